Source: an optimization exercise on an open RTL-to-GDS flow (aim: small area, a short achievable clock period and few clock cycles). Production flows keep margins and buffers that such runs may drop. RTL that was checked went through simulation tests only; none was proved equivalent to the original. Runs are listed by start time; runs that overlapped did not see each other's results, and the first one shown may already differ from the original design. Some runs may be left out. An edit can pass the tests and still lose a function that they never use. The RTL of runs 2, 3, 5, 6, 9, 10, 24, 30 to 32 and 38 was laid out without a check of its function. No activity file was given, so power comes from the tool's default toggle rates.

===== design/flow/run.sh =====
#!/bin/bash
# synth_recipe.tcl (not shown) runs the flow's synth.tcl, then flattens the netlist and writes it again
# the make line also repeats each setting of config.mk as NAME=value (left out here)
make -C /OpenROAD-flow-scripts/flow DESIGN_CONFIG=/design/flow/config.mk WORK_HOME=/design/flow/orfs CLKGATE_MAP_FILE= SYNTH_SCRIPT=/design/flow/synth_recipe.tcl finish

===== design/flow/config.mk =====
export PLATFORM = sky130hd
export DESIGN_NAME = SNN
export DESIGN_NICKNAME = SNN
export VERILOG_FILES = /design/flow/design.v
export SDC_FILE = /design/flow/constraint.sdc
export NUM_CORES = 4
export LEC_CHECK = 0
export CAP_MARGIN = 20
export CORE_MARGIN = 2
export CORE_UTILIZATION = 40
export SLEW_MARGIN = 20

===== design/flow/constraint.sdc =====
create_clock -name core_clock -period 15.0 [get_ports {clk}]
set_input_delay 3.0000 -clock core_clock [delete_from_list [all_inputs] [get_ports {clk}]]
set_output_delay 3.0000 -clock core_clock [all_outputs]
set_load 0.01 [all_outputs]

===== design/flow/design.v =====
module SNN(
	clk,
	rst_n,
	in_valid,
	img,
	ker,
	weight,
	out_valid,
	out_data
);
input clk;
input rst_n;
input in_valid;
input [7:0] img;
input [7:0] ker;
input [7:0] weight;
output reg out_valid;
output reg [9:0] out_data;
parameter IDLE = 4'b0000;
parameter IN_DATA = 4'b0001;
parameter CONV = 4'b0010;
parameter QUAN = 4'b0011;
parameter MAX_P = 4'b0100;
parameter F_C = 4'b0101;
parameter L1_D = 4'b0110;
parameter ACTIVE = 4'b0111;
parameter OUT = 4'b1000;
integer i;
reg [3:0] current_state,next_state;
wire conv_done,quan_done,mp_done,fc_done,l1_done,ac_done;
reg conv_start,quan_start,mp_start,fc_start,l1_start,ac_start;
reg [7:0] in_cnt;
reg [1:0] matrix_cnt;
reg [7:0] m_in[0:71]; 
reg [7:0] kernel [0:8];
reg [7:0] w[0:3];
reg [7:0] nn1,nn2,nn3,nn4,nn5,nn6,nn7,nn8; 
reg [7:0] c1,c2,c3,c4,c5,c6,c7,c8,c9,c10,c11,c12,c13,c14,c15,c16,c17,c18,c19,c20,c21,c22,c23,c24,c25,c26,c27,c28,c29,c30,c31,c32,c33,c34,c35,c36;
wire [19:0] q1,q2,q3,q4,q5,q6,q7,q8,q9,q10,q11,q12,q13,q14,q15,q16;
wire [7:0] mp1,mp2,mp3,mp4,mp5,mp6,mp7,mp8,mp9,mp10,mp11,mp12,mp13,mp14,mp15,mp16;
wire [7:0] fc1,fc2,fc3,fc4;
wire [7:0] snn1,snn2,snn3,snn4;
wire [9:0] fo,l1o;
reg sleep_in,sleep_conv,sleep_quan,sleep_mp,sleep_fc,sleep_l1,sleep_ac,sleep_out;
always @(posedge clk or negedge rst_n) begin
	if(!rst_n) conv_start<=0;
	else if(next_state==CONV) conv_start<=1;
	else  conv_start<=0;
end
always @(posedge clk or negedge rst_n) begin
	if(!rst_n) quan_start<=0;
	else if(next_state==QUAN) quan_start<=1;
	else quan_start<=0;
end
always @(posedge clk or negedge rst_n) begin
	if(!rst_n) mp_start<=0;
	else if(next_state==MAX_P) mp_start<=1;
	else mp_start<=0;
end
always @(posedge clk or negedge rst_n) begin
	if(!rst_n) fc_start<=0;
	else if(next_state==F_C) fc_start<=1;
	else fc_start<=0;
end
always @(posedge clk or negedge rst_n) begin
	if(!rst_n) l1_start<=0;
	else if(next_state==L1_D) l1_start<=1;
	else l1_start<=0;
end
always @(posedge clk or negedge rst_n) begin
	if(!rst_n) ac_start<=0;
	else if(next_state==ACTIVE) ac_start<=1;
	else ac_start<=0;
end
always @(posedge clk or negedge rst_n) begin
	if(!rst_n) matrix_cnt<=0;
	else if(current_state==MAX_P&&(next_state==MAX_P)) matrix_cnt<=matrix_cnt+1;
	else if(current_state==L1_D) matrix_cnt<=0;
end
always @(posedge clk or negedge rst_n) begin
	if(!rst_n) in_cnt<=0;
	else if(in_cnt==71) in_cnt<=0;
	else if(in_valid) in_cnt<=in_cnt+1;
end
always @(posedge clk or negedge rst_n) begin
	if(!rst_n) begin
		for(i=0;i<72;i=i+1) begin
			m_in[i]<=0;
		end
	end
	else if(in_valid) m_in[in_cnt]<=img;
end
always @(posedge clk or negedge rst_n) begin
	if(!rst_n)begin
		for(i=0;i<9;i=i+1) kernel[i]<=0;
	end
	else if(in_valid&&(in_cnt<9)) kernel[in_cnt]<=ker;
end
always @(posedge clk or negedge rst_n) begin
	if(!rst_n) begin
		for(i=0;i<4;i=i+1) w[i]<=0;
	end
	else if(in_valid&&(in_cnt<4)) w[in_cnt]<=weight;
end
always @(posedge clk or negedge rst_n) begin
	if(!rst_n) current_state<=0;
	else current_state<=next_state;
end
always @(*) begin
	case(current_state)
	IDLE:begin 
		if(in_valid) next_state = IN_DATA;
		else next_state = IDLE;
	end
	IN_DATA:begin 
		if(in_cnt==71) next_state = CONV;
		else next_state = IN_DATA;
	end
	CONV:begin 
		if(conv_done) next_state = QUAN;
		else next_state = CONV;
	end
	QUAN:begin 
		if(quan_done) next_state = MAX_P;
		else next_state = QUAN;
	end
	MAX_P:begin 
		if(mp_done) next_state = F_C;
		else next_state = MAX_P;
	end
	F_C:begin 
		if(fc_done)begin
			if(matrix_cnt==2) next_state = L1_D;
			else next_state = CONV;
		end
		else next_state = F_C;
	end
	L1_D:begin 
		if(l1_done) next_state = ACTIVE;
		else next_state = L1_D;
	end
	ACTIVE:begin 
		next_state = OUT;
	end
	OUT:begin 
		next_state = IDLE;
	end
	default:next_state = IDLE;
	endcase
end
always @(posedge clk or negedge rst_n) begin
	if(!rst_n)begin
		c1<=0;
		c2<=0;
		c3<=0;
		c4<=0;
		c5<=0;
		c6<=0;
		c7<=0;
		c8<=0;
		c9<=0;
		c10<=0;
		c11<=0;
		c12<=0;
		c13<=0;
		c14<=0;
		c15<=0;
		c16<=0;
		c17<=0;
		c18<=0;
		c19<=0;
		c20<=0;
		c21<=0;
		c22<=0;
		c23<=0;
		c24<=0;
		c25<=0;
		c26<=0;
		c27<=0;
		c28<=0;
		c29<=0;
		c30<=0;
		c31<=0;
		c32<=0;
		c33<=0;
		c34<=0;
		c35<=0;
		c36<=0;
	end
	else  if(matrix_cnt==0&&next_state==CONV)begin
		c1 <= m_in[0];
		c2 <= m_in[1];
		c3 <= m_in[2];
		c4 <= m_in[3];
		c5 <= m_in[4];
		c6 <= m_in[5];
		c7 <= m_in[6];
		c8 <= m_in[7];
		c9 <= m_in[8];
		c10 <= m_in[9];
		c11 <= m_in[10];
		c12 <= m_in[11];
		c13 <= m_in[12];
		c14 <= m_in[13];
		c15 <= m_in[14];
		c16 <= m_in[15];
		c17 <= m_in[16];
		c18 <= m_in[17];
		c19 <= m_in[18];
		c20 <= m_in[19];
		c21 <= m_in[20];
		c22 <= m_in[21];
		c23 <= m_in[22];
		c24 <= m_in[23];
		c25 <= m_in[24];
		c26 <= m_in[25];
		c27 <= m_in[26];
		c28 <= m_in[27];
		c29 <= m_in[28];
		c30 <= m_in[29];
		c31 <= m_in[30];
		c32 <= m_in[31];
		c33 <= m_in[32];
		c34 <= m_in[33];
		c35 <= m_in[34];
		c36 <= m_in[35];
	end
	else if(matrix_cnt==1&&next_state==CONV) begin
		c1 <= m_in[36];
		c2 <= m_in[37];
		c3 <= m_in[38];
		c4 <= m_in[39];
		c5 <= m_in[40];
		c6 <= m_in[41];
		c7 <= m_in[42];
		c8 <= m_in[43];
		c9 <= m_in[44];
		c10 <= m_in[45];
		c11 <= m_in[46];
		c12 <= m_in[47];
		c13 <= m_in[48];
		c14 <= m_in[49];
		c15 <= m_in[50];
		c16 <= m_in[51];
		c17 <= m_in[52];
		c18 <= m_in[53];
		c19 <= m_in[54];
		c20 <= m_in[55];
		c21 <= m_in[56];
		c22 <= m_in[57];
		c23 <= m_in[58];
		c24 <= m_in[59];
		c25 <= m_in[60];
		c26 <= m_in[61];
		c27 <= m_in[62];
		c28 <= m_in[63];
		c29 <= m_in[64];
		c30 <= m_in[65];
		c31 <= m_in[66];
		c32 <= m_in[67];
		c33 <= m_in[68];
		c34 <= m_in[69];
		c35 <= m_in[70];
		c36 <= m_in[71];
	end
end
always @(posedge clk or negedge rst_n) begin
	if(!rst_n) nn1<=0;
	else if(fc_done&&(matrix_cnt==1)) nn1<=snn1;
end
always @(posedge clk or negedge rst_n) begin
	if(!rst_n) nn2<=0;
	else if(fc_done&&(matrix_cnt==1)) nn2<=snn2;
end
always @(posedge clk or negedge rst_n) begin
	if(!rst_n) nn3<=0;
	else if(fc_done&&(matrix_cnt==1)) nn3<=snn3;
end
always @(posedge clk or negedge rst_n) begin
	if(!rst_n) nn4<=0;
	else if(fc_done&&(matrix_cnt==1)) nn4<=snn4;
end
always @(posedge clk or negedge rst_n) begin
	if(!rst_n) nn5<=0;
	else if(fc_done&&(matrix_cnt==2))nn5<=snn1;
end
always @(posedge clk or negedge rst_n) begin
	if(!rst_n) nn6<=0;
	else if(fc_done&&(matrix_cnt==2)) nn6<=snn2;
end
always @(posedge clk or negedge rst_n) begin
	if(!rst_n) nn7<=0;
	else if(fc_done&&(matrix_cnt==2))nn7<=snn3;
end
always @(posedge clk or negedge rst_n) begin
	if(!rst_n) nn8<=0;
	else if(fc_done&&(matrix_cnt==2)) nn8<=snn4;
end
CONVOLUTION C1(.clk(clk),.rst_n(rst_n),.start(conv_start),.in1(c1),.in2(c2),.in3(c3),.in4(c4),.in5(c5),.in6(c6),.in7(c7),.in8(c8),.in9(c9),.in10(c10),.in11(c11),
.in12(c12),.in13(c13),.in14(c14),.in15(c15),.in16(c16),.in17(c17),.in18(c18),.in19(c19),.in20(c20),.in21(c21),.in22(c22),.in23(c23),.in24(c24),.in25(c25),.in26(c26),.in27(c27),
.in28(c28),.in29(c29),.in30(c30),.in31(c31),.in32(c32),.in33(c33),.in34(c34),.in35(c35),.in36(c36),
.k1(kernel[0]),.k2(kernel[1]),.k3(kernel[2]),.k4(kernel[3]),.k5(kernel[4]),.k6(kernel[5]),.k7(kernel[6]),.k8(kernel[7]),.k9(kernel[8]),
.out1(q1),.out2(q2),.out3(q3),.out4(q4),.out5(q5),.out6(q6),.out7(q7),.out8(q8),.out9(q9),.out10(q10),.out11(q11),.out12(q12),.out13(q13),.out14(q14),.out15(q15),.out16(q16),
.done(conv_done));
QUANTIZATION Q1(.clk(clk),.rst_n(rst_n),.start(quan_start),.in1(q1),.in2(q2),.in3(q3),.in4(q4),.in5(q5),.in6(q6),.in7(q7),.in8(q8),.in9(q9),.in10(q10),.in11(q11),.in12(q12),.in13(q13),.in14(q14),.in15(q15),.in16(q16),
.out1(mp1),.out2(mp2),.out3(mp3),.out4(mp4),.out5(mp5),.out6(mp6),.out7(mp7),.out8(mp8),.out9(mp9),.out10(mp10),.out11(mp11),.out12(mp12),.out13(mp13),.out14(mp14),.out15(mp15),.out16(mp16),.done(quan_done));
MAX_POOLING MP1(.clk(clk),.rst_n(rst_n),.start(mp_start),.in1(mp1),.in2(mp2),.in3(mp3),.in4(mp4),.in5(mp5),.in6(mp6),.in7(mp7),.in8(mp8),.in9(mp9),.in10(mp10),.in11(mp11),.in12(mp12),.in13(mp13),.in14(mp14),.in15(mp15),.in16(mp16),
.out1(fc1),.out2(fc2),.out3(fc3),.out4(fc4),.done(mp_done));
FULLLY_CONNECT FC1(.clk(clk),.rst_n(rst_n),.start(fc_start),.in1(fc1),.in2(fc2),.in3(fc3),.in4(fc4),.w1(w[0]),.w2(w[1]),.w3(w[2]),.w4(w[3]),.out1(snn1),.out2(snn2),.out3(snn3),.out4(snn4),.done(fc_done));
L1_DISTANCE LD1(.clk(clk),.rst_n(rst_n),.start(l1_start),.in11(nn1),.in12(nn2),.in13(nn3),.in14(nn4),.in21(nn5),.in22(nn6),.in23(nn7),.in24(nn8),.out(l1o),.done(l1_done));
ACTIVATION AC1(.clk(clk),.rst_n(rst_n),.start(ac_start),.in(l1o),.out(fo),.done(ac_done));
always @(posedge clk or negedge rst_n) begin
	if(!rst_n) out_data<=0;
	else if(current_state==OUT) out_data<=fo;
	else out_data<=0;
end
always @(posedge clk or negedge rst_n) begin
	if(!rst_n) out_valid<=0;
	else if(current_state==OUT) out_valid<=1;
	else out_valid<=0;
end
endmodule
module CONVOLUTION (clk,rst_n,start,
in1,in2,in3,in4,in5,in6,in7,in8,in9,in10,in11,in12,in13,in14,in15,in16,in17,in18,in19,in20,in21,in22,in23,in24,in25,in26,in27,in28,in29,in30,in31,in32,in33,in34,in35,in36,
k1,k2,k3,k4,k5,k6,k7,k8,k9,
out1,out2,out3,out4,out5,out6,out7,out8,out9,out10,out11,out12,out13,out14,out15,out16,
done
);	
input clk,rst_n,start;
input [7:0] in1,in2,in3,in4,in5,in6,in7,in8,in9,in10,in11,in12,in13,in14,in15,in16,in17,in18,in19,in20,in21,in22,in23,in24,in25,in26,in27,in28,in29,in30,in31,in32,in33,in34,in35,in36;
input [7:0] k1,k2,k3,k4,k5,k6,k7,k8,k9;
output reg done;
output reg [19:0] out1,out2,out3,out4,out5,out6,out7,out8,out9,out10,out11,out12,out13,out14,out15,out16;
reg [7:0] now_cal1,now_cal2,now_cal3,now_cal4,now_cal5,now_cal6,now_cal7,now_cal8,now_cal9;
wire [19:0] out;
reg [5:0] conv_cnt;
always @(posedge clk or negedge rst_n) begin
	if(!rst_n) conv_cnt<=0;
	else if(conv_cnt==17) conv_cnt<=0;
	else if(start) conv_cnt<=conv_cnt+1;
end
always @(posedge clk or negedge rst_n) begin
	if(!rst_n) done<=0;
	else if(conv_cnt>15) done<=1;
	else done<=0;
end
always @(*) begin
	case(conv_cnt)
	0:begin
		now_cal1 = in1;
		now_cal2 = in2;
		now_cal3 = in3;
		now_cal4 = in7;
		now_cal5 = in8;
		now_cal6 = in9;
		now_cal7 =in13;
		now_cal8 =in14;
		now_cal9 =in15;
	end
	1:begin
		now_cal1 = in2;
		now_cal2 = in3;
		now_cal3 = in4;
		now_cal4 = in8;
		now_cal5 = in9;
		now_cal6 = in10;
		now_cal7 = in14;
		now_cal8 = in15;
		now_cal9 = in16;
	end
	2:begin
		now_cal1 = in3;
		now_cal2 = in4;
		now_cal3 = in5;
		now_cal4 = in9;
		now_cal5 =in10;
		now_cal6 =in11;
		now_cal7 =in15;
		now_cal8 =in16;
		now_cal9 =in17;
	end
	3:begin
		now_cal1 = in4;
		now_cal2 =in5;
		now_cal3 =in6;
		now_cal4 =in10;
		now_cal5 =in11;
		now_cal6 =in12;
		now_cal7 =in16;
		now_cal8 =in17;
		now_cal9 =in18;
	end
	4:begin
		now_cal1 = in7;
		now_cal2 =in8;
		now_cal3 =in9;
		now_cal4 =in13;
		now_cal5 =in14;
		now_cal6 =in15;
		now_cal7 =in19;
		now_cal8 =in20;
		now_cal9 =in21;
	end
	5:begin
		now_cal1 = in8;
		now_cal2 =in9;
		now_cal3 =in10;
		now_cal4 =in14;
		now_cal5 =in15;
		now_cal6 =in16;
		now_cal7 =in20;
		now_cal8 =in21;
		now_cal9 =in22;
	end
	6:begin
		now_cal1 = in9;
		now_cal2 =in10;
		now_cal3 =in11;
		now_cal4 =in15;
		now_cal5 =in16;
		now_cal6 =in17;
		now_cal7 =in21;
		now_cal8 =in22;
		now_cal9 =in23;
	end
	7:begin
		now_cal1 = in10;
		now_cal2 =in11;
		now_cal3 =in12;
		now_cal4 =in16;
		now_cal5 =in17;
		now_cal6 =in18;
		now_cal7 =in22;
		now_cal8 =in23;
		now_cal9 =in24;
	end
	8:begin
		now_cal1 = in13;
		now_cal2 =in14;
		now_cal3 =in15;
		now_cal4 =in19;
		now_cal5 =in20;
		now_cal6 =in21;
		now_cal7 =in25;
		now_cal8 =in26;
		now_cal9 =in27;
	end
	9:begin
		now_cal1 = in14;
		now_cal2 =in15;
		now_cal3 =in16;
		now_cal4 =in20;
		now_cal5 =in21;
		now_cal6 =in22;
		now_cal7 =in26;
		now_cal8 =in27;
		now_cal9 =in28;
	end
	10:begin
		now_cal1 = in15;
		now_cal2 =in16;
		now_cal3 =in17;
		now_cal4 =in21;
		now_cal5 =in22;
		now_cal6 =in23;
		now_cal7 =in27;
		now_cal8 =in28;
		now_cal9 =in29;
	end
	11:begin
		now_cal1 = in16;
		now_cal2 =in17;
		now_cal3 =in18;
		now_cal4 =in22;
		now_cal5 =in23;
		now_cal6 =in24;
		now_cal7 =in28;
		now_cal8 =in29;
		now_cal9 =in30;
	end
	12:begin
		now_cal1 = in19;
		now_cal2 =in20;
		now_cal3 =in21;
		now_cal4 =in25;
		now_cal5 =in26;
		now_cal6 =in27;
		now_cal7 =in31;
		now_cal8 =in32;
		now_cal9 =in33;
	end
	13:begin
		now_cal1 = in20;
		now_cal2 =in21;
		now_cal3 =in22;
		now_cal4 =in26;
		now_cal5 =in27;
		now_cal6 =in28;
		now_cal7 =in32;
		now_cal8 =in33;
		now_cal9 =in34;
	end
	14:begin
		now_cal1 = in21;
		now_cal2 =in22;
		now_cal3 =in23;
		now_cal4 =in27;
		now_cal5 =in28;
		now_cal6 =in29;
		now_cal7 =in33;
		now_cal8 =in34;
		now_cal9 =in35;
	end
	15:begin
		now_cal1 = in22;
		now_cal2 =in23;
		now_cal3 =in24;
		now_cal4 =in28;
		now_cal5 =in29;
		now_cal6 =in30;
		now_cal7 =in34;
		now_cal8 =in35;
		now_cal9 =in36;
	end
	default:begin
		now_cal1 = 0;
		now_cal2 =0;
		now_cal3 =0;
		now_cal4 =0;
		now_cal5 =0;
		now_cal6 =0;
		now_cal7 =0;
		now_cal8 =0;
		now_cal9 =0;
	end
	endcase
end
CONV_CELL CC1(.in1(now_cal1),.in2(now_cal2),.in3(now_cal3),.in4(now_cal4),.in5(now_cal5),.in6(now_cal6),.in7(now_cal7),.in8(now_cal8),.in9(now_cal9),
.k1(k1),.k2(k2),.k3(k3),.k4(k4),.k5(k5),.k6(k6),.k7(k7),.k8(k8),.k9(k9),.out(out));
always @(posedge clk or negedge rst_n) begin
	if(!rst_n)begin
		out1<=0;
		out2<=0;
		out3<=0;
		out4<=0;
		out5<=0;
		out6<=0;
		out7<=0;
		out8<=0;
		out9<=0;
		out10<=0;
		out11<=0;
		out12<=0;
		out13<=0;
		out14<=0;
		out15<=0;
		out16<=0;
	end
	else begin
		case(conv_cnt)
		0:out1<=out;
		1:out2<=out;
		2:out3<=out;
		3:out4<=out;
		4:out5<=out;
		5:out6<=out;
		6:out7<=out;
		7:out8<=out;
		8:out9<=out;
		9:out10<=out;
		10:out11<=out;
		11:out12<=out;
		12:out13<=out;
		13:out14<=out;
		14:out15<=out;
		15:out16<=out;
		endcase
	end
end
endmodule
module CONV_CELL (
	in1,in2,in3,in4,in5,in6,in7,in8,in9,
	k1,k2,k3,k4,k5,k6,k7,k8,k9,
	out
);
input [7:0] in1,in2,in3,in4,in5,in6,in7,in8,in9;
input [7:0] k1,k2,k3,k4,k5,k6,k7,k8,k9;
output reg [19:0] out;
always @(*) begin
	out =in1*k1+in2*k2+in3*k3+in4*k4+in5*k5+in6*k6+in7*k7+in8*k8+in9*k9;	
end
endmodule
module QUANTIZATION (
	clk,rst_n,start,
	in1,in2,in3,in4,in5,in6,in7,in8,in9,in10,in11,in12,in13,in14,in15,in16,
    out1,out2,out3,out4,out5,out6,out7,out8,out9,out10,out11,out12,out13,out14,out15,out16,
	done
);
	input clk,rst_n,start;
	input [19:0] in1,in2,in3,in4,in5,in6,in7,in8,in9,in10,in11,in12,in13,in14,in15,in16;
	output reg [7:0]  out1,out2,out3,out4,out5,out6,out7,out8,out9,out10,out11,out12,out13,out14,out15,out16;
	output reg done;
reg [4:0] qua_cnt;
parameter down = 2295;
always @(posedge clk or negedge rst_n) begin
	if(!rst_n) qua_cnt<=0;
	else if(qua_cnt==17) qua_cnt<=0;
	else if(start) qua_cnt<=qua_cnt+1;
end
always @(posedge clk or negedge rst_n) begin
	if(!rst_n)done<=0;
	else if(qua_cnt>15) done<=1;
	else done<=0;
end
always @(posedge clk or negedge rst_n) begin
	if(!rst_n)begin
		out1<=0;
		out2<=0;
		out3<=0;
		out4<=0;
		out5<=0;
		out6<=0;
		out7<=0;
		out8<=0;
		out9<=0;
		out10<=0;
		out11<=0;
		out12<=0;
		out13<=0;
		out14<=0;
		out15<=0;
		out16<=0;
	end
	else begin
		case(qua_cnt)
		0:out1<=in1/down;
		1:out2<=in2/down;
		2:out3<=in3/down;
		3:out4<=in4/down;
		4:out5<=in5/down;
		5:out6<=in6/down;
		6:out7<=in7/down;
		7:out8<=in8/down;
		8:out9<=in9/down;
		9:out10<=in10/down;
		10:out11<=in11/down;
		11:out12<=in12/down;
		12:out13<=in13/down;
		13:out14<=in14/down;
		14:out15<=in15/down;
		15:out16<=in16/down;
		endcase
	end
end
endmodule
module MAX_POOLING (
	clk,rst_n,start,
	in1,in2,in3,in4,in5,in6,in7,in8,in9,in10,in11,in12,in13,in14,in15,in16,
	out1,out2,out3,out4,
	done
);
	input clk,rst_n,start;
	input [7:0]in1,in2,in3,in4,in5,in6,in7,in8,in9,in10,in11,in12,in13,in14,in15,in16;
	output reg [7:0] out1,out2,out3,out4;
	output reg done;
	wire [7:0] b1,b2,b3,b4;
	FBB f1(.in1(in1),.in2(in2),.in3(in5),.in4(in6),.out(b1));
	FBB f2(.in1(in3),.in2(in4),.in3(in7),.in4(in8),.out(b2));
	FBB f3(.in1(in9),.in2(in10),.in3(in13),.in4(in14),.out(b3));
	FBB f4(.in1(in11),.in2(in12),.in3(in15),.in4(in16),.out(b4));
	always @(*) begin
		out1 = b1;
		out2 = b2;
		out3 = b3;
		out4 = b4;
	end
	always @(posedge clk or negedge rst_n) begin
		if(!rst_n) done<=0;
		else if(start) done<=1;
		else done<=0;
	end
endmodule
module FBB (
	in1,in2,in3,in4,
	out
);
input [7:0] in1,in2,in3,in4;
output reg [7:0] out;
	always @(*) begin
		if((in1>=in2)&&(in1>=in3)&&(in1>=in4)) out = in1;
		else if((in2>in1)&&(in2>=in3)&&(in2>=in4)) out = in2;
		else if((in3>in1)&&(in3>in2)&&(in3>=in4)) out = in3;
		else out = in4;
	end
endmodule
module FULLLY_CONNECT (
	clk,rst_n,start,
	in1,in2,in3,in4,
	w1,w2,w3,w4,
	out1,out2,out3,out4,
	done
);
	input clk,rst_n,start;
	input [7:0] in1,in2,in3,in4;
	input [7:0] w1,w2,w3,w4;
	output reg [7:0] out1,out2,out3,out4;
	output reg done;
	reg [2:0] fc_cnt;
	reg [19:0] o1,o2,o3,o4;
	parameter down = 510;
	always @(posedge clk or negedge rst_n) begin
		if(!rst_n) fc_cnt<=0;
		else if(fc_cnt==4)fc_cnt<=0;
		else if(start&&(!done)) fc_cnt<=fc_cnt+1;
	end
	always @(posedge clk or negedge rst_n) begin
		if(!rst_n) done<=0;
		else if(fc_cnt==4) done<=1;
		else done<=0;
	end
	always @(posedge clk or negedge rst_n) begin
		if(!rst_n)begin
			o1<=0;
			o2<=0;
			o3<=0;
			o4<=0;
		end
		else begin
			case(fc_cnt)
			0: o1<=in1*w1+in2*w3;
			1: o2<=in1*w2+in2*w4;
			2: o3<=in3*w1+in4*w3;
			3: o4<=in3*w2+in4*w4;
			endcase
		end
	end
	always @(posedge clk or negedge rst_n) begin
		if(!rst_n)begin
			out1<=0;
			out2<=0;
			out3<=0;
			out4<=0;
		end
		else begin
			case(fc_cnt)
			1:out1<=o1/down;
			2:out2<=o2/down;
			3:out3<=o3/down;
			4:out4<=o4/down;
			endcase
		end
	end
endmodule
module L1_DISTANCE (
	clk,rst_n,start,
	in11,in12,in13,in14,
	in21,in22,in23,in24,
	out,
	done
);	
	input clk,rst_n,start;
	input [7:0] in11,in12,in13,in14;
	input [7:0] in21,in22,in23,in24;
	output reg [9:0] out;
	output reg done;
	wire [7:0] big1,big2,big3,big4;
	wire [7:0] small1,small2,small3,small4;
	reg [2:0] l1_cnt;
	reg [7:0] o1,o2,o3,o4;
	always @(posedge clk or negedge rst_n) begin
		if(!rst_n) l1_cnt<=0;
		else if(start) l1_cnt<=l1_cnt+1;
		else l1_cnt<=0;
	end
	always @(posedge clk or negedge rst_n) begin
		if(!rst_n) done<=0;
		else if(l1_cnt==4) done<=1;
		else done<=0;
	end
		assign big1 = (in11>in21)?in11:in21;
		assign big2 = (in12>in22)?in12:in22;
		assign big3 = (in13>in23)?in13:in23;
		assign big4 = (in14>in24)?in14:in24;
		assign small1 = (in11<in21)?in11:in21;
		assign small2 = (in12<in22)?in12:in22;
		assign small3 = (in13<in23)?in13:in23;
		assign small4 = (in14<in24)?in14:in24;
	always @(posedge clk or negedge rst_n) begin
		if(!rst_n)begin
			o1<=0;
			o2<=0;
			o3<=0;
			o4<=0;
		end
		else begin
			case(l1_cnt)
			0:o1<=big1-small1;
			1:o2<=big2-small2;
			2:o3<=big3-small3;
			3:o4<=big4-small4;
			endcase
		end
	end
	always @(posedge clk or negedge rst_n) begin
		if(!rst_n) out<=0;
		else begin
			case(l1_cnt)
			4:out<=o1+o2+o3+o4;
			endcase
		end
	end
endmodule
module ACTIVATION (
	clk,rst_n,start,
	in,
	out,
	done
);
	input clk,rst_n,start;
	input [9:0] in;
	output reg [9:0] out;
	output reg done;
	always @(posedge clk or negedge rst_n) begin
		if(!rst_n) done<=0;
		else if(start) done<=1;
		else done<=0;
	end
	always @(posedge clk or negedge rst_n) begin
		if(!rst_n) out<=0;
		else if(start) out<=(in>=16)?in:0;
	end
endmodule

==> results of run 1 <==
==> worst max-delay path: cells and delay by family, from the launching register on <==
family	cells	cell delay, ns
simple gates	6	2.34
compound gates	18	3.74
buf+inv	9	1.59
xor+xnor	1	0.13
flops	1	0.40
fa+ha+maj	11	5.21
==> synthesized netlist by cell type, drive strengths merged (94+ instances only) <==
cell | count | area (µm²)
a22o | 241 | 2111
o211ai | 194 | 1516
nor2b | 275 | 1720
nand4 | 160 | 1020
o21ai | 1470 | 7428
dfrtp | 1681 | 42070
a221oi | 250 | 2215
nand3 | 509 | 2572
nand2b | 251 | 1573
maj3 | 94 | 944.7
mux2 | 887 | 9988
and2 | 666 | 4169
o21bai | 150 | 1134
buf | 266 | 1196
a31oi | 271 | 1792
or3 | 138 | 878.3
or2 | 136 | 850.8
mux2i | 499 | 5010
xnor2 | 633 | 5574
and3 | 270 | 1689
nor4 | 103 | 724.4
o21a | 117 | 878.3
nand2 | 2354 | 8848
a21o | 208 | 1562
nor3 | 387 | 2073
a21oi | 882 | 4493
ha | 928 | 11610
o31ai | 144 | 1187
a22oi | 194 | 1471
xor2 | 248 | 2172
inv | 1563 | 5867
a211oi | 204 | 1684
clkbuf | 778 | 2925
fa | 836 | 16740
nor2 | 1005 | 3792
==> layer usage <==
metal / global-route usage / vias up
met5: 0 / -
met3: 0.03334 / 1131
met4: 0.1040 / 14
met2: 0.4111 / 4889
li1: - / 72110
met1: 0.3445 / 75780
==> area by class of cell <==
| cell class | instances | area share |
|---|---|---|
| Antenna cell | 32 | 0.0004288 |
| Clock inverter | 90 | 0.006084 |
| Clock buffer | 267 | 0.02952 |
| Inverter | 1564 | 0.03144 |
| Timing Repair Buffer | 219 | 0.009682 |
| Sequential cell | 1681 | 0.2253 |
| Tap cell | 5734 | 0.03842 |
| Multi-Input combinational cell | 16160 | 0.6592 |
==> logic make-up after synthesis <==
group,after synthesis
multiplexers,1386
adder cells (fa/ha/maj),1858
XOR/XNOR,881
AND/OR/NAND/NOR,6603
AO/OA/AOI/OAI,5434
buffers and inverters,2608
flip-flops,1681
==> power by group <==
| group | leakage (nW) | switching [mW] | internal (mW) | total (mW) |
|---|---|---|---|---|
| registers | 23.0 | 0.747 | 5.06 | 5.81 |
| logic | 54.1 | 0.531 | 0.599 | 1.13 |
| clock network | 3.24 | 2.16 | 2.87 | 5.03 |
==> worst paths after layout <==
check / start / to / slack (ns) / cells after the start
max: C1.conv_cnt[5]$_DFFE_PN0P_ / C1.out5[19]$_DFFE_PN0N_ / 1.33 / 45
min: mp_start$_DFF_PN0_ / MP1.done$_DFF_PN0_ / 0.36 / 0
max reg2reg: C1.conv_cnt[5]$_DFFE_PN0P_ / C1.out5[19]$_DFFE_PN0N_ / 1.33 / 45
min reg2reg: mp_start$_DFF_PN0_ / MP1.done$_DFF_PN0_ / 0.36 / 0
max in group asynchronous: rst_n / c32[5]$_DFFE_PN0P_ / 9.65 / 4
min in group asynchronous: rst_n / FC1.out2[6]$_DFFE_PN0N_ / 2.05 / 1
==> per-stage QoR <==
stage	total power [mW]	area [µm²]	std cells	hold WS (ns)
4_1_cts	12.08	186600	25720	0.3568
3_3_place_gp	6.972	180000	25360	0.3315
3_5_place_dp	7.030	180000	25360	0.3418
5_1_grt	12.43	186700	25720	0.3587
2_1_floorplan	6.378	174700	20450	0.3312
6_report	11.97	186700	25750	0.3553
==> run notes, run 1 <==
CTS
The H-tree depth is 4. The count of hold buffers inserted by post-cts repair is 0. The count of cells resized by post-cts repair is 0. The clock tree from TritonCTS is built. The buffer levels on the longest clock path is 4. TritonCTS created between 150 and 200 clock buffers.

Clock-pin slew was measured on the worst setup and hold paths at 0.06 ns. The tree built by TritonCTS fans out to roughly 1,700 sinks. After clock tree synthesis, the setup repair step added 0 buffers.

Clock tree synthesis selected as its root buffer the cell sky130_fd_sc_hd__clkbuf_16. The later-pin clock latency in the skew report is about 1.0 ns.

Pwr
The worst-case vdd ir drop is ~0.00013 V. The static power due to leakage is 80.41 nW. In this run the power density over the cells is around 64 nW/µm².

Yosys
Yosys mapped a number of flops with a built-in enable equal to 0. The post-synthesis xor/xnor area fraction is 0.04433. After synthesis, the share of flip-flops with an asynchronous set or reset is 1.000.

Of the post-synthesis cell area, the part taken by muxes is 0.08583. Of the total synthesized cell area, the portion taken by AND, OR, NAND and NOR gates is 0.1884. The register bit total from synthesis is between 1,500 and 2,000.

The synthesized-area fraction occupied by ao, oa, aoi and oai cells is 0.2159. Of the total synthesized cell area, the portion taken by full adders, half adders and majority gates is 0.1676. The total of warnings raised by yosys is 15. The prevailing post-synth register cell is sky130_fd_sc_hd__dfrtp_1.

The area of the mapped netlist is 174,700 µm². The net count of the mapped netlist is ~22,000. The average footprint of a synthesized cell is ~8.5 µm². The count of mapped cells out of synthesis is between 20,000 and 25,000.

The largest family of logic cells by synthesized area is compound AO/OA/AOI/OAI gates. The number of distinct library cells after synthesis is roughly 160. The sequential element share of the synthesized area is 0.2407.

Setup path
In this design, the stage delay of the slowest critical-path cell is 0.79 ns. The data required time at the worst endpoint is roughly 16 ns. The worst setup path is captured at a flip-flop.

The standard cell with the maximum stage delay on the critical path is sky130_fd_sc_hd__and2_2. The type of origin of the critical path is a flip-flop. The largest driver fanout on the critical path is 33. The arrival time of the worst setup path is ~14 ns.

The critical path class is reg2reg. The most numerous cell type found on the critical path is sky130_fd_sc_hd__fa_1.

Timing
Dividing the final minimum period by the clock period gives 0.9115. The final worst-path setup slack is approximately 1.3 ns. The clock period minus final worst setup slack is approximately 14 ns. The worst clock skew is 0.1502 ns. The worst pin sits at a relative slew slack of 0.2230. The actual slew at the worst max-slew pin is between 1 and 1.5 ns.

After routing, the total negative slack on setup checks comes to 0 ns. The fmax is about 73 MHz. Setup repair after global routing left no endpoint under its margin.

The final max-slew violation count came to 0. The number of hold-slack violations in the final timing report is 0. The number of setup violations in the final report is 0.

Die
The die is around 660 µm wide. The initial utilization of the core area, before any placement, comes to 0.4019. For this design the top-level I/O count stands at 38.

The initialized floorplan defines approximately 240 standard-cell rows. The die covers around 440,000 µm². The die is 665.0 µm tall.

The core region area is about 430,000 µm².

Finish
The flip-flop count of the largest register, all copies and words added is between 500 and 600. After the last flow step, the layout net total stands at ~22,000. The fraction of final layout cells with drive strength greater than 1 is 0.09768. The area used by sequential logic in the layout is about 42,000 µm². Counting the fill cells in the layout gives around 43,000. Once layout is complete, the utilization of the core stands at 0.4295. In the final layout, the multi-input gates occupy ~120,000 µm². The top cell types in the final layout, fill and taps aside, are 2,339 x sky130_fd_sc_hd__nand2_1, 1,681 x sky130_fd_sc_hd__dfrtp_1, 1,563 x sky130_fd_sc_hd__inv_1. Counting flops per register, the top entry is m_in.

The leading cell type in the layout, fill and taps excluded is sky130_fd_sc_hd__nand2_1. The layout-stage area growth over the synthesis result is 6.863%.

Global route
The number of global-route vias before repair came to ~150k. The maximum number of pins on one net before global-route repair is ~240. The global-route wire length before repair is 895,100 µm. The total routing usage reported by global routing is 0.2548. After global routing the overflow that remains totals 0. The number of antenna violations at the first check in global routing is 47.

Routing
Using the TritonRoute via totals, the vias-per-cell ratio works out to 5.978. The met3 routed wirelength is roughly 35,000 µm. The DRC violation count after routing is 0. The number of DRC markers in iteration 0 is approximately 14,000. The routed layout has 153,900 vias. The mean routed wirelength per cell is roughly 23 µm.

The final layout contains routed wiring with a total length of approximately 580,000 µm. The routed design uses between 200,000 and 300,000 µm of met2 wire. In this run the remaining antenna-violating nets after routing total 0. The detailed-routing iteration count for the pre-antenna-repair pass is 6.

For this block, wires on met1 add up to 254,300 µm. The detailed router used layers up to and including met5.

Placement
At the placement stage, the worst setup path has a slack of 1.628 ns. The number of input and output port buffers inserted is 37. The routability congestion estimate from global placement is 0.9681. The detailed-placement wirelength estimate is ~440,000 µm.

Job
The number of maximum-capacitance constraint violations is 0.

Worst hold path
The type of the tightest min-delay check is reg2reg.

Outcome
The run finished with no timing, DRC or antenna violations.
Testbench counts, summed over its fixed seeds: cycles 53,768.
==> inputs of run 2 (changes only) <==
==> design/flow/design.v (replaced) <==
module SNN(
	clk,
	rst_n,
	in_valid,
	img,
	ker,
	weight,
	out_valid,
	out_data
);
input clk;
input rst_n;
input in_valid;
input [7:0] img;
input [7:0] ker;
input [7:0] weight;
output reg out_valid;
output reg [9:0] out_data;
integer i;
reg [2:0] col, row;
reg       im;
always @(posedge clk or negedge rst_n) begin
	if(!rst_n) begin
		col <= 0; row <= 0; im <= 0;
	end
	else if(in_valid) begin
		if(col == 5) begin
			col <= 0;
			if(row == 5) begin
				row <= 0;
				im  <= ~im;
			end
			else row <= row + 1;
		end
		else col <= col + 1;
	end
end
wire [3:0] kpos = row[0] ? col + 6 : {1'b0, col};
wire kload = in_valid && !im && row[2:1] == 0;
reg [7:0] k [0:8];
reg [7:0] w [0:3];
always @(posedge clk) begin
	for(i = 0; i < 9; i = i + 1)
		if(kload && kpos == i) k[i] <= ker;
end
always @(posedge clk) begin
	for(i = 0; i < 4; i = i + 1)
		if(kload && kpos == i) w[i] <= weight;
end
reg [7:0] px;
reg       v1;
reg [2:0] col1, row1;
reg       im1;
always @(posedge clk) begin
	px <= img;
	col1 <= col;
	row1 <= row;
	im1 <= im;
end
always @(posedge clk or negedge rst_n) begin
	if(!rst_n) v1 <= 0;
	else v1 <= in_valid;
end
reg [7:0] lb [0:11];
always @(posedge clk) begin
	lb[0] <= px;
	for(i = 1; i < 12; i = i + 1) lb[i] <= lb[i-1];
end
wire [7:0] pt = lb[11];
wire [7:0] pm = lb[5];
wire [7:0] pb = px;
reg [17:0] s1;
reg [18:0] s2;
reg [19:0] cv;
reg        v2;
reg [1:0]  c2;
reg [1:0]  r2;
reg        im2;
always @(posedge clk) begin
	s1 <= pt*k[0] + pm*k[3] + pb*k[6];
	s2 <= s1 + pt*k[1] + pm*k[4] + pb*k[7];
	cv <= s2 + pt*k[2] + pm*k[5] + pb*k[8];
	c2 <= col1 - 2;
	r2 <= row1 - 2;
	im2 <= im1;
end
always @(posedge clk or negedge rst_n) begin
	if(!rst_n) v2 <= 0;
	else v2 <= v1 && row1 >= 2 && col1 >= 2;
end
reg [19:0] mx [0:1];
reg        v3;
reg [1:0]  q3;     
reg        im3;
always @(posedge clk) begin
	if(v2) begin
		if(!r2[0] && !c2[0]) mx[c2[1]] <= cv;
		else if(cv > mx[c2[1]]) mx[c2[1]] <= cv;
	end
	q3 <= {r2[1], c2[1]};
	im3 <= im2;
end
always @(posedge clk or negedge rst_n) begin
	if(!rst_n) v3 <= 0;
	else v3 <= v2 && r2[0] && c2[0];
end
wire [19:0] pooled = mx[q3[0]];
reg [7:0] qv;
reg       v4;
reg [1:0] q4;
reg       im4;
always @(posedge clk) begin
	qv <= (pooled * 38'd233931) >> 29;
	q4 <= q3;
	im4 <= im3;
end
always @(posedge clk or negedge rst_n) begin
	if(!rst_n) v4 <= 0;
	else v4 <= v3;
end
reg [7:0] qa, qb, qc;
always @(posedge clk) begin
	if(v4 && q4 == 0) qa <= qv;
	if(v4 && q4 == 2) qc <= qv;
end
wire [7:0] fu = q4[1] ? qc : qa;
reg [16:0] fa, fb;
reg        v5, h5, im5;
always @(posedge clk) begin
	fa <= fu*w[0] + qv*w[2];
	fb <= fu*w[1] + qv*w[3];
	h5 <= q4[1];
	im5 <= im4;
end
always @(posedge clk or negedge rst_n) begin
	if(!rst_n) v5 <= 0;
	else v5 <= v4 && q4[0];
end
reg [7:0] na, nb;
reg       v6, h6, im6;
always @(posedge clk) begin
	na <= (fa * 35'd131587) >> 26;
	nb <= (fb * 35'd131587) >> 26;
	h6 <= h5;
	im6 <= im5;
end
always @(posedge clk or negedge rst_n) begin
	if(!rst_n) v6 <= 0;
	else v6 <= v5;
end
reg [7:0] n1 [0:3];
reg [8:0] dh;
always @(posedge clk) begin
	if(v6 && !im6) begin
		n1[{h6,1'b0}] <= na;
		n1[{h6,1'b1}] <= nb;
	end
end
wire [7:0] da = (na > n1[{h6,1'b0}]) ? na - n1[{h6,1'b0}] : n1[{h6,1'b0}] - na;
wire [7:0] db = (nb > n1[{h6,1'b1}]) ? nb - n1[{h6,1'b1}] : n1[{h6,1'b1}] - nb;
wire [9:0] l1d = dh + da + db;
always @(posedge clk) begin
	if(v6 && im6 && !h6) dh <= da + db;
end
wire fin = v6 && im6 && h6;
always @(posedge clk or negedge rst_n) begin
	if(!rst_n) begin
		out_valid <= 0;
		out_data <= 0;
	end
	else begin
		out_valid <= fin;
		out_data <= (fin && l1d >= 16) ? l1d : 10'd0;
	end
end
endmodule
==> run notes, run 2 <==
Outcome
The flow ran to the end and the layout has no timing, DRC or antenna violations.

Die
In this run the horizontal extent of the chip is about 370 µm. The region available for standard cell placement spans 133,300 µm². Measured along the y axis, the die boundary spans approximately 370 µm. The die covers roughly 140,000 µm². For this configuration, the core starts out at a cell density of 0.4029.

During I/O placement, the number of pins put on the boundary was 38. The number of standard-cell rows in the floorplan is 134.

Setup path
The type of origin of the critical path is a flip-flop. The stage delay of the slowest cell on the critical path is between 1 and 1.5 ns. The source of the critical timing path is lb[11][4]$_DFF_P_. The number of cells on the worst reg-to-reg path is 22. The endpoint identified for the worst register-to-register timing path is s1[17]$_DFF_P_. The critical path goes through and2_1 -> fa_1 -> inv_1 -> fa_1 -> fa_1 -> inv_1 -> fa_1 -> fa_1 -> inv_1 -> fa_1 -> inv_1 -> fa_1 -> ha_1 -> nor2b_1 -> o21ai_1 -> a21boi_1 -> nor4_1 -> o31ai_1 -> or4_1 -> a31o_1 -> a21oi_1 -> xnor2_1.

The category of the worst setup path capture point is a flip-flop. Data arrives at the worst endpoint at between 7 and 8 ns. The critical path endpoint is s1[17]$_DFF_P_.

Along the worst path, the maximum fanout reaches 24. The critical path's most frequent cell is sky130_fd_sc_hd__fa_1. The data required time at the worst endpoint is around 16 ns. By startpoint and endpoint, the worst setup path is classified as reg2reg.

The startpoint identified for the worst register-to-register timing path is lb[11][4]$_DFF_P_. The worst register-to-register path has a setup slack of 7.78 ns. For this design, the slowest cell found on the critical path is sky130_fd_sc_hd__dfxtp_1.

CTS
For this design, the CTS-stage hold fixing added 0 buffers. The longest clock path from root to sink contains 3 buffers. Clock tree synthesis inserted a total of 58 buffers. The later-pin clock latency in the skew report is between 0.6 and 0.7 ns.

TritonCTS built the clock tree. CTS built an H-tree with a depth of 2. The count of clock tree sinks is 466. The root buffer cell is sky130_fd_sc_hd__clkbuf_16. The count of cells resized by post-cts repair is 0.

Clock-pin slew was measured on the worst setup and hold paths at approximately 0.06 ns. The post-CTS setup buffer count is 0.

Finish
Ranked by flip-flop count, first place goes to lb. The library cells used most frequently in the layout, excluding fill and tap cells, are 1,329 x sky130_fd_sc_hd__inv_1, 840 x sky130_fd_sc_hd__fa_1, 835 x sky130_fd_sc_hd__ha_1. The library cell used most frequently in the layout, excluding fill and tap cells, is sky130_fd_sc_hd__inv_1. The flip-flop count of the largest register, all copies and words added is 96. The share of the core filled with cells in the final layout is 0.4372. In the final design database the tool counted roughly 7,000 nets. The layout-stage area growth over the synthesis result is 8.520%. The count of placed standard cells in the final layout, fillers left out is approximately 7,000. The fraction of final layout cells with drive strength greater than 1 is 0.03235.

The number of antenna diodes in the final layout is 0.

Routing
Detailed routing inserted a total of 33,560 vias. The detailed-routing iteration count for the pre-antenna-repair pass is 5. The total wirelength of the detailed-routed design is about 120,000 µm. The number of DRC markers in iteration 0 is between 1,000 and 1,500.

After detailed routing, the average wire length per cell comes to between 15 and 20 µm. The DRC violation count after routing is 0. The count of nets left with antenna violations once routing finished came out at 0. Dividing the detail-routed via count by the number of cells gives approximately 4.8.

Timing
Of the available clock period, the critical path in the final layout requires 0.4815. The final max-slew violation count is 0. After routing, the total negative slack on setup checks comes to 0 ns. The actual slew at the worst max-slew pin is approximately 1.1 ns. On the final layout, the worst clock skew is about 0.057 ns.

Across all hold checks on the routed design, the worst slack comes to a little under 0.3 ns. Static timing analysis puts the maximum clock frequency at approximately 140 MHz. The worst pin sits at a relative slew slack of 0.2412. The clock period minus final worst setup slack is slightly above 7 ns. Setup repair after global routing left no endpoint under its margin.

The number of hold-slack violations in the final timing report came to 0. The number of setup violations in the final report is 0.

Yosys
The leading area contributor after synthesis is sky130_fd_sc_hd__fa_1. The most used flip-flop cell after synthesis is sky130_fd_sc_hd__dfxtp_1. Sorting the synthesized cells by how often they occur yields 1,329 x sky130_fd_sc_hd__inv_1, 840 x sky130_fd_sc_hd__fa_1, 835 x sky130_fd_sc_hd__ha_1. The sequential element share of the synthesized area is 0.2134. The average footprint of a synthesized cell is between 10 and 15 µm².

In this run, synthesis inferred ~200 flip-flops with an integrated enable. Counting flops with an async set or reset pin after synthesis yields a share of 0.05150. The count of mapped cells out of synthesis is between 5,000 and 6,000. Synthesis instantiated between 60 and 70 different standard cells from the library. The number of nets handed over by synthesis was slightly below 7,000.

The most common cell in the synthesized netlist is sky130_fd_sc_hd__inv_1. Synthesis inferred around 470 register bits. The share of synthesized area in the top cell type comes to 0.3131. In this run the cell area of the synthesized design comes to 53,700 µm². Sorting the synthesized cells by area gives the leading types as sky130_fd_sc_hd__fa_1 31%, sky130_fd_sc_hd__ha_1 19%, sky130_fd_sc_hd__edfxtp_1 11%.

The total of warnings raised by yosys is 4.

Placement
Input and output buffers added on the ports amount to 37. The routability congestion estimate from global placement is 0.8543. The detailed-placement wirelength estimate is between 90,000 and 100,000 µm. The placed instance count is 6,914.

Job
The tool flagged a number of max-cap violations equal to 0.

Global route
Entering global routing, the biggest net connects 26 pins. The first global-routing pass estimated slightly below 200,000 µm of wire. The total congestion overflow is 0. The number of antenna violations at the first check in global routing is 9. For this run, the total global-route usage over all layers was measured as 0.1845. The number of global-route vias before repair is ~37,000.

Worst hold path
In this run the worst hold path is classified as reg2reg. The worst hold path passes through 0 cells.
## run 2: metal layers
layer,part of all wire,vias to the layer above,track usage
li1,-,15930,-
met1,0.43,16890,0.2347
met2,0.50,566,0.3298
met3,0.039,171,0.02039
met4,0.029,4,0.05230
met5,0.00020,-,0
## run 2: critical path, delay by kind of cell (launching register included)
kind                     cells  cell delay (ns)
flip-flops                   1             1.06
XOR/XNOR                     1             0.13
buffers and inverters        4             0.24
AO/OA/AOI/OAI                5             0.88
adder cells (fa/ha/maj)      8             3.67
AND/OR/NAND/NOR              4             1.20
## run 2: final cells by class
cell class	count	area, µm²
fillers	12690	75010
multi-input cells	3281	36970
flip-flops and latches	466	11460
inverters	1329	4989
well taps	1768	2212
clock buffers	69	1523
repair buffers	71	633.1
clock inverters	39	484.2
## run 2: how the worst min path moves through the flow
stage                  endpoint  slack, ns        startpoint
2_1_floorplan     c2[0]$_DFF_P_       0.31   col1[0]$_DFF_P_
3_3_place_gp   lb[4][5]$_DFF_P_       0.31  lb[3][5]$_DFF_P_
3_5_place_dp        im4$_DFF_P_       0.31       im3$_DFF_P_
4_1_cts             im4$_DFF_P_       0.28       im3$_DFF_P_
5_1_grt             im4$_DFF_P_       0.30       im3$_DFF_P_
6_report            im4$_DFF_P_       0.30       im3$_DFF_P_
## run 2: kinds of logic (layout without fill, tap and decap cells)
kind of cell | count (synthesis) | in the layout | share of synthesized area
xor gates and xnor gates | 122 | 122 | 0.01990
adders and majority gates | 1675 | 1675 | 0.5077
and+or+nand+nor | 1105 | 1105 | 0.1081
DFF | 466 | 466 | 0.2134
AOI/OAI and AO/OA | 301 | 301 | 0.03728
buffers and inverters | 1409 | 1508 | 0.09869
muxes | 78 | 78 | 0.01493
## run 2: stage by stage
| stage | area [µm²] | worst slack (ns) |
|---|---|---|
| 6_report | 58280 | 7.777 |
| 5_1_grt | 58280 | 7.499 |
| 4_1_cts | 58250 | 7.783 |
| 3_5_place_dp | 56240 | 7.844 |
| 3_3_place_gp | 56240 | 7.923 |
| 2_1_floorplan | 53700 | 8.611 |
Power of run 2 is not shown: default switching activity piles up to over one toggle a cycle in this logic, so the estimate is an artifact.
--- run 3: outline of the changes from run 2 ---
design/flow/design.v: 176 -> 1772 lines; modules unchanged: 0
  SNN: edited, 176 -> 1772 lines, shown in part
==> module SNN, changes in run 3, first 34 of 1776 lines <==
@@ -42,8 +42,6 @@
 always @(posedge clk) begin
 	for(i = 0; i < 9; i = i + 1)
 		if(kload && kpos == i) k[i] <= ker;
-end
-always @(posedge clk) begin
 	for(i = 0; i < 4; i = i + 1)
 		if(kload && kpos == i) w[i] <= weight;
 end
@@ -69,100 +67,1698 @@
 wire [7:0] pt = lb[11];
 wire [7:0] pm = lb[5];
 wire [7:0] pb = px;
+wire [7:0] k0 = k[0], k1 = k[1], k2 = k[2], k3 = k[3], k4 = k[4],
+           k5 = k[5], k6 = k[6], k7 = k[7], k8 = k[8];
 reg [17:0] s1;
 reg [18:0] s2;
 reg [19:0] cv;
+wire [17:0] s1_n;
+wire [18:0] s2_n;
+wire [19:0] cv_n;
+wire cva_1 = (pt[0] & k0[6]) ^ (pt[1] & k0[5]) ^ (pt[2] & k0[4]);
+wire cva_2 = ((pt[0] & k0[6]) & (pt[1] & k0[5])) | ((pt[0] & k0[6]) & (pt[2] & k0[4])) | ((pt[1] & k0[5]) & (pt[2] & k0[4]));
+wire cva_3 = (pt[0] & k0[7]) ^ (pt[1] & k0[6]) ^ (pt[2] & k0[5]);
+wire cva_4 = ((pt[0] & k0[7]) & (pt[1] & k0[6])) | ((pt[0] & k0[7]) & (pt[2] & k0[5])) | ((pt[1] & k0[6]) & (pt[2] & k0[5]));
+wire cva_5 = (pt[3] & k0[4]) ^ (pt[4] & k0[3]) ^ (pt[5] & k0[2]);
+wire cva_6 = ((pt[3] & k0[4]) & (pt[4] & k0[3])) | ((pt[3] & k0[4]) & (pt[5] & k0[2])) | ((pt[4] & k0[3]) & (pt[5] & k0[2]));
+wire cva_7 = (pt[6] & k0[1]) ^ (pt[7] & k0[0]) ^ (pm[0] & k3[7]);
+wire cva_8 = ((pt[6] & k0[1]) & (pt[7] & k0[0])) | ((pt[6] & k0[1]) & (pm[0] & k3[7])) | ((pt[7] & k0[0]) & (pm[0] & k3[7]));
+wire cva_9 = (pt[1] & k0[7]) ^ (pt[2] & k0[6]) ^ (pt[3] & k0[5]);
+wire cva_10 = ((pt[1] & k0[7]) & (pt[2] & k0[6])) | ((pt[1] & k0[7]) & (pt[3] & k0[5])) | ((pt[2] & k0[6]) & (pt[3] & k0[5]));
+wire cva_11 = (pt[4] & k0[4]) ^ (pt[5] & k0[3]) ^ (pt[6] & k0[2]);
+wire cva_12 = ((pt[4] & k0[4]) & (pt[5] & k0[3])) | ((pt[4] & k0[4]) & (pt[6] & k0[2])) | ((pt[5] & k0[3]) & (pt[6] & k0[2]));
+wire cva_13 = (pt[7] & k0[1]) ^ (pm[1] & k3[7]);
==> run notes, run 3 <==
Outcome
The flow ran to the end and the layout has no timing, DRC or antenna violations.

Routing
The number of DRC markers in iteration 0 is around 1,700. In this run the remaining antenna-violating nets after routing total 0. The mean number of vias per cell is around 5.1. The detailed router placed roughly 27,000 vias in this run. In the final routed layout, each cell accounts on average for 19.50 µm. The detailed-routing iteration count for the pre-antenna-repair pass is 8.

The total wirelength of the detailed-routed design is about 100,000 µm. After detailed routing, the number of remaining DRC violations is 0.

Timing
The clock period minus final worst setup slack is 8.536 ns. Setup violations remaining at the end of the flow were counted as 0. For the final database, setup skew stands at between 0.02 and 0.025 ns. The final max-slew violation count is 0. At the pin with the least slew margin, the transition time is 1.014 ns. The fmax is around 120 MHz.

In the finished design, the share of the clock period the worst path needs comes to 0.5691. The worst pin sits at a relative slew slack of 0.3225. Setup total negative slack on the finished layout was measured at 0 ns. Setup repair after global routing left no endpoint under its margin. The number of hold-slack violations in the final timing report is 0.

Setup path
The data required time at the worst endpoint is 15.48 ns. STA puts the critical path data arrival time at between 9 and 10 ns. In this run the worst setup path begins at c3[1]$_DFF_P_. The reg-to-reg endpoint is f5[16]$_DFF_P_. The largest driver fanout on the critical path is 65. The startpoint of the lowest-slack register-to-register path is c3[1]$_DFF_P_. The depth of the most critical reg-to-reg path is 24. The slack of the worst reg-to-reg path is roughly 6.5 ns.

The critical path class is reg2reg. STA classifies the critical path startpoint as a flip-flop. The worst setup path is captured at a flip-flop.

Die
Measured along the y axis, the die boundary spans 319.4 µm. 38 I/O pins were placed. The region available for standard cell placement spans 98,560 µm².

The floorplan step defined a die boundary enclosing around 100,000 µm². The initial standard-cell utilization of the core is 0.4038. The floorplan has between 100 and 150 rows. The die boundary width is ~320 µm.

Yosys
The net count of the mapped netlist is approximately 4,900. The share of the Yosys chip area taken by registers is 0.2387. In the post-synthesis netlist, the biggest area contributors are sky130_fd_sc_hd__fa_1 35%, sky130_fd_sc_hd__edfxtp_1 12%, sky130_fd_sc_hd__dfxtp_1 10%. By count the netlist is led by 810 x sky130_fd_sc_hd__inv_1, 701 x sky130_fd_sc_hd__fa_1, 436 x sky130_fd_sc_hd__and2_1. The prevailing post-synth register cell is sky130_fd_sc_hd__dfxtp_1.

After synthesis the netlist holds a flip-flop and latch count of 387. The biggest area contributor in the post-synthesis netlist is sky130_fd_sc_hd__fa_1. The cell with the most instances after synthesis is sky130_fd_sc_hd__inv_1. Summing every instance area after synthesis gives 39,800 µm².

The top-area cell type share of the netlist area is 0.3526. The total of warnings raised by yosys is 5. The average footprint of a synthesized cell is ~10 µm². The count of mapped cells out of synthesis is ~3,900. Of all flip-flops after synthesis, the portion carrying an async set or reset was 0.06718. In this run, distinct cell masters in the synthesized netlist total 77. The count of flip-flops with a built-in enable after synthesis is 162.

Finish
The number of nets in the layout is approximately 4,900. In the final layout, flip-flops and latches occupy between 9000 and 10,000 µm². The area growth from synthesis to layout is 8.727%.

After filler insertion, the fill cell instance count of the layout stands at 9,382. The flip-flop count of the largest register, all copies and words added is 96. The count of placed standard cells in the final layout, fillers left out is 5,235. The fraction of final layout cells with drive strength greater than 1 is 0.04206.

The multi-input combinational cells in the finished layout cover a total of 26,810 µm². Counting flops per register, the top entry is lb. Leaving out fill and tap cells, the most frequent cell in the layout is sky130_fd_sc_hd__inv_1. The library cells used most frequently in the layout, excluding fill and tap cells, are 810 x sky130_fd_sc_hd__inv_1, 701 x sky130_fd_sc_hd__fa_1, 436 x sky130_fd_sc_hd__and2_1.

Placement
The routability congestion estimate from global placement is roughly 0.9. Counting tap cells, the placed design contains a total of between 5,000 and 6,000 instances. The number of input and output port buffers inserted is 37. The detailed-placement wirelength estimate is 79,590 µm.

CTS
The H-tree generated during clock tree synthesis spans 2 levels. The number of clock buffers added by TritonCTS is 44. Post-CTS repair changed the size of 0 cells. The clock drives slightly below 400 sinks. The clock tree from TritonCTS is built. The buffer levels on the longest clock path is 3. For this design, the CTS-stage hold fixing added 0 buffers.

Clock-pin slew was measured on the worst setup and hold paths at 0.06 ns. The number of setup buffers added after CTS is 0. The later-pin clock latency in the skew report is between 0.6 and 0.7 ns. The root buffer cell is sky130_fd_sc_hd__clkbuf_16.

Worst hold path
The tightest min-delay check is of the reg2reg type. The depth of the worst hold-timing path is 0. In this run the most critical hold path is launched from c2[0]$_DFF_P_. The terminating pin of the worst hold path is c3[0]$_DFF_P_.

Job
Max-cap violations in this run came to 0.

Global route
The first global-routing pass estimated between 150,000 and 200,000 µm of wire. The total routing usage reported by global routing is 0.2061. The maximum number of pins on one net before global-route repair is 77. The number of antenna violations at the first check in global routing is 4.

The number of global-route vias before repair is roughly 29,000. The total congestion overflow is 0.
[run 3: cell count changes after synthesis, sizes merged, moves of 39 or more]
cell,change
inv,-519
and2,-115
nor3,+59
nand2,-79
nand3,+62
fa,-139
dfxtp,-42
a211oi,+69
mux2i,-40
edfxtp,-39
ha,-607
[run 3: cell families after synthesis]
group,count (synthesis),synth area share
AO/OA/AOI/OAI,430,0.07586
AND/OR/NAND/NOR,1099,0.1451
adder cells (fa/ha/maj),929,0.4243
XOR/XNOR,84,0.01849
buffers and inverters,933,0.08834
flip-flops,387,0.2387
multiplexers,35,0.009243
[run 3: worst max-delay path by stage]
stage                          end  cells after the start
finish              f5[16]$_DFF_P_                     24
floorplan           f5[16]$_DFF_P_                     26
CTS                 f5[16]$_DFF_P_                     24
global route        f5[16]$_DFF_P_                     24
global placement    f5[16]$_DFF_P_                     24
detailed placement  f5[16]$_DFF_P_                     24
[run 3: metrics by stage]
step	cell area, µm²	setup slack [ns]	util	hold WS, ns
floorplan	39800	7.636	-	0.3096
global placement	41730	6.736	0.4234	0.3095
detailed placement	41730	6.609	0.4234	0.3121
CTS	43270	6.556	0.4390	0.3213
global route	43270	6.028	0.4390	0.3237
finish	43270	6.464	0.4390	0.3134
[run 3: area by class of cell]
type / instances / area share
Clock inverter: 24 / 0.005696
Timing Repair Buffer: 89 / 0.01758
Clock buffer: 58 / 0.02981
Sequential cell: 387 / 0.2197
Inverter: 812 / 0.07044
Multi-Input combinational cell: 2577 / 0.6195
Antenna cell: 1 / 0.00005783
Tap cell: 1287 / 0.03721
[run 3: critical path, cell delays in order (launching register included)]
cell and delay (ns):
sky130_fd_sc_hd__dfxtp_1 0.75, sky130_fd_sc_hd__mux2i_1 0.77, sky130_fd_sc_hd__ha_1 0.38, sky130_fd_sc_hd__nor2b_1 0.14, sky130_fd_sc_hd__o21a_1 0.16, sky130_fd_sc_hd__o21a_1 0.16
sky130_fd_sc_hd__o21ai_0 0.28, sky130_fd_sc_hd__a211oi_2 0.21, sky130_fd_sc_hd__nor2_4 0.13, sky130_fd_sc_hd__buf_4 0.57, sky130_fd_sc_hd__a211oi_1 0.21, sky130_fd_sc_hd__fa_1 0.58
sky130_fd_sc_hd__inv_1 0.05, sky130_fd_sc_hd__fa_1 0.53, sky130_fd_sc_hd__inv_1 0.05, sky130_fd_sc_hd__fa_1 0.46, sky130_fd_sc_hd__fa_1 0.52, sky130_fd_sc_hd__fa_1 0.52
sky130_fd_sc_hd__inv_1 0.04, sky130_fd_sc_hd__ha_1 0.22, sky130_fd_sc_hd__or3_1 0.38, sky130_fd_sc_hd__o221a_2 0.27, sky130_fd_sc_hd__o41ai_1 0.50, sky130_fd_sc_hd__o21ai_0 0.24
sky130_fd_sc_hd__a31o_2 0.29
[run 3: routing by layer]
metal / track usage / wire (µm) / share of wire
met4: 0.06677 / 3194 / 0.031
met3: 0.02501 / 4817 / 0.047
met1: 0.2779 / 45360 / 0.44
met5: 0 / 0 / 0
met2: 0.3458 / 48730 / 0.48
Power of run 3 is left out for the same reason.
==> run 4: too many edits to list; what changed since run 3 <==
design/flow/design.v: 1772 -> 1670 lines; modules unchanged: 0
  SNN: edited, 1772 -> 1670 lines, shown in part
==> module SNN, changes in run 4, first 29 of 2716 lines <==
@@ -69,1113 +69,1073 @@
 wire [7:0] pb = px;
 wire [7:0] k0 = k[0], k1 = k[1], k2 = k[2], k3 = k[3], k4 = k[4],
            k5 = k[5], k6 = k[6], k7 = k[7], k8 = k[8];
+wire [7:0] nt = lb[10];
+wire [7:0] nm = lb[4];
+reg  [16:0] tm0, tm1, tm2;
+wire [16:0] tm0_n, tm1_n, tm2_n;
 reg [17:0] s1;
 reg [18:0] s2;
 reg [19:0] cv;
 wire [17:0] s1_n;
 wire [18:0] s2_n;
 wire [19:0] cv_n;
-wire cva_1 = (pt[0] & k0[6]) ^ (pt[1] & k0[5]) ^ (pt[2] & k0[4]);
-wire cva_2 = ((pt[0] & k0[6]) & (pt[1] & k0[5])) | ((pt[0] & k0[6]) & (pt[2] & k0[4])) | ((pt[1] & k0[5]) & (pt[2] & k0[4]));
-wire cva_3 = (pt[0] & k0[7]) ^ (pt[1] & k0[6]) ^ (pt[2] & k0[5]);
-wire cva_4 = ((pt[0] & k0[7]) & (pt[1] & k0[6])) | ((pt[0] & k0[7]) & (pt[2] & k0[5])) | ((pt[1] & k0[6]) & (pt[2] & k0[5]));
-wire cva_5 = (pt[3] & k0[4]) ^ (pt[4] & k0[3]) ^ (pt[5] & k0[2]);
-wire cva_6 = ((pt[3] & k0[4]) & (pt[4] & k0[3])) | ((pt[3] & k0[4]) & (pt[5] & k0[2])) | ((pt[4] & k0[3]) & (pt[5] & k0[2]));
-wire cva_7 = (pt[6] & k0[1]) ^ (pt[7] & k0[0]) ^ (pm[0] & k3[7]);
-wire cva_8 = ((pt[6] & k0[1]) & (pt[7] & k0[0])) | ((pt[6] & k0[1]) & (pm[0] & k3[7])) | ((pt[7] & k0[0]) & (pm[0] & k3[7]));
-wire cva_9 = (pt[1] & k0[7]) ^ (pt[2] & k0[6]) ^ (pt[3] & k0[5]);
-wire cva_10 = ((pt[1] & k0[7]) & (pt[2] & k0[6])) | ((pt[1] & k0[7]) & (pt[3] & k0[5])) | ((pt[2] & k0[6]) & (pt[3] & k0[5]));
-wire cva_11 = (pt[4] & k0[4]) ^ (pt[5] & k0[3]) ^ (pt[6] & k0[2]);
-wire cva_12 = ((pt[4] & k0[4]) & (pt[5] & k0[3])) | ((pt[4] & k0[4]) & (pt[6] & k0[2])) | ((pt[5] & k0[3]) & (pt[6] & k0[2]));
-wire cva_13 = (pt[7] & k0[1]) ^ (pm[1] & k3[7]);
-wire cva_14 = (pt[7] & k0[1]) & (pm[1] & k3[7]);
-wire cva_15 = (pt[2] & k0[7]) ^ (pt[3] & k0[6]) ^ (pt[4] & k0[5]);
==> run notes, run 4 <==
Die
The total I/O pin count is 38. Measured along the x axis, the die boundary spans ~320 µm. The vertical extent of the die is 324.2 µm. For this configuration, the core starts out at a cell density of 0.4031.

The number of standard-cell rows in the floorplan is 117. The core region is 101,700 µm². The die covers around 110,000 µm².

Placement
The detailed-placement wirelength estimate is approximately 72,000 µm. Buffers placed on the I/O ports in this run total 37. The routability congestion estimate from global placement is 0.8796. The pre-CTS worst setup slack is roughly 8.6 ns.

Setup path
Along the worst path, the maximum fanout reaches 10. At the worst endpoint, the arrival time is slightly below 7 ns. The data required time at the worst endpoint is 15.49 ns. The setup path with the least slack is of type reg2reg. The worst register-to-register path begins at c3[1]$_DFF_P_. The category of the worst setup path capture point is a flip-flop. Tracing the worst setup path back leads to its startpoint at c3[1]$_DFF_P_. The type of origin of the critical path is a flip-flop.

The depth of the most critical reg-to-reg path is 20.

Worst hold path
The depth of the worst hold-timing path is 0. The path class of the tightest hold or removal check is reg2reg. The source of the worst hold timing path is lb[0][2]$_DFF_P_.

Routing
The DRC violation count after routing is 0. For this block, the initial DRC count from the detailed router was about 1,200. Before antenna repair, the detailed router went through 8 iterations. In the final routed layout, each cell accounts on average for around 17 µm. The final antenna-violating net count is 0.

Summed over all layers, the routed wires come to between 90,000 and 100,000 µm. In the routed layout, each cell is associated on average with a via count of roughly 4.8. Summing over every cut layer, the via total after detailed routing is 25,620.

Outcome
The run finished with no timing, DRC or antenna violations.

Yosys
The number of distinct library cells after synthesis is 67. The area of the mapped netlist is approximately 40,000 µm². After synthesis the netlist holds a flip-flop and latch count of 471.

The count of flip-flops with a built-in enable after synthesis is about 200. The share of synthesized flip-flops with an asynchronous set or reset is 0.05520. The leading area contributor after synthesis is sky130_fd_sc_hd__fa_1. The prevailing post-synth register cell is sky130_fd_sc_hd__dfxtp_1. Counting every net in the synthesized netlist gives between 4,000 and 5,000. Sorting the synthesized cells by how often they occur yields 811 x sky130_fd_sc_hd__inv_1, 634 x sky130_fd_sc_hd__fa_1, 493 x sky130_fd_sc_hd__and2_1. Yosys attributes the largest share of cell area to sky130_fd_sc_hd__fa_1 31%, sky130_fd_sc_hd__edfxtp_1 15%, sky130_fd_sc_hd__dfxtp_1 12%. The Yosys step of the flow raised 5 warnings. In the post-synthesis netlist, the cell with the most instances is sky130_fd_sc_hd__inv_1. Synthesis produced 3,870 cells.

Of the synthesized area, sequential elements account for 0.2824. The top-area cell type share of the netlist area is 0.3094. The average instance in the mapped netlist occupies 10.60 µm².

CTS
The clock transition time at the flip-flop clock pins of the worst setup and hold paths is approximately 0.070 ns. The count of hold buffers inserted by post-cts repair is 0. In this run the number of H-tree levels came out at 2. The clock net in this run drives a total of approximately 470 sinks. TritonCTS built the clock tree. The later-pin clock latency in the skew report is between 0.6 and 0.7 ns.

Gates resized during post-CTS repair numbered 0. The tree is rooted in a sky130_fd_sc_hd__clkbuf_16. The clock passes through at most 3 buffers. The number of buffers created by CTS is slightly above 50.

Buffers added to address setup during post-CTS repair amount to 0.

Global route
In the global route stage, overall resource usage came out at 0.1853. The number of antenna violations at the first check in global routing is 1. The number of global-route vias before repair came to 27,510.

The maximum number of pins on one net before global-route repair is 48. For this run the aggregate overflow at the end of global routing stands at 0. The first global-routing pass estimated 151,400 µm of wire.

Timing
Dividing the final minimum period by the clock period gives 0.4262. On the final layout, the worst clock skew is 0.03517 ns. The headroom to the max-slew limit is 0.2574.

The fmax is about 160 MHz. Hold timing on the final database bottoms out at a slack of 0.3081 ns. The final worst-path setup slack is ~8.6 ns. The clock period minus final worst setup slack is 6.393 ns. The final max-slew violation count was 0. The actual slew at the worst max-slew pin is around 1.1 ns. The number of hold-slack violations in the final timing report came to 0. Setup repair after global routing left no endpoint under its margin. The number of setup violations in the final report is 0. The post-route setup TNS is 0 ns.

Job
The tool flagged a number of max-cap violations equal to 0.

Finish
The fraction of final layout cells with drive strength greater than 1 is 0.04371. From synthesis to final layout, the design area changed by 9.386%. The final layout contains between 4,000 and 5,000 nets. The share of the core filled with cells in the final layout is 0.4410.

The flip-flop count of the largest register, all copies and words added is 88. Counting flops per register, the top entry is lb. The library cell used most frequently in the layout, excluding fill and tap cells, is sky130_fd_sc_hd__inv_1. In the layout the commonest cells are 811 x sky130_fd_sc_hd__inv_1, 634 x sky130_fd_sc_hd__fa_1, 493 x sky130_fd_sc_hd__and2_1.
## run 4: cell types whose count changed in the layout (fill, tap and decap cells not counted), sizes merged, moves of 44 or more
| cell | delta |
|---|---|
| and2 | +57 |
| fa | -67 |
| ha | +62 |
| a211oi | -59 |
| nor3 | -65 |
| nand3 | -62 |
| dfxtp | +44 |
## run 4: worst paths after layout
kind,end,slack (ns)
worst max-delay path,f5[16]$_DFF_P_,8.61
worst min-delay path,lb[1][2]$_DFF_P_,0.31
worst max register to register,f5[16]$_DFF_P_,8.61
worst min register to register,lb[1][2]$_DFF_P_,0.31
max in group asynchronous,v5$_DFF_PN0_,11.94
min in group asynchronous,nim$_DFFE_PN0P_,2.77
## run 4: cell type report
cell class	count	area, µm²
inverters	811	3044
clock inverters	28	262.8
clock buffers	67	1545
flip-flops and latches	471	11580
multi-input cells	2513	26120
well taps	1368	1712
repair buffers	68	603.1
diodes	1	2.502
fillers	9663	56870
## run 4: per-layer routing
metal	track usage	routed length (µm)	part of all wire	vias to the layer above
li1	-	-	-	12130
met1	0.2422	40610	0.44	12890
met2	0.3137	45020	0.48	453
met3	0.02497	3607	0.039	147
met4	0.06934	3624	0.039	0
met5	0	0	0	-
## run 4: cells by family after synthesis
group	Yosys count	share of synthesized area
xor+xnor	131	0.02797
buf+inv	886	0.08157
simple gates	994	0.1304
flops	471	0.2824
compound gates	393	0.06162
fa+ha+maj	924	0.3979
mux	71	0.01821
## run 4: worst max-delay path, cell delays in order (launching register included)
cell                      delay [ns]
sky130_fd_sc_hd__dfxtp_1        0.64
sky130_fd_sc_hd__mux2i_1        0.24
sky130_fd_sc_hd__nor2_1         0.05
sky130_fd_sc_hd__a21oi_1        0.17
sky130_fd_sc_hd__nor2_1         0.06
sky130_fd_sc_hd__a21oi_1        0.58
sky130_fd_sc_hd__nor2_1         0.16
sky130_fd_sc_hd__fa_1           0.54
sky130_fd_sc_hd__inv_1          0.06
sky130_fd_sc_hd__fa_1           0.48
sky130_fd_sc_hd__fa_1           0.55
sky130_fd_sc_hd__fa_1           0.43
sky130_fd_sc_hd__fa_1           0.51
sky130_fd_sc_hd__inv_1          0.04
sky130_fd_sc_hd__ha_1           0.34
sky130_fd_sc_hd__a21o_1         0.20
sky130_fd_sc_hd__or4_1          0.50
sky130_fd_sc_hd__a31oi_1        0.23
sky130_fd_sc_hd__nor3_1         0.11
sky130_fd_sc_hd__a31oi_1        0.24
sky130_fd_sc_hd__o21ai_0        0.13
## run 4: through the flow
step	cells	cell area [µm²]
4_1_cts	5326	44860
3_5_place_dp	5231	43060
5_1_grt	5326	44860
6_report	5327	44870
2_1_floorplan	3870	41020
3_3_place_gp	5231	43060
Testbench counts for the RTL of run 4, summed over its fixed seeds: cycles 24,648.
Power of run 4 is left out for the same reason.
==> run 5: too many edits to list; what changed since run 4 <==
design/flow/design.v: 1670 -> 1600 lines; modules unchanged: 0
  SNN: edited, 1670 -> 1600 lines, shown in part
==> module SNN, changes in run 5, first 39 of 2982 lines <==
@@ -69,1077 +69,1194 @@
 wire [7:0] pb = px;
 wire [7:0] k0 = k[0], k1 = k[1], k2 = k[2], k3 = k[3], k4 = k[4],
            k5 = k[5], k6 = k[6], k7 = k[7], k8 = k[8];
+reg        fa_a, fa_b, fa_cd, fb_cd;
+reg  [7:0] q3;
+reg  [7:0] mx [0:1];
 wire [7:0] nt = lb[10];
 wire [7:0] nm = lb[4];
-reg  [16:0] tm0, tm1, tm2;
-wire [16:0] tm0_n, tm1_n, tm2_n;
+wire [7:0] ua = fa_a ? mx[0] : nt;
+wire [7:0] um = fa_a ? 8'd0 : nm;
+wire [7:0] kw0 = fa_a ? w[0] : k0;
+wire [7:0] kw1 = fa_a ? w[1] : k1;
+reg  [7:0] pbm, kw6, kw7;
+reg  [16:0] tm0a, tm0b, tm1a, tm1b, tm2a, tm2b;
+wire [16:0] tm0a_n, tm0b_n, tm1a_n, tm1b_n, tm2a_n, tm2b_n;
 reg [17:0] s1;
 reg [18:0] s2;
 reg [19:0] cv;
 wire [17:0] s1_n;
 wire [18:0] s2_n;
 wire [19:0] cv_n;
-wire tm0_1 = (nt[0] & k0[6]) ^ (nt[1] & k0[5]);
-wire tm0_2 = (nt[0] & k0[6]) & (nt[1] & k0[5]);
-wire tm0_3 = (nt[0] & k0[7]) ^ (nt[1] & k0[6]) ^ (nt[2] & k0[5]);
-wire tm0_4 = ((nt[0] & k0[7]) & (nt[1] & k0[6])) | ((nt[0] & k0[7]) & (nt[2] & k0[5])) | ((nt[1] & k0[6]) & (nt[2] & k0[5]));
-wire tm0_5 = (nt[3] & k0[4]) ^ (nt[4] & k0[3]) ^ (nt[5] & k0[2]);
-wire tm0_6 = ((nt[3] & k0[4]) & (nt[4] & k0[3])) | ((nt[3] & k0[4]) & (nt[5] & k0[2])) | ((nt[4] & k0[3]) & (nt[5] & k0[2]));
-wire tm0_7 = (nt[1] & k0[7]) ^ (nt[2] & k0[6]) ^ (nt[3] & k0[5]);
-wire tm0_8 = ((nt[1] & k0[7]) & (nt[2] & k0[6])) | ((nt[1] & k0[7]) & (nt[3] & k0[5])) | ((nt[2] & k0[6]) & (nt[3] & k0[5]));
-wire tm0_9 = (nt[4] & k0[4]) ^ (nt[5] & k0[3]);
-wire tm0_10 = (nt[4] & k0[4]) & (nt[5] & k0[3]);
-wire tm0_11 = (nt[2] & k0[7]) ^ (nt[3] & k0[6]);
-wire tm0_12 = (nt[2] & k0[7]) & (nt[3] & k0[6]);
-wire tm0_13 = (nt[0] & k0[4]) ^ (nt[1] & k0[3]);
-wire tm0_14 = (nt[0] & k0[4]) & (nt[1] & k0[3]);
-wire tm0_15 = (nt[0] & k0[5]) ^ (nt[1] & k0[4]) ^ (nt[2] & k0[3]);
==> run notes, run 5 <==
Outcome
The run finished with no timing, DRC or antenna violations.

Routing
Detailed routing placed a total of approximately 4700 µm of wire on met3. For this block, wires on met1 add up to just over 40,000 µm. Dividing the detail-routed via count by the number of cells gives roughly 4.8. In the detailed route, the total length drawn on met2 is around 39,000 µm. The first detailed-routing pass ran for 5 iterations. The first routing iteration left approximately 1,300 violations. The count of vias placed by the detailed router is 23,070. The total wirelength of the detailed-routed design is about 86,000 µm.

After detailed routing, the number of remaining DRC violations is 0. The highest layer used for signal routing is met4. The final antenna-violating net count is 0.

After detailed routing, the average wire length per cell comes to 17.79 µm.

Worst hold path
In this run the worst hold path is classified as reg2reg.

Yosys
In the synthesized netlist, the cells that appear most often are 730 x sky130_fd_sc_hd__inv_1, 592 x sky130_fd_sc_hd__fa_1, 406 x sky130_fd_sc_hd__and2_1. The sequential element share of the synthesized area is 0.3359. The cell with the most instances after synthesis is sky130_fd_sc_hd__inv_1. In this run, synthesis produced a sequential element count of approximately 540. After synthesis, the netlist uses 80 different library cells. The share of synthesized flip-flops with an asynchronous set or reset is 0.05176. In the synthesized netlist, the number of instances is 3,451. Of the post-synthesis cell area, the dominant cell type holds 0.3064.

Yosys printed 5 warnings. Ranked by total cell area, the synthesized netlist is headed by sky130_fd_sc_hd__fa_1 31%, sky130_fd_sc_hd__dfxtp_1 16%, sky130_fd_sc_hd__edfxtp_1 16%. The largest total area in the synthesized netlist belongs to sky130_fd_sc_hd__fa_1. Each instance of the synthesized netlist takes up on average ~11 µm². Yosys mapped a number of flops with a built-in enable equal to 202.

The net count of the mapped netlist is between 4,000 and 5,000. The synthesized netlist occupies a cell area of 38,680 µm². Among all flip-flop cells after synthesis, the most frequent one is sky130_fd_sc_hd__dfxtp_1.

Placement
The number of input and output port buffers inserted is 37. Routability-driven placement finished with a final weighted congestion of ~0.86. Including well taps, the total number of placed cells is about 4,700. The detailed-placement wirelength estimate is roughly 69,000 µm.

Timing
The number of hold-slack violations in the final timing report came to 0. Setup violations remaining at the end of the flow were counted as 0. The actual slew at the worst max-slew pin is about 1.1 ns. The worst clock skew is between 0.04 and 0.05 ns. The final max-slew violation count is 0. Measured against its own limit, the worst slew margin works out to 0.2786. For the final routed database, the setup TNS stands at 0 ns. After layout, the minimum clock period comes to approximately 5.6 ns. The fmax is ~180 MHz. The part of the cycle the worst path needs is 0.3765. Setup repair after global routing left no endpoint under its margin.

Setup path
The worst setup path is of the reg2reg kind. The worst setup path is launched from a flip-flop. In this run the worst path has a maximum fanout of 10. The data required time at the worst endpoint is roughly 15 ns. STA classifies the critical path endpoint as a flip-flop. Data arrives at the worst endpoint at about 6.1 ns.

Finish
For this run, the number of standard cells in the final layout without fillers is 4,856. The layout-stage area growth over the synthesis result is 10.28%. More flip-flops sit in one register than any other, and that register is lb. In the layout the commonest cells are 730 x sky130_fd_sc_hd__inv_1, 592 x sky130_fd_sc_hd__fa_1, 406 x sky130_fd_sc_hd__and2_1. The antenna diode instance count is 0. In the final layout, the share of cells above drive strength 1 is 0.05196. The number of nets in the layout is approximately 4,400. The flip-flop count of the largest register, all copies and words added is a little under 90. The share of the core filled with cells in the final layout is 0.4430.

The leading cell type in the layout, fill and taps excluded is sky130_fd_sc_hd__inv_1. The filler cell count in the final layout is 9,029.

CTS
The clock passes through at most 3 buffers. The H-tree depth is 2. After clock tree synthesis, the repair step resized 0 gates. The later-pin clock latency in the skew report is ~0.65 ns. The count of clock tree sinks is 541. TritonCTS built the clock tree. The root buffer cell is sky130_fd_sc_hd__clkbuf_16. Clock-pin slew was measured on the worst setup and hold paths at approximately 0.060 ns. Post-CTS timing repair inserted 0 buffers for setup. The number of buffers created by CTS is between 50 and 60.

Hold repair after CTS inserted 0 buffers.

Die
After floorplanning, the core was sized to cover 96,280 µm². After floorplanning, the core was divided into 114 placement rows. The die boundary width is between 300 and 400 µm. The initial standard-cell utilization of the core is 0.4017. Pin placement for this block handled 38 I/O pins. The vertical extent of the die is 315.0 µm.

The die covers around 99,000 µm².

Global route
The global-route wire length before repair is around 140,000 µm. The number of global-route vias before repair came to around 25,000. Across every metal layer, demand over resource in global routing totals 0.1817. The total congestion overflow is 0. Entering global routing, the biggest net connects 50 pins. The number of antenna violations at the first check in global routing is 1.

Job
Across the run, the number of max-cap violations was 0.
==> run 5: cell count changes after synthesis, sizes merged, moves of 33 or more <==
cell,delta
a21oi,-47
nor2,+110
ha,-53
nand2,-106
xnor2,-36
clkbuf,-33
inv,-81
fa,-42
dfxtp,+68
and2,-86
==> run 5: final timing paths <==
| check | slack, ns | cells after the start | start | endpoint |
|---|---|---|---|---|
| worst max-delay path | 9.35 | 23 | na[0]$_DFF_P_ | out_data[0]$_DFF_PN0_ |
| worst min-delay path | 0.32 | 0 | fb_cd$_DFF_PN0_ | cd5$_DFF_P_ |
| worst max register to register | 9.35 | 23 | na[0]$_DFF_P_ | out_data[0]$_DFF_PN0_ |
| worst min register to register | 0.32 | 0 | fb_cd$_DFF_PN0_ | cd5$_DFF_P_ |
| max in group asynchronous | 11.92 | 2 | rst_n | fa_a$_DFF_PN0_ |
| min in group asynchronous | 2.75 | 2 | rst_n | v1$_DFF_PN0_ |
==> run 5: cell families (layout without fill, tap and decap cells) <==
family | after synthesis | count (layout) | share of synthesized area
buf+inv | 775 | 904 | 0.07644
xor+xnor | 95 | 95 | 0.02151
compound gates | 259 | 259 | 0.04471
mux | 63 | 63 | 0.01692
simple gates | 889 | 889 | 0.1215
fa+ha+maj | 829 | 829 | 0.3831
flops | 541 | 541 | 0.3359
==> run 5: cell type report <==
| type | instances | area (µm²) | share of cell area |
|---|---|---|---|
| multi-input combinational | 2135 | 22770 | 0.5339 |
| sequential | 541 | 13000 | 0.3047 |
| clock buffer | 81 | 1682 | 0.03942 |
| inverter | 731 | 2745 | 0.06436 |
| timing repair buffer | 62 | 558.0 | 0.01308 |
| clock inverter | 30 | 301.5 | 0.007069 |
| tap | 1276 | 1597 | 0.03743 |
==> run 5: per-stage QoR <==
| step | cell area [µm²] | hold slack (ns) | setup WS (ns) |
|---|---|---|---|
| floorplan | 38680 | 0.3096 | 9.994 |
| global placement | 40660 | 0.3098 | 9.220 |
| detailed placement | 40660 | 0.3121 | 9.326 |
| CTS | 42640 | 0.3188 | 9.304 |
| global route | 42650 | 0.3282 | 8.871 |
| finish | 42650 | 0.3181 | 9.353 |
==> run 5: critical path, stage by stage, from the launching register on <==
cell,delay (ns)
sky130_fd_sc_hd__dfxtp_1,0.30
sky130_fd_sc_hd__inv_1,0.05
sky130_fd_sc_hd__ha_1,0.16
sky130_fd_sc_hd__inv_1,0.05
sky130_fd_sc_hd__fa_1,0.40
sky130_fd_sc_hd__nand2_1,0.08
sky130_fd_sc_hd__nand2_1,0.05
sky130_fd_sc_hd__a21oi_1,0.21
sky130_fd_sc_hd__o21ai_0,0.10
sky130_fd_sc_hd__a21oi_1,0.30
sky130_fd_sc_hd__o21ai_0,0.13
sky130_fd_sc_hd__a21oi_1,0.79
sky130_fd_sc_hd__xnor2_1,0.22
sky130_fd_sc_hd__fa_1,0.57
sky130_fd_sc_hd__inv_1,0.04
sky130_fd_sc_hd__ha_1,0.32
sky130_fd_sc_hd__nor2b_1,0.14
sky130_fd_sc_hd__o21ai_0,0.14
sky130_fd_sc_hd__nand2b_1,0.10
sky130_fd_sc_hd__a311oi_1,0.38
sky130_fd_sc_hd__xor2_1,0.28
sky130_fd_sc_hd__nand3_1,0.13
sky130_fd_sc_hd__nor4_2,0.46
sky130_fd_sc_hd__nor3b_1,0.11
==> run 5: metal layers <==
metal,vias up,global-route usage
met2,478,0.2863
met4,0,0.05368
li1,10810,-
met1,11650,0.2554
met5,-,0
met3,127,0.03401
Power of run 5 is left out for the same reason.
==> inputs of run 6 (changes only) <==
--- a/design/flow/design.v
+++ b/design/flow/design.v
@@ -35,16 +35,6 @@
 		else col <= col + 1;
 	end
 end
-wire [3:0] kpos = row[0] ? col + 6 : {1'b0, col};
-wire kload = in_valid && !im && row[2:1] == 0;
-reg [7:0] k [0:8];
-reg [7:0] w [0:3];
-always @(posedge clk) begin
-	for(i = 0; i < 9; i = i + 1)
-		if(kload && kpos == i) k[i] <= ker;
-	for(i = 0; i < 4; i = i + 1)
-		if(kload && kpos == i) w[i] <= weight;
-end
 reg [7:0] px;
 reg       v1;
 reg [2:0] col1, row1;
@@ -59,6 +49,21 @@
 	if(!rst_n) v1 <= 0;
 	else v1 <= in_valid;
 end
+reg [7:0] ker1, wt1;
+always @(posedge clk) begin
+	ker1 <= ker;
+	wt1 <= weight;
+end
+wire [3:0] kpos = row1[0] ? col1 + 6 : {1'b0, col1};
+wire kload = v1 && !im1 && row1[2:1] == 0;
+reg [7:0] k [0:8];
+reg [7:0] w [0:3];
+always @(posedge clk) begin
+	for(i = 0; i < 9; i = i + 1)
+		if(kload && kpos == i) k[i] <= ker1;
+	for(i = 0; i < 4; i = i + 1)
+		if(kload && kpos == i) w[i] <= wt1;
+end
 reg [7:0] lb [0:11];
 always @(posedge clk) begin
 	lb[0] <= px;
@@ -74,10 +79,7 @@
 reg  [7:0] mx [0:1];
 wire [7:0] nt = lb[10];
 wire [7:0] nm = lb[4];
-wire [7:0] ua = fa_a ? mx[0] : nt;
-wire [7:0] um = fa_a ? 8'd0 : nm;
-wire [7:0] kw0 = fa_a ? w[0] : k0;
-wire [7:0] kw1 = fa_a ? w[1] : k1;
+reg  [7:0] ua, um, kw0, kw1;
 reg  [7:0] pbm, kw6, kw7;
 reg  [16:0] tm0a, tm0b, tm1a, tm1b, tm2a, tm2b;
 wire [16:0] tm0a_n, tm0b_n, tm1a_n, tm1b_n, tm2a_n, tm2b_n;
@@ -1458,36 +1460,43 @@
 wire [22:0] qa_189 = {qa_187, qa_185, qa_183, qa_181, qa_179, qa_177, qa_175, qa_173, qa_171, qa_169, qa_167, qa_165, qa_163, qa_161, qa_159, qa_157, qa_155, qa_153, qa_151, qa_149, qa_147, qa_145, 1'b1};
 wire [22:0] qa_190 = {qa_186, qa_184, qa_182, qa_180, qa_178, qa_176, qa_174, qa_172, qa_170, qa_168, qa_166, qa_164, qa_162, qa_160, qa_158, qa_156, qa_154, qa_152, qa_150, qa_148, qa_146, qa_144, qa_143};
 assign qp = qa_189 + qa_190;
-reg [19:0] mr [0:1];
+reg [19:0] mr;
 wire first2 = !r2[0] && !c2[0];
-wire gt2 = first2 || cv > mr[c2[1]];
+wire gt2 = cv > mr;
 always @(posedge clk) begin
-	if(v2 && gt2) mr[c2[1]] <= cv;
+	if(v2 && c2[1] && (first2 || gt2)) mr <= cv;
 end
-reg       v3, gt3;
-reg [1:0] c3;
+reg       v3;
+reg [1:0] c3, r3;
 always @(posedge clk) begin
 	q3 <= qp[22:15];
-	gt3 <= gt2;
 	c3 <= c2;
+	r3 <= r2;
 end
 always @(posedge clk or negedge rst_n) begin
 	if(!rst_n) v3 <= 0;
 	else v3 <= v2;
 end
-wire [7:0] pool = gt3 ? q3 : mx[c3[1]];
+wire first3 = !r3[0] && !c3[0];
+wire [7:0] mxs = mx[c3[1]];
+wire [7:0] pool = (first3 || q3 > mxs) ? q3 : mxs;
 always @(posedge clk) begin
 	if(v3) mx[c3[1]] <= pool;
 end
-wire [7:0] m3 = gt3 ? q3 : mx[1];
-wire [7:0] vb = !fa_cd ? mx[1] : gt2 ? qp[22:15] : m3;
+wire a_cd = v1 && row1 == 5 && col1 == 5;
+wire a_ab = v1 && row1 == 4 && col1 == 3;
+wire       bq = fa_a && fa_cd && gt2;
+wire [7:0] vr = !fa_a ? img : !fa_cd ? mx[1] : pool;
+wire a_next = a_cd || a_ab;
 always @(posedge clk) begin
-	pbm <= fa_a ? vb : img;
+	pbm <= ({8{bq}} & qp[22:15]) | ({8{!bq}} & vr);
+	ua <= a_next ? (a_cd ? pool : mx[0]) : lb[9];
+	um <= a_next ? 8'd0 : lb[3];
+	kw0 <= a_next ? w[0] : k0;
+	kw1 <= a_next ? w[1] : k1;
 	kw6 <= fa_a ? w[2] : k6;
 	kw7 <= fa_a ? w[3] : k7;
 end
-wire a_cd = v1 && row1 == 5 && col1 == 5;
-wire a_ab = v1 && row1 == 4 && col1 == 3;
 reg  v5;
 always @(posedge clk or negedge rst_n) begin
 	if(!rst_n) begin
@@ -1501,60 +1510,98 @@
 		v5 <= fa_b;
 	end
 end
-wire [17:0] npa, npb;
-wire dva_1 = s1[0] ^ s1[8];
-wire dva_2 = s1[0] & s1[8];
-wire dva_3 = s1[16] ^ dva_1;
-wire dva_4 = s1[16] & dva_1;
-wire dva_5, dva_6;
-assign {dva_6, dva_5} = {1'b0, s1[1]} + {1'b0, s1[9]} + {1'b0, dva_2};
-wire dva_7 = s1[2] ^ s1[10];
-wire dva_8 = s1[2] & s1[10];
-wire dva_9 = s1[3] ^ s1[11];
-wire dva_10 = s1[3] & s1[11];
-wire dva_11 = s1[4] ^ s1[12];
-wire dva_12 = s1[4] & s1[12];
-wire dva_13 = s1[5] ^ s1[13];
-wire dva_14 = s1[5] & s1[13];
-wire dva_15 = s1[6] ^ s1[14];
-wire dva_16 = s1[6] & s1[14];
-wire dva_17 = s1[7] ^ s1[15];
-wire dva_18 = s1[7] & s1[15];
-wire dva_19 = s1[8] ^ s1[16];
-wire dva_20 = s1[8] & s1[16];
-wire [17:0] dva_21 = {1'b0, s1[16], s1[15], s1[14], s1[13], s1[12], s1[11], s1[10], s1[9], dva_19, dva_17, dva_15, dva_13, dva_11, dva_9, dva_7, dva_5, 1'b1};
-wire [17:0] dva_22 = {1'b0, 1'b0, 1'b0, 1'b0, 1'b0, 1'b0, 1'b0, 1'b0, dva_20, dva_18, dva_16, dva_14, dva_12, dva_10, dva_8, dva_6, dva_4, dva_3};
-assign npa = dva_21 + dva_22;
-wire dvb_1 = s2[0] ^ s2[8];
-wire dvb_2 = s2[0] & s2[8];
-wire dvb_3 = s2[16] ^ dvb_1;
-wire dvb_4 = s2[16] & dvb_1;
-wire dvb_5, dvb_6;
-assign {dvb_6, dvb_5} = {1'b0, s2[1]} + {1'b0, s2[9]} + {1'b0, dvb_2};
-wire dvb_7 = s2[2] ^ s2[10];
-wire dvb_8 = s2[2] & s2[10];
-wire dvb_9 = s2[3] ^ s2[11];
-wire dvb_10 = s2[3] & s2[11];
-wire dvb_11 = s2[4] ^ s2[12];
-wire dvb_12 = s2[4] & s2[12];
-wire dvb_13 = s2[5] ^ s2[13];
-wire dvb_14 = s2[5] & s2[13];
-wire dvb_15 = s2[6] ^ s2[14];
-wire dvb_16 = s2[6] & s2[14];
-wire dvb_17 = s2[7] ^ s2[15];
-wire dvb_18 = s2[7] & s2[15];
-wire dvb_19 = s2[8] ^ s2[16];
-wire dvb_20 = s2[8] & s2[16];
-wire [17:0] dvb_21 = {1'b0, s2[16], s2[15], s2[14], s2[13], s2[12], s2[11], s2[10], s2[9], dvb_19, dvb_17, dvb_15, dvb_13, dvb_11, dvb_9, dvb_7, dvb_5, 1'b1};
-wire [17:0] dvb_22 = {1'b0, 1'b0, 1'b0, 1'b0, 1'b0, 1'b0, 1'b0, 1'b0, dvb_20, dvb_18, dvb_16, dvb_14, dvb_12, dvb_10, dvb_8, dvb_6, dvb_4, dvb_3};
-assign npb = dvb_21 + dvb_22;
-reg  [7:0] na, nb;
-reg        v6, cd6;
+reg [7:0] n1 [0:3];
 reg        pim;      
+wire [7:0] n0m = pim ? n1[0] : 8'd0;
+wire [7:0] n1m = pim ? n1[1] : 8'd0;
+wire [18:0] nqa, nqb;
+wire dqa_1 = s1[0] ^ s1[8];
+wire dqa_2 = s1[0] & s1[8];
+wire dqa_3 = s1[16] ^ dqa_1;
+wire dqa_4 = s1[16] & dqa_1;
+wire dqa_5, dqa_6;
+assign {dqa_6, dqa_5} = {1'b0, s1[1]} + {1'b0, s1[9]} + {1'b0, dqa_2};
+wire dqa_7 = s1[2] ^ s1[10];
+wire dqa_8 = s1[2] & s1[10];
+wire dqa_9 = s1[3] ^ s1[11];
+wire dqa_10 = s1[3] & s1[11];
+wire dqa_11 = s1[4] ^ s1[12];
+wire dqa_12 = s1[4] & s1[12];
+wire dqa_13 = s1[5] ^ s1[13];
+wire dqa_14 = s1[5] & s1[13];
+wire dqa_15 = s1[6] ^ s1[14];
+wire dqa_16 = s1[6] & s1[14];
+wire dqa_17 = s1[7] ^ s1[15];
+wire dqa_18 = s1[7] & s1[15];
+wire dqa_19 = s1[8] ^ s1[16];
+wire dqa_20 = s1[8] & s1[16];
+wire dqa_21, dqa_22;
+assign {dqa_22, dqa_21} = {1'b0, s1[9]} + {1'b0, ~n0m[0]} + {1'b0, 1'b1};
+wire dqa_23 = s1[10] ^ ~n0m[1];
+wire dqa_24 = s1[10] & ~n0m[1];
+wire dqa_25 = s1[11] ^ ~n0m[2];
+wire dqa_26 = s1[11] & ~n0m[2];
+wire dqa_27 = s1[12] ^ ~n0m[3];
+wire dqa_28 = s1[12] & ~n0m[3];
+wire dqa_29 = s1[13] ^ ~n0m[4];
+wire dqa_30 = s1[13] & ~n0m[4];
+wire dqa_31 = s1[14] ^ ~n0m[5];
+wire dqa_32 = s1[14] & ~n0m[5];
+wire dqa_33 = s1[15] ^ ~n0m[6];
+wire dqa_34 = s1[15] & ~n0m[6];
+wire dqa_35 = s1[16] ^ ~n0m[7];
+wire dqa_36 = s1[16] & ~n0m[7];
+wire [18:0] dqa_37 = {1'b1, 1'b1, dqa_35, dqa_33, dqa_31, dqa_29, dqa_27, dqa_25, dqa_23, dqa_21, dqa_19, dqa_17, dqa_15, dqa_13, dqa_11, dqa_9, dqa_7, dqa_5, 1'b1};
+wire [18:0] dqa_38 = {1'b0, dqa_36, dqa_34, dqa_32, dqa_30, dqa_28, dqa_26, dqa_24, dqa_22, dqa_20, dqa_18, dqa_16, dqa_14, dqa_12, dqa_10, dqa_8, dqa_6, dqa_4, dqa_3};
+assign nqa = dqa_37 + dqa_38;
+wire dqb_1 = s2[0] ^ s2[8];
+wire dqb_2 = s2[0] & s2[8];
+wire dqb_3 = s2[16] ^ dqb_1;
+wire dqb_4 = s2[16] & dqb_1;
+wire dqb_5, dqb_6;
+assign {dqb_6, dqb_5} = {1'b0, s2[1]} + {1'b0, s2[9]} + {1'b0, dqb_2};
+wire dqb_7 = s2[2] ^ s2[10];
+wire dqb_8 = s2[2] & s2[10];
+wire dqb_9 = s2[3] ^ s2[11];
+wire dqb_10 = s2[3] & s2[11];
+wire dqb_11 = s2[4] ^ s2[12];
+wire dqb_12 = s2[4] & s2[12];
+wire dqb_13 = s2[5] ^ s2[13];
+wire dqb_14 = s2[5] & s2[13];
+wire dqb_15 = s2[6] ^ s2[14];
+wire dqb_16 = s2[6] & s2[14];
+wire dqb_17 = s2[7] ^ s2[15];
+wire dqb_18 = s2[7] & s2[15];
+wire dqb_19 = s2[8] ^ s2[16];
+wire dqb_20 = s2[8] & s2[16];
+wire dqb_21, dqb_22;
+assign {dqb_22, dqb_21} = {1'b0, s2[9]} + {1'b0, ~n1m[0]} + {1'b0, 1'b1};
+wire dqb_23 = s2[10] ^ ~n1m[1];
+wire dqb_24 = s2[10] & ~n1m[1];
+wire dqb_25 = s2[11] ^ ~n1m[2];
+wire dqb_26 = s2[11] & ~n1m[2];
+wire dqb_27 = s2[12] ^ ~n1m[3];
+wire dqb_28 = s2[12] & ~n1m[3];
+wire dqb_29 = s2[13] ^ ~n1m[4];
+wire dqb_30 = s2[13] & ~n1m[4];
+wire dqb_31 = s2[14] ^ ~n1m[5];
+wire dqb_32 = s2[14] & ~n1m[5];
+wire dqb_33 = s2[15] ^ ~n1m[6];
+wire dqb_34 = s2[15] & ~n1m[6];
+wire dqb_35 = s2[16] ^ ~n1m[7];
+wire dqb_36 = s2[16] & ~n1m[7];
+wire [18:0] dqb_37 = {1'b1, 1'b1, dqb_35, dqb_33, dqb_31, dqb_29, dqb_27, dqb_25, dqb_23, dqb_21, dqb_19, dqb_17, dqb_15, dqb_13, dqb_11, dqb_9, dqb_7, dqb_5, 1'b1};
+wire [18:0] dqb_38 = {1'b0, dqb_36, dqb_34, dqb_32, dqb_30, dqb_28, dqb_26, dqb_24, dqb_22, dqb_20, dqb_18, dqb_16, dqb_14, dqb_12, dqb_10, dqb_8, dqb_6, dqb_4, dqb_3};
+assign nqb = dqb_37 + dqb_38;
+reg  [7:0] xa, xb;
+reg        sa, sb;
+reg        v6, cd6;
 reg        cd5;
 always @(posedge clk) begin
-	na <= npa[16:9];
-	nb <= npb[16:9];
+	xa <= nqa[16:9] ^ {8{nqa[18]}};
+	xb <= nqb[16:9] ^ {8{nqb[18]}};
+	sa <= nqa[18];
+	sb <= nqb[18];
 	cd5 <= fb_cd;
 	cd6 <= cd5;
 end
@@ -1569,20 +1616,15 @@
 		else if(v1 && !im1 && row1 == 0 && col1 == 0) pim <= 0;
 	end
 end
-reg [7:0] n1 [0:3];
-wire [8:0] da = {1'b0, na} - {1'b0, n1[0]};
-wire [8:0] db = {1'b0, nb} - {1'b0, n1[1]};
-wire [7:0] xa = da[7:0] ^ {8{da[8]}};
-wire [7:0] xb = db[7:0] ^ {8{db[8]}};
 reg  [9:0] dacc;
 wire [9:0] dbase = cd6 ? dacc : 10'd0;
-wire [9:0] l1d = dbase + xa + xb + da[8] + db[8];
+wire [9:0] l1d = dbase + xa + xb + sa + sb;
 always @(posedge clk) begin
 	if(v6) begin
 		n1[0] <= n1[2];
 		n1[1] <= n1[3];
-		n1[2] <= na;
-		n1[3] <= nb;
+		n1[2] <= xa;
+		n1[3] <= xb;
 		dacc <= l1d;
 	end
 end
==> run notes, run 6 <==
Job
Across the run, the number of max-cap violations was 0.

Timing
The number of setup violations in the final report is 0. The post-route setup TNS is 0 ns. Setup repair after global routing left no endpoint under its margin. The final max-slew violation count is 0.

The clock period minus final worst setup slack is 5.465 ns. The number of hold-slack violations in the final timing report is 0. Timing would allow up to 183.0 MHz. In the finished design, the share of the clock period the worst path needs comes to 0.3643.

At the pin with the least slew margin, the transition time is 1.068 ns. For the final database, setup skew stands at 0.05423 ns. Headroom to the max-slew limit came out at 0.2872.

CTS
Clock latency on the worst-skew pair, taken at its later pin, is 0.68 ns. The clock tree from TritonCTS is built. The H-tree depth is 2. The tree is rooted in a sky130_fd_sc_hd__clkbuf_16. The clock passes through at most 3 buffers. Once the clock tree was built, the resizer swapped 0 gates to a different size.

The clock transition time at the flip-flop clock pins of the worst setup and hold paths is around 0.070 ns. The number of buffers created by CTS is 61. The clock drives around 570 sinks. After clock tree synthesis, the setup repair step added 0 buffers.

After clock tree synthesis, the flow added hold-fix buffers numbering 0.

Die
Measured along the x axis, the die boundary spans ~320 µm. For this configuration, the core starts out at a cell density of 0.4015. The die outline area is between 100,000 and 150,000 µm². The core region is just under 100,000 µm². Pin placement for this block handled 38 I/O pins. Measured along the y axis, the die boundary spans between 300 and 400 µm. The number of standard-cell rows in the floorplan is approximately 120.

Setup path
The worst register-to-register path begins at pbm[0]$_DFF_P_. The arrival time of the worst setup path is ~6 ns. The number of cells on the worst reg-to-reg path is 16. The category of the worst setup path capture point is a flip-flop. The source of the critical timing path is pbm[0]$_DFF_P_. The data required time at the worst endpoint is ~16 ns.

The largest driver fanout on the critical path is 16. The critical path class is reg2reg. The worst setup path is launched from a flip-flop.

Routing
The final antenna-violating net count is 0. The routed design has roughly 90,000 µm of wire. After detailed routing, the number of vias per cell comes to roughly 4.8. The first routing iteration left 1,366 violations. The mean routed wirelength per cell is around 19 µm. After detailed routing, the number of remaining DRC violations is 0.

The detailed-routing iteration count for the pre-antenna-repair pass is 5. The final route contains 23,270 vias.

Finish
Of the cells placed in the final design, the portion with a size suffix greater than 1 is 0.05298. The register bank with the most flops is lb. The leading cell type in the layout, fill and taps excluded is sky130_fd_sc_hd__inv_1.

Compared with the post-synthesis result, the final layout area differs by 10.73%. After filler insertion, the fill cell instance count of the layout stands at between 9,000 and 10,000. The library cells used most frequently in the layout, excluding fill and tap cells, are 732 x sky130_fd_sc_hd__inv_1, 593 x sky130_fd_sc_hd__fa_1, 485 x sky130_fd_sc_hd__and2_1. The register with the most flip-flops in the layout has 88 of them. The net count of the finished layout is about 4,400.

Yosys
For this run, the number of Yosys warnings is 5. The register bit total from synthesis is about 570. The leading area contributor after synthesis is sky130_fd_sc_hd__fa_1.

The share of the Yosys chip area taken by registers is 0.3409. The average footprint of a synthesized cell is approximately 11 µm². The cell with the most instances after synthesis is sky130_fd_sc_hd__inv_1. In this run, distinct cell masters in the synthesized netlist total 73. Yosys mapped a number of flops with a built-in enable equal to 182. The prevailing post-synth register cell is sky130_fd_sc_hd__dfxtp_1.

The cell count after synthesis came out at around 3,500. Counting instances in the post-synthesis netlist gives the leading cell types as 732 x sky130_fd_sc_hd__inv_1, 593 x sky130_fd_sc_hd__fa_1, 485 x sky130_fd_sc_hd__and2_1. The area of the mapped netlist is between 30,000 and 40,000 µm². Sorting the synthesized cells by area gives the leading types as sky130_fd_sc_hd__fa_1 30%, sky130_fd_sc_hd__dfxtp_1 18%, sky130_fd_sc_hd__edfxtp_1 14%.

The net count of the mapped netlist is 4,340. The share of synthesized flip-flops with an asynchronous set or reset is 0.04895. The top-area cell type share of the netlist area is 0.3017.

Placement
The number of input and output port buffers inserted is 37. The HPWL after detailed placement is about 72,000 µm. The routability congestion estimate from global placement is 0.8237.

Global route
The total routing usage reported by global routing is 0.1893. The number of global-route vias before repair is between 20,000 and 25,000. Entering global routing, the biggest net connects 51 pins. The total congestion overflow is 0. The global-route wire length before repair is 145,700 µm.

The number of antenna violations at the first check in global routing is 5.

Worst hold path
The worst hold path begins at lb[6][6]$_DFF_P_. The depth of the worst hold-timing path is 0. The type of the tightest min-delay check is reg2reg.

Outcome
The flow ran to the end and the layout has no timing, DRC or antenna violations.
[run 6: worst paths after layout]
| check | end | slack, ns |
|---|---|---|
| max | s2[17]$_DFF_P_ | 9.53 |
| max in group asynchronous | fa_a$_DFF_PN0_ | 11.97 |
| max reg2reg | s2[17]$_DFF_P_ | 9.53 |
| min | lb[7][6]$_DFF_P_ | 0.32 |
| min reg2reg | lb[7][6]$_DFF_P_ | 0.32 |
| min in group asynchronous | out_data[4]$_DFF_PN0_ | 2.71 |
[run 6: through the flow]
stage	area (µm²)	worst slack [ns]	hold slack, ns	instances	util
floorplan	39340	9.969	0.3096	3463	-
global placement	41280	9.631	0.3098	4757	0.4213
detailed placement	41280	9.547	0.3121	4757	0.4213
CTS	43560	9.535	0.3159	4873	0.4445
global route	43560	9.226	0.3140	4873	0.4445
finish	43560	9.535	0.3181	4875	0.4446
[run 6: cell type report]
class                      instances  area, µm²  area share
multi-input combinational       2113      23020      0.5284
sequential                       572      13420      0.3079
inverter                         732       2748     0.06307
clock buffer                      70       1687     0.03872
tap                             1287       1610     0.03696
clock inverter                    46      589.3     0.01353
timing repair buffer              53      490.5     0.01126
antenna                            2      5.005   0.0001149
[run 6: critical path, stage by stage (launching register included)]
cell and delay (ns):
sky130_fd_sc_hd__dfxtp_1 0.67, sky130_fd_sc_hd__and2_1 0.22, sky130_fd_sc_hd__fa_1 0.41, sky130_fd_sc_hd__inv_1 0.09
sky130_fd_sc_hd__fa_1 0.44, sky130_fd_sc_hd__fa_1 0.55, sky130_fd_sc_hd__fa_1 0.43, sky130_fd_sc_hd__fa_1 0.49
sky130_fd_sc_hd__inv_1 0.04, sky130_fd_sc_hd__ha_1 0.19, sky130_fd_sc_hd__or4_1 0.54, sky130_fd_sc_hd__o21bai_1 0.21
sky130_fd_sc_hd__and4b_1 0.24, sky130_fd_sc_hd__o21a_1 0.20, sky130_fd_sc_hd__o31ai_1 0.32, sky130_fd_sc_hd__mux2i_1 0.23
sky130_fd_sc_hd__nand2_1 0.06
[run 6: logic make-up (layout without fill, tap and decap cells)]
kind of cell / Yosys count / in the layout / share of synthesized area
AO/OA/AOI/OAI: 235 / 235 / 0.04106
buffers and inverters: 778 / 901 / 0.07477
AND/OR/NAND/NOR: 878 / 878 / 0.1232
other: 0 / 2 / 0
adder cells (fa/ha/maj): 850 / 850 / 0.3835
XOR/XNOR: 90 / 90 / 0.02004
flip-flops: 572 / 572 / 0.3409
multiplexers: 60 / 60 / 0.01654
[run 6: metal layers]
| layer | global-route usage | up-vias | share of wire |
|---|---|---|---|
| met3 | 0.03707 | 119 | 0.058 |
| met1 | 0.2703 | 11850 | 0.47 |
| li1 | - | 10800 | - |
| met2 | 0.2977 | 500 | 0.45 |
| met4 | 0.04487 | 4 | 0.022 |
| met5 | 0 | - | 0.00027 |
Power of run 6 is left out for the same reason.
==> inputs of run 7 (changes only) <==
--- a/design/flow/design.v
+++ b/design/flow/design.v
@@ -17,38 +17,33 @@
 output reg out_valid;
 output reg [9:0] out_data;
 integer i;
-reg [2:0] col, row;
-reg       im;
-always @(posedge clk or negedge rst_n) begin
-	if(!rst_n) begin
-		col <= 0; row <= 0; im <= 0;
-	end
-	else if(in_valid) begin
-		if(col == 5) begin
-			col <= 0;
-			if(row == 5) begin
-				row <= 0;
-				im  <= ~im;
-			end
-			else row <= row + 1;
-		end
-		else col <= col + 1;
-	end
-end
 reg [7:0] px;
 reg       v1;
 reg [2:0] col1, row1;
 reg       im1;
 always @(posedge clk) begin
 	px <= img;
-	col1 <= col;
-	row1 <= row;
-	im1 <= im;
 end
 always @(posedge clk or negedge rst_n) begin
 	if(!rst_n) v1 <= 0;
 	else v1 <= in_valid;
 end
+always @(posedge clk or negedge rst_n) begin
+	if(!rst_n) begin
+		col1 <= 0; row1 <= 0; im1 <= 0;
+	end
+	else if(v1) begin
+		if(col1 == 5) begin
+			col1 <= 0;
+			if(row1 == 5) begin
+				row1 <= 0;
+				im1  <= ~im1;
+			end
+			else row1 <= row1 + 1;
+		end
+		else col1 <= col1 + 1;
+	end
+end
 reg [7:0] ker1, wt1;
 always @(posedge clk) begin
 	ker1 <= ker;
==> run notes, run 7 <==
Outcome
The run finished with no timing, DRC or antenna violations.

Yosys
For this run, the number of Yosys warnings is 5. In the synthesized netlist, the number of instances is 3,481. The share of synthesized flip-flops with an asynchronous set or reset is 0.04956. The net count of the mapped netlist is roughly 4,400.

After synthesis the netlist holds a flip-flop and latch count of ~570. After synthesis the cells add up to slightly below 40,000 µm². Among all flip-flop cells after synthesis, the most frequent one is sky130_fd_sc_hd__dfxtp_1. Sorting the synthesized cells by area gives the leading types as sky130_fd_sc_hd__fa_1 30%, sky130_fd_sc_hd__dfxtp_1 18%, sky130_fd_sc_hd__edfxtp_1 14%. The count of flip-flops with a built-in enable after synthesis is between 150 and 200. The cell with the most instances after synthesis is sky130_fd_sc_hd__inv_1. The top-area cell type share of the netlist area is 0.3023. The share of the Yosys chip area taken by registers is 0.3374. The average footprint of a synthesized cell is about 11 µm². The number of distinct library cells after synthesis is 73. In the synthesized netlist, the cells that appear most often are 735 x sky130_fd_sc_hd__inv_1, 594 x sky130_fd_sc_hd__fa_1, 519 x sky130_fd_sc_hd__and2_1.

The leading area contributor after synthesis is sky130_fd_sc_hd__fa_1.

Global route
The number of antenna violations at the first check in global routing is 3. The number of global-route vias before repair is 24,740. For this run the aggregate overflow at the end of global routing stands at 0.

The global-route wire length before repair is roughly 140,000 µm. The maximum number of pins on one net before global-route repair is between 50 and 60. Across every metal layer, demand over resource in global routing totals 0.1847.

Routing
In this run the remaining antenna-violating nets after routing total 0. The number of DRC markers in iteration 0 is 1,472. The total wirelength of the detailed-routed design is around 90,000 µm. The routed wire length on met2 is 39,770 µm.

The mean routed wirelength per cell is 18.37 µm. The detailed-routing iteration count for the pre-antenna-repair pass is 6. After detailed routing, the wire length on met1 is between 40,000 and 50,000 µm. Detailed routing placed a total of between 3000 and 4000 µm of wire on met3. The DRC violation count after routing is 0.

For this block, the via count after detailed routing is around 23,000. The mean number of vias per cell is ~4.7. The highest layer used for signal routing is met4.

CTS
The clock transition time at the flip-flop clock pins of the worst setup and hold paths is roughly 0.060 ns. Hold repair after CTS inserted 0 buffers. Clock latency on the worst-skew pair, taken at its later pin, is between 0.6 and 0.7 ns. After clock tree synthesis, the setup repair step added 0 buffers. The clock drives between 500 and 600 sinks.

The clock tree from TritonCTS is built. The buffer levels on the longest clock path is 3. The root buffer cell is sky130_fd_sc_hd__clkbuf_16. The count of cells resized by post-cts repair is 0. The number of buffers created by CTS is 66.

The H-tree generated during clock tree synthesis spans 3 levels.

Timing
The post-route setup TNS is 0 ns. The number of hold-slack violations in the final timing report was 0. Setup violations remaining at the end of the flow were counted as 0.

The worst clock skew is slightly above 0.05 ns. The part of the cycle the worst path needs is 0.3554. Setup repair after global routing left no endpoint under its margin. For the pin with the worst max-slew slack, the measured transition is between 0.9 and 1 ns. The final max-slew violation count was 0. Measured against its own limit, the worst slew margin works out to 0.3631. Subtracting the final worst setup slack from the clock period gives between 5 and 6 ns. Timing would allow up to ~190 MHz.

Die
In this run the horizontal extent of the chip is around 320 µm. In this run the count of I/O pins placed on the die edge is 38. The initial utilization of the core area, before any placement, comes to 0.4015. The die is around 320 µm tall. The die outline area is ~100,000 µm². The region available for standard cell placement spans approximately 98,000 µm². The number of standard-cell rows in the floorplan is about 120.

Finish
The register with the most flip-flops in the final layout is lb. Leaving out fill and tap cells, the most frequent cell in the layout is sky130_fd_sc_hd__inv_1. The number of nets in the layout is roughly 4,400. The layout-stage area growth over the synthesis result is 10.90%. The flip-flop count of the largest register, all copies and words added is a little under 90. The footprint of the multi-input gates is 23,140 µm².

The top cell types in the final layout, fill and taps aside, are 735 x sky130_fd_sc_hd__inv_1, 594 x sky130_fd_sc_hd__fa_1, 519 x sky130_fd_sc_hd__and2_1. After filler insertion, the fill cell instance count of the layout stands at just over 9,000. The fraction of final layout cells with drive strength greater than 1 is 0.04824.

The area used by sequential logic in the layout is 13,280 µm².

Worst hold path
The type of the tightest min-delay check is reg2reg.

Setup path
The worst setup path is launched from a flip-flop. For the worst setup path, the data required time is between 15 and 20 ns. The category of the worst setup path capture point is a flip-flop. The worst register-to-register path has a setup slack of between 9 and 10 ns. STA puts the critical path data arrival time at 5.87 ns. In this run the worst path has a maximum fanout of 16. The critical path class is reg2reg.

Placement
During placement, the flow inserted port buffers numbering 37. The routability congestion estimate from global placement is slightly below 0.9. Once detailed placement completed, the half-perimeter wirelength came to 71,540 µm.

Job
Across the run, the number of max-cap violations was 0.
run 7: cell types whose count changed in the layout (fill, tap and decap cells not counted), sizes merged, moves of 6 or more:
cell	previous run	this run
o211ai	2	8
clkbuf	70	82
nand2b	13	6
and2	485	519
a221oi	8	1
xnor2	59	66
mux2i	23	14
xor2	31	18
nand2	167	158
or3	5	12
dfxtp	362	355
a21oi	62	75
o21ai	39	53
nor2b	37	21
run 7: cell families after synthesis:
group           synth area share
compound gates           0.04624
xor+xnor                 0.01870
fa+ha+maj                 0.3843
flops                     0.3374
simple gates              0.1233
buf+inv                  0.07506
mux                      0.01501
run 7: layout make-up:
class / count / share of cell area
clock buffer: 82 / 0.04207
clock inverter: 39 / 0.01213
sequential: 565 / 0.3043
timing repair buffer: 50 / 0.01061
antenna: 1 / 0.00005736
multi-input combinational: 2132 / 0.5304
inverter: 739 / 0.06358
tap: 1287 / 0.03691
run 7: per-stage QoR:
stage                     hold WS, ns  cell area (µm²)  std cells  setup WS, ns  utilization
after CTS                      0.3216            43620       4894         9.597       0.4452
after floorplan                0.3096            39340       3481         10.08            -
after global placement         0.3097            41260       4773         9.787       0.4210
final                          0.3198            43630       4895         9.669       0.4453
after global routing           0.3253            43630       4894         9.339       0.4452
after detailed placement       0.3121            41260       4773         9.702       0.4210
run 7: worst paths after layout:
check	startpoint	end	depth (start not counted)
worst max-delay path	pbm[0]$_DFF_P_	s2[17]$_DFF_P_	17
min in group asynchronous	rst_n	out_data[8]$_DFF_PN0_	1
worst min-delay path	lb[5][1]$_DFF_P_	lb[6][1]$_DFF_P_	0
worst min register to register	lb[5][1]$_DFF_P_	lb[6][1]$_DFF_P_	0
worst max register to register	pbm[0]$_DFF_P_	s2[17]$_DFF_P_	17
max in group asynchronous	rst_n	fa_a$_DFF_PN0_	1
run 7: layer usage:
layer,global-route usage,up-vias
li1,-,10900
met1,0.2729,11780
met2,0.2866,403
met3,0.02974,103
met4,0.03968,0
met5,0,-
run 7: worst max-delay path, stage by stage (launching register included):
cell,delay (ns)
sky130_fd_sc_hd__dfxtp_1,0.63
sky130_fd_sc_hd__and2_1,0.22
sky130_fd_sc_hd__fa_1,0.41
sky130_fd_sc_hd__inv_1,0.09
sky130_fd_sc_hd__fa_1,0.44
sky130_fd_sc_hd__fa_1,0.56
sky130_fd_sc_hd__fa_1,0.45
sky130_fd_sc_hd__fa_1,0.49
sky130_fd_sc_hd__inv_1,0.04
sky130_fd_sc_hd__ha_1,0.34
sky130_fd_sc_hd__a21o_1,0.19
sky130_fd_sc_hd__a21oi_1,0.24
sky130_fd_sc_hd__nand2_1,0.09
sky130_fd_sc_hd__o21a_1,0.23
sky130_fd_sc_hd__a211o_1,0.29
sky130_fd_sc_hd__a31o_1,0.20
sky130_fd_sc_hd__a21oi_1,0.17
sky130_fd_sc_hd__xnor2_1,0.13
Testbench counts for the RTL of run 7, summed over its fixed seeds: cycles 24,648.
Power of run 7 is left out for the same reason.
==> inputs of run 8 (changes only) <==
--- a/design/flow/config.mk
+++ b/design/flow/config.mk
@@ -7,5 +7,6 @@
 export LEC_CHECK = 0
 export CAP_MARGIN = 20
 export CORE_MARGIN = 2
-export CORE_UTILIZATION = 40
+export CORE_UTILIZATION = 65
+export CTS_BUF_LIST = sky130_fd_sc_hd__clkbuf_4 sky130_fd_sc_hd__clkbuf_8
 export SLEW_MARGIN = 20
==> run notes, run 8 <==
Die
The vertical extent of the die is between 200 and 300 µm. The floorplan step defined a core boundary enclosing ~60,000 µm². The floorplan has 90 rows. The initial standard-cell utilization of the core is 0.6542. Pin placement for this block handled 38 I/O pins. The die covers between 60,000 and 70,000 µm². From left edge to right edge, the die measures roughly 250 µm.

CTS
Gates resized during post-CTS repair numbered 0. The clock transition time at the flip-flop clock pins of the worst setup and hold paths is about 0.060 ns. The count of clock tree sinks is 565. The number of setup buffers added after CTS is 0. The later-pin clock latency in the skew report is just over 0.7 ns.

CTS placed an instance of sky130_fd_sc_hd__clkbuf_8 at the clock tree root. The count of hold buffers inserted by post-cts repair is 0. The number of buffers created by CTS is 94.

The clock tree from TritonCTS is built. The H-tree depth is 3. The longest clock path from root to sink contains 3 buffers.

Setup path
At the worst endpoint, the required time is approximately 16 ns. The worst setup path is captured at a flip-flop. The startpoint identified for the worst register-to-register timing path is pbm[0]$_DFF_P_.

The reg-to-reg endpoint is s2[17]$_DFF_P_. For the worst flop-to-flop path, the logic depth is 17. The worst setup path is of the reg2reg kind.

The worst setup path is launched from a flip-flop. The slack of the worst reg-to-reg path is 9.57 ns. STA puts the critical path data arrival time at approximately 6 ns.

The largest driver fanout on the critical path is 16.

Yosys
After synthesis, the cell types taking the most area are sky130_fd_sc_hd__fa_1 30%, sky130_fd_sc_hd__dfxtp_1 18%, sky130_fd_sc_hd__edfxtp_1 14%. The count of mapped cells out of synthesis is between 3,000 and 4,000. The synthesized-area fraction occupied by ao, oa, aoi and oai cells is 0.04624. The area of the mapped netlist is approximately 40,000 µm². The count of flip-flops with a built-in enable after synthesis is around 180.

After synthesis, the largest family of logic cells by area is adder cells. The synthesized design contains 565 register bits. The sequential element share of the synthesized area is 0.3374. Of the total synthesized cell area, the portion taken by XOR and XNOR cells is 0.01870. The top-area cell type share of the netlist area is 0.3023. The cell with the most instances after synthesis is sky130_fd_sc_hd__inv_1.

For this run, asynchronously set or reset flops after synthesis account for 0.04956. The number of different library cells used by synthesis comes to 73. The leading area contributor after synthesis is sky130_fd_sc_hd__fa_1.

The post-synthesis share of cell area spent on full adders, half adders and majority gates is 0.3843. For this run, the number of Yosys warnings is 5. After synthesis, the share of cell area in mux cells is 0.01501.

Of the total synthesized cell area, the portion taken by AND, OR, NAND and NOR gates is 0.1233. Among all flip-flop cells after synthesis, the most frequent one is sky130_fd_sc_hd__dfxtp_1. In the synthesized netlist, the cells that appear most often are 735 x sky130_fd_sc_hd__inv_1, 594 x sky130_fd_sc_hd__fa_1, 519 x sky130_fd_sc_hd__and2_1. Counting every net in the synthesized netlist gives 4,360. The average footprint of a synthesized cell is ~11 µm².

Routing
The first routing iteration left about 1,600 violations. Dividing the detail-routed wire length by the instance count gives around 21 µm. The final antenna-violating net count is 0. The first detailed-routing pass ran for 5 iterations. The total wirelength of the detailed-routed design is 91,640 µm. The count of vias placed by the detailed router is 23,980. The DRC violation count after routing is 0.

Using the TritonRoute via totals, the vias-per-cell ratio works out to between 5 and 6.

Timing
Dividing the final minimum period by the clock period gives 0.3619. Setup repair after global routing left no endpoint under its margin. The number of hold-slack violations in the final timing report was 0. Setup violations remaining at the end of the flow were counted as 0.

The actual slew at the worst max-slew pin is between 1 and 1.5 ns. The final max-slew violation count is 0. The post-route setup TNS is 0 ns. On the final layout, the worst clock skew is 0.03678 ns. The fmax is around 180 MHz. The headroom to the max-slew limit is 0.2174. The clock period minus final worst setup slack is around 5.4 ns.

Global route
The global-route wire length before repair is around 150,000 µm. The total routing usage reported by global routing is 0.3070. The number of antenna violations at the first check in global routing is 3. The maximum number of pins on one net before global-route repair is 51.

Summed over all layers, the global routing overflow is 0. The number of global-route vias before repair is around 26,000.

Placement
Routability-driven placement finished with a final weighted congestion of about 0.93. Port buffering added 37 buffers. The detailed-placement wirelength estimate is about 70,000 µm.

Finish
The library cell used most frequently in the layout, excluding fill and tap cells, is sky130_fd_sc_hd__inv_1. Fill cells in the final layout number approximately 4,300. Leaving out fill and tap cells, the most frequent cells in the layout are 735 x sky130_fd_sc_hd__inv_1, 594 x sky130_fd_sc_hd__fa_1, 519 x sky130_fd_sc_hd__and2_1. For this run, the post-layout net count is approximately 4,500.

The register bank with the most flops is lb. The footprint of the multi-input gates is 23,140 µm². The register with the most flip-flops in the layout has between 80 and 90 of them. The fraction of final layout cells with drive strength greater than 1 is 0.06289. Summing all flip-flop and latch instances after layout gives 13,280 µm². The layout-stage area growth over the synthesis result is 8.730%.

Worst hold path
In this run the most critical hold path is launched from lb[6][7]$_DFF_P_. The terminating pin of the worst hold path is lb[7][7]$_DFF_P_. The worst hold path was traced through 0 stages. The worst hold path belongs to the class reg2reg.

Job
The number of maximum-capacitance constraint violations is 0.

Outcome
The run finished with no timing, DRC or antenna violations.
==> run 8: cell count changes in the layout (fill, tap and decap cells not counted), moves of 2 or more <==
cell,previous run,this run
sky130_fd_sc_hd__clkbuf_8,6,115
sky130_fd_sc_hd__inv_6,4,1
sky130_fd_sc_hd__clkbuf_16,69,0
sky130_fd_sc_hd__clkbuf_1,7,0
sky130_fd_sc_hd__clkinvlp_4,4,6
sky130_fd_sc_hd__inv_12,0,2
sky130_fd_sc_hd__clkinv_16,5,0
sky130_fd_sc_hd__clkbuf_4,0,23
sky130_fd_sc_hd__clkinv_8,1,4
sky130_fd_sc_hd__clkinv_2,10,14
sky130_fd_sc_hd__buf_4,13,8
sky130_fd_sc_hd__nor3_2,3,1
sky130_fd_sc_hd__dfrtp_2,2,0
==> run 8: routing by layer <==
layer  share of wire  track usage  vias up
li1                -            -    10950
met1            0.46       0.4481    12140
met2            0.45       0.4754      757
met3           0.070      0.06008      141
met4           0.022      0.08469        0
met5               0            0        -
==> run 8: critical path, stage by stage (launching register included) <==
cell,delay (ns)
sky130_fd_sc_hd__dfxtp_1,0.70
sky130_fd_sc_hd__and2_1,0.24
sky130_fd_sc_hd__fa_1,0.42
sky130_fd_sc_hd__inv_1,0.10
sky130_fd_sc_hd__fa_1,0.45
sky130_fd_sc_hd__fa_1,0.54
sky130_fd_sc_hd__fa_1,0.43
sky130_fd_sc_hd__fa_1,0.49
sky130_fd_sc_hd__inv_1,0.05
sky130_fd_sc_hd__ha_1,0.34
sky130_fd_sc_hd__a21o_1,0.19
sky130_fd_sc_hd__a21oi_1,0.24
sky130_fd_sc_hd__nand2_1,0.08
sky130_fd_sc_hd__o21a_1,0.22
sky130_fd_sc_hd__a211o_1,0.29
sky130_fd_sc_hd__a31o_1,0.22
sky130_fd_sc_hd__a21oi_1,0.18
sky130_fd_sc_hd__xnor2_1,0.14
==> run 8: final cells by class <==
cell class	count	area share
Timing Repair Buffer	45	0.009945
Sequential cell	565	0.3104
Tap cell	782	0.02287
Multi-Input combinational cell	2132	0.5409
Clock buffer	138	0.04104
Antenna cell	1	0.00005850
Clock inverter	38	0.009945
Inverter	739	0.06485
==> run 8: logic make-up (layout without fill, tap and decap cells) <==
group	after synthesis	count (layout)
compound gates	266	266
simple gates	876	876
other cells	0	1
buf+inv	784	960
flops	565	565
mux	54	54
xor+xnor	84	84
fa+ha+maj	852	852
==> run 8: worst max-delay path by stage <==
| stage | from | to | slack, ns |
|---|---|---|---|
| 3_5_place_dp | pbm[0]$_DFF_P_ | s2[17]$_DFF_P_ | 9.65 |
| 3_3_place_gp | cv[14]$_DFF_P_ | pbm[3]$_DFF_P_ | 9.76 |
| 2_1_floorplan | pbm[0]$_DFF_P_ | s2[17]$_DFF_P_ | 10.08 |
| 4_1_cts | pbm[0]$_DFF_P_ | s2[17]$_DFF_P_ | 9.60 |
| 5_1_grt | pbm[0]$_DFF_P_ | s2[17]$_DFF_P_ | 9.33 |
| 6_report | pbm[0]$_DFF_P_ | s2[17]$_DFF_P_ | 9.57 |
==> run 8: through the flow <==
step,hold WS (ns),std cells,instance area [µm²],utilization,setup slack (ns)
after floorplan,0.3096,3481,39340,-,10.08
after global placement,0.3099,4263,40590,0.6750,9.760
after detailed placement,0.3121,4263,40590,0.6750,9.652
after CTS,0.3240,4439,42770,0.7112,9.603
after global routing,0.3282,4440,42770,0.7113,9.330
final,0.3186,4440,42770,0.7113,9.572
Power of run 8 is left out for the same reason.
--- run 9: outline of the changes from run 8 ---
design/flow/design.v: 1637 -> 1636 lines; modules unchanged: 0
  SNN: edited, 1637 -> 1636 lines, shown in part
==> module SNN, changes in run 9, first 35 of 846 lines <==
@@ -72,8 +72,8 @@
 reg        fa_a, fa_b, fa_cd, fb_cd;
 reg  [7:0] q3;
 reg  [7:0] mx [0:1];
-wire [7:0] nt = lb[10];
-wire [7:0] nm = lb[4];
+wire [7:0] nt2 = lb[9];
+wire [7:0] nm2 = lb[3];
 reg  [7:0] ua, um, kw0, kw1;
 reg  [7:0] pbm, kw6, kw7;
 reg  [16:0] tm0a, tm0b, tm1a, tm1b, tm2a, tm2b;
@@ -512,76 +512,76 @@
 wire [16:0] tm1_212 = {1'b0, tm1_210, tm1_208, tm1_206, tm1_204, tm1_202, tm1_200, tm1_198, tm1_196, tm1_194, tm1_192, tm1_190, tm1_188, tm1_186, tm1_184, tm1_183, (um[0] & k4[0])};
 assign tm1a_n = tm1_211;
 assign tm1b_n = tm1_212;
-wire tm2_1 = (nt[0] & k2[6]) ^ (nt[1] & k2[5]);
-wire tm2_2 = (nt[0] & k2[6]) & (nt[1] & k2[5]);
+wire tm2_1 = (nt2[0] & k2[6]) ^ (nt2[1] & k2[5]);
+wire tm2_2 = (nt2[0] & k2[6]) & (nt2[1] & k2[5]);
 wire tm2_3, tm2_4;
-assign {tm2_4, tm2_3} = {1'b0, (nt[0] & k2[7])} + {1'b0, (nt[1] & k2[6])} + {1'b0, (nt[2] & k2[5])};
+assign {tm2_4, tm2_3} = {1'b0, (nt2[0] & k2[7])} + {1'b0, (nt2[1] & k2[6])} + {1'b0, (nt2[2] & k2[5])};
 wire tm2_5, tm2_6;
-assign {tm2_6, tm2_5} = {1'b0, (nt[3] & k2[4])} + {1'b0, (nt[4] & k2[3])} + {1'b0, (nt[5] & k2[2])};
+assign {tm2_6, tm2_5} = {1'b0, (nt2[3] & k2[4])} + {1'b0, (nt2[4] & k2[3])} + {1'b0, (nt2[5] & k2[2])};
 wire tm2_7, tm2_8;
-assign {tm2_8, tm2_7} = {1'b0, (nt[1] & k2[7])} + {1'b0, (nt[2] & k2[6])} + {1'b0, (nt[3] & k2[5])};
-wire tm2_9 = (nt[4] & k2[4]) ^ (nt[5] & k2[3]);
-wire tm2_10 = (nt[4] & k2[4]) & (nt[5] & k2[3]);
-wire tm2_11 = (nt[2] & k2[7]) ^ (nt[3] & k2[6]);
-wire tm2_12 = (nt[2] & k2[7]) & (nt[3] & k2[6]);
-wire tm2_13 = (nt[0] & k2[4]) ^ (nt[1] & k2[3]);
-wire tm2_14 = (nt[0] & k2[4]) & (nt[1] & k2[3]);
+assign {tm2_8, tm2_7} = {1'b0, (nt2[1] & k2[7])} + {1'b0, (nt2[2] & k2[6])} + {1'b0, (nt2[3] & k2[5])};
+wire tm2_9 = (nt2[4] & k2[4]) ^ (nt2[5] & k2[3]);
--- a/design/flow/config.mk
+++ b/design/flow/config.mk
@@ -8,5 +8,6 @@
 export CAP_MARGIN = 20
 export CORE_MARGIN = 2
 export CORE_UTILIZATION = 65
-export CTS_BUF_LIST = sky130_fd_sc_hd__clkbuf_4 sky130_fd_sc_hd__clkbuf_8
+export CTS_BUF_LIST = sky130_fd_sc_hd__clkbuf_4 sky130_fd_sc_hd__clkbuf_8 sky130_fd_sc_hd__clkbuf_16
+export CTS_CLUSTER_SIZE = 20
 export SLEW_MARGIN = 20
==> run notes, run 9 <==
Outcome
The flow ran to the end and the layout has no timing, DRC or antenna violations.

Routing
The DRC violation count after routing is 0. The routed layout has 24,780 vias. For this block, the initial DRC count from the detailed router was ~1,700. In the final routed layout, each cell accounts on average for 21.24 µm. Once detail routing completed, the nets flagged for antenna violations numbered 0. Wires add up to ~95,000 µm. The detailed-routing iteration count for the pre-antenna-repair pass is 5. The mean number of vias per cell is roughly 5.6.

Global route
The number of global-route vias before repair is roughly 27,000. The global-route wire length before repair is between 150,000 and 200,000 µm. The total routing usage reported by global routing is 0.3186. Entering global routing, the biggest net connects 50 pins. The total congestion overflow is 0. The number of antenna violations at the first check in global routing was 2.

Die
38 I/O pins were placed. The die is roughly 250 µm wide. The die covers roughly 63,000 µm². Row generation in the floorplan step produced 90 rows. The vertical extent of the die is 250.5 µm. The initial standard-cell utilization of the core is 0.6555. The core region is 60,250 µm².

Yosys
Of the total synthesized cell area, the portion taken by full adders, half adders and majority gates is 0.3824. The area of the mapped netlist is between 30,000 and 40,000 µm². The most used flip-flop cell after synthesis is sky130_fd_sc_hd__dfxtp_1.

The largest family of logic cells by synthesized area is adder cells. Of the total synthesized cell area, the portion taken by AND, OR, NAND and NOR gates is 0.1366. In this run the mean area of a mapped cell was between 10 and 15 µm². The cell with the most instances after synthesis is sky130_fd_sc_hd__inv_1. The post-synthesis xor/xnor area fraction is 0.01841. By area the synthesized netlist is led by sky130_fd_sc_hd__fa_1 30%, sky130_fd_sc_hd__dfxtp_1 18%, sky130_fd_sc_hd__edfxtp_1 14%. The synthesized-area fraction occupied by ao, oa, aoi and oai cells came to 0.04598.

The share of synthesized flip-flops with an asynchronous set or reset is 0.05027. The top-area cell type share of the netlist area is 0.3016. Counting flops and latches in the post-synthesis netlist gives roughly 560.

The leading area contributor after synthesis is sky130_fd_sc_hd__fa_1. The synthesized design contains ~180 enable-type register cells. Ranked by instance count, the synthesized netlist is headed by 729 x sky130_fd_sc_hd__inv_1, 595 x sky130_fd_sc_hd__fa_1, 503 x sky130_fd_sc_hd__and2_1. The net count of the mapped netlist is roughly 4,500.

The share of synthesized area spent on multiplexers is 0.009854. Synthesis produced around 3,600 cells. After synthesis, the netlist uses 70 different library cells. The share of the Yosys chip area taken by registers is 0.3321. The total of warnings raised by yosys is 5.

Finish
The number of nets in the layout is roughly 4,500. The fraction of final layout cells with drive strength greater than 1 is 0.04484. The library cell used most frequently in the layout, excluding fill and tap cells, is sky130_fd_sc_hd__inv_1. The flip-flop count of the largest register, all copies and words added is 80. The register bank with the most flops is lb. The area growth from synthesis to layout is 8.381%. In the layout the commonest cells are 729 x sky130_fd_sc_hd__inv_1, 595 x sky130_fd_sc_hd__fa_1, 503 x sky130_fd_sc_hd__and2_1.

Setup path
The category of the worst setup path capture point is a flip-flop. The worst register-to-register path begins at cv[12]$_DFF_P_. The reg-to-reg endpoint is pbm[7]$_DFF_P_. The type of origin of the critical path is a flip-flop. The data required time at the worst endpoint is ~15 ns.

Measured in cells, the most critical reg-to-reg path has a length of 14. Counting stages on the worst path, the most repeated cell is sky130_fd_sc_hd__fa_1. Walking the worst path, the cells encountered are inv_1 -> fa_1 -> fa_1 -> fa_1 -> inv_1 -> fa_1 -> ha_1 -> o21ai_0 -> o21ai_1 -> a211oi_1 -> o31ai_1 -> a211o_1 -> a311o_1 -> mux2_2. The worst setup path is of the reg2reg kind. The stage delay of the slowest cell on the critical path is 0.66 ns. The largest driver fanout on the critical path is 7. The standard cell with the maximum stage delay on the critical path is sky130_fd_sc_hd__a211oi_1.

STA puts the critical path data arrival time at 6.11 ns. For flop-to-flop paths, the worst setup slack is roughly 9.4 ns.

Timing
The part of the cycle the worst path needs is 0.3743. The final max-slew violation count is 0. The number of hold-slack violations in the final timing report is 0. Setup repair after global routing left no endpoint under its margin. The number of setup violations in the final report is 0. The clock period minus final worst setup slack is around 5.6 ns. Measured against its own limit, the worst slew margin works out to 0.2979. Based on the critical path, the design can be clocked at up to roughly 180 MHz.

Adding up every negative setup slack in the final design gives 0 ns. At the pin with the least slew margin, the transition time is 1.047 ns. Across the routed clock network, the largest skew measured is slightly below 0.07 ns.

CTS
After clock tree synthesis, the repair step resized 0 gates. After clock tree synthesis, the flow added hold-fix buffers numbering 0. The post-CTS setup buffer count is 0. The number of buffers created by CTS is a little under 60.

The later-pin clock latency in the skew report is approximately 0.67 ns. The buffer levels on the longest clock path is 3. The count of clock tree sinks is approximately 560.

The clock transition time at the flip-flop clock pins of the worst setup and hold paths is 0.06 ns. The root buffer cell chosen for the clock tree is sky130_fd_sc_hd__clkbuf_16. The clock tree from TritonCTS is built.

In this run the number of H-tree levels came out at 2.

Worst hold path
The worst hold path was traced through 0 stages. The type of the tightest min-delay check is reg2reg. The worst hold path begins at lb[1][1]$_DFF_P_. The terminating pin of the worst hold path is lb[2][1]$_DFF_P_.

Placement
Once detailed placement completed, the half-perimeter wirelength came to ~74,000 µm. The number of input and output port buffers inserted is 37. The routability congestion estimate from global placement is 0.9074.

Job
The number of maximum-capacitance constraint violations is 0.
-- run 9: worst max-delay path, delay by kind of cell, from the launching register on --
kind	cells	cell delay [ns]
DFF	1	0.57
buffers and inverters	2	0.27
muxes	1	0.26
AOI/OAI and AO/OA	6	2.01
adders and majority gates	5	2.39
-- run 9: kinds of logic after synthesis --
kind of cell / Yosys count
multiplexers: 36
buffers and inverters: 785
flip-flops: 557
AO/OA/AOI/OAI: 275
adder cells (fa/ha/maj): 850
XOR/XNOR: 83
AND/OR/NAND/NOR: 989
-- run 9: per-layer routing --
metal,track usage,up-vias,wire [µm]
met2,0.5321,815,45060
met5,0,-,0
li1,-,11190,-
met1,0.4340,12590,40040
met4,0.09872,0,3248
met3,0.04884,193,6440
-- run 9: how the worst max path moves through the flow --
stage          depth (start not counted)  slack, ns           start        endpoint
2_1_floorplan                         18      10.18  pbm[2]$_DFF_P_  s2[16]$_DFF_P_
3_3_place_gp                          16       9.56  cv[14]$_DFF_P_  pbm[7]$_DFF_P_
3_5_place_dp                          14       9.45  cv[12]$_DFF_P_  pbm[7]$_DFF_P_
4_1_cts                               14       9.42  cv[12]$_DFF_P_  pbm[7]$_DFF_P_
5_1_grt                               16       9.13  cv[14]$_DFF_P_  pbm[7]$_DFF_P_
6_report                              14       9.39  cv[12]$_DFF_P_  pbm[7]$_DFF_P_
-- run 9: final cells by class --
class / instances / area [µm²]
clock buffers: 83 / 1748
well taps: 782 / 978.4
flip-flops and latches: 557 / 13110
fillers: 4366 / 17450
inverters: 733 / 2751
multi-input cells: 2233 / 23450
repair buffers: 45 / 425.4
diodes: 1 / 2.502
clock inverters: 29 / 326.6
-- run 9: per-stage QoR --
stage               instances  utilization  hold slack (ns)  worst slack [ns]  instance area [µm²]
floorplan                3575            -           0.3096             10.18                39490
global placement         4350       0.6759           0.3096             9.560                40720
detailed placement       4350       0.6759           0.3138             9.448                40720
CTS                      4462       0.7103           0.2697             9.416                42790
global route             4462       0.7103           0.2774             9.128                42790
finish                   4463       0.7104           0.2697             9.385                42800
Power of run 9 is left out for the same reason.
==> inputs of run 10 (changes only) <==
==> design/flow/config.mk (replaced) <==
export PLATFORM = sky130hd
export DESIGN_NAME = SNN
export DESIGN_NICKNAME = SNN
export VERILOG_FILES = /design/flow/design.v
export SDC_FILE = /design/flow/constraint.sdc
export NUM_CORES = 4
export LEC_CHECK = 0
export CAP_MARGIN = 20
export CORE_MARGIN = 2
export CORE_UTILIZATION = 40
export SLEW_MARGIN = 20
==> run notes, run 10 <==
Outcome
The flow ran to the end and the layout has no timing, DRC or antenna violations.

Yosys
The share of synthesized flip-flops with an asynchronous set or reset is 0.05027. The prevailing post-synth register cell is sky130_fd_sc_hd__dfxtp_1. The register bit total from synthesis is ~560. The leading area contributor after synthesis is sky130_fd_sc_hd__fa_1. The number of different library cells used by synthesis comes to 70. The commonest cells after synthesis are 729 x sky130_fd_sc_hd__inv_1, 595 x sky130_fd_sc_hd__fa_1, 503 x sky130_fd_sc_hd__and2_1.

The net count of the mapped netlist is 4,452. The sequential element share of the synthesized area is 0.3321. The area of the mapped netlist is roughly 39,000 µm². In the post-synthesis netlist, the biggest area contributors are sky130_fd_sc_hd__fa_1 30%, sky130_fd_sc_hd__dfxtp_1 18%, sky130_fd_sc_hd__edfxtp_1 14%. Each instance of the synthesized netlist takes up on average 11.05 µm². The count of flip-flops with a built-in enable after synthesis is around 180. The cell with the most instances after synthesis is sky130_fd_sc_hd__inv_1. The total of warnings raised by yosys is 5. The top-area cell type share of the netlist area is 0.3016. The count of mapped cells out of synthesis is about 3,600.

Placement
The number of input and output port buffers inserted is 37. The HPWL after detailed placement is roughly 74,000 µm. The placed instance area is between 40,000 and 50,000 µm².

The routability congestion estimate from global placement is between 0.8 and 0.9. In this run, placement finished with an instance count of a little under 5,000.

Timing
Setup repair after global routing left no endpoint under its margin. The part of the cycle the worst path needs is 0.3644. The actual slew at the worst max-slew pin is about 0.93 ns. The number of hold-slack violations in the final timing report was 0. The number of setup violations in the final report is 0. The worst clock skew is 0.03451 ns. Subtracting the final worst setup slack from the clock period gives 5.466 ns.

The final max-slew violation count is 0. For the final routed database, the setup TNS stands at 0 ns. Headroom to the max-slew limit came out at 0.3749. Hold timing on the final database bottoms out at a slack of 0.3205 ns.

Derived from the worst setup path, the maximum achievable clock frequency is around 180 MHz.

Die
In this run the core area contains 115 standard-cell rows. The die is approximately 320 µm wide. The die covers slightly above 100,000 µm². The vertical extent of the die is approximately 320 µm. The region available for standard cell placement spans 98,130 µm². For this configuration, the core starts out at a cell density of 0.4024. In this run the count of I/O pins placed on the die edge is 38.

CTS
In this run, post-CTS repair resized a total of 0 instances. The H-tree was split into 2 levels. Clock tree synthesis found a total of about 560 sinks. In this run, post-CTS hold repair placed 0 buffers.

TritonCTS built the clock tree. The clock transition time at the flip-flop clock pins of the worst setup and hold paths is about 0.070 ns. The cell sitting at the root of the clock tree is a sky130_fd_sc_hd__clkbuf_16.

The post-CTS setup buffer count is 0. Counting the buffers created by CTS gives between 50 and 60. The longest clock path from root to sink contains 3 buffers. For the worst-skew pair, the clock arrives at the later sink with an insertion delay of roughly 0.66 ns.

Finish
The top cell types in the final layout, fill and taps aside, are 729 x sky130_fd_sc_hd__inv_1, 595 x sky130_fd_sc_hd__fa_1, 503 x sky130_fd_sc_hd__and2_1. The library cell used most frequently in the layout, excluding fill and tap cells, is sky130_fd_sc_hd__inv_1. The fraction of final layout cells with drive strength greater than 1 is 0.04315. The layout-stage area growth over the synthesis result is 10.07%.

The final non-filler cell area is 43,460 µm². The register bank with the most flops is lb. The flip-flop count of the largest register, all copies and words added is 80. Once layout is complete, the cells apart from fillers number between 4,000 and 5,000. The number of nets in the layout is 4,511.

Global route
Entering global routing, the biggest net connects 59 pins. The total routing usage reported by global routing is 0.1944. The most used routing layer is met2. The total congestion overflow is 0.

The first global-routing pass estimated roughly 150,000 µm of wire. The number of global-route vias before repair is about 26,000. For this run, global-route usage on met2 was measured as 0.3142. The number of antenna violations at the first check in global routing is 2.

The fraction of met3 tracks used by global routing is 0.03053. In the global route stage, met1 resource usage came out at 0.2720.

Setup path
The worst setup path is launched from a flip-flop. The data required time at the worst endpoint is 15.52 ns. Data arrives at the worst endpoint at 5.99 ns. The largest driver fanout on the critical path is 7.

The category of the worst setup path capture point is a flip-flop. The critical path class is reg2reg.

Routing
The DRC violation count after routing is 0. For this run, the detailed router's first-pass iteration total came to 4. The routed layout has roughly 24,000 vias. The total wirelength of the detailed-routed design is between 90,000 and 100,000 µm. The final antenna-violating net count is 0. The mean number of vias per cell is roughly 4.8. In this run, the number of DRC markers left after iteration 0 of detailed routing was 1,440.

In the final routed layout, each cell accounts on average for around 19 µm.

Job
Across the run, the number of max-cap violations was 0.

Worst hold path
The path class of the tightest hold or removal check is reg2reg.
==> run 10: cell counts after synthesis <==
No cell type changed its count.
==> run 10: worst max-delay path, stage by stage, from the launching register on <==
cell and delay [ns]:
sky130_fd_sc_hd__dfxtp_1 0.55, sky130_fd_sc_hd__inv_1 0.23, sky130_fd_sc_hd__fa_1 0.56, sky130_fd_sc_hd__inv_1 0.10, sky130_fd_sc_hd__fa_1 0.51, sky130_fd_sc_hd__inv_1 0.05
sky130_fd_sc_hd__fa_1 0.41, sky130_fd_sc_hd__fa_1 0.51, sky130_fd_sc_hd__inv_1 0.04, sky130_fd_sc_hd__ha_1 0.29, sky130_fd_sc_hd__nand4_1 0.14, sky130_fd_sc_hd__nor3_1 0.07
sky130_fd_sc_hd__a211oi_1 0.64, sky130_fd_sc_hd__o31ai_1 0.31, sky130_fd_sc_hd__a211o_1 0.34, sky130_fd_sc_hd__a311o_1 0.33, sky130_fd_sc_hd__mux2_2 0.26
==> run 10: worst paths after layout <==
| kind | from | endpoint | slack [ns] | depth (start not counted) |
|---|---|---|---|---|
| setup / recovery | cv[12]$_DFF_P_ | pbm[7]$_DFF_P_ | 9.53 | 16 |
| hold / removal | lb[2][7]$_DFF_P_ | lb[3][7]$_DFF_P_ | 0.32 | 0 |
| max in group asynchronous | rst_n | v6$_DFF_PN0_ | 11.90 | 1 |
| min in group asynchronous | rst_n | col1[0]$_DFFE_PN0P_ | 2.48 | 1 |
| hold reg to reg | lb[2][7]$_DFF_P_ | lb[3][7]$_DFF_P_ | 0.32 | 0 |
| setup reg to reg | cv[12]$_DFF_P_ | pbm[7]$_DFF_P_ | 9.53 | 16 |
==> run 10: layout make-up <==
| cell class | count | area, µm² |
|---|---|---|
| Timing Repair Buffer | 50 | 470.5 |
| Antenna cell | 2 | 5.005 |
| Tap cell | 1287 | 1610 |
| Fill cell | 9240 | 54670 |
| Multi-Input combinational cell | 2233 | 23450 |
| Clock inverter | 34 | 346.6 |
| Sequential cell | 557 | 13120 |
| Clock buffer | 78 | 1715 |
| Inverter | 733 | 2751 |
==> run 10: cells by family after synthesis <==
logic type,after synthesis,synth area share
xor+xnor,83,0.01841
compound gates,275,0.04598
simple gates,989,0.1366
flops,557,0.3321
fa+ha+maj,850,0.3824
mux,36,0.009854
buf+inv,785,0.07465
==> run 10: per-layer routing <==
metal  wire length (µm)  vias to the layer above
li1                   -                    11190
met1              44380                    12200
met2              43670                      532
met3               4927                      133
met4               2356                        0
met5                  0                        -
==> run 10: through the flow <==
stage               utilization  setup slack, ns
floorplan                     -            10.18
global placement         0.4217            9.528
detailed placement       0.4217            9.462
CTS                      0.4427            9.448
global route             0.4429            9.164
finish                   0.4429            9.534
Power of run 10 is left out for the same reason.
==> inputs of run 11 (changes only) <==
--- a/design/flow/design.v
+++ b/design/flow/design.v
@@ -74,7 +74,9 @@
 reg  [7:0] mx [0:1];
 wire [7:0] nt2 = lb[9];
 wire [7:0] nm2 = lb[3];
-reg  [7:0] ua, um, kw0, kw1;
+reg  [7:0] ua, um;
+wire [7:0] kw0 = fa_a ? w[0] : k0;
+wire [7:0] kw1 = fa_a ? w[1] : k1;
 reg  [7:0] pbm, kw6, kw7;
 reg  [16:0] tm0a, tm0b, tm1a, tm1b, tm2a, tm2b;
 wire [16:0] tm0a_n, tm0b_n, tm1a_n, tm1b_n, tm2a_n, tm2b_n;
@@ -1486,8 +1488,6 @@
 	pbm <= ({8{bq}} & qp[22:15]) | ({8{!bq}} & vr);
 	ua <= a_next ? (a_cd ? pool : mx[0]) : lb[9];
 	um <= a_next ? 8'd0 : lb[3];
-	kw0 <= a_next ? w[0] : k0;
-	kw1 <= a_next ? w[1] : k1;
 	kw6 <= fa_a ? w[2] : k6;
 	kw7 <= fa_a ? w[3] : k7;
 end
==> run notes, run 11 <==
Outcome
The run finished with no timing, DRC or antenna violations.

Yosys
The cell with the most instances after synthesis is sky130_fd_sc_hd__inv_1. The count of mapped cells out of synthesis is around 3,400. The leading area contributor after synthesis is sky130_fd_sc_hd__fa_1. The register bit total from synthesis is around 540. The share of synthesized area spent on multiplexers is 0.01755. The total of warnings raised by yosys is 5. The post-synthesis xor/xnor area fraction is 0.02101. After synthesis, the share of flip-flops with an asynchronous set or reset is 0.05176.

The number of distinct library cells after synthesis is 65. When the netlist entered floorplanning its net count stood at approximately 4,300. The synthesized design contains between 150 and 200 enable-type register cells.

The post-synthesis share of cell area spent on full adders, half adders and majority gates is 0.3900. For this run, the register share of the synthesized area comes to 0.3304. By count the netlist is led by 732 x sky130_fd_sc_hd__inv_1, 595 x sky130_fd_sc_hd__fa_1, 382 x sky130_fd_sc_hd__and2_1. The area of the mapped netlist is ~39,000 µm². The synthesized-area fraction occupied by ao, oa, aoi and oai cells came to 0.03855.

The top-area cell type share of the netlist area is 0.3076. By area the synthesized netlist is led by sky130_fd_sc_hd__fa_1 31%, sky130_fd_sc_hd__dfxtp_1 17%, sky130_fd_sc_hd__edfxtp_1 14%. The prevailing post-synth register cell is sky130_fd_sc_hd__dfxtp_1. Of the total synthesized cell area, the portion taken by AND, OR, NAND and NOR gates is 0.1266.

The average footprint of a synthesized cell is approximately 11 µm². The largest family of logic cells by synthesized area is adder cells.

Finish
Leaving out fill and tap cells, the most frequent cells in the layout are 732 x sky130_fd_sc_hd__inv_1, 595 x sky130_fd_sc_hd__fa_1, 382 x sky130_fd_sc_hd__and2_1. The number of nets in the layout is around 4,400. The multi-input combinational cells in the finished layout cover a total of approximately 23,000 µm². More flip-flops sit in one register than any other, and that register is lb. The antenna diode instance count is 0. Of the cells placed in the final design, the portion with a size suffix greater than 1 is 0.04345.

The flip-flop count of the largest register, all copies and words added is 80. Counting the fill cells in the layout gives between 9,000 and 10,000. The leading cell type in the layout, fill and taps excluded is sky130_fd_sc_hd__inv_1. The layout-stage area growth over the synthesis result is 9.769%. The area used by sequential logic in the layout is approximately 13,000 µm².

CTS
The number of buffers created by CTS is 57. The count of cells resized by post-cts repair is 0. TritonCTS built the clock tree. The clock drives approximately 540 sinks.

The clock transition time at the flip-flop clock pins of the worst setup and hold paths is around 0.06 ns. The later-pin clock latency in the skew report is roughly 0.65 ns. In this run the deepest clock path goes through 3 buffers. For this design, the CTS-stage hold fixing added 0 buffers.

The H-tree generated during clock tree synthesis spans 2 levels. The post-CTS setup buffer count is 0. The root buffer cell is sky130_fd_sc_hd__clkbuf_16.

Die
From bottom edge to top edge, the die measures ~320 µm. The total I/O pin count is 38. The floorplan step defined a die boundary enclosing 99,300 µm². From left edge to right edge, the die measures about 320 µm.

The floorplan step defined a core boundary enclosing between 90,000 and 100,000 µm². The initial utilization of the core area, before any placement, comes to 0.4021. The floorplan has about 110 rows.

Setup path
The worst setup path is launched from a flip-flop. STA classifies the critical path endpoint as a flip-flop. The worst register-to-register path begins at pbm[1]$_DFF_P_. The critical path class is reg2reg. The critical path starts at pbm[1]$_DFF_P_. Data on the critical path arrives at its endpoint at about 6.1 ns. The slack of the worst reg-to-reg path is approximately 9.4 ns. Of all nets on the critical path, the largest fanout is 16.

STA puts the critical path data required time at roughly 16 ns. The reg-to-reg endpoint is s2[17]$_DFF_P_. The depth of the most critical reg-to-reg path is 17.

Global route
The global-route wire length before repair is around 140,000 µm. The maximum number of pins on one net before global-route repair is 54. Summed over all layers, the global routing overflow is 0.

The number of antenna violations at the first check in global routing came to 9. The total routing usage reported by global routing is 0.1907. The number of global-route vias before repair came to about 24,000.

Routing
The detailed-routing iteration count for the pre-antenna-repair pass is 4. The detailed router placed 22,880 vias in this run. The mean routed wirelength per cell is 18.90 µm. For this run, design rule violations remaining after detail routing come to 0. Summed over all layers, the routed wires come to between 90,000 and 100,000 µm.

In this run the remaining antenna-violating nets after routing total 0. For this block, the initial DRC count from the detailed router was ~1,300. After detailed routing, the number of vias per cell comes to ~4.7.

Timing
Setup violations remaining at the end of the flow were counted as 0. Headroom to the max-slew limit came out at 0.3227. Timing would allow up to around 180 MHz. The number of hold-slack violations in the final timing report was 0. The post-route setup TNS is 0 ns. The final max-slew violation count is 0.

The actual slew at the worst max-slew pin is just under 1 ns. Setup repair after global routing left no endpoint under its margin. Dividing the final minimum period by the clock period gives 0.3708.

The clock period minus final worst setup slack is 5.562 ns. The clock arrives with between 0.03 and 0.04 ns of skew.

Worst hold path
Along the worst hold path, the cell count comes to 0. The worst hold path begins at lb[6][2]$_DFF_P_. The type of the tightest min-delay check is reg2reg. The terminating pin of the worst hold path is lb[7][2]$_DFF_P_.

Placement
The detailed-placement wirelength estimate is ~71,000 µm. Port buffering added 37 buffers. At the end of routability-driven placement, the weighted congestion stood at 0.8856.

Job
Across the run, the number of max-cap violations was 0.
[run 11: stage by stage]
stage | util | cell area [µm²] | hold WS, ns | std cells | worst slack, ns
floorplan | - | 38720 | 0.3096 | 3433 | 9.817
global placement | 0.4217 | 40610 | 0.3100 | 4711 | 9.541
detailed placement | 0.4218 | 40610 | 0.3121 | 4711 | 9.471
CTS | 0.4414 | 42500 | 0.3221 | 4819 | 9.448
global route | 0.4414 | 42500 | 0.3299 | 4820 | 9.059
finish | 0.4414 | 42500 | 0.3229 | 4820 | 9.438
[run 11: worst max-delay path by stage]
stage | slack (ns) | depth (start not counted) | end
after floorplan | 9.82 | 18 | s2[17]$_DFF_P_
after global placement | 9.54 | 16 | pbm[2]$_DFF_P_
after detailed placement | 9.47 | 17 | s2[17]$_DFF_P_
after CTS | 9.45 | 17 | s2[17]$_DFF_P_
after global routing | 9.06 | 18 | pbm[7]$_DFF_P_
final | 9.44 | 17 | s2[17]$_DFF_P_
[run 11: cell type report]
cell class | instances | area share
Sequential cell | 541 | 0.3011
Timing Repair Buffer | 51 | 0.01101
Inverter | 732 | 0.06465
Multi-Input combinational cell | 2112 | 0.5413
Tap cell | 1276 | 0.03756
Clock inverter | 41 | 0.008214
Clock buffer | 67 | 0.03615
[run 11: logic make-up (layout without fill, tap and decap cells)]
group,Yosys count,after routing
AO/OA/AOI/OAI,230,230
flip-flops,541,541
multiplexers,65,65
XOR/XNOR,92,92
AND/OR/NAND/NOR,875,875
buffers and inverters,780,891
adder cells (fa/ha/maj),850,850
[run 11: worst max-delay path, cell delays in order, from the launching register on]
cell	delay, ns
sky130_fd_sc_hd__dfxtp_1	0.66
sky130_fd_sc_hd__and2_1	0.23
sky130_fd_sc_hd__fa_1	0.45
sky130_fd_sc_hd__fa_1	0.52
sky130_fd_sc_hd__inv_1	0.05
sky130_fd_sc_hd__fa_1	0.45
sky130_fd_sc_hd__fa_1	0.48
sky130_fd_sc_hd__fa_1	0.49
sky130_fd_sc_hd__inv_1	0.04
sky130_fd_sc_hd__ha_1	0.19
sky130_fd_sc_hd__nor3_1	0.18
sky130_fd_sc_hd__o21ai_0	0.15
sky130_fd_sc_hd__and3_1	0.23
sky130_fd_sc_hd__a41o_1	0.25
sky130_fd_sc_hd__or4_1	0.53
sky130_fd_sc_hd__a311o_1	0.29
sky130_fd_sc_hd__a21oi_1	0.17
sky130_fd_sc_hd__xnor2_1	0.12
[run 11: routing by layer]
metal  vias up  part of all wire  global-route usage  wire length (µm)
met5         -           0.00036                   0                33
li1      10660                 -                   -                 -
met1     11520              0.46              0.2718             42020
met4         4             0.026             0.04729              2380
met3       129             0.062             0.03697              5663
met2       557              0.45              0.2992             41020
Testbench counts for the RTL of run 11, summed over its fixed seeds: cycles 24,648.
Power of run 11 is left out for the same reason.
==> inputs of run 12 (changes only) <==
==> design/flow/config.mk (replaced) <==
export PLATFORM = sky130hd
export DESIGN_NAME = SNN
export DESIGN_NICKNAME = SNN
export VERILOG_FILES = /design/flow/design.v
export SDC_FILE = /design/flow/constraint.sdc
export NUM_CORES = 4
export LEC_CHECK = 0
export CAP_MARGIN = 50
export CORE_MARGIN = 2
export CORE_UTILIZATION = 60
export SLEW_MARGIN = 70
==> run notes, run 12 <==
Yosys
The cell with the most instances after synthesis is sky130_fd_sc_hd__inv_1. Yosys attributes the largest share of cell area to sky130_fd_sc_hd__fa_1 31%, sky130_fd_sc_hd__dfxtp_1 17%, sky130_fd_sc_hd__edfxtp_1 14%. The most used flip-flop cell after synthesis is sky130_fd_sc_hd__dfxtp_1.

The sequential element share of the synthesized area is 0.3304. The top-area cell type share of the netlist area is 0.3076. When the netlist entered floorplanning its net count stood at ~4,300. In this run, synthesis inferred ~180 flip-flops with an integrated enable.

In the synthesized netlist, the cells that appear most often are 732 x sky130_fd_sc_hd__inv_1, 595 x sky130_fd_sc_hd__fa_1, 382 x sky130_fd_sc_hd__and2_1. The area of the mapped netlist is 38,720 µm². During synthesis, Yosys emitted a total of 5 warnings. The average footprint of a synthesized cell is about 11 µm². The leading area contributor after synthesis is sky130_fd_sc_hd__fa_1. Counting distinct cell types in the post-synthesis netlist gives between 60 and 70.

Synthesis produced roughly 3,400 cells. The register bit total from synthesis is roughly 540. The share of synthesized flip-flops with an asynchronous set or reset is 0.05176.

Timing
The tightest hold path in the finished design has a slack of about 0.32 ns. The number of hold-slack violations in the final timing report came to 0. The clock period minus final worst setup slack is 5.485 ns. Of the available clock period, the critical path in the final layout requires 0.3657.

Setup violations remaining at the end of the flow were counted as 0. The final max-slew violation count came to 0. Timing would allow up to around 180 MHz. Across the routed clock network, the largest skew measured is about 0.035 ns. The actual slew at the worst max-slew pin is 0.4362 ns. Adding up every negative setup slack in the final design gives 0 ns. Setup repair after global routing left no endpoint under its margin. Headroom to the max-slew limit came out at 0.7030.

Routing
The final antenna-violating net count is 0. Before antenna repair, the detailed router went through 7 iterations. For this run, design rule violations remaining after detail routing come to 0.

The mean number of vias per cell is ~5.3. Dividing the detail-routed wire length by the instance count gives between 20 and 25 µm. Summed over all layers, the routed wires come to approximately 93,000 µm. The final route contains around 24,000 vias. After the first detailed-routing iteration, the DRC count stood at 1,567.

Finish
For this run, the post-layout net count is ~4,400. The library cell used most frequently in the layout, excluding fill and tap cells, is sky130_fd_sc_hd__inv_1. The filler cell count in the final layout is just under 5,000. In the final layout, the share of cells above drive strength 1 is 0.07244. The count of cells in the finished layout, fillers not included, comes to between 4,000 and 5,000. The share of the core filled with cells in the final layout is 0.6643.

lb holds more flip-flops than any other register. The register with the most flip-flops in the layout has 80 of them. The library cells used most frequently in the layout, excluding fill and tap cells, are 731 x sky130_fd_sc_hd__inv_1, 595 x sky130_fd_sc_hd__fa_1, 382 x sky130_fd_sc_hd__and2_1. From synthesis to final layout, the design area changed by 9.998%.

The antenna diode instance count is 0.

Placement
The placed instance count is roughly 4,300. Buffers placed on the I/O ports in this run total 37. The routability congestion estimate from global placement is approximately 0.91. Summed over all nets, the half-perimeter wirelength after detailed placement is between 70,000 and 80,000 µm.

Setup path
The standard cell with the maximum stage delay on the critical path is sky130_fd_sc_hd__or4_1. The critical path goes through and2_1 -> fa_1 -> fa_1 -> inv_1 -> fa_1 -> fa_1 -> fa_1 -> inv_1 -> ha_1 -> nor3_1 -> o21ai_0 -> and3_1 -> a41o_1 -> or4_1 -> a311o_1 -> a21oi_1 -> xnor2_1. Of all nets on the critical path, the largest fanout is 8. The category of the worst setup path capture point is a flip-flop. The type of origin of the critical path is a flip-flop. The arrival time of the worst setup path is between 6 and 7 ns. The family with the most delay on the worst path is adder cells. The data required time at the worst endpoint is 15.53 ns.

Counting both buffers and inverters, the worst setup path holds a total of 2. The critical path's most frequent cell is sky130_fd_sc_hd__fa_1. For this run, the slowest stage of the critical path takes between 0.5 and 0.6 ns.

The critical path class is reg2reg.

Worst hold path
In this run the worst hold path is classified as reg2reg.

Die
The core region area is ~64,000 µm². The total I/O pin count is 38. The die outline area is between 60,000 and 70,000 µm². The initial standard-cell utilization of the core is 0.6039. The die boundary width is 258.0 µm. The number of standard-cell rows in the floorplan is 93. The die is 258.0 µm tall.

CTS
The clock tree from TritonCTS is built. In this run the number of H-tree levels came out at 2. In this run the deepest clock path goes through 3 buffers. For this design, the sink count on the clock tree is approximately 540. The clock reaches the later pin of the worst-skew pair after approximately 0.62 ns. Buffers inserted during clock tree synthesis total between 50 and 60.

Once the clock tree was built, the setup fixing pass inserted 0 buffers. After clock tree synthesis, the repair step resized 0 gates. The count of hold buffers inserted by post-cts repair is 0. After clock tree synthesis, the clock-pin slew on the worst setup and hold paths is approximately 0.06 ns. The root buffer cell is sky130_fd_sc_hd__clkbuf_16.

Outcome
The run finished with no timing, DRC or antenna violations.

Global route
The number of global-route vias before repair came to ~26,000. The global-route wire length before repair is 148,600 µm. The total routing usage reported by global routing is 0.2949. Entering global routing, the biggest net connects 55 pins. The total congestion overflow is 0. The number of antenna violations at the first check in global routing is 5.

Job
Across the run, the number of max-cap violations was 0.
run 12: metrics by stage:
stage,cell area (µm²),setup WS (ns)
global route,42590,9.265
global placement,40050,9.569
CTS,42480,9.548
finish,42590,9.515
floorplan,38720,9.817
detailed placement,40560,9.590
run 12: layer usage:
metal  GRT usage  share of wire
met1      0.4071           0.44
met3     0.04348          0.054
met5           0              0
met2      0.4907           0.48
met4     0.08317          0.028
run 12: final timing paths:
kind	startpoint	endpoint	slack, ns	cells after the start
max	kw7[5]$_DFF_P_	s2[17]$_DFF_P_	9.52	17
min	lb[2][7]$_DFF_P_	lb[3][7]$_DFF_P_	0.32	0
max reg2reg	kw7[5]$_DFF_P_	s2[17]$_DFF_P_	9.52	17
min reg2reg	lb[2][7]$_DFF_P_	lb[3][7]$_DFF_P_	0.32	0
max in group asynchronous	rst_n	fa_a$_DFF_PN0_	12.40	1
min in group asynchronous	rst_n	out_data[7]$_DFF_PN0_	2.28	1
run 12: kinds of logic (layout without fill, tap and decap cells):
group           count (synthesis)  count (layout)  synth area share
mux                            65              65           0.01755
compound gates                230             230           0.03855
fa+ha+maj                     850             850            0.3900
flops                         541             541            0.3304
xor+xnor                       92              92           0.02101
buf+inv                       780             895           0.07581
simple gates                  875             875            0.1266
run 12: final cells by class:
class                   count  area, µm²  share of cell area
flip-flops and latches    541      12910              0.3030
multi-input cells        2112      23350              0.5482
clock buffers              81       1704             0.04001
repair buffers             58      596.8             0.01401
well taps                 855       1070             0.02512
inverters                 732       2748             0.06451
clock inverters            24      219.0            0.005141
Power of run 12 is left out for the same reason.
==> inputs of run 13 (changes only) <==
--- a/design/flow/config.mk
+++ b/design/flow/config.mk
@@ -7,5 +7,5 @@
 export LEC_CHECK = 0
 export CAP_MARGIN = 50
 export CORE_MARGIN = 2
-export CORE_UTILIZATION = 60
+export CORE_UTILIZATION = 40
 export SLEW_MARGIN = 70
==> run notes, run 13 <==
Outcome
The run finished with no timing, DRC or antenna violations.

CTS
In this run the clock root is driven by a sky130_fd_sc_hd__clkbuf_16. The buffer levels on the longest clock path is 3. The tree built by TritonCTS fans out to ~540 sinks. Clock tree synthesis inserted a total of 58 buffers. Post-CTS repair changed the size of 0 cells.

The number of setup buffers added after CTS is 0. The clock transition time at the flip-flop clock pins of the worst setup and hold paths is 0.06 ns. The later-pin clock latency in the skew report is between 0.6 and 0.7 ns. The H-tree depth is 2.

The clock tree from TritonCTS is built. In this run, post-CTS hold repair placed 0 buffers.

Finish
The count of placed standard cells in the final layout, fillers left out is roughly 4,800. The filler cells instantiated in the layout total roughly 9,000. The library cells used most frequently in the layout, excluding fill and tap cells, are 731 x sky130_fd_sc_hd__inv_1, 595 x sky130_fd_sc_hd__fa_1, 381 x sky130_fd_sc_hd__and2_1. The footprint of the multi-input gates is 23,340 µm². In the final layout, the share of cells above drive strength 1 is 0.07103.

The leading cell type in the layout, fill and taps excluded is sky130_fd_sc_hd__inv_1. The area growth from synthesis to layout is 11.37%. Across the whole layout, storage elements account for around 13,000 µm². The final non-filler cell area is approximately 43,000 µm². The register bank with the most flops is lb.

The number of nets in the layout is 4,389. The flip-flop count of the largest register, all copies and words added is 80.

Die
The region available for standard cell placement spans 96,280 µm². The floorplan has between 100 and 150 rows. The die is approximately 320 µm tall. The total I/O pin count is 38. The die boundary width is 315.1 µm. For this configuration, the core starts out at a cell density of 0.4021. The die outline area is 99,300 µm².

Global route
The number of antenna violations at the first check in global routing was 6. The total routing usage reported by global routing is 0.1919. The maximum number of pins on one net before global-route repair is 45.

The global-route wire length before repair is roughly 140,000 µm. The total overflow left after global routing is 0. The number of global-route vias before repair came to approximately 24,000.

Placement
The wire-length estimate of the detail-placed layout is between 70,000 and 80,000 µm. In this run, placement finished with an instance count of approximately 4,700. Once placement finished, the instance area stood at about 41,000 µm². The number of input and output port buffers inserted is 37. The congestion estimate from routability-driven global placement came to around 0.89.

Yosys
The top-area cell type share of the netlist area is 0.3076. The Yosys step of the flow raised 5 warnings. The count of flip-flops with a built-in enable after synthesis is 182. After synthesis the cells add up to between 30,000 and 40,000 µm². By area the synthesized netlist is led by sky130_fd_sc_hd__fa_1 31%, sky130_fd_sc_hd__dfxtp_1 17%, sky130_fd_sc_hd__edfxtp_1 14%. The most used flip-flop cell after synthesis is sky130_fd_sc_hd__dfxtp_1. The share of the Yosys chip area taken by registers is 0.3304. The average footprint of a synthesized cell is approximately 11 µm². Summed over all instances, the cell type with the most area after synthesis is sky130_fd_sc_hd__fa_1. For this run, asynchronously set or reset flops after synthesis account for 0.05176.

The register bit total from synthesis is between 500 and 600. When the netlist entered floorplanning its net count stood at between 4,000 and 5,000. The count of mapped cells out of synthesis is approximately 3,400. The commonest cells after synthesis are 732 x sky130_fd_sc_hd__inv_1, 595 x sky130_fd_sc_hd__fa_1, 382 x sky130_fd_sc_hd__and2_1. The cell with the most instances after synthesis is sky130_fd_sc_hd__inv_1.

In this run, distinct cell masters in the synthesized netlist total 65.

Setup path
Data on the critical path arrives at its endpoint at 5.95 ns. The signal on the critical path passes through and2_1 -> fa_1 -> fa_1 -> inv_1 -> fa_1 -> fa_1 -> fa_1 -> inv_1 -> ha_1 -> o21ai_0 -> nand2b_1 -> and3_1 -> a41o_1 -> or4_1 -> a311o_1 -> a21oi_1 -> xnor2_1. The worst register-to-register path begins at kw7[5]$_DFF_P_. In this design, the stage delay of the slowest critical-path cell is between 0.5 and 0.6 ns. The type of origin of the critical path is a flip-flop. The data required time at the worst endpoint is ~16 ns. In this run the worst setup path begins at kw7[5]$_DFF_P_. The largest individual stage delay along the critical path comes from the cell sky130_fd_sc_hd__or4_1. STA classifies the critical path endpoint as a flip-flop. The critical path class is reg2reg. Of all nets on the critical path, the largest fanout is 8. By instance count, the cell type seen most on the critical path is sky130_fd_sc_hd__fa_1.

Routing
The first routing iteration left approximately 1,300 violations. The count of vias placed by the detailed router is around 23,000. Using the TritonRoute via totals, the vias-per-cell ratio works out to between 4 and 5. The total wirelength of the detailed-routed design is a little over 90,000 µm.

After detailed routing, the number of remaining DRC violations is 0. The final antenna-violating net count is 0. The mean routed wirelength per cell is roughly 19 µm.

The detailed-routing iteration count for the pre-antenna-repair pass is 4.

Timing
The clock period minus final worst setup slack is between 5 and 6 ns. The post-route setup TNS is 0 ns. Setup violations remaining at the end of the flow were counted as 0. The number of hold-slack violations in the final timing report is 0. The final max-slew violation count is 0.

Timing would allow up to between 150 and 200 MHz. The part of the cycle the worst path needs is 0.3588. The actual slew at the worst max-slew pin is about 0.46 ns. The headroom to the max-slew limit is 0.6925. Setup repair after global routing left no endpoint under its margin. The worst clock skew is about 0.038 ns.

Job
Max-cap violations in this run came to 0.

Worst hold path
The type of the tightest min-delay check is reg2reg. In this run the most critical hold path is launched from lb[1][3]$_DFF_P_.
run 13: cell counts after synthesis:
No cell type changed its count.
run 13: kinds of logic after synthesis:
logic type,Yosys count,synth area share
compound gates,230,0.03855
xor+xnor,92,0.02101
fa+ha+maj,850,0.3900
buf+inv,780,0.07581
flops,541,0.3304
mux,65,0.01755
simple gates,875,0.1266
run 13: metal layers:
layer / global-route usage / up-vias / share of wire
met1: 0.2729 / 11500 / 0.47
li1: - / 10700 / -
met3: 0.03888 / 125 / 0.061
met5: 0 / - / 0.00014
met2: 0.2986 / 500 / 0.45
met4: 0.05173 / 2 / 0.026
run 13: final timing paths:
path,end,slack (ns),cells past startpoint
min in group asynchronous,fa_cd$_DFF_PN0_,2.20,1
max reg2reg,s2[17]$_DFF_P_,9.62,17
min reg2reg,lb[2][3]$_DFF_P_,0.31,0
max,s2[17]$_DFF_P_,9.62,17
min,lb[2][3]$_DFF_P_,0.31,0
max in group asynchronous,v6$_DFF_PN0_,12.41,2
run 13: cell type report:
type	instances	area share
Multi-Input combinational cell	2112	0.5413
Clock buffer	85	0.03726
Antenna cell	2	0.0001161
Inverter	732	0.06372
Sequential cell	541	0.2991
Tap cell	1276	0.03702
Timing Repair Buffer	67	0.01567
Clock inverter	25	0.005832
run 13: through the flow:
stage / utilization / hold WS, ns / worst slack [ns]
after floorplan: - / 0.3096 / 9.817
after global placement: 0.4217 / 0.3100 / 9.541
after detailed placement: 0.4278 / 0.3121 / 9.609
after CTS: 0.4471 / 0.2934 / 9.564
after global routing: 0.4478 / 0.3236 / 9.348
final: 0.4479 / 0.3145 / 9.618
run 13: critical path, delay by kind of cell (launching register included):
family	cells	cell delay (ns)
AOI/OAI and AO/OA	4	0.81
and+or+nand+nor	4	1.07
xor gates and xnor gates	1	0.13
adders and majority gates	6	2.71
buffers and inverters	2	0.09
DFF	1	0.50
Power of run 13 is left out for the same reason.
==> inputs of run 14 (changes only) <==
==> design/flow/config.mk (replaced) <==
export PLATFORM = sky130hd
export DESIGN_NAME = SNN
export DESIGN_NICKNAME = SNN
export VERILOG_FILES = /design/flow/design.v
export SDC_FILE = /design/flow/constraint.sdc
export NUM_CORES = 4
export LEC_CHECK = 0
export CAP_MARGIN = 70
export CORE_MARGIN = 2
export CORE_UTILIZATION = 40
export SLEW_MARGIN = 85
==> run notes, run 14 <==
Yosys
The leading area contributor after synthesis is sky130_fd_sc_hd__fa_1. The top-area cell type share of the netlist area is 0.3076. The area of the mapped netlist is between 30,000 and 40,000 µm². Synthesis handed over a netlist of 3,433 instances.

The netlist uses 65 different library cells. Dividing the synthesized area by the synthesized cell count gives approximately 11 µm². By area the synthesized netlist is led by sky130_fd_sc_hd__fa_1 31%, sky130_fd_sc_hd__dfxtp_1 17%, sky130_fd_sc_hd__edfxtp_1 14%.

The commonest cells after synthesis are 732 x sky130_fd_sc_hd__inv_1, 595 x sky130_fd_sc_hd__fa_1, 382 x sky130_fd_sc_hd__and2_1. The share of synthesized flip-flops with an asynchronous set or reset is 0.05176. In this run, synthesis inferred approximately 180 flip-flops with an integrated enable. The register bit total from synthesis is between 500 and 600. The net count of the mapped netlist is between 4,000 and 5,000. The prevailing post-synth register cell is sky130_fd_sc_hd__dfxtp_1. The cell with the most instances after synthesis is sky130_fd_sc_hd__inv_1. Of the synthesized area, sequential elements account for 0.3304.

The total of warnings raised by yosys is 5.

Die
The die outline area is between 90,000 and 100,000 µm². The die is about 320 µm tall. The die boundary width is 315.1 µm. The initial standard-cell utilization of the core is 0.4021.

After floorplanning, the core was divided into 114 placement rows. Pin placement for this block handled 38 I/O pins. The total area inside the core boundary comes to about 96,000 µm².

Outcome
The flow ran to the end and the layout has no timing, DRC or antenna violations.

Timing
The post-route setup TNS is 0 ns. The number of setup violations in the final report is 0. Setup repair after global routing left no endpoint under its margin.

The worst path in the final design needs a cycle of 14.21 ns, including I/O delays and setup. The final worst-path setup slack is 0.7926 ns. Final hold analysis gives a worst-case slack of roughly 0.32 ns. The number of hold-slack violations in the final timing report is 0. Between clock sinks in the finished design, the worst skew comes to about 0.033 ns.

The final max-slew violation count is 0. The headroom to the max-slew limit is 0.8541. The part of the cycle the worst path needs is 0.9472. The actual slew at the worst max-slew pin is around 0.21 ns. The fmax is just over 70 MHz.

Routing
The total wirelength of the detailed-routed design is roughly 94,000 µm. The DRC violation count after routing is 0. The count of vias placed by the detailed router is between 20,000 and 25,000. The mean routed wirelength per cell is approximately 18 µm. After detailed routing, the met2 layer carries 43,350 µm of wire. The final antenna-violating net count is 0. The detailed-routing iteration count for the pre-antenna-repair pass is 5.

The highest layer used for signal routing is met4. The post-route met1 wirelength is roughly 43,000 µm. The number of DRC markers in iteration 0 is 1,278. The mean number of vias per cell is roughly 4.7. The met3 routed wirelength is about 5500 µm.

Global route
The total routing usage reported by global routing is 0.1961. Summed over all layers, the global routing overflow is 0. The maximum number of pins on one net before global-route repair is 21.

The first global-routing pass estimated between 100,000 and 150,000 µm of wire. The number of antenna violations at the first check in global routing is 8. The number of global-route vias before repair is between 20,000 and 30,000.

CTS
Clock latency on the worst-skew pair, taken at its later pin, is 0.66 ns. The number of hold buffers added after CTS was 0. The count of clock tree sinks is approximately 540. The clock tree from TritonCTS is built. The buffer levels on the longest clock path is 3. The H-tree was split into 2 levels. The number of buffers created by CTS is 58.

The tree is rooted in a sky130_fd_sc_hd__clkbuf_16. The clock transition time at the flip-flop clock pins of the worst setup and hold paths is about 0.06 ns.

Setup path
The critical path class is reg2reg. The arrival time of the worst setup path is roughly 15 ns. The data required time at the worst endpoint is roughly 16 ns. The category of the worst setup path capture point is a flip-flop. The stage delay of the slowest cell on the critical path is around 0.55 ns. Among the stages of the critical path, the cell type that occurs most often is sky130_fd_sc_hd__clkdlybuf4s50_1. The type of origin of the critical path is a flip-flop. The depth of the most critical reg-to-reg path is 39. The largest driver fanout on the critical path is 5. The standard cell with the maximum stage delay on the critical path is sky130_fd_sc_hd__fa_1.

Placement
The number of input and output port buffers inserted is 37. The detailed-placement wirelength estimate is between 70,000 and 80,000 µm. The congestion estimate from routability-driven global placement came to 0.8856. The pre-CTS worst setup slack is between 6 and 7 ns.

Finish
The fraction of final layout cells with drive strength greater than 1 is 0.1682. The library cells used most frequently in the layout, excluding fill and tap cells, are 716 x sky130_fd_sc_hd__inv_1, 590 x sky130_fd_sc_hd__fa_1, 380 x sky130_fd_sc_hd__and2_1. The number of nets in the layout is ~4,700. The leading cell type in the layout, fill and taps excluded is sky130_fd_sc_hd__inv_1. The flip-flop count of the largest register, all copies and words added is 80. Compared with the post-synthesis result, the final layout area differs by 20.27%.

The antenna diode instance count is 0. The register bank with the most flops is lb.

Job
The number of maximum-capacitance constraint violations is 0.

Worst hold path
Along the worst hold path, the cell count comes to 0. The min-delay analysis places its worst path in the category reg2reg.
## run 14: logic make-up after synthesis
logic type / Yosys count / synth area share
multiplexers: 65 / 0.01755
adder cells (fa/ha/maj): 850 / 0.3900
flip-flops: 541 / 0.3304
AO/OA/AOI/OAI: 230 / 0.03855
XOR/XNOR: 92 / 0.02101
buffers and inverters: 780 / 0.07581
AND/OR/NAND/NOR: 875 / 0.1266
## run 14: worst max-delay path, delay by kind of cell, from the launching register on
family          cells  cell delay (ns)
buf+inv            27             9.93
fa+ha+maj           5             2.34
compound gates      5             1.06
flops               1             0.39
simple gates        1             0.21
xor+xnor            1             0.15
## run 14: routing by layer
layer	global-route usage	up-vias
met2	0.3095	494
met1	0.2730	12180
met5	0	-
li1	-	11230
met4	0.05260	0
met3	0.04322	130
## run 14: worst paths after layout
path | startpoint | end | slack, ns
setup / recovery | cv[6]$_DFF_P_ | pbm[2]$_DFF_P_ | 0.79
hold / removal | lb[8][5]$_DFF_P_ | lb[9][5]$_DFF_P_ | 0.32
setup reg to reg | cv[6]$_DFF_P_ | pbm[2]$_DFF_P_ | 0.79
hold reg to reg | lb[8][5]$_DFF_P_ | lb[9][5]$_DFF_P_ | 0.32
max in group asynchronous | rst_n | v6$_DFF_PN0_ | 12.51
min in group asynchronous | rst_n | pim$_DFFE_PN0P_ | 2.15
## run 14: area by class of cell
class | count | area (µm²)
multi-input cells | 2112 | 24570
fillers | 8640 | 49720
repair buffers | 340 | 2529
well taps | 1276 | 1597
clock inverters | 18 | 132.6
inverters | 732 | 2760
flip-flops and latches | 541 | 13140
clock buffers | 92 | 1836
## run 14: through the flow
step	cell area, µm²	instances	util
floorplan	38720	3433	-
global placement	40610	4711	0.4217
detailed placement	43560	4945	0.4524
CTS	45520	5055	0.4728
global route	46560	5111	0.4836
finish	46560	5111	0.4836
## run 14: timing repair
item,4_1_cts,5_1_grt
setup endpoints to repair,0,6
setup buffers,0,3
resized for setup,0,2
Power of run 14 is left out for the same reason.
==> inputs of run 15 (changes only) <==
==> design/flow/flow/run.sh (new file) <==
#!/bin/bash
# The standard layout with one netlist pass between synthesis and floorplan:
# flow/invopt.py folds away the inverters that Yosys's full-adder extraction
# leaves between full adder cells (a full adder is self-dual, so adders are
# flipped to need fewer inverters). Registers and all other cells are kept.
# Each tool writes its full output to its own log in this folder.
set -euo pipefail
R=orfs/results/${FLOW_PLATFORM}/SNN/base
bash standard.sh synth > synth.log 2>&1
cp "$R/1_2_yosys.v" 1_2_yosys.before_invopt.v
python3 flow/invopt.py "$R/1_2_yosys.v" > invopt.log 2>&1
rm -f "$R/1_synth.odb" "$R/1_synth.sdc"
bash standard.sh > layout.log 2>&1
==> design/flow/flow/invopt.py (new file) <==
#!/usr/bin/env python3
"""Removes the inverters that Yosys's full-adder extraction leaves between
full adder cells. A full adder is self-dual (FA(~a,~b,~c) = ~FA(a,b,c) on
both outputs), so each full adder may be flipped: its inputs and outputs
change polarity. Flips are chosen by local search to minimise the number of
signals whose complement is needed; then every inverter is rebuilt, one per
signal that needs its complement. Registers and all other cells are kept.
usage: invopt.py netlist.v  (rewrites the file in place)"""
import re, sys

path = sys.argv[1]
src = open(path).read()
m = re.search(r'^(.*?\bmodule\s+\S+\s*\(.*?\);)(.*)(\bendmodule\b.*)$', src, re.S)
head, body, tail = m.group(1), m.group(2), m.group(3)

OUTS = {'X', 'Y', 'Q', 'Q_N', 'SUM', 'COUT', 'HI', 'LO'}
stmts = [s for s in body.split(';')]
decls, insts, others = [], [], []
inst_re = re.compile(r'^\s*(sky130_fd_sc_hd__\w+)\s+(\S+)\s*\((.*)\)\s*$', re.S)
pin_re = re.compile(r'\.(\w+)\s*\(\s*(.*?)\s*\)\s*(?:,|$)', re.S)
for s in stmts:
    t = re.sub(r'\(\*.*?\*\)', '', s).strip()
    if not t:
        continue
    mi = inst_re.match(t)
    if mi:
        pins = [(p, n.strip()) for p, n in pin_re.findall(mi.group(3))]
        insts.append([mi.group(1), mi.group(2), pins])
    elif re.match(r'^(input|output|inout|wire|reg)\b', t):
        decls.append(t)
    else:
        others.append(t)

# nets referenced outside cell pins (ports, assigns) stay as they are
port_nets = set()
for d in decls:
    if d.startswith('output') or d.startswith('input'):
        pass
fixed_text = ' '.join(others)

driver = {}
for idx, (typ, name, pins) in enumerate(insts):
    for p, n in pins:
        if p in OUTS:
            driver[n] = (idx, p)

def is_inv(idx):
    return insts[idx][0].startswith('sky130_fd_sc_hd__inv_')

out_ports = set()
for d in decls:
    mo = re.match(r'^output\s+(?:\[(\d+):(\d+)\]\s*)?(\S+)', d)
    if mo:
        if mo.group(1):
            for b in range(int(mo.group(2)), int(mo.group(1)) + 1):
                out_ports.add(f'{mo.group(3)}[{b}]')
        else:
            out_ports.add(mo.group(3))

def keep_inv(idx):
    y = dict(insts[idx][2])['Y']
    return y in out_ports or y in fixed_text

def root(n):
    """(root net, parity) following removable inverters"""
    par = 0
    seen = 0
    while n in driver and is_inv(driver[n][0]) and not keep_inv(driver[n][0]) and seen < 100:
        n = dict(insts[driver[n][0]][2])['A']
        par ^= 1
        seen += 1
    return n, par

# consumers: (inst idx, pin, root, parity)
cons = []
for idx, (typ, name, pins) in enumerate(insts):
    if is_inv(idx) and not keep_inv(idx):
        continue
    for p, n in pins:
        if p in OUTS:
            continue
        r, par = root(n)
        cons.append([idx, p, r, par])

fa = [i for i, (t, _, _) in enumerate(insts) if t.startswith('sky130_fd_sc_hd__fa_')]
fa_set = set(fa)
flip = {i: 0 for i in fa}

def drv_flip(r):
    d = driver.get(r)
    if d and d[0] in fa_set:
        return flip[d[0]]
    return 0

by_root = {}
for c in cons:
    by_root.setdefault(c[2], []).append(c)
def need_comp(r):
    f = drv_flip(r)
    for idx, p, rr, par in by_root[r]:
        e = par ^ f ^ (flip[idx] if idx in fa_set else 0)
        if e:
            return 1
    return 0
def cost_around(i):
    roots = set()
    for p, n in insts[i][2]:
        if p in OUTS:
            roots.add(n)
        else:
            roots.add(root(n)[0])
    return sum(need_comp(r) for r in roots if r in by_root), roots

before = sum(need_comp(r) for r in by_root)
improved = True
rounds = 0
while improved and rounds < 50:
    improved = False
    rounds += 1
    for i in fa:
        c0, roots = cost_around(i)
        flip[i] ^= 1
        c1 = sum(need_comp(r) for r in roots if r in by_root)
        if c1 < c0:
            improved = True
        else:
            flip[i] ^= 1
after = sum(need_comp(r) for r in by_root)

# rebuild: remove removable inverters, one new inverter per root needing its complement
comp_net = {}
new_insts = []
k = 0
for r in sorted(by_root):
    if need_comp(r):
        k += 1
        nn = f'_invopt_n{k}_'
        comp_net[r] = nn
        new_insts.append(['sky130_fd_sc_hd__inv_1', f'_invopt_{k}_', [('A', r), ('Y', nn)]])
newpins = {}
for idx, p, r, par in cons:
    e = par ^ drv_flip(r) ^ (flip[idx] if idx in fa_set else 0)
    newpins[(idx, p)] = comp_net[r] if e else r
out = []
for idx, (typ, name, pins) in enumerate(insts):
    if is_inv(idx) and not keep_inv(idx):
        continue
    ps = [(p, newpins.get((idx, p), n)) for p, n in pins]
    out.append([typ, name, ps])
out += new_insts

def net(n):
    return n + ' ' if n.startswith('\\') else n
lines = [head]
for d in decls:
    lines.append('  ' + d + ' ;')
for d in new_insts:
    lines.append(f'  wire {d[2][1][1]};')
for typ, name, ps in out:
    conn = ',\n    '.join(f'.{p}({net(n)})' for p, n in ps)
    lines.append(f'  {typ} {net(name)}(\n    {conn}\n  );')
for o in others:
    lines.append('  ' + o + ' ;')
lines.append(tail)
open(path, 'w').write('\n'.join(lines) + ('\n' if not tail.endswith('\n') else ''))
ninv = sum(1 for i in range(len(insts)) if is_inv(i))
print(f'invopt: {ninv} inverters before, {len(new_insts)} after '
      f'({sum(1 for i in range(len(insts)) if is_inv(i) and keep_inv(i))} kept on ports); '
      f'{sum(flip.values())} of {len(fa)} full adders flipped; {rounds} rounds')
==> design/flow/standard.sh (new file) <==
#!/bin/bash
# synth_recipe.tcl (not shown) runs the flow's synth.tcl, then flattens the netlist and writes it again
# the make line also repeats each setting of config.mk as NAME=value (left out here)
make -C /OpenROAD-flow-scripts/flow DESIGN_CONFIG=/design/flow/config.mk WORK_HOME=/design/flow/orfs CLKGATE_MAP_FILE= SYNTH_SCRIPT=/design/flow/synth_recipe.tcl "${@:-finish}"
==> design/flow/config.mk (replaced) <==
export PLATFORM = sky130hd
export DESIGN_NAME = SNN
export DESIGN_NICKNAME = SNN
export VERILOG_FILES = /design/flow/design.v
export SDC_FILE = /design/flow/constraint.sdc
export NUM_CORES = 4
export LEC_CHECK = 0
export CAP_MARGIN = 20
export CORE_MARGIN = 2
export CORE_UTILIZATION = 40
export SLEW_MARGIN = 20
removed: design/flow/run.sh
==> run notes, run 15 <==
Outcome
The flow ran to the end and the layout has no timing, DRC or antenna violations.

Global route
The number of antenna violations at the first check in global routing is 6. Entering global routing, the biggest net connects 53 pins. The global-route wire length before repair is ~140,000 µm.

The total congestion overflow is 0. The total routing usage reported by global routing is 0.1947. The number of global-route vias before repair is between 20,000 and 25,000.

Die
The core region area is between 90,000 and 100,000 µm². Pin placement for this block handled 38 I/O pins. The number of standard-cell rows in the floorplan is roughly 110. The die covers ~95,000 µm². The vertical extent of the die is roughly 310 µm.

The initial standard-cell utilization of the core is 0.4033. The die is 307.8 µm wide.

Finish
The repair_antennas step left the layout with diodes totalling 0. The top cell types in the final layout, fill and taps aside, are 595 x sky130_fd_sc_hd__fa_1, 382 x sky130_fd_sc_hd__and2_1, 331 x sky130_fd_sc_hd__dfxtp_1. The flip-flop count of the largest register, all copies and words added is 80.

The leading cell type in the layout, fill and taps excluded is sky130_fd_sc_hd__fa_1. After filler insertion, the fill cell instance count of the layout stands at roughly 8,300. The layout-stage area growth over the synthesis result is 10.64%. The number of nets in the layout is just under 4,000. The fraction of final layout cells with drive strength greater than 1 is 0.05172.

Ranked by flip-flop count, first place goes to lb. Leaving out filler cells and counting taps, the final layout contains 4,260.

Yosys
The net count of the mapped netlist is 3,828. The total of warnings raised by yosys is 5. Synthesis handed over a netlist of 2,951 instances. The mapped netlist covers 36,910 µm².

After synthesis, the mean cell area works out to around 13 µm².

Routing
The mean routed wirelength per cell is between 20 and 25 µm. The routed wire length on met2 is 40,620 µm. For this block, the via count after detailed routing is 21,410. The total wirelength of the detailed-routed design is slightly below 90,000 µm.

For this run, the detailed router's first-pass iteration total came to 5. The post-route met1 wirelength is about 40,000 µm. In this run, the number of DRC markers left after iteration 0 of detailed routing was roughly 1,300. In this run the remaining antenna-violating nets after routing total 0. Dividing the detail-routed via count by the number of cells gives between 5 and 6. The DRC violation count after routing is 0. The highest layer used for signal routing is met4. Summed over all nets, wire length on met3 after detailed routing comes to between 5000 and 6000 µm.

Timing
Timing would allow up to 176.9 MHz. The worst-case hold slack is approximately 0.31 ns. For the final database, setup skew stands at 0.04296 ns. The clock period minus final worst setup slack is about 5.7 ns. The part of the cycle the worst path needs is 0.3768.

The final max-slew violation count was 0. The number of hold-slack violations in the final timing report came to 0. For the final routed database, the setup TNS stands at 0 ns. Setup repair after global routing left no endpoint under its margin. In this run the tightest slew margin relative to its limit is 0.2923.

At the pin with the least slew margin, the transition time is around 1.1 ns. Setup violations remaining at the end of the flow were counted as 0.

Setup path
The category of the worst setup path capture point is a flip-flop. The type of origin of the critical path is a flip-flop. The worst setup path is of the reg2reg kind. The arrival time of the worst setup path is around 6.2 ns.

The largest driver fanout on the critical path is 16. STA puts the critical path data required time at around 16 ns.

CTS
The clock tree from TritonCTS is built. The post-CTS setup buffer count is 0. The count of hold buffers inserted by post-cts repair is 0. TritonCTS created 61 clock buffers. The later-pin clock latency in the skew report is ~0.68 ns. The count of clock tree sinks is around 540.

The H-tree depth is 2. After clock tree synthesis, the clock-pin slew on the worst setup and hold paths is about 0.070 ns. The clock passes through at most 3 buffers. The count of cells resized by post-cts repair is 0. The root buffer cell is sky130_fd_sc_hd__clkbuf_16.

Worst hold path
The tightest min-delay check is of the reg2reg type.

Placement
The routability congestion estimate from global placement is between 0.8 and 0.9. Input and output buffers added on the ports amount to 37. Once placement completed, the tool counted placed cells totaling a little over 4,000. Detailed placement ended at an HPWL of about 69,000 µm.

Job
The number of maximum-capacitance constraint violations is 0.
==> run 15: through the flow <==
stage	cell area (µm²)	worst slack, ns	utilization
global route	40840	8.963	0.4462
CTS	40840	9.338	0.4462
detailed placement	38720	9.356	0.4231
global placement	38710	9.503	0.4230
floorplan	36910	9.907	-
finish	40840	9.349	0.4462
==> run 15: worst max-delay path, stage by stage (launching register included) <==
cell                      delay (ns)
sky130_fd_sc_hd__dfxtp_1        0.81
sky130_fd_sc_hd__and2_1         0.26
sky130_fd_sc_hd__fa_1           0.44
sky130_fd_sc_hd__fa_1           0.54
sky130_fd_sc_hd__fa_1           0.43
sky130_fd_sc_hd__fa_1           0.53
sky130_fd_sc_hd__fa_1           0.42
sky130_fd_sc_hd__ha_1           0.22
sky130_fd_sc_hd__nor3_1         0.17
sky130_fd_sc_hd__o21ai_0        0.15
sky130_fd_sc_hd__and3_1         0.23
sky130_fd_sc_hd__a41o_1         0.26
sky130_fd_sc_hd__or4_1          0.53
sky130_fd_sc_hd__a311o_1        0.29
sky130_fd_sc_hd__a21oi_1        0.18
sky130_fd_sc_hd__xnor2_1        0.13
==> run 15: area by class of cell <==
type                    count  area, µm²  area share
repair buffers             55      500.5     0.01226
clock inverters            30      352.8    0.008640
inverters                 250      938.4     0.02298
clock buffers              86       1765     0.04323
well taps                1186       1484     0.03634
flip-flops and latches    541      12800      0.3133
multi-input cells        2112      23000      0.5632
==> run 15: metal layers <==
layer,GRT usage,vias up
li1,-,9717
met1,0.2710,10950
met2,0.3071,605
met3,0.04164,138
met4,0.05536,0
met5,0,-
==> run 15: path summary, 6_finish.rpt <==
path / from / endpoint / slack [ns] / cells past startpoint
worst max-delay path: pbm[0]$_DFF_P_ / s2[17]$_DFF_P_ / 9.35 / 15
worst min-delay path: lb[0][3]$_DFF_P_ / lb[1][3]$_DFF_P_ / 0.31 / 0
worst max register to register: pbm[0]$_DFF_P_ / s2[17]$_DFF_P_ / 9.35 / 15
worst min register to register: lb[0][3]$_DFF_P_ / lb[1][3]$_DFF_P_ / 0.31 / 0
max in group asynchronous: rst_n / fa_a$_DFF_PN0_ / 11.84 / 1
min in group asynchronous: rst_n / out_data[9]$_DFF_PN0_ / 2.48 / 1
Power of run 15 is left out for the same reason.
==> inputs of run 16 (changes only) <==
==> design/flow/config.mk (replaced) <==
export PLATFORM = sky130hd
export DESIGN_NAME = SNN
export DESIGN_NICKNAME = SNN
export VERILOG_FILES = /design/flow/design.v
export SDC_FILE = /design/flow/constraint.sdc
export NUM_CORES = 4
export LEC_CHECK = 0
export CAP_MARGIN = 50
export CORE_MARGIN = 2
export CORE_UTILIZATION = 40
export SLEW_MARGIN = 70
==> run notes, run 16 <==
Die
The die is between 300 and 400 µm wide. Pin placement for this block handled 38 I/O pins. The core region area is 91,520 µm². The initial standard-cell utilization of the core is 0.4033. The die covers approximately 95,000 µm².

The number of standard-cell rows in the floorplan is between 100 and 150. From bottom edge to top edge, the die measures 307.8 µm.

Timing
The worst clock skew is between 0.05 and 0.06 ns. The post-route setup TNS is 0 ns. The number of hold-slack violations in the final timing report was 0. The actual slew at the worst max-slew pin is about 0.47 ns. The clock period minus final worst setup slack is about 5.3 ns. Dividing the final minimum period by the clock period gives 0.3555. Setup violations remaining at the end of the flow were counted as 0. The final max-slew violation count is 0. The headroom to the max-slew limit is 0.6828. Derived from the worst setup path, the maximum achievable clock frequency is around 190 MHz. Setup repair after global routing left no endpoint under its margin.

Global route
The total congestion overflow is 0. The first global-routing pass estimated ~140,000 µm of wire. The number of antenna violations at the first check in global routing is 4. Entering global routing, the biggest net connects between 40 and 50 pins.

The number of global-route vias before repair is ~23,000. In the global route stage, overall resource usage came out at 0.1956.

Finish
Summing all multi-input logic gate instances after layout gives about 23,000 µm². The register bank with the most flops is lb. The number of nets in the layout is roughly 4,000. The library cell used most frequently in the layout, excluding fill and tap cells, is sky130_fd_sc_hd__fa_1. From synthesis to final layout, the design area changed by 12.04%.

The flip-flop count of the largest register, all copies and words added is 80. In the final layout, the share of cells above drive strength 1 is 0.08498. The repair_antennas step left the layout with diodes totalling 0. Leaving out fill and tap cells, the most frequent cells in the layout are 595 x sky130_fd_sc_hd__fa_1, 381 x sky130_fd_sc_hd__and2_1, 275 x sky130_fd_sc_hd__dfxtp_1. After filler insertion, the fill cell instance count of the layout stands at around 8,200. Summing all flip-flop and latch instances after layout gives 12,890 µm².

Yosys
During synthesis, Yosys emitted a total of 5 warnings. The cell area that synthesis handed to floorplanning was between 30,000 and 40,000 µm². The number of nets handed over by synthesis was around 3,800. The count of mapped cells out of synthesis is around 3,000. The average footprint of a synthesized cell is ~13 µm².

Routing
The mean number of vias per cell is about 5.0. The DRC violation count after routing is 0. The detailed-routing iteration count for the pre-antenna-repair pass is 7. The mean routed wirelength per cell is about 21 µm. The count of nets left with antenna violations once routing finished came out at 0. The count of vias placed by the detailed router is 21,400. Summed over all layers, the routed wires come to between 80,000 and 90,000 µm. The first routing iteration left between 1,000 and 1,500 violations.

Placement
Routability-driven placement finished with a final weighted congestion of 0.8591. Detailed placement ended at an HPWL of roughly 70,000 µm. Port buffering added 37 buffers.

Setup path
Among all stages on the critical path, the largest delay is contributed by sky130_fd_sc_hd__dfxtp_2. Among the stages of the critical path, the cell type that occurs most often is sky130_fd_sc_hd__fa_1. The arrival time of the worst setup path is 5.89 ns. STA classifies the critical path endpoint as a flip-flop. The largest driver fanout on the critical path is 16. In this design, the stage delay of the slowest critical-path cell is ~0.56 ns. The data required time at the worst endpoint is 15.55 ns.

The worst setup path is launched from a flip-flop. The signal on the critical path passes through and2_1 -> fa_1 -> fa_1 -> fa_1 -> fa_1 -> fa_1 -> ha_1 -> nor3_1 -> o21ai_0 -> and3_1 -> a41o_1 -> or4_1 -> a311o_1 -> a21oi_1 -> xnor2_1. The critical path class is reg2reg.

CTS
The root buffer cell is sky130_fd_sc_hd__clkbuf_16. The H-tree depth is 2. The longest clock path from root to sink contains 3 buffers.

The count of hold buffers inserted by post-cts repair is 0. The post-CTS setup buffer count is 0. Clock tree synthesis found a total of about 540 sinks. TritonCTS built the clock tree.

The number of buffers created by CTS is 60. The count of cells resized by post-cts repair is 0. The later pin in the worst-skew pair is clocked with a latency of around 0.66 ns. After clock tree synthesis, the clock-pin slew on the worst setup and hold paths is 0.06 ns.

Outcome
The run finished with no timing, DRC or antenna violations.

Job
The number of maximum-capacitance constraint violations is 0.

Worst hold path
The type of the tightest min-delay check is reg2reg.
[run 16: final timing paths]
kind / start / cells after the start / slack [ns] / endpoint
max: pbm[0]$_DFF_P_ / 15 / 9.67 / s2[17]$_DFF_P_
min: lb[1][3]$_DFF_P_ / 0 / 0.30 / lb[2][3]$_DFF_P_
max reg2reg: pbm[0]$_DFF_P_ / 15 / 9.67 / s2[17]$_DFF_P_
min reg2reg: lb[1][3]$_DFF_P_ / 0 / 0.30 / lb[2][3]$_DFF_P_
max in group asynchronous: rst_n / 1 / 12.41 / pim$_DFFE_PN0P_
min in group asynchronous: rst_n / 1 / 2.25 / v3$_DFF_PN0_
[run 16: metal layers]
metal / share of wire / global-route usage / up-vias / wire length [µm]
li1: - / - / 9751 / -
met4: 0.025 / 0.05661 / 4 / 2261
met3: 0.065 / 0.03923 / 128 / 5754
met1: 0.45 / 0.2714 / 10980 / 39830
met2: 0.46 / 0.3110 / 536 / 40980
met5: 0.00030 / 0 / - / 27
[run 16: worst max-delay path: cells and delay by family (launching register included)]
family                   cells  cell delay [ns]
AO/OA/AOI/OAI                4             0.87
XOR/XNOR                     1             0.13
flip-flops                   1             0.56
AND/OR/NAND/NOR              4             1.13
adder cells (fa/ha/maj)      6             2.57
[run 16: layout make-up]
class / instances / share of cell area
clock inverters: 27 / 0.007867
multi-input cells: 2112 / 0.5627
inverters: 250 / 0.02269
repair buffers: 67 / 0.01640
clock buffers: 86 / 0.04266
flip-flops and latches: 541 / 0.3118
well taps: 1186 / 0.03588
[run 16: stage by stage]
| step | instances | hold slack [ns] | setup slack [ns] | instance area, µm² | utilization |
|---|---|---|---|---|---|
| 2_1_floorplan | 2951 | 0.3096 | 9.907 | 36910 | - |
| 3_3_place_gp | 4143 | 0.3099 | 9.503 | 38710 | 0.4230 |
| 3_5_place_dp | 4154 | 0.3121 | 9.651 | 39200 | 0.4282 |
| 4_1_cts | 4267 | 0.2997 | 9.623 | 41280 | 0.4511 |
| 5_1_grt | 4269 | 0.3055 | 9.366 | 41350 | 0.4518 |
| 6_report | 4269 | 0.2987 | 9.667 | 41350 | 0.4518 |
Power of run 16 is left out for the same reason.
==> inputs of run 17 (changes only) <==
--- a/design/flow/flow/run.sh
+++ b/design/flow/flow/run.sh
@@ -10,4 +10,5 @@
 cp "$R/1_2_yosys.v" 1_2_yosys.before_invopt.v
 python3 flow/invopt.py "$R/1_2_yosys.v" > invopt.log 2>&1
 rm -f "$R/1_synth.odb" "$R/1_synth.sdc"
-bash standard.sh > layout.log 2>&1
+# repair aims at a setup slack of 10.5 ns (the clock period is unchanged)
+bash standard.sh finish SETUP_SLACK_MARGIN=10.5 > layout.log 2>&1
--- a/design/flow/flow/invopt.py
+++ b/design/flow/flow/invopt.py
@@ -92,16 +92,34 @@
         return flip[d[0]]
     return 0
 
+# simple gates that have a complementary cell with the same inputs: a root
+# driven by one whose consumers all want the complement is swapped instead
+SWAP = {}
+for a, b in [('and2_1', 'nand2_1'), ('or2_1', 'nor2_1'), ('xor2_1', 'xnor2_1'),
+             ('and3_1', 'nand3_1'), ('or3_1', 'nor3_1'), ('a21o_1', 'a21oi_1'),
+             ('o21a_1', 'o21ai_1'), ('a22o_1', 'a22oi_1'), ('o22a_1', 'o22ai_1'),
+             ('a31o_1', 'a31oi_1'), ('a211o_1', 'a211oi_1'), ('o211a_1', 'o211ai_1')]:
+    SWAP['sky130_fd_sc_hd__' + a] = ('sky130_fd_sc_hd__' + b, 'X', 'Y')
+    SWAP['sky130_fd_sc_hd__' + b] = ('sky130_fd_sc_hd__' + a, 'Y', 'X')
+def swappable(r):
+    d = driver.get(r)
+    return d is not None and insts[d[0]][0] in SWAP and r not in out_ports and r not in fixed_text
+
 by_root = {}
 for c in cons:
     by_root.setdefault(c[2], []).append(c)
+def comp_state(r):
+    """0: no consumer wants the complement, 1: some do (an inverter), 2: all
+    do and the driver can be swapped for its complement instead"""
+    f = drv_flip(r)
+    es = [par ^ f ^ (flip[idx] if idx in fa_set else 0) for idx, p, rr, par in by_root[r]]
+    if not any(es):
+        return 0
+    if all(es) and swappable(r):
+        return 2
+    return 1
 def need_comp(r):
-    f = drv_flip(r)
-    for idx, p, rr, par in by_root[r]:
-        e = par ^ f ^ (flip[idx] if idx in fa_set else 0)
-        if e:
-            return 1
-    return 0
+    return 1 if comp_state(r) == 1 else 0
 def cost_around(i):
     roots = set()
     for p, n in insts[i][2]:
@@ -112,27 +130,49 @@
     return sum(need_comp(r) for r in roots if r in by_root), roots
 
 before = sum(need_comp(r) for r in by_root)
-improved = True
-rounds = 0
-while improved and rounds < 50:
-    improved = False
-    rounds += 1
+def descend():
+    rounds = 0
+    improved = True
+    while improved and rounds < 50:
+        improved = False
+        rounds += 1
+        for i in fa:
+            c0, roots = cost_around(i)
+            flip[i] ^= 1
+            c1 = sum(need_comp(r) for r in roots if r in by_root)
+            if c1 < c0:
+                improved = True
+            else:
+                flip[i] ^= 1
+    return rounds
+import random
+rng = random.Random(1)
+rounds = descend()
+best = (sum(need_comp(r) for r in by_root), dict(flip))
+for trial in range(300):
+    # perturb the best solution and descend again
     for i in fa:
-        c0, roots = cost_around(i)
+        flip[i] = best[1][i]
+    for i in rng.sample(fa, max(1, len(fa) // 10)):
         flip[i] ^= 1
-        c1 = sum(need_comp(r) for r in roots if r in by_root)
-        if c1 < c0:
-            improved = True
-        else:
-            flip[i] ^= 1
+    descend()
+    c = sum(need_comp(r) for r in by_root)
+    if c < best[0]:
+        best = (c, dict(flip))
+for i in fa:
+    flip[i] = best[1][i]
 after = sum(need_comp(r) for r in by_root)
 
 # rebuild: remove removable inverters, one new inverter per root needing its complement
 comp_net = {}
 new_insts = []
+swapped = set()
 k = 0
 for r in sorted(by_root):
-    if need_comp(r):
+    if comp_state(r) == 2:
+        swapped.add(r)
+        comp_net[r] = r
+    elif need_comp(r):
         k += 1
         nn = f'_invopt_n{k}_'
         comp_net[r] = nn
@@ -146,6 +186,11 @@
     if is_inv(idx) and not keep_inv(idx):
         continue
     ps = [(p, newpins.get((idx, p), n)) for p, n in pins]
+    outnets = [n for p, n in pins if p in OUTS]
+    if outnets and outnets[0] in swapped:
+        ntyp, po, pn = SWAP[typ]
+        typ = ntyp
+        ps = [(pn if p == po else p, n) for p, n in ps]
     out.append([typ, name, ps])
 out += new_insts
 
@@ -166,4 +211,4 @@
 ninv = sum(1 for i in range(len(insts)) if is_inv(i))
 print(f'invopt: {ninv} inverters before, {len(new_insts)} after '
       f'({sum(1 for i in range(len(insts)) if is_inv(i) and keep_inv(i))} kept on ports); '
-      f'{sum(flip.values())} of {len(fa)} full adders flipped; {rounds} rounds')
+      f'{sum(flip.values())} of {len(fa)} full adders flipped; {len(swapped)} gates swapped')
==> run notes, run 17 <==
Placement
The detailed-placement wirelength estimate is around 72,000 µm. During placement, the flow inserted port buffers numbering 37. The routability congestion estimate from global placement is around 0.89. The placed instance count is between 4,000 and 5,000.

Timing analysis after detailed placement gives a worst setup slack of slightly below 10 ns.

Finish
The filler cells instantiated in the layout total around 8,000. The layout-stage area growth over the synthesis result is 16.33%. The footprint of the multi-input gates is 24,290 µm².

The number of antenna diodes in the final layout is 0. Leaving out fill and tap cells, the most frequent cells in the layout are 580 x sky130_fd_sc_hd__fa_1, 447 x sky130_fd_sc_hd__and2_1, 251 x sky130_fd_sc_hd__dfxtp_1. The leading cell type in the layout, fill and taps excluded is sky130_fd_sc_hd__fa_1. The register bank with the most flops is lb. After the last flow step, the layout net total stands at roughly 3,900. The flip-flop count of the largest register, all copies and words added is 80. Excluding fillers, the count of instances in the completed layout stands at ~4,200. The area used by sequential logic in the layout is about 13,000 µm².

The fraction of final layout cells with drive strength greater than 1 is 0.1643.

Timing
The part of the cycle the worst path needs is 0.3268. The worst clock skew is between 0.02 and 0.03 ns. Setup repair after global routing could not meet its margin everywhere. The post-route setup TNS is 0 ns.

For the pin with the worst max-slew slack, the measured transition is 0.4593 ns. The clock period minus final worst setup slack is 4.901 ns. The worst pin sits at a relative slew slack of 0.6924. The final max-slew violation count is 0. The number of setup violations in the final report is 0.

The number of hold-slack violations in the final timing report is 0. Across all setup checks in the final design, the least slack found is about 10 ns. The fmax is 204.0 MHz.

Die
The die outline area is around 94,000 µm². For this design the top-level I/O count stands at 38. The vertical extent of the die is ~310 µm. The initial utilization of the core area, before any placement, comes to 0.4017. The floorplan has between 100 and 150 rows.

After floorplanning, the core was sized to cover between 90,000 and 100,000 µm². The die boundary width is 306.7 µm.

Yosys
The average instance in the mapped netlist occupies approximately 13 µm². The total of warnings raised by yosys is 5. The net count of the mapped netlist is between 3,000 and 4,000. The cell count after synthesis came out at 2,826. The area of the mapped netlist is 36,650 µm².

Global route
The maximum number of pins on one net before global-route repair is 45. For met3 alone, demand over resource in global routing was 0.04742. The number of global-route vias before repair came to ~24,000.

The first global-routing pass estimated approximately 140,000 µm of wire. The total congestion overflow is 0. The number of antenna violations at the first check in global routing was 1. For met1 alone, demand over resource in global routing was 0.2695. The total routing usage reported by global routing is 0.2038. The most used routing layer is met2.

For met2 alone, demand over resource in global routing was 0.3339.

Setup path
In this run the register-to-register setup slack is about 10 ns. The category of the worst setup path capture point is a flip-flop. Walking the worst path, the cells encountered are and2_4 -> fa_1 -> fa_1 -> fa_1 -> fa_1 -> fa_1 -> ha_4 -> nor3_4 -> o21ai_2 -> and3_4 -> a41o_1 -> or4_4 -> a311o_1 -> a21oi_2 -> xnor2_1. The critical path is of the reg2reg type.

The reg-to-reg endpoint is s2[17]$_DFF_P_. The stage delay of the slowest cell on the critical path is approximately 0.52 ns. The arrival time of the worst setup path is roughly 5.5 ns. In this run the worst path has a maximum fanout of 4.

The worst register-to-register path has a depth of 15. The type of origin of the critical path is a flip-flop. The cell that appears most often on the critical path is sky130_fd_sc_hd__fa_1. The largest individual stage delay along the critical path comes from the cell sky130_fd_sc_hd__fa_1. The startpoint of the lowest-slack register-to-register path is pbm[1]$_DFF_P_. The data required time at the worst endpoint is roughly 16 ns.

CTS
The root buffer cell is sky130_fd_sc_hd__clkbuf_16. The buffer levels on the longest clock path is 3. At the later pin of the worst-skew pair, clock insertion delay measures 0.65 ns. TritonCTS built the clock tree. After clock tree synthesis, the clock-pin slew on the worst setup and hold paths is about 0.060 ns. The count of hold buffers inserted by post-cts repair is 0. CTS built an H-tree with a depth of 2. The number of buffers created by CTS is 59. Clock tree synthesis found a total of 541 sinks.

Routing
In the final routed layout, each cell accounts on average for about 22 µm. After detailed routing, the number of vias per cell comes to 5.179. For this run, the detailed router's first-pass iteration total came to 5. For this block, the routed nets add up to about 94,000 µm of wire. In the routed design, unresolved DRC markers number 0.

The final antenna-violating net count is 0. For this block, the initial DRC count from the detailed router was 1,413. Summing over every cut layer, the via total after detailed routing is roughly 22,000.

Worst hold path
The worst hold path begins at lb[8][1]$_DFF_P_. The path class of the tightest hold or removal check is reg2reg. The worst hold path terminates at lb[9][1]$_DFF_P_. Counting instances, the worst hold path has a depth of 0.

Job
The tool flagged a number of max-cap violations equal to 0.

Outcome
The run finished with no timing, DRC or antenna violations.
run 17: cell types whose count changed in the layout (fill, tap and decap cells not counted), moves of 18 or more:
cell,change
sky130_fd_sc_hd__ha_1,-18
sky130_fd_sc_hd__nand2_1,-89
sky130_fd_sc_hd__and2_1,+66
sky130_fd_sc_hd__dfxtp_4,+28
sky130_fd_sc_hd__dfxtp_1,-24
sky130_fd_sc_hd__buf_4,+70
sky130_fd_sc_hd__inv_1,-130
sky130_fd_sc_hd__and2_4,+19
run 17: area by class of cell:
cell class / instances / area share
multi-input cells: 2112 / 0.5698
flip-flops and latches: 541 / 0.3047
clock buffers: 76 / 0.03909
well taps: 1186 / 0.03480
repair buffers: 153 / 0.03090
inverters: 125 / 0.01147
clock inverters: 36 / 0.009243
run 17: routing by layer:
metal	share of wire	wire, µm	vias to the layer above
met3	0.070	6638	153
li1	-	-	9649
met4	0.030	2841	0
met1	0.42	40080	11480
met2	0.47	44750	623
met5	0	0	-
run 17: worst max-delay path by stage:
stage / startpoint / to / slack (ns) / cells past startpoint
2_1_floorplan: pbm[0]$_DFF_P_ / s2[17]$_DFF_P_ / 10.15 / 16
3_3_place_gp: cv[13]$_DFF_P_ / pbm[2]$_DFF_P_ / 9.74 / 13
3_5_place_dp: cv[15]$_DFF_P_ / pbm[2]$_DFF_P_ / 9.77 / 14
4_1_cts: tm2a[5]$_SDFF_PP0_ / s2[17]$_DFF_P_ / 10.09 / 14
5_1_grt: pbm[1]$_DFF_P_ / s2[17]$_DFF_P_ / 9.91 / 16
6_report: pbm[1]$_DFF_P_ / s2[17]$_DFF_P_ / 10.10 / 15
run 17: what timing repair did:
action | CTS | global route
pin swaps | 57 | 86
setup buffers | 62 | 22
gates resized for setup | 121 | 78
endpoints found under the setup margin | 47 | 34
run 17: critical path, delay by kind of cell (launching register included):
kind / cells / cell delay [ns]
AOI/OAI and AO/OA: 4 / 0.77
xor gates and xnor gates: 1 / 0.12
and+or+nand+nor: 4 / 1.00
DFF: 1 / 0.36
adders and majority gates: 6 / 2.60
run 17: per-stage QoR:
step / utilization / cell area (µm²) / hold slack, ns
CTS: 0.4607 / 42040 / 0.3255
finish: 0.4673 / 42640 / 0.3215
detailed placement: 0.4279 / 39040 / 0.3120
floorplan: - / 36770 / 0.3096
global placement: 0.4222 / 38530 / 0.3099
global route: 0.4673 / 42640 / 0.3266
Power of run 17 is left out for the same reason.
==> inputs of run 18 (changes only) <==
--- a/design/flow/flow/run.sh
+++ b/design/flow/flow/run.sh
@@ -10,5 +10,5 @@
 cp "$R/1_2_yosys.v" 1_2_yosys.before_invopt.v
 python3 flow/invopt.py "$R/1_2_yosys.v" > invopt.log 2>&1
 rm -f "$R/1_synth.odb" "$R/1_synth.sdc"
-# repair aims at a setup slack of 10.5 ns (the clock period is unchanged)
-bash standard.sh finish SETUP_SLACK_MARGIN=10.5 > layout.log 2>&1
+# repair aims at a setup slack of 10 ns (the clock period is unchanged)
+bash standard.sh finish SETUP_SLACK_MARGIN=10 > layout.log 2>&1
==> run notes, run 18 <==
Timing
Setup repair after global routing could not meet its margin everywhere. The part of the cycle the worst path needs is 0.3332. The final worst-path setup slack is roughly 10 ns. For this run, the top clock speed supported by timing is roughly 200 MHz. The final max-slew violation count is 0. The worst path needs 4.998 ns of the cycle, external delays included. The actual slew at the worst max-slew pin is 0.4614 ns. On the final layout, the worst clock skew is ~0.051 ns.

The number of setup violations in the final report is 0. The headroom to the max-slew limit is 0.6920. Adding up every negative setup slack in the final design gives 0 ns. The number of hold-slack violations in the final timing report is 0.

Routing
The first routing iteration left 1,190 violations. The mean routed wirelength per cell is between 20 and 25 µm. After detailed routing, the number of remaining DRC violations is 0.

Dividing the detail-routed via count by the number of cells gives 5.146. The count of vias placed by the detailed router is roughly 22,000. The detailed-routing iteration count for the pre-antenna-repair pass is 5. Wires add up to around 92,000 µm. The final antenna-violating net count is 0.

Placement
The congestion estimate from routability-driven global placement came to 0.8587. The number of input and output port buffers inserted is 37. The wire-length estimate of the detail-placed layout is 71,550 µm. The pre-CTS worst setup slack is about 9.7 ns. The placed instance area is just under 40,000 µm².

Setup path
The critical path endpoint is s2[17]$_DFF_P_. For flop-to-flop paths, the worst setup slack is around 10 ns. STA puts the critical path data arrival time at 5.57 ns. The type of origin of the critical path is a flip-flop. The startpoint of the lowest-slack register-to-register path is tm1a[5]$_DFF_P_. The stage delay of the slowest cell on the critical path is 0.56 ns. In this run the worst path has a maximum fanout of 3. Tracing the worst setup path back leads to its startpoint at tm1a[5]$_DFF_P_.

The depth of the most critical reg-to-reg path is 14. The worst register-to-register path ends at s2[17]$_DFF_P_. For this design, the slowest cell found on the critical path is sky130_fd_sc_hd__fa_1. At the worst endpoint, the required time is about 16 ns. The critical path's most frequent cell is sky130_fd_sc_hd__fa_1. Traced cell by cell, the critical path runs through fa_1 -> fa_1 -> fa_1 -> fa_1 -> fa_1 -> ha_1 -> o21ai_0 -> nand2b_1 -> and3_4 -> a41o_1 -> or4_4 -> a311o_1 -> a21oi_2 -> xnor2_1. The critical path is of the reg2reg type. The category of the worst setup path capture point is a flip-flop.

Finish
The register bank with the most flops is lb. The layout has approximately 8,000 filler cells. Measured on the finished design, the core utilization comes to 0.4577. In the layout the commonest cells are 593 x sky130_fd_sc_hd__fa_1, 464 x sky130_fd_sc_hd__and2_1, 261 x sky130_fd_sc_hd__dfxtp_1. The number of nets in the layout is 3,821. Summing all multi-input logic gate instances after layout gives 23,720 µm². The sequential cells in the finished layout cover a total of about 13,000 µm². In the final layout, the share of cells above drive strength 1 is 0.1152. The flip-flop count of the largest register, all copies and words added is 80. The final non-filler cell area is approximately 42,000 µm².

Leaving out fill and tap cells, the most frequent cell in the layout is sky130_fd_sc_hd__fa_1. The layout-stage area growth over the synthesis result is 13.94%.

Die
The core region area is approximately 90,000 µm². The vertical extent of the die is 306.7 µm. In this run the core area contains ~110 standard-cell rows. The floorplan step defined a die boundary enclosing around 94,000 µm².

38 I/O pins were placed. The initial utilization of the core area, before any placement, comes to 0.4017. The die boundary width is roughly 310 µm.

Global route
Global routing finished with a remaining overflow of 0. The total routing usage reported by global routing is 0.2015. The number of global-route vias before repair is about 24,000. The global-route wire length before repair is between 100,000 and 150,000 µm. The number of antenna violations at the first check in global routing is 4. The maximum number of pins on one net before global-route repair is 45.

Yosys
Synthesis produced approximately 2,800 cells. Counting every net in the synthesized netlist gives between 3,000 and 4,000. Dividing the synthesized area by the synthesized cell count gives approximately 13 µm².

For this run, the number of Yosys warnings is 5. The area of the mapped netlist is between 30,000 and 40,000 µm².

CTS
The later-pin clock latency in the skew report is roughly 0.65 ns. The clock tree from TritonCTS is built. The root buffer cell is sky130_fd_sc_hd__clkbuf_16. Hold repair after CTS inserted 0 buffers. The number of buffers created by CTS is between 60 and 70. After clock tree synthesis, the clock-pin slew on the worst setup and hold paths is 0.06 ns. The H-tree was split into 2 levels. The clock drives between 500 and 600 sinks.

The buffer levels on the longest clock path is 3.

Job
The number of maximum-capacitance constraint violations is 0.

Outcome
The run finished with no timing, DRC or antenna violations.

Worst hold path
The type of the tightest min-delay check is reg2reg.
-- run 18: cell types whose count changed in the layout (fill, tap and decap cells not counted), moves of 12 or more --
| cell | delta |
|---|---|
| sky130_fd_sc_hd__a21oi_1 | +12 |
| sky130_fd_sc_hd__and2_1 | +17 |
| sky130_fd_sc_hd__and2_4 | -16 |
| sky130_fd_sc_hd__buf_4 | -42 |
| sky130_fd_sc_hd__fa_1 | +13 |
| sky130_fd_sc_hd__fa_2 | -13 |
| sky130_fd_sc_hd__ha_1 | +15 |
| sky130_fd_sc_hd__ha_4 | -15 |
-- run 18: per-stage QoR --
stage	instances	hold WS (ns)
after floorplan	2826	0.3096
after global placement	4012	0.3097
after detailed placement	4033	0.3120
after CTS	4152	0.3161
after global routing	4182	0.3160
final	4185	0.3163
-- run 18: worst max-delay path: cells and delay by family, from the launching register on --
family                   cells  cell delay (ns)
flip-flops                   1             0.31
AO/OA/AOI/OAI                4             0.85
XOR/XNOR                     1             0.14
adder cells (fa/ha/maj)      6             2.83
AND/OR/NAND/NOR              3             0.79
-- run 18: area by class of cell --
cell class,count,area share
multi-input combinational,2112,0.5679
sequential,541,0.3103
clock buffer,77,0.04075
tap,1186,0.03553
timing repair buffer,103,0.02265
inverter,125,0.01177
clock inverter,38,0.01097
antenna,3,0.0001798
-- run 18: timing repair --
item,CTS,global route
setup buffers,4,27
pin swaps,3,15
hold endpoints to repair,0,0
setup endpoints to repair,11,13
resized for setup,30,32
-- run 18: worst min-delay path by stage --
| stage | startpoint | endpoint | slack, ns | depth (start not counted) |
|---|---|---|---|---|
| detailed placement | lb[2][5]$_DFF_P_ | lb[3][5]$_DFF_P_ | 0.31 | 0 |
| floorplan | cd5$_DFF_P_ | cd6$_DFF_P_ | 0.31 | 0 |
| global placement | lb[8][6]$_DFF_P_ | lb[9][6]$_DFF_P_ | 0.31 | 0 |
| global route | lb[2][3]$_DFF_P_ | lb[3][3]$_DFF_P_ | 0.32 | 0 |
| finish | lb[0][5]$_DFF_P_ | lb[1][5]$_DFF_P_ | 0.32 | 0 |
| CTS | lb[0][5]$_DFF_P_ | lb[1][5]$_DFF_P_ | 0.32 | 0 |
-- run 18: per-layer routing --
metal / track usage / wire length [µm] / vias up / share of wire
li1: - / - / 9556 / -
met1: 0.2709 / 39970 / 11190 / 0.43
met2: 0.3251 / 42960 / 595 / 0.47
met3: 0.03763 / 5395 / 198 / 0.059
met4: 0.07592 / 3622 / 0 / 0.039
met5: 0 / 0 / - / 0
Power of run 18 is left out for the same reason.
==> inputs of run 19 (changes only) <==
==> design/flow/flow/invopt.py: back to that of run 15 <==
==> run notes, run 19 <==
Outcome
The flow ran to the end and the layout has no timing, DRC or antenna violations.

Global route
The number of antenna violations at the first check in global routing came to 5. Summed over all layers, the global routing overflow is 0. The maximum number of pins on one net before global-route repair is 45.

Across every metal layer, demand over resource in global routing totals 0.1984. The global-route wire length before repair is approximately 140,000 µm. The number of global-route vias before repair is roughly 24,000.

Routing
For this block, the routed nets add up to roughly 90,000 µm of wire. The DRC violation count after routing is 0. The count of nets left with antenna violations once routing finished came out at 0.

The detailed-routing iteration count for the pre-antenna-repair pass is 5. The mean routed wirelength per cell is around 21 µm. The count of vias placed by the detailed router is ~22,000.

After the first detailed-routing iteration, the DRC count stood at approximately 1,200. After detailed routing, the number of vias per cell comes to between 5 and 6.

Die
The initial standard-cell utilization of the core is 0.4033. Measured along the y axis, the die boundary spans between 300 and 400 µm. The floorplan step defined a core boundary enclosing ~92,000 µm².

Row generation in the floorplan step produced between 100 and 150 rows. From left edge to right edge, the die measures between 300 and 400 µm. The die outline area is ~95,000 µm². For this design the top-level I/O count stands at 38.

Timing
The clock period minus final worst setup slack is slightly below 5 ns. The final worst-path setup slack is a little over 10 ns. Setup violations remaining at the end of the flow were counted as 0. The post-route setup TNS is 0 ns. The worst clock skew is 0.03461 ns.

The final max-slew violation count was 0. In the finished design, the share of the clock period the worst path needs comes to 0.3274. The number of hold-slack violations in the final timing report came to 0. The headroom to the max-slew limit is 0.7131. The fmax is around 200 MHz. Setup repair after global routing could not meet its margin everywhere.

The actual slew at the worst max-slew pin is 0.4214 ns.

Finish
The number of nets in the layout is 3,945. Summing all multi-input logic gate instances after layout gives ~24,000 µm². With fillers left out, the area of the finished cells amounts to between 40,000 and 50,000 µm². The area used by sequential logic in the layout is about 13,000 µm².

Leaving out fill and tap cells, the most frequent cells in the layout are 594 x sky130_fd_sc_hd__fa_1, 381 x sky130_fd_sc_hd__and2_1, 264 x sky130_fd_sc_hd__dfxtp_1. The leading cell type in the layout, fill and taps excluded is sky130_fd_sc_hd__fa_1. Counting flops per register, the top entry is lb. After filler insertion, the fill cell instance count of the layout stands at 8,178. The flip-flop count of the largest register, all copies and words added is 80. The area growth from synthesis to layout is 13.89%. The fraction of final layout cells with drive strength greater than 1 is 0.1115. Measured on the finished design, the core utilization comes to 0.4593.

CTS
The later-pin clock latency in the skew report is around 0.63 ns. The clock tree from TritonCTS is built. After clock tree synthesis, the clock-pin slew on the worst setup and hold paths is roughly 0.060 ns. The H-tree was split into 3 levels. The root buffer cell is sky130_fd_sc_hd__clkbuf_16.

Clock tree synthesis found a total of between 500 and 600 sinks. Counting the buffers created by CTS gives 66. The clock passes through at most 3 buffers.

Yosys
Averaged over all synthesized cells, the footprint is roughly 13 µm². The count of mapped cells out of synthesis is roughly 3,000. The number of nets handed over by synthesis was around 3,800. The total of warnings raised by yosys is 5.

The area of the mapped netlist is roughly 37,000 µm².

Setup path
The critical path class is reg2reg. The type of origin of the critical path is a flip-flop. For the worst setup path, the data arrival time is ~5.4 ns. The category of the worst setup path capture point is a flip-flop.

The data required time at the worst endpoint is ~16 ns. In this run the worst path has a maximum fanout of 5.

Worst hold path
In this run the worst hold path is classified as reg2reg.

Placement
Routability-driven placement finished with a final weighted congestion of about 0.86. Prior to clock tree synthesis, the placed netlist has a worst setup slack of about 9.7 ns. Buffers placed on the I/O ports in this run total 37. After detailed placement, the total cell area comes to slightly below 40,000 µm². The detailed-placement wirelength estimate is a little under 70,000 µm.

Job
The number of maximum-capacitance constraint violations is 0.
run 19: critical path: stages (launching register included):
cell and delay [ns]:
sky130_fd_sc_hd__dfxtp_4 0.38, sky130_fd_sc_hd__buf_4 0.16, sky130_fd_sc_hd__and2_1 0.14, sky130_fd_sc_hd__fa_1 0.50
sky130_fd_sc_hd__inv_1 0.05, sky130_fd_sc_hd__fa_1 0.45, sky130_fd_sc_hd__fa_1 0.49, sky130_fd_sc_hd__inv_1 0.05
sky130_fd_sc_hd__fa_1 0.47, sky130_fd_sc_hd__fa_1 0.54, sky130_fd_sc_hd__ha_4 0.22, sky130_fd_sc_hd__and3_4 0.16
sky130_fd_sc_hd__a41o_1 0.22, sky130_fd_sc_hd__or4_4 0.43, sky130_fd_sc_hd__a311o_1 0.29, sky130_fd_sc_hd__a21oi_2 0.16
sky130_fd_sc_hd__xnor2_1 0.13
run 19: through the flow:
stage               cells  hold WS, ns
floorplan            2951       0.3096
global placement     4144       0.3098
detailed placement   4157       0.3121
CTS                  4297       0.3222
global route         4306       0.3253
finish               4308       0.3196
run 19: what timing repair did:
| item | 4_1_cts | 5_1_grt |
|---|---|---|
| gates resized for setup | 40 | 30 |
| pin swaps | 21 | 19 |
| hold buffers | 0 | 0 |
| setup endpoints to repair | 13 | 17 |
| setup buffers | 20 | 7 |
run 19: final cells by class:
| cell class | count | area share |
|---|---|---|
| Clock inverter | 32 | 0.007144 |
| Tap cell | 1186 | 0.03530 |
| Sequential cell | 541 | 0.3083 |
| Clock buffer | 88 | 0.04596 |
| Inverter | 250 | 0.02250 |
| Antenna cell | 2 | 0.0001191 |
| Timing Repair Buffer | 97 | 0.02158 |
| Multi-Input combinational cell | 2112 | 0.5591 |
run 19: final timing paths:
check | from | end | slack (ns) | cells after the start
setup / recovery | pbm[4]$_DFF_P_ | s2[17]$_DFF_P_ | 10.09 | 16
min in group asynchronous | rst_n | fa_a$_DFF_PN0_ | 2.31 | 1
hold reg to reg | lb[0][7]$_DFF_P_ | lb[1][7]$_DFF_P_ | 0.32 | 0
setup reg to reg | pbm[4]$_DFF_P_ | s2[17]$_DFF_P_ | 10.09 | 16
max in group asynchronous | rst_n | col1[0]$_DFFE_PN0P_ | 12.40 | 1
hold / removal | lb[0][7]$_DFF_P_ | lb[1][7]$_DFF_P_ | 0.32 | 0
run 19: per-layer routing:
layer | GRT usage | vias up | wire [µm]
li1 | - | 9830 | -
met1 | 0.2718 | 11070 | 40590
met3 | 0.03613 | 116 | 4949
met5 | 0 | - | 0
met2 | 0.3229 | 525 | 42710
met4 | 0.05604 | 0 | 2298
Power of run 19 is left out for the same reason.
==> inputs of run 20 (changes only) <==
==> design/flow/flow/invopt.py: back to that of run 17 <==
--- a/design/flow/config.mk
+++ b/design/flow/config.mk
@@ -7,5 +7,5 @@
 export LEC_CHECK = 0
 export CAP_MARGIN = 50
 export CORE_MARGIN = 2
-export CORE_UTILIZATION = 40
+export CORE_UTILIZATION = 60
 export SLEW_MARGIN = 70
==> run notes, run 20 <==
Routing
For this block, the routed nets add up to roughly 91,000 µm of wire. The detailed-routing iteration count for the pre-antenna-repair pass is 5. The count of vias placed by the detailed router is roughly 22,000. The mean number of vias per cell is approximately 5.7. For this block, the initial DRC count from the detailed router was approximately 1,400. For this run, design rule violations remaining after detail routing come to 0. Once detail routing completed, the nets flagged for antenna violations numbered 0. After detailed routing, the average wire length per cell comes to between 20 and 25 µm.

Global route
The global-route wire length before repair is about 140,000 µm. The number of global-route vias before repair came to 24,280. The routing usage on met2 is 0.5033. The total overflow left after global routing is 0. The number of antenna violations at the first check in global routing is 8. Entering global routing, the biggest net connects 44 pins. The total routing usage reported by global routing is 0.3049. The fraction of met3 tracks used by global routing is 0.04608. In the global route stage, met1 resource usage came out at 0.4223. met2 is the most crowded layer.

CTS
The count of hold buffers inserted by post-cts repair is 0. The clock transition time at the flip-flop clock pins of the worst setup and hold paths is 0.06 ns. The buffer levels on the longest clock path is 3. CTS saw 541 sinks.

TritonCTS created 58 clock buffers. In this run the clock root is driven by a sky130_fd_sc_hd__clkbuf_16. TritonCTS built the clock tree.

The later-pin clock latency in the skew report is 0.66 ns. In this run the number of H-tree levels came out at 2.

Setup path
The arrival time of the worst setup path is around 5.5 ns. Across all register-to-register paths, the minimum setup slack is ~10 ns. STA classifies the critical path startpoint as a flip-flop. STA classifies the critical path endpoint as a flip-flop. The largest driver fanout on the critical path is 5. The depth of the most critical reg-to-reg path is 16.

The startpoint identified for the worst register-to-register timing path is pbm[1]$_DFF_P_. The critical path class is reg2reg. The endpoint identified for the worst register-to-register timing path is s2[15]$_DFF_P_. For the worst setup path, the data required time is ~16 ns.

Timing
The number of hold-slack violations in the final timing report came to 0. Setup violations remaining at the end of the flow were counted as 0. Clock skew on the completed layout was measured at between 0.06 and 0.07 ns.

In the finished design, the share of the clock period the worst path needs comes to 0.3318. Setup repair after global routing could not meet its margin everywhere. The clock period minus final worst setup slack is 4.977 ns. Adding up every negative setup slack in the final design gives 0 ns.

Headroom to the max-slew limit came out at 0.6930. For this run, the top clock speed supported by timing is 200.9 MHz. The final max-slew violation count is 0. For the pin with the worst max-slew slack, the measured transition is ~0.46 ns.

Job
The number of maximum-capacitance constraint violations is 0.

Die
After floorplanning, the core was sized to cover approximately 60,000 µm². The total I/O pin count is 38. The die boundary width is between 200 and 300 µm. The initial utilization of the core area, before any placement, comes to 0.6073.

The die covers 63,080 µm². The number of standard-cell rows in the floorplan is 90. The vertical extent of the die is roughly 250 µm.

Worst hold path
The type of the tightest min-delay check is reg2reg. The depth of the worst hold-timing path is 0. The source of the worst hold timing path is lb[6][0]$_DFF_P_.

The terminating pin of the worst hold path is lb[7][0]$_DFF_P_.

Finish
The library cell used most frequently in the layout, excluding fill and tap cells, is sky130_fd_sc_hd__fa_1. Ranked by flip-flop count, first place goes to lb. The register with the most flip-flops in the layout has 80 of them. The fraction of final layout cells with drive strength greater than 1 is 0.1090.

At the end of the flow, the number of nets in the layout was roughly 3,800. The library cells used most frequently in the layout, excluding fill and tap cells, are 594 x sky130_fd_sc_hd__fa_1, 465 x sky130_fd_sc_hd__and2_1, 261 x sky130_fd_sc_hd__dfxtp_1. The antenna diode instance count is 0. The area growth from synthesis to layout is 11.63%.

Placement
The routability congestion estimate from global placement is around 0.90. The detailed-placement wirelength estimate is just over 70,000 µm. The number of input and output port buffers inserted is 37.

Yosys
When the netlist entered floorplanning its net count stood at about 3,700. Averaged over all synthesized cells, the footprint is approximately 13 µm². The count of mapped cells out of synthesis is between 2,000 and 3,000. For this run, the number of Yosys warnings is 5. The mapped netlist covers around 37,000 µm².

Outcome
The flow ran to the end and the layout has no timing, DRC or antenna violations.
[run 20: metal layers]
| metal | wire length [µm] | part of all wire |
|---|---|---|
| met5 | 45 | 0.00049 |
| met4 | 2877 | 0.032 |
| met3 | 5158 | 0.056 |
| met2 | 43930 | 0.48 |
| met1 | 39290 | 0.43 |
[run 20: through the flow]
stage / worst slack [ns] / utilization / instances / hold WS [ns] / area [µm²]
after detailed placement: 9.474 / 0.6359 / 3619 / 0.3121 / 38380
after global routing: 9.898 / 0.6779 / 3754 / 0.3293 / 40920
after floorplan: 10.01 / - / 2826 / 0.3096 / 36650
after global placement: 9.372 / 0.6284 / 3611 / 0.3098 / 37930
after CTS: 9.993 / 0.6734 / 3741 / 0.3220 / 40640
final: 10.02 / 0.6779 / 3754 / 0.3216 / 40920
[run 20: worst max-delay path by stage]
stage                               from        endpoint
final                     pbm[1]$_DFF_P_  s2[15]$_DFF_P_
after global routing      pbm[1]$_DFF_P_  s2[15]$_DFF_P_
after CTS                 pbm[0]$_DFF_P_  s2[17]$_DFF_P_
after detailed placement  pbm[1]$_DFF_P_  s2[17]$_DFF_P_
after global placement    cv[17]$_DFF_P_  pbm[6]$_DFF_P_
after floorplan           pbm[0]$_DFF_P_  s2[17]$_DFF_P_
[run 20: area by class of cell]
| cell class | instances | area, µm² |
|---|---|---|
| Clock buffer | 79 | 1663 |
| Sequential cell | 541 | 12940 |
| Clock inverter | 31 | 372.9 |
| Timing Repair Buffer | 84 | 769.5 |
| Inverter | 125 | 476.7 |
| Fill cell | 4395 | 19440 |
| Multi-Input combinational cell | 2112 | 23710 |
| Tap cell | 782 | 978.4 |
[run 20: what timing repair did]
action | 4_1_cts | 5_1_grt
pin swaps | 17 | 15
buffers inserted | 12 | 9
setup endpoints to repair | 10 | 11
resized for setup | 40 | 18
[run 20: critical path: stages, from the launching register on]
cell,delay (ns)
sky130_fd_sc_hd__dfxtp_4,0.36
sky130_fd_sc_hd__and2_4,0.16
sky130_fd_sc_hd__fa_1,0.47
sky130_fd_sc_hd__fa_1,0.53
sky130_fd_sc_hd__fa_1,0.43
sky130_fd_sc_hd__fa_1,0.51
sky130_fd_sc_hd__fa_1,0.46
sky130_fd_sc_hd__ha_4,0.20
sky130_fd_sc_hd__nor3_4,0.15
sky130_fd_sc_hd__o21ai_2,0.10
sky130_fd_sc_hd__and3_4,0.18
sky130_fd_sc_hd__a41o_1,0.22
sky130_fd_sc_hd__or4_4,0.42
sky130_fd_sc_hd__buf_4,0.15
sky130_fd_sc_hd__a31o_2,0.23
sky130_fd_sc_hd__a21oi_2,0.15
sky130_fd_sc_hd__xnor2_1,0.12
Power of run 20 is left out for the same reason.
==> inputs of run 21 (changes only) <==
--- a/design/flow/config.mk
+++ b/design/flow/config.mk
@@ -8,4 +8,5 @@
 export CAP_MARGIN = 50
 export CORE_MARGIN = 2
 export CORE_UTILIZATION = 60
+export CTS_BUF_LIST = sky130_fd_sc_hd__clkbuf_8
 export SLEW_MARGIN = 70
==> run notes, run 21 <==
CTS
The H-tree depth is 3. The count of clock tree sinks is ~540. The number of hold buffers added after CTS was 0.

The number of buffers created by CTS is between 90 and 100. The later-pin clock latency in the skew report is approximately 0.71 ns. TritonCTS built the clock tree. CTS placed an instance of sky130_fd_sc_hd__clkbuf_8 at the clock tree root. The clock transition time at the flip-flop clock pins of the worst setup and hold paths is around 0.07 ns. The buffer levels on the longest clock path is 3.

Global route
In the global route stage, met3 resource usage came out at 0.05498. In the global route stage, overall resource usage came out at 0.3066. The most used routing layer is met2. For this run, global-route usage on met1 was measured as 0.4229. The global-route wire length before repair is roughly 140,000 µm. The maximum number of pins on one net before global-route repair is 44. The number of antenna violations at the first check in global routing is 6. The number of global-route vias before repair is 24,510. Summed over all layers, the global routing overflow is 0. For this run, global-route usage on met2 was measured as 0.4951.

Timing
The worst clock skew is around 0.044 ns. The headroom to the max-slew limit is 0.6751. The final max-slew violation count is 0. The clock period minus final worst setup slack is 4.950 ns. Setup repair after global routing could not meet its margin everywhere. The number of hold-slack violations in the final timing report came to 0. The post-route setup TNS is 0 ns. Setup violations remaining at the end of the flow were counted as 0.

On the final layout, the worst hold slack is 0.3196 ns. The actual slew at the worst max-slew pin is slightly below 0.5 ns. The part of the cycle the worst path needs is 0.3300. For this run, the top clock speed supported by timing is roughly 200 MHz.

Routing
The total wirelength of the detailed-routed design is slightly above 90,000 µm. The mean number of vias per cell is approximately 5.7. The number of DRC markers in iteration 0 is 1,444. For this run, the detailed router's first-pass iteration total came to 5. In the routed design, unresolved DRC markers number 0.

The count of vias placed by the detailed router is roughly 22,000. Dividing the detail-routed wire length by the instance count gives around 24 µm. In this run the remaining antenna-violating nets after routing total 0.

Finish
The leading cell type in the layout, fill and taps excluded is sky130_fd_sc_hd__fa_1. In the layout the commonest cells are 594 x sky130_fd_sc_hd__fa_1, 466 x sky130_fd_sc_hd__and2_1, 261 x sky130_fd_sc_hd__dfxtp_1. The fraction of final layout cells with drive strength greater than 1 is 0.1218. The register bank with the most flops is lb. The flip-flop count of the largest register, all copies and words added is 80. The layout-stage area growth over the synthesis result is 11.73%. The share of the core filled with cells in the final layout is 0.6785. In the final design database the tool counted around 3,800 nets.

Setup path
The critical path class is reg2reg. The critical path's most frequent cell is sky130_fd_sc_hd__fa_1. Along the worst path, the maximum fanout reaches 8. The slack of the worst reg-to-reg path is about 10 ns.

The worst path buffer plus inverter count is 0. On the worst path, the slowest cell contributes a delay of 0.53 ns. For the worst setup path, the data arrival time is ~5.6 ns.

The standard cell with the maximum stage delay on the critical path is sky130_fd_sc_hd__fa_1. The data required time at the worst endpoint is 15.62 ns. The type of origin of the critical path is a flip-flop. The category of the worst setup path capture point is a flip-flop. The critical path goes through and2_4 -> fa_1 -> fa_1 -> fa_1 -> fa_1 -> fa_1 -> ha_4 -> nor3_4 -> o21ai_2 -> and3_4 -> a41o_1 -> or4_4 -> a311o_1 -> a21oi_2 -> xnor2_1. The cell family contributing the most delay on the critical path is adder cells.

Yosys
The area of the mapped netlist is around 37,000 µm². In this run the mean area of a mapped cell was 12.97 µm². The total of warnings raised by yosys is 5.

In the synthesized netlist, the number of instances is 2,826. The net count of the mapped netlist is roughly 3,700.

Die
The total I/O pin count is 38. The number of standard-cell rows in the floorplan is 90. The die boundary width is between 200 and 300 µm. The vertical extent of the die is ~250 µm. The core region is 60,360 µm². For this configuration, the core starts out at a cell density of 0.6073. The die outline area is about 63,000 µm².

Placement
The detailed-placement wirelength estimate is approximately 71,000 µm. The congestion estimate from routability-driven global placement came to roughly 0.9. The number of input and output port buffers inserted is 37.

Job
The number of maximum-capacitance constraint violations is 0.

Outcome
The flow ran to the end and the layout has no timing, DRC or antenna violations.

Worst hold path
The worst hold path belongs to the class reg2reg.
[run 21: final cells by class]
type / count / area (µm²)
Antenna cell: 2 / 5.005
Clock buffer: 106 / 1459
Clock inverter: 65 / 656.9
Fill cell: 4431 / 19410
Inverter: 125 / 476.7
Multi-Input combinational cell: 2112 / 23680
Sequential cell: 541 / 12950
Tap cell: 782 / 978.4
Timing Repair Buffer: 81 / 749.5
[run 21: path summary, 6_finish.rpt]
path                                       end              from  cells past startpoint
setup / recovery                s2[17]$_DFF_P_    kw7[6]$_DFF_P_                     15
hold / removal                lb[9][4]$_DFF_P_  lb[8][4]$_DFF_P_                      0
setup reg to reg                s2[17]$_DFF_P_    kw7[6]$_DFF_P_                     15
hold reg to reg               lb[9][4]$_DFF_P_  lb[8][4]$_DFF_P_                      0
max in group asynchronous         v6$_DFF_PN0_             rst_n                      1
min in group asynchronous  row1[0]$_DFFE_PN0P_             rst_n                      1
[run 21: layer usage]
| metal | wire [µm] | up-vias |
|---|---|---|
| li1 | - | 9600 |
| met1 | 39340 | 11310 |
| met2 | 43520 | 706 |
| met3 | 5635 | 195 |
| met4 | 3251 | 2 |
| met5 | 13 | - |
[run 21: per-stage QoR]
stage          instance area (µm²)  worst slack, ns  std cells
3_3_place_gp                 37930            9.372       3611
6_report                     40950            10.05       3814
3_5_place_dp                 38380            9.474       3619
2_1_floorplan                36650            10.01       2826
4_1_cts                      40670            9.998       3798
5_1_grt                      40950            9.922       3813
[run 21: repair_timing]
action,4_1_cts,5_1_grt
setup endpoints to repair,10,13
gates resized for setup,39,16
buffers inserted,8,11
pin swaps,14,11
[run 21: worst reg2reg max path, cell delays in order (launching register included)]
cell and delay, ns:
sky130_fd_sc_hd__dfxtp_4 0.38, sky130_fd_sc_hd__and2_4 0.16, sky130_fd_sc_hd__fa_1 0.53, sky130_fd_sc_hd__fa_1 0.44
sky130_fd_sc_hd__fa_1 0.53, sky130_fd_sc_hd__fa_1 0.43, sky130_fd_sc_hd__fa_1 0.50, sky130_fd_sc_hd__ha_4 0.20
sky130_fd_sc_hd__nor3_4 0.15, sky130_fd_sc_hd__o21ai_2 0.09, sky130_fd_sc_hd__and3_4 0.19, sky130_fd_sc_hd__a41o_1 0.22
sky130_fd_sc_hd__or4_4 0.43, sky130_fd_sc_hd__a311o_1 0.30, sky130_fd_sc_hd__a21oi_2 0.15, sky130_fd_sc_hd__xnor2_1 0.14
Power of run 21 is left out for the same reason.
==> inputs of run 22 (changes only) <==
--- a/design/flow/config.mk
+++ b/design/flow/config.mk
@@ -8,5 +8,7 @@
 export CAP_MARGIN = 50
 export CORE_MARGIN = 2
 export CORE_UTILIZATION = 60
-export CTS_BUF_LIST = sky130_fd_sc_hd__clkbuf_8
+export CTS_BUF_LIST = sky130_fd_sc_hd__clkbuf_16
+export CTS_CLUSTER_DIAMETER = 70
+export CTS_CLUSTER_SIZE = 32
 export SLEW_MARGIN = 70
==> run notes, run 22 <==
Timing
The worst clock skew is about 0.05 ns. The final worst-path setup slack is approximately 10 ns. Setup repair after global routing could not meet its margin everywhere. Counting I/O delays and the setup requirement, the final critical path takes roughly 4.9 ns. Setup violations remaining at the end of the flow were counted as 0. In this run the tightest slew margin relative to its limit is 0.7005. Based on the critical path, the design can be clocked at up to 202.3 MHz. The part of the cycle the worst path needs is 0.3295. The number of hold-slack violations in the final timing report is 0.

The final max-slew violation count is 0. Summed over all failing endpoints, the final setup total negative slack is 0 ns. At the pin with the least slew margin, the transition time is approximately 0.45 ns.

Setup path
The stage delay of the slowest cell on the critical path is roughly 0.57 ns. STA classifies the critical path endpoint as a flip-flop. The setup path with the least slack is of type reg2reg. Traced cell by cell, the critical path runs through buf_12 -> and2_4 -> fa_1 -> fa_1 -> fa_1 -> fa_1 -> fa_1 -> ha_4 -> a21o_1 -> or3_4 -> a31o_4 -> nand3_4 -> nand3_4 -> a31o_4 -> a21oi_2 -> xnor2_1. Of all nets on the critical path, the largest fanout is 5. The depth of the most critical reg-to-reg path is 16. Among all stages on the critical path, the largest delay is contributed by sky130_fd_sc_hd__fa_1.

The type of origin of the critical path is a flip-flop. The arrival time of the worst setup path is around 5.5 ns. For the worst setup path, the data required time is 15.52 ns. By instance count, the cell type seen most on the critical path is sky130_fd_sc_hd__fa_1.

Finish
In the layout the commonest cells are 592 x sky130_fd_sc_hd__fa_1, 463 x sky130_fd_sc_hd__and2_1, 261 x sky130_fd_sc_hd__dfxtp_1. The final non-filler cell area is slightly above 40,000 µm². Ranked by flip-flop count, first place goes to lb.

Relative to the synthesized area, the layout overhead comes to 10.68%. The number of nets in the layout is between 3,000 and 4,000. The fraction of final layout cells with drive strength greater than 1 is 0.1087.

The flip-flop count of the largest register, all copies and words added is 80. The leading cell type in the layout, fill and taps excluded is sky130_fd_sc_hd__fa_1.

Routing
In this run the remaining antenna-violating nets after routing total 0. The mean routed wirelength per cell is 24.31 µm. In this run, the number of DRC markers left after iteration 0 of detailed routing was approximately 1,400. For this run, the detailed router's first-pass iteration total came to 5. For this run, design rule violations remaining after detail routing come to 0. The count of vias placed by the detailed router is 21,620.

The mean number of vias per cell is 5.795. Wires add up to just over 90,000 µm.

Die
The die is around 250 µm tall. The core region area is approximately 60,000 µm². The number of standard-cell rows in the floorplan is 90. The die outline area is about 63,000 µm².

The initial utilization of the core area, before any placement, comes to 0.6073. The total I/O pin count is 38. The die is roughly 250 µm wide.

Global route
The number of antenna violations at the first check in global routing is 5. The met1 demand-to-capacity share in global routing is 0.4202. Summed over all layers, the global routing overflow is 0. The fraction of met3 tracks used by global routing is 0.04960.

The number of global-route vias before repair is between 20,000 and 25,000. The routing usage on met2 is 0.4987. The layer flagged by global routing as most heavily used is met2. The first global-routing pass estimated roughly 140,000 µm of wire. Entering global routing, the biggest net connects between 40 and 50 pins. In the global route stage, overall resource usage came out at 0.3027.

Placement
The routability congestion estimate from global placement is ~0.9. The placed instances occupy a cell area of ~38,000 µm². Input and output buffers added on the ports amount to 37. The pre-CTS worst setup slack is between 9 and 10 ns. The wire-length estimate of the detail-placed layout is 70,980 µm.

Outcome
The flow ran to the end and the layout has no timing, DRC or antenna violations.

CTS
CTS built an H-tree with a depth of 2. The clock passes through at most 3 buffers. TritonCTS built the clock tree. After clock tree synthesis, the clock-pin slew on the worst setup and hold paths is 0.11 ns. Clock tree synthesis selected as its root buffer the cell sky130_fd_sc_hd__clkbuf_16. Buffers inserted during clock tree synthesis total 38.

The count of clock tree sinks is about 540. The later-pin clock latency in the skew report is roughly 0.62 ns.

Worst hold path
The depth of the worst hold-timing path is 0. The type of the tightest min-delay check is reg2reg.

Job
Max-cap violations in this run came to 0.

Yosys
The total of warnings raised by yosys is 5. The mapped netlist covers approximately 37,000 µm². Synthesis handed over a netlist of between 2,000 and 3,000 instances. Counting every net in the synthesized netlist gives approximately 3,700.

The average footprint of a synthesized cell is approximately 13 µm².
[run 22: per-layer routing]
layer | wire length [µm] | share of wire
met1 | 39020 | 0.43
met2 | 43380 | 0.48
met4 | 2851 | 0.031
met3 | 5384 | 0.059
met5 | 39 | 0.00043
[run 22: layout make-up]
class / instances / area, µm²
clock buffers: 39 / 975.9
multi-input cells: 2112 / 23790
repair buffers: 97 / 885.9
diodes: 3 / 7.507
inverters: 125 / 484.2
clock inverters: 31 / 504.2
flip-flops and latches: 541 / 12940
well taps: 782 / 978.4
fillers: 4415 / 19790
[run 22: final timing paths]
check | start | endpoint | slack, ns
setup / recovery | kw7[6]$_DFF_P_ | s2[18]$_DFF_P_ | 10.06
hold / removal | lb[5][6]$_DFF_P_ | lb[6][6]$_DFF_P_ | 0.32
setup reg to reg | kw7[6]$_DFF_P_ | s2[18]$_DFF_P_ | 10.06
hold reg to reg | lb[5][6]$_DFF_P_ | lb[6][6]$_DFF_P_ | 0.32
max in group asynchronous | rst_n | v6$_DFF_PN0_ | 12.40
min in group asynchronous | rst_n | col1[2]$_DFFE_PN0P_ | 2.29
[run 22: critical path: cells and delay by family (launching register included)]
family | cells | cell delay, ns
adder cells (fa/ha/maj) | 6 | 2.74
AO/OA/AOI/OAI | 4 | 0.82
buffers and inverters | 1 | 0.13
flip-flops | 1 | 0.38
XOR/XNOR | 1 | 0.12
AND/OR/NAND/NOR | 4 | 0.65
[run 22: through the flow]
stage | util | instances | hold slack (ns)
after floorplan | - | 2826 | 0.3096
after global placement | 0.6284 | 3611 | 0.3098
after detailed placement | 0.6359 | 3619 | 0.3121
after CTS | 0.6654 | 3707 | 0.3242
after global routing | 0.6720 | 3727 | 0.3197
final | 0.6721 | 3730 | 0.3241
[run 22: what timing repair did]
item                                    in CTS  in global routing
gates resized for setup                     44                 28
endpoints found under the setup margin      11                 15
setup buffers                               18                 17
hold buffers                                 0                  0
pin swaps                                   23                 29
Power of run 22 is left out for the same reason.
==> inputs of run 23 (changes only) <==
--- a/design/flow/config.mk
+++ b/design/flow/config.mk
@@ -9,6 +9,6 @@
 export CORE_MARGIN = 2
 export CORE_UTILIZATION = 60
 export CTS_BUF_LIST = sky130_fd_sc_hd__clkbuf_16
-export CTS_CLUSTER_DIAMETER = 70
-export CTS_CLUSTER_SIZE = 32
+export CTS_CLUSTER_DIAMETER = 60
+export CTS_CLUSTER_SIZE = 24
 export SLEW_MARGIN = 70
==> run notes, run 23 <==
Outcome
The flow ran to the end and the layout has no timing, DRC or antenna violations.

Timing
The final max-slew violation count is 0. The number of setup violations in the final report is 0. The number of hold-slack violations in the final timing report is 0. For the final database, setup skew stands at 0.06021 ns. In the finished design, the share of the clock period the worst path needs comes to 0.3295.

Timing would allow up to ~200 MHz. The post-route setup TNS is 0 ns. Setup repair after global routing could not meet its margin everywhere. The headroom to the max-slew limit is 0.6912.

Setup slack closes at around 10 ns. The actual slew at the worst max-slew pin is 0.4633 ns. The clock period minus final worst setup slack is 4.942 ns.

Routing
Across all layers, the routed design uses about 22,000 vias. The number of DRC markers in iteration 0 is between 1,000 and 1,500. The total wirelength of the detailed-routed design is slightly above 90,000 µm.

The detailed-routing iteration count for the pre-antenna-repair pass is 7. The final antenna-violating net count is 0. The mean routed wirelength per cell is between 20 and 25 µm.

Dividing the detail-routed via count by the number of cells gives about 5.8. In the routed design, unresolved DRC markers number 0.

Job
The number of maximum-capacitance constraint violations is 0.

Setup path
The arrival time of the worst setup path is between 5 and 6 ns. The source of the critical timing path is pbm[1]$_DFF_P_. The critical path class is reg2reg. The slack of the worst reg-to-reg path is between 10 and 15 ns. At the worst endpoint, the required time is 15.53 ns. The startpoint of the lowest-slack register-to-register path is pbm[1]$_DFF_P_. The largest driver fanout on the critical path is 5. The category of the worst setup path capture point is a flip-flop. The type of origin of the critical path is a flip-flop.

CTS
The later-pin clock latency in the skew report is around 0.65 ns. The H-tree was split into 2 levels. The root buffer cell is sky130_fd_sc_hd__clkbuf_16. The clock tree from TritonCTS is built. The number of buffers created by CTS is 43. No sink is reached through more buffers than the 3 on the longest clock path. The tree built by TritonCTS fans out to about 540 sinks. The clock transition time at the flip-flop clock pins of the worst setup and hold paths is 0.09 ns.

Die
38 I/O pins were placed. The initial utilization of the core area, before any placement, comes to 0.6073. Measured along the y axis, the die boundary spans ~250 µm.

The die boundary width is roughly 250 µm. The number of standard-cell rows in the floorplan is 90. The floorplan step defined a core boundary enclosing roughly 60,000 µm².

The floorplan step defined a die boundary enclosing 63,080 µm².

Global route
Entering global routing, the biggest net connects 44 pins. The number of antenna violations at the first check in global routing is 6. The number of global-route vias before repair was between 20,000 and 25,000.

The total congestion overflow is 0. The global-route wire length before repair is 142,100 µm. Across every metal layer, demand over resource in global routing totals 0.3017.

Finish
The register bank with the most flops is lb. The layout-stage area growth over the synthesis result is 11.17%. Leaving out fill and tap cells, the most frequent cell in the layout is sky130_fd_sc_hd__fa_1.

The flip-flop count of the largest register, all copies and words added is 80. The net count of the finished layout is about 3,800. In the layout the commonest cells are 589 x sky130_fd_sc_hd__fa_1, 464 x sky130_fd_sc_hd__and2_1, 261 x sky130_fd_sc_hd__dfxtp_1. The filler cell count in the final layout is 4,430.

The fraction of final layout cells with drive strength greater than 1 is 0.1137.

Placement
The routability congestion estimate from global placement is about 0.90. The number of input and output port buffers inserted is 37. At the placement stage, the worst setup path has a slack of 9.474 ns. The HPWL after detailed placement is slightly above 70,000 µm.

Yosys
The cell area that synthesis handed to floorplanning was roughly 37,000 µm². The count of mapped cells out of synthesis is 2,826. The average footprint of a synthesized cell is 12.97 µm². Yosys printed 5 warnings. The net count of the mapped netlist is about 3,700.

Worst hold path
The type of the tightest min-delay check is reg2reg. The worst hold path begins at lb[6][5]$_DFF_P_.
run 23: metrics by stage:
stage | hold slack, ns | cells | utilization | instance area [µm²]
6_report | 0.3176 | 3751 | 0.6751 | 40750
3_3_place_gp | 0.3098 | 3611 | 0.6284 | 37930
5_1_grt | 0.3164 | 3745 | 0.6749 | 40730
4_1_cts | 0.3216 | 3714 | 0.6666 | 40230
3_5_place_dp | 0.3121 | 3619 | 0.6359 | 38380
2_1_floorplan | 0.3096 | 2826 | - | 36650
run 23: layout make-up:
type / instances / area [µm²] / area share
Timing Repair Buffer: 105 / 930.9 / 0.02285
Sequential cell: 541 / 12960 / 0.3181
Tap cell: 782 / 978.4 / 0.02401
Clock inverter: 37 / 530.5 / 0.01302
Inverter: 125 / 488.0 / 0.01198
Multi-Input combinational cell: 2112 / 23770 / 0.5833
Antenna cell: 6 / 15.01 / 0.0003685
Clock buffer: 43 / 1076 / 0.02641
run 23: timing repair:
item | 4_1_cts | 5_1_grt
pin swaps | 21 | 28
buffers inserted | 15 | 27
gates resized for setup | 41 | 39
hold endpoints to repair | 0 | 0
setup endpoints to repair | 11 | 18
hold buffers | 0 | 0
run 23: final timing paths:
path / endpoint / cells past startpoint
setup / recovery: s2[15]$_DFF_P_ / 15
hold / removal: lb[7][5]$_DFF_P_ / 0
setup reg to reg: s2[15]$_DFF_P_ / 15
hold reg to reg: lb[7][5]$_DFF_P_ / 0
max in group asynchronous: v6$_DFF_PN0_ / 1
min in group asynchronous: v2$_DFF_PN0_ / 1
run 23: critical path, cell delays in order, from the launching register on:
cell and delay (ns):
sky130_fd_sc_hd__dfxtp_4 0.37, sky130_fd_sc_hd__buf_6 0.12, sky130_fd_sc_hd__and2_4 0.15, sky130_fd_sc_hd__fa_2 0.54
sky130_fd_sc_hd__fa_1 0.46, sky130_fd_sc_hd__fa_2 0.60, sky130_fd_sc_hd__fa_1 0.41, sky130_fd_sc_hd__fa_1 0.54
sky130_fd_sc_hd__ha_4 0.21, sky130_fd_sc_hd__buf_4 0.14, sky130_fd_sc_hd__a41o_1 0.25, sky130_fd_sc_hd__or4_4 0.42
sky130_fd_sc_hd__buf_4 0.15, sky130_fd_sc_hd__a31o_2 0.23, sky130_fd_sc_hd__a21oi_2 0.13, sky130_fd_sc_hd__xnor2_1 0.12
run 23: per-layer routing:
layer,vias up,track usage,routed length [µm]
met5,-,0,27
met2,599,0.4967,43530
li1,9532,-,-
met1,11330,0.4214,39650
met3,168,0.04659,4942
met4,4,0.08282,2569
Power of run 23 is left out for the same reason.
==> inputs of run 24 (changes only) <==
--- a/design/flow/design.v
+++ b/design/flow/design.v
@@ -74,7 +74,8 @@
 reg  [7:0] mx [0:1];
 wire [7:0] nt2 = lb[9];
 wire [7:0] nm2 = lb[3];
-reg  [7:0] ua, um;
+wire [7:0] ua = fa_a ? mx[0] : lb[10];
+wire [7:0] um = fa_a ? 8'd0 : lb[4];
 wire [7:0] kw0 = fa_a ? w[0] : k0;
 wire [7:0] kw1 = fa_a ? w[1] : k1;
 reg  [7:0] pbm, kw6, kw7;
@@ -1486,8 +1487,6 @@
 wire a_next = a_cd || a_ab;
 always @(posedge clk) begin
 	pbm <= ({8{bq}} & qp[22:15]) | ({8{!bq}} & vr);
-	ua <= a_next ? (a_cd ? pool : mx[0]) : lb[9];
-	um <= a_next ? 8'd0 : lb[3];
 	kw6 <= fa_a ? w[2] : k6;
 	kw7 <= fa_a ? w[3] : k7;
 end
--- a/design/flow/flow/run.sh
+++ b/design/flow/flow/run.sh
@@ -2,7 +2,8 @@
 # The standard layout with one netlist pass between synthesis and floorplan:
 # flow/invopt.py folds away the inverters that Yosys's full-adder extraction
 # leaves between full adder cells (a full adder is self-dual, so adders are
-# flipped to need fewer inverters). Registers and all other cells are kept.
+# flipped to need fewer inverters, and simple gates swapped for their
+# complementary cells). Registers and all other cells are kept.
 # Each tool writes its full output to its own log in this folder.
 set -euo pipefail
 R=orfs/results/${FLOW_PLATFORM}/SNN/base
--- a/design/flow/flow/invopt.py
+++ b/design/flow/flow/invopt.py
@@ -3,8 +3,10 @@
 full adder cells. A full adder is self-dual (FA(~a,~b,~c) = ~FA(a,b,c) on
 both outputs), so each full adder may be flipped: its inputs and outputs
 change polarity. Flips are chosen by local search to minimise the number of
-signals whose complement is needed; then every inverter is rebuilt, one per
-signal that needs its complement. Registers and all other cells are kept.
+signals whose complement is needed; a simple gate whose loads all want its
+complement is swapped for its complementary cell (and2 <-> nand2, ...);
+then every remaining inverter is rebuilt, one per signal that needs its
+complement. Registers and all other cells are kept as they are.
 usage: invopt.py netlist.v  (rewrites the file in place)"""
 import re, sys
 
@@ -94,13 +96,32 @@
 
 # simple gates that have a complementary cell with the same inputs: a root
 # driven by one whose consumers all want the complement is swapped instead
+INV_AREA = 3.75
+PAIRS = [('and2_1','nand2_1',6.26,3.75,'X','Y'), ('or2_1','nor2_1',6.26,3.75,'X','Y'),
+    ('xor2_1','xnor2_1',8.76,8.76,'X','Y'), ('and3_1','nand3_1',6.26,5.00,'X','Y'),
+    ('or3_1','nor3_1',6.26,5.00,'X','Y'), ('nor2b_1','or2b_1',6.26,7.51,'Y','X'),
+    ('nand2b_1','and2b_1',6.26,7.51,'Y','X'), ('a21o_1','a21oi_1',7.51,5.00,'X','Y'),
+    ('o21a_1','o21ai_1',7.51,5.00,'X','Y'), ('o21a_1','o21ai_0',7.51,5.00,'X','Y'),
+    ('a22o_1','a22oi_1',8.76,7.51,'X','Y'), ('o22a_1','o22ai_1',8.76,6.26,'X','Y'),
+    ('a31o_1','a31oi_1',8.76,6.26,'X','Y'), ('a211o_1','a211oi_1',8.76,7.51,'X','Y'),
+    ('o211a_1','o211ai_1',10.01,7.51,'X','Y'), ('mux2_1','mux2i_1',11.26,10.01,'X','Y'),
+    ('and4_1','nand4_1',8.76,6.26,'X','Y'), ('or4_1','nor4_1',7.51,6.26,'X','Y'),
+    ('a21bo_1','a21boi_0',10.01,7.51,'X','Y'), ('o21ba_1','o21bai_1',10.01,7.51,'X','Y'),
+    ('a2bb2o_1','a2bb2oi_1',10.01,8.76,'X','Y'), ('o2bb2a_1','o2bb2ai_1',10.01,8.76,'X','Y'),
+    ('a32o_1','a32oi_1',10.01,8.76,'X','Y'), ('o31a_1','o31ai_1',8.76,7.51,'X','Y'),
+    ('o32a_1','o32ai_1',10.01,8.76,'X','Y'), ('a311o_1','a311oi_1',10.01,8.76,'X','Y'),
+    ('o311a_1','o311ai_0',10.01,8.76,'X','Y'), ('a41o_1','a41oi_1',10.01,8.76,'X','Y'),
+    ('o41a_1','o41ai_1',11.26,8.76,'X','Y'), ('a221o_1','a221oi_1',10.01,8.76,'X','Y'),
+    ('o221a_1','o221ai_1',11.26,8.76,'X','Y'), ('a2111o_1','a2111oi_0',11.26,8.76,'X','Y'),
+    ('o2111a_1','o2111ai_1',11.26,8.76,'X','Y'), ('and3b_1','nand3b_1',8.76,7.51,'X','Y'),
+    ('or3b_1','nor3b_1',8.76,7.51,'X','Y'), ('and4b_1','nand4b_1',10.01,8.76,'X','Y'),
+    ('or4b_1','nor4b_1',10.01,8.76,'X','Y')]
+# cell -> (complementary cell, its output pin here, output pin there, area change)
 SWAP = {}
-for a, b in [('and2_1', 'nand2_1'), ('or2_1', 'nor2_1'), ('xor2_1', 'xnor2_1'),
-             ('and3_1', 'nand3_1'), ('or3_1', 'nor3_1'), ('a21o_1', 'a21oi_1'),
-             ('o21a_1', 'o21ai_1'), ('a22o_1', 'a22oi_1'), ('o22a_1', 'o22ai_1'),
-             ('a31o_1', 'a31oi_1'), ('a211o_1', 'a211oi_1'), ('o211a_1', 'o211ai_1')]:
-    SWAP['sky130_fd_sc_hd__' + a] = ('sky130_fd_sc_hd__' + b, 'X', 'Y')
-    SWAP['sky130_fd_sc_hd__' + b] = ('sky130_fd_sc_hd__' + a, 'Y', 'X')
+for a, b, aa, ab, oa, ob in PAIRS:
+    pa, pb = 'sky130_fd_sc_hd__' + a, 'sky130_fd_sc_hd__' + b
+    SWAP.setdefault(pa, (pb, oa, ob, ab - aa))
+    SWAP.setdefault(pb, (pa, ob, oa, aa - ab))
 def swappable(r):
     d = driver.get(r)
     return d is not None and insts[d[0]][0] in SWAP and r not in out_ports and r not in fixed_text
@@ -109,17 +130,29 @@
 for c in cons:
     by_root.setdefault(c[2], []).append(c)
 def comp_state(r):
-    """0: no consumer wants the complement, 1: some do (an inverter), 2: all
-    do and the driver can be swapped for its complement instead"""
+    """(state, area): 0 no consumer wants the complement; 1 some do (an
+    inverter); 2 all do and swapping the driver for its complementary cell
+    costs less than an inverter"""
     f = drv_flip(r)
     es = [par ^ f ^ (flip[idx] if idx in fa_set else 0) for idx, p, rr, par in by_root[r]]
     if not any(es):
-        return 0
+        return 0, 0.0
     if all(es) and swappable(r):
-        return 2
-    return 1
+        d = SWAP[insts[driver[r][0]][0]][3]
+        if d < INV_AREA:
+            return 2, d
+    return 1, INV_AREA
+PHASE = [1]
 def need_comp(r):
-    return 1 if comp_state(r) == 1 else 0
+    st, a = comp_state(r)
+    if PHASE[0] == 1:
+        # first phase: count inverters only, any swap is free
+        if st == 0:
+            return 0.0
+        f = drv_flip(r)
+        es = [par ^ f ^ (flip[idx] if idx in fa_set else 0) for idx, p, rr, par in by_root[r]]
+        return 0.0 if (all(es) and swappable(r)) else 1.0
+    return a
 def cost_around(i):
     roots = set()
     for p, n in insts[i][2]:
@@ -140,27 +173,32 @@
             c0, roots = cost_around(i)
             flip[i] ^= 1
             c1 = sum(need_comp(r) for r in roots if r in by_root)
-            if c1 < c0:
+            if c1 < c0 - 1e-9:
                 improved = True
             else:
                 flip[i] ^= 1
     return rounds
 import random
 rng = random.Random(1)
-rounds = descend()
-best = (sum(need_comp(r) for r in by_root), dict(flip))
-for trial in range(300):
-    # perturb the best solution and descend again
+def search(trials):
+    descend()
+    best = (sum(need_comp(r) for r in by_root), dict(flip))
+    for trial in range(trials):
+        # perturb the best solution and descend again
+        for i in fa:
+            flip[i] = best[1][i]
+        for i in rng.sample(fa, max(1, len(fa) // 10)):
+            flip[i] ^= 1
+        descend()
+        c = sum(need_comp(r) for r in by_root)
+        if c < best[0] - 1e-9:
+            best = (c, dict(flip))
     for i in fa:
         flip[i] = best[1][i]
-    for i in rng.sample(fa, max(1, len(fa) // 10)):
-        flip[i] ^= 1
-    descend()
-    c = sum(need_comp(r) for r in by_root)
-    if c < best[0]:
-        best = (c, dict(flip))
-for i in fa:
-    flip[i] = best[1][i]
+search(300)
+PHASE[0] = 2
+before = len([i for i in range(len(insts)) if is_inv(i)]) * INV_AREA
+search(100)
 after = sum(need_comp(r) for r in by_root)
 
 # rebuild: remove removable inverters, one new inverter per root needing its complement
@@ -169,10 +207,10 @@
 swapped = set()
 k = 0
 for r in sorted(by_root):
-    if comp_state(r) == 2:
+    if comp_state(r)[0] == 2:
         swapped.add(r)
         comp_net[r] = r
-    elif need_comp(r):
+    elif comp_state(r)[0] == 1:
         k += 1
         nn = f'_invopt_n{k}_'
         comp_net[r] = nn
@@ -188,7 +226,7 @@
     ps = [(p, newpins.get((idx, p), n)) for p, n in pins]
     outnets = [n for p, n in pins if p in OUTS]
     if outnets and outnets[0] in swapped:
-        ntyp, po, pn = SWAP[typ]
+        ntyp, po, pn, _ = SWAP[typ]
         typ = ntyp
         ps = [(pn if p == po else p, n) for p, n in ps]
     out.append([typ, name, ps])
@@ -209,6 +247,6 @@
 lines.append(tail)
 open(path, 'w').write('\n'.join(lines) + ('\n' if not tail.endswith('\n') else ''))
 ninv = sum(1 for i in range(len(insts)) if is_inv(i))
-print(f'invopt: {ninv} inverters before, {len(new_insts)} after '
+print(f'invopt: area of inverters and swaps {before:.1f} -> {after:.1f} um2; {ninv} inverters before, {len(new_insts)} after '
       f'({sum(1 for i in range(len(insts)) if is_inv(i) and keep_inv(i))} kept on ports); '
       f'{sum(flip.values())} of {len(fa)} full adders flipped; {len(swapped)} gates swapped')
==> run notes, run 24 <==
Outcome
The flow ran to the end and the layout has no timing, DRC or antenna violations.

Finish
Counting the fill cells in the layout gives 4,433. In the layout the commonest cells are 595 x sky130_fd_sc_hd__fa_1, 347 x sky130_fd_sc_hd__nand2_1, 268 x sky130_fd_sc_hd__inv_1. The flip-flop count of the largest register, all copies and words added is 88. Once layout is complete, the utilization of the core stands at 0.6708.

The antenna diode instance count is 0. lb holds more flip-flops than any other register. The layout-stage area growth over the synthesis result is 11.19%.

The leading cell type in the layout, fill and taps excluded is sky130_fd_sc_hd__fa_1. In the final layout, the share of cells above drive strength 1 is 0.1070. The number of nets in the layout is 3,962.

Yosys
The total of warnings raised by yosys is 5. The net count of the mapped netlist is just under 4,000. The area of the mapped netlist is approximately 36,000 µm². The average footprint of a synthesized cell is between 10 and 15 µm². In the synthesized netlist, the number of instances is 2,976.

Routing
For this block, the initial DRC count from the detailed router was around 1,500. The first detailed-routing pass ran for 5 iterations. The total wirelength of the detailed-routed design is roughly 90,000 µm. The count of vias placed by the detailed router is between 20,000 and 25,000.

In the final routed layout, each cell accounts on average for 23.04 µm. The DRC violation count after routing is 0. The detail route stage leaves a number of antenna-violating nets equal to 0.

The mean number of vias per cell is 5.675.

Die
From left edge to right edge, the die measures 249.7 µm. The initial standard-cell utilization of the core is 0.6033. The floorplan has 90 rows. Measured along the y axis, the die boundary spans 249.7 µm.

The total I/O pin count is 38. The floorplan step defined a core boundary enclosing ~60,000 µm². The die outline area is roughly 62,000 µm².

Global route
The number of antenna violations at the first check in global routing is 2. After global routing the overflow that remains totals 0. The total routing usage reported by global routing is 0.3026. Entering global routing, the biggest net connects 42 pins. The first global-routing pass estimated about 140,000 µm of wire. The number of global-route vias before repair is between 20,000 and 25,000.

Worst hold path
The worst hold path was traced through 0 stages. The terminating pin of the worst hold path is lb[3][0]$_DFF_P_. The source of the worst hold timing path is lb[2][0]$_DFF_P_. In this run the worst hold path is classified as reg2reg.

Setup path
The source of the critical timing path is kw7[6]$_DFF_P_. STA classifies the critical path startpoint as a flip-flop. The startpoint of the lowest-slack register-to-register path is kw7[6]$_DFF_P_. The critical path's most frequent cell is sky130_fd_sc_hd__fa_1. The critical path goes through and2_4 -> fa_1 -> fa_1 -> fa_1 -> fa_1 -> fa_1 -> ha_4 -> a21oi_1 -> o21ai_0 -> a21boi_2 -> a41o_1 -> or4_4 -> a311oi_4 -> a21oi_2 -> xor2_1. In this run the critical register-to-register path is captured at s2[18]$_DFF_P_.

At the worst endpoint, the arrival time is between 5 and 6 ns. The critical path class is reg2reg. For the worst flop-to-flop path, the logic depth is 15. The standard cell with the maximum stage delay on the critical path is sky130_fd_sc_hd__fa_1. For flop-to-flop paths, the worst setup slack is just over 10 ns. The largest driver fanout on the critical path is 8. The data required time at the worst endpoint is 15.50 ns.

STA classifies the critical path endpoint as a flip-flop. In this design, the stage delay of the slowest critical-path cell is ~0.57 ns.

Timing
Setup violations remaining at the end of the flow were counted as 0. The fmax is between 200 and 250 MHz. The worst clock skew is around 0.053 ns.

Measured against its own limit, the worst slew margin works out to 0.6849. The actual slew at the worst max-slew pin is between 0.4 and 0.5 ns. Adding up every negative setup slack in the final design gives 0 ns. Counting I/O delays and the setup requirement, the final critical path takes a little under 5 ns. The final max-slew violation count is 0. Setup repair after global routing could not meet its margin everywhere.

The tightest hold path in the finished design has a slack of ~0.3 ns. The number of hold-slack violations in the final timing report is 0. Of the available clock period, the critical path in the final layout requires 0.3279. The final worst-path setup slack is 10.08 ns.

Placement
Buffers placed on the I/O ports in this run total 37. At the placement stage, the worst setup path has a slack of slightly below 10 ns. At the end of routability-driven placement, the weighted congestion stood at approximately 0.93. Summed over all nets, the half-perimeter wirelength after detailed placement is just over 70,000 µm.

CTS
The tree is rooted in a sky130_fd_sc_hd__clkbuf_16. Clock-pin slew was measured on the worst setup and hold paths at around 0.090 ns. Clock tree synthesis found a total of about 530 sinks.

The H-tree depth is 2. TritonCTS built the clock tree. The buffer levels on the longest clock path is 3. At the later pin of the worst-skew pair, clock insertion delay measures around 0.63 ns.

The number of buffers created by CTS is 44.

Job
The number of maximum-capacitance constraint violations is 0.
run 24: changes by cell type in the layout (fill, tap and decap cells not counted), sizes merged, moves of 8 or more:
cell	change
and3	-15
nand2b	-11
nor2b	-114
or2	+8
xnor2	-11
nand2	+285
nor2	+132
dfxtp	-8
and2	-277
o21ai	-14
inv	+146
run 24: worst max-delay path: cells and delay by family, from the launching register on:
family	cells	cell delay [ns]
adder cells (fa/ha/maj)	6	2.75
AND/OR/NAND/NOR	2	0.61
flip-flops	1	0.39
AO/OA/AOI/OAI	6	0.92
XOR/XNOR	1	0.15
run 24: worst max path at each step:
stage	cells past startpoint	slack, ns	end
floorplan	16	10.03	s2[18]$_DFF_P_
global placement	16	9.69	s2[18]$_DFF_P_
detailed placement	15	9.78	s2[18]$_DFF_P_
CTS	15	9.95	s2[18]$_DFF_P_
global route	15	9.95	s2[18]$_DFF_P_
finish	15	10.08	s2[18]$_DFF_P_
run 24: final cells by class:
class | instances | area [µm²] | share of cell area
clock buffer | 44 | 1101 | 0.02735
clock inverter | 38 | 534.3 | 0.01327
inverter | 270 | 1025 | 0.02545
multi-input combinational | 2125 | 22850 | 0.5675
sequential | 533 | 12760 | 0.3169
tap | 782 | 978.4 | 0.02430
timing repair buffer | 111 | 1015 | 0.02520
run 24: timing repair:
item | 4_1_cts | 5_1_grt
endpoints found under the setup margin | 23 | 26
cloned | 1 | 0
buffers inserted | 10 | 14
pin swaps | 5 | 6
hold buffers | 0 | 0
gates resized for setup | 22 | 25
endpoints found under the hold margin | 0 | 0
run 24: stage by stage:
step	instance area, µm²	std cells
finish	40260	3903
global route	40260	3903
CTS	39940	3882
detailed placement	38150	3789
global placement	37550	3766
floorplan	36240	2976
run 24: routing by layer:
layer	GRT usage	up-vias	wire length, µm
li1	-	9858	-
met1	0.4107	11340	37350
met2	0.4957	745	43200
met3	0.04172	203	5234
met4	0.1260	0	4147
met5	0	-	0
Power of run 24 is left out for the same reason.
==> inputs of run 25 (changes only) <==
--- a/design/flow/design.v
+++ b/design/flow/design.v
@@ -74,8 +74,7 @@
 reg  [7:0] mx [0:1];
 wire [7:0] nt2 = lb[9];
 wire [7:0] nm2 = lb[3];
-wire [7:0] ua = fa_a ? mx[0] : lb[10];
-wire [7:0] um = fa_a ? 8'd0 : lb[4];
+reg  [7:0] ua, um;
 wire [7:0] kw0 = fa_a ? w[0] : k0;
 wire [7:0] kw1 = fa_a ? w[1] : k1;
 reg  [7:0] pbm, kw6, kw7;
@@ -1487,6 +1486,8 @@
 wire a_next = a_cd || a_ab;
 always @(posedge clk) begin
 	pbm <= ({8{bq}} & qp[22:15]) | ({8{!bq}} & vr);
+	ua <= a_next ? (a_cd ? pool : mx[0]) : lb[9];
+	um <= a_next ? 8'd0 : lb[3];
 	kw6 <= fa_a ? w[2] : k6;
 	kw7 <= fa_a ? w[3] : k7;
 end
==> run notes, run 25 <==
Timing
Setup repair after global routing could not meet its margin everywhere. In the finished design, the share of the clock period the worst path needs comes to 0.3268. The number of hold-slack violations in the final timing report is 0. The number of setup violations in the final report is 0. The worst path meets setup with 10.10 ns of slack. Subtracting the final worst setup slack from the clock period gives ~5 ns. For the final database, setup skew stands at between 0.03 and 0.04 ns. For the final routed database, the setup TNS stands at 0 ns. The headroom to the max-slew limit is 0.6974. The actual slew at the worst max-slew pin is ~0.45 ns. Across all hold checks on the routed design, the worst slack comes to approximately 0.32 ns. The final max-slew violation count is 0. The fmax is between 200 and 250 MHz.

CTS
The later-pin clock latency in the skew report is 0.60 ns. The H-tree depth is 2. The root buffer cell chosen for the clock tree is sky130_fd_sc_hd__clkbuf_16.

The number of buffers created by CTS is 41. TritonCTS built the clock tree. The tree built by TritonCTS fans out to between 500 and 600 sinks. The count of hold buffers inserted by post-cts repair is 0.

The clock transition time at the flip-flop clock pins of the worst setup and hold paths is 0.09 ns. The clock passes through at most 3 buffers.

Global route
The number of antenna violations at the first check in global routing is 5. The number of global-route vias before repair is 23,920. The global-route wire length before repair is about 140,000 µm. The total congestion overflow is 0. For this run, the total global-route usage over all layers was measured as 0.2931. The maximum number of pins on one net before global-route repair is 45.

Finish
0 antenna diodes ended up in the layout. The leading cell type in the layout, fill and taps excluded is sky130_fd_sc_hd__fa_1. In the layout the commonest cells are 595 x sky130_fd_sc_hd__fa_1, 352 x sky130_fd_sc_hd__nand2_1, 276 x sky130_fd_sc_hd__inv_1. The filler cell count in the final layout is ~4,500.

Ranked by flip-flop count, first place goes to lb. The count of placed standard cells in the final layout, fillers left out is a little under 4,000. The register with the most flip-flops in the layout has 80 of them. The fraction of final layout cells with drive strength greater than 1 is 0.1005. The area growth from synthesis to layout is 10.55%. The number of nets in the layout is 3,949.

Routing
The detailed router finished its first iteration with about 1,400 violations. The routed layout has between 20,000 and 25,000 vias. Dividing the detail-routed via count by the number of cells gives ~5.7.

In the routed design, unresolved DRC markers number 0. The detail route stage leaves a number of antenna-violating nets equal to 0. The pre-antenna-repair detailed-routing pass consisted of 5 iterations. The mean routed wirelength per cell is 22.84 µm. For this block, the routed nets add up to slightly below 90,000 µm of wire.

Placement
Including well taps, the total number of placed cells is about 3,800. At the end of routability-driven placement, the weighted congestion stood at about 0.94. In this run the tool buffered the top-level ports with 37 buffer cells. The pre-CTS worst setup slack is 9.689 ns. The detailed-placement wirelength estimate is roughly 71,000 µm.

Setup path
The data required time at the worst endpoint is ~16 ns. The most critical setup path has its startpoint at kw7[6]$_DFF_P_. The type of origin of the critical path is a flip-flop. Following the worst setup path forward leads to its endpoint at s2[17]$_DFF_P_.

The arrival time of the worst setup path is approximately 5.4 ns. The critical path class is reg2reg. In this run the critical register-to-register path is captured at s2[17]$_DFF_P_. For the worst flop-to-flop path, the logic depth is 14.

The slack of the worst reg-to-reg path is between 10 and 15 ns. STA classifies the critical path endpoint as a flip-flop. The startpoint of the lowest-slack register-to-register path is kw7[6]$_DFF_P_. The largest driver fanout on the critical path is 4.

Yosys
The count of mapped cells out of synthesis is between 2,000 and 3,000. The average footprint of a synthesized cell is 12.27 µm². The area of the mapped netlist is around 36,000 µm². The net count of the mapped netlist is 3,852. The Yosys step of the flow raised 5 warnings.

Die
The vertical extent of the die is between 200 and 300 µm. The number of standard-cell rows in the floorplan is 90. The total I/O pin count is 38. The core region is roughly 60,000 µm². The initial standard-cell utilization of the core is 0.6058.

The die outline area is roughly 63,000 µm². In this run the horizontal extent of the chip is between 200 and 300 µm.

Outcome
The run finished with no timing, DRC or antenna violations.

Worst hold path
The path class of the tightest hold or removal check is reg2reg.

Job
The tool flagged a number of max-cap violations equal to 0.
-- run 25: cell count changes in the layout (fill, tap and decap cells not counted), moves of 8 or more --
cell / change
sky130_fd_sc_hd__xnor2_1: +11
sky130_fd_sc_hd__and2_1: -11
sky130_fd_sc_hd__nor2_1: -132
sky130_fd_sc_hd__dfxtp_4: +8
sky130_fd_sc_hd__nor2b_1: +120
sky130_fd_sc_hd__inv_1: +8
sky130_fd_sc_hd__and3_1: +14
sky130_fd_sc_hd__o21ai_0: +11
sky130_fd_sc_hd__or2_2: -8
-- run 25: what timing repair did --
| item | in CTS | in global routing |
|---|---|---|
| pin swaps | 14 | 11 |
| buffers inserted | 17 | 21 |
| gates cloned | 0 | 0 |
| resized for setup | 33 | 30 |
| setup endpoints to repair | 8 | 14 |
-- run 25: critical path, stage by stage (launching register included) --
cell and delay [ns]:
sky130_fd_sc_hd__dfxtp_4 0.36, sky130_fd_sc_hd__buf_4 0.14, sky130_fd_sc_hd__and2_1 0.14, sky130_fd_sc_hd__fa_1 0.51, sky130_fd_sc_hd__fa_1 0.44, sky130_fd_sc_hd__fa_1 0.57
sky130_fd_sc_hd__fa_1 0.44, sky130_fd_sc_hd__fa_1 0.56, sky130_fd_sc_hd__ha_4 0.22, sky130_fd_sc_hd__a21o_1 0.21, sky130_fd_sc_hd__buf_4 0.14, sky130_fd_sc_hd__or4_4 0.49
sky130_fd_sc_hd__a311o_1 0.31, sky130_fd_sc_hd__a21oi_2 0.14, sky130_fd_sc_hd__xnor2_1 0.14
-- run 25: final cells by class --
type / count / area [µm²] / area share
clock inverters: 33 / 414.1 / 0.01026
repair buffers: 102 / 949.7 / 0.02354
well taps: 782 / 978.4 / 0.02425
multi-input cells: 2112 / 22960 / 0.5691
clock buffers: 42 / 1051 / 0.02605
flip-flops and latches: 541 / 12960 / 0.3212
inverters: 274 / 1032 / 0.02558
-- run 25: worst min path at each step --
| stage | start | to | slack (ns) | cells after the start |
|---|---|---|---|---|
| 6_report | lb[8][6]$_DFF_P_ | lb[9][6]$_DFF_P_ | 0.32 | 0 |
| 4_1_cts | lb[8][6]$_DFF_P_ | lb[9][6]$_DFF_P_ | 0.32 | 0 |
| 3_5_place_dp | lb[4][1]$_DFF_P_ | lb[5][1]$_DFF_P_ | 0.31 | 0 |
| 2_1_floorplan | cd5$_DFF_P_ | cd6$_DFF_P_ | 0.31 | 0 |
| 3_3_place_gp | lb[7][1]$_DFF_P_ | lb[8][1]$_DFF_P_ | 0.31 | 0 |
| 5_1_grt | lb[5][6]$_DFF_P_ | lb[6][6]$_DFF_P_ | 0.32 | 0 |
-- run 25: stage by stage --
stage	cell area, µm²	util
after floorplan	36500	-
after global placement	37750	0.6266
after detailed placement	38270	0.6352
after CTS	39960	0.6633
after global routing	40350	0.6697
final	40350	0.6697
-- run 25: metal layers --
layer,routed length (µm),vias to the layer above,global-route usage
li1,-,9809,-
met4,2655,2,0.08435
met5,13,-,0
met3,5871,154,0.04957
met2,42450,679,0.4810
met1,37750,11360,0.4062
Testbench counts for the RTL of run 25, summed over its fixed seeds: cycles 24,648.
Power of run 25 is left out for the same reason.
==> inputs of run 26 (changes only) <==
--- a/design/flow/config.mk
+++ b/design/flow/config.mk
@@ -11,4 +11,5 @@
 export CTS_BUF_LIST = sky130_fd_sc_hd__clkbuf_16
 export CTS_CLUSTER_DIAMETER = 60
 export CTS_CLUSTER_SIZE = 24
+export PLACE_DENSITY = 0.75
 export SLEW_MARGIN = 70
==> run notes, run 26 <==
CTS
The buffer levels on the longest clock path is 3. The count of clock tree sinks is 541. TritonCTS created 42 clock buffers. The cell sitting at the root of the clock tree is a sky130_fd_sc_hd__clkbuf_16. After clock tree synthesis, the clock-pin slew on the worst setup and hold paths is approximately 0.08 ns. The H-tree depth is 2.

TritonCTS built the clock tree. For the worst-skew pair, the clock arrives at the later sink with an insertion delay of between 0.6 and 0.7 ns.

Finish
The register with the most flip-flops in the layout has 80 of them. Compared with the post-synthesis result, the final layout area differs by 10.34%. In the layout the commonest cells are 595 x sky130_fd_sc_hd__fa_1, 352 x sky130_fd_sc_hd__nand2_1, 274 x sky130_fd_sc_hd__inv_1.

The area used by sequential logic in the layout is 12,940 µm². The register bank with the most flops is lb. The footprint of the multi-input gates is about 23,000 µm². The number of nets in the layout is 3,952.

In the final layout, the share of cells above drive strength 1 is 0.09746. The leading cell type in the layout, fill and taps excluded is sky130_fd_sc_hd__fa_1. The share of the core filled with cells in the final layout is 0.6685. The filler cell count in the final layout is roughly 4,300.

Setup path
Of all nets on the critical path, the largest fanout is 8. The critical path class is reg2reg. STA puts the critical path data arrival time at approximately 5.5 ns.

The category of the worst setup path capture point is a flip-flop. The data required time at the worst endpoint is approximately 16 ns. STA classifies the critical path startpoint as a flip-flop.

Timing
The post-route setup TNS is 0 ns. Of the available clock period, the critical path in the final layout requires 0.3343. The final max-slew violation count is 0. The worst clock skew is just over 0.04 ns. The headroom to the max-slew limit is 0.6776.

Setup repair after global routing could not meet its margin everywhere. Setup violations remaining at the end of the flow were counted as 0. The final worst-path setup slack is 9.986 ns. For the pin with the worst max-slew slack, the measured transition is 0.4820 ns.

The fmax is roughly 200 MHz. The number of hold-slack violations in the final timing report is 0. The worst path needs 5.014 ns of the cycle, external delays included.

Global route
Entering global routing, the biggest net connects 44 pins. The total congestion overflow is 0. The global-route wire length before repair is ~140,000 µm. The number of global-route vias before repair is approximately 25,000. The number of antenna violations at the first check in global routing is 6. In the global route stage, overall resource usage came out at 0.2915.

Die
The floorplan step defined a die boundary enclosing around 63,000 µm². The die is between 200 and 300 µm tall. The total I/O pin count is 38. In this run the horizontal extent of the chip is between 200 and 300 µm. The number of standard-cell rows in the floorplan is 90. In this run the standard cell core region covers approximately 60,000 µm². For this configuration, the core starts out at a cell density of 0.6058.

Routing
The total wirelength of the detailed-routed design is around 87,000 µm. The mean number of vias per cell is approximately 5.8. The DRC violation count after routing is 0. Dividing the detail-routed wire length by the instance count gives around 22 µm. The detailed-routing iteration count for the pre-antenna-repair pass is 7. The routed layout has 22,440 vias. The final antenna-violating net count is 0. The detailed router finished its first iteration with between 1,500 and 2,000 violations.

Yosys
Synthesis produced a netlist with a net count of about 3,900. After synthesis the cells add up to 36,500 µm². The count of mapped cells out of synthesis is ~3,000. The average footprint of a synthesized cell is approximately 12 µm².

Yosys printed 5 warnings.

Job
The tool flagged a number of max-cap violations equal to 0.

Placement
The detailed-placement wirelength estimate is 69,110 µm. At the placement stage, the worst setup path has a slack of ~9.7 ns. Port buffering added 37 buffers.

At the end of routability-driven placement, the weighted congestion stood at approximately 0.94.

Outcome
The flow ran to the end and the layout has no timing, DRC or antenna violations.

Worst hold path
The worst hold path belongs to the class reg2reg.
## run 26: worst max-delay path, stage by stage, from the launching register on
cell	delay, ns
sky130_fd_sc_hd__dfxtp_4	0.38
sky130_fd_sc_hd__and2_4	0.16
sky130_fd_sc_hd__fa_1	0.52
sky130_fd_sc_hd__fa_1	0.44
sky130_fd_sc_hd__fa_1	0.56
sky130_fd_sc_hd__fa_1	0.42
sky130_fd_sc_hd__fa_1	0.44
sky130_fd_sc_hd__ha_1	0.21
sky130_fd_sc_hd__nor3_2	0.14
sky130_fd_sc_hd__o21ai_1	0.12
sky130_fd_sc_hd__and3_4	0.20
sky130_fd_sc_hd__a41o_1	0.26
sky130_fd_sc_hd__or4_4	0.51
sky130_fd_sc_hd__a311o_1	0.29
sky130_fd_sc_hd__a21oi_2	0.15
sky130_fd_sc_hd__xnor2_1	0.13
## run 26: final cells by class
class,count,area share
multi-input cells,2112,0.5688
flip-flops and latches,541,0.3213
inverters,274,0.02573
diodes,1,0.00006214
clock inverters,35,0.01028
repair buffers,104,0.02287
clock buffers,43,0.02672
well taps,782,0.02430
## run 26: through the flow
stage	cells	hold slack (ns)	cell area [µm²]
finish	3892	0.3208	40270
global route	3891	0.3295	40270
CTS	3864	0.3226	39950
detailed placement	3772	0.3121	38280
global placement	3755	0.3111	37750
floorplan	2975	0.3096	36500
## run 26: path summary, 6_finish.rpt
kind                                   from                to  slack, ns  cells past startpoint
setup reg to reg             kw7[6]$_DFF_P_    s2[17]$_DFF_P_       9.99                     15
hold reg to reg            lb[8][3]$_DFF_P_  lb[9][3]$_DFF_P_       0.32                      0
min in group asynchronous             rst_n   fa_cd$_DFF_PN0_       2.29                      1
hold / removal             lb[8][3]$_DFF_P_  lb[9][3]$_DFF_P_       0.32                      0
max in group asynchronous             rst_n      v6$_DFF_PN0_      12.38                      1
setup / recovery             kw7[6]$_DFF_P_    s2[17]$_DFF_P_       9.99                     15
## run 26: what timing repair did
| action | CTS | global route |
|---|---|---|
| pin swaps | 7 | 1 |
| endpoints found under the hold margin | 0 | 0 |
| resized for setup | 26 | 22 |
| buffers inserted | 14 | 24 |
| gates cloned | 0 | 0 |
| endpoints found under the setup margin | 6 | 16 |
| hold buffers | 0 | 0 |
## run 26: layer usage
metal | share of wire | track usage | vias up
met5 | 0.00015 | 0 | -
li1 | - | - | 9816
met4 | 0.038 | 0.1126 | 2
met3 | 0.077 | 0.05082 | 216
met1 | 0.41 | 0.3929 | 11520
met2 | 0.47 | 0.4765 | 888
Power of run 26 is left out for the same reason.
==> inputs of run 27 (changes only) <==
--- a/design/flow/config.mk
+++ b/design/flow/config.mk
@@ -7,9 +7,8 @@
 export LEC_CHECK = 0
 export CAP_MARGIN = 50
 export CORE_MARGIN = 2
-export CORE_UTILIZATION = 60
+export CORE_UTILIZATION = 70
 export CTS_BUF_LIST = sky130_fd_sc_hd__clkbuf_16
 export CTS_CLUSTER_DIAMETER = 60
 export CTS_CLUSTER_SIZE = 24
-export PLACE_DENSITY = 0.75
 export SLEW_MARGIN = 70
==> run notes, run 27 <==
Global route
The number of antenna violations at the first check in global routing is 3. The total overflow left after global routing is 0. The total routing usage reported by global routing is 0.3562.

Entering global routing, the biggest net connects 41 pins. The global-route wire length before repair is 142,500 µm. The number of global-route vias before repair is between 20,000 and 30,000.

Finish
In the layout the commonest cells are 594 x sky130_fd_sc_hd__fa_1, 349 x sky130_fd_sc_hd__nand2_1, 271 x sky130_fd_sc_hd__inv_1. The layout-stage area growth over the synthesis result is 11.34%. The leading cell type in the layout, fill and taps excluded is sky130_fd_sc_hd__fa_1. The register bank with the most flops is lb. The register with the most flip-flops in the layout has 80 of them. The area used by sequential logic in the layout is about 13,000 µm². At the end of the flow, the number of nets in the layout was roughly 4,000. The fraction of final layout cells with drive strength greater than 1 is 0.1146. In the final layout, the multi-input gates occupy 23,050 µm². Excluding fillers, the count of instances in the completed layout stands at ~3,800. The filler cell count in the final layout is about 3,100.

Worst hold path
The startpoint identified for the worst hold timing path is lb[7][1]$_DFF_P_. The terminating pin of the worst hold path is lb[8][1]$_DFF_P_. The min-delay analysis places its worst path in the category reg2reg. The depth of the worst hold-timing path is 0.

Yosys
The net count of the mapped netlist is roughly 3,900. During synthesis, Yosys emitted a total of 5 warnings. Dividing the synthesized area by the synthesized cell count gives between 10 and 15 µm². The count of mapped cells out of synthesis is 2,975. The area of the mapped netlist is approximately 36,000 µm².

Job
Across the run, the number of max-cap violations was 0.

Timing
Setup repair after global routing could not meet its margin everywhere. In this run the tightest slew margin relative to its limit is 0.6694. The clock period minus final worst setup slack is between 5 and 6 ns. Hold is met by ~0.31 ns. The fmax is 199.3 MHz.

The worst clock skew is a little over 0.04 ns. The post-route setup TNS is 0 ns. The final worst-path setup slack is roughly 10 ns. The number of hold-slack violations in the final timing report is 0. Of the available clock period, the critical path in the final layout requires 0.3346.

The final max-slew violation count is 0. Setup violations remaining at the end of the flow were counted as 0. The actual slew at the worst max-slew pin is just under 0.5 ns.

CTS
For the worst-skew pair, the clock arrives at the later sink with an insertion delay of between 0.6 and 0.7 ns. The count of hold buffers inserted by post-cts repair is 0. The clock transition time at the flip-flop clock pins of the worst setup and hold paths is 0.09 ns. The clock passes through at most 3 buffers. The number of buffers created by CTS is 43.

TritonCTS built the clock tree. The tree is rooted in a sky130_fd_sc_hd__clkbuf_16. The count of clock tree sinks is between 500 and 600.

In this run the number of H-tree levels came out at 2.

Die
The die outline area is approximately 54,000 µm². The vertical extent of the die is ~230 µm. In this run the standard cell core region covers between 50,000 and 60,000 µm². Pin placement for this block handled 38 I/O pins. The initial standard-cell utilization of the core is 0.7100. In this run the horizontal extent of the chip is between 200 and 250 µm. The number of standard-cell rows in the floorplan is 83.

Setup path
The slack of the worst reg-to-reg path is 9.98 ns. Data on the critical path arrives at its endpoint at 5.52 ns. The critical path goes through buf_4 -> and2_1 -> ha_1 -> fa_1 -> fa_1 -> fa_1 -> fa_1 -> ha_4 -> nor3_4 -> o21ai_2 -> buf_4 -> buf_6 -> buf_4 -> buf_6 -> buf_6 -> buf_6 -> buf_6 -> buf_6 -> buf_6 -> buf_6 -> buf_6 -> buf_6 -> a21oi_2 -> nor2_1.

The worst setup path is launched from a flip-flop. The largest driver fanout on the critical path is 5. In this design, the stage delay of the slowest critical-path cell is about 0.54 ns.

The critical path is of the reg2reg type. The depth of the most critical reg-to-reg path is 24. The standard cell with the maximum stage delay on the critical path is sky130_fd_sc_hd__fa_1. The category of the worst setup path capture point is a flip-flop. The endpoint identified for the worst register-to-register timing path is s2[7]$_DFF_P_. The data required time at the worst endpoint is approximately 16 ns. The startpoint of the lowest-slack register-to-register path is pbm[2]$_DFF_P_. The cell that appears most often on the critical path is sky130_fd_sc_hd__buf_6.

Routing
The first detailed-routing pass took 6 iterations. After detailed routing, the number of vias per cell comes to 6.057. Dividing the detail-routed wire length by the instance count gives about 24 µm. The final layout contains routed wiring with a total length of between 90,000 and 100,000 µm.

Detailed routing inserted a total of between 20,000 and 25,000 vias. The DRC violation count after routing is 0. Once detail routing completed, the nets flagged for antenna violations numbered 0. The number of DRC markers in iteration 0 is around 2,000.

Placement
At the placement stage, the worst setup path has a slack of around 9.7 ns. The placed instance count is between 3,000 and 4,000. Once detailed placement completed, the half-perimeter wirelength came to slightly below 70,000 µm.

Routability-driven placement finished with a final weighted congestion of ~1. Input and output buffers added on the ports amount to 37.

Outcome
The run finished with no timing, DRC or antenna violations.
[run 27: changes by cell type in the layout (fill, tap and decap cells not counted), moves of 5 or more]
cell / before / now
sky130_fd_sc_hd__buf_4: 52 / 66
sky130_fd_sc_hd__buf_6: 2 / 16
sky130_fd_sc_hd__dfxtp_1: 262 / 255
sky130_fd_sc_hd__dfxtp_2: 49 / 54
sky130_fd_sc_hd__buf_2: 10 / 3
sky130_fd_sc_hd__clkinv_8: 2 / 8
[run 27: cell type report]
class                           count  share of cell area
Antenna cell                        1          0.00006158
Timing Repair Buffer              126             0.02876
Multi-Input combinational cell   2112              0.5673
Inverter                          274             0.02559
Clock inverter                     37             0.01216
Tap cell                          680             0.02094
Sequential cell                   541              0.3187
Clock buffer                       43             0.02648
[run 27: worst max-delay path, delay by kind of cell (launching register included)]
kind | cells | cell delay [ns]
simple gates | 3 | 0.36
compound gates | 2 | 0.24
flops | 1 | 0.38
fa+ha+maj | 6 | 2.49
buf+inv | 13 | 1.47
[run 27: how the worst max path moves through the flow]
stage               slack [ns]              to            from
CTS                       9.94  s2[17]$_DFF_P_  pbm[0]$_DFF_P_
detailed placement        9.67  s2[17]$_DFF_P_  pbm[1]$_DFF_P_
finish                    9.98   s2[7]$_DFF_P_  pbm[2]$_DFF_P_
global placement          9.65  pbm[6]$_DFF_P_  cv[13]$_DFF_P_
global route              9.85   s2[7]$_DFF_P_  kw7[5]$_DFF_P_
floorplan                10.01  s2[17]$_DFF_P_  pbm[4]$_DFF_P_
[run 27: per-layer routing]
layer	wire length (µm)	global-route usage	up-vias
met5	0	0	-
met4	4523	0.1512	0
met3	7297	0.06643	310
met2	44320	0.5822	1116
met1	35960	0.4722	11790
li1	-	-	9882
[run 27: stage by stage]
step	util	instance area [µm²]
floorplan	-	36500
CTS	0.7791	40050
detailed placement	0.7412	38100
global route	0.7905	40630
finish	0.7905	40640
global placement	0.7320	37630
[run 27: what timing repair did]
item	4_1_cts	5_1_grt
pin swaps	21	49
setup endpoints to repair	6	16
gates cloned	0	0
buffers inserted	31	31
resized for setup	40	51
Power of run 27 is left out for the same reason.
==> run 28: too many edits to list; what changed since run 27 <==
design/flow/design.v: 1636 -> 1295 lines; modules unchanged: 0
  SNN: edited, 1636 -> 1295 lines, shown in part
==> module SNN as of run 28, first 80 of 1295 lines <==
module SNN(
	clk,
	rst_n,
	in_valid,
	img,
	ker,
	weight,
	out_valid,
	out_data
);
input clk;
input rst_n;
input in_valid;
input [7:0] img;
input [7:0] ker;
input [7:0] weight;
output reg out_valid;
output reg [9:0] out_data;
integer i;
reg [7:0] px;
reg       v1;
reg [2:0] col1, row1;
reg       im1;
always @(posedge clk) begin
	px <= img;
end
always @(posedge clk or negedge rst_n) begin
	if(!rst_n) v1 <= 0;
	else v1 <= in_valid;
end
always @(posedge clk or negedge rst_n) begin
	if(!rst_n) begin
		col1 <= 0; row1 <= 0; im1 <= 0;
	end
	else if(v1) begin
		if(col1 == 5) begin
			col1 <= 0;
			if(row1 == 5) begin
				row1 <= 0;
				im1  <= ~im1;
			end
			else row1 <= row1 + 1;
		end
		else col1 <= col1 + 1;
	end
end
reg [7:0] ker1, wt1;
always @(posedge clk) begin
	ker1 <= ker;
	wt1 <= weight;
end
wire [3:0] kpos = row1[0] ? col1 + 6 : {1'b0, col1};
wire kload = v1 && !im1 && row1[2:1] == 0;
reg [7:0] k [0:8];
reg [7:0] w [0:3];
always @(posedge clk) begin
	for(i = 0; i < 9; i = i + 1)
		if(kload && kpos == i) k[i] <= ker1;
	for(i = 0; i < 4; i = i + 1)
		if(kload && kpos == i) w[i] <= wt1;
end
reg [7:0] lb [0:11];
always @(posedge clk) begin
	lb[0] <= px;
	for(i = 1; i < 12; i = i + 1) lb[i] <= lb[i-1];
end
wire [7:0] pt = lb[11];
wire [7:0] pm = lb[5];
wire [7:0] pb = px;
wire [7:0] k0 = k[0], k1 = k[1], k2 = k[2], k3 = k[3], k4 = k[4],
           k5 = k[5], k6 = k[6], k7 = k[7], k8 = k[8];
reg  [7:0] q3;
reg  [7:0] mx [0:1];
reg  [7:0] ab_a, ab_b;
reg        e0, e1, e2, e3, e4;    
wire [7:0] l10 = lb[10], l11 = lb[11], l4 = lb[4], l5 = lb[5];
reg        pj1, qj1, pacc, qrqd, qzero;
wire [2:0] ncol = v1 ? (col1 == 5 ? 3'd0 : col1 + 1) : col1;    
wire [7:0] pta = e0 ? ab_a : e2 ? mx[0] : pj1 ? l11 : l10;
wire [7:0] ptb = e0 ? ab_b : e2 ? 8'd0  : pj1 ? l5 : l4;
--- a/design/flow/config.mk
+++ b/design/flow/config.mk
@@ -7,7 +7,7 @@
 export LEC_CHECK = 0
 export CAP_MARGIN = 50
 export CORE_MARGIN = 2
-export CORE_UTILIZATION = 70
+export CORE_UTILIZATION = 60
 export CTS_BUF_LIST = sky130_fd_sc_hd__clkbuf_16
 export CTS_CLUSTER_DIAMETER = 60
 export CTS_CLUSTER_SIZE = 24
==> run notes, run 28 <==
Outcome
The run finished with no timing, DRC or antenna violations.

Global route
Entering global routing, the biggest net connects 45 pins. The total congestion overflow is 0. The global-route wire length before repair is 128,400 µm. The total routing usage reported by global routing is 0.2961. The number of antenna violations at the first check in global routing came to 1. The number of global-route vias before repair came to between 20,000 and 25,000.

Die
The die boundary width is approximately 240 µm. The total I/O pin count is 38. The region available for standard cell placement spans 55,310 µm².

The vertical extent of the die is between 200 and 250 µm. The number of standard-cell rows in the floorplan is between 80 and 90. The die covers 58,020 µm². The initial utilization of the core area, before any placement, comes to 0.6087.

Finish
The filler cell count in the final layout is a little over 4,000. Relative to the synthesized area, the layout overhead comes to 13.33%. The leading cell type in the layout, fill and taps excluded is sky130_fd_sc_hd__fa_1. The flip-flop count of the largest register, all copies and words added is 96.

The fraction of final layout cells with drive strength greater than 1 is 0.1431. The number of nets in the layout is approximately 3,600. The final non-filler cell area is approximately 38,000 µm². In the layout the commonest cells are 431 x sky130_fd_sc_hd__fa_1, 346 x sky130_fd_sc_hd__nor2_1, 295 x sky130_fd_sc_hd__dfxtp_1. The repair_antennas step left the layout with diodes totalling 0.

The register bank with the most flops is lb.

Placement
The detailed-placement wirelength estimate is around 66,000 µm. The placed instance area is between 30,000 and 40,000 µm². The number of input and output port buffers inserted is 37. The routability congestion estimate from global placement is 0.9212. Prior to clock tree synthesis, the placed netlist has a worst setup slack of around 9.8 ns.

Setup path
The worst setup path is of the reg2reg kind. The worst setup path is captured at a flip-flop. At the worst endpoint, the required time is 15.47 ns. The stage delay of the slowest cell on the critical path is around 0.55 ns.

The number of buffers and inverters on the critical path is 4. STA classifies the critical path startpoint as a flip-flop. Broken down by cell family, the worst path's largest delay share belongs to adder cells.

The arrival time of the worst setup path is between 5 and 6 ns. Walking the worst path, the cells encountered are buf_8 -> or2_4 -> buf_8 -> buf_16 -> nor2_2 -> a21oi_2 -> or2_2 -> fa_1 -> inv_1 -> fa_1 -> fa_1 -> fa_2 -> fa_1 -> fa_1. The critical path's most frequent cell is sky130_fd_sc_hd__fa_1. In this run the worst path has a maximum fanout of 19. The standard cell with the maximum stage delay on the critical path is sky130_fd_sc_hd__fa_1.

CTS
Clock tree synthesis found a total of approximately 560 sinks. After clock tree synthesis, the clock-pin slew on the worst setup and hold paths is approximately 0.090 ns. Buffers inserted to repair hold after CTS numbered 0. The H-tree depth is 2. The root buffer cell is sky130_fd_sc_hd__clkbuf_16. The later pin in the worst-skew pair is clocked with a latency of around 0.62 ns. The clock passes through at most 3 buffers. TritonCTS built the clock tree.

The number of buffers created by CTS is 42.

Timing
For the pin with the worst max-slew slack, the measured transition is a little under 0.5 ns. Setup repair after global routing could not meet its margin everywhere. The number of hold-slack violations in the final timing report is 0. Setup violations remaining at the end of the flow were counted as 0. The worst clock skew is about 0.045 ns. The fmax is about 200 MHz. The post-route setup TNS is 0 ns. The worst-case hold slack is between 0.3 and 0.4 ns.

The clock period minus final worst setup slack is approximately 5 ns. The final worst-path setup slack is roughly 10 ns. The final max-slew violation count is 0. The part of the cycle the worst path needs is 0.3255. The worst pin sits at a relative slew slack of 0.6668.

Yosys
The net count of the mapped netlist is approximately 3,500. The count of mapped cells out of synthesis is 2,799. A synthesized cell averages 12.03 µm². The area of the mapped netlist is about 34,000 µm². The total of warnings raised by yosys is 5.

Routing
The final antenna-violating net count is 0. In the final routed layout, each cell accounts on average for roughly 22 µm. The final layout contains routed wiring with a total length of ~83,000 µm.

Detailed routing inserted a total of between 20,000 and 25,000 vias. The number of DRC markers in iteration 0 is 1,558. In the routed design, unresolved DRC markers number 0. In the routed layout, each cell is associated on average with a via count of about 5.7. The detailed-routing iteration count for the pre-antenna-repair pass is 7.

Job
The number of maximum-capacitance constraint violations is 0.

Worst hold path
The type of the tightest min-delay check is reg2reg.
run 28: worst paths after layout:
check | from | end | slack, ns | depth (start not counted)
min in group asynchronous | rst_n | e1$_DFF_PN0_ | 2.30 | 1
worst max register to register | e2$_DFF_PN0_ | tpa[8]$_DFF_P_ | 10.12 | 14
worst min register to register | lb[7][0]$_DFF_P_ | lb[8][0]$_DFF_P_ | 0.32 | 0
worst max-delay path | e2$_DFF_PN0_ | tpa[8]$_DFF_P_ | 10.12 | 14
worst min-delay path | lb[7][0]$_DFF_P_ | lb[8][0]$_DFF_P_ | 0.32 | 0
max in group asynchronous | rst_n | e4$_DFF_PN0_ | 12.37 | 1
run 28: per-stage QoR:
stage / utilization / cells
2_1_floorplan: - / 2799
3_3_place_gp: 0.6313 / 3549
3_5_place_dp: 0.6501 / 3565
4_1_cts: 0.6802 / 3651
5_1_grt: 0.6898 / 3689
6_report: 0.6898 / 3689
run 28: per-layer routing:
| metal | global-route usage | vias to the layer above | share of wire |
|---|---|---|---|
| li1 | - | 9566 | - |
| met1 | 0.4046 | 10810 | 0.42 |
| met2 | 0.4924 | 636 | 0.49 |
| met3 | 0.04987 | 126 | 0.067 |
| met4 | 0.08287 | 0 | 0.025 |
| met5 | 0 | - | 0 |
run 28: layout make-up:
cell class / count / area, µm² / area share
well taps: 748 / 935.9 / 0.02453
flip-flops and latches: 561 / 13450 / 0.3525
multi-input cells: 1993 / 20320 / 0.5326
inverters: 190 / 735.7 / 0.01928
clock buffers: 45 / 1126 / 0.02951
clock inverters: 33 / 434.2 / 0.01138
repair buffers: 119 / 1151 / 0.03017
run 28: what timing repair did:
action,in CTS,in global routing
gates cloned,0,1
pin swaps,1,12
gates resized for setup,10,40
buffers inserted,8,33
endpoints found under the setup margin,25,31
run 28: worst register-to-register path, delay by kind of cell (launching register included):
kind | cells | cell delay [ns]
buffers and inverters | 4 | 0.54
and+or+nand+nor | 3 | 0.71
DFF | 1 | 0.49
adders and majority gates | 6 | 2.89
AOI/OAI and AO/OA | 1 | 0.10
Testbench counts for the RTL of run 28, summed over its fixed seeds: cycles 24,968.
Power of run 28 is left out for the same reason.
==> inputs of run 29 (changes only) <==
--- a/design/flow/config.mk
+++ b/design/flow/config.mk
@@ -9,6 +9,6 @@
 export CORE_MARGIN = 2
 export CORE_UTILIZATION = 60
 export CTS_BUF_LIST = sky130_fd_sc_hd__clkbuf_16
-export CTS_CLUSTER_DIAMETER = 60
-export CTS_CLUSTER_SIZE = 24
+export CTS_CLUSTER_DIAMETER = 70
+export CTS_CLUSTER_SIZE = 32
 export SLEW_MARGIN = 70
==> run notes, run 29 <==
Setup path
The slowest stage of the critical path belongs to the cell sky130_fd_sc_hd__fa_1. For the worst setup path, the data arrival time is about 5.4 ns. The startpoint of the lowest-slack register-to-register path is e2$_DFF_PN0_. The type of origin of the critical path is a flip-flop. The data required time at the worst endpoint is around 15 ns. The critical path class is reg2reg. Along the worst path, the maximum fanout reaches 19. In this run the worst setup path begins at e2$_DFF_PN0_. The signal on the critical path passes through buf_8 -> or2_4 -> buf_8 -> buf_16 -> nor2_2 -> a21oi_2 -> or2_2 -> fa_1 -> inv_1 -> fa_1 -> fa_1 -> fa_2 -> fa_1 -> fa_1. The stage delay of the slowest cell on the critical path is around 0.56 ns.

Counting stages on the worst path, the most repeated cell is sky130_fd_sc_hd__fa_1. The category of the worst setup path capture point is a flip-flop.

Global route
The number of antenna violations at the first check in global routing is 2. The global-route wire length before repair is roughly 130,000 µm. Entering global routing, the biggest net connects 45 pins.

In the global route stage, overall resource usage came out at 0.2949. For this run the aggregate overflow at the end of global routing stands at 0. The number of global-route vias before repair is about 22,000.

Yosys
The area of the mapped netlist is approximately 34,000 µm². In the synthesized netlist, the number of instances is roughly 2,800. Yosys printed 5 warnings.

The average footprint of a synthesized cell is approximately 12 µm². When the netlist entered floorplanning its net count stood at between 3,000 and 4,000.

Timing
The worst clock skew is roughly 0.054 ns. The worst path in the final design needs a cycle of 4.903 ns, including I/O delays and setup. The number of hold-slack violations in the final timing report is 0. The headroom to the max-slew limit is 0.6504.

The number of setup violations in the final report is 0. The final max-slew violation count is 0. The fmax is a little over 200 MHz.

Setup repair after global routing could not meet its margin everywhere. The actual slew at the worst max-slew pin is a little over 0.5 ns. Of the available clock period, the critical path in the final layout requires 0.3269. The post-route setup TNS is 0 ns.

CTS
The count of clock tree sinks is 561. Counting the buffers created by CTS gives 34. In this run the deepest clock path goes through 3 buffers. The root buffer cell is sky130_fd_sc_hd__clkbuf_16. The clock transition time at the flip-flop clock pins of the worst setup and hold paths is roughly 0.11 ns. The clock tree from TritonCTS is built. For the worst-skew pair, the clock arrives at the later sink with an insertion delay of 0.59 ns. The H-tree depth is 2. The count of hold buffers inserted by post-cts repair is 0.

Die
The die covers a little under 60,000 µm². The initial utilization of the core area, before any placement, comes to 0.6087. Measured along the y axis, the die boundary spans around 240 µm. The number of standard-cell rows in the floorplan is 86. The die is between 200 and 250 µm wide. The total I/O pin count is 38.

The core region area is 55,310 µm².

Routing
Using the TritonRoute via totals, the vias-per-cell ratio works out to 5.727. The count of vias placed by the detailed router is between 20,000 and 25,000. After the first detailed-routing iteration, the DRC count stood at roughly 1,400. The detail route stage leaves a number of antenna-violating nets equal to 0. The final layout contains routed wiring with a total length of 82,590 µm. The DRC violation count after routing is 0. The mean routed wirelength per cell is 22.49 µm. The first detailed-routing pass ran for 5 iterations.

Placement
The count of buffers added on input and output ports is 37. The detailed-placement wirelength estimate is roughly 66,000 µm. At the end of routability-driven placement, the weighted congestion stood at just over 0.9.

Worst hold path
The type of the tightest min-delay check is reg2reg. The source of the worst hold timing path is lb[0][0]$_DFF_P_.

Finish
The layout-stage area growth over the synthesis result is 12.25%. Leaving out fill and tap cells, the most frequent cells in the layout are 431 x sky130_fd_sc_hd__fa_1, 346 x sky130_fd_sc_hd__nor2_1, 296 x sky130_fd_sc_hd__dfxtp_1. The number of nets in the layout is between 3,000 and 4,000. After filler insertion, the fill cell instance count of the layout stands at 4,175. The leading cell type in the layout, fill and taps excluded is sky130_fd_sc_hd__fa_1. Of the cells placed in the final design, the portion with a size suffix greater than 1 is 0.1378. Ranked by flip-flop count, first place goes to lb. The number of antenna diodes in the final layout is 0.

The register with the most flip-flops in the layout has 96 of them.

Outcome
The run finished with no timing, DRC or antenna violations.

Job
The number of maximum-capacitance constraint violations is 0.
[run 29: critical path, delay by kind of cell (launching register included)]
kind	cells	cell delay [ns]
adder cells (fa/ha/maj)	6	2.91
buffers and inverters	4	0.54
AND/OR/NAND/NOR	3	0.70
flip-flops	1	0.50
AO/OA/AOI/OAI	1	0.10
[run 29: cell type report]
type	instances	area (µm²)	area share
sequential	561	13450	0.3558
clock buffer	36	900.9	0.02384
clock inverter	25	276.5	0.007317
multi-input combinational	1993	20340	0.5383
timing repair buffer	119	1154	0.03053
tap	748	935.9	0.02477
inverter	190	735.7	0.01947
[run 29: path summary, 6_finish.rpt]
path | to | slack [ns] | cells past startpoint
max in group asynchronous | e4$_DFF_PN0_ | 12.35 | 1
hold / removal | lb[1][0]$_DFF_P_ | 0.33 | 0
min in group asynchronous | e1$_DFF_PN0_ | 2.32 | 1
setup reg to reg | tpa[8]$_DFF_P_ | 10.10 | 14
setup / recovery | tpa[8]$_DFF_P_ | 10.10 | 14
hold reg to reg | lb[1][0]$_DFF_P_ | 0.33 | 0
[run 29: per-stage QoR]
stage          utilization  hold slack (ns)  instances  cell area [µm²]  worst slack, ns
6_report            0.6833           0.3277       3672            37790            10.10
3_5_place_dp        0.6501           0.3121       3565            35960            9.789
4_1_cts             0.6733           0.3325       3634            37240            9.947
2_1_floorplan            -           0.3096       2799            33670            10.00
5_1_grt             0.6833           0.3403       3672            37790            9.926
3_3_place_gp        0.6313           0.3096       3549            34910            9.278
[run 29: what timing repair did]
| action | in CTS | in global routing |
|---|---|---|
| resized for setup | 10 | 38 |
| gates cloned | 0 | 1 |
| pin swaps | 1 | 14 |
| setup buffers | 8 | 34 |
| endpoints found under the setup margin | 23 | 30 |
[run 29: metal layers]
layer  vias to the layer above  share of wire  global-route usage
li1                       9537              -                   -
met1                     10710           0.42              0.4008
met2                       635           0.49              0.4912
met3                       146          0.063             0.05296
met4                         0          0.026             0.08006
met5                         -              0                   0
Power of run 29 is left out for the same reason.
==> inputs of run 30 (changes only) <==
--- a/design/flow/design.v
+++ b/design/flow/design.v
@@ -74,7 +74,7 @@
 reg  [7:0] ab_a, ab_b;
 reg        e0, e1, e2, e3, e4;    
 wire [7:0] l10 = lb[10], l11 = lb[11], l4 = lb[4], l5 = lb[5];
-reg        pj1, qj1, pacc, qrqd, qzero;
+reg        pj1, qj1, pacc, qrqd, qrp;
 wire [2:0] ncol = v1 ? (col1 == 5 ? 3'd0 : col1 + 1) : col1;    
 wire [7:0] pta = e0 ? ab_a : e2 ? mx[0] : pj1 ? l11 : l10;
 wire [7:0] ptb = e0 ? ab_b : e2 ? 8'd0  : pj1 ? l5 : l4;
@@ -92,7 +92,7 @@
 wire [18:0] RP_n;
 wire [19:0] RQ_n;
 wire [18:0] accp = pacc ? RPd : 19'd0;
-wire [18:0] accq = qzero ? 19'd0 : qrqd ? RQd : RP;
+wire [18:0] accq = ({19{qrqd}} & RQd) | ({19{qrp}} & RP);
 wire tmp_1 = (pta[0] & pka[6]) ^ (pta[1] & pka[5]);
 wire tmp_2 = (pta[0] & pka[6]) & (pta[1] & pka[5]);
 wire tmp_3, tmp_4;
@@ -907,8 +907,8 @@
 	pj1 <= ncol == 3 || ncol == 4;
 	qj1 <= ncol == 0 || ncol == 1;
 	pacc <= (ncol == 4 || ncol == 5) && !e0 && !e2;
-	qrqd <= ncol == 3 || ncol == 4;
-	qzero <= e1 || e2;
+	qrqd <= (ncol == 3 || ncol == 4) && !e1 && !e2;
+	qrp <= !(ncol == 3 || ncol == 4) && !e1 && !e2;
 end
 always @(posedge clk or negedge rst_n) begin
 	if(!rst_n) begin
--- a/design/flow/config.mk
+++ b/design/flow/config.mk
@@ -9,6 +9,6 @@
 export CORE_MARGIN = 2
 export CORE_UTILIZATION = 60
 export CTS_BUF_LIST = sky130_fd_sc_hd__clkbuf_16
-export CTS_CLUSTER_DIAMETER = 70
-export CTS_CLUSTER_SIZE = 32
+export CTS_CLUSTER_DIAMETER = 60
+export CTS_CLUSTER_SIZE = 24
 export SLEW_MARGIN = 70
==> run notes, run 30 <==
Outcome
The flow ran to the end and the layout has no timing, DRC or antenna violations.

Worst hold path
The type of the tightest min-delay check is reg2reg. Along the worst hold path, the cell count comes to 0.

Global route
The number of antenna violations at the first check in global routing was 2. The number of global-route vias before repair is around 23,000. The total congestion overflow is 0.

In the global route stage, overall resource usage came out at 0.2987. The maximum number of pins on one net before global-route repair is 59. The first global-routing pass estimated about 130,000 µm of wire.

Timing
The clock arrives with about 0.037 ns of skew. The fmax is 203.3 MHz. The post-route setup TNS is 0 ns. Counting I/O delays and the setup requirement, the final critical path takes between 4 and 5 ns. Setup repair after global routing could not meet its margin everywhere.

Setup violations remaining at the end of the flow were counted as 0. The actual slew at the worst max-slew pin is 0.4257 ns. The number of hold-slack violations in the final timing report is 0. The headroom to the max-slew limit is 0.7081.

The final max-slew violation count is 0. The part of the cycle the worst path needs is 0.3279.

CTS
In this run, CTS created clock tree buffers numbering 42. For this design, the CTS-stage hold fixing added 0 buffers. No sink is reached through more buffers than the 3 on the longest clock path. At the later pin of the worst-skew pair, clock insertion delay measures 0.61 ns. The clock tree from TritonCTS is built. Clock tree synthesis selected as its root buffer the cell sky130_fd_sc_hd__clkbuf_16. Clock-pin slew was measured on the worst setup and hold paths at ~0.09 ns.

Clock tree synthesis found a total of roughly 560 sinks. The H-tree depth is 2.

Die
The initial standard-cell utilization of the core is 0.6103. After floorplanning, the core was sized to cover ~55,000 µm². The floorplan has 86 rows.

The vertical extent of the die is 241.2 µm. The total I/O pin count is 38. The die outline area is 58,170 µm². The die boundary width is between 200 and 250 µm.

Setup path
The critical path class is reg2reg. The category of the worst setup path capture point is a flip-flop. The arrival time of the worst setup path is approximately 5.4 ns.

STA classifies the critical path startpoint as a flip-flop. Measured in cells, the most critical reg-to-reg path has a length of 16. STA puts the critical path data required time at around 16 ns. The largest driver fanout on the critical path is 7.

Finish
The fraction of final layout cells with drive strength greater than 1 is 0.1334. The number of nets in the layout is around 3,600. In the layout the commonest cells are 433 x sky130_fd_sc_hd__fa_1, 322 x sky130_fd_sc_hd__nor2_1, 299 x sky130_fd_sc_hd__dfxtp_1. The leading cell type in the layout, fill and taps excluded is sky130_fd_sc_hd__fa_1. The flip-flop count of the largest register, all copies and words added is 96.

The filler cell count in the final layout is 4,104. The register bank with the most flops is lb. From synthesis to final layout, the design area changed by 12.46%.

Yosys
The count of mapped cells out of synthesis is about 2,800. The average footprint of a synthesized cell is roughly 12 µm². The total of warnings raised by yosys is 5. In this run the cell area of the synthesized design comes to between 30,000 and 40,000 µm². The number of nets in the synthesized netlist is 3,475.

Routing
The total wirelength of the detailed-routed design is between 80,000 and 90,000 µm. The mean number of vias per cell is 5.807. The detailed router placed 21,210 vias in this run. For this run, design rule violations remaining after detail routing come to 0. The final antenna-violating net count is 0. The pre-antenna-repair detailed-routing pass consisted of 5 iterations.

The mean routed wirelength per cell is around 23 µm. The detailed router finished its first iteration with 1,460 violations.

Placement
The number of input and output port buffers inserted is 37. The routability congestion estimate from global placement is 0.8949. The detailed-placement wirelength estimate is about 66,000 µm.

Job
The number of maximum-capacitance constraint violations is 0.
## run 30: cell count changes in the layout (fill, tap and decap cells not counted), sizes merged, moves of 14 or more
cell   delta
nor2     -29
buf      -27
mux2i    -26
a22o     +16
a21o     +14
## run 30: path summary, 6_finish.rpt
kind / startpoint / end / slack (ns)
worst min-delay path: lb[7][1]$_DFF_P_ / lb[8][1]$_DFF_P_ / 0.32
worst max-delay path: pbot[0]$_SDFF_PP0_ / RP[16]$_DFF_P_ / 10.08
worst max register to register: pbot[0]$_SDFF_PP0_ / RP[16]$_DFF_P_ / 10.08
min in group asynchronous: rst_n / row1[2]$_DFFE_PN0P_ / 2.31
worst min register to register: lb[7][1]$_DFF_P_ / lb[8][1]$_DFF_P_ / 0.32
max in group asynchronous: rst_n / pim$_DFFE_PN0P_ / 12.37
## run 30: per-layer routing
metal / wire length, µm / track usage / up-vias
met2: 40720 / 0.4969 / 619
met5: 0 / 0 / -
met1: 35200 / 0.4074 / 10880
met3: 5018 / 0.04678 / 153
met4: 2565 / 0.09035 / 0
li1: - / - / 9557
## run 30: area by class of cell
type                       count  area, µm²  share of cell area
multi-input combinational   1982      20420              0.5381
sequential                   562      13460              0.3546
clock buffer                  43       1076             0.02835
timing repair buffer          91      955.9             0.02518
tap                          748      935.9             0.02466
inverter                     189      713.2             0.01879
clock inverter                35      386.6             0.01019
antenna                        3      7.507           0.0001978
## run 30: critical path, stage by stage, from the launching register on
cell	delay [ns]
sky130_fd_sc_hd__dfxtp_4	0.41
sky130_fd_sc_hd__and2_4	0.18
sky130_fd_sc_hd__fa_1	0.46
sky130_fd_sc_hd__fa_1	0.49
sky130_fd_sc_hd__inv_1	0.06
sky130_fd_sc_hd__fa_1	0.45
sky130_fd_sc_hd__fa_1	0.51
sky130_fd_sc_hd__inv_1	0.06
sky130_fd_sc_hd__fa_1	0.51
sky130_fd_sc_hd__ha_4	0.20
sky130_fd_sc_hd__nor3_2	0.10
sky130_fd_sc_hd__o211ai_1	0.19
sky130_fd_sc_hd__a31o_2	0.34
sky130_fd_sc_hd__o41ai_4	0.38
sky130_fd_sc_hd__o21bai_1	0.14
sky130_fd_sc_hd__a21oi_2	0.18
sky130_fd_sc_hd__xnor2_2	0.14
## run 30: through the flow
step / area (µm²) / std cells / hold slack, ns / utilization / worst slack (ns)
final: 37960 / 3653 / 0.3248 / 0.6863 / 10.08
after global routing: 37950 / 3650 / 0.3248 / 0.6862 / 9.934
after CTS: 37600 / 3636 / 0.3237 / 0.6798 / 9.966
after detailed placement: 36080 / 3557 / 0.3121 / 0.6523 / 9.765
after global placement: 35040 / 3544 / 0.3098 / 0.6336 / 9.406
after floorplan: 33750 / 2786 / 0.3096 / - / 10.27
## run 30: what timing repair did
action,4_1_cts,5_1_grt
gates resized for setup,16,31
cloned,0,1
endpoints found under the hold margin,0,0
pin swaps,3,17
buffers inserted,1,13
setup endpoints to repair,17,31
Power of run 30 is left out for the same reason.
==> inputs of run 31 (changes only) <==
--- a/design/flow/flow/run.sh
+++ b/design/flow/flow/run.sh
@@ -11,5 +11,5 @@
 cp "$R/1_2_yosys.v" 1_2_yosys.before_invopt.v
 python3 flow/invopt.py "$R/1_2_yosys.v" > invopt.log 2>&1
 rm -f "$R/1_synth.odb" "$R/1_synth.sdc"
-# repair aims at a setup slack of 10 ns (the clock period is unchanged)
-bash standard.sh finish SETUP_SLACK_MARGIN=10 > layout.log 2>&1
+# repair aims at a setup slack of 10.5 ns (the clock period is unchanged)
+bash standard.sh finish SETUP_SLACK_MARGIN=10.5 > layout.log 2>&1
==> run notes, run 31 <==
Outcome
The run finished with no timing, DRC or antenna violations.

CTS
After clock tree synthesis, the clock-pin slew on the worst setup and hold paths is about 0.09 ns. The number of buffers created by CTS is between 40 and 50. The longest clock path from root to sink contains 3 buffers. CTS placed an instance of sky130_fd_sc_hd__clkbuf_16 at the clock tree root. The H-tree was split into 2 levels. For the worst-skew pair, the clock arrives at the later sink with an insertion delay of a little over 0.6 ns. The clock tree from TritonCTS is built. The count of hold buffers inserted by post-cts repair is 0. The count of clock tree sinks is about 560.

Global route
For this run, the total global-route usage over all layers was measured as 0.3093. After global routing the overflow that remains totals 0. The number of antenna violations at the first check in global routing is 1. The number of global-route vias before repair is ~23,000. The maximum number of pins on one net before global-route repair is 45. The global-route wire length before repair is around 130,000 µm.

Yosys
The synthesized netlist occupies a cell area of between 30,000 and 40,000 µm². The average instance in the mapped netlist occupies approximately 12 µm². The net count of the mapped netlist is about 3,500. Yosys printed 5 warnings. After technology mapping, the gate count stands at 2,786.

Routing
The mean routed wirelength per cell is between 20 and 25 µm. The first TritonRoute pass finished after 6 iterations. The total wirelength of the detailed-routed design is roughly 87,000 µm.

The mean number of vias per cell is approximately 5.8. The final antenna-violating net count is 0. The detailed router finished its first iteration with 1,751 violations. In the routed design, unresolved DRC markers number 0.

The detailed router placed roughly 22,000 vias in this run.

Die
For this configuration, the core starts out at a cell density of 0.6103. The core region is 55,310 µm². The total I/O pin count is 38.

The die covers between 50,000 and 60,000 µm². The die boundary width is 241.2 µm. The vertical extent of the die is ~240 µm. Row generation in the floorplan step produced 86 rows.

Setup path
STA classifies the critical path startpoint as a flip-flop. STA puts the critical path data required time at between 15 and 20 ns. The largest driver fanout on the critical path is 8. The critical path class is reg2reg. The slack of the worst reg-to-reg path is 10.19 ns. STA classifies the critical path endpoint as a flip-flop. The worst register-to-register path begins at e2$_DFF_PN0_. For the worst flop-to-flop path, the logic depth is 14. Data arrives at the worst endpoint at roughly 5.3 ns. In this run the critical register-to-register path is captured at tpa[8]$_DFF_P_.

Finish
The filler cells instantiated in the layout total around 4,000. The leading cell type in the layout, fill and taps excluded is sky130_fd_sc_hd__fa_1. The share of the core filled with cells in the final layout is 0.7215. The register bank with the most flops is lb. The register with the most flip-flops in the layout has 96 of them. In the final design database the tool counted approximately 3,700 nets. The repair_antennas step left the layout with diodes totalling 0. Of the cells placed in the final design, the portion with a size suffix greater than 1 is 0.2209. Compared with the post-synthesis result, the final layout area differs by 18.23%. In the layout the commonest cells are 387 x sky130_fd_sc_hd__fa_1, 302 x sky130_fd_sc_hd__nor2_1, 289 x sky130_fd_sc_hd__dfxtp_1.

Placement
The HPWL after detailed placement is about 65,000 µm. The routability congestion estimate from global placement is roughly 0.96. Input and output buffers added on the ports amount to 37. The pre-CTS worst setup slack is between 9 and 10 ns.

Worst hold path
The worst hold path begins at lb[0][1]$_DFF_P_. The worst hold path belongs to the class reg2reg. The worst hold path passes through 0 cells.

The worst hold path terminates at lb[1][1]$_DFF_P_.

Timing
The final worst-path setup slack is approximately 10 ns. The actual slew at the worst max-slew pin is roughly 0.45 ns. Subtracting the final worst setup slack from the clock period gives roughly 4.8 ns. In this run the tightest slew margin relative to its limit is 0.6909. Of the available clock period, the critical path in the final layout requires 0.3207. The number of hold-slack violations in the final timing report came to 0. Hold timing on the final database bottoms out at a slack of 0.3290 ns. The post-route setup TNS is 0 ns. Setup violations remaining at the end of the flow were counted as 0. The final max-slew violation count is 0. The clock arrives with about 0.043 ns of skew. Setup repair after global routing could not meet its margin everywhere.

Static timing analysis puts the maximum clock frequency at around 210 MHz.

Job
The number of maximum-capacitance constraint violations is 0.
run 31: layout make-up:
type | count | area (µm²) | share of cell area
timing repair buffer | 182 | 1752 | 0.04390
clock inverter | 35 | 479.2 | 0.01201
multi-input combinational | 1983 | 21340 | 0.5347
sequential | 562 | 13510 | 0.3385
inverter | 189 | 743.2 | 0.01862
clock buffer | 46 | 1151 | 0.02885
tap | 748 | 935.9 | 0.02345
run 31: worst max path at each step:
stage,to,from,depth (start not counted)
after floorplan,RQ[19]$_DFF_P_,qbot[0]$_SDFF_PP0_,15
after global placement,qbot[7]$_SDFF_PP0_,RQ[16]$_DFF_P_,14
after detailed placement,tpa[8]$_DFF_P_,e2$_DFF_PN0_,14
after CTS,tpa[8]$_DFF_P_,e2$_DFF_PN0_,14
after global routing,tqa[8]$_DFF_P_,e2$_DFF_PN0_,13
final,tpa[8]$_DFF_P_,e2$_DFF_PN0_,14
run 31: routing by layer:
metal / wire length, µm / up-vias / GRT usage
met5: 0 / - / 0
met4: 3066 / 0 / 0.1074
met3: 5467 / 176 / 0.04861
met2: 42030 / 706 / 0.5047
met1: 36710 / 11190 / 0.4246
li1: - / 9718 / -
run 31: timing repair:
| action | in CTS | in global routing |
|---|---|---|
| setup endpoints to repair | 75 | 66 |
| gates resized for setup | 221 | 93 |
| cloned | 4 | 0 |
| buffers inserted | 92 | 24 |
| pin swaps | 151 | 103 |
run 31: worst max-delay path, stage by stage, from the launching register on:
cell                      delay [ns]
sky130_fd_sc_hd__dfrtp_4        0.51
sky130_fd_sc_hd__buf_16         0.15
sky130_fd_sc_hd__buf_16         0.13
sky130_fd_sc_hd__or2_4          0.29
sky130_fd_sc_hd__buf_12         0.16
sky130_fd_sc_hd__nor2_4         0.10
sky130_fd_sc_hd__a21oi_4        0.06
sky130_fd_sc_hd__or2_4          0.24
sky130_fd_sc_hd__fa_1           0.54
sky130_fd_sc_hd__inv_1          0.05
sky130_fd_sc_hd__fa_2           0.54
sky130_fd_sc_hd__fa_2           0.45
sky130_fd_sc_hd__fa_2           0.55
sky130_fd_sc_hd__fa_2           0.44
sky130_fd_sc_hd__fa_1           0.44
run 31: per-stage QoR:
stage,cell area (µm²),cells
global route,39900,3745
floorplan,33810,2786
finish,39900,3745
global placement,35020,3536
CTS,39280,3721
detailed placement,35970,3544
Power of run 31 is left out for the same reason.
==> inputs of run 32 (changes only) <==
--- a/design/flow/flow/run.sh
+++ b/design/flow/flow/run.sh
@@ -11,5 +11,5 @@
 cp "$R/1_2_yosys.v" 1_2_yosys.before_invopt.v
 python3 flow/invopt.py "$R/1_2_yosys.v" > invopt.log 2>&1
 rm -f "$R/1_synth.odb" "$R/1_synth.sdc"
-# repair aims at a setup slack of 10.5 ns (the clock period is unchanged)
-bash standard.sh finish SETUP_SLACK_MARGIN=10.5 > layout.log 2>&1
+# repair aims at a setup slack of 9.6 ns (the clock period is unchanged)
+bash standard.sh finish SETUP_SLACK_MARGIN=9.6 > layout.log 2>&1
==> run notes, run 32 <==
Setup path
The critical path endpoint is tpa[8]$_DFF_P_. The reg-to-reg endpoint is tpa[8]$_DFF_P_. On the worst path, the slowest cell contributes a delay of approximately 0.54 ns.

Among cell families on the critical path, the largest total delay comes from adder cells. The critical path goes through clkbuf_8 -> or2_4 -> buf_8 -> buf_16 -> nor2_1 -> a21oi_4 -> or2_2 -> fa_1 -> inv_1 -> fa_1 -> fa_1 -> fa_1 -> fa_1 -> fa_1. STA puts the critical path data required time at roughly 15 ns.

The worst path buffer plus inverter count is 4. The type of origin of the critical path is a flip-flop. The arrival time of the worst setup path is between 5 and 6 ns. The number of cells on the worst reg-to-reg path is 14. The critical path class is reg2reg. The startpoint of the lowest-slack register-to-register path is e2$_DFF_PN0_. The category of the worst setup path capture point is a flip-flop. The critical path's most frequent cell is sky130_fd_sc_hd__fa_1. The slack of the worst reg-to-reg path is around 10 ns. In this run the worst setup path begins at e2$_DFF_PN0_. Of all nets on the critical path, the largest fanout is a little under 60. The critical path runs through a total of 14 cells.

The largest individual stage delay along the critical path comes from the cell sky130_fd_sc_hd__fa_1.

Die
The total I/O pin count is 38. The initial standard-cell utilization of the core is 0.6103. The number of standard-cell rows in the floorplan is 86.

The core region area is between 50,000 and 60,000 µm². The die boundary width is roughly 240 µm. The die outline area is 58,170 µm². The die is roughly 240 µm tall.

Timing
In the finished design, the share of the clock period the worst path needs comes to 0.3433. The worst path needs ~5 ns of the cycle, external delays included. Across the routed clock network, the largest skew measured is between 0.03 and 0.04 ns. At the pin with the least slew margin, the transition time is around 0.45 ns.

Based on the critical path, the design can be clocked at up to approximately 200 MHz. The post-route setup TNS is 0 ns. The number of setup violations in the final report is 0. The final max-slew violation count was 0. The number of hold-slack violations in the final timing report is 0. The headroom to the max-slew limit is 0.6964. Setup repair after global routing left no endpoint under its margin.

CTS
The later-pin clock latency in the skew report is 0.61 ns. The root buffer cell is sky130_fd_sc_hd__clkbuf_16. The number of buffers created by CTS is 42.

TritonCTS built the clock tree. The H-tree depth is 2. The clock drives around 560 sinks.

Clock-pin slew was measured on the worst setup and hold paths at around 0.09 ns. Counting along the longest clock path gives a buffer depth of 3.

Placement
During placement, the flow inserted port buffers numbering 37. The routability congestion estimate from global placement is just under 0.9. The detailed-placement wirelength estimate is around 66,000 µm.

Routing
After detailed routing, the total wire length is slightly above 80,000 µm. After detailed routing, the number of remaining DRC violations is 0. The pre-antenna-repair detailed-routing pass consisted of 5 iterations.

The mean routed wirelength per cell is about 23 µm. Using the TritonRoute via totals, the vias-per-cell ratio works out to ~5.8. The detailed router finished its first iteration with approximately 1,400 violations. The final route contains about 21,000 vias. Once detail routing completed, the nets flagged for antenna violations numbered 0.

Global route
The total overflow left after global routing is 0. The first global-routing pass estimated roughly 130,000 µm of wire. The number of antenna violations at the first check in global routing is 3. The maximum number of pins on one net before global-route repair is between 50 and 60. The number of global-route vias before repair came to between 20,000 and 25,000. Across every metal layer, demand over resource in global routing totals 0.2987.

Yosys
The net count of the mapped netlist is 3,475. The total of warnings raised by yosys is 5. The average footprint of a synthesized cell is ~12 µm². The count of mapped cells out of synthesis is around 2,800. Summing every instance area after synthesis gives 33,750 µm².

Worst hold path
The type of the tightest min-delay check is reg2reg. The source of the worst hold timing path is lb[7][1]$_DFF_P_.

Job
The number of maximum-capacitance constraint violations is 0.

Finish
The register with the most flip-flops in the layout has 96 of them. The fraction of final layout cells with drive strength greater than 1 is 0.1215. The register with the most flip-flops in the final layout is lb. Leaving out fill and tap cells, the most frequent cell in the layout is sky130_fd_sc_hd__fa_1. For this run, the post-layout net count is 3,543.

Compared with the post-synthesis result, the final layout area differs by 11.67%. In the layout the commonest cells are 433 x sky130_fd_sc_hd__fa_1, 323 x sky130_fd_sc_hd__nor2_1, 307 x sky130_fd_sc_hd__dfxtp_1.

Outcome
The run finished with no timing, DRC or antenna violations.
[run 32: worst min path at each step]
| stage | slack [ns] | cells past startpoint | end |
|---|---|---|---|
| 3_5_place_dp | 0.31 | 0 | lb[2][7]$_DFF_P_ |
| 3_3_place_gp | 0.31 | 0 | lb[9][7]$_DFF_P_ |
| 2_1_floorplan | 0.31 | 0 | lb[10][0]$_DFF_P_ |
| 4_1_cts | 0.32 | 0 | lb[8][1]$_DFF_P_ |
| 6_report | 0.32 | 0 | lb[8][1]$_DFF_P_ |
| 5_1_grt | 0.32 | 0 | lb[8][1]$_DFF_P_ |
[run 32: per-layer routing]
layer / vias to the layer above / part of all wire / track usage
met5: - / 0 / 0
met4: 0 / 0.031 / 0.09035
met3: 154 / 0.065 / 0.04678
met2: 643 / 0.49 / 0.4967
met1: 10840 / 0.42 / 0.4073
li1: 9532 / - / -
[run 32: what timing repair did]
item,4_1_cts,5_1_grt
endpoints found under the setup margin,0,2
buffers inserted,0,1
hold buffers,0,0
gates resized for setup,0,1
endpoints found under the hold margin,0,0
[run 32: metrics by stage]
| step | instance area (µm²) | worst slack (ns) | utilization | hold WS (ns) | cells |
|---|---|---|---|---|---|
| floorplan | 33750 | 10.27 | - | 0.3096 | 2786 |
| global placement | 35040 | 9.406 | 0.6336 | 0.3098 | 3544 |
| detailed placement | 36080 | 9.765 | 0.6523 | 0.3121 | 3557 |
| CTS | 37540 | 9.768 | 0.6788 | 0.3237 | 3635 |
| global route | 37680 | 9.648 | 0.6812 | 0.3248 | 3636 |
| finish | 37690 | 9.851 | 0.6815 | 0.3235 | 3641 |
[run 32: layout make-up]
| type | count | area, µm² |
|---|---|---|
| multi-input combinational | 1982 | 20320 |
| fill | 4142 | 17620 |
| sequential | 562 | 13420 |
| clock buffer | 43 | 1076 |
| tap | 748 | 935.9 |
| timing repair buffer | 77 | 827.0 |
| inverter | 189 | 709.4 |
| clock inverter | 35 | 386.6 |
| antenna | 5 | 12.51 |
Power of run 32 is left out for the same reason.
==> inputs of run 33 (changes only) <==
--- a/design/flow/design.v
+++ b/design/flow/design.v
@@ -74,7 +74,7 @@
 reg  [7:0] ab_a, ab_b;
 reg        e0, e1, e2, e3, e4;    
 wire [7:0] l10 = lb[10], l11 = lb[11], l4 = lb[4], l5 = lb[5];
-reg        pj1, qj1, pacc, qrqd, qrp;
+reg        pj1, qj1, pacc, qrqd, qzero;
 wire [2:0] ncol = v1 ? (col1 == 5 ? 3'd0 : col1 + 1) : col1;    
 wire [7:0] pta = e0 ? ab_a : e2 ? mx[0] : pj1 ? l11 : l10;
 wire [7:0] ptb = e0 ? ab_b : e2 ? 8'd0  : pj1 ? l5 : l4;
@@ -92,7 +92,7 @@
 wire [18:0] RP_n;
 wire [19:0] RQ_n;
 wire [18:0] accp = pacc ? RPd : 19'd0;
-wire [18:0] accq = ({19{qrqd}} & RQd) | ({19{qrp}} & RP);
+wire [18:0] accq = qzero ? 19'd0 : qrqd ? RQd : RP;
 wire tmp_1 = (pta[0] & pka[6]) ^ (pta[1] & pka[5]);
 wire tmp_2 = (pta[0] & pka[6]) & (pta[1] & pka[5]);
 wire tmp_3, tmp_4;
@@ -907,8 +907,8 @@
 	pj1 <= ncol == 3 || ncol == 4;
 	qj1 <= ncol == 0 || ncol == 1;
 	pacc <= (ncol == 4 || ncol == 5) && !e0 && !e2;
-	qrqd <= (ncol == 3 || ncol == 4) && !e1 && !e2;
-	qrp <= !(ncol == 3 || ncol == 4) && !e1 && !e2;
+	qrqd <= ncol == 3 || ncol == 4;
+	qzero <= e1 || e2;
 end
 always @(posedge clk or negedge rst_n) begin
 	if(!rst_n) begin
--- a/design/flow/flow/run.sh
+++ b/design/flow/flow/run.sh
@@ -11,5 +11,5 @@
 cp "$R/1_2_yosys.v" 1_2_yosys.before_invopt.v
 python3 flow/invopt.py "$R/1_2_yosys.v" > invopt.log 2>&1
 rm -f "$R/1_synth.odb" "$R/1_synth.sdc"
-# repair aims at a setup slack of 9.6 ns (the clock period is unchanged)
-bash standard.sh finish SETUP_SLACK_MARGIN=9.6 > layout.log 2>&1
+# repair aims at a setup slack of 10 ns (the clock period is unchanged)
+bash standard.sh > layout.log 2>&1
==> run notes, run 33 <==
Die
The total I/O pin count is 38. The die boundary width is about 240 µm. The die outline area is slightly below 60,000 µm². The initialized floorplan defines 86 standard-cell rows. From bottom edge to top edge, the die measures approximately 240 µm. The initial standard-cell utilization of the core is 0.6087. The core region area is approximately 55,000 µm².

Finish
The final non-filler cell area is roughly 38,000 µm². The share of the core filled with cells in the final layout is 0.6787. The fraction of final layout cells with drive strength greater than 1 is 0.1192. The area growth from synthesis to layout is 11.49%. The footprint of the multi-input gates is between 20,000 and 25,000 µm². The library cells used most frequently in the layout, excluding fill and tap cells, are 433 x sky130_fd_sc_hd__fa_1, 350 x sky130_fd_sc_hd__nor2_1, 309 x sky130_fd_sc_hd__dfxtp_1.

Leaving out fill and tap cells, the most frequent cell in the layout is sky130_fd_sc_hd__fa_1. The final layout contains between 3,000 and 4,000 nets. Registers take ~13,000 µm². The filler cell count in the final layout is just over 4,000. The flip-flop count of the largest register, all copies and words added is 96. lb holds more flip-flops than any other register.

Placement
The placed instance area is 35,900 µm². The number of input and output port buffers inserted is 37. The detailed-placement wirelength estimate is about 67,000 µm. The routability congestion estimate from global placement is 0.9225.

Timing
The clock arrives with about 0.045 ns of skew. Headroom to the max-slew limit came out at 0.6756. The part of the cycle the worst path needs is 0.3450. The post-route setup TNS is 0 ns. Setup repair after global routing left no endpoint under its margin. At the pin with the least slew margin, the transition time is 0.4847 ns. The number of hold-slack violations in the final timing report is 0.

Setup violations remaining at the end of the flow were counted as 0. The final max-slew violation count was 0. Based on the critical path, the design can be clocked at up to a little under 200 MHz. The clock period minus final worst setup slack is a little over 5 ns.

CTS
After clock tree synthesis, the setup repair step added 0 buffers. The later-pin clock latency in the skew report is 0.61 ns. The count of clock tree sinks is about 560. In this run, CTS created clock tree buffers numbering 41. The count of cells resized by post-cts repair is 0. The H-tree was split into 2 levels. The clock transition time at the flip-flop clock pins of the worst setup and hold paths is approximately 0.09 ns. TritonCTS built the clock tree.

The clock passes through at most 3 buffers. CTS placed an instance of sky130_fd_sc_hd__clkbuf_16 at the clock tree root. After clock tree synthesis, the flow added hold-fix buffers numbering 0.

Job
Across the run, the number of max-cap violations was 0.

Worst hold path
The type of the tightest min-delay check is reg2reg. The source of the worst hold timing path is lb[9][6]$_DFF_P_.

Routing
The mean number of vias per cell is about 5.7. For this run, design rule violations remaining after detail routing come to 0. The final antenna-violating net count is 0. Dividing the detail-routed wire length by the instance count gives around 23 µm.

The number of DRC markers in iteration 0 is between 1,000 and 1,500. Summing over every cut layer, the via total after detailed routing is about 21,000. The first TritonRoute pass finished after 7 iterations. Summed over all layers, the routed wires come to 82,500 µm.

Setup path
The family with the most delay on the worst path is adder cells. The startpoint of the lowest-slack register-to-register path is RQ[12]$_DFF_P_. The slowest stage of the critical path is the sky130_fd_sc_hd__fa_1 cell. The critical path class is reg2reg. The worst setup path is captured at a flip-flop. The stage delay of the slowest cell on the critical path is 0.66 ns. The worst register-to-register path has a setup slack of a little under 10 ns.

The signal on the critical path passes through inv_1 -> fa_1 -> fa_1 -> fa_1 -> fa_1 -> ha_1 -> nand4_1 -> nor3_1 -> a311oi_1 -> and3_1 -> o31ai_2 -> a21oi_1 -> xnor2_1 -> a221o_1. The most critical setup path has its startpoint at RQ[12]$_DFF_P_. The worst path buffer plus inverter count is 1.

Counting stages on the worst path, the most repeated cell is sky130_fd_sc_hd__fa_1. Along the worst path, the maximum fanout reaches 8. Data on the critical path is required at its endpoint by about 15 ns. The type of origin of the critical path is a flip-flop. At the worst endpoint, the arrival time is about 5.6 ns.

Global route
The first global-routing pass estimated ~130,000 µm of wire. The total congestion overflow is 0. The maximum number of pins on one net before global-route repair is 45.

The number of global-route vias before repair came to 22,000. For this run, the total global-route usage over all layers was measured as 0.2951. The number of antenna violations at the first check in global routing was 4.

Yosys
Yosys printed 5 warnings. Counting every net in the synthesized netlist gives approximately 3,500. The area of the mapped netlist is approximately 34,000 µm².

In this run the mean area of a mapped cell was 12.03 µm². Synthesis produced around 2,800 cells.

Outcome
The run finished with no timing, DRC or antenna violations.
run 33: per-stage QoR:
stage,hold slack [ns],cells,setup WS [ns]
4_1_cts,0.3272,3640,9.790
3_5_place_dp,0.3121,3564,9.822
2_1_floorplan,0.3096,2799,9.849
3_3_place_gp,0.3096,3547,9.405
5_1_grt,0.3316,3643,9.549
6_report,0.3227,3647,9.825
run 33: metal layers:
metal	track usage	share of wire	up-vias
met3	0.06920	0.074	123
met5	0	0.00016	-
met1	0.3870	0.41	10680
met4	0.08698	0.027	2
met2	0.4919	0.49	607
li1	-	-	9477
run 33: area by class of cell:
cell class	count	area share
clock buffers	42	0.02800
flip-flops and latches	561	0.3570
well taps	748	0.02493
diodes	4	0.0002667
clock inverters	34	0.01043
repair buffers	75	0.02130
inverters	190	0.01900
multi-input cells	1993	0.5391
run 33: path summary, 6_finish.rpt:
path	endpoint	cells past startpoint
setup / recovery	qbot[6]$_SDFF_PP0_	14
hold / removal	lb[10][6]$_DFF_P_	0
setup reg to reg	qbot[6]$_SDFF_PP0_	14
hold reg to reg	lb[10][6]$_DFF_P_	0
max in group asynchronous	e3$_DFF_PN0_	1
min in group asynchronous	col1[2]$_DFFE_PN0P_	1
Testbench counts for the RTL of run 33, summed over its fixed seeds: cycles 24,968.
Power of run 33 is left out for the same reason.
==> inputs of run 34 (changes only) <==
==> design/flow/run.sh (new file) <==
#!/bin/bash
# synth_recipe.tcl (not shown) runs the flow's synth.tcl, then flattens the netlist and writes it again
# the make line also repeats each setting of config.mk as NAME=value (left out here)
make -C /OpenROAD-flow-scripts/flow DESIGN_CONFIG=/design/flow/config.mk WORK_HOME=/design/flow/orfs CLKGATE_MAP_FILE= SYNTH_SCRIPT=/design/flow/synth_recipe.tcl finish
removed: design/flow/flow/run.sh
removed: design/flow/flow/invopt.py
removed: design/flow/standard.sh
==> run notes, run 34 <==
CTS
After clock tree synthesis, the clock-pin slew on the worst setup and hold paths is approximately 0.09 ns. The count of clock tree sinks is 561. The number of buffers created by CTS is 43. The count of hold buffers inserted by post-cts repair is 0. In this run the deepest clock path goes through 3 buffers. CTS placed an instance of sky130_fd_sc_hd__clkbuf_16 at the clock tree root. The count of cells resized by post-cts repair is 0.

The clock tree from TritonCTS is built. Post-CTS timing repair inserted 0 buffers for setup. The later-pin clock latency in the skew report is 0.63 ns. The H-tree depth is 2.

Yosys
The share of synthesized area in the top cell type comes to 0.2469. During synthesis, Yosys emitted a total of 5 warnings. The leading area contributor after synthesis is sky130_fd_sc_hd__fa_1.

The count of flip-flops with a built-in enable after synthesis is 198. After synthesis the cells add up to ~35,000 µm². After synthesis, the mean cell area works out to between 10 and 15 µm². The sequential element share of the synthesized area is 0.3805. In this run, distinct cell masters in the synthesized netlist total 70.

The cell with the most instances after synthesis is sky130_fd_sc_hd__inv_1. The register bit total from synthesis is ~560. By area the synthesized netlist is led by sky130_fd_sc_hd__fa_1 25%, sky130_fd_sc_hd__dfxtp_1 19%, sky130_fd_sc_hd__edfxtp_1 17%.

The share of synthesized flip-flops with an asynchronous set or reset is 0.05169. The number of nets handed over by synthesis was approximately 3,800. The prevailing post-synth register cell is sky130_fd_sc_hd__dfxtp_1. Ranked by instance count, the synthesized netlist is headed by 550 x sky130_fd_sc_hd__inv_1, 433 x sky130_fd_sc_hd__fa_1, 355 x sky130_fd_sc_hd__nor2_1. Synthesis produced 3,159 cells.

Timing
The fmax is 187.7 MHz. In the final timing run, aggregate negative setup slack is 0 ns. Setup repair after global routing left no endpoint under its margin.

The final max-slew violation count is 0. Clock skew on the completed layout was measured at ~0.058 ns. Setup violations remaining at the end of the flow were counted as 0.

The worst path needs ~5.3 ns of the cycle, external delays included. The number of hold-slack violations in the final timing report was 0. At the pin with the least slew margin, the transition time is about 0.46 ns. The worst pin sits at a relative slew slack of 0.6910. In the finished design, the share of the clock period the worst path needs comes to 0.3553.

Worst hold path
The type of the tightest min-delay check is reg2reg. In this run the most critical hold path is launched from lb[2][2]$_DFF_P_.

Setup path
In this run the worst path has a maximum fanout of 27. Among all stages on the critical path, the largest delay is contributed by sky130_fd_sc_hd__fa_1. For the worst setup path, the data required time is 15.49 ns.

Grouping stages by cell kind, the critical path spends the most delay in adder cells. Tracing the worst setup path back leads to its startpoint at e2$_DFF_PN0_. The signal on the critical path passes through buf_8 -> buf_16 -> or2_4 -> buf_8 -> buf_16 -> nor2_1 -> a21oi_2 -> or2_2 -> fa_1 -> fa_1 -> fa_1 -> fa_1 -> fa_1 -> inv_1 -> fa_1. The critical path's most frequent cell is sky130_fd_sc_hd__fa_1. In this design, the stage delay of the slowest critical-path cell is between 0.5 and 0.6 ns. The worst register-to-register path begins at e2$_DFF_PN0_.

The type of origin of the critical path is a flip-flop. The critical path class is reg2reg. STA puts the critical path data arrival time at around 5.8 ns. The category of the worst setup path capture point is a flip-flop.

The number of buffers and inverters on the critical path is 5.

Finish
Counting the fill cells in the layout gives between 4,000 and 5,000. The leading cell type in the layout, fill and taps excluded is sky130_fd_sc_hd__inv_1. The layout-stage area growth over the synthesis result is 11.25%. Leaving out fill and tap cells, the most frequent cells in the layout are 558 x sky130_fd_sc_hd__inv_1, 433 x sky130_fd_sc_hd__fa_1, 352 x sky130_fd_sc_hd__nor2_1. The antenna diode instance count is 0. The footprint of the multi-input gates is between 20,000 and 25,000 µm².

The register bank with the most flops is lb. The number of nets in the layout is roughly 3,900. In the final layout, the share of cells above drive strength 1 is 0.1026. The area used by sequential logic in the layout is ~13,000 µm². The flip-flop count of the largest register, all copies and words added is 96.

Routing
In the routed layout, each cell is associated on average with a via count of around 5.5. The DRC violation count after routing is 0. The final layout contains routed wiring with a total length of about 87,000 µm. For this block, the initial DRC count from the detailed router was ~1,300. For this run, the detailed router's first-pass iteration total came to 7. The mean routed wirelength per cell is roughly 22 µm. Once detail routing completed, the nets flagged for antenna violations numbered 0. Summing over every cut layer, the via total after detailed routing is approximately 22,000.

Placement
The detailed-placement wirelength estimate is about 69,000 µm. The congestion estimate from routability-driven global placement came to between 0.9 and 1. During placement, the flow inserted port buffers numbering 37.

Die
After floorplanning, the core was sized to cover about 58,000 µm². The die is around 250 µm tall. The floorplan step defined a die boundary enclosing between 60,000 and 70,000 µm². Pin placement for this block handled 38 I/O pins. For this configuration, the core starts out at a cell density of 0.6073.

In this run the horizontal extent of the chip is between 200 and 250 µm. The number of standard-cell rows in the floorplan is 88.

Global route
The number of antenna violations at the first check in global routing was 1. The maximum number of pins on one net before global-route repair is 45. The global-route wire length before repair is approximately 130,000 µm. For this run the aggregate overflow at the end of global routing stands at 0. The number of global-route vias before repair is approximately 24,000.

The total routing usage reported by global routing is 0.2974.

Job
The number of maximum-capacitance constraint violations is 0.

Outcome
The flow ran to the end and the layout has no timing, DRC or antenna violations.
==> run 34: cell types whose count changed in the layout (fill, tap and decap cells not counted), moves of 5 or more <==
| cell | before | now |
|---|---|---|
| sky130_fd_sc_hd__inv_1 | 192 | 558 |
| sky130_fd_sc_hd__mux2i_1 | 104 | 109 |
| sky130_fd_sc_hd__nand2_1 | 157 | 121 |
| sky130_fd_sc_hd__and2_1 | 98 | 134 |
| sky130_fd_sc_hd__buf_4 | 15 | 20 |
| sky130_fd_sc_hd__a21oi_1 | 63 | 74 |
| sky130_fd_sc_hd__a21oi_4 | 54 | 43 |
==> run 34: metrics by stage <==
step | hold slack (ns) | util | area (µm²) | std cells | worst slack [ns]
2_1_floorplan | 0.3096 | - | 35110 | 3159 | 9.756
3_3_place_gp | 0.3110 | 0.6299 | 36410 | 3931 | 9.464
3_5_place_dp | 0.3121 | 0.6453 | 37300 | 3948 | 9.721
4_1_cts | 0.3069 | 0.6729 | 38890 | 4028 | 9.672
5_1_grt | 0.3148 | 0.6756 | 39060 | 4030 | 9.500
6_report | 0.3086 | 0.6756 | 39060 | 4030 | 9.671
==> run 34: worst paths after layout <==
| check | end | slack [ns] | cells after the start |
|---|---|---|---|
| worst max-delay path | tqa[8]$_DFF_P_ | 9.67 | 15 |
| worst min-delay path | lb[3][2]$_DFF_P_ | 0.31 | 0 |
| worst max register to register | tqa[8]$_DFF_P_ | 9.67 | 15 |
| worst min register to register | lb[3][2]$_DFF_P_ | 0.31 | 0 |
| max in group asynchronous | e4$_DFF_PN0_ | 12.42 | 1 |
| min in group asynchronous | e1$_DFF_PN0_ | 2.27 | 1 |
==> run 34: layer usage <==
metal	GRT usage	routed length [µm]	up-vias
li1	-	-	10210
met5	0	16	-
met2	0.4903	41390	563
met1	0.4097	38270	11220
met4	0.1052	3387	2
met3	0.03503	3830	142
==> run 34: logic make-up (layout without fill, tap and decap cells) <==
logic type / count (synthesis) / count (layout) / synth area share
buf+inv: 605 / 711 / 0.06536
simple gates: 801 / 801 / 0.1072
compound gates: 310 / 310 / 0.05674
mux: 146 / 146 / 0.04280
xor+xnor: 74 / 74 / 0.01885
flops: 561 / 561 / 0.3805
fa+ha+maj: 662 / 662 / 0.3285
==> run 34: final cells by class <==
type | instances | area share
clock buffers | 43 | 0.02755
clock inverters | 37 | 0.01329
inverters | 550 | 0.05286
multi-input cells | 1993 | 0.5171
flip-flops and latches | 561 | 0.3431
well taps | 765 | 0.02451
repair buffers | 81 | 0.02153
==> run 34: worst register-to-register path: cells and delay by family (launching register included) <==
family                     cells  cell delay, ns
AOI/OAI and AO/OA              1            0.10
adders and majority gates      6            2.94
buffers and inverters          5            0.76
DFF                            1            0.57
and+or+nand+nor                3            0.82
Power of run 34 is left out for the same reason.
==> inputs of run 35 (changes only) <==
==> design/flow/flow/run.sh (new file) <==
#!/bin/bash
# The standard layout with one netlist pass between synthesis and floorplan:
# flow/invopt.py folds away the inverters that Yosys's full-adder extraction
# leaves between full adder cells (a full adder is self-dual, so adders are
# flipped to need fewer inverters, and simple gates swapped for their
# complementary cells). Registers and all other cells are kept.
# Each tool writes its full output to its own log in this folder.
set -euo pipefail
R=orfs/results/${FLOW_PLATFORM}/SNN/base
bash standard.sh synth > synth.log 2>&1
cp "$R/1_2_yosys.v" 1_2_yosys.before_invopt.v
python3 flow/invopt.py "$R/1_2_yosys.v" > invopt.log 2>&1
rm -f "$R/1_synth.odb" "$R/1_synth.sdc"
bash standard.sh > layout.log 2>&1
==> design/flow/flow/invopt.py: back to that of run 24 <==
==> design/flow/standard.sh (new file) <==
#!/bin/bash
# synth_recipe.tcl (not shown) runs the flow's synth.tcl, then flattens the netlist and writes it again
# the make line also repeats each setting of config.mk as NAME=value (left out here)
make -C /OpenROAD-flow-scripts/flow DESIGN_CONFIG=/design/flow/config.mk WORK_HOME=/design/flow/orfs CLKGATE_MAP_FILE= SYNTH_SCRIPT=/design/flow/synth_recipe.tcl "${@:-finish}"
removed: design/flow/run.sh
==> run notes, run 35 <==
Setup path
In this run the worst setup path terminates at qbot[6]$_SDFF_PP0_. The type of origin of the critical path is a flip-flop. Along the worst path, the maximum fanout reaches 8.

Among all stages on the critical path, the largest delay is contributed by sky130_fd_sc_hd__fa_1. The arrival time of the worst setup path is approximately 5.6 ns. Measured in cells, the most critical reg-to-reg path has a length of 14. The startpoint identified for the worst register-to-register timing path is RQ[12]$_DFF_P_. The critical path runs through a total of 14 cells. The critical path starts at RQ[12]$_DFF_P_. For this run, the slowest stage of the critical path takes about 0.66 ns. The slack of the worst reg-to-reg path is roughly 10 ns. The worst path buffer plus inverter count is 1. The family with the most delay on the worst path is adder cells. By instance count, the cell type seen most on the critical path is sky130_fd_sc_hd__fa_1.

At the worst endpoint, the required time is 15.46 ns. The category of the worst setup path capture point is a flip-flop. By startpoint and endpoint, the worst setup path is classified as reg2reg. The worst register-to-register path ends at qbot[6]$_SDFF_PP0_. Walking the worst path, the cells encountered are inv_1 -> fa_1 -> fa_1 -> fa_1 -> fa_1 -> ha_1 -> nand4_1 -> nor3_1 -> a311oi_1 -> and3_1 -> o31ai_2 -> a21oi_1 -> xnor2_1 -> a221o_1.

CTS
The post-CTS setup buffer count is 0. The clock tree from TritonCTS is built. The root buffer cell is sky130_fd_sc_hd__clkbuf_16. The buffer levels on the longest clock path is 3. In this run the number of H-tree levels came out at 2. The clock transition time at the flip-flop clock pins of the worst setup and hold paths is ~0.09 ns.

The number of buffers created by CTS is 41. Hold repair after CTS inserted 0 buffers. The later pin in the worst-skew pair is clocked with a latency of 0.61 ns. The count of clock tree sinks is roughly 560. Post-CTS repair changed the size of 0 cells.

Timing
The final worst-path setup slack is 9.825 ns. Dividing the final minimum period by the clock period gives 0.3450. The actual slew at the worst max-slew pin is 0.4847 ns. The number of hold-slack violations in the final timing report came to 0. Setup violations remaining at the end of the flow were counted as 0.

The final max-slew violation count was 0. Setup repair after global routing left no endpoint under its margin. Measured against its own limit, the worst slew margin works out to 0.6756.

Clock skew on the completed layout was measured at approximately 0.045 ns. After routing, the total negative slack on setup checks comes to 0 ns. The clock period could shrink to 5.175 ns. Timing would allow up to just under 200 MHz.

Routing
After detailed routing, the number of vias per cell comes to 5.727. The mean routed wirelength per cell is approximately 23 µm. In the routed design, unresolved DRC markers number 0.

The detail route stage leaves a number of antenna-violating nets equal to 0. The detailed-routing iteration count for the pre-antenna-repair pass is 7. The count of vias placed by the detailed router is between 20,000 and 25,000.

In this run, the number of DRC markers left after iteration 0 of detailed routing was roughly 1,500. The routed design has roughly 82,000 µm of wire.

Die
The die boundary width is 240.9 µm. The initialized floorplan defines 86 standard-cell rows. The core region area is between 50,000 and 60,000 µm². The initial standard-cell utilization of the core is 0.6087. 38 I/O pins were placed. The vertical extent of the die is around 240 µm. The floorplan step defined a die boundary enclosing roughly 58,000 µm².

Finish
The register with the most flip-flops in the layout has 96 of them. Leaving out fill and tap cells, the most frequent cell in the layout is sky130_fd_sc_hd__fa_1. Compared with the post-synthesis result, the final layout area differs by 11.49%. The fraction of final layout cells with drive strength greater than 1 is 0.1192.

In the final design database the tool counted about 3,600 nets. lb holds more flip-flops than any other register. For this run, the share of the core covered by cells in the final layout is 0.6787. The count of placed standard cells in the final layout, fillers left out is about 3,600. The top cell types in the final layout, fill and taps aside, are 433 x sky130_fd_sc_hd__fa_1, 350 x sky130_fd_sc_hd__nor2_1, 309 x sky130_fd_sc_hd__dfxtp_1.

After filler insertion, the fill cell instance count of the layout stands at just over 4,000.

Yosys
The count of mapped cells out of synthesis is around 2,800. The area of the mapped netlist is 33,670 µm². The net count of the mapped netlist is ~3,500. In this run the mean area of a mapped cell was roughly 12 µm². The total of warnings raised by yosys is 5.

Global route
The maximum number of pins on one net before global-route repair is 45. After global routing the overflow that remains totals 0. The global-route wire length before repair is between 100,000 and 150,000 µm. The number of global-route vias before repair is 22,000.

The number of antenna violations at the first check in global routing is 4. Across every metal layer, demand over resource in global routing totals 0.2951.

Placement
The number of input and output port buffers inserted is 37. Once detailed placement completed, the half-perimeter wirelength came to roughly 67,000 µm. The congestion estimate from routability-driven global placement came to 0.9225. The placed instance count is approximately 3,600. The pre-CTS worst setup slack is around 10 ns.

Outcome
The run finished with no timing, DRC or antenna violations.

Worst hold path
The type of the tightest min-delay check is reg2reg.

Job
The number of maximum-capacitance constraint violations is 0.
[run 35: cell types whose count changed in the layout (fill, tap and decap cells not counted), moves of 4 or more]
cell,before,now
sky130_fd_sc_hd__and2_1,134,98
sky130_fd_sc_hd__nor3_2,9,5
sky130_fd_sc_hd__diode_2,0,4
sky130_fd_sc_hd__a21oi_4,43,54
sky130_fd_sc_hd__a21oi_1,74,63
sky130_fd_sc_hd__buf_4,20,15
sky130_fd_sc_hd__nand2_1,121,157
sky130_fd_sc_hd__inv_1,558,192
sky130_fd_sc_hd__mux2i_1,109,104
[run 35: how the worst min path moves through the flow]
| stage | endpoint | from | slack [ns] | cells past startpoint |
|---|---|---|---|---|
| after global routing | lb[4][4]$_DFF_P_ | lb[3][4]$_DFF_P_ | 0.33 | 0 |
| after floorplan | lb[10][0]$_DFF_P_ | lb[9][0]$_DFF_P_ | 0.31 | 0 |
| final | lb[10][6]$_DFF_P_ | lb[9][6]$_DFF_P_ | 0.32 | 0 |
| after global placement | lb[4][5]$_DFF_P_ | lb[3][5]$_DFF_P_ | 0.31 | 0 |
| after CTS | lb[10][6]$_DFF_P_ | lb[9][6]$_DFF_P_ | 0.33 | 0 |
| after detailed placement | lb[4][4]$_DFF_P_ | lb[3][4]$_DFF_P_ | 0.31 | 0 |
[run 35: final cells by class]
class | instances | area [µm²] | share of cell area
diodes | 4 | 10.01 | 0.0002667
clock buffers | 42 | 1051 | 0.02800
clock inverters | 34 | 391.6 | 0.01043
inverters | 190 | 713.2 | 0.01900
multi-input cells | 1993 | 20240 | 0.5391
flip-flops and latches | 561 | 13400 | 0.3570
well taps | 748 | 935.9 | 0.02493
repair buffers | 75 | 799.5 | 0.02130
[run 35: routing by layer]
metal | track usage | part of all wire | vias up | wire length (µm)
met5 | 0 | 0.00016 | - | 13
met4 | 0.08698 | 0.027 | 2 | 2201
met3 | 0.06920 | 0.074 | 123 | 6104
met2 | 0.4919 | 0.49 | 607 | 40510
li1 | - | - | 9477 | -
met1 | 0.3870 | 0.41 | 10680 | 33660
[run 35: stage by stage]
stage / hold slack (ns) / instance area [µm²]
after floorplan: 0.3096 / 33670
after global placement: 0.3096 / 34900
after detailed placement: 0.3121 / 35900
after CTS: 0.3272 / 37340
after global routing: 0.3316 / 37530
final: 0.3227 / 37540
Power of run 35 is left out for the same reason.
==> inputs of run 36 (changes only) <==
--- a/design/flow/flow/run.sh
+++ b/design/flow/flow/run.sh
@@ -11,4 +11,5 @@
 cp "$R/1_2_yosys.v" 1_2_yosys.before_invopt.v
 python3 flow/invopt.py "$R/1_2_yosys.v" > invopt.log 2>&1
 rm -f "$R/1_synth.odb" "$R/1_synth.sdc"
-bash standard.sh > layout.log 2>&1
+# repair aims at a setup slack of 10 ns (the clock period is unchanged)
+bash standard.sh finish SETUP_SLACK_MARGIN=10 > layout.log 2>&1
--- a/design/flow/config.mk
+++ b/design/flow/config.mk
@@ -12,3 +12,4 @@
 export CTS_CLUSTER_DIAMETER = 60
 export CTS_CLUSTER_SIZE = 24
 export SLEW_MARGIN = 70
+export TNS_END_PERCENT = 20
==> run notes, run 36 <==
Die
The die boundary width is about 240 µm. The vertical extent of the die is roughly 240 µm. The core region is between 50,000 and 60,000 µm². The initial utilization of the core area, before any placement, comes to 0.6087. The initialized floorplan defines 86 standard-cell rows. The total I/O pin count is 38. The die outline area is roughly 58,000 µm².

Finish
In the layout the commonest cells are 431 x sky130_fd_sc_hd__fa_1, 346 x sky130_fd_sc_hd__nor2_1, 296 x sky130_fd_sc_hd__dfxtp_1. The fraction of final layout cells with drive strength greater than 1 is 0.1425. The number of nets in the layout is 3,596. Fill cells in the final layout number 4,120. The register with the most flip-flops in the layout has 96 of them. The number of antenna diodes in the final layout is 0. Ranked by flip-flop count, first place goes to lb.

The share of the core filled with cells in the final layout is 0.6896. The leading cell type in the layout, fill and taps excluded is sky130_fd_sc_hd__fa_1. The layout-stage area growth over the synthesis result is 13.29%.

Timing
The actual slew at the worst max-slew pin is ~0.50 ns. Setup repair after global routing could not meet its margin everywhere. Dividing the final minimum period by the clock period gives 0.3256.

The clock period minus final worst setup slack is around 4.9 ns. The number of hold-slack violations in the final timing report was 0. The headroom to the max-slew limit is 0.6662.

Based on the critical path, the design can be clocked at up to a little over 200 MHz. Setup violations remaining at the end of the flow were counted as 0. Hold is met by 0.3226 ns. Across the routed clock network, the largest skew measured is between 0.04 and 0.05 ns. In the final timing run, aggregate negative setup slack is 0 ns. The final max-slew violation count is 0.

Global route
The number of antenna violations at the first check in global routing is 1. Entering global routing, the biggest net connects 45 pins. The number of global-route vias before repair was about 23,000.

The routing usage on met2 is 0.4935. The total routing usage reported by global routing is 0.2962. The most used routing layer is met2. The first global-routing pass estimated between 100,000 and 150,000 µm of wire. For this run, global-route usage on met1 was measured as 0.4049. The total congestion overflow is 0. The fraction of met3 tracks used by global routing is 0.04987.

Yosys
Yosys printed 5 warnings. The area of the mapped netlist is 33,670 µm². Synthesis produced 2,799 cells. The average footprint of a synthesized cell is ~12 µm².

Synthesis produced a netlist with a net count of approximately 3,500.

Routing
In the routed design, unresolved DRC markers number 0. The final layout contains routed wiring with a total length of about 83,000 µm. Detailed routing inserted a total of about 21,000 vias.

In the final routed layout, each cell accounts on average for approximately 22 µm. The final antenna-violating net count is 0. The number of DRC markers in iteration 0 is 1,504. For this run, the detailed router's first-pass iteration total came to 8. In the routed layout, each cell is associated on average with a via count of about 5.7.

Worst hold path
The path with the worst hold slack has its endpoint at lb[8][0]$_DFF_P_. The source of the worst hold timing path is lb[7][0]$_DFF_P_. The min-delay analysis places its worst path in the category reg2reg. The depth of the worst hold-timing path is 0.

Setup path
Data on the critical path is required at its endpoint by 15.47 ns. The depth of the most critical reg-to-reg path is 14. The worst register-to-register path ends at tpa[8]$_DFF_P_.

The critical path's most frequent cell is sky130_fd_sc_hd__fa_1. The critical path is of the reg2reg type. STA classifies the critical path startpoint as a flip-flop. The setup check on the worst reg-to-reg path leaves a slack of 10.12 ns. The arrival time of the worst setup path is ~5.4 ns. The worst register-to-register path begins at e2$_DFF_PN0_. The stage delay of the slowest cell on the critical path is around 0.55 ns. The largest driver fanout on the critical path is 19. The category of the worst setup path capture point is a flip-flop. Among all stages on the critical path, the largest delay is contributed by sky130_fd_sc_hd__fa_1. The signal on the critical path passes through buf_8 -> or2_4 -> buf_8 -> buf_16 -> nor2_2 -> a21oi_2 -> or2_2 -> fa_1 -> inv_1 -> fa_1 -> fa_1 -> fa_2 -> fa_1 -> fa_1.

CTS
Clock-pin slew was measured on the worst setup and hold paths at 0.09 ns. The clock tree from TritonCTS is built. The H-tree depth is 2. In this run the clock root is driven by a sky130_fd_sc_hd__clkbuf_16. The later pin in the worst-skew pair is clocked with a latency of around 0.62 ns. In this run, CTS created clock tree buffers numbering 42. The buffer levels on the longest clock path is 3. The number of hold buffers added after CTS was 0. The count of clock tree sinks is 561.

Job
The tool flagged a number of max-cap violations equal to 0.

Placement
During placement, the flow inserted port buffers numbering 37. The detailed-placement wirelength estimate is roughly 66,000 µm. Routability-driven placement finished with a final weighted congestion of approximately 0.92.

Outcome
The run finished with no timing, DRC or antenna violations.
## run 36: worst max path at each step
| stage | startpoint | endpoint | cells past startpoint |
|---|---|---|---|
| after global routing | RQ[14]$_DFF_P_ | qbot[6]$_SDFF_PP0_ | 15 |
| after global placement | e2$_DFF_PN0_ | tpa[8]$_DFF_P_ | 11 |
| after detailed placement | RQ[18]$_DFF_P_ | qbot[6]$_SDFF_PP0_ | 15 |
| after floorplan | pj1$_DFF_P_ | RQ[18]$_DFF_P_ | 19 |
| final | e2$_DFF_PN0_ | tpa[8]$_DFF_P_ | 14 |
| after CTS | e2$_DFF_PN0_ | tpa[8]$_DFF_P_ | 14 |
## run 36: worst max-delay path: cells and delay by family (launching register included)
family / cells / cell delay [ns]
adders and majority gates: 6 / 2.89
AOI/OAI and AO/OA: 1 / 0.10
buffers and inverters: 4 / 0.54
and+or+nand+nor: 3 / 0.70
DFF: 1 / 0.49
## run 36: cell type report
type	instances	area, µm²	share of cell area
inverters	190	735.7	0.01929
well taps	748	935.9	0.02454
multi-input cells	1993	20310	0.5325
clock buffers	45	1126	0.02952
clock inverters	33	434.2	0.01138
flip-flops and latches	561	13450	0.3526
repair buffers	119	1151	0.03018
## run 36: repair_timing
item,CTS,global route
setup endpoints to repair,25,36
gates cloned,0,1
buffers inserted,7,34
gates resized for setup,10,38
pin swaps,0,8
## run 36: metal layers
layer	vias up	part of all wire	wire, µm
met4	0	0.024	1990
met5	-	0	0
li1	9573	-	-
met3	131	0.070	5794
met2	701	0.49	40840
met1	10740	0.41	34360
## run 36: per-stage QoR
stage          area [µm²]  cells  setup slack (ns)
6_report            38140   3689             10.12
5_1_grt             38140   3689             9.924
3_3_place_gp        34910   3549             9.278
2_1_floorplan       33670   2799             10.00
3_5_place_dp        35960   3565             9.789
4_1_cts             37610   3650             9.927
Power of run 36 is left out for the same reason.
==> inputs of run 37 (changes only) <==
--- a/design/flow/config.mk
+++ b/design/flow/config.mk
@@ -12,4 +12,4 @@
 export CTS_CLUSTER_DIAMETER = 60
 export CTS_CLUSTER_SIZE = 24
 export SLEW_MARGIN = 70
-export TNS_END_PERCENT = 20
+export TNS_END_PERCENT = 50
==> run notes, run 37 <==
CTS
TritonCTS built the clock tree. The number of buffers created by CTS is between 40 and 50. The root buffer cell is sky130_fd_sc_hd__clkbuf_16.

The clock passes through at most 3 buffers. The H-tree depth is 2. Counting every sink on the clock net gives between 500 and 600. The later-pin clock latency in the skew report is between 0.6 and 0.7 ns. Buffers inserted to repair hold after CTS numbered 0. The clock transition time at the flip-flop clock pins of the worst setup and hold paths is roughly 0.090 ns.

Finish
In the final layout, the share of cells above drive strength 1 is 0.1431. The footprint of the multi-input gates is about 20,000 µm². The register with the most flip-flops in the layout has 96 of them.

The leading cell type in the layout, fill and taps excluded is sky130_fd_sc_hd__fa_1. Compared with the post-synthesis result, the final layout area differs by 13.33%. The area used by sequential logic in the layout is 13,450 µm². The filler cell count in the final layout is 4,115. The library cells used most frequently in the layout, excluding fill and tap cells, are 431 x sky130_fd_sc_hd__fa_1, 346 x sky130_fd_sc_hd__nor2_1, 295 x sky130_fd_sc_hd__dfxtp_1. The register bank with the most flops is lb. The antenna diode instance count is 0. The number of nets in the layout is 3,596.

Setup path
The critical path class is reg2reg. The type of origin of the critical path is a flip-flop. The startpoint identified for the worst register-to-register timing path is e2$_DFF_PN0_. The category of the worst setup path capture point is a flip-flop. The largest driver fanout on the critical path is 19. The data required time at the worst endpoint is roughly 15 ns. The worst register-to-register path ends at tpa[8]$_DFF_P_. STA puts the critical path data arrival time at roughly 5.4 ns. The slack of the worst reg-to-reg path is 10.12 ns. Counting cells, the worst reg-to-reg path comes to 14.

Worst hold path
The tightest min-delay check is of the reg2reg type. The terminating pin of the worst hold path is lb[8][0]$_DFF_P_. The worst hold path passes through 0 cells. The source of the worst hold timing path is lb[7][0]$_DFF_P_.

Timing
Across the routed clock network, the largest skew measured is between 0.04 and 0.05 ns. The final max-slew violation count is 0. The worst pin sits at a relative slew slack of 0.6668. The fmax is 204.8 MHz.

For the pin with the worst max-slew slack, the measured transition is slightly below 0.5 ns. Setup repair after global routing could not meet its margin everywhere. The part of the cycle the worst path needs is 0.3255. The post-route setup TNS is 0 ns. The routed design could run at a clock period as short as between 4 and 5 ns. Setup violations remaining at the end of the flow were counted as 0. The number of hold-slack violations in the final timing report is 0.

Die
The die is approximately 240 µm tall. The initial utilization of the core area, before any placement, comes to 0.6087. Measured along the x axis, the die boundary spans between 200 and 250 µm. The floorplan has 86 rows. The die outline area is between 50,000 and 60,000 µm². The core region area is roughly 55,000 µm². 38 I/O pins were placed.

Routing
The DRC violation count after routing is 0. For this run, the detailed router's first-pass iteration total came to 7. The detail route stage leaves a number of antenna-violating nets equal to 0. After detailed routing, the total wire length is between 80,000 and 90,000 µm. Using the TritonRoute via totals, the vias-per-cell ratio works out to 5.729. The count of vias placed by the detailed router is approximately 21,000.

In this run, the number of DRC markers left after iteration 0 of detailed routing was ~1,600. In the final routed layout, each cell accounts on average for between 20 and 25 µm.

Global route
Global routing finished with a remaining overflow of 0. The number of global-route vias before repair is approximately 23,000. The number of antenna violations at the first check in global routing is 1. The global-route wire length before repair is about 130,000 µm.

The maximum number of pins on one net before global-route repair is 45. The total routing usage reported by global routing is 0.2961.

Yosys
The area of the mapped netlist is approximately 34,000 µm². The average footprint of a synthesized cell is 12.03 µm². The net count of the mapped netlist is 3,488. The cell count after synthesis came out at 2,799. The total of warnings raised by yosys is 5.

Placement
The detailed-placement wirelength estimate is ~66,000 µm. During placement, the flow inserted port buffers numbering 37. The routability congestion estimate from global placement is around 0.92.

Outcome
The flow ran to the end and the layout has no timing, DRC or antenna violations.

Job
The number of maximum-capacitance constraint violations is 0.
[run 37: how the worst max path moves through the flow]
stage                         from                 end  slack, ns  depth (start not counted)
detailed placement  RQ[18]$_DFF_P_  qbot[6]$_SDFF_PP0_       9.79                         15
global route        RQ[14]$_DFF_P_  qbot[6]$_SDFF_PP0_       9.93                         15
CTS                 RQ[17]$_DFF_P_  qbot[6]$_SDFF_PP0_       9.96                         14
finish                e2$_DFF_PN0_      tpa[8]$_DFF_P_      10.12                         14
global placement      e2$_DFF_PN0_      tpa[8]$_DFF_P_       9.28                         11
floorplan              pj1$_DFF_P_      RQ[18]$_DFF_P_      10.00                         19
[run 37: cell type report]
| class | count | share of cell area |
|---|---|---|
| clock buffers | 45 | 0.02951 |
| inverters | 190 | 0.01928 |
| repair buffers | 119 | 0.03017 |
| clock inverters | 33 | 0.01138 |
| multi-input cells | 1993 | 0.5326 |
| flip-flops and latches | 561 | 0.3525 |
| well taps | 748 | 0.02453 |
[run 37: worst max-delay path: stages, from the launching register on]
cell and delay [ns]:
sky130_fd_sc_hd__dfrtp_4 0.49, sky130_fd_sc_hd__buf_8 0.16, sky130_fd_sc_hd__or2_4 0.25, sky130_fd_sc_hd__buf_8 0.16, sky130_fd_sc_hd__buf_16 0.17, sky130_fd_sc_hd__nor2_2 0.13
sky130_fd_sc_hd__a21oi_2 0.10, sky130_fd_sc_hd__or2_2 0.32, sky130_fd_sc_hd__fa_1 0.51, sky130_fd_sc_hd__inv_1 0.05, sky130_fd_sc_hd__fa_1 0.46, sky130_fd_sc_hd__fa_1 0.55
sky130_fd_sc_hd__fa_2 0.45, sky130_fd_sc_hd__fa_1 0.51, sky130_fd_sc_hd__fa_1 0.41
[run 37: metal layers]
layer / up-vias / global-route usage / routed length [µm]
met5: - / 0 / 0
met4: 0 / 0.08287 / 2049
met3: 126 / 0.04987 / 5523
met2: 636 / 0.4924 / 40820
met1: 10810 / 0.4046 / 34560
li1: 9566 / - / -
[run 37: metrics by stage]
step	hold WS, ns	instances	utilization	area [µm²]	worst slack [ns]
after global placement	0.3096	3549	0.6313	34910	9.278
after detailed placement	0.3121	3565	0.6501	35960	9.789
after global routing	0.3353	3689	0.6898	38150	9.934
after floorplan	0.3096	2799	-	33670	10.00
final	0.3234	3689	0.6898	38150	10.12
after CTS	0.3244	3651	0.6802	37620	9.958
[run 37: repair_timing]
item,4_1_cts,5_1_grt
cloned,0,1
setup endpoints to repair,25,31
gates resized for setup,10,40
pin swaps,1,12
buffers inserted,8,33
hold endpoints to repair,0,0
Power of run 37 is left out for the same reason.
==> inputs of run 38 (changes only) <==
--- a/design/flow/design.v
+++ b/design/flow/design.v
@@ -72,7 +72,7 @@
 reg  [7:0] q3;
 reg  [7:0] mx [0:1];
 reg  [7:0] ab_a, ab_b;
-reg        e0, e1, e2, e3, e4;    
+reg        ep, e0, e1, e2, e3, e4;    
 wire [7:0] l10 = lb[10], l11 = lb[11], l4 = lb[4], l5 = lb[5];
 reg        pj1, qj1, pacc, qrqd, qzero;
 wire [2:0] ncol = v1 ? (col1 == 5 ? 3'd0 : col1 + 1) : col1;    
@@ -891,8 +891,8 @@
 wire [19:0] vq_183 = {1'b0, accq[18], vq_181, vq_179, vq_177, vq_175, vq_173, vq_171, vq_169, vq_167, vq_165, vq_163, vq_161, vq_159, vq_157, vq_155, vq_153, vq_151, vq_149, vq_113};
 wire [19:0] vq_184 = {1'b0, vq_182, vq_180, vq_178, vq_176, vq_174, vq_172, vq_170, vq_168, vq_166, vq_164, vq_162, vq_160, vq_158, vq_156, vq_154, vq_152, vq_150, vq_148, vq_147};
 assign RQ_n = vq_183 + vq_184;
-wire       bq = e2 && gt2;
-wire [7:0] vb = bq ? qp[22:15] : pool;
+wire       bq = e2 && gty;
+wire [7:0] vb = bq ? qp[12:5] : pool;
 always @(posedge clk) begin
 	tpa <= tpa_n; tpb <= tpb_n;
 	tqa <= tqa_n; tqb <= tqb_n;
@@ -912,10 +912,11 @@
 end
 always @(posedge clk or negedge rst_n) begin
 	if(!rst_n) begin
-		e0 <= 0; e1 <= 0; e2 <= 0; e3 <= 0; e4 <= 0;
+		ep <= 0; e0 <= 0; e1 <= 0; e2 <= 0; e3 <= 0; e4 <= 0;
 	end
 	else begin
-		e0 <= v1 && row1 == 5 && col1 == 4;
+		ep <= v1 && row1 == 5 && col1 == 4;
+		e0 <= ep;
 		e1 <= e0;
 		e2 <= e1;
 		e3 <= e2;
@@ -942,216 +943,133 @@
 		p5 <= v1 && row1 >= 2 && col1 == 5;
 	end
 end
-wire [22:0] qp;
+wire [21:0] qys;
+reg  [11:0] qy;
+wire [14:0] qp;
 wire       gt2;
 wire [7:0] pool;
-wire qa_1 = ~cv[14] ^ ~cv[12];
-wire qa_2 = ~cv[14] & ~cv[12];
-wire qa_3, qa_4;
-assign {qa_4, qa_3} = {1'b0, ~cv[15]} + {1'b0, ~cv[13]} + {1'b0, cv[11]};
-wire qa_5, qa_6;
-assign {qa_6, qa_5} = {1'b0, ~cv[16]} + {1'b0, ~cv[14]} + {1'b0, cv[12]};
-wire qa_7 = ~cv[10] ^ cv[7];
-wire qa_8 = ~cv[10] & cv[7];
-wire qa_9, qa_10;
-assign {qa_10, qa_9} = {1'b0, ~cv[17]} + {1'b0, ~cv[15]} + {1'b0, cv[13]};
-wire qa_11 = ~cv[11] ^ cv[8];
-wire qa_12 = ~cv[11] & cv[8];
+wire qa_1 = cv[0] ^ cv[8];
+wire qa_2 = cv[0] & cv[8];
+wire qa_3 = cv[1] ^ cv[9];
+wire qa_4 = cv[1] & cv[9];
+wire qa_5 = cv[2] ^ cv[10];
+wire qa_6 = cv[2] & cv[10];
+wire qa_7 = cv[3] ^ cv[11];
+wire qa_8 = cv[3] & cv[11];
+wire qa_9 = cv[16] ^ qa_1;
+wire qa_10 = cv[16] & qa_1;
+wire qa_11, qa_12;
+assign {qa_12, qa_11} = {1'b0, cv[17]} + {1'b0, qa_3} + {1'b0, qa_2};
 wire qa_13, qa_14;
-assign {qa_14, qa_13} = {1'b0, ~cv[18]} + {1'b0, ~cv[16]} + {1'b0, cv[14]};
+assign {qa_14, qa_13} = {1'b0, cv[18]} + {1'b0, qa_5} + {1'b0, qa_4};
 wire qa_15, qa_16;
-assign {qa_16, qa_15} = {1'b0, ~cv[12]} + {1'b0, cv[9]} + {1'b0, cv[6]};
+assign {qa_16, qa_15} = {1'b0, cv[19]} + {1'b0, qa_7} + {1'b0, qa_6};
 wire qa_17, qa_18;
-assign {qa_18, qa_17} = {1'b0, ~cv[19]} + {1'b0, ~cv[17]} + {1'b0, cv[15]};
-wire qa_19, qa_20;
-assign {qa_20, qa_19} = {1'b0, ~cv[13]} + {1'b0, cv[10]} + {1'b0, cv[7]};
-wire qa_21, qa_22;
-assign {qa_22, qa_21} = {1'b0, ~cv[18]} + {1'b0, cv[16]} + {1'b0, ~cv[14]};
-wire qa_23, qa_24;
-assign {qa_24, qa_23} = {1'b0, cv[11]} + {1'b0, cv[8]} + {1'b0, ~cv[5]};
-wire qa_25, qa_26;
-assign {qa_26, qa_25} = {1'b0, ~cv[19]} + {1'b0, cv[17]} + {1'b0, ~cv[15]};
-wire qa_27, qa_28;
-assign {qa_28, qa_27} = {1'b0, cv[12]} + {1'b0, cv[9]} + {1'b0, ~cv[6]};
-wire qa_29, qa_30;
-assign {qa_30, qa_29} = {1'b0, cv[18]} + {1'b0, ~cv[16]} + {1'b0, cv[13]};
-wire qa_31, qa_32;
-assign {qa_32, qa_31} = {1'b0, cv[19]} + {1'b0, ~cv[17]} + {1'b0, cv[14]};
-wire qa_33 = ~cv[18] ^ cv[15];
-wire qa_34 = ~cv[18] & cv[15];
-wire qa_35 = ~cv[19] ^ cv[16];
-wire qa_36 = ~cv[19] & cv[16];
-wire qa_37, qa_38;
-assign {qa_38, qa_37} = {1'b0, cv[10]} + {1'b0, ~cv[8]} + {1'b0, cv[5]};
-wire qa_39, qa_40;
-assign {qa_40, qa_39} = {1'b0, ~cv[9]} + {1'b0, cv[6]} + {1'b0, cv[3]};
-wire qa_41 = ~cv[0] ^ qa_3;
-wire qa_42 = ~cv[0] & qa_3;
-wire qa_43, qa_44;
-assign {qa_44, qa_43} = {1'b0, cv[4]} + {1'b0, ~cv[1]} + {1'b0, qa_5};
-wire qa_45, qa_46;
-assign {qa_46, qa_45} = {1'b0, qa_7} + {1'b0, qa_4} + {1'b0, 1'b1};
-wire qa_47, qa_48;
-assign {qa_48, qa_47} = {1'b0, cv[5]} + {1'b0, ~cv[2]} + {1'b0, qa_9};
-wire qa_49, qa_50;
-assign {qa_50, qa_49} = {1'b0, qa_11} + {1'b0, qa_6} + {1'b0, qa_8};
-wire qa_51, qa_52;
-assign {qa_52, qa_51} = {1'b0, ~cv[3]} + {1'b0, cv[0]} + {1'b0, qa_13};
-wire qa_53, qa_54;
-assign {qa_54, qa_53} = {1'b0, qa_15} + {1'b0, qa_10} + {1'b0, qa_12};
-wire qa_55, qa_56;
-assign {qa_56, qa_55} = {1'b0, ~cv[4]} + {1'b0, cv[1]} + {1'b0, qa_17};
-wire qa_57, qa_58;
-assign {qa_58, qa_57} = {1'b0, qa_19} + {1'b0, qa_14} + {1'b0, qa_16};
-wire qa_59, qa_60;
-assign {qa_60, qa_59} = {1'b0, cv[2]} + {1'b0, qa_21} + {1'b0, qa_23};
-wire qa_61, qa_62;
-assign {qa_62, qa_61} = {1'b0, qa_18} + {1'b0, qa_20} + {1'b0, 1'b1};
-wire qa_63, qa_64;
-assign {qa_64, qa_63} = {1'b0, cv[3]} + {1'b0, qa_25} + {1'b0, qa_27};
-wire qa_65, qa_66;
-assign {qa_66, qa_65} = {1'b0, qa_22} + {1'b0, qa_24} + {1'b0, 1'b1};
-wire qa_67, qa_68;
-assign {qa_68, qa_67} = {1'b0, cv[10]} + {1'b0, ~cv[7]} + {1'b0, cv[4]};
-wire qa_69, qa_70;
-assign {qa_70, qa_69} = {1'b0, qa_29} + {1'b0, qa_26} + {1'b0, qa_28};
-wire qa_71, qa_72;
-assign {qa_72, qa_71} = {1'b0, cv[11]} + {1'b0, ~cv[8]} + {1'b0, cv[5]};
-wire qa_73, qa_74;
-assign {qa_74, qa_73} = {1'b0, qa_31} + {1'b0, qa_30} + {1'b0, 1'b1};
-wire qa_75, qa_76;
-assign {qa_76, qa_75} = {1'b0, cv[12]} + {1'b0, ~cv[9]} + {1'b0, cv[6]};
-wire qa_77, qa_78;
-assign {qa_78, qa_77} = {1'b0, qa_33} + {1'b0, qa_32} + {1'b0, 1'b1};
-wire qa_79, qa_80;
-assign {qa_80, qa_79} = {1'b0, cv[13]} + {1'b0, ~cv[10]} + {1'b0, cv[7]};
-wire qa_81, qa_82;
-assign {qa_82, qa_81} = {1'b0, qa_35} + {1'b0, qa_34} + {1'b0, 1'b1};
-wire qa_83, qa_84;
-assign {qa_84, qa_83} = {1'b0, cv[17]} + {1'b0, cv[14]} + {1'b0, ~cv[11]};
-wire qa_85 = cv[8] ^ qa_36;
-wire qa_86 = cv[8] & qa_36;
-wire qa_87, qa_88;
-assign {qa_88, qa_87} = {1'b0, cv[18]} + {1'b0, cv[15]} + {1'b0, ~cv[12]};
-wire qa_89 = cv[9] ^ 1'b1;
-wire qa_90 = cv[9] & 1'b1;
-wire qa_91, qa_92;
-assign {qa_92, qa_91} = {1'b0, cv[19]} + {1'b0, cv[16]} + {1'b0, ~cv[13]};
-wire qa_93 = cv[10] ^ 1'b1;
-wire qa_94 = cv[10] & 1'b1;
-wire qa_95, qa_96;
-assign {qa_96, qa_95} = {1'b0, cv[17]} + {1'b0, ~cv[14]} + {1'b0, cv[11]};
-wire qa_97 = cv[18] ^ ~cv[15];
-wire qa_98 = cv[18] & ~cv[15];
-wire qa_99 = cv[19] ^ ~cv[16];
-wire qa_100 = cv[19] & ~cv[16];
-wire qa_101 = cv[2] ^ qa_1;
-wire qa_102 = cv[2] & qa_1;
-wire qa_103, qa_104;
-assign {qa_104, qa_103} = {1'b0, qa_2} + {1'b0, qa_39} + {1'b0, qa_41};
-wire qa_105, qa_106;
-assign {qa_106, qa_105} = {1'b0, qa_43} + {1'b0, qa_45} + {1'b0, qa_40};
-wire qa_107, qa_108;
-assign {qa_108, qa_107} = {1'b0, qa_47} + {1'b0, qa_49} + {1'b0, qa_44};
-wire qa_109, qa_110;
-assign {qa_110, qa_109} = {1'b0, qa_51} + {1'b0, qa_53} + {1'b0, qa_48};
-wire qa_111, qa_112;
-assign {qa_112, qa_111} = {1'b0, qa_55} + {1'b0, qa_57} + {1'b0, qa_52};
-wire qa_113, qa_114;
-assign {qa_114, qa_113} = {1'b0, qa_59} + {1'b0, qa_61} + {1'b0, qa_56};
-wire qa_115, qa_116;
-assign {qa_116, qa_115} = {1'b0, qa_63} + {1'b0, qa_65} + {1'b0, qa_60};
-wire qa_117, qa_118;
-assign {qa_118, qa_117} = {1'b0, qa_67} + {1'b0, qa_69} + {1'b0, qa_64};
-wire qa_119, qa_120;
-assign {qa_120, qa_119} = {1'b0, qa_71} + {1'b0, qa_73} + {1'b0, qa_68};
-wire qa_121, qa_122;
-assign {qa_122, qa_121} = {1'b0, qa_75} + {1'b0, qa_77} + {1'b0, qa_72};
-wire qa_123, qa_124;
-assign {qa_124, qa_123} = {1'b0, qa_79} + {1'b0, qa_81} + {1'b0, qa_76};
-wire qa_125, qa_126;
-assign {qa_126, qa_125} = {1'b0, qa_83} + {1'b0, qa_85} + {1'b0, qa_80};
-wire qa_127, qa_128;
-assign {qa_128, qa_127} = {1'b0, qa_87} + {1'b0, qa_89} + {1'b0, qa_84};
-wire qa_129, qa_130;
-assign {qa_130, qa_129} = {1'b0, qa_91} + {1'b0, qa_93} + {1'b0, qa_88};
-wire qa_131, qa_132;
-assign {qa_132, qa_131} = {1'b0, qa_95} + {1'b0, qa_92} + {1'b0, qa_94};
-wire qa_133, qa_134;
-assign {qa_134, qa_133} = {1'b0, cv[12]} + {1'b0, qa_97} + {1'b0, qa_96};
-wire qa_135, qa_136;
-assign {qa_136, qa_135} = {1'b0, cv[13]} + {1'b0, qa_99} + {1'b0, qa_98};
-wire qa_137, qa_138;
-assign {qa_138, qa_137} = {1'b0, ~cv[17]} + {1'b0, cv[14]} + {1'b0, qa_100};
-wire qa_139 = ~cv[18] ^ cv[15];
-wire qa_140 = ~cv[18] & cv[15];
-wire qa_141 = ~cv[19] ^ cv[16];
-wire qa_142 = ~cv[19] & cv[16];
-wire qa_143 = qa_37 ^ qa_101;
-wire qa_144 = qa_37 & qa_101;
-wire qa_145, qa_146;
-assign {qa_146, qa_145} = {1'b0, qa_38} + {1'b0, qa_103} + {1'b0, qa_102};
-wire qa_147, qa_148;
-assign {qa_148, qa_147} = {1'b0, qa_42} + {1'b0, qa_105} + {1'b0, qa_104};
-wire qa_149, qa_150;
-assign {qa_150, qa_149} = {1'b0, qa_46} + {1'b0, qa_107} + {1'b0, qa_106};
-wire qa_151, qa_152;
-assign {qa_152, qa_151} = {1'b0, qa_50} + {1'b0, qa_109} + {1'b0, qa_108};
-wire qa_153, qa_154;
-assign {qa_154, qa_153} = {1'b0, qa_54} + {1'b0, qa_111} + {1'b0, qa_110};
-wire qa_155, qa_156;
-assign {qa_156, qa_155} = {1'b0, qa_58} + {1'b0, qa_113} + {1'b0, qa_112};
-wire qa_157, qa_158;
-assign {qa_158, qa_157} = {1'b0, qa_62} + {1'b0, qa_115} + {1'b0, qa_114};
-wire qa_159, qa_160;
-assign {qa_160, qa_159} = {1'b0, qa_66} + {1'b0, qa_117} + {1'b0, qa_116};
-wire qa_161, qa_162;
-assign {qa_162, qa_161} = {1'b0, qa_70} + {1'b0, qa_119} + {1'b0, qa_118};
-wire qa_163, qa_164;
-assign {qa_164, qa_163} = {1'b0, qa_74} + {1'b0, qa_121} + {1'b0, qa_120};
-wire qa_165, qa_166;
-assign {qa_166, qa_165} = {1'b0, qa_78} + {1'b0, qa_123} + {1'b0, qa_122};
-wire qa_167, qa_168;
-assign {qa_168, qa_167} = {1'b0, qa_82} + {1'b0, qa_125} + {1'b0, qa_124};
-wire qa_169, qa_170;
-assign {qa_170, qa_169} = {1'b0, qa_86} + {1'b0, qa_127} + {1'b0, qa_126};
-wire qa_171, qa_172;
-assign {qa_172, qa_171} = {1'b0, qa_90} + {1'b0, qa_129} + {1'b0, qa_128};
-wire qa_173, qa_174;
-assign {qa_174, qa_173} = {1'b0, qa_131} + {1'b0, qa_130} + {1'b0, 1'b1};
-wire qa_175, qa_176;
-assign {qa_176, qa_175} = {1'b0, qa_133} + {1'b0, qa_132} + {1'b0, 1'b1};
-wire qa_177, qa_178;
-assign {qa_178, qa_177} = {1'b0, qa_135} + {1'b0, qa_134} + {1'b0, 1'b1};
-wire qa_179, qa_180;
-assign {qa_180, qa_179} = {1'b0, qa_137} + {1'b0, qa_136} + {1'b0, 1'b1};
-wire qa_181, qa_182;
-assign {qa_182, qa_181} = {1'b0, qa_139} + {1'b0, qa_138} + {1'b0, 1'b1};
-wire qa_183, qa_184;
-assign {qa_184, qa_183} = {1'b0, qa_141} + {1'b0, qa_140} + {1'b0, 1'b1};
-wire qa_185 = cv[17] ^ qa_142;
-wire qa_186 = cv[17] & qa_142;
-wire qa_187 = cv[18] ^ 1'b1;
-wire qa_188 = cv[18] & 1'b1;
-wire [22:0] qa_189 = {qa_187, qa_185, qa_183, qa_181, qa_179, qa_177, qa_175, qa_173, qa_171, qa_169, qa_167, qa_165, qa_163, qa_161, qa_159, qa_157, qa_155, qa_153, qa_151, qa_149, qa_147, qa_145, 1'b1};
-wire [22:0] qa_190 = {qa_186, qa_184, qa_182, qa_180, qa_178, qa_176, qa_174, qa_172, qa_170, qa_168, qa_166, qa_164, qa_162, qa_160, qa_158, qa_156, qa_154, qa_152, qa_150, qa_148, qa_146, qa_144, qa_143};
-assign qp = qa_189 + qa_190;
+assign {qa_18, qa_17} = {1'b0, cv[4]} + {1'b0, cv[12]} + {1'b0, qa_8};
+wire qa_19 = cv[5] ^ cv[13];
+wire qa_20 = cv[5] & cv[13];
+wire qa_21 = cv[6] ^ cv[14];
+wire qa_22 = cv[6] & cv[14];
+wire qa_23 = cv[7] ^ cv[15];
+wire qa_24 = cv[7] & cv[15];
+wire qa_25 = cv[8] ^ cv[16];
+wire qa_26 = cv[8] & cv[16];
+wire qa_27 = cv[9] ^ cv[17];
+wire qa_28 = cv[9] & cv[17];
+wire qa_29 = cv[10] ^ cv[18];
+wire qa_30 = cv[10] & cv[18];
+wire qa_31 = cv[11] ^ cv[19];
+wire qa_32 = cv[11] & cv[19];
+wire [21:0] qa_33 = {1'b0, cv[19], cv[18], cv[17], cv[16], cv[15], cv[14], cv[13], cv[12], qa_31, qa_29, qa_27, qa_25, qa_23, qa_21, qa_19, qa_17, qa_15, qa_13, qa_11, 1'b1, cv[7]};
+wire [21:0] qa_34 = {1'b0, 1'b0, 1'b0, 1'b0, 1'b0, 1'b0, 1'b0, 1'b0, qa_32, qa_30, qa_28, qa_26, qa_24, qa_22, qa_20, qa_18, qa_16, qa_14, qa_12, qa_10, qa_9, cv[15]};
+assign qys = qa_33 + qa_34;
+wire qb_1 = qy[0] ^ ~qy[3];
+wire qb_2 = qy[0] & ~qy[3];
+wire qb_3 = qy[1] ^ ~qy[4];
+wire qb_4 = qy[1] & ~qy[4];
+wire qb_5 = qy[2] ^ ~qy[5];
+wire qb_6 = qy[2] & ~qy[5];
+wire qb_7 = qy[3] ^ ~qy[6];
+wire qb_8 = qy[3] & ~qy[6];
+wire qb_9 = qy[4] ^ ~qy[7];
+wire qb_10 = qy[4] & ~qy[7];
+wire qb_11 = qy[5] ^ ~qy[8];
+wire qb_12 = qy[5] & ~qy[8];
+wire qb_13 = qy[6] ^ ~qy[9];
+wire qb_14 = qy[6] & ~qy[9];
+wire qb_15, qb_16;
+assign {qb_16, qb_15} = {1'b0, qy[7]} + {1'b0, ~qy[10]} + {1'b0, qb_3};
+wire qb_17, qb_18;
+assign {qb_18, qb_17} = {1'b0, qy[8]} + {1'b0, ~qy[11]} + {1'b0, qb_5};
+wire qb_19, qb_20;
+assign {qb_20, qb_19} = {1'b0, qy[9]} + {1'b0, qb_7} + {1'b0, qb_6};
+wire qb_21, qb_22;
+assign {qb_22, qb_21} = {1'b0, qy[10]} + {1'b0, qb_9} + {1'b0, qb_8};
+wire qb_23, qb_24;
+assign {qb_24, qb_23} = {1'b0, qy[11]} + {1'b0, qb_11} + {1'b0, qb_10};
+wire qb_25, qb_26;
+assign {qb_26, qb_25} = {1'b0, qy[6]} + {1'b0, ~qy[9]} + {1'b0, qb_12};
+wire qb_27 = qy[7] ^ ~qy[10];
+wire qb_28 = qy[7] & ~qy[10];
+wire qb_29 = qy[8] ^ ~qy[11];
+wire qb_30 = qy[8] & ~qy[11];
+wire qb_31 = ~qy[1] ^ qy[4];
+wire qb_32 = ~qy[1] & qy[4];
+wire qb_33, qb_34;
+assign {qb_34, qb_33} = {1'b0, ~qy[2]} + {1'b0, qy[5]} + {1'b0, ~qy[8]};
+wire qb_35, qb_36;
+assign {qb_36, qb_35} = {1'b0, qb_1} + {1'b0, qb_13} + {1'b0, 1'b1};
+wire qb_37, qb_38;
+assign {qb_38, qb_37} = {1'b0, qb_2} + {1'b0, qb_15} + {1'b0, qb_14};
+wire qb_39, qb_40;
+assign {qb_40, qb_39} = {1'b0, qb_4} + {1'b0, qb_17} + {1'b0, qb_16};
+wire qb_41, qb_42;
+assign {qb_42, qb_41} = {1'b0, qb_19} + {1'b0, qb_18} + {1'b0, 1'b1};
+wire qb_43, qb_44;
+assign {qb_44, qb_43} = {1'b0, qb_21} + {1'b0, qb_20} + {1'b0, 1'b1};
+wire qb_45, qb_46;
+assign {qb_46, qb_45} = {1'b0, qb_23} + {1'b0, qb_22} + {1'b0, 1'b1};
+wire qb_47, qb_48;
+assign {qb_48, qb_47} = {1'b0, qb_25} + {1'b0, qb_24} + {1'b0, 1'b1};
+wire qb_49, qb_50;
+assign {qb_50, qb_49} = {1'b0, qb_27} + {1'b0, qb_26} + {1'b0, 1'b1};
+wire qb_51, qb_52;
+assign {qb_52, qb_51} = {1'b0, qb_29} + {1'b0, qb_28} + {1'b0, 1'b1};
+wire qb_53 = qy[9] ^ qb_30;
+wire qb_54 = qy[9] & qb_30;
+wire qb_55 = qy[10] ^ 1'b1;
+wire qb_56 = qy[10] & 1'b1;
+wire qb_57 = qy[11] ^ 1'b1;
+wire qb_58 = qy[11] & 1'b1;
+wire [14:0] qb_59 = {1'b1, qb_57, qb_55, qb_53, qb_51, qb_49, qb_47, qb_45, qb_43, qb_41, qb_39, qb_37, qb_35, qb_33, ~qy[7]};
+wire [14:0] qb_60 = {qb_58, qb_56, qb_54, qb_52, qb_50, qb_48, qb_46, qb_44, qb_42, qb_40, qb_38, qb_36, qb_34, qb_32, qb_31};
+assign qp = qb_59 + qb_60;
 reg [19:0] mr;
 wire first2 = !r2[0] && !c2[0];
 assign gt2 = cv > mr;
 always @(posedge clk) begin
 	if(v2 && c2[1] && (first2 || gt2)) mr <= cv;
 end
-reg       v3;
-reg [1:0] c3, r3;
+reg       vy, v3, gty;
+reg [1:0] cy, ry, c3, r3;
 always @(posedge clk) begin
-	q3 <= qp[22:15];
-	c3 <= c2;
-	r3 <= r2;
+	qy <= qys[20:9];
+	cy <= c2;
+	ry <= r2;
+	gty <= gt2;
+	q3 <= qp[12:5];
+	c3 <= cy;
+	r3 <= ry;
 end
 always @(posedge clk or negedge rst_n) begin
-	if(!rst_n) v3 <= 0;
-	else v3 <= v2;
+	if(!rst_n) begin
+		vy <= 0;
+		v3 <= 0;
+	end
+	else begin
+		vy <= v2;
+		v3 <= vy;
+	end
 end
 wire first3 = !r3[0] && !c3[0];
 wire [7:0] mxs = mx[c3[1]];
--- a/design/flow/config.mk
+++ b/design/flow/config.mk
@@ -12,4 +12,3 @@
 export CTS_CLUSTER_DIAMETER = 60
 export CTS_CLUSTER_SIZE = 24
 export SLEW_MARGIN = 70
-export TNS_END_PERCENT = 50
==> run notes, run 38 <==
Global route
After global routing the overflow that remains totals 0. The number of antenna violations at the first check in global routing came to 3. In the global route stage, overall resource usage came out at 0.2996.

Entering global routing, the biggest net connects 46 pins. The global-route wire length before repair is 127,700 µm. The number of global-route vias before repair is approximately 22,000.

Yosys
The mapped netlist covers 33,010 µm². The average footprint of a synthesized cell is between 10 and 15 µm². The Yosys step of the flow raised 5 warnings.

The count of mapped cells out of synthesis is 2,738. Counting every net in the synthesized netlist gives between 3,000 and 4,000.

Routing
The final antenna-violating net count is 0. The post-route met1 wirelength is 35,140 µm. The first detailed-routing pass took 5 iterations. For this run, design rule violations remaining after detail routing come to 0. In the detailed route, the total length drawn on met3 is approximately 5100 µm.

Summed over all layers, the routed wires come to roughly 84,000 µm. The number of DRC markers in iteration 0 is ~1,300. Summing over every cut layer, the via total after detailed routing is between 20,000 and 25,000.

The routed wire length on met2 is roughly 41,000 µm. In the routed layout, each cell is associated on average with a via count of around 6. Routed signal wires occupy layers up through met5. After detailed routing, the average wire length per cell comes to 23.73 µm.

Timing
For the pin with the worst max-slew slack, the measured transition is 0.4824 ns. The worst clock skew is ~0.035 ns. The post-route setup TNS is 0 ns. Setup repair after global routing could not meet its margin everywhere. The final max-slew violation count is 0. The headroom to the max-slew limit is 0.6763.

The number of hold-slack violations in the final timing report came to 0. Setup violations remaining at the end of the flow were counted as 0. Dividing the final minimum period by the clock period gives 0.3417. The fmax is about 200 MHz. The clock period minus final worst setup slack is a little over 5 ns.

Finish
After the last flow step, the layout net total stands at 3,448. The layout-stage area growth over the synthesis result is 12.76%. In the layout the commonest cells are 374 x sky130_fd_sc_hd__fa_1, 325 x sky130_fd_sc_hd__dfxtp_1, 323 x sky130_fd_sc_hd__nor2_1.

The leading cell type in the layout, fill and taps excluded is sky130_fd_sc_hd__fa_1. The flip-flop count of the largest register, all copies and words added is 96. Counting the fill cells in the layout gives 3,929. The register bank with the most flops is lb. Of the cells placed in the final design, the portion with a size suffix greater than 1 is 0.1354.

Die
The floorplan has 85 rows. Pin placement for this block handled 38 I/O pins. The initial standard-cell utilization of the core is 0.6099. The core region is 54,130 µm². The vertical extent of the die is between 200 and 250 µm. The die boundary width is ~240 µm. The floorplan step defined a die boundary enclosing between 50,000 and 60,000 µm².

Outcome
The flow ran to the end and the layout has no timing, DRC or antenna violations.

CTS
The count of clock tree sinks is 580. The H-tree depth is 2. The buffer levels on the longest clock path is 3. CTS placed an instance of sky130_fd_sc_hd__clkbuf_16 at the clock tree root. The clock tree from TritonCTS is built.

The clock transition time at the flip-flop clock pins of the worst setup and hold paths is ~0.090 ns. The number of buffers created by CTS is 43. For the worst-skew pair, the clock arrives at the later sink with an insertion delay of 0.60 ns.

Placement
The number of input and output port buffers inserted is 37. Once detailed placement completed, the half-perimeter wirelength came to approximately 65,000 µm. Routability-driven placement finished with a final weighted congestion of ~0.94.

Setup path
Walking the worst path, the cells encountered are and2_1 -> fa_1 -> fa_1 -> fa_1 -> fa_1 -> fa_1 -> ha_2 -> a2111oi_4 -> a21boi_4 -> o31ai_2 -> or4_1 -> a31o_1 -> a21oi_2 -> xnor2_1. For this run, the slowest stage of the critical path takes just under 0.6 ns. The worst setup path is captured at a flip-flop. The endpoint identified for the worst register-to-register timing path is RQ[18]$_DFF_P_. STA puts the critical path data arrival time at 5.63 ns. The data required time at the worst endpoint is about 16 ns.

For flop-to-flop paths, the worst setup slack is a little under 10 ns. The depth of the most critical reg-to-reg path is 14. The standard cell with the maximum stage delay on the critical path is sky130_fd_sc_hd__fa_1.

The type of origin of the critical path is a flip-flop. The largest driver fanout on the critical path is 8. The critical path's most frequent cell is sky130_fd_sc_hd__fa_1.

By startpoint and endpoint, the worst setup path is classified as reg2reg. The startpoint of the lowest-slack register-to-register path is qbot[1]$_SDFF_PP0_.

Job
The number of maximum-capacitance constraint violations is 0.

Worst hold path
The worst hold path belongs to the class reg2reg. The source of the worst hold timing path is lb[7][4]$_DFF_P_. The worst hold path was traced through 0 stages. The terminating pin of the worst hold path is lb[8][4]$_DFF_P_.
-- run 38: final cells by class --
class                           instances  area (µm²)  share of cell area
Multi-Input combinational cell       1918       19380              0.5207
Sequential cell                       580       13810              0.3709
Clock buffer                           44        1101             0.02958
Timing Repair Buffer                   94        1032             0.02773
Tap cell                              696       870.8             0.02339
Inverter                              181       679.4             0.01825
Clock inverter                         34       349.1            0.009377
Antenna cell                            1       2.502          0.00006722
-- run 38: per-stage QoR --
| stage | util | hold WS, ns | worst slack [ns] | cells | instance area, µm² |
|---|---|---|---|---|---|
| finish | 0.6877 | 0.3254 | 9.874 | 3548 | 37230 |
| global route | 0.6876 | 0.3305 | 9.697 | 3547 | 37220 |
| CTS | 0.6784 | 0.3295 | 9.872 | 3530 | 36730 |
| detailed placement | 0.6506 | 0.3121 | 9.652 | 3450 | 35220 |
| global placement | 0.6322 | 0.3103 | 9.428 | 3437 | 34220 |
| floorplan | - | 0.3096 | 9.757 | 2738 | 33070 |
-- run 38: worst max-delay path: cells and delay by family (launching register included) --
kind | cells | cell delay (ns)
flip-flops | 1 | 0.38
AO/OA/AOI/OAI | 5 | 1.13
AND/OR/NAND/NOR | 2 | 0.61
XOR/XNOR | 1 | 0.13
adder cells (fa/ha/maj) | 6 | 2.81
-- run 38: worst max-delay path by stage --
stage | startpoint | endpoint | slack (ns) | cells past startpoint
2_1_floorplan | pj1$_DFF_P_ | RQ[18]$_DFF_P_ | 9.76 | 21
3_3_place_gp | pj1$_DFF_P_ | RQ[18]$_DFF_P_ | 9.43 | 16
3_5_place_dp | qbot[0]$_SDFF_PP0_ | RQ[18]$_DFF_P_ | 9.65 | 15
4_1_cts | qbot[0]$_SDFF_PP0_ | RQ[18]$_DFF_P_ | 9.87 | 15
5_1_grt | qbot[2]$_SDFF_PP0_ | RQ[18]$_DFF_P_ | 9.70 | 14
6_report | qbot[1]$_SDFF_PP0_ | RQ[18]$_DFF_P_ | 9.87 | 14
-- run 38: timing repair --
item / in CTS / in global routing
resized for setup: 14 / 39
endpoints found under the setup margin: 11 / 20
buffers inserted: 1 / 10
gates cloned: 1 / 5
hold buffers: 0 / 0
pin swaps: 5 / 17
-- run 38: per-layer routing --
layer  up-vias  track usage
met1     10640       0.4024
met2       631       0.4980
met3       144      0.04330
met5         -            0
met4         4       0.1131
li1       9402            -
Power of run 38 is left out for the same reason.
==> inputs of run 39 (changes only) <==
--- a/design/flow/design.v
+++ b/design/flow/design.v
@@ -74,7 +74,7 @@
 reg  [7:0] ab_a, ab_b;
 reg        ep, e0, e1, e2, e3, e4;    
 wire [7:0] l10 = lb[10], l11 = lb[11], l4 = lb[4], l5 = lb[5];
-reg        pj1, qj1, pacc, qrqd, qzero;
+reg        pj1, qj1, pacc, qrqd, qrp;
 wire [2:0] ncol = v1 ? (col1 == 5 ? 3'd0 : col1 + 1) : col1;    
 wire [7:0] pta = e0 ? ab_a : e2 ? mx[0] : pj1 ? l11 : l10;
 wire [7:0] ptb = e0 ? ab_b : e2 ? 8'd0  : pj1 ? l5 : l4;
@@ -92,7 +92,7 @@
 wire [18:0] RP_n;
 wire [19:0] RQ_n;
 wire [18:0] accp = pacc ? RPd : 19'd0;
-wire [18:0] accq = qzero ? 19'd0 : qrqd ? RQd : RP;
+wire [18:0] accq = ({19{qrqd}} & RQd) | ({19{qrp}} & RP);
 wire tmp_1 = (pta[0] & pka[6]) ^ (pta[1] & pka[5]);
 wire tmp_2 = (pta[0] & pka[6]) & (pta[1] & pka[5]);
 wire tmp_3, tmp_4;
@@ -907,8 +907,8 @@
 	pj1 <= ncol == 3 || ncol == 4;
 	qj1 <= ncol == 0 || ncol == 1;
 	pacc <= (ncol == 4 || ncol == 5) && !e0 && !e2;
-	qrqd <= ncol == 3 || ncol == 4;
-	qzero <= e1 || e2;
+	qrqd <= (ncol == 3 || ncol == 4) && !e1 && !e2;
+	qrp <= !(ncol == 3 || ncol == 4) && !e1 && !e2;
 end
 always @(posedge clk or negedge rst_n) begin
 	if(!rst_n) begin
==> run notes, run 39 <==
Routing
The routed layout has 20,860 vias. The highest layer used for signal routing is met4. After detailed routing, the wire length on met1 is 34,800 µm.

In the detailed route, the total length drawn on met2 is about 38,000 µm. The final layout contains routed wiring with a total length of between 80,000 and 90,000 µm. In the routed design, unresolved DRC markers number 0. The detail route stage leaves a number of antenna-violating nets equal to 0.

After detailed routing, the average wire length per cell comes to 22.47 µm. The met3 routed wirelength is about 5000 µm. The mean number of vias per cell is approximately 5.8.

The first TritonRoute pass finished after 5 iterations. The number of DRC markers in iteration 0 is 1,432.

Die
The core region area is between 50,000 and 60,000 µm². The vertical extent of the die is approximately 240 µm. The die outline area is 57,050 µm².

The total I/O pin count is 38. Row generation in the floorplan step produced 86 rows. The die boundary width is 238.9 µm.

The initial utilization of the core area, before any placement, comes to 0.6042.

Global route
The maximum number of pins on one net before global-route repair is between 40 and 50. The total congestion overflow is 0. The number of global-route vias before repair is about 22,000. In the global route stage, overall resource usage came out at 0.2899. The number of antenna violations at the first check in global routing was 5. The global-route wire length before repair is around 120,000 µm.

Finish
Across the whole layout, storage elements account for 13,810 µm². The filler cell count in the final layout is approximately 4,100. The leading cell type in the layout, fill and taps excluded is sky130_fd_sc_hd__fa_1. In the final layout, the share of cells above drive strength 1 is 0.1420.

The count of placed standard cells in the final layout, fillers left out is about 3,600. The register with the most flip-flops in the layout has 96 of them. Summing all multi-input logic gate instances after layout gives 19,360 µm². The finished cells cover about 37,000 µm². The number of nets in the layout is ~3,500. The layout-stage area growth over the synthesis result is 12.57%. More flip-flops sit in one register than any other, and that register is lb.

The library cells used most frequently in the layout, excluding fill and tap cells, are 377 x sky130_fd_sc_hd__fa_1, 331 x sky130_fd_sc_hd__dfxtp_1, 316 x sky130_fd_sc_hd__nor2_1.

Timing
The number of hold-slack violations in the final timing report is 0. The headroom to the max-slew limit is 0.6943. Setup repair after global routing left no endpoint under its margin. Summed over all failing endpoints, the final setup total negative slack is 0 ns. Based on the critical path, the design can be clocked at up to roughly 210 MHz. The actual slew at the worst max-slew pin is 0.4458 ns.

The clock period minus final worst setup slack is about 5 ns. The final max-slew violation count is 0. The part of the cycle the worst path needs is 0.3236. The number of setup violations in the final report is 0. The worst clock skew is roughly 0.048 ns. Setup slack on the critical path of the routed design comes to between 10 and 15 ns.

Yosys
The average footprint of a synthesized cell is between 10 and 15 µm². The cell area that synthesis handed to floorplanning was 33,090 µm². Yosys printed 5 warnings.

Counting every instance in the synthesized netlist gives 2,751. Synthesis produced a netlist with a net count of 3,381.

CTS
The count of hold buffers inserted by post-cts repair is 0. The buffer levels on the longest clock path is 3. In this run, CTS created clock tree buffers numbering between 40 and 50. In this run the number of H-tree levels came out at 2. TritonCTS built the clock tree. The count of clock tree sinks is ~580. Clock-pin slew was measured on the worst setup and hold paths at 0.10 ns. CTS placed an instance of sky130_fd_sc_hd__clkbuf_16 at the clock tree root. Clock latency on the worst-skew pair, taken at its later pin, is between 0.6 and 0.7 ns.

Setup path
The type of origin of the critical path is a flip-flop. The critical path in this run is classified as reg2reg. The data required time at the worst endpoint is approximately 15 ns. STA puts the critical path data arrival time at 5.32 ns. Of all nets on the critical path, the largest fanout is 19. STA classifies the critical path endpoint as a flip-flop.

Placement
The placed instance count is around 3,500. The number of input and output port buffers inserted is 37. The detailed-placement wirelength estimate is about 64,000 µm. The routability congestion estimate from global placement is ~0.94.

At the placement stage, the worst setup path has a slack of about 9.7 ns. After detailed placement, the total cell area comes to around 35,000 µm².

Job
Across the run, the number of max-cap violations was 0.

Worst hold path
The type of the tightest min-delay check is reg2reg.

Outcome
The run finished with no timing, DRC or antenna violations.
==> run 39: area by class of cell <==
type,count,area share
Antenna cell,2,0.0001343
Sequential cell,581,0.3708
Timing Repair Buffer,96,0.02502
Clock inverter,36,0.01139
Tap cell,704,0.02364
Inverter,182,0.01834
Multi-Input combinational cell,1933,0.5198
Clock buffer,46,0.03090
==> run 39: path summary, 6_finish.rpt <==
| kind | end | cells past startpoint | from | slack, ns |
|---|---|---|---|---|
| worst max-delay path | tqa[8]$_DFF_P_ | 13 | e2$_DFF_PN0_ | 10.15 |
| worst min-delay path | lb[8][3]$_DFF_P_ | 0 | lb[7][3]$_DFF_P_ | 0.32 |
| worst max register to register | tqa[8]$_DFF_P_ | 13 | e2$_DFF_PN0_ | 10.15 |
| worst min register to register | lb[8][3]$_DFF_P_ | 0 | lb[7][3]$_DFF_P_ | 0.32 |
| max in group asynchronous | pim$_DFFE_PN0P_ | 1 | rst_n | 12.38 |
| min in group asynchronous | e0$_DFF_PN0_ | 1 | rst_n | 2.30 |
==> run 39: repair_timing <==
item / 4_1_cts / 5_1_grt
buffers inserted: 1 / 5
gates cloned: 0 / 2
endpoints found under the setup margin: 16 / 28
pin swaps: 1 / 1
resized for setup: 7 / 20
==> run 39: metal layers <==
metal,track usage,vias to the layer above
met5,0,-
met3,0.04538,118
li1,-,9491
met2,0.4711,621
met1,0.4084,10630
met4,0.07955,0
==> run 39: through the flow <==
stage / hold slack [ns] / util
2_1_floorplan: 0.3096 / -
3_3_place_gp: 0.3098 / 0.6265
3_5_place_dp: 0.3121 / 0.6444
4_1_cts: 0.3251 / 0.6738
5_1_grt: 0.3270 / 0.6801
6_report: 0.3184 / 0.6802
==> run 39: critical path, stage by stage, from the launching register on <==
cell and delay [ns]:
sky130_fd_sc_hd__dfrtp_4 0.54, sky130_fd_sc_hd__inv_1 0.17, sky130_fd_sc_hd__buf_12 0.19, sky130_fd_sc_hd__nor2_1 0.10, sky130_fd_sc_hd__a211oi_2 0.25, sky130_fd_sc_hd__a21oi_2 0.13, sky130_fd_sc_hd__or2_2 0.34, sky130_fd_sc_hd__fa_1 0.54
sky130_fd_sc_hd__inv_1 0.06, sky130_fd_sc_hd__fa_1 0.53, sky130_fd_sc_hd__fa_1 0.43, sky130_fd_sc_hd__fa_1 0.46, sky130_fd_sc_hd__fa_1 0.53, sky130_fd_sc_hd__fa_1 0.41
Testbench counts for the RTL of run 39, summed over its fixed seeds: cycles 25,288.
Power of run 39 is left out for the same reason.
==> inputs of run 40 (changes only) <==
--- a/design/flow/design.v
+++ b/design/flow/design.v
@@ -72,7 +72,7 @@
 reg  [7:0] q3;
 reg  [7:0] mx [0:1];
 reg  [7:0] ab_a, ab_b;
-reg        ep, e0, e1, e2, e3, e4;    
+reg        ep, eq, e0, e1, e2, e3, e4;    
 wire [7:0] l10 = lb[10], l11 = lb[11], l4 = lb[4], l5 = lb[5];
 reg        pj1, qj1, pacc, qrqd, qrp;
 wire [2:0] ncol = v1 ? (col1 == 5 ? 3'd0 : col1 + 1) : col1;    
@@ -891,8 +891,7 @@
 wire [19:0] vq_183 = {1'b0, accq[18], vq_181, vq_179, vq_177, vq_175, vq_173, vq_171, vq_169, vq_167, vq_165, vq_163, vq_161, vq_159, vq_157, vq_155, vq_153, vq_151, vq_149, vq_113};
 wire [19:0] vq_184 = {1'b0, vq_182, vq_180, vq_178, vq_176, vq_174, vq_172, vq_170, vq_168, vq_166, vq_164, vq_162, vq_160, vq_158, vq_156, vq_154, vq_152, vq_150, vq_148, vq_147};
 assign RQ_n = vq_183 + vq_184;
-wire       bq = e2 && gty;
-wire [7:0] vb = bq ? qp[12:5] : pool;
+wire [7:0] vb = pool;
 always @(posedge clk) begin
 	tpa <= tpa_n; tpb <= tpb_n;
 	tqa <= tqa_n; tqb <= tqb_n;
@@ -912,11 +911,12 @@
 end
 always @(posedge clk or negedge rst_n) begin
 	if(!rst_n) begin
-		ep <= 0; e0 <= 0; e1 <= 0; e2 <= 0; e3 <= 0; e4 <= 0;
+		ep <= 0; eq <= 0; e0 <= 0; e1 <= 0; e2 <= 0; e3 <= 0; e4 <= 0;
 	end
 	else begin
 		ep <= v1 && row1 == 5 && col1 == 4;
-		e0 <= ep;
+		eq <= ep;
+		e0 <= eq;
 		e1 <= e0;
 		e2 <= e1;
 		e3 <= e2;
@@ -946,7 +946,6 @@
 wire [21:0] qys;
 reg  [11:0] qy;
 wire [14:0] qp;
-wire       gt2;
 wire [7:0] pool;
 wire qa_1 = cv[0] ^ cv[8];
 wire qa_2 = cv[0] & cv[8];
@@ -1044,19 +1043,12 @@
 wire [14:0] qb_59 = {1'b1, qb_57, qb_55, qb_53, qb_51, qb_49, qb_47, qb_45, qb_43, qb_41, qb_39, qb_37, qb_35, qb_33, ~qy[7]};
 wire [14:0] qb_60 = {qb_58, qb_56, qb_54, qb_52, qb_50, qb_48, qb_46, qb_44, qb_42, qb_40, qb_38, qb_36, qb_34, qb_32, qb_31};
 assign qp = qb_59 + qb_60;
-reg [19:0] mr;
-wire first2 = !r2[0] && !c2[0];
-assign gt2 = cv > mr;
-always @(posedge clk) begin
-	if(v2 && c2[1] && (first2 || gt2)) mr <= cv;
-end
-reg       vy, v3, gty;
+reg       vy, v3;
 reg [1:0] cy, ry, c3, r3;
 always @(posedge clk) begin
 	qy <= qys[20:9];
 	cy <= c2;
 	ry <= r2;
-	gty <= gt2;
 	q3 <= qp[12:5];
 	c3 <= cy;
 	r3 <= ry;
==> run notes, run 40 <==
Outcome
The flow ran to the end and the layout has no timing, DRC or antenna violations.

Global route
The number of global-route vias before repair is 21,700. The global-route wire length before repair is 124,900 µm. The maximum number of pins on one net before global-route repair is 45. For this run, the total global-route usage over all layers was measured as 0.2956.

After global routing the overflow that remains totals 0. The number of antenna violations at the first check in global routing is 5.

Routing
The total wirelength of the detailed-routed design is ~81,000 µm. The count of vias placed by the detailed router is between 20,000 and 25,000. The first TritonRoute pass finished after 6 iterations. After the first detailed-routing iteration, the DRC count stood at 1,473. The final antenna-violating net count is 0.

In the routed layout, each cell is associated on average with a via count of just under 6. After detailed routing, the number of remaining DRC violations is 0. Dividing the detail-routed wire length by the instance count gives around 23 µm.

Timing
Setup repair after global routing left no endpoint under its margin. The number of hold-slack violations in the final timing report is 0. The actual slew at the worst max-slew pin is 0.4753 ns.

The headroom to the max-slew limit is 0.6827. The post-route setup TNS is 0 ns. The worst clock skew is between 0.02 and 0.03 ns. The final max-slew violation count is 0.

The final worst-path setup slack is roughly 10 ns. Setup violations remaining at the end of the flow were counted as 0. Based on the critical path, the design can be clocked at up to ~200 MHz. The part of the cycle the worst path needs is 0.3259. Subtracting the final worst setup slack from the clock period gives ~5 ns.

Placement
The number of input and output port buffers inserted is 37. The detailed-placement wirelength estimate is 62,590 µm. The placed instance area is between 30,000 and 40,000 µm². Routability-driven placement finished with a final weighted congestion of roughly 0.87. The pre-CTS worst setup slack is roughly 9.6 ns.

Worst hold path
The type of the tightest min-delay check is reg2reg.

Die
The vertical extent of the die is between 200 and 250 µm. The floorplan step defined a die boundary enclosing 55,290 µm². The total I/O pin count is 38. The die boundary width is roughly 240 µm. The core region is roughly 53,000 µm². The initialized floorplan defines 84 standard-cell rows.

The initial utilization of the core area, before any placement, comes to 0.6088.

CTS
The longest clock path from root to sink contains 3 buffers. The number of buffers created by CTS is 44. TritonCTS built the clock tree. The H-tree was split into 2 levels.

The count of clock tree sinks is approximately 560. The number of hold buffers added after CTS was 0. The root buffer cell chosen for the clock tree is sky130_fd_sc_hd__clkbuf_16.

At the later pin of the worst-skew pair, clock insertion delay measures between 0.6 and 0.7 ns. The clock transition time at the flip-flop clock pins of the worst setup and hold paths is 0.09 ns.

Yosys
Counting every net in the synthesized netlist gives 3,295. The synthesized netlist occupies a cell area of 32,060 µm². The total of warnings raised by yosys is 5. Dividing the synthesized area by the synthesized cell count gives 11.94 µm². After technology mapping, the gate count stands at 2,684.

Setup path
On the worst path, the slowest cell contributes a delay of around 0.53 ns. The standard cell with the maximum stage delay on the critical path is sky130_fd_sc_hd__fa_1. The critical path class is reg2reg.

In this run the register-to-register setup slack is a little over 10 ns. The category of the worst setup path capture point is a flip-flop. STA classifies the critical path startpoint as a flip-flop. Together, buffers and inverters on the worst path number 5. Counting stages on the worst path, the most repeated cell is sky130_fd_sc_hd__fa_1.

At the worst endpoint, the required time is ~15 ns. The signal on the critical path passes through buf_16 -> clkinvlp_4 -> buf_12 -> buf_12 -> nor2_1 -> a211oi_2 -> a21oi_4 -> or2_2 -> fa_1 -> inv_1 -> fa_1 -> fa_1 -> fa_1 -> fa_1 -> fa_1. Among cell families on the critical path, the largest total delay comes from adder cells. For the worst setup path, the data arrival time is around 5.4 ns. In this run the worst path has a maximum fanout of 13.

Finish
The area growth from synthesis to layout is 13.66%. The register with the most flip-flops in the layout has 96 of them. The library cells used most frequently in the layout, excluding fill and tap cells, are 378 x sky130_fd_sc_hd__fa_1, 339 x sky130_fd_sc_hd__dfxtp_1, 307 x sky130_fd_sc_hd__nor2_1. The final non-filler cell area is 36,430 µm². The fraction of final layout cells with drive strength greater than 1 is 0.1427. The register bank with the most flops is lb.

The filler cell count in the final layout is about 3,800. The number of nets in the layout is between 3,000 and 4,000. Leaving out fill and tap cells, the most frequent cell in the layout is sky130_fd_sc_hd__fa_1.

Job
The number of maximum-capacitance constraint violations is 0.
run 40: cell type report:
type / instances / area (µm²) / share of cell area
sequential: 561 / 13210 / 0.3626
clock buffer: 46 / 1151 / 0.03159
multi-input combinational: 1909 / 18920 / 0.5193
antenna: 1 / 2.502 / 0.00006868
tap: 688 / 860.8 / 0.02363
timing repair buffer: 126 / 1229 / 0.03372
inverter: 154 / 581.8 / 0.01597
clock inverter: 36 / 478.0 / 0.01312
run 40: worst register-to-register path, stage by stage, from the launching register on:
cell and delay [ns]:
sky130_fd_sc_hd__dfrtp_4 0.51, sky130_fd_sc_hd__buf_16 0.16, sky130_fd_sc_hd__clkinvlp_4 0.09, sky130_fd_sc_hd__buf_12 0.13, sky130_fd_sc_hd__buf_12 0.14, sky130_fd_sc_hd__nor2_1 0.08
sky130_fd_sc_hd__a211oi_2 0.27, sky130_fd_sc_hd__a21oi_4 0.10, sky130_fd_sc_hd__or2_2 0.33, sky130_fd_sc_hd__fa_1 0.53, sky130_fd_sc_hd__inv_1 0.05, sky130_fd_sc_hd__fa_1 0.48
sky130_fd_sc_hd__fa_1 0.52, sky130_fd_sc_hd__fa_1 0.43, sky130_fd_sc_hd__fa_1 0.52, sky130_fd_sc_hd__fa_1 0.42
run 40: repair_timing:
| action | in CTS | in global routing |
|---|---|---|
| setup endpoints to repair | 22 | 16 |
| pin swaps | 0 | 11 |
| resized for setup | 13 | 18 |
| setup buffers | 2 | 17 |
| gates cloned | 1 | 5 |
run 40: worst paths after layout:
check | start | end | cells past startpoint
max reg2reg | e2$_DFF_PN0_ | tpa[8]$_DFF_P_ | 15
max | e2$_DFF_PN0_ | tpa[8]$_DFF_P_ | 15
max in group asynchronous | rst_n | e4$_DFF_PN0_ | 1
min reg2reg | lb[9][3]$_DFF_P_ | lb[10][3]$_DFF_P_ | 0
min in group asynchronous | rst_n | col1[1]$_DFFE_PN0P_ | 1
min | lb[9][3]$_DFF_P_ | lb[10][3]$_DFF_P_ | 0
run 40: routing by layer:
layer / wire [µm] / GRT usage / share of wire / up-vias
li1: - / - / - / 9327
met1: 34550 / 0.4192 / 0.43 / 10620
met2: 38520 / 0.4802 / 0.48 / 635
met3: 5528 / 0.04374 / 0.068 / 128
met4: 2220 / 0.07998 / 0.027 / 2
met5: 18 / 0 / 0.00022 / -
run 40: through the flow:
step | util | hold slack (ns) | std cells
CTS | 0.6820 | 0.3293 | 3494
finish | 0.6919 | 0.3274 | 3521
detailed placement | 0.6497 | 0.3121 | 3409
floorplan | - | 0.3096 | 2684
global route | 0.6919 | 0.3308 | 3520
global placement | 0.6314 | 0.3097 | 3374
Testbench counts for the RTL of run 40, summed over its fixed seeds: cycles 25,608.
Power of run 40 is left out for the same reason.

## what the ideal ports hide
Ports are ideal in the flow. The routed layouts listed here were re-timed in OpenROAD.
Step 1 sets driving cells, clkbuf_16 on the clock port and buf_2 on the other inputs (assumed; they add their load-dependent delay and slew).
Step 2 also shifts input and output timing later by t, the mid clock arrival at the registers, as if the neighbouring blocks saw the same clock.
a / b / c = ideal ports / drivers / drivers and shift; a / b = the first two.
| run | t, ns | setup slack, ns | hold WS [ns] | worst data-port slew with drivers (ns) |
|---|---|---|---|---|
| run 1 | 1.045 | 1.327 / 1.327 / 1.327 | 0.355 / 0.355 / 0.355 | 0.15 |
| run 2 | 0.725 | 7.777 / 7.777 / 7.777 | 0.298 / 0.298 / 0.298 | 0.13 |
| run 3 | 0.663 | 6.464 / 6.464 / 6.464 | 0.313 / 0.313 / 0.313 | 0.08 |
| run 4 | 0.671 | 8.607 / 8.607 / 8.607 | 0.308 / 0.308 / 0.308 | 0.10 |
| run 5 | 0.693 | 9.353 / 9.353 / 9.337 | 0.318 / 0.318 / 0.318 | 0.04 |
| run 6 | 0.716 | 9.535 / 9.535 / 9.535 | 0.318 / 0.318 / 0.318 | 0.04 |
| run 7 | 0.695 | 9.669 / 9.669 / 9.669 | 0.320 / 0.320 / 0.320 | 0.04 |
| run 8 | 0.764 | 9.572 / 9.572 / 9.572 | 0.319 / 0.319 / 0.319 | 0.04 |
| run 9 | 0.702 | 9.385 / 9.385 / 9.385 | 0.270 / 0.270 / 0.270 | 0.04 |
| run 10 | 0.710 | 9.534 / 9.534 / 9.534 | 0.320 / 0.320 / 0.320 | 0.04 |
| run 11 | 0.704 | 9.438 / 9.438 / 9.438 | 0.323 / 0.323 / 0.323 | 0.06 |
| run 12 | 0.667 | 9.515 / 9.515 / 9.515 | 0.316 / 0.316 / 0.316 | 0.04 |
| run 13 | 0.704 | 9.618 / 9.618 / 9.618 | 0.314 / 0.314 / 0.314 | 0.06 |
| run 14 | 0.705 | 0.793 / 0.793 / 0.793 | 0.321 / 0.321 / 0.321 | 0.06 |
| run 15 | 0.725 | 9.349 / 9.349 / 9.349 | 0.313 / 0.313 / 0.313 | 0.05 |
| run 16 | 0.703 | 9.667 / 9.667 / 9.667 | 0.299 / 0.299 / 0.299 | 0.05 |
| run 17 | 0.703 | 10.099 / 10.099 / 10.099 | 0.321 / 0.321 / 0.321 | 0.05 |
| run 18 | 0.690 | 10.002 / 10.002 / 10.002 | 0.316 / 0.316 / 0.316 | 0.04 |
| run 19 | 0.678 | 10.089 / 10.089 / 10.089 | 0.320 / 0.320 / 0.320 | 0.04 |
| run 20 | 0.694 | 10.023 / 10.023 / 10.023 | 0.322 / 0.322 / 0.322 | 0.04 |
| run 21 | 0.750 | 10.050 / 10.050 / 10.050 | 0.320 / 0.320 / 0.320 | 0.04 |
| run 22 | 0.659 | 10.058 / 10.058 / 10.058 | 0.324 / 0.324 / 0.324 | 0.04 |
| run 23 | 0.680 | 10.058 / 10.058 / 10.058 | 0.318 / 0.318 / 0.318 | 0.04 |
| run 24 | 0.670 | 10.081 / 10.081 / 10.081 | 0.299 / 0.299 / 0.299 | 0.04 |
| run 25 | 0.647 | 10.099 / 10.099 / 10.099 | 0.319 / 0.319 / 0.319 | 0.04 |
| run 26 | 0.655 | 9.986 / 9.986 / 9.986 | 0.321 / 0.321 / 0.321 | 0.04 |
| run 27 | 0.659 | 9.981 / 9.981 / 9.981 | 0.315 / 0.315 / 0.315 | 0.05 |
| run 28 | 0.658 | 10.118 / 10.118 / 10.118 | 0.323 / 0.323 / 0.323 | 0.05 |
| run 29 | 0.630 | 10.097 / 10.097 / 10.097 | 0.328 / 0.328 / 0.328 | 0.06 |
| run 30 | 0.654 | 10.081 / 10.081 / 10.081 | 0.325 / 0.325 / 0.325 | 0.05 |
| run 31 | 0.661 | 10.189 / 10.189 / 10.189 | 0.329 / 0.329 / 0.329 | 0.05 |
| run 32 | 0.653 | 9.851 / 9.851 / 9.851 | 0.324 / 0.324 / 0.324 | 0.04 |
| run 33 | 0.652 | 9.825 / 9.825 / 9.825 | 0.323 / 0.323 / 0.323 | 0.04 |
| run 34 | 0.661 | 9.671 / 9.671 / 9.671 | 0.309 / 0.309 / 0.309 | 0.09 |
| run 35 | 0.652 | 9.825 / 9.825 / 9.825 | 0.323 / 0.323 / 0.323 | 0.04 |
| run 36 | 0.661 | 10.116 / 10.116 / 10.116 | 0.323 / 0.323 / 0.323 | 0.05 |
| run 37 | 0.658 | 10.118 / 10.118 / 10.118 | 0.323 / 0.323 / 0.323 | 0.05 |
| run 38 | 0.645 | 9.874 / 9.874 / 9.874 | 0.325 / 0.325 / 0.325 | 0.06 |
| run 39 | 0.667 | 10.145 / 10.145 / 10.145 | 0.318 / 0.318 / 0.318 | 0.05 |
| run 40 | 0.659 | 10.111 / 10.111 / 10.111 | 0.327 / 0.327 / 0.327 | 0.05 |
After both steps every run listed still meets setup and hold. For run 5, which loses most, drivers alone change the setup slack by 0.000 ns; drivers and shift together by -0.016 ns.
